Background: an optimization exercise with open tools, aiming at small area, a short achievable clock period and few clock cycles. Do not read the settings as production practice.
RTL that was checked went through simulation tests only; none was proved equivalent to the original.
Runs are listed by start time; runs that overlapped did not see each other's results, and the first one shown may already differ from the original design.
The series may have gaps, and a smaller design here may also do less where the tests do not look.
For runs 10 and 13 to 24, only the layout was checked, not whether the RTL still works.

$ cat config.mk
export PLATFORM = sky130hd
export DESIGN_NAME = produto_escalar
export DESIGN_NICKNAME = produto_escalar
export VERILOG_FILES = /design/flow/design.v
export SDC_FILE = /design/flow/constraint.sdc
export NUM_CORES = 4
export LEC_CHECK = 0
export CAP_MARGIN = 20
export CORE_MARGIN = 2
export CORE_UTILIZATION = 40
export SLEW_MARGIN = 20
$ cat run.sh
#!/bin/bash
# synth_recipe.tcl (not shown) runs the flow's synth.tcl, then flattens the netlist and writes it again
# the make line also repeats each setting of config.mk as NAME=value (left out here)
make -C /OpenROAD-flow-scripts/flow DESIGN_CONFIG=/design/flow/config.mk WORK_HOME=/design/flow/orfs CLKGATE_MAP_FILE= SYNTH_SCRIPT=/design/flow/synth_recipe.tcl finish
$ cat design.v
module produto_escalar (
    input  logic         clk_i,
    input  logic         rst_i,      
    input  logic         iniciar,      
    input  logic [31:0]  a0, a1, a2, a3, a4, a5, a6, a7,
    input  logic [31:0]  b0, b1, b2, b3, b4, b5, b6, b7,
    output logic [63:0]  resultado,
    output logic         concluido
);
    typedef enum logic [1:0] {
        ESTADO_PARADO     = 2'b00,
        ESTADO_CALCULANDO = 2'b01,
        ESTADO_CONCLUIDO  = 2'b10
    } estado_t;
    estado_t estado, estado_proximo;
    logic [2:0] contador, contador_proximo; 
    logic signed [63:0] acumulador, acumulador_proximo;
    logic [63:0] resultado_proximo;
    logic signed [31:0] a_signed [0:7];
    logic signed [31:0] b_signed [0:7];
    logic iniciar_prev;
    always_ff @(posedge clk_i) begin
        if (rst_i) iniciar_prev <= 1'b0;
        else iniciar_prev <= iniciar;
    end
    wire iniciar_pulse = iniciar && !iniciar_prev;
    always_comb begin
        a_signed[0] = a0; a_signed[1] = a1; a_signed[2] = a2; a_signed[3] = a3;
        a_signed[4] = a4; a_signed[5] = a5; a_signed[6] = a6; a_signed[7] = a7;
        b_signed[0] = b0; b_signed[1] = b1; b_signed[2] = b2; b_signed[3] = b3;
        b_signed[4] = b4; b_signed[5] = b5; b_signed[6] = b6; b_signed[7] = b7;
    end
    always_comb begin
        estado_proximo      = estado;
        contador_proximo    = contador;
        acumulador_proximo  = acumulador;
        resultado_proximo   = resultado;  
        case (estado)
            ESTADO_PARADO: begin
                if (iniciar_pulse) begin
                    estado_proximo     = ESTADO_CALCULANDO;
                    contador_proximo   = 3'd0;
                    acumulador_proximo = 64'sd0;
                end
            end
            ESTADO_CALCULANDO: begin
                acumulador_proximo = acumulador + (a_signed[contador] * b_signed[contador]);
                contador_proximo   = contador + 3'd1;
                if (contador == 3'd7) begin
                    estado_proximo    = ESTADO_CONCLUIDO;
                    resultado_proximo = acumulador_proximo; 
                end
            end
            ESTADO_CONCLUIDO: begin
                if (iniciar_pulse) begin
                    estado_proximo     = ESTADO_CALCULANDO;
                    contador_proximo   = 3'd0;
                    acumulador_proximo = 64'sd0;
                end
            end
            default: begin
                estado_proximo = ESTADO_PARADO;
            end
        endcase
    end
    always_ff @(posedge clk_i) begin
        if (rst_i) begin
            estado      <= ESTADO_PARADO;
            contador    <= 3'd0;
            acumulador  <= 64'sd0;
            resultado   <= 64'sd0;
            concluido   <= 1'b0;
        end else begin
            estado      <= estado_proximo;
            contador    <= contador_proximo;
            acumulador  <= acumulador_proximo;
            resultado   <= resultado_proximo;
            concluido   <= (estado_proximo == ESTADO_CONCLUIDO);
        end
    end
endmodule
$ cat constraint.sdc
create_clock -name core_clock -period 11.5 [get_ports {clk_i}]
set_input_delay 2.3000 -clock core_clock [delete_from_list [all_inputs] [get_ports {clk_i}]]
set_output_delay 2.3000 -clock core_clock [all_outputs]
set_load 0.01 [all_outputs]
==> results of run 1 <==
[layout make-up]
cell class / count / area (um^2) / share of cell area [%]
clock buffers: 18 / 439 / 0.756
clock inverters: 14 / 179 / 0.308
diodes: 19 / 47.5 / 0.0819
inverters: 1331 / 5000 / 8.60
multi-input cells: 3664 / 39000 / 67.2
flip-flops and latches: 135 / 2710 / 4.66
well taps: 1536 / 1920 / 3.31
repair buffers: 947 / 8770 / 15.1
[per-layer routing]
layer  GRT usage, %  up-vias
met2           51.5     1848
met4           14.6       12
li1               -    17496
met3           6.32      334
met5              0        -
met1           39.3    20881
[per-stage QoR]
step | setup WS (ps) | std cells | instance area (um^2)
2_1_floorplan | 786 | 5415 | 47500
3_3_place_gp | 256 | 7613 | 57400
3_5_place_dp | 190 | 7613 | 57400
4_1_cts | 602 | 7645 | 58000
5_1_grt | 12.0 | 7654 | 58000
6_report | 256 | 7664 | 58100
[cell families (layout without fill, tap and decap cells)]
kind of cell,count (synthesis),count (layout),share of synthesized area [%]
mux,97,97,2.30
xor+xnor,79,79,1.46
flops,135,135,5.69
simple gates,1518,1518,13.0
fa+ha+maj,1434,1434,56.9
buf+inv,1616,2310,12.8
compound gates,536,536,7.88
other cells,0,19,0
[critical path: cells and delay by family]
kind / cells / cell delay [ps]
fa+ha+maj: 9 / 4310
compound gates: 9 / 2300
xor+xnor: 1 / 180
buf+inv: 11 / 1840
simple gates: 4 / 650
[sequential cells by signal, summed over array words and instances, names as in the netlist]
signal	flops
concluido	1
iniciar_prev	1
acumulador	64
resultado	64
contador	3
estado	2
[worst max path at each step]
stage | depth (start not counted) | end | startpoint | slack, ps
6_report | 34 | resultado[60]$_SDFFE_PP0P_ | a7[31] | 260
5_1_grt | 30 | acumulador[53]$_SDFFE_PP0P_ | b4[12] | 10
4_1_cts | 30 | acumulador[61]$_SDFFE_PP0P_ | b6[2] | 600
3_5_place_dp | 30 | acumulador[61]$_SDFFE_PP0P_ | b6[2] | 190
3_3_place_gp | 30 | resultado[63]$_SDFFE_PP0P_ | b7[17] | 260
2_1_floorplan | 28 | resultado[62]$_SDFFE_PP0P_ | b6[0] | 790
[cell usage in the layout (no fill, tap or decap), types with 96 or more instances in the layout]
cell type / instances
sky130_fd_sc_hd__clkdlybuf4s50_1: 578
sky130_fd_sc_hd__nor2_1: 503
sky130_fd_sc_hd__dfxtp_1: 134
sky130_fd_sc_hd__fa_1: 1210
sky130_fd_sc_hd__nand2_1: 816
sky130_fd_sc_hd__inv_1: 1330
sky130_fd_sc_hd__ha_1: 220
sky130_fd_sc_hd__a21oi_1: 127
sky130_fd_sc_hd__mux2_2: 96
sky130_fd_sc_hd__buf_4: 352
[synth_stat cells, drive strengths merged (27+ instances only)]
library cell	count	share of area (%)
buf	29	0.26
a222oi	64	1.3
xnor2	50	0.92
a22oi	64	1.0
and2	40	0.53
xor2	29	0.53
nor2	504	4.0
clkbuf	256	2.0
fa	1210	51
ha	224	5.9
o21a	48	0.76
dfxtp	135	5.7
nand4	62	0.82
inv	1331	11
o21ai	96	1.0
a21o	27	0.43
a21oi	127	1.3
mux2	96	2.3
nand2	819	6.5
[repair_timing]
item                                    CTS  global route
resized for setup                         0             1
endpoints found under the setup margin    0             4
buffers inserted                          0             0
==> load_flow_metrics.sql, run 1 <==
INSERT INTO impl_metrics (metric_group, metric, value, unit) VALUES
('status', 'outcome', 'finished clean', ''),
('timing', 'final_period_minus_worst_setup_slack', '11240', 'ps'),
('route', 'detailroute.via_count', '40571', ''),
('finish', 'design.final.nets', '8045', ''),
('finish', 'final_util', '49.2', '%'),
('route', 'routed_wl', '187000', 'um'),
('hold_path', 'worstHoldPathCells', '2', ''),
('setup_path', 'worst-endpoint-required', '11860', 'ps'),
('grt', 'grt.total_usage', '31.2', '%'),
('route', 'wl_met2', '89600', 'um'),
('yosys', 'ys_types', '65', ''),
('route', 'ant_nets', '0', ''),
('setup_path', 'timing.critical_path.mode_cell', 'sky130_fd_sc_hd__fa_1', ''),
('setup_path', 'category_of_the_most_critical_setup_path', 'input port to flip-flop', ''),
('route', 'route.detailed.wl_per_inst', '24.4', 'um'),
('setup_path', 'worstReg2RegStart', 'contador[0]$_SDFFE_PP0P_', ''),
('route', 'detailed_routing_iteration_count_for_the_pre_antenna_repair_pass', '6', ''),
('timing', 'fin_skew', '9.99', 'ps'),
('finish', 'final_layout_size_suffix_gt1_share', '9.12', '%'),
('timing', 'timing.setup.tns', '0', 'ps'),
('finish', 'fill_cells', '11265', ''),
('setup_path', 'crit_arrival', '11610', 'ps'),
('timing', 'tightestPinTransition', '1110', 'ps'),
('setup_path', 'worst_setup_path_start_kind', 'input port', ''),
('clock_tree', 'cts_hold_buffers', '0', ''),
('setup_path', 'regToRegEndpoint', 'acumulador[61]$_SDFFE_PP0P_', ''),
('die', 'design.die.area', '122000', 'um^2'),
('route', 'drt-met1-wl', '72200', 'um'),
('yosys', 'avgSynthCellArea', '8.77', 'um^2'),
('setup_path', 'critical_path.max_fanout', '9', ''),
('hold_path', 'whs_endpoint', 'resultado[49]$_SDFFE_PP0P_', ''),
('yosys', 'synth_seq_area_share', '5.69', '%'),
('setup_path', 'setup.worst_path.end_class', 'flip-flop', ''),
('yosys', 'synth-seq-cells', '135', ''),
('yosys', 'ys_async_sr_fraction', '0', '%'),
('route', 'detail_route.vias_per_cell', '5.29', ''),
('timing', 'max_slew_margin', '26.3', '%'),
('yosys', 'synth_flop_cell', 'sky130_fd_sc_hd__dfxtp_1', ''),
('setup_path', 'slowest_delay', '680', 'ps'),
('timing', 'hold_violations', '0', ''),
('route', 'wl_met3', '15100', 'um'),
('hold_path', 'hold_path_startpoint', 'resultado[49]$_SDFFE_PP0P_', ''),
('setup_path', 'rrSetupSlack', '850', 'ps'),
('clock_tree', 'max-clock-path-buffers', '2', ''),
('route', 'drc', '0', ''),
('hold_path', 'worstHoldPathType', 'flip-flop to flip-flop', ''),
('clock_tree', 'cts_tree', 'yes', ''),
('clock_tree', 'clk_lat_worst_skew', '430', 'ps'),
('die', 'fp.coreArea', '118000', 'um^2'),
('clock_tree', 'number_of_clock_buffers_inserted_by_tritoncts', '17', ''),
('clock_tree', 'root_buffer', 'sky130_fd_sc_hd__clkbuf_16', ''),
('setup_path', 'slowest_stage', 'sky130_fd_sc_hd__clkdlybuf4s50_1', ''),
('route', 'maxUsedRoutingLayer', 'met5', ''),
('grt', 'gr-total-overflow', '0', ''),
('timing', 'post-route-period-util', '97.8', '%'),
('grt', 'pin_count_of_the_biggest_net_entering_global_routing', '100', ''),
('die', 'placement_rows', '126', ''),
('placement', 'place_congestion', '0.955', ''),
('clock_tree', 'cts_max_level', '4', ''),
('grt', 'grt_antenna_before_repair', '23', ''),
('grt', 'wire_length_of_the_first_global_routing_pass', '281000', 'um'),
('yosys', 'post_synth_edffs', '0', ''),
('timing', 'rsz_0062_raised_after_global_routing', 'no', ''),
('yosys', 'syn-instance-count', '5415', ''),
('die', 'die-width', '349', 'um'),
('finish', 'synthToLayoutAreaGrowth', '22.2', '%'),
('placement', 'port_buffers', '579', ''),
('route', 'detail_route.iter0.violations', '3644', ''),
('grt', 'grt_pass1_vias', '42731', ''),
('timing', 'hold_ws', '455', 'ps'),
('die', 'boundaryPins', '580', ''),
('clock_tree', 'clock_sink_count', '135', ''),
('clock_tree', 'clkTransAtPathRegs', '70', 'ps'),
('yosys', 'yosys_warnings', '3', ''),
('timing', 'drv_slew', '0', ''),
('die', 'initial_utilization', '40.3', '%'),
('die', 'chipHeight', '349', 'um'),
('yosys', 'netlist_area', '47500', 'um^2'),
('flow_run', 'max-cap-violations', '0', ''),
('placement', 'place_hpwl', '161000', 'um'),
('timing', 'timing.final.setup_violations', '0', ''),
('timing', 'fmax', '0.0889', 'GHz'),
('setup_path', 'ff2ff_path_depth', '32', '');
Testbench counts, summed over its fixed seeds: cycles 24,000.
Power of run 1 is not shown: default switching activity piles up to over one toggle a cycle in this logic, so the estimate is an artifact.
## Run 2: large edit since run 1, in outline
design.v: 81 -> 1406 lines; modules unchanged: 0
  produto_escalar: edited, 81 -> 1406 lines, shown in part
==> module produto_escalar as of run 2, first 43 of 1406 lines <==
module produto_escalar (
    input  logic         clk_i,
    input  logic         rst_i,
    input  logic         iniciar,
    input  logic [31:0]  a0, a1, a2, a3, a4, a5, a6, a7,
    input  logic [31:0]  b0, b1, b2, b3, b4, b5, b6, b7,
    output logic [63:0]  resultado,
    output logic         concluido
);
  logic        iniciar_prev;
  logic [7:1]  fase;           
  logic [63:0] acc_s, acc_c;
  wire ocupado = |fase;
  wire inicio  = iniciar & ~iniciar_prev & ~ocupado;
  wire en      = ocupado | inicio;
  always_ff @(posedge clk_i) begin
    if (rst_i) begin
      iniciar_prev <= 1'b0;
      fase         <= 7'd0;
      concluido    <= 1'b0;
    end else begin
      iniciar_prev <= iniciar;
      fase         <= {fase[6:1], inicio};
      if (inicio)       concluido <= 1'b0;
      else if (fase[7]) concluido <= 1'b1;
    end
  end
  wire [31:0] a_sel = ({32{~ocupado}} & a0) | ({32{fase[1]}} & a1) |
                      ({32{fase[2]}} & a2) | ({32{fase[3]}} & a3) |
                      ({32{fase[4]}} & a4) | ({32{fase[5]}} & a5) |
                      ({32{fase[6]}} & a6) | ({32{fase[7]}} & a7);
  wire [31:0] b_sel = ({32{~ocupado}} & b0) | ({32{fase[1]}} & b1) |
                      ({32{fase[2]}} & b2) | ({32{fase[3]}} & b3) |
                      ({32{fase[4]}} & b4) | ({32{fase[5]}} & b5) |
                      ({32{fase[6]}} & b6) | ({32{fase[7]}} & b7);
  wire [32:0] a_ext = {a_sel[31], a_sel};
  wire [15:0] neg;
  wire one0 = en & (b_sel[0] ^ 1'b0);
  wire two0 = en & ((b_sel[1] & ~b_sel[0] & ~1'b0) | (~b_sel[1] & b_sel[0] & 1'b0));
  assign neg[0] = en & b_sel[1];
  wire [32:0] x0 = ({33{one0}} & a_ext) | ({33{two0}} & {a_ext[31:0], 1'b0});
  wire [32:0] pp0 = {~(x0[32] ^ neg[0]), x0[31:0] ^ {32{neg[0]}}};
  wire one1 = en & (b_sel[2] ^ b_sel[1]);
==> run 2 against run 1 <==
  * Register-to-register slack better by 2700 ps
  * Final cell count down 32%
  * Utilization up 0.12 points
  * Setup slack better by 2200 ps
  * Area after synthesis down 31%
  * Count of clock-buffer cells in the layout unchanged
  * Critical path depth down 17
  * Fmax up 24%
  * Sequential share of layout area up 1.4 points
  * Clock skew up 5.9 ps
  * Global-route usage up 7.9 points
  * Sequential cell count down 15
==> load_flow_metrics.sql, run 2 <==
INSERT INTO impl_metrics (metric_group, metric, value, unit) VALUES
('status', 'outcome', 'finished clean', ''),
('yosys', 'synthXorXnorAreaFrac', '15.8', '%'),
('route', 'drc', '0', ''),
('clock_tree', 'clk_lat_worst_skew', '500', 'ps'),
('finish', 'largest_registers_ranked_by_flip_flop_count', 'acc_s: 64 flops, acc_c: 47 flops, fase: 7 flops', ''),
('yosys', 'synth_mux_area_share', '0.218', '%'),
('timing', 'fin_skew', '15.9', 'ps'),
('grt', 'gr-total-overflow', '0', ''),
('route', 'detail_route.iter0.violations', '3801', ''),
('yosys', 'netlist_area', '32700', 'um^2'),
('timing', 'hold_violations', '0', ''),
('yosys', 'synth_seq_area_share', '7.34', '%'),
('placement', 'port_buffers', '579', ''),
('finish', 'synthToLayoutAreaGrowth', '21.9', '%'),
('placement', 'instance_area_at_placement', '39300', 'um^2'),
('timing', 'rsz_0062_raised_after_global_routing', 'no', ''),
('clock_tree', 'max-clock-path-buffers', '2', ''),
('die', 'initial_utilization', '40.5', '%'),
('yosys', 'yosys_warnings', '1', ''),
('route', 'detailed_routing_iteration_count_for_the_pre_antenna_repair_pass', '8', ''),
('placement', 'place_congestion', '1.05', ''),
('yosys', 'synth-seq-cells', '120', ''),
('clock_tree', 'clkTransAtPathRegs', '70', 'ps'),
('clock_tree', 'clock_sink_count', '120', ''),
('finish', 'design.final.nets', '5224', ''),
('timing', 'tightestPinTransition', '1190', 'ps'),
('timing', 'max_slew_margin', '20.8', '%'),
('setup_path', 'category_of_the_most_critical_setup_path', 'input port to flip-flop', ''),
('die', 'chipHeight', '290', 'um'),
('finish', 'layout_commonest_cell', 'sky130_fd_sc_hd__a22oi_1', ''),
('yosys', 'ys_types', '73', ''),
('setup_path', 'crit_arrival', '9420', 'ps'),
('die', 'boundaryPins', '580', ''),
('timing', 'timing.setup.tns', '0', 'ps'),
('finish', 'largest_reg_flops', '64', ''),
('grt', 'wire_length_of_the_first_global_routing_pass', '237000', 'um'),
('grt', 'grt.total_usage', '39.1', '%'),
('placement', 'place_hpwl', '128000', 'um'),
('die', 'design.die.area', '84100', 'um^2'),
('clock_tree', 'cts_tree', 'yes', ''),
('setup_path', 'worst-endpoint-required', '11860', 'ps'),
('grt', 'pin_count_of_the_biggest_net_entering_global_routing', '60', ''),
('yosys', 'synthTopCellsByArea', 'sky130_fd_sc_hd__fa_1 (34%), sky130_fd_sc_hd__xnor2_1 (15%), sky130_fd_sc_hd__a22oi_1 (14%)', ''),
('finish', 'final_layout_size_suffix_gt1_share', '5.69', '%'),
('timing', 'final_period_minus_worst_setup_slack', '9060', 'ps'),
('yosys', 'synthMostInstantiatedCell', 'sky130_fd_sc_hd__a22oi_1', ''),
('setup_path', 'critical_path.max_fanout', '20', ''),
('setup_path', 'worst_setup_path_start_kind', 'input port', ''),
('die', 'die-width', '290', 'um'),
('die', 'fp.coreArea', '80800', 'um^2'),
('yosys', 'synth_flop_cell', 'sky130_fd_sc_hd__dfxtp_1', ''),
('clock_tree', 'number_of_clock_buffers_inserted_by_tritoncts', '17', ''),
('yosys', 'netlist_top_cells_count', 'sky130_fd_sc_hd__a22oi_1 (596), sky130_fd_sc_hd__inv_1 (570), sky130_fd_sc_hd__fa_1 (559)', ''),
('clock_tree', 'cts_hold_buffers', '0', ''),
('timing', 'drv_slew', '0', ''),
('timing', 'post-route-period-util', '78.8', '%'),
('yosys', 'synth_adder_area_share', '36.0', '%'),
('yosys', 'avgSynthCellArea', '8.83', 'um^2'),
('yosys', 'synth_compound_area_share', '21.1', '%'),
('yosys', 'synth_top_family_by_area', 'adder cells', ''),
('grt', 'grt_pass1_vias', '32570', ''),
('clock_tree', 'cts.repair_timing.setup_buffer_count', '0', ''),
('finish', 'final_design_area_no_fill', '39900', 'um^2'),
('yosys', 'yosysTopAreaCellShare', '34.2', '%'),
('finish', 'largest-register', 'acc_s', ''),
('die', 'placement_rows', '104', ''),
('yosys', 'syn-instance-count', '3706', ''),
('setup_path', 'setup.worst_path.end_class', 'flip-flop', ''),
('timing', 'fmax', '0.110', 'GHz'),
('flow_run', 'max-cap-violations', '0', ''),
('route', 'ant_nets', '0', ''),
('clock_tree', 'cts_max_level', '4', ''),
('clock_tree', 'root_buffer', 'sky130_fd_sc_hd__clkbuf_16', ''),
('clock_tree', 'post_cts_resize_count', '0', ''),
('finish', 'final_cell_mix', 'sky130_fd_sc_hd__a22oi_1 (596), sky130_fd_sc_hd__clkdlybuf4s50_1 (579), sky130_fd_sc_hd__inv_1 (568), sky130_fd_sc_hd__fa_1 (559), sky130_fd_sc_hd__xnor2_1 (555)', ''),
('hold_path', 'worstHoldPathType', 'flip-flop to flip-flop', ''),
('grt', 'grt_antenna_before_repair', '15', ''),
('route', 'detailroute.via_count', '31222', ''),
('yosys', 'post_synth_edffs', '0', ''),
('route', 'detail_route.vias_per_cell', '6.02', ''),
('timing', 'timing.final.setup_violations', '0', ''),
('route', 'route.detailed.wl_per_inst', '31.7', 'um'),
('yosys', 'synthesized_area_fraction_occupied_by_and_or_nand_nor_cells', '7.89', '%'),
('yosys', 'synthDominantAreaCellType', 'sky130_fd_sc_hd__fa_1', ''),
('route', 'routed_wl', '165000', 'um'),
('yosys', 'ys_async_sr_fraction', '0', '%');
==> run 2: cell count changes after synthesis, moves of 37 or more <==
cell,change
sky130_fd_sc_hd__a21oi_1,-67
sky130_fd_sc_hd__a22oi_1,+532
sky130_fd_sc_hd__buf_2,+125
sky130_fd_sc_hd__buf_4,+37
sky130_fd_sc_hd__clkbuf_1,-102
sky130_fd_sc_hd__fa_1,-651
sky130_fd_sc_hd__ha_1,-177
sky130_fd_sc_hd__inv_1,-760
sky130_fd_sc_hd__mux2_2,-95
sky130_fd_sc_hd__nand2_1,-601
sky130_fd_sc_hd__nor2_1,-421
sky130_fd_sc_hd__xnor2_1,+505
==> run 2: cells by family after synthesis <==
family,count (synthesis)
compound gates,935
buf+inv,917
fa+ha+maj,606
xor+xnor,592
simple gates,529
flops,120
mux,7
==> run 2: cell type report <==
type / count / area, um^2
flip-flops and latches: 120 / 2410
multi-input cells: 2669 / 26600
clock inverters: 14 / 118
clock buffers: 18 / 429
fillers: 7830 / 40900
repair buffers: 713 / 6810
well taps: 1060 / 1330
diodes: 12 / 30.0
inverters: 582 / 2180
==> run 2: final timing paths <==
path / cells past startpoint / endpoint / slack [ps] / from
worst min register to register: 2 / concluido$_SDFFE_PP0P_ / 510 / concluido$_SDFFE_PP0P_
worst max-delay path: 17 / acc_s[39]$_DFF_P_ / 2440 / b7[22]
worst max register to register: 20 / acc_s[39]$_DFF_P_ / 3570 / fase[2]$_SDFF_PP0_
worst min-delay path: 2 / concluido$_SDFFE_PP0P_ / 510 / concluido$_SDFFE_PP0P_
==> run 2: worst max-delay path, stage by stage <==
cell and delay [ps]:
sky130_fd_sc_hd__clkdlybuf4s50_1 410, sky130_fd_sc_hd__a222oi_1 1020, sky130_fd_sc_hd__nand4_1 450, sky130_fd_sc_hd__or3_4 480, sky130_fd_sc_hd__a21oi_4 810, sky130_fd_sc_hd__a22oi_1 240
sky130_fd_sc_hd__xnor2_1 200, sky130_fd_sc_hd__fa_1 520, sky130_fd_sc_hd__inv_1 60, sky130_fd_sc_hd__fa_1 410, sky130_fd_sc_hd__inv_1 110, sky130_fd_sc_hd__fa_1 450
sky130_fd_sc_hd__fa_1 530, sky130_fd_sc_hd__fa_1 520, sky130_fd_sc_hd__fa_1 410, sky130_fd_sc_hd__inv_1 90, sky130_fd_sc_hd__fa_1 390
==> run 2: layer usage <==
metal  up-vias  global-route usage (%)  wire length [um]
li1      13157                       -                 -
met1     15649                    50.5             64700
met2      2015                    60.3             72800
met3       397                    8.96             16800
met4         4                    22.1             10400
met5         -                       0                22
==> run 2: through the flow <==
step	worst slack [ps]	instances	utilization, %	hold slack, ps
floorplan	3800	3706	-	463
detailed placement	2100	5144	48.7	496
finish	2440	5188	49.4	505
global placement	2140	5144	48.7	491
global route	2250	5187	49.4	568
CTS	2600	5176	49.3	506
Testbench counts for the RTL of run 2, summed over its fixed seeds: cycles 21,600.
Power of run 2 is left out for the same reason.
--- run 3: outline of the changes from run 2 ---
design.v: 1406 -> 1413 lines; modules unchanged: 0
  produto_escalar: edited, 1406 -> 1406 lines, shown in part
  produto_escalar_fa: new, 7 lines
==> module produto_escalar as of run 3, first 43 of 1406 lines <==
module produto_escalar (
    input  logic         clk_i,
    input  logic         rst_i,
    input  logic         iniciar,
    input  logic [31:0]  a0, a1, a2, a3, a4, a5, a6, a7,
    input  logic [31:0]  b0, b1, b2, b3, b4, b5, b6, b7,
    output logic [63:0]  resultado,
    output logic         concluido
);
  logic        iniciar_prev;
  logic [7:1]  fase;           
  logic [63:0] acc_s, acc_c;
  wire ocupado = |fase;
  wire inicio  = iniciar & ~iniciar_prev & ~ocupado;
  wire en      = ocupado | inicio;
  always_ff @(posedge clk_i) begin
    if (rst_i) begin
      iniciar_prev <= 1'b0;
      fase         <= 7'd0;
      concluido    <= 1'b0;
    end else begin
      iniciar_prev <= iniciar;
      fase         <= {fase[6:1], inicio};
      if (inicio)       concluido <= 1'b0;
      else if (fase[7]) concluido <= 1'b1;
    end
  end
  wire [31:0] a_sel = ({32{~ocupado}} & a0) | ({32{fase[1]}} & a1) |
                      ({32{fase[2]}} & a2) | ({32{fase[3]}} & a3) |
                      ({32{fase[4]}} & a4) | ({32{fase[5]}} & a5) |
                      ({32{fase[6]}} & a6) | ({32{fase[7]}} & a7);
  wire [31:0] b_sel = ({32{~ocupado}} & b0) | ({32{fase[1]}} & b1) |
                      ({32{fase[2]}} & b2) | ({32{fase[3]}} & b3) |
                      ({32{fase[4]}} & b4) | ({32{fase[5]}} & b5) |
                      ({32{fase[6]}} & b6) | ({32{fase[7]}} & b7);
  wire [32:0] a_ext = {a_sel[31], a_sel};
  wire [15:0] neg;
  wire one0 = en & (b_sel[0] ^ 1'b0);
  wire two0 = en & ((b_sel[1] & ~b_sel[0] & ~1'b0) | (~b_sel[1] & b_sel[0] & 1'b0));
  assign neg[0] = en & b_sel[1];
  wire [32:0] x0 = ({33{one0}} & a_ext) | ({33{two0}} & {a_ext[31:0], 1'b0});
  wire [32:0] pp0 = {~(x0[32] ^ neg[0]), x0[31:0] ^ {32{neg[0]}}};
  wire one1 = en & (b_sel[2] ^ b_sel[1]);
==> module produto_escalar_fa as of run 3 <==
module produto_escalar_fa (
    input  logic a, b, c,
    output logic s, co
);
  assign s  = a ^ b ^ c;
  assign co = (a & b) | (a & c) | (b & c);
endmodule
--- a/config.mk
+++ b/config.mk
@@ -11 +11,3 @@
 export SLEW_MARGIN = 20
+export SYNTH_HIERARCHICAL = 1
+export SYNTH_MINIMUM_KEEP_SIZE = 0
==> run 3 against run 2 <==
  * First-iteration DRC count is 19% higher
  * Wire length down 6.8%
  * Critical path depth fell by 2
  * Final cell count down 11%
  * Critical path type unchanged
  * Largest cell class unchanged
==> load_flow_metrics.sql, run 3 <==
INSERT INTO impl_metrics (metric_group, metric, value, unit) VALUES
('finish', 'final_layout_size_suffix_gt1_share', '5.84', '%'),
('yosys', 'netlist_top_cells_count', 'sky130_fd_sc_hd__a22oi_1 (595), sky130_fd_sc_hd__fa_1 (577), sky130_fd_sc_hd__xnor2_1 (561)', ''),
('setup_path', 'regToRegEndpoint', 'acc_s[35]$_DFF_P_', ''),
('yosys', 'synthTopCellsByArea', 'sky130_fd_sc_hd__fa_1 (37%), sky130_fd_sc_hd__xnor2_1 (16%), sky130_fd_sc_hd__a22oi_1 (14%)', ''),
('die', 'fp.coreArea', '76200', 'um^2'),
('finish', 'largest_reg_flops', '64', ''),
('finish', 'largest_registers_ranked_by_flip_flop_count', 'acc_s: 64 flops, acc_c: 47 flops, fase: 7 flops', ''),
('finish', 'synthToLayoutAreaGrowth', '23.8', '%'),
('hold_path', 'whs_endpoint', 'concluido$_SDFFE_PP0P_', ''),
('die', 'chipHeight', '282', 'um'),
('setup_path', 'worstPathCellList', 'clkdlybuf4s50_1 > a22oi_1 > nand4_1 > or3_1 > a21oi_2 > a22oi_1 > xnor2_1 > fa_1 > fa_1 > fa_1 > fa_1 > fa_1 > fa_1 > fa_1 > fa_1', ''),
('timing', 'drv_slew', '0', ''),
('clock_tree', 'root_buffer', 'sky130_fd_sc_hd__clkbuf_16', ''),
('finish', 'final_cell_mix', 'sky130_fd_sc_hd__a22oi_1 (595), sky130_fd_sc_hd__clkdlybuf4s50_1 (579), sky130_fd_sc_hd__fa_1 (577), sky130_fd_sc_hd__xnor2_1 (561), sky130_fd_sc_hd__nand2_1 (141)', ''),
('timing', 'tightestPinTransition', '1190', 'ps'),
('setup_path', 'rrSetupSlack', '3370', 'ps'),
('hold_path', 'hold_path_startpoint', 'concluido$_SDFFE_PP0P_', ''),
('yosys', 'yosys_warnings', '7', ''),
('grt', 'pin_count_of_the_biggest_net_entering_global_routing', '70', ''),
('route', 'detailed_routing_iteration_count_for_the_pre_antenna_repair_pass', '12', ''),
('route', 'drc', '0', ''),
('yosys', 'ys_async_sr_fraction', '0', '%'),
('route', 'detailroute.via_count', '29758', ''),
('clock_tree', 'cts.repair_timing.setup_buffer_count', '0', ''),
('route', 'route.detailed.wl_per_inst', '33.1', 'um'),
('clock_tree', 'cts_tree', 'yes', ''),
('timing', 'rsz_0062_raised_after_global_routing', 'no', ''),
('timing', 'hold_ws', '527', 'ps'),
('placement', 'place_hpwl', '117000', 'um'),
('die', 'die-width', '282', 'um'),
('setup_path', 'category_of_the_most_critical_setup_path', 'input port to flip-flop', ''),
('route', 'detail_route.vias_per_cell', '6.42', ''),
('timing', 'fin_skew', '26.7', 'ps'),
('grt', 'gr-total-overflow', '0', ''),
('placement', 'instance_area_at_placement', '37600', 'um^2'),
('setup_path', 'timing.critical_path.mode_cell', 'sky130_fd_sc_hd__fa_1', ''),
('hold_path', 'worstHoldPathCells', '2', ''),
('finish', 'fill_cells', '7081', ''),
('hold_path', 'worstHoldPathType', 'flip-flop to flip-flop', ''),
('setup_path', 'worst-endpoint-required', '11880', 'ps'),
('clock_tree', 'max-clock-path-buffers', '2', ''),
('route', 'ant_nets', '0', ''),
('die', 'boundaryPins', '580', ''),
('setup_path', 'worstReg2RegStart', 'fase[5]$_SDFF_PP0_', ''),
('grt', 'grt_pass1_vias', '30497', ''),
('clock_tree', 'number_of_clock_buffers_inserted_by_tritoncts', '17', ''),
('timing', 'final_period_minus_worst_setup_slack', '9050', 'ps'),
('route', 'routed_wl', '153000', 'um'),
('finish', 'final_util', '50.1', '%'),
('flow_run', 'max-cap-violations', '0', ''),
('clock_tree', 'cts_max_level', '4', ''),
('timing', 'hold_violations', '0', ''),
('setup_path', 'crit_arrival', '9430', 'ps'),
('finish', 'final_design_area_no_fill', '38200', 'um^2'),
('yosys', 'ys_types', '65', ''),
('placement', 'port_buffers', '579', ''),
('timing', 'timing.final.setup_violations', '0', ''),
('clock_tree', 'post_cts_resize_count', '0', ''),
('yosys', 'synth_seq_area_share', '7.79', '%'),
('route', 'detail_route.iter0.violations', '4530', ''),
('setup_path', 'slowest_stage', 'sky130_fd_sc_hd__a21oi_2', ''),
('yosys', 'syn-instance-count', '3182', ''),
('yosys', 'yosysTopAreaCellShare', '37.4', '%'),
('finish', 'largest-register', 'acc_s', ''),
('die', 'initial_utilization', '40.5', '%'),
('clock_tree', 'clkTransAtPathRegs', '70', 'ps'),
('setup_path', 'ff2ff_path_depth', '18', ''),
('timing', 'post-route-period-util', '78.7', '%'),
('yosys', 'post_synth_edffs', '0', ''),
('setup_path', 'setup.worst_path.end_class', 'flip-flop', ''),
('grt', 'grt_antenna_before_repair', '15', ''),
('clock_tree', 'clk_lat_worst_skew', '520', 'ps'),
('yosys', 'avgSynthCellArea', '9.69', 'um^2'),
('grt', 'grt.total_usage', '39.0', '%'),
('grt', 'wire_length_of_the_first_global_routing_pass', '221000', 'um'),
('clock_tree', 'cts_hold_buffers', '0', ''),
('setup_path', 'slowest_delay', '860', 'ps'),
('setup_path', 'critical_path.max_fanout', '12', ''),
('yosys', 'synthMostInstantiatedCell', 'sky130_fd_sc_hd__a22oi_1', ''),
('yosys', 'synth_flop_cell', 'sky130_fd_sc_hd__dfxtp_1', ''),
('die', 'design.die.area', '79400', 'um^2'),
('finish', 'layout_commonest_cell', 'sky130_fd_sc_hd__a22oi_1', ''),
('status', 'outcome', 'finished clean', ''),
('setup_path', 'worst_setup_path_start_kind', 'input port', ''),
('finish', 'design.final.nets', '4722', ''),
('timing', 'timing.setup.tns', '0', 'ps'),
('clock_tree', 'clock_sink_count', '120', ''),
('placement', 'place_congestion', '0.988', ''),
('timing', 'max_slew_margin', '19.8', '%'),
('yosys', 'synth-seq-cells', '120', ''),
('yosys', 'synthDominantAreaCellType', 'sky130_fd_sc_hd__fa_1', ''),
('die', 'placement_rows', '101', ''),
('yosys', 'netlist_area', '30800', 'um^2'),
('timing', 'fmax', '0.111', 'GHz');
run 3: cell count changes after synthesis, sizes merged, moves of 18 or more:
cell / delta
a21oi: +31
nand2: -75
o211ai: -19
clkbuf: +76
buf: -67
nor3: +33
fa: +18
and2: +84
inv: -545
o21ai: -23
run 3: layout make-up:
cell class / instances / area [um^2] / share of cell area, %
antenna: 8 / 20.0 / 0.0524
multi-input combinational: 2720 / 27100 / 71.0
clock inverter: 14 / 143 / 0.373
clock buffer: 18 / 429 / 1.12
inverter: 30 / 113 / 0.295
timing repair buffer: 694 / 6670 / 17.5
sequential: 120 / 2410 / 6.31
tap: 1030 / 1290 / 3.37
run 3: per-module statistics from Yosys (local to each module, per instance):
| module | flops+latches | cells |
|---|---|---|
| produto_escalar | 120 | 2606 |
| produto_escalar_fa | 0 | 1 |
run 3: worst max-delay path by stage:
stage | from | end | slack (ps) | depth (start not counted)
CTS | b5[7] | acc_s[37]$_DFF_P_ | 2670 | 15
detailed placement | b5[7] | acc_s[37]$_DFF_P_ | 2130 | 15
global placement | b5[7] | acc_s[35]$_DFF_P_ | 2130 | 15
floorplan | b1[3] | acc_s[35]$_DFF_P_ | 3740 | 15
finish | b5[7] | acc_s[37]$_DFF_P_ | 2450 | 15
global route | b5[27] | acc_s[35]$_DFF_P_ | 2310 | 15
run 3: kinds of logic (layout without fill, tap and decap cells):
| kind of cell | count (synthesis) | count (layout) | share of synthesized area (%) |
|---|---|---|---|
| XOR/XNOR | 586 | 586 | 16.6 |
| AO/OA/AOI/OAI | 922 | 922 | 21.7 |
| flip-flops | 120 | 120 | 7.79 |
| AND/OR/NAND/NOR | 553 | 553 | 9.37 |
| buffers and inverters | 374 | 756 | 5.06 |
| multiplexers | 1 | 1 | 0.0325 |
| other | 2 | 42 | 0.0243 |
| adder cells (fa/ha/maj) | 624 | 624 | 39.4 |
run 3: layer usage:
metal | up-vias | global-route usage [%] | routed length (um)
met5 | - | 0 | 79
met4 | 12 | 21.0 | 9620
met3 | 391 | 10.9 | 19000
met1 | 14914 | 50.3 | 56700
met2 | 2345 | 59.5 | 68100
li1 | 12096 | - | -
run 3: per-stage QoR:
stage               setup WS [ps]  instances
global route                 2310       4632
floorplan                    3740       3214
detailed placement           2130       4594
CTS                          2670       4626
global placement             2130       4594
finish                       2450       4634
run 3: worst max-delay path, delay by kind of cell:
kind | cells | cell delay, ps
buffers and inverters | 1 | 400
XOR/XNOR | 1 | 230
adder cells (fa/ha/maj) | 8 | 3590
AO/OA/AOI/OAI | 3 | 1600
AND/OR/NAND/NOR | 2 | 1290
Testbench counts for the RTL of run 3, summed over its fixed seeds: cycles 21,600.
Power of run 3 is not shown: the default activity estimate is doubtful for this run.
==> run 4, diff against run 3 <==
--- a/config.mk
+++ b/config.mk
@@ -7,2 +7,3 @@
 export LEC_CHECK = 0
+export ABC_CLOCK_PERIOD_IN_PS = 4000
 export CAP_MARGIN = 20
==> run 4 against run 3 <==
  * Still clean
  * Non-clock buffer count did not move
  * Via count did not move
  * Worst hold slack is the same
  * Utilization is the same
  * Cell area stayed put
  * Fmax did not move
  * Area after synthesis stayed put
  * Die area unchanged
  * Sequential cell count stayed put
  * Sequential share of layout area stayed put
  * Global-route usage unchanged
  * Critical path type unchanged
==> load_flow_metrics.sql, run 4 <==
INSERT INTO impl_metrics (metric_group, metric, value, unit) VALUES
('setup_path', 'worstReg2RegStart', 'fase[5]$_SDFF_PP0_', ''),
('route', 'detail_route.vias_per_cell', '6.42', ''),
('yosys', 'avgSynthCellArea', '9.69', 'um^2'),
('setup_path', 'category_of_the_most_critical_setup_path', 'input port to flip-flop', ''),
('timing', 'final_period_minus_worst_setup_slack', '9050', 'ps'),
('die', 'placement_rows', '101', ''),
('setup_path', 'slowest_delay', '860', 'ps'),
('finish', 'largest_reg_flops', '64', ''),
('setup_path', 'crit_arrival', '9430', 'ps'),
('hold_path', 'worstHoldPathType', 'flip-flop to flip-flop', ''),
('timing', 'max_slew_margin', '19.8', '%'),
('yosys', 'yosys_warnings', '7', ''),
('yosys', 'yosysTopAreaCellShare', '37.4', '%'),
('clock_tree', 'cts_tree', 'yes', ''),
('timing', 'drv_slew', '0', ''),
('route', 'detailroute.via_count', '29758', ''),
('grt', 'gr-total-overflow', '0', ''),
('yosys', 'ys_async_sr_fraction', '0', '%'),
('grt', 'grt.total_usage', '39.0', '%'),
('setup_path', 'worstPathCellList', 'clkdlybuf4s50_1 > a22oi_1 > nand4_1 > or3_1 > a21oi_2 > a22oi_1 > xnor2_1 > fa_1 > fa_1 > fa_1 > fa_1 > fa_1 > fa_1 > fa_1 > fa_1', ''),
('finish', 'layout_commonest_cell', 'sky130_fd_sc_hd__a22oi_1', ''),
('clock_tree', 'clk_lat_worst_skew', '520', 'ps'),
('die', 'initial_utilization', '40.5', '%'),
('yosys', 'syn-instance-count', '3182', ''),
('yosys', 'synthTopCellsByArea', 'sky130_fd_sc_hd__fa_1 (37%), sky130_fd_sc_hd__xnor2_1 (16%), sky130_fd_sc_hd__a22oi_1 (14%)', ''),
('clock_tree', 'root_buffer', 'sky130_fd_sc_hd__clkbuf_16', ''),
('flow_run', 'max-cap-violations', '0', ''),
('yosys', 'post_synth_edffs', '0', ''),
('clock_tree', 'cts_hold_buffers', '0', ''),
('clock_tree', 'cts.repair_timing.setup_buffer_count', '0', ''),
('timing', 'fin_skew', '26.7', 'ps'),
('setup_path', 'worst_setup_path_start_kind', 'input port', ''),
('setup_path', 'worst-endpoint-required', '11880', 'ps'),
('route', 'detail_route.iter0.violations', '4530', ''),
('setup_path', 'critical_path.startpoint', 'b5[7]', ''),
('setup_path', 'setup.worst_path.end_class', 'flip-flop', ''),
('route', 'route.detailed.wl_per_inst', '33.1', 'um'),
('die', 'chipHeight', '282', 'um'),
('timing', 'timing.final.setup_violations', '0', ''),
('placement', 'place_congestion', '0.988', ''),
('yosys', 'netlist_area', '30800', 'um^2'),
('status', 'outcome', 'finished clean', ''),
('setup_path', 'critical_path.max_fanout', '12', ''),
('grt', 'pin_count_of_the_biggest_net_entering_global_routing', '70', ''),
('placement', 'port_buffers', '579', ''),
('clock_tree', 'max-clock-path-buffers', '2', ''),
('route', 'routed_wl', '153000', 'um'),
('route', 'detailed_routing_iteration_count_for_the_pre_antenna_repair_pass', '12', ''),
('yosys', 'synthDominantAreaCellType', 'sky130_fd_sc_hd__fa_1', ''),
('die', 'die-width', '282', 'um'),
('clock_tree', 'cts_max_level', '4', ''),
('yosys', 'netlist_top_cells_count', 'sky130_fd_sc_hd__a22oi_1 (595), sky130_fd_sc_hd__fa_1 (577), sky130_fd_sc_hd__xnor2_1 (561)', ''),
('finish', 'final_cell_mix', 'sky130_fd_sc_hd__a22oi_1 (595), sky130_fd_sc_hd__clkdlybuf4s50_1 (579), sky130_fd_sc_hd__fa_1 (577), sky130_fd_sc_hd__xnor2_1 (561), sky130_fd_sc_hd__nand2_1 (141)', ''),
('grt', 'grt_antenna_before_repair', '15', ''),
('timing', 'post-route-period-util', '78.7', '%'),
('timing', 'rsz_0062_raised_after_global_routing', 'no', ''),
('route', 'ant_nets', '0', ''),
('yosys', 'synth_seq_area_share', '7.79', '%'),
('finish', 'largest_registers_ranked_by_flip_flop_count', 'acc_s: 64 flops, acc_c: 47 flops, fase: 7 flops', ''),
('clock_tree', 'number_of_clock_buffers_inserted_by_tritoncts', '17', ''),
('yosys', 'synthMostInstantiatedCell', 'sky130_fd_sc_hd__a22oi_1', ''),
('timing', 'timing.setup.tns', '0', 'ps'),
('finish', 'synthToLayoutAreaGrowth', '23.8', '%'),
('clock_tree', 'clock_sink_count', '120', ''),
('die', 'fp.coreArea', '76200', 'um^2'),
('yosys', 'synth-seq-cells', '120', ''),
('placement', 'place_hpwl', '117000', 'um'),
('finish', 'design.final.nets', '4722', ''),
('clock_tree', 'post_cts_resize_count', '0', ''),
('setup_path', 'cp_num_buf_inv', '1', ''),
('setup_path', 'timing.critical_path.mode_cell', 'sky130_fd_sc_hd__fa_1', ''),
('hold_path', 'hold_path_startpoint', 'concluido$_SDFFE_PP0P_', ''),
('finish', 'largest-register', 'acc_s', ''),
('timing', 'hold_violations', '0', ''),
('finish', 'final_layout_size_suffix_gt1_share', '5.84', '%'),
('die', 'boundaryPins', '580', ''),
('clock_tree', 'clkTransAtPathRegs', '70', 'ps'),
('timing', 'tightestPinTransition', '1190', 'ps'),
('route', 'drc', '0', ''),
('grt', 'wire_length_of_the_first_global_routing_pass', '221000', 'um'),
('yosys', 'ys_types', '65', ''),
('timing', 'fmax', '0.111', 'GHz'),
('setup_path', 'timing.critical_path.max_delay_family', 'adder cells', ''),
('die', 'design.die.area', '79400', 'um^2'),
('grt', 'grt_pass1_vias', '30497', ''),
('setup_path', 'slowest_stage', 'sky130_fd_sc_hd__a21oi_2', ''),
('yosys', 'synth_flop_cell', 'sky130_fd_sc_hd__dfxtp_1', '');
run 4: Yosys stat by module, one instance, submodules excluded:
module              cells  copies in the design  cell area [um^2]
produto_escalar      2606                     1             19300
produto_escalar_fa      1                   576              20.0
run 4: logic make-up (layout without fill, tap and decap cells):
group | Yosys count | count (layout) | synth area share [%]
buffers and inverters | 374 | 756 | 5.06
and+or+nand+nor | 553 | 553 | 9.37
AOI/OAI and AO/OA | 922 | 922 | 21.7
muxes | 1 | 1 | 0.0325
xor gates and xnor gates | 586 | 586 | 16.6
DFF | 120 | 120 | 7.79
adders and majority gates | 624 | 624 | 39.4
other | 2 | 42 | 0.0243
run 4: layout make-up:
type                       instances  area [um^2]
antenna                            8         20.0
clock buffer                      18          429
clock inverter                    14          143
fill                            7081        38000
inverter                          30          113
multi-input combinational       2720        27100
sequential                       120         2410
tap                             1030         1290
timing repair buffer             694         6670
run 4: metrics by stage:
stage	cells	util [%]	worst slack (ps)	hold WS, ps	area [um^2]
2_1_floorplan	3214	-	3740	515	31000
4_1_cts	4626	50.1	2670	531	38200
6_report	4634	50.1	2450	527	38200
3_3_place_gp	4594	49.4	2130	507	37600
3_5_place_dp	4594	49.4	2130	517	37600
5_1_grt	4632	50.1	2310	591	38200
run 4: metal layers:
metal  up-vias  part of all wire [%]  GRT usage [%]
met3       391                    12           10.9
li1      12096                     -              -
met5         -                 0.051              0
met2      2345                    44           59.5
met1     14914                    37           50.3
met4        12                   6.3           21.0
run 4: final timing paths:
check | end | slack (ps) | cells past startpoint
setup / recovery | acc_s[37]$_DFF_P_ | 2450 | 15
hold / removal | concluido$_SDFFE_PP0P_ | 530 | 2
setup reg to reg | acc_s[35]$_DFF_P_ | 3370 | 18
hold reg to reg | concluido$_SDFFE_PP0P_ | 530 | 2
run 4: worst reg2reg max path, cell delays in order, from the launching register on:
cell and delay [ps]:
sky130_fd_sc_hd__dfxtp_2 310, sky130_fd_sc_hd__buf_4 300, sky130_fd_sc_hd__or4_4 630, sky130_fd_sc_hd__nor4_4 180, sky130_fd_sc_hd__buf_4 490, sky130_fd_sc_hd__nand2_1 130, sky130_fd_sc_hd__nand4_1 460, sky130_fd_sc_hd__or3b_2 520
sky130_fd_sc_hd__a21oi_2 840, sky130_fd_sc_hd__a22oi_1 270, sky130_fd_sc_hd__xnor2_1 270, sky130_fd_sc_hd__fa_1 470, sky130_fd_sc_hd__fa_1 460, sky130_fd_sc_hd__fa_1 450, sky130_fd_sc_hd__fa_1 450, sky130_fd_sc_hd__fa_1 500
sky130_fd_sc_hd__fa_1 400, sky130_fd_sc_hd__fa_1 420, sky130_fd_sc_hd__fa_1 430
Power of run 4 is not shown: the default activity estimate is doubtful for this run.
--- run 5: outline of the changes from run 4 ---
design.v: 1413 -> 1485 lines; modules unchanged: 1
  produto_escalar: edited, 1406 -> 1478 lines, shown in part
==> module produto_escalar, changes in run 5, first 42 of 2279 lines <==
@@ -10,3 +10,5 @@
   logic        iniciar_prev;
-  logic [7:1]  fase;           
+  logic [8:1]  fase;           
+  logic [31:0] a_r;
+  logic [15:0] one_r, two_r, neg_r;
   logic [63:0] acc_s, acc_c;
@@ -14,3 +16,3 @@
   wire inicio  = iniciar & ~iniciar_prev & ~ocupado;
-  wire en      = ocupado | inicio;
+  wire en      = inicio | (|fase[7:1]);
   always_ff @(posedge clk_i) begin
@@ -18,3 +20,3 @@
       iniciar_prev <= 1'b0;
-      fase         <= 7'd0;
+      fase         <= 8'd0;
       concluido    <= 1'b0;
@@ -22,5 +24,5 @@
       iniciar_prev <= iniciar;
-      fase         <= {fase[6:1], inicio};
+      fase         <= {fase[7:1], inicio};
       if (inicio)       concluido <= 1'b0;
-      else if (fase[7]) concluido <= 1'b1;
+      else if (fase[8]) concluido <= 1'b1;
     end
@@ -35,1367 +37,1437 @@
                       ({32{fase[6]}} & b6) | ({32{fase[7]}} & b7);
-  wire [32:0] a_ext = {a_sel[31], a_sel};
-  wire [15:0] neg;
-  wire one0 = en & (b_sel[0] ^ 1'b0);
-  wire two0 = en & ((b_sel[1] & ~b_sel[0] & ~1'b0) | (~b_sel[1] & b_sel[0] & 1'b0));
-  assign neg[0] = en & b_sel[1];
-  wire [32:0] x0 = ({33{one0}} & a_ext) | ({33{two0}} & {a_ext[31:0], 1'b0});
-  wire [32:0] pp0 = {~(x0[32] ^ neg[0]), x0[31:0] ^ {32{neg[0]}}};
-  wire one1 = en & (b_sel[2] ^ b_sel[1]);
-  wire two1 = en & ((b_sel[3] & ~b_sel[2] & ~b_sel[1]) | (~b_sel[3] & b_sel[2] & b_sel[1]));
-  assign neg[1] = en & b_sel[3];
-  wire [32:0] x1 = ({33{one1}} & a_ext) | ({33{two1}} & {a_ext[31:0], 1'b0});
-  wire [32:0] pp1 = {~(x1[32] ^ neg[1]), x1[31:0] ^ {32{neg[1]}}};
-  wire one2 = en & (b_sel[4] ^ b_sel[3]);
-  wire two2 = en & ((b_sel[5] & ~b_sel[4] & ~b_sel[3]) | (~b_sel[5] & b_sel[4] & b_sel[3]));
-  assign neg[2] = en & b_sel[5];
--- a/config.mk
+++ b/config.mk
@@ -7,3 +7,2 @@
 export LEC_CHECK = 0
-export ABC_CLOCK_PERIOD_IN_PS = 4000
 export CAP_MARGIN = 20
==> run 5 against run 4 <==
  * Critical path depth down 3
  * Clock skew up 2.4 ps
  * Worst hold slack worse by 51 ps
  * Critical path type is now flip-flop to output port
  * Critical endpoint is now resultado[54]
==> load_flow_metrics.sql, run 5 <==
INSERT INTO impl_metrics (metric_group, metric, value, unit) VALUES
('status', 'outcome', 'finished clean', ''),
('die', 'chipHeight', '294', 'um'),
('setup_path', 'setup.worst_path.end_class', 'output port', ''),
('clock_tree', 'number_of_clock_buffers_inserted_by_tritoncts', '28', ''),
('route', 'route.detailed.wl_per_inst', '32.7', 'um'),
('yosys', 'synthTopCellsByArea', 'sky130_fd_sc_hd__fa_1 (33%), sky130_fd_sc_hd__xnor2_1 (14%), sky130_fd_sc_hd__a22oi_1 (14%)', ''),
('setup_path', 'worstPathCellList', 'ha_1 > fa_1 > a21oi_1 > o21ai_1 > o21a_1 > o21bai_1 > a2111oi_2 > o21ai_0 > a21oi_1 > a21oi_1 > xnor2_1 > clkdlybuf4s50_1', ''),
('finish', 'design.final.nets', '4878', ''),
('route', 'ant_nets', '0', ''),
('setup_path', 'slowest_stage', 'sky130_fd_sc_hd__o21ai_0', ''),
('clock_tree', 'cts_max_level', '1', ''),
('yosys', 'netlist_top_cells_count', 'sky130_fd_sc_hd__a22oi_1 (624), sky130_fd_sc_hd__xnor2_1 (549), sky130_fd_sc_hd__fa_1 (548)', ''),
('clock_tree', 'cts_hold_buffers', '0', ''),
('placement', 'place_congestion', '0.959', ''),
('yosys', 'synth_flop_cell', 'sky130_fd_sc_hd__dfxtp_1', ''),
('timing', 'fin_skew', '29.1', 'ps'),
('route', 'detailroute.via_count', '30415', ''),
('clock_tree', 'root_buffer', 'sky130_fd_sc_hd__clkbuf_16', ''),
('finish', 'area_of_the_multi_input_gates', '27600', 'um^2'),
('yosys', 'ys_async_sr_fraction', '0', '%'),
('setup_path', 'ff2ff_path_depth', '8', ''),
('yosys', 'yosys_warnings', '7', ''),
('die', 'die-width', '294', 'um'),
('clock_tree', 'cts_tree', 'yes', ''),
('finish', 'combined_flip_flop_and_latch_cell_area', '4420', 'um^2'),
('grt', 'wire_length_of_the_first_global_routing_pass', '226000', 'um'),
('hold_path', 'worstHoldPathType', 'flip-flop to flip-flop', ''),
('yosys', 'netlist_area', '33600', 'um^2'),
('finish', 'final_cell_mix', 'sky130_fd_sc_hd__a22oi_1 (624), sky130_fd_sc_hd__clkdlybuf4s50_1 (579), sky130_fd_sc_hd__xnor2_1 (549), sky130_fd_sc_hd__fa_1 (548), sky130_fd_sc_hd__dfxtp_1 (175)', ''),
('clock_tree', 'max-clock-path-buffers', '3', ''),
('clock_tree', 'post_cts_resize_count', '0', ''),
('yosys', 'ys_types', '77', ''),
('grt', 'grt_antenna_before_repair', '14', ''),
('timing', 'tightestPinTransition', '1230', 'ps'),
('finish', 'layout_commonest_cell', 'sky130_fd_sc_hd__a22oi_1', ''),
('die', 'fp.coreArea', '83400', 'um^2'),
('yosys', 'yosysTopAreaCellShare', '32.7', '%'),
('yosys', 'syn-instance-count', '3369', ''),
('setup_path', 'critical_path.max_fanout', '4', ''),
('yosys', 'synth_seq_area_share', '13.0', '%'),
('timing', 'max_slew_margin', '17.8', '%'),
('route', 'detail_route.vias_per_cell', '6.33', ''),
('yosys', 'synth-seq-cells', '218', ''),
('yosys', 'post_synth_edffs', '0', ''),
('flow_run', 'max-cap-violations', '0', ''),
('grt', 'gr-total-overflow', '0', ''),
('timing', 'post-route-period-util', '64.0', '%'),
('hold_path', 'worstHoldPathCells', '1', ''),
('finish', 'synthToLayoutAreaGrowth', '22.1', '%'),
('setup_path', 'category_of_the_most_critical_setup_path', 'flip-flop to output port', ''),
('yosys', 'avgSynthCellArea', '9.97', 'um^2'),
('timing', 'timing.final.setup_violations', '0', ''),
('timing', 'rsz_0062_raised_after_global_routing', 'no', ''),
('grt', 'grt.total_usage', '36.0', '%'),
('clock_tree', 'clk_lat_worst_skew', '600', 'ps'),
('clock_tree', 'clock_sink_count', '218', ''),
('finish', 'fill_cells', '7732', ''),
('route', 'detail_route.iter0.violations', '3800', ''),
('placement', 'place_hpwl', '114000', 'um'),
('timing', 'fmax', '0.136', 'GHz'),
('setup_path', 'slowest_delay', '950', 'ps'),
('die', 'boundaryPins', '580', ''),
('grt', 'grt_pass1_vias', '31881', ''),
('setup_path', 'timing.critical_path.mode_cell', 'sky130_fd_sc_hd__a21oi_1', ''),
('setup_path', 'crit_arrival', '5060', 'ps'),
('finish', 'largest_registers_ranked_by_flip_flop_count', 'acc_c: 64 flops, acc_s: 64 flops, a_r: 32 flops', ''),
('die', 'design.die.area', '86300', 'um^2'),
('clock_tree', 'cts.repair_timing.setup_buffer_count', '0', ''),
('setup_path', 'worst-endpoint-required', '9200', 'ps'),
('timing', 'final_period_minus_worst_setup_slack', '7360', 'ps'),
('die', 'initial_utilization', '40.3', '%'),
('setup_path', 'worst_setup_path_start_kind', 'flip-flop', ''),
('finish', 'final_layout_size_suffix_gt1_share', '5.92', '%'),
('timing', 'hold_violations', '0', ''),
('clock_tree', 'clkTransAtPathRegs', '60', 'ps'),
('timing', 'drv_slew', '0', ''),
('route', 'detailed_routing_iteration_count_for_the_pre_antenna_repair_pass', '11', ''),
('timing', 'timing.setup.tns', '0', 'ps'),
('die', 'placement_rows', '106', ''),
('yosys', 'synthDominantAreaCellType', 'sky130_fd_sc_hd__fa_1', ''),
('placement', 'port_buffers', '579', ''),
('route', 'drc', '0', ''),
('route', 'routed_wl', '157000', 'um'),
('yosys', 'synthMostInstantiatedCell', 'sky130_fd_sc_hd__a22oi_1', ''),
('grt', 'pin_count_of_the_biggest_net_entering_global_routing', '67', '');
[run 5: cell count changes after synthesis, moves of 29 or more]
| cell | previous run | this run |
|---|---|---|
| sky130_fd_sc_hd__fa_1 | 577 | 548 |
| sky130_fd_sc_hd__xor2_1 | 25 | 55 |
| sky130_fd_sc_hd__a21o_1 | 7 | 41 |
| sky130_fd_sc_hd__nand2_1 | 142 | 103 |
| sky130_fd_sc_hd__buf_1 | 16 | 50 |
| sky130_fd_sc_hd__a22oi_1 | 595 | 624 |
| sky130_fd_sc_hd__and2_1 | 126 | 3 |
| sky130_fd_sc_hd__nor3_1 | 42 | 10 |
| sky130_fd_sc_hd__clkbuf_1 | 232 | 314 |
| sky130_fd_sc_hd__dfxtp_1 | 120 | 218 |
| sky130_fd_sc_hd__ha_1 | 47 | 119 |
| sky130_fd_sc_hd__nor2b_1 | 12 | 116 |
| sky130_fd_sc_hd__buf_2 | 81 | 5 |
[run 5: kinds of logic (layout without fill, tap and decap cells)]
family	after synthesis	after routing	share of synthesized area [%]
buffers and inverters	417	763	4.73
flip-flops	218	218	13.0
other	0	8	0
AO/OA/AOI/OAI	965	965	21.4
adder cells (fa/ha/maj)	667	667	37.1
XOR/XNOR	604	604	15.8
AND/OR/NAND/NOR	498	498	8.06
[run 5: routing by layer]
metal | share of wire, % | wire length (um) | vias to the layer above | global-route usage (%)
met2 | 45 | 70600 | 2187 | 56.5
li1 | - | - | 12629 | -
met5 | 0 | 0 | - | 0
met3 | 10 | 16200 | 465 | 8.16
met1 | 36 | 56900 | 15134 | 43.7
met4 | 8.6 | 13500 | 0 | 25.9
[run 5: final cells by class]
class	instances	area share, %
diodes	8	0.0488
clock buffers	42	2.08
clock inverters	7	0.156
inverters	45	0.412
multi-input cells	2734	67.4
flip-flops and latches	218	10.8
well taps	1080	3.30
repair buffers	669	15.8
[run 5: worst paths after layout]
check | endpoint | from | slack [ps]
worst max-delay path | resultado[54] | acc_s[0]$_DFF_P_ | 4140
worst min-delay path | fase[7]$_SDFF_PP0_ | fase[6]$_SDFF_PP0_ | 480
worst max register to register | acc_c[36]$_DFF_P_ | a_r[10]$_DFF_P_ | 6850
worst min register to register | fase[7]$_SDFF_PP0_ | fase[6]$_SDFF_PP0_ | 480
[run 5: stage by stage]
stage	cells	worst slack, ps	util (%)	instance area, um^2	hold WS, ps
after floorplan	3369	6440	-	33600	453
after global placement	4746	4930	48.0	40100	460
after detailed placement	4746	4960	48.0	40100	464
after global routing	4802	4090	49.1	41000	494
final	4803	4140	49.1	41000	476
after CTS	4795	4300	49.1	41000	474
[run 5: critical path, delay by kind of cell (launching register included)]
family	cells	cell delay [ps]
buf+inv	1	580
flops	1	310
xor+xnor	1	150
compound gates	8	2750
fa+ha+maj	2	680
[run 5: modules after synthesis (local to each module, per instance)]
module	flops+latches	cells inside	cell area (um^2)	times used
produto_escalar_fa	0	1	20.0	547
produto_escalar	218	2822	22600	1
Testbench counts for the RTL of run 5, summed over its fixed seeds: cycles 24,000.
Power of run 5 is not shown: the default activity estimate is doubtful for this run.
==> run 6, diff against run 5 <==
--- a/config.mk
+++ b/config.mk
@@ -10,2 +10,3 @@
 export CORE_UTILIZATION = 40
+export SETUP_SLACK_MARGIN = 5
 export SLEW_MARGIN = 20
==> run 6 against run 5 <==
  * Still clean
  * Sequential share of layout area down 0.067 points
  * Setup slack better by 920 ps
  * Sequential cell count unchanged
  * Register-to-register slack about the same
  * Via count up 0.11%
  * Count of clock-buffer cells in the layout unchanged
==> load_flow_metrics.sql, run 6 <==
INSERT INTO impl_metrics (metric_group, metric, value, unit) VALUES
('clock_tree', 'max-clock-path-buffers', '3', ''),
('clock_tree', 'clk_lat_worst_skew', '610', 'ps'),
('die', 'design.die.area', '86300', 'um^2'),
('grt', 'wire_length_of_the_first_global_routing_pass', '226000', 'um'),
('setup_path', 'worstPathCellList', 'ha_1 > a211oi_1 > nor2_1 > a2111o_1 > o211ai_2 > o211a_4 > o41ai_4 > a311oi_4 > o21ai_1 > xor2_1 > clkdlybuf4s50_1', ''),
('yosys', 'avgSynthCellArea', '9.97', 'um^2'),
('timing', 'max_slew_margin', '19.9', '%'),
('grt', 'pin_count_of_the_biggest_net_entering_global_routing', '67', ''),
('yosys', 'yosysTopAreaCellShare', '32.7', '%'),
('die', 'chipHeight', '294', 'um'),
('setup_path', 'setup.worst_path.end_class', 'output port', ''),
('finish', 'final_util', '49.4', '%'),
('yosys', 'ys_async_sr_fraction', '0', '%'),
('timing', 'drv_slew', '0', ''),
('flow_run', 'max-cap-violations', '0', ''),
('yosys', 'synth_flop_cell', 'sky130_fd_sc_hd__dfxtp_1', ''),
('timing', 'post-route-period-util', '56.1', '%'),
('route', 'route.detailed.wl_per_inst', '32.8', 'um'),
('clock_tree', 'cts_max_level', '1', ''),
('die', 'placement_rows', '106', ''),
('grt', 'grt_antenna_before_repair', '15', ''),
('route', 'detailed_routing_iteration_count_for_the_pre_antenna_repair_pass', '9', ''),
('setup_path', 'category_of_the_most_critical_setup_path', 'flip-flop to output port', ''),
('route', 'detail_route.vias_per_cell', '6.33', ''),
('timing', 'tightestPinTransition', '1200', 'ps'),
('yosys', 'synthDominantAreaCellType', 'sky130_fd_sc_hd__fa_1', ''),
('timing', 'post-route-worst-setup-slack', '5050', 'ps'),
('finish', 'largest_registers_ranked_by_flip_flop_count', 'acc_c: 64 flops, acc_s: 64 flops, a_r: 32 flops', ''),
('die', 'initial_utilization', '40.3', '%'),
('die', 'die-width', '294', 'um'),
('placement', 'instance_area_at_placement', '40100', 'um^2'),
('setup_path', 'slowest_delay', '570', 'ps'),
('die', 'fp.coreArea', '83400', 'um^2'),
('placement', 'place_hpwl', '114000', 'um'),
('timing', 'timing.setup.tns', '0', 'ps'),
('grt', 'grt_pass1_vias', '31884', ''),
('setup_path', 'slowest_stage', 'sky130_fd_sc_hd__clkdlybuf4s50_1', ''),
('placement', 'dp_worst_setup_slack', '4960', 'ps'),
('finish', 'design.final.nets', '4884', ''),
('timing', 'fmax', '0.155', 'GHz'),
('route', 'detail_route.iter0.violations', '3828', ''),
('yosys', 'post_synth_edffs', '0', ''),
('clock_tree', 'clock_sink_count', '218', ''),
('timing', 'hold_violations', '0', ''),
('finish', 'final_layout_size_suffix_gt1_share', '6.72', '%'),
('clock_tree', 'clkTransAtPathRegs', '60', 'ps'),
('timing', 'timing.final.setup_violations', '0', ''),
('route', 'drc', '0', ''),
('timing', 'fin_skew', '30.8', 'ps'),
('setup_path', 'crit_arrival', '4150', 'ps'),
('grt', 'gr-total-overflow', '0', ''),
('placement', 'place_congestion', '0.959', ''),
('clock_tree', 'root_buffer', 'sky130_fd_sc_hd__clkbuf_16', ''),
('yosys', 'ys_types', '77', ''),
('timing', 'rsz_0062_raised_after_global_routing', 'yes', ''),
('finish', 'synthToLayoutAreaGrowth', '22.8', '%'),
('finish', 'fill_cells', '7709', ''),
('yosys', 'yosys_warnings', '7', ''),
('setup_path', 'timing.critical_path.max_delay_family', 'compound AO/OA/AOI/OAI gates', ''),
('setup_path', 'cp_num_buf_inv', '1', ''),
('timing', 'final_period_minus_worst_setup_slack', '6450', 'ps'),
('route', 'ant_nets', '0', ''),
('yosys', 'synthTopCellsByArea', 'sky130_fd_sc_hd__fa_1 (33%), sky130_fd_sc_hd__xnor2_1 (14%), sky130_fd_sc_hd__a22oi_1 (14%)', ''),
('placement', 'port_buffers', '579', ''),
('yosys', 'synth-seq-cells', '218', ''),
('setup_path', 'critical_path.max_fanout', '5', ''),
('yosys', 'syn-instance-count', '3369', ''),
('yosys', 'synthMostInstantiatedCell', 'sky130_fd_sc_hd__a22oi_1', ''),
('yosys', 'synth_seq_area_share', '13.0', '%'),
('finish', 'final_design_area_no_fill', '41200', 'um^2'),
('hold_path', 'worstHoldPathType', 'flip-flop to flip-flop', ''),
('setup_path', 'worst-endpoint-required', '9200', 'ps'),
('yosys', 'netlist_area', '33600', 'um^2'),
('die', 'boundaryPins', '580', ''),
('yosys', 'netlist_top_cells_count', 'sky130_fd_sc_hd__a22oi_1 (624), sky130_fd_sc_hd__xnor2_1 (549), sky130_fd_sc_hd__fa_1 (548)', ''),
('setup_path', 'worst_setup_path_start_kind', 'flip-flop', ''),
('finish', 'layout_commonest_cell', 'sky130_fd_sc_hd__a22oi_1', ''),
('finish', 'final_cell_mix', 'sky130_fd_sc_hd__a22oi_1 (624), sky130_fd_sc_hd__clkdlybuf4s50_1 (574), sky130_fd_sc_hd__xnor2_1 (549), sky130_fd_sc_hd__fa_1 (547), sky130_fd_sc_hd__dfxtp_1 (175)', ''),
('route', 'routed_wl', '158000', 'um'),
('route', 'detailroute.via_count', '30449', ''),
('clock_tree', 'cts_tree', 'yes', ''),
('grt', 'grt.total_usage', '36.1', '%'),
('clock_tree', 'number_of_clock_buffers_inserted_by_tritoncts', '28', ''),
('status', 'outcome', 'finished clean', '');
==> run 6: cell counts after synthesis <==
Identical to the previous run, type by type.
==> run 6: per-layer routing <==
layer  part of all wire (%)  global-route usage [%]  routed length, um  vias up
li1                       -                       -                  -    12642
met1                     36                    43.7              56900    15177
met2                     45                    56.4              70300     2184
met3                     10                    8.36              16500      444
met4                    8.8                    26.0              13900        2
met5                 0.0082                       0                 13        -
==> run 6: stage by stage <==
stage,std cells,hold WS (ps)
global placement,4746,460
finish,4809,475
floorplan,3369,453
detailed placement,4746,464
CTS,4799,474
global route,4808,494
==> run 6: modules after synthesis, one instance, submodules excluded <==
| module | cells inside | times used |
|---|---|---|
| produto_escalar | 2822 | 1 |
| produto_escalar_fa | 1 | 547 |
==> run 6: worst reg2reg max path, delay by kind of cell, from the launching register on <==
family,cells,cell delay [ps]
AO/OA/AOI/OAI,1,170
adder cells (fa/ha/maj),6,2940
XOR/XNOR,1,210
flip-flops,1,760
buffers and inverters,1,440
==> run 6: worst paths after layout <==
path / startpoint / slack, ps / to / depth (start not counted)
worst max-delay path: acc_s[8]$_DFF_P_ / 5050 / resultado[51] / 11
worst min-delay path: fase[6]$_SDFF_PP0_ / 480 / fase[7]$_SDFF_PP0_ / 1
worst max register to register: a_r[3]$_DFF_P_ / 6850 / acc_c[29]$_DFF_P_ / 9
worst min register to register: fase[6]$_SDFF_PP0_ / 480 / fase[7]$_SDFF_PP0_ / 1
==> run 6: final cells by class <==
| class | instances | area [um^2] | share of cell area [%] |
|---|---|---|---|
| antenna | 8 | 20.0 | 0.0485 |
| clock buffer | 42 | 855 | 2.07 |
| clock inverter | 7 | 63.8 | 0.155 |
| inverter | 45 | 169 | 0.410 |
| multi-input combinational | 2734 | 27800 | 67.4 |
| sequential | 218 | 4420 | 10.7 |
| tap | 1080 | 1350 | 3.28 |
| timing repair buffer | 675 | 6550 | 15.9 |
==> run 6: cells by family (layout without fill, tap and decap cells) <==
logic type,count (synthesis),in the layout,share of synthesized area (%)
AND/OR/NAND/NOR,498,498,8.06
buffers and inverters,417,769,4.73
flip-flops,218,218,13.0
adder cells (fa/ha/maj),667,667,37.1
AO/OA/AOI/OAI,965,965,21.4
XOR/XNOR,604,604,15.8
other,0,8,0
==> run 6: what timing repair did <==
action,4_1_cts,5_1_grt
pin swaps,4,5
endpoints found under the setup margin,20,18
hold buffers,0,0
setup buffers,4,2
resized for setup,20,20
Power of run 6 is not shown: the default activity estimate is doubtful for this run.
==> run 7, diff against run 6 <==
==> flow/run.sh (new file) <==
#!/bin/bash
set -e
echo 'export BUFFER_PORTS_ARGS = -buffer_cell sky130_fd_sc_hd__buf_1' >> config.mk
bash standard.sh > standard.log 2>&1
==> standard.sh (new file) <==
#!/bin/bash
# synth_recipe.tcl (not shown) runs the flow's synth.tcl, then flattens the netlist and writes it again
# the make line also repeats each setting of config.mk as NAME=value (left out here)
make -C /OpenROAD-flow-scripts/flow DESIGN_CONFIG=/design/flow/config.mk WORK_HOME=/design/flow/orfs CLKGATE_MAP_FILE= SYNTH_SCRIPT=/design/flow/synth_recipe.tcl "${@:-finish}"
--- a/config.mk
+++ b/config.mk
@@ -10,3 +10,2 @@
 export CORE_UTILIZATION = 40
-export SETUP_SLACK_MARGIN = 5
 export SLEW_MARGIN = 20
@@ -14 +13,2 @@
 export SYNTH_MINIMUM_KEEP_SIZE = 0
+export BUFFER_PORTS_ARGS = -buffer_cell sky130_fd_sc_hd__buf_1
removed: run.sh
==> run 7 against run 6 <==
  * Clock skew fell by 16 ps
  * Register-to-register slack worse by 60 ps
  * Critical path depth is the same
  * Area after synthesis did not move
  * Via count up 0.77%
  * Synthesized cell count stayed put
  * Highest routed layer unchanged
  * First-iteration DRC count up 5.3%
  * Die area unchanged
  * Wire length about the same
  * Utilization fell by 4.5 points
  * Global-route usage increased by 0.26 points
  * Still clean on timing, DRC and antenna
==> load_flow_metrics.sql, run 7 <==
INSERT INTO impl_metrics (metric_group, metric, value, unit) VALUES
('status', 'outcome', 'finished clean', ''),
('route', 'drc', '0', ''),
('placement', 'dp_worst_setup_slack', '5310', 'ps'),
('finish', 'combined_flip_flop_and_latch_cell_area', '4420', 'um^2'),
('placement', 'place_congestion', '0.984', ''),
('yosys', 'avgSynthCellArea', '9.97', 'um^2'),
('grt', 'grt_antenna_before_repair', '17', ''),
('yosys', 'synthMostInstantiatedCell', 'sky130_fd_sc_hd__a22oi_1', ''),
('timing', 'tightestPinTransition', '1280', 'ps'),
('yosys', 'syn-instance-count', '3369', ''),
('flow_run', 'max-cap-violations', '0', ''),
('die', 'design.die.area', '86300', 'um^2'),
('yosys', 'synth_flop_cell', 'sky130_fd_sc_hd__dfxtp_1', ''),
('route', 'detail_route.iter0.violations', '4032', ''),
('timing', 'fmax', '0.144', 'GHz'),
('finish', 'final_cell_mix', 'sky130_fd_sc_hd__a22oi_1 (623), sky130_fd_sc_hd__buf_1 (579), sky130_fd_sc_hd__xnor2_1 (549), sky130_fd_sc_hd__fa_1 (548), sky130_fd_sc_hd__dfxtp_1 (177)', ''),
('finish', 'fill_cells', '8023', ''),
('setup_path', 'setup.worst_path.end_class', 'output port', ''),
('route', 'detail_route.vias_per_cell', '6.38', ''),
('setup_path', 'timing.critical_path.max_delay_family', 'compound AO/OA/AOI/OAI gates', ''),
('timing', 'post-route-worst-setup-slack', '4570', 'ps'),
('setup_path', 'timing.critical_path.mode_cell', 'sky130_fd_sc_hd__a21oi_1', ''),
('timing', 'timing.final.setup_violations', '0', ''),
('timing', 'hold_violations', '0', ''),
('grt', 'grt_pass1_vias', '31727', ''),
('clock_tree', 'root_buffer', 'sky130_fd_sc_hd__clkbuf_16', ''),
('route', 'ant_nets', '0', ''),
('timing', 'max_slew_margin', '14.5', '%'),
('finish', 'design.final.nets', '4883', ''),
('route', 'detailed_routing_iteration_count_for_the_pre_antenna_repair_pass', '12', ''),
('setup_path', 'crit_cells', '11', ''),
('die', 'die-width', '294', 'um'),
('timing', 'drv_slew', '0', ''),
('die', 'chipHeight', '294', 'um'),
('timing', 'timing.setup.tns', '0', 'ps'),
('setup_path', 'slowest_stage', 'sky130_fd_sc_hd__o21ai_0', ''),
('timing', 'rsz_0062_raised_after_global_routing', 'no', ''),
('setup_path', 'cp_num_buf_inv', '1', ''),
('die', 'initial_utilization', '40.3', '%'),
('yosys', 'netlist_area', '33600', 'um^2'),
('finish', 'layout_commonest_cell', 'sky130_fd_sc_hd__a22oi_1', ''),
('clock_tree', 'clock_sink_count', '218', ''),
('setup_path', 'ff2ff_path_depth', '8', ''),
('placement', 'port_buffers', '579', ''),
('hold_path', 'worstHoldPathCells', '2', ''),
('yosys', 'synthTopCellsByArea', 'sky130_fd_sc_hd__fa_1 (33%), sky130_fd_sc_hd__xnor2_1 (14%), sky130_fd_sc_hd__a22oi_1 (14%)', ''),
('setup_path', 'worstPathCellList', 'ha_1 > fa_1 > a21oi_1 > o21ai_1 > o21a_1 > o21bai_1 > a2111oi_2 > o21ai_0 > a21oi_1 > o311a_1 > buf_1', ''),
('clock_tree', 'post_cts_resize_count', '0', ''),
('setup_path', 'category_of_the_most_critical_setup_path', 'flip-flop to output port', ''),
('grt', 'gr-total-overflow', '0', ''),
('setup_path', 'worst-endpoint-required', '9200', 'ps'),
('setup_path', 'worst_setup_path_start_kind', 'flip-flop', ''),
('yosys', 'ys_types', '77', ''),
('grt', 'pin_count_of_the_biggest_net_entering_global_routing', '67', ''),
('yosys', 'synth_seq_area_share', '13.0', '%'),
('grt', 'grt.total_usage', '36.3', '%'),
('yosys', 'post_synth_edffs', '0', ''),
('clock_tree', 'max-clock-path-buffers', '3', ''),
('finish', 'finish.cell_count_without_fillers', '4812', ''),
('placement', 'dpl.cell_count', '4747', ''),
('setup_path', 'crit_arrival', '4630', 'ps'),
('yosys', 'ys_async_sr_fraction', '0', '%'),
('yosys', 'synth-seq-cells', '218', ''),
('yosys', 'yosys_warnings', '7', ''),
('clock_tree', 'cts_tree', 'yes', ''),
('finish', 'area_of_the_multi_input_gates', '27600', 'um^2'),
('clock_tree', 'clkTransAtPathRegs', '70', 'ps'),
('setup_path', 'slowest_delay', '870', 'ps'),
('setup_path', 'critical_path.max_fanout', '4', ''),
('finish', 'largest_registers_ranked_by_flip_flop_count', 'acc_c: 64 flops, acc_s: 64 flops, a_r: 32 flops', ''),
('yosys', 'netlist_top_cells_count', 'sky130_fd_sc_hd__a22oi_1 (624), sky130_fd_sc_hd__xnor2_1 (549), sky130_fd_sc_hd__fa_1 (548)', ''),
('clock_tree', 'cts_max_level', '1', ''),
('finish', 'final_layout_size_suffix_gt1_share', '6.10', '%'),
('grt', 'wire_length_of_the_first_global_routing_pass', '226000', 'um'),
('timing', 'post-route-period-util', '60.2', '%'),
('placement', 'place_hpwl', '113000', 'um'),
('clock_tree', 'cts.repair_timing.setup_buffer_count', '0', ''),
('clock_tree', 'number_of_clock_buffers_inserted_by_tritoncts', '28', ''),
('die', 'placement_rows', '106', ''),
('timing', 'final_period_minus_worst_setup_slack', '6930', 'ps'),
('yosys', 'yosysTopAreaCellShare', '32.7', '%'),
('clock_tree', 'cts_hold_buffers', '0', ''),
('die', 'fp.coreArea', '83400', 'um^2'),
('hold_path', 'worstHoldPathType', 'flip-flop to flip-flop', ''),
('finish', 'synthToLayoutAreaGrowth', '11.7', '%'),
('timing', 'fin_skew', '14.6', 'ps'),
('route', 'route.detailed.wl_per_inst', '32.8', 'um'),
('die', 'boundaryPins', '580', ''),
('route', 'routed_wl', '158000', 'um'),
('clock_tree', 'clk_lat_worst_skew', '610', 'ps'),
('yosys', 'synthDominantAreaCellType', 'sky130_fd_sc_hd__fa_1', ''),
('route', 'detailroute.via_count', '30683', '');
run 7: worst paths after layout:
| check | start | end | slack [ps] |
|---|---|---|---|
| setup / recovery | acc_s[0]$_DFF_P_ | resultado[58] | 4570 |
| hold / removal | iniciar_prev$_SDFF_PP0_ | fase[1]$_SDFF_PP0_ | 530 |
| setup reg to reg | a_r[10]$_DFF_P_ | acc_c[36]$_DFF_P_ | 6790 |
| hold reg to reg | iniciar_prev$_SDFF_PP0_ | fase[1]$_SDFF_PP0_ | 530 |
run 7: final cells by class:
type / count / area share, %
diodes: 10 / 0.0667
clock buffers: 36 / 2.05
clock inverters: 15 / 0.664
inverters: 45 / 0.450
multi-input cells: 2734 / 73.7
flip-flops and latches: 218 / 11.8
well taps: 1080 / 3.60
repair buffers: 674 / 7.70
run 7: metrics by stage:
step / utilization [%] / hold WS (ps) / cell area [um^2]
after global routing: 45.0 / 544 / 37500
after floorplan: - / 453 / 33600
final: 45.0 / 529 / 37500
after CTS: 44.9 / 529 / 37500
after global placement: 43.7 / 516 / 36400
after detailed placement: 43.7 / 518 / 36400
run 7: metal layers:
layer  share of wire, %  GRT usage [%]
met3                 12           11.5
met5              0.032              0
met1                 35           42.8
met2                 43           54.2
met4                9.7           29.9
run 7: worst min-delay path: cells and delay by family (launching register included):
kind,cells,cell delay (ps)
flops,1,310
simple gates,2,170
run 7: logic make-up (layout without fill, tap and decap cells):
group	count (synthesis)	count (layout)	share of synthesized area, %
AOI/OAI and AO/OA	965	965	21.4
xor gates and xnor gates	604	604	15.8
adders and majority gates	667	667	37.1
buffers and inverters	417	770	4.73
DFF	218	218	13.0
other	0	10	0
and+or+nand+nor	498	498	8.06
run 7: Yosys stat by module, one instance, submodules excluded:
module              cells  copies in the design  area, um^2
produto_escalar      2822                     1       22600
produto_escalar_fa      1                   547        20.0
Power of run 7 is not shown: default switching activity piles up to over one toggle a cycle in this logic, so the estimate is an artifact.
==> run 8, diff against run 7 <==
==> flow/run.sh (replaced) <==
#!/bin/bash
set -e
echo 'export BUFFER_PORTS_ARGS = -buffer_cell sky130_fd_sc_hd__buf_1' >> config.mk
bash standard.sh SETUP_SLACK_MARGIN=7 ABC_CLOCK_PERIOD_IN_PS=1500 finish > standard.log 2>&1
==> run 8 against run 7 <==
  * First-iteration DRC count up 1.1%
  * Non-clock buffer count rose by 62
  * Utilization grew 2.4 points
  * Wire length shrank 1.3%
  * Die area is the same
==> load_flow_metrics.sql, run 8 <==
INSERT INTO impl_metrics (metric_group, metric, value, unit) VALUES
('yosys', 'syn-instance-count', '3369', ''),
('finish', 'final_cell_mix', 'sky130_fd_sc_hd__a22oi_1 (622), sky130_fd_sc_hd__fa_1 (547), sky130_fd_sc_hd__xnor2_1 (534), sky130_fd_sc_hd__buf_1 (520), sky130_fd_sc_hd__dfxtp_1 (153)', ''),
('clock_tree', 'cts_tree', 'yes', ''),
('grt', 'grt_pass1_vias', '32173', ''),
('yosys', 'post_synth_edffs', '0', ''),
('grt', 'gr-total-overflow', '0', ''),
('clock_tree', 'clkTransAtPathRegs', '60', 'ps'),
('yosys', 'synth_seq_area_share', '13.0', '%'),
('yosys', 'synthMostInstantiatedCell', 'sky130_fd_sc_hd__a22oi_1', ''),
('timing', 'fin_skew', '22.4', 'ps'),
('timing', 'drv_slew', '0', ''),
('setup_path', 'rrSetupSlack', '7030', 'ps'),
('grt', 'grt_antenna_before_repair', '5', ''),
('yosys', 'synth_flop_cell', 'sky130_fd_sc_hd__dfxtp_1', ''),
('route', 'routed_wl', '156000', 'um'),
('yosys', 'synthDominantAreaCellType', 'sky130_fd_sc_hd__fa_1', ''),
('die', 'chipHeight', '294', 'um'),
('route', 'detailroute.via_count', '31128', ''),
('timing', 'max_slew_margin', '14.1', '%'),
('setup_path', 'setup.worst_path.end_class', 'output port', ''),
('yosys', 'yosysTopAreaCellShare', '32.7', '%'),
('setup_path', 'critical_path.max_fanout', '4', ''),
('die', 'initial_utilization', '40.3', '%'),
('finish', 'synthToLayoutAreaGrowth', '17.7', '%'),
('setup_path', 'critical_path.startpoint', 'acc_c[0]$_DFF_P_', ''),
('grt', 'grt.total_usage', '35.6', '%'),
('route', 'detailed_routing_iteration_count_for_the_pre_antenna_repair_pass', '12', ''),
('yosys', 'ys_types', '77', ''),
('setup_path', 'worst-endpoint-required', '9200', 'ps'),
('route', 'ant_nets', '0', ''),
('yosys', 'synthTopCellsByArea', 'sky130_fd_sc_hd__fa_1 (33%), sky130_fd_sc_hd__xnor2_1 (14%), sky130_fd_sc_hd__a22oi_1 (14%)', ''),
('yosys', 'synth-seq-cells', '218', ''),
('setup_path', 'category_of_the_most_critical_setup_path', 'flip-flop to output port', ''),
('placement', 'port_buffers', '579', ''),
('finish', 'largest_registers_ranked_by_flip_flop_count', 'acc_c: 64 flops, acc_s: 64 flops, a_r: 32 flops', ''),
('placement', 'place_congestion', '0.978', ''),
('die', 'placement_rows', '106', ''),
('flow_run', 'max-cap-violations', '0', ''),
('clock_tree', 'clock_sink_count', '218', ''),
('clock_tree', 'cts_max_level', '1', ''),
('timing', 'fmax', '0.167', 'GHz'),
('setup_path', 'ff2ff_path_depth', '8', ''),
('timing', 'final_period_minus_worst_setup_slack', '5990', 'ps'),
('die', 'design.die.area', '86300', 'um^2'),
('grt', 'pin_count_of_the_biggest_net_entering_global_routing', '74', ''),
('yosys', 'avgSynthCellArea', '9.97', 'um^2'),
('clock_tree', 'number_of_clock_buffers_inserted_by_tritoncts', '28', ''),
('finish', 'final_layout_size_suffix_gt1_share', '13.5', '%'),
('route', 'detail_route.iter0.violations', '4077', ''),
('grt', 'wire_length_of_the_first_global_routing_pass', '223000', 'um'),
('placement', 'place_hpwl', '109000', 'um'),
('setup_path', 'crit_path_end', 'resultado[54]', ''),
('yosys', 'yosys_warnings', '7', ''),
('timing', 'hold_violations', '0', ''),
('timing', 'rsz_0062_raised_after_global_routing', 'yes', ''),
('finish', 'design.final.nets', '4945', ''),
('setup_path', 'crit_arrival', '3690', 'ps'),
('clock_tree', 'root_buffer', 'sky130_fd_sc_hd__clkbuf_16', ''),
('status', 'outcome', 'finished clean', ''),
('die', 'die-width', '294', 'um'),
('timing', 'timing.setup.tns', '0', 'ps'),
('route', 'detail_route.vias_per_cell', '6.39', ''),
('timing', 'timing.final.setup_violations', '0', ''),
('timing', 'post-route-period-util', '52.1', '%'),
('finish', 'layout_commonest_cell', 'sky130_fd_sc_hd__a22oi_1', ''),
('setup_path', 'regToRegEndpoint', 'acc_c[24]$_DFF_P_', ''),
('setup_path', 'worst_setup_path_start_kind', 'flip-flop', ''),
('die', 'boundaryPins', '580', ''),
('clock_tree', 'max-clock-path-buffers', '3', ''),
('setup_path', 'worstReg2RegStart', 'fase[1]$_SDFF_PP0_', ''),
('yosys', 'netlist_top_cells_count', 'sky130_fd_sc_hd__a22oi_1 (624), sky130_fd_sc_hd__xnor2_1 (549), sky130_fd_sc_hd__fa_1 (548)', ''),
('yosys', 'netlist_area', '33600', 'um^2'),
('clock_tree', 'clk_lat_worst_skew', '610', 'ps'),
('hold_path', 'worstHoldPathType', 'flip-flop to flip-flop', ''),
('timing', 'tightestPinTransition', '1290', 'ps'),
('yosys', 'ys_async_sr_fraction', '0', '%'),
('die', 'fp.coreArea', '83400', 'um^2'),
('route', 'route.detailed.wl_per_inst', '31.9', 'um'),
('route', 'drc', '0', '');
[run 8: cell counts after synthesis]
No cell type changed its count.
[run 8: logic make-up after synthesis]
family          share of synthesized area (%)
fa+ha+maj                                37.1
xor+xnor                                 15.8
buf+inv                                  4.73
compound gates                           21.4
simple gates                             8.06
flops                                    13.0
[run 8: worst min-delay path by stage]
stage                             endpoint  slack, ps                   start  cells past startpoint
floorplan                 acc_s[0]$_DFF_P_        450        neg_r[0]$_DFF_P_                      1
global placement    concluido$_SDFFE_PP0P_        480  concluido$_SDFFE_PP0P_                      2
detailed placement  concluido$_SDFFE_PP0P_        490  concluido$_SDFFE_PP0P_                      2
CTS                 concluido$_SDFFE_PP0P_        500  concluido$_SDFFE_PP0P_                      2
global route        concluido$_SDFFE_PP0P_        550  concluido$_SDFFE_PP0P_                      2
finish              concluido$_SDFFE_PP0P_        500  concluido$_SDFFE_PP0P_                      2
[run 8: modules after synthesis (local to each module, per instance)]
module	cells	cell area [um^2]	copies in the design
produto_escalar	2822	22600	1
produto_escalar_fa	1	20.0	547
[run 8: timing repair]
| item | 4_1_cts | 5_1_grt |
|---|---|---|
| buffers inserted | 35 | 33 |
| hold buffers | 0 | 0 |
| pin swaps | 46 | 69 |
| endpoints found under the setup margin | 86 | 86 |
| gates resized for setup | 167 | 151 |
[run 8: layout make-up]
| type | instances | area [um^2] |
|---|---|---|
| clock inverter | 16 | 185 |
| tap | 1080 | 1350 |
| fill | 7794 | 43900 |
| timing repair buffer | 736 | 3700 |
| inverter | 45 | 169 |
| clock buffer | 33 | 749 |
| antenna | 8 | 20.0 |
| sequential | 218 | 4470 |
| multi-input combinational | 2734 | 28900 |
[run 8: per-stage QoR]
| stage | worst slack [ps] | cells | utilization (%) | hold slack [ps] | instance area [um^2] |
|---|---|---|---|---|---|
| 2_1_floorplan | 6730 | 3369 | - | 453 | 33900 |
| 3_3_place_gp | 5710 | 4742 | 44.0 | 476 | 36700 |
| 3_5_place_dp | 5690 | 4742 | 44.0 | 491 | 36700 |
| 4_1_cts | 5570 | 4826 | 46.2 | 504 | 38600 |
| 5_1_grt | 5430 | 4864 | 47.4 | 551 | 39500 |
| 6_report | 5510 | 4870 | 47.4 | 496 | 39500 |
[run 8: per-layer routing]
metal / GRT usage, % / wire, um / up-vias
met5: 0 / 0 / -
met4: 30.8 / 16600 / 0
met3: 11.4 / 18000 / 561
met2: 52.9 / 66600 / 2289
met1: 41.4 / 54200 / 15514
li1: - / - / 12764
[run 8: critical path, cell delays in order, from the launching register on]
cell and delay (ps):
sky130_fd_sc_hd__dfxtp_2 330, sky130_fd_sc_hd__ha_4 170, sky130_fd_sc_hd__fa_2 370, sky130_fd_sc_hd__a21oi_2 200, sky130_fd_sc_hd__o21ai_2 100, sky130_fd_sc_hd__o21a_2 240, sky130_fd_sc_hd__buf_4 140, sky130_fd_sc_hd__buf_6 110
sky130_fd_sc_hd__o21bai_4 140, sky130_fd_sc_hd__a2111oi_4 90, sky130_fd_sc_hd__buf_6 160, sky130_fd_sc_hd__buf_6 120, sky130_fd_sc_hd__o21ai_4 310, sky130_fd_sc_hd__a21oi_4 150, sky130_fd_sc_hd__a21oi_2 190, sky130_fd_sc_hd__xnor2_2 120
sky130_fd_sc_hd__buf_2 140
Power of run 8 is left out for the same reason.
==> run 9, diff against run 8 <==
==> flow/run.sh (replaced) <==
#!/bin/bash
set -e
echo 'export BUFFER_PORTS_ARGS = -buffer_cell sky130_fd_sc_hd__buf_1' >> config.mk
bash standard.sh SETUP_SLACK_MARGIN=7 finish > standard.log 2>&1
==> run 9 against run 8 <==
  * Sequential cell count did not move
  * Clock skew is the same
  * Fmax unchanged
  * Worst hold slack did not move
  * Critical path type unchanged
  * Still clean
  * Global-route usage stayed put
  * Cell area unchanged
  * First-iteration DRC count did not move
==> load_flow_metrics.sql, run 9 <==
INSERT INTO impl_metrics (metric_group, metric, value, unit) VALUES
('status', 'outcome', 'finished clean', ''),
('grt', 'gr-total-overflow', '0', ''),
('placement', 'place_congestion', '0.978', ''),
('route', 'detail_route.vias_per_cell', '6.39', ''),
('setup_path', 'crit_arrival', '3690', 'ps'),
('yosys', 'yosys_warnings', '7', ''),
('setup_path', 'worst_setup_path_start_kind', 'flip-flop', ''),
('timing', 'timing.final.setup_violations', '0', ''),
('yosys', 'synth-seq-cells', '218', ''),
('finish', 'synthToLayoutAreaGrowth', '17.7', '%'),
('clock_tree', 'clkTransAtPathRegs', '60', 'ps'),
('clock_tree', 'max-clock-path-buffers', '3', ''),
('timing', 'post-route-period-util', '52.1', '%'),
('route', 'ant_nets', '0', ''),
('clock_tree', 'cts_hold_buffers', '0', ''),
('yosys', 'synthTopCellsByArea', 'sky130_fd_sc_hd__fa_1 (33%), sky130_fd_sc_hd__xnor2_1 (14%), sky130_fd_sc_hd__a22oi_1 (14%)', ''),
('setup_path', 'ff2ff_path_depth', '8', ''),
('die', 'placement_rows', '106', ''),
('finish', 'layout_commonest_cell', 'sky130_fd_sc_hd__a22oi_1', ''),
('setup_path', 'setup.worst_path.end_class', 'output port', ''),
('yosys', 'yosysTopAreaCellShare', '32.7', '%'),
('timing', 'hold_violations', '0', ''),
('timing', 'fin_skew', '22.4', 'ps'),
('setup_path', 'crit_cells', '16', ''),
('yosys', 'netlist_top_cells_count', 'sky130_fd_sc_hd__a22oi_1 (624), sky130_fd_sc_hd__xnor2_1 (549), sky130_fd_sc_hd__fa_1 (548)', ''),
('route', 'route.detailed.wl_per_inst', '31.9', 'um'),
('yosys', 'synthDominantAreaCellType', 'sky130_fd_sc_hd__fa_1', ''),
('grt', 'pin_count_of_the_biggest_net_entering_global_routing', '74', ''),
('grt', 'grt_pass1_vias', '32173', ''),
('timing', 'hold_ws', '496', 'ps'),
('route', 'drc', '0', ''),
('clock_tree', 'clk_lat_worst_skew', '610', 'ps'),
('placement', 'place_hpwl', '109000', 'um'),
('finish', 'final_cell_mix', 'sky130_fd_sc_hd__a22oi_1 (622), sky130_fd_sc_hd__fa_1 (547), sky130_fd_sc_hd__xnor2_1 (534), sky130_fd_sc_hd__buf_1 (520), sky130_fd_sc_hd__dfxtp_1 (153)', ''),
('setup_path', 'slowest_delay', '370', 'ps'),
('placement', 'port_buffers', '579', ''),
('setup_path', 'timing.critical_path.mode_cell', 'sky130_fd_sc_hd__buf_6', ''),
('setup_path', 'worst-endpoint-required', '9200', 'ps'),
('setup_path', 'worstPathCellList', 'ha_4 > fa_2 > a21oi_2 > o21ai_2 > o21a_2 > buf_4 > buf_6 > o21bai_4 > a2111oi_4 > buf_6 > buf_6 > o21ai_4 > a21oi_4 > a21oi_2 > xnor2_2 > buf_2', ''),
('finish', 'final_layout_size_suffix_gt1_share', '13.5', '%'),
('timing', 'tightestPinTransition', '1290', 'ps'),
('grt', 'grt_antenna_before_repair', '5', ''),
('clock_tree', 'cts_max_level', '1', ''),
('yosys', 'ys_types', '77', ''),
('grt', 'grt.total_usage', '35.6', '%'),
('timing', 'final_period_minus_worst_setup_slack', '5990', 'ps'),
('hold_path', 'worstHoldPathCells', '2', ''),
('setup_path', 'critical_path.max_fanout', '4', ''),
('finish', 'design.final.nets', '4945', ''),
('finish', 'fill_cells', '7794', ''),
('clock_tree', 'number_of_clock_buffers_inserted_by_tritoncts', '28', ''),
('finish', 'largest_registers_ranked_by_flip_flop_count', 'acc_c: 64 flops, acc_s: 64 flops, a_r: 32 flops', ''),
('yosys', 'netlist_area', '33600', 'um^2'),
('yosys', 'avgSynthCellArea', '9.97', 'um^2'),
('yosys', 'synth_seq_area_share', '13.0', '%'),
('timing', 'max_slew_margin', '14.1', '%'),
('die', 'design.die.area', '86300', 'um^2'),
('yosys', 'synthMostInstantiatedCell', 'sky130_fd_sc_hd__a22oi_1', ''),
('setup_path', 'cp_num_buf_inv', '5', ''),
('timing', 'rsz_0062_raised_after_global_routing', 'yes', ''),
('die', 'die-width', '294', 'um'),
('timing', 'drv_slew', '0', ''),
('flow_run', 'max-cap-violations', '0', ''),
('clock_tree', 'clock_sink_count', '218', ''),
('route', 'detailed_routing_iteration_count_for_the_pre_antenna_repair_pass', '12', ''),
('yosys', 'ys_async_sr_fraction', '0', '%'),
('route', 'detail_route.iter0.violations', '4077', ''),
('route', 'routed_wl', '156000', 'um'),
('clock_tree', 'cts_tree', 'yes', ''),
('yosys', 'syn-instance-count', '3369', ''),
('die', 'initial_utilization', '40.3', '%'),
('yosys', 'post_synth_edffs', '0', ''),
('setup_path', 'category_of_the_most_critical_setup_path', 'flip-flop to output port', ''),
('route', 'detailroute.via_count', '31128', ''),
('timing', 'fmax', '0.167', 'GHz'),
('yosys', 'synth_flop_cell', 'sky130_fd_sc_hd__dfxtp_1', ''),
('grt', 'wire_length_of_the_first_global_routing_pass', '223000', 'um'),
('die', 'chipHeight', '294', 'um'),
('die', 'boundaryPins', '580', ''),
('hold_path', 'worstHoldPathType', 'flip-flop to flip-flop', ''),
('clock_tree', 'root_buffer', 'sky130_fd_sc_hd__clkbuf_16', ''),
('timing', 'timing.setup.tns', '0', 'ps'),
('setup_path', 'slowest_stage', 'sky130_fd_sc_hd__fa_2', ''),
('setup_path', 'timing.critical_path.max_delay_family', 'compound AO/OA/AOI/OAI gates', ''),
('die', 'fp.coreArea', '83400', 'um^2');
==> run 9: layer usage <==
layer  vias to the layer above  share of wire (%)  GRT usage [%]
met5                         -                  0              0
met4                         0                 11           30.8
met3                       561                 12           11.4
met2                      2289                 43           52.9
met1                     15514                 35           41.4
li1                      12764                  -              -
==> run 9: logic make-up (layout without fill, tap and decap cells) <==
kind of cell	after synthesis	in the layout	share of synthesized area, %
AO/OA/AOI/OAI	965	965	21.4
adder cells (fa/ha/maj)	667	667	37.1
XOR/XNOR	604	604	15.8
AND/OR/NAND/NOR	498	498	8.06
buffers and inverters	417	830	4.73
flip-flops	218	218	13.0
other	0	8	0
==> run 9: final timing paths <==
| kind | from | to | slack [ps] |
|---|---|---|---|
| min reg2reg | concluido$_SDFFE_PP0P_ | concluido$_SDFFE_PP0P_ | 500 |
| max reg2reg | fase[1]$_SDFF_PP0_ | acc_c[24]$_DFF_P_ | 7030 |
| max | acc_c[0]$_DFF_P_ | resultado[54] | 5510 |
| min | concluido$_SDFFE_PP0P_ | concluido$_SDFFE_PP0P_ | 500 |
==> run 9: repair_timing <==
item                       in CTS  in global routing
setup endpoints to repair      86                 86
gates resized for setup       167                151
pin swaps                      46                 69
buffers inserted               35                 33
gates cloned                    0                  0
==> run 9: per-module statistics from Yosys, one instance, submodules excluded <==
| module | flip-flops and latches | area, um^2 | cells inside | times used |
|---|---|---|---|---|
| produto_escalar | 218 | 22600 | 2822 | 1 |
| produto_escalar_fa | 0 | 20.0 | 1 | 547 |
==> run 9: worst register-to-register path, cell delays in order, from the launching register on <==
cell                      delay (ps)
sky130_fd_sc_hd__dfxtp_4         430
sky130_fd_sc_hd__buf_12          230
sky130_fd_sc_hd__nor2b_1         550
sky130_fd_sc_hd__fa_1            550
sky130_fd_sc_hd__fa_1            460
sky130_fd_sc_hd__fa_1            600
sky130_fd_sc_hd__fa_1            440
sky130_fd_sc_hd__fa_1            470
sky130_fd_sc_hd__fa_1            580
==> run 9: area by class of cell <==
type / instances / area (um^2) / area share, %
Antenna cell: 8 / 20.0 / 0.0506
Clock buffer: 33 / 749 / 1.90
Clock inverter: 16 / 185 / 0.468
Inverter: 45 / 169 / 0.427
Multi-Input combinational cell: 2734 / 28900 / 73.1
Sequential cell: 218 / 4470 / 11.3
Tap cell: 1080 / 1350 / 3.42
Timing Repair Buffer: 736 / 3700 / 9.37
==> run 9: metrics by stage <==
| stage | setup WS, ps | util, % | cell area [um^2] | instances |
|---|---|---|---|---|
| 5_1_grt | 5430 | 47.4 | 39500 | 4864 |
| 6_report | 5510 | 47.4 | 39500 | 4870 |
| 4_1_cts | 5570 | 46.2 | 38600 | 4826 |
| 3_3_place_gp | 5710 | 44.0 | 36700 | 4742 |
| 2_1_floorplan | 6730 | - | 33900 | 3369 |
| 3_5_place_dp | 5690 | 44.0 | 36700 | 4742 |
Power of run 9 is left out for the same reason.
==> run 10, diff against run 9 <==
--- a/design.v
+++ b/design.v
@@ -1476,3 +1476,24 @@
   end
-  assign resultado = acc_s + acc_c;
+  produto_escalar_add64 u_soma (.x(acc_s), .y(acc_c), .s(resultado));
+endmodule
+module produto_escalar_add64 (
+    input  logic [63:0] x, y,
+    output logic [63:0] s
+);
+  logic [63:0] g [0:6];
+  logic [63:0] p [0:6];
+  assign g[0] = x & y;
+  assign p[0] = x ^ y;
+  for (genvar l = 0; l < 6; l++) begin : nivel
+    for (genvar i = 0; i < 64; i++) begin : bit_
+      if (i >= (1 << l)) begin : comb
+        assign g[l+1][i] = g[l][i] | (p[l][i] & g[l][i - (1 << l)]);
+        assign p[l+1][i] = p[l][i] & p[l][i - (1 << l)];
+      end else begin : pass
+        assign g[l+1][i] = g[l][i];
+        assign p[l+1][i] = p[l][i];
+      end
+    end
+  end
+  assign s = p[0] ^ {g[6][62:0], 1'b0};
 endmodule
==> run 10 against run 9 <==
  * Still clean
  * Fmax shrank 1.6%
  * Count of clock-buffer cells in the layout grew 5
  * Die area shrank 0.47%
  * Clock skew grew 21 ps
==> load_flow_metrics.sql, run 10 <==
INSERT INTO impl_metrics (metric_group, metric, value, unit) VALUES
('status', 'outcome', 'finished clean', ''),
('clock_tree', 'cts_tree', 'yes', ''),
('flow_run', 'max-cap-violations', '0', ''),
('grt', 'grt.total_usage', '37.5', '%'),
('grt', 'pin_count_of_the_biggest_net_entering_global_routing', '107', ''),
('finish', 'design.final.nets', '4955', ''),
('clock_tree', 'number_of_clock_buffers_inserted_by_tritoncts', '30', ''),
('placement', 'place_hpwl', '116000', 'um'),
('timing', 'fmax', '0.164', 'GHz'),
('timing', 'hold_violations', '0', ''),
('setup_path', 'critical_path.max_fanout', '3', ''),
('route', 'detailed_routing_iteration_count_for_the_pre_antenna_repair_pass', '8', ''),
('setup_path', 'worstReg2RegStart', 'a_r[29]$_DFF_P_', ''),
('yosys', 'yosysTopAreaCellShare', '32.8', '%'),
('finish', 'synthToLayoutAreaGrowth', '20.2', '%'),
('yosys', 'ys_types', '67', ''),
('die', 'initial_utilization', '40.2', '%'),
('setup_path', 'setup.worst_path.end_class', 'output port', ''),
('setup_path', 'worst_setup_path_start_kind', 'flip-flop', ''),
('yosys', 'synthMostInstantiatedCell', 'sky130_fd_sc_hd__xnor2_1', ''),
('route', 'routed_wl', '163000', 'um'),
('clock_tree', 'cts_max_level', '1', ''),
('finish', 'largest_registers_ranked_by_flip_flop_count', 'acc_c: 64 flops, acc_s: 64 flops, a_r: 32 flops', ''),
('die', 'fp.coreArea', '83200', 'um^2'),
('clock_tree', 'clkTransAtPathRegs', '60', 'ps'),
('route', 'detail_route.iter0.violations', '3888', ''),
('yosys', 'synthDominantAreaCellType', 'sky130_fd_sc_hd__fa_1', ''),
('hold_path', 'worstHoldPathCells', '1', ''),
('route', 'ant_nets', '0', ''),
('finish', 'fill_cells', '7740', ''),
('timing', 'max_slew_margin', '15.3', '%'),
('yosys', 'synthTopCellsByArea', 'sky130_fd_sc_hd__fa_1 (33%), sky130_fd_sc_hd__xnor2_1 (15%), sky130_fd_sc_hd__dfxtp_1 (13%)', ''),
('route', 'detailroute.via_count', '31122', ''),
('yosys', 'synth_seq_area_share', '13.1', '%'),
('timing', 'tightestPinTransition', '1270', 'ps'),
('route', 'detail_route.vias_per_cell', '6.36', ''),
('clock_tree', 'max-clock-path-buffers', '3', ''),
('setup_path', 'regToRegEndpoint', 'acc_c[35]$_DFF_P_', ''),
('yosys', 'synth_flop_cell', 'sky130_fd_sc_hd__dfxtp_1', ''),
('clock_tree', 'clk_lat_worst_skew', '630', 'ps'),
('finish', 'layout_commonest_cell', 'sky130_fd_sc_hd__a22oi_1', ''),
('hold_path', 'hold_path_startpoint', 'iniciar_prev$_SDFF_PP0_', ''),
('timing', 'timing.setup.tns', '0', 'ps'),
('timing', 'drv_slew', '0', ''),
('grt', 'wire_length_of_the_first_global_routing_pass', '232000', 'um'),
('setup_path', 'ff2ff_path_depth', '9', ''),
('grt', 'grt_pass1_vias', '31740', ''),
('placement', 'port_buffers', '579', ''),
('die', 'die-width', '293', 'um'),
('grt', 'gr-total-overflow', '0', ''),
('yosys', 'yosys_warnings', '10', ''),
('die', 'chipHeight', '293', 'um'),
('timing', 'rsz_0062_raised_after_global_routing', 'yes', ''),
('clock_tree', 'root_buffer', 'sky130_fd_sc_hd__clkbuf_16', ''),
('die', 'boundaryPins', '580', ''),
('yosys', 'post_synth_edffs', '0', ''),
('setup_path', 'worst-endpoint-required', '9200', 'ps'),
('timing', 'fin_skew', '43.2', 'ps'),
('route', 'route.detailed.wl_per_inst', '33.2', 'um'),
('yosys', 'netlist_top_cells_count', 'sky130_fd_sc_hd__xnor2_1 (564), sky130_fd_sc_hd__a22oi_1 (560), sky130_fd_sc_hd__fa_1 (548)', ''),
('clock_tree', 'clock_sink_count', '218', ''),
('yosys', 'avgSynthCellArea', '9.99', 'um^2'),
('finish', 'final_layout_size_suffix_gt1_share', '15.5', '%'),
('setup_path', 'crit_arrival', '3790', 'ps'),
('route', 'drc', '0', ''),
('setup_path', 'category_of_the_most_critical_setup_path', 'flip-flop to output port', ''),
('clock_tree', 'cts_hold_buffers', '0', ''),
('finish', 'combined_flip_flop_and_latch_cell_area', '4490', 'um^2'),
('timing', 'timing.final.setup_violations', '0', ''),
('die', 'placement_rows', '106', ''),
('yosys', 'synth-seq-cells', '218', ''),
('timing', 'post-route-period-util', '53.0', '%'),
('finish', 'area_of_the_multi_input_gates', '29100', 'um^2'),
('die', 'design.die.area', '85900', 'um^2'),
('yosys', 'syn-instance-count', '3345', ''),
('hold_path', 'whs_endpoint', 'fase[1]$_SDFF_PP0_', ''),
('yosys', 'netlist_area', '33400', 'um^2'),
('grt', 'grt_antenna_before_repair', '27', ''),
('yosys', 'ys_async_sr_fraction', '0', '%'),
('timing', 'final_period_minus_worst_setup_slack', '6090', 'ps'),
('setup_path', 'rrSetupSlack', '7040', 'ps'),
('finish', 'final_cell_mix', 'sky130_fd_sc_hd__a22oi_1 (555), sky130_fd_sc_hd__fa_1 (547), sky130_fd_sc_hd__xnor2_1 (545), sky130_fd_sc_hd__buf_1 (520), sky130_fd_sc_hd__buf_4 (147)', ''),
('hold_path', 'worstHoldPathType', 'flip-flop to flip-flop', ''),
('placement', 'place_congestion', '0.982', '');
## run 10: changes by cell type in the layout (fill, tap and decap cells not counted), moves of 18 or more
cell                       previous run  this run
sky130_fd_sc_hd__a22oi_1            622       555
sky130_fd_sc_hd__nand3_1             29        71
sky130_fd_sc_hd__nand4_1             60        20
sky130_fd_sc_hd__a22o_1               0        33
sky130_fd_sc_hd__a221oi_1             0        32
sky130_fd_sc_hd__buf_4              118       147
sky130_fd_sc_hd__xor2_1              46        26
sky130_fd_sc_hd__a21o_1              41        23
## run 10: worst max-delay path, cell delays in order (launching register included)
cell and delay (ps):
sky130_fd_sc_hd__dfxtp_2 330, sky130_fd_sc_hd__ha_4 160, sky130_fd_sc_hd__fa_2 370, sky130_fd_sc_hd__a211oi_2 220
sky130_fd_sc_hd__o21ai_2 120, sky130_fd_sc_hd__o21ai_2 150, sky130_fd_sc_hd__a211o_1 200, sky130_fd_sc_hd__a2111o_1 300
sky130_fd_sc_hd__a2111oi_4 110, sky130_fd_sc_hd__buf_4 190, sky130_fd_sc_hd__or3b_4 480, sky130_fd_sc_hd__a31oi_2 270
sky130_fd_sc_hd__xnor2_1 150, sky130_fd_sc_hd__buf_2 160
## run 10: cells by family (layout without fill, tap and decap cells)
logic type / Yosys count / after routing / share of synthesized area (%)
and+or+nand+nor: 476 / 476 / 7.58
xor gates and xnor gates: 604 / 604 / 15.8
buffers and inverters: 409 / 860 / 4.68
AOI/OAI and AO/OA: 971 / 971 / 21.6
DFF: 218 / 218 / 13.1
other: 0 / 16 / 0
adders and majority gates: 667 / 667 / 37.3
## run 10: Yosys stat by module, one instance, submodules excluded
module,area [um^2],cells inside,copies in the design
produto_escalar,18800,2248,1
produto_escalar_add64,3670,550,1
produto_escalar_fa,20.0,1,547
## run 10: layer usage
| layer | track usage, % | vias to the layer above | wire (um) |
|---|---|---|---|
| li1 | - | 12772 | - |
| met1 | 44.3 | 15561 | 57100 |
| met2 | 57.2 | 2273 | 71300 |
| met3 | 10.2 | 508 | 17400 |
| met4 | 30.9 | 8 | 16700 |
| met5 | 0.964 | - | 52 |
## run 10: cell type report
type	instances	share of cell area (%)
Multi-Input combinational cell	2718	72.6
Sequential cell	218	11.2
Timing Repair Buffer	762	9.71
Tap cell	1080	3.36
Clock buffer	38	2.04
Clock inverter	17	0.651
Inverter	43	0.402
Antenna cell	16	0.0997
## run 10: per-stage QoR
step	cells	setup slack (ps)	cell area, um^2	hold WS (ps)	util (%)
after CTS	4831	5380	39200	458	47.1
after global routing	4885	5270	40200	475	48.3
after global placement	4722	5810	36600	435	44.0
after detailed placement	4722	5770	36600	446	44.0
after floorplan	3345	6620	33800	420	-
final	4892	5410	40200	469	48.3
## run 10: how the worst max path moves through the flow
stage                            startpoint             to  slack, ps  cells after the start
after floorplan            acc_s[7]$_DFF_P_  resultado[58]       6620                     11
after global placement    acc_c[19]$_DFF_P_  resultado[60]       5810                     10
after detailed placement  acc_s[10]$_DFF_P_  resultado[62]       5770                     11
after CTS                  acc_c[0]$_DFF_P_  resultado[62]       5380                     13
after global routing       acc_c[0]$_DFF_P_  resultado[62]       5270                     13
final                      acc_c[0]$_DFF_P_  resultado[58]       5410                     13
## run 10: what timing repair did
| action | in CTS | in global routing |
|---|---|---|
| pin swaps | 88 | 81 |
| buffers inserted | 54 | 36 |
| setup endpoints to repair | 75 | 87 |
| gates resized for setup | 258 | 122 |
| cloned | 0 | 1 |
Power of run 10 is left out for the same reason.
==> run 11, diff against run 10 <==
--- a/design.v
+++ b/design.v
@@ -10,3 +10,3 @@
   logic        iniciar_prev;
-  logic [8:1]  fase;           
+  logic [9:1]  fase;           
   logic [31:0] a_r;
@@ -20,3 +20,3 @@
       iniciar_prev <= 1'b0;
-      fase         <= 8'd0;
+      fase         <= 9'd0;
       concluido    <= 1'b0;
@@ -24,5 +24,5 @@
       iniciar_prev <= iniciar;
-      fase         <= {fase[7:1], inicio};
+      fase         <= {fase[8:1], inicio};
       if (inicio)       concluido <= 1'b0;
-      else if (fase[8]) concluido <= 1'b1;
+      else if (fase[9]) concluido <= 1'b1;
     end
@@ -1475,25 +1475,4 @@
     acc_c <= nxt_c;
+    resultado <= acc_s + acc_c;
   end
-  produto_escalar_add64 u_soma (.x(acc_s), .y(acc_c), .s(resultado));
-endmodule
-module produto_escalar_add64 (
-    input  logic [63:0] x, y,
-    output logic [63:0] s
-);
-  logic [63:0] g [0:6];
-  logic [63:0] p [0:6];
-  assign g[0] = x & y;
-  assign p[0] = x ^ y;
-  for (genvar l = 0; l < 6; l++) begin : nivel
-    for (genvar i = 0; i < 64; i++) begin : bit_
-      if (i >= (1 << l)) begin : comb
-        assign g[l+1][i] = g[l][i] | (p[l][i] & g[l][i - (1 << l)]);
-        assign p[l+1][i] = p[l][i] & p[l][i - (1 << l)];
-      end else begin : pass
-        assign g[l+1][i] = g[l][i];
-        assign p[l+1][i] = p[l][i];
-      end
-    end
-  end
-  assign s = p[0] ^ {g[6][62:0], 1'b0};
 endmodule
==> run 11 against run 10 <==
  * First-iteration DRC count increased by 6.7%
  * Critical path depth decreased by 4
  * Final cell count increased by 3.0%
  * Worst hold slack improved by 12 ps
  * Non-clock buffer count decreased by 87
  * Wire length increased by 0.20%
  * Synthesized cell count increased by 4.8%
  * Area after synthesis increased by 4.7%
  * Clock skew increased by 2.3 ps
  * Fmax increased by 38%
  * Via count increased by 2.5%
  * Setup slack improved by 1700 ps
==> load_flow_metrics.sql, run 11 <==
INSERT INTO impl_metrics (metric_group, metric, value, unit) VALUES
('setup_path', 'category_of_the_most_critical_setup_path', 'flip-flop to flip-flop', ''),
('route', 'detailed_routing_iteration_count_for_the_pre_antenna_repair_pass', '10', ''),
('grt', 'grt.total_usage', '35.8', '%'),
('route', 'routed_wl', '163000', 'um'),
('die', 'placement_rows', '108', ''),
('die', 'design.die.area', '89900', 'um^2'),
('clock_tree', 'clock_sink_count', '283', ''),
('timing', 'max_slew_margin', '26.5', '%'),
('die', 'chipHeight', '300', 'um'),
('clock_tree', 'number_of_clock_buffers_inserted_by_tritoncts', '39', ''),
('clock_tree', 'root_buffer', 'sky130_fd_sc_hd__clkbuf_16', ''),
('yosys', 'yosys_warnings', '7', ''),
('grt', 'gr-total-overflow', '0', ''),
('setup_path', 'worstReg2RegStart', 'a_r[17]$_DFF_P_', ''),
('clock_tree', 'cts.repair_timing.setup_buffer_count', '0', ''),
('yosys', 'netlist_top_cells_count', 'sky130_fd_sc_hd__a22oi_1 (624), sky130_fd_sc_hd__fa_1 (548), sky130_fd_sc_hd__xnor2_1 (546)', ''),
('yosys', 'ys_async_sr_fraction', '0', '%'),
('placement', 'place_hpwl', '115000', 'um'),
('yosys', 'synth-seq-cells', '283', ''),
('clock_tree', 'clk_lat_worst_skew', '600', 'ps'),
('setup_path', 'worst_setup_path_start_kind', 'flip-flop', ''),
('finish', 'synthToLayoutAreaGrowth', '12.5', '%'),
('timing', 'tightestPinTransition', '1100', 'ps'),
('setup_path', 'regToRegEndpoint', 'acc_c[39]$_DFF_P_', ''),
('finish', 'final_layout_size_suffix_gt1_share', '5.87', '%'),
('timing', 'fmax', '0.227', 'GHz'),
('yosys', 'yosysTopAreaCellShare', '31.3', '%'),
('finish', 'finish.cell_count_without_fillers', '5037', ''),
('yosys', 'post_synth_edffs', '0', ''),
('yosys', 'netlist_area', '35000', 'um^2'),
('setup_path', 'critical_path.startpoint', 'a_r[17]$_DFF_P_', ''),
('yosys', 'synthDominantAreaCellType', 'sky130_fd_sc_hd__fa_1', ''),
('placement', 'dpl.cell_count', '4956', ''),
('die', 'die-width', '300', 'um'),
('die', 'fp.coreArea', '86800', 'um^2'),
('setup_path', 'setup.worst_path.end_class', 'flip-flop', ''),
('timing', 'post-route-period-util', '38.3', '%'),
('setup_path', 'worst-endpoint-required', '11930', 'ps'),
('flow_run', 'max-cap-violations', '0', ''),
('yosys', 'synth_seq_area_share', '16.2', '%'),
('route', 'ant_nets', '0', ''),
('finish', 'layout_commonest_cell', 'sky130_fd_sc_hd__a22oi_1', ''),
('hold_path', 'worstHoldPathType', 'flip-flop to flip-flop', ''),
('setup_path', 'ff2ff_path_depth', '9', ''),
('yosys', 'ys_types', '67', ''),
('placement', 'port_buffers', '579', ''),
('timing', 'final_period_minus_worst_setup_slack', '4410', 'ps'),
('timing', 'fin_skew', '45.5', 'ps'),
('placement', 'place_congestion', '0.965', ''),
('grt', 'pin_count_of_the_biggest_net_entering_global_routing', '67', ''),
('placement', 'dp_worst_setup_slack', '6680', 'ps'),
('finish', 'fill_cells', '8472', ''),
('route', 'detail_route.iter0.violations', '4150', ''),
('timing', 'hold_violations', '0', ''),
('finish', 'largest_registers_ranked_by_flip_flop_count', 'acc_c: 64 flops, acc_s: 64 flops, resultado: 64 flops', ''),
('grt', 'grt_pass1_vias', '32961', ''),
('route', 'route.detailed.wl_per_inst', '32.3', 'um'),
('clock_tree', 'clkTransAtPathRegs', '60', 'ps'),
('route', 'detailroute.via_count', '31887', ''),
('yosys', 'synth_flop_cell', 'sky130_fd_sc_hd__dfxtp_1', ''),
('clock_tree', 'post_cts_resize_count', '3', ''),
('timing', 'timing.setup.tns', '0', 'ps'),
('yosys', 'synthMostInstantiatedCell', 'sky130_fd_sc_hd__a22oi_1', ''),
('yosys', 'synthTopCellsByArea', 'sky130_fd_sc_hd__fa_1 (31%), sky130_fd_sc_hd__dfxtp_1 (16%), sky130_fd_sc_hd__xnor2_1 (14%)', ''),
('die', 'initial_utilization', '40.4', '%'),
('finish', 'final_cell_mix', 'sky130_fd_sc_hd__a22oi_1 (624), sky130_fd_sc_hd__buf_1 (579), sky130_fd_sc_hd__fa_1 (548), sky130_fd_sc_hd__xnor2_1 (546), sky130_fd_sc_hd__dfxtp_1 (245)', ''),
('clock_tree', 'cts_hold_buffers', '0', ''),
('timing', 'rsz_0062_raised_after_global_routing', 'yes', ''),
('yosys', 'syn-instance-count', '3504', ''),
('timing', 'drv_slew', '0', ''),
('grt', 'grt_antenna_before_repair', '14', ''),
('route', 'drc', '0', ''),
('status', 'outcome', 'finished clean', ''),
('setup_path', 'critical_path.max_fanout', '32', ''),
('clock_tree', 'cts_max_level', '2', ''),
('timing', 'post-route-worst-setup-slack', '7090', 'ps'),
('die', 'boundaryPins', '580', ''),
('setup_path', 'crit_path_end', 'acc_c[39]$_DFF_P_', ''),
('clock_tree', 'cts_tree', 'yes', ''),
('yosys', 'avgSynthCellArea', '9.99', 'um^2'),
('setup_path', 'rrSetupSlack', '7090', 'ps'),
('finish', 'design.final.nets', '5026', ''),
('grt', 'wire_length_of_the_first_global_routing_pass', '233000', 'um'),
('setup_path', 'crit_arrival', '4840', 'ps'),
('timing', 'timing.final.setup_violations', '0', ''),
('route', 'detail_route.vias_per_cell', '6.33', ''),
('clock_tree', 'max-clock-path-buffers', '3', '');
==> run 11: worst max-delay path, stage by stage (launching register included) <==
cell	delay, ps
sky130_fd_sc_hd__dfxtp_1	310
sky130_fd_sc_hd__buf_4	520
sky130_fd_sc_hd__a22oi_1	210
sky130_fd_sc_hd__xnor2_1	200
sky130_fd_sc_hd__fa_1	560
sky130_fd_sc_hd__fa_1	530
sky130_fd_sc_hd__fa_1	510
sky130_fd_sc_hd__fa_1	420
sky130_fd_sc_hd__fa_1	520
sky130_fd_sc_hd__fa_1	420
==> run 11: how the worst min path moves through the flow <==
stage	startpoint	endpoint	slack, ps	cells past startpoint
2_1_floorplan	acc_c[0]$_DFF_P_	resultado[0]$_DFF_P_	440	1
3_3_place_gp	fase[8]$_SDFF_PP0_	fase[9]$_SDFF_PP0_	460	1
3_5_place_dp	fase[8]$_SDFF_PP0_	fase[9]$_SDFF_PP0_	470	1
4_1_cts	fase[8]$_SDFF_PP0_	fase[9]$_SDFF_PP0_	480	1
5_1_grt	fase[8]$_SDFF_PP0_	fase[9]$_SDFF_PP0_	490	1
6_report	fase[8]$_SDFF_PP0_	fase[9]$_SDFF_PP0_	480	1
==> run 11: cell families after synthesis <==
logic type                 Yosys count  synth area share [%]
AOI/OAI and AO/OA                  975                  20.3
xor gates and xnor gates           600                  15.0
buffers and inverters              430                  4.64
adders and majority gates          667                  35.6
and+or+nand+nor                    548                  8.24
DFF                                283                  16.2
muxes                                1                0.0286
==> run 11: per-stage QoR <==
step	utilization [%]	area, um^2	hold slack, ps
global route	45.4	39400	488
detailed placement	43.8	38000	474
CTS	45.3	39300	481
floorplan	-	35000	435
finish	45.4	39400	481
global placement	43.8	38000	465
==> run 11: final cells by class <==
| cell class | instances | area [um^2] | share of cell area, % |
|---|---|---|---|
| clock inverters | 11 | 168 | 0.426 |
| flip-flops and latches | 283 | 5720 | 14.5 |
| repair buffers | 675 | 2910 | 7.40 |
| diodes | 12 | 30.0 | 0.0763 |
| clock buffers | 56 | 1150 | 2.92 |
| well taps | 1155 | 1450 | 3.67 |
| inverters | 54 | 203 | 0.515 |
| multi-input cells | 2791 | 27700 | 70.5 |
==> run 11: routing by layer <==
layer / vias to the layer above / part of all wire, % / global-route usage [%] / wire length, um
li1: 13103 / - / - / -
met1: 15701 / 35 / 42.7 / 57300
met2: 2493 / 44 / 54.2 / 71000
met3: 590 / 11 / 9.80 / 18500
met4: 0 / 9.8 / 29.2 / 16000
met5: - / 0 / 0.212 / 0
==> run 11: Yosys stat by module, one instance, submodules excluded <==
module | times used | flip-flops and latches | cells inside
produto_escalar | 1 | 283 | 2957
produto_escalar_fa | 547 | 0 | 1
Testbench counts for the RTL of run 11, summed over its fixed seeds: cycles 26,400.
Power of run 11 is not shown: the default activity estimate is doubtful for this run.
==> run 12: too many edits to list; what changed since run 11 <==
design.v: 1485 -> 1551 lines; modules unchanged: 1
  produto_escalar: edited, 1478 -> 1544 lines, shown in part
==> module produto_escalar, changes in run 12, first 42 of 2240 lines <==
@@ -13,3 +13,3 @@
   logic [15:0] one_r, two_r, neg_r;
-  logic [63:0] acc_s, acc_c;
+  logic [63:0] acc0, acc1, acc2;
   wire ocupado = |fase;
@@ -125,1353 +125,1419 @@
   wire [32:0] pp15 = {~(x15[32] ^ neg_r[15]), x15[31:0] ^ {32{neg_r[15]}}};
-  wire [63:0] acc_s_g = acc_s & {64{~fase[1]}};
-  wire [63:0] acc_c_g = acc_c & {64{~fase[1]}};
-  wire [63:0] nxt_s, nxt_c;
-  wire hs0 = acc_c_g[20] ^ acc_s_g[20];
-  wire hc0 = acc_c_g[20] & acc_s_g[20];
-  wire hs1 = acc_c_g[21] ^ acc_s_g[21];
-  wire hc1 = acc_c_g[21] & acc_s_g[21];
-  wire fs0, fc0;
-  produto_escalar_fa u_fa0 (.a(acc_c_g[22]), .b(acc_s_g[22]), .c(neg_r[11]), .s(fs0), .co(fc0));
-  wire hs2 = pp0[22] ^ pp10[2];
-  wire hc2 = pp0[22] & pp10[2];
+  wire [63:0] acc0_g = acc0 & {64{~fase[1]}};
+  wire [63:0] acc1_g = acc1 & {64{~fase[1]}};
+  wire [63:0] acc2_g = acc2 & {64{~fase[1]}};
+  wire [63:0] nxt0, nxt1, nxt2;
+  wire hs0 = acc0_g[30] ^ acc1_g[30];
+  wire hc0 = acc0_g[30] & acc1_g[30];
+  wire hs1 = acc0_g[31] ^ acc1_g[31];
+  wire hc1 = acc0_g[31] & acc1_g[31];
+  wire fs0 = ~(acc0_g[32] ^ acc1_g[32]);
+  wire fc0 = acc0_g[32] | acc1_g[32];
+  wire hs2 = ~acc0_g[33];
+  wire hc2 = acc0_g[33];
+  wire hs3 = acc0_g[18] ^ acc1_g[18];
+  wire hc3 = acc0_g[18] & acc1_g[18];
+  wire hs4 = acc0_g[19] ^ acc1_g[19];
+  wire hc4 = acc0_g[19] & acc1_g[19];
   wire fs1, fc1;
-  produto_escalar_fa u_fa1 (.a(acc_c_g[23]), .b(acc_s_g[23]), .c(pp0[23]), .s(fs1), .co(fc1));
-  wire hs3 = pp10[3] ^ pp11[1];
-  wire hc3 = pp10[3] & pp11[1];
+  produto_escalar_fa u_fa1 (.a(acc0_g[20]), .b(acc1_g[20]), .c(acc2_g[20]), .s(fs1), .co(fc1));
+  wire hs5 = neg_r[10] ^ pp0[20];
+  wire hc5 = neg_r[10] & pp0[20];
   wire fs2, fc2;
==> flow/run.sh (replaced) <==
#!/bin/bash
set -e
echo 'export BUFFER_PORTS_ARGS = -buffer_cell sky130_fd_sc_hd__buf_1' >> config.mk
bash standard.sh SETUP_SLACK_MARGIN=7.5 finish > standard.log 2>&1
==> run 12 against run 11 <==
  * Sequential cell count rose by 64
  * Clock skew fell by 9.5 ps
  * Worst hold slack barely moved
  * Critical endpoint is now acc2[33]$_DFF_P_
  * Critical path type unchanged
  * Global-route usage fell by 2.4 points
  * Utilization barely moved
  * Non-clock buffer count fell by 4
  * Still clean
  * Largest cell class unchanged
  * Via count rose by 2.6%
  * Synthesized cell count rose by 3.5%
==> load_flow_metrics.sql, run 12 <==
INSERT INTO impl_metrics (metric_group, metric, value, unit) VALUES
('route', 'detail_route.vias_per_cell', '6.22', ''),
('yosys', 'netlist_area', '37700', 'um^2'),
('die', 'placement_rows', '112', ''),
('finish', 'final_layout_size_suffix_gt1_share', '6.57', '%'),
('yosys', 'synth-seq-cells', '347', ''),
('timing', 'fin_skew', '36.1', 'ps'),
('setup_path', 'worstReg2RegStart', 'a_r[18]$_DFF_P_', ''),
('route', 'drc', '0', ''),
('timing', 'max_slew_margin', '16.3', '%'),
('yosys', 'synthDominantAreaCellType', 'sky130_fd_sc_hd__fa_1', ''),
('die', 'design.die.area', '96800', 'um^2'),
('route', 'detail_route.iter0.violations', '4369', ''),
('finish', 'finish.cell_count_without_fillers', '5260', ''),
('grt', 'use_met3', '8.34', '%'),
('grt', 'gr-usage-met2', '51.5', '%'),
('yosys', 'synth_flop_cell', 'sky130_fd_sc_hd__dfxtp_1', ''),
('timing', 'tightestPinTransition', '1260', 'ps'),
('grt', 'pin_count_of_the_biggest_net_entering_global_routing', '105', ''),
('placement', 'dpl.cell_count', '5163', ''),
('yosys', 'ys_async_sr_fraction', '0', '%'),
('grt', 'gr-total-overflow', '0', ''),
('finish', 'layout_commonest_cell', 'sky130_fd_sc_hd__a22oi_1', ''),
('clock_tree', 'cts_tree', 'yes', ''),
('hold_path', 'worstHoldPathCells', '1', ''),
('finish', 'fill_cells', '8951', ''),
('hold_path', 'hold_path_startpoint', 'fase[8]$_SDFF_PP0_', ''),
('yosys', 'yosys_warnings', '7', ''),
('timing', 'hold_violations', '0', ''),
('status', 'outcome', 'finished clean', ''),
('grt', 'grt.total_usage', '33.4', '%'),
('die', 'initial_utilization', '40.4', '%'),
('grt', 'grt_pass1_vias', '34264', ''),
('setup_path', 'worst-endpoint-required', '11980', 'ps'),
('timing', 'fmax', '0.253', 'GHz'),
('placement', 'port_buffers', '579', ''),
('setup_path', 'timing.critical_path.mode_cell', 'sky130_fd_sc_hd__fa_1', ''),
('finish', 'synthToLayoutAreaGrowth', '12.4', '%'),
('setup_path', 'crit_arrival', '4430', 'ps'),
('die', 'die-width', '311', 'um'),
('placement', 'dp_worst_setup_slack', '6970', 'ps'),
('setup_path', 'category_of_the_most_critical_setup_path', 'flip-flop to flip-flop', ''),
('setup_path', 'critical_path.max_fanout', '32', ''),
('die', 'fp.coreArea', '93500', 'um^2'),
('setup_path', 'regToRegEndpoint', 'acc2[33]$_DFF_P_', ''),
('clock_tree', 'clk_lat_worst_skew', '610', 'ps'),
('yosys', 'avgSynthCellArea', '10.4', 'um^2'),
('timing', 'timing.setup.tns', '0', 'ps'),
('hold_path', 'whs_endpoint', 'fase[9]$_SDFF_PP0_', ''),
('clock_tree', 'clock_sink_count', '347', ''),
('yosys', 'synth_seq_area_share', '18.4', '%'),
('setup_path', 'slowest_stage', 'sky130_fd_sc_hd__fa_1', ''),
('setup_path', 'worst_setup_path_start_kind', 'flip-flop', ''),
('yosys', 'netlist_top_cells_count', 'sky130_fd_sc_hd__a22oi_1 (626), sky130_fd_sc_hd__fa_1 (611), sky130_fd_sc_hd__xnor2_1 (545)', ''),
('die', 'boundaryPins', '580', ''),
('hold_path', 'worstHoldPathType', 'flip-flop to flip-flop', ''),
('clock_tree', 'clkTransAtPathRegs', '60', 'ps'),
('placement', 'place_congestion', '0.958', ''),
('finish', 'final_cell_mix', 'sky130_fd_sc_hd__a22oi_1 (626), sky130_fd_sc_hd__fa_1 (611), sky130_fd_sc_hd__buf_1 (579), sky130_fd_sc_hd__xnor2_1 (545), sky130_fd_sc_hd__dfxtp_1 (292)', ''),
('setup_path', 'rrSetupSlack', '7550', 'ps'),
('yosys', 'post_synth_edffs', '0', ''),
('timing', 'final_period_minus_worst_setup_slack', '3950', 'ps'),
('grt', 'grt_antenna_before_repair', '20', ''),
('grt', 'top_usage_layer', 'met2', ''),
('yosys', 'yosysTopAreaCellShare', '32.4', '%'),
('clock_tree', 'root_buffer', 'sky130_fd_sc_hd__clkbuf_16', ''),
('die', 'chipHeight', '311', 'um'),
('timing', 'drv_slew', '0', ''),
('setup_path', 'setup.worst_path.end_class', 'flip-flop', ''),
('yosys', 'ys_types', '76', ''),
('finish', 'design.final.nets', '5203', ''),
('setup_path', 'worstPathCellList', 'buf_4 > a22oi_1 > xnor2_1 > fa_1 > fa_1 > fa_1 > fa_1 > fa_1', ''),
('clock_tree', 'cts_max_level', '2', ''),
('timing', 'timing.final.setup_violations', '0', ''),
('yosys', 'synthTopCellsByArea', 'sky130_fd_sc_hd__fa_1 (32%), sky130_fd_sc_hd__dfxtp_1 (18%), sky130_fd_sc_hd__xnor2_1 (13%)', ''),
('clock_tree', 'number_of_clock_buffers_inserted_by_tritoncts', '42', ''),
('route', 'routed_wl', '164000', 'um'),
('flow_run', 'max-cap-violations', '0', ''),
('route', 'ant_nets', '0', ''),
('timing', 'rsz_0062_raised_after_global_routing', 'yes', ''),
('timing', 'post-route-worst-setup-slack', '7550', 'ps'),
('route', 'detailed_routing_iteration_count_for_the_pre_antenna_repair_pass', '10', ''),
('setup_path', 'slowest_delay', '580', 'ps'),
('clock_tree', 'max-clock-path-buffers', '3', ''),
('yosys', 'synthMostInstantiatedCell', 'sky130_fd_sc_hd__a22oi_1', ''),
('placement', 'place_hpwl', '115000', 'um'),
('yosys', 'syn-instance-count', '3627', ''),
('route', 'detailroute.via_count', '32710', ''),
('timing', 'post-route-period-util', '34.4', '%'),
('route', 'route.detailed.wl_per_inst', '31.1', 'um'),
('setup_path', 'ff2ff_path_depth', '8', ''),
('grt', 'groute.layer.met1.usage', '39.4', '%'),
('grt', 'wire_length_of_the_first_global_routing_pass', '238000', 'um');
run 12: worst max-delay path by stage:
stage                             from                    end  cells after the start
global route           a_r[18]$_DFF_P_       acc2[33]$_DFF_P_                      8
floorplan           fase[1]$_SDFF_PP0_       acc2[34]$_DFF_P_                     13
finish                 a_r[18]$_DFF_P_       acc2[33]$_DFF_P_                      8
detailed placement  fase[1]$_SDFF_PP0_       acc2[50]$_DFF_P_                      7
global placement       acc0[1]$_DFF_P_  resultado[43]$_DFF_P_                     12
CTS                   acc1[12]$_DFF_P_  resultado[62]$_DFF_P_                     11
run 12: timing repair:
action                                  CTS  global route
endpoints found under the hold margin     0             0
pin swaps                                 1             1
endpoints found under the setup margin  101            45
hold buffers                              0             0
gates resized for setup                  17            15
setup buffers                             2             3
run 12: per-stage QoR:
step	instance area, um^2	util, %	hold WS (ps)
2_1_floorplan	37800	-	439
4_1_cts	42300	45.2	482
3_3_place_gp	40700	43.6	472
5_1_grt	42400	45.4	496
6_report	42400	45.4	481
3_5_place_dp	40700	43.6	471
run 12: cell families after synthesis:
| logic type | count (synthesis) | synth area share (%) |
|---|---|---|
| compound gates | 950 | 18.5 |
| fa+ha+maj | 729 | 36.3 |
| xor+xnor | 603 | 14.0 |
| simple gates | 561 | 8.27 |
| buf+inv | 437 | 4.51 |
| flops | 347 | 18.4 |
run 12: per-module statistics from Yosys, one instance, submodules excluded:
module | cell area (um^2) | times used | cells | flops+latches
produto_escalar_fa | 20.0 | 547 | 1 | 0
produto_escalar | 26800 | 1 | 3080 | 347
run 12: final cells by class:
type	count	area, um^2	area share (%)
inverter	54	203	0.478
timing repair buffer	671	2940	6.92
antenna	16	40.0	0.0944
clock buffer	56	1180	2.79
tap	1254	1570	3.70
sequential	347	7050	16.6
multi-input combinational	2843	29200	68.8
clock inverter	19	248	0.584
run 12: critical path, delay by kind of cell (launching register included):
kind	cells	cell delay (ps)
buf+inv	1	490
fa+ha+maj	5	2550
flops	1	330
xor+xnor	1	190
compound gates	1	220
run 12: layer usage:
layer | share of wire, % | wire length [um]
met5 | 0.015 | 24
met4 | 10 | 17000
met3 | 11 | 17400
met2 | 44 | 71800
met1 | 35 | 57400
Testbench counts for the RTL of run 12, summed over its fixed seeds: cycles 26,400.
Power of run 12 is not shown: the default activity estimate is doubtful for this run.
==> run 13: too many edits to list; what changed since run 12 <==
design.v: 1551 -> 1613 lines; modules unchanged: 1
  produto_escalar: edited, 1544 -> 1606 lines, shown in part
==> module produto_escalar, changes in run 13, first 44 of 2359 lines <==
@@ -13,3 +13,3 @@
   logic [15:0] one_r, two_r, neg_r;
-  logic [63:0] acc0, acc1, acc2;
+  logic [63:0] acc0, acc1, acc2, acc3;
   wire ocupado = |fase;
@@ -128,1411 +128,1472 @@
   wire [63:0] acc2_g = acc2 & {64{~fase[1]}};
-  wire [63:0] nxt0, nxt1, nxt2;
-  wire hs0 = acc0_g[30] ^ acc1_g[30];
-  wire hc0 = acc0_g[30] & acc1_g[30];
-  wire hs1 = acc0_g[31] ^ acc1_g[31];
-  wire hc1 = acc0_g[31] & acc1_g[31];
-  wire fs0 = ~(acc0_g[32] ^ acc1_g[32]);
-  wire fc0 = acc0_g[32] | acc1_g[32];
-  wire hs2 = ~acc0_g[33];
-  wire hc2 = acc0_g[33];
-  wire hs3 = acc0_g[18] ^ acc1_g[18];
-  wire hc3 = acc0_g[18] & acc1_g[18];
-  wire hs4 = acc0_g[19] ^ acc1_g[19];
-  wire hc4 = acc0_g[19] & acc1_g[19];
+  wire [63:0] acc3_g = acc3 & {64{~fase[1]}};
+  wire [63:0] nxt0, nxt1, nxt2, nxt3;
+  wire hs0 = acc0_g[28] ^ acc1_g[28];
+  wire hc0 = acc0_g[28] & acc1_g[28];
+  wire hs1 = acc0_g[29] ^ acc1_g[29];
+  wire hc1 = acc0_g[29] & acc1_g[29];
+  wire fs0, fc0;
+  produto_escalar_fa u_fa0 (.a(acc0_g[30]), .b(acc1_g[30]), .c(acc2_g[30]), .s(fs0), .co(fc0));
+  wire hs2 = acc3_g[30] ^ neg_r[15];
+  wire hc2 = acc3_g[30] & neg_r[15];
   wire fs1, fc1;
-  produto_escalar_fa u_fa1 (.a(acc0_g[20]), .b(acc1_g[20]), .c(acc2_g[20]), .s(fs1), .co(fc1));
-  wire hs5 = neg_r[10] ^ pp0[20];
-  wire hc5 = neg_r[10] & pp0[20];
-  wire fs2, fc2;
-  produto_escalar_fa u_fa2 (.a(acc0_g[21]), .b(acc1_g[21]), .c(acc2_g[21]), .s(fs2), .co(fc2));
-  wire hs6 = pp0[21] ^ pp10[1];
-  wire hc6 = pp0[21] & pp10[1];
+  produto_escalar_fa u_fa1 (.a(acc0_g[31]), .b(acc1_g[31]), .c(acc2_g[31]), .s(fs1), .co(fc1));
+  wire hs3 = acc3_g[31] ^ pp0[31];
+  wire hc3 = acc3_g[31] & pp0[31];
+  wire fs2 = ~(acc0_g[32] ^ acc1_g[32]);
+  wire fc2 = acc0_g[32] | acc1_g[32];
   wire fs3, fc3;
==> flow/run.sh (replaced) <==
#!/bin/bash
set -e
echo 'export BUFFER_PORTS_ARGS = -buffer_cell sky130_fd_sc_hd__buf_1' >> config.mk
bash standard.sh SETUP_SLACK_MARGIN=8 finish > standard.log 2>&1
==> run 13 against run 12 <==
  * Synthesized cell count is 15% higher
  * Via count is 8.2% higher
  * Sequential share of layout area is 0.46 points higher
  * Critical path depth is 9 higher
  * Area after synthesis is 10% higher
  * Die area is 10% higher
  * Non-clock buffer count is 52 higher
  * Highest routed layer unchanged
  * Global-route usage is 1.9 points lower
  * Sequential cell count is 64 higher
  * Fmax is 2.6% higher
  * Critical endpoint is now resultado[61]$_DFF_P_
==> load_flow_metrics.sql, run 13 <==
INSERT INTO impl_metrics (metric_group, metric, value, unit) VALUES
('status', 'outcome', 'finished clean', ''),
('yosys', 'synth_adder_area_share', '35.9', '%'),
('clock_tree', 'clock_sink_count', '411', ''),
('grt', 'grt_pass1_vias', '36563', ''),
('clock_tree', 'clk_lat_worst_skew', '640', 'ps'),
('die', 'boundaryPins', '580', ''),
('finish', 'fill_cells', '9720', ''),
('finish', 'synthToLayoutAreaGrowth', '17.7', '%'),
('route', 'detail_route.iter0.violations', '4149', ''),
('finish', 'design.final.nets', '5877', ''),
('placement', 'port_buffers', '579', ''),
('yosys', 'synth_top_family_by_area', 'adder cells', ''),
('timing', 'fmax', '0.260', 'GHz'),
('hold_path', 'worstHoldPathCells', '1', ''),
('yosys', 'synth_seq_area_share', '19.8', '%'),
('flow_run', 'max-cap-violations', '0', ''),
('setup_path', 'ff2ff_path_depth', '17', ''),
('route', 'detail_route.vias_per_cell', '5.89', ''),
('yosys', 'ys_types', '78', ''),
('yosys', 'synthTopCellsByArea', 'sky130_fd_sc_hd__fa_1 (32%), sky130_fd_sc_hd__dfxtp_1 (20%), sky130_fd_sc_hd__xnor2_1 (12%)', ''),
('grt', 'gr-total-overflow', '0', ''),
('placement', 'place_congestion', '0.960', ''),
('yosys', 'netlist_area', '41600', 'um^2'),
('yosys', 'synthXorXnorAreaFrac', '12.8', '%'),
('die', 'design.die.area', '106000', 'um^2'),
('finish', 'final_cell_mix', 'sky130_fd_sc_hd__fa_1 (646), sky130_fd_sc_hd__a22oi_1 (623), sky130_fd_sc_hd__buf_1 (556), sky130_fd_sc_hd__xnor2_1 (543), sky130_fd_sc_hd__inv_1 (376)', ''),
('yosys', 'synth_compound_area_share', '17.0', '%'),
('grt', 'pin_count_of_the_biggest_net_entering_global_routing', '90', ''),
('clock_tree', 'max-clock-path-buffers', '3', ''),
('yosys', 'synthDominantAreaCellType', 'sky130_fd_sc_hd__fa_1', ''),
('timing', 'timing.setup.tns', '0', 'ps'),
('yosys', 'synth_flop_cell', 'sky130_fd_sc_hd__dfxtp_1', ''),
('die', 'placement_rows', '118', ''),
('yosys', 'synth-seq-cells', '411', ''),
('yosys', 'post_synth_edffs', '0', ''),
('timing', 'hold_violations', '0', ''),
('die', 'die-width', '326', 'um'),
('yosys', 'synth_mux_area_share', '0', '%'),
('setup_path', 'worstPathCellList', 'inv_2 > fa_1 > inv_1 > fa_1 > ha_2 > fa_2 > a21o_1 > a221oi_4 > buf_4 > buf_6 > a22o_4 > a21oi_4 > a21bo_4 > a31oi_4 > o21ai_2 > a21oi_2 > xnor2_1', ''),
('route', 'drc', '0', ''),
('timing', 'fin_skew', '21.3', 'ps'),
('timing', 'timing.final.setup_violations', '0', ''),
('yosys', 'synthMostInstantiatedCell', 'sky130_fd_sc_hd__fa_1', ''),
('hold_path', 'worstHoldPathType', 'flip-flop to flip-flop', ''),
('route', 'ant_nets', '0', ''),
('timing', 'final_period_minus_worst_setup_slack', '3850', 'ps'),
('setup_path', 'crit_cells', '17', ''),
('yosys', 'avgSynthCellArea', '9.93', 'um^2'),
('setup_path', 'slowest_delay', '540', 'ps'),
('route', 'detailroute.via_count', '35404', ''),
('setup_path', 'setup.worst_path.end_class', 'flip-flop', ''),
('clock_tree', 'number_of_clock_buffers_inserted_by_tritoncts', '51', ''),
('setup_path', 'critical_path.max_fanout', '4', ''),
('yosys', 'syn-instance-count', '4185', ''),
('grt', 'wire_length_of_the_first_global_routing_pass', '248000', 'um'),
('clock_tree', 'clkTransAtPathRegs', '60', 'ps'),
('timing', 'tightestPinTransition', '950', 'ps'),
('setup_path', 'category_of_the_most_critical_setup_path', 'flip-flop to flip-flop', ''),
('setup_path', 'timing.critical_path.max_delay_family', 'adder cells', ''),
('placement', 'place_hpwl', '117000', 'um'),
('die', 'initial_utilization', '40.2', '%'),
('setup_path', 'cp_num_buf_inv', '4', ''),
('die', 'fp.coreArea', '103000', 'um^2'),
('finish', 'final_layout_size_suffix_gt1_share', '12.5', '%'),
('yosys', 'ys_async_sr_fraction', '0', '%'),
('timing', 'drv_slew', '0', ''),
('route', 'route.detailed.wl_per_inst', '28.6', 'um'),
('setup_path', 'worst-endpoint-required', '12050', 'ps'),
('yosys', 'netlist_top_cells_count', 'sky130_fd_sc_hd__fa_1 (672), sky130_fd_sc_hd__a22oi_1 (625), sky130_fd_sc_hd__xnor2_1 (554)', ''),
('route', 'detailed_routing_iteration_count_for_the_pre_antenna_repair_pass', '12', ''),
('clock_tree', 'cts_max_level', '2', ''),
('setup_path', 'worst_setup_path_start_kind', 'flip-flop', ''),
('route', 'routed_wl', '172000', 'um'),
('grt', 'grt.total_usage', '31.5', '%'),
('finish', 'layout_commonest_cell', 'sky130_fd_sc_hd__fa_1', ''),
('setup_path', 'slowest_stage', 'sky130_fd_sc_hd__fa_1', ''),
('timing', 'rsz_0062_raised_after_global_routing', 'yes', ''),
('die', 'chipHeight', '326', 'um'),
('timing', 'max_slew_margin', '36.7', '%'),
('grt', 'grt_antenna_before_repair', '24', ''),
('yosys', 'yosys_warnings', '7', ''),
('setup_path', 'crit_arrival', '4400', 'ps'),
('setup_path', 'timing.critical_path.mode_cell', 'sky130_fd_sc_hd__fa_1', ''),
('timing', 'post-route-period-util', '33.5', '%'),
('clock_tree', 'root_buffer', 'sky130_fd_sc_hd__clkbuf_16', ''),
('clock_tree', 'cts_tree', 'yes', ''),
('yosys', 'synthesized_area_fraction_occupied_by_and_or_nand_nor_cells', '7.36', '%'),
('yosys', 'yosysTopAreaCellShare', '32.4', '%');
-- run 13: cell types whose count changed in the layout (fill, tap and decap cells not counted), sizes merged, moves of 5 or more --
cell | previous run | this run
a21oi | 111 | 116
buf | 671 | 715
clkbuf | 56 | 68
dfxtp | 347 | 411
fa | 611 | 672
inv | 57 | 396
nand2 | 116 | 122
nand3 | 33 | 26
nor2 | 57 | 272
nor2b | 176 | 42
o21ai | 58 | 63
xnor2 | 545 | 554
-- run 13: stage by stage --
| stage | area (um^2) | hold slack, ps | worst slack, ps | std cells | util [%] |
|---|---|---|---|---|---|
| 3_5_place_dp | 44900 | 456 | 7250 | 5838 | 43.4 |
| 2_1_floorplan | 41900 | 329 | 7840 | 4185 | - |
| 3_3_place_gp | 44800 | 456 | 6890 | 5837 | 43.4 |
| 6_report | 48900 | 466 | 7650 | 6006 | 47.3 |
| 5_1_grt | 48900 | 489 | 7490 | 6001 | 47.3 |
| 4_1_cts | 47900 | 463 | 7620 | 5964 | 46.3 |
-- run 13: cell type report --
type                       count  area (um^2)  share of cell area [%]
multi-input combinational   2998        31800                    64.9
inverter                     388         1460                    2.98
clock inverter                33          437                   0.893
tap                         1380         1730                    3.53
timing repair buffer         723         3750                    7.67
clock buffer                  61         1390                    2.85
antenna                       12         30.0                  0.0614
sequential                   411         8350                    17.1
-- run 13: worst paths after layout --
path | startpoint | to | slack [ps]
worst max-delay path | acc0[1]$_DFF_P_ | resultado[61]$_DFF_P_ | 7650
worst min-delay path | acc3[0]$_DFF_P_ | acc0[0]$_DFF_P_ | 470
worst max register to register | acc0[1]$_DFF_P_ | resultado[61]$_DFF_P_ | 7650
worst min register to register | acc3[0]$_DFF_P_ | acc0[0]$_DFF_P_ | 470
-- run 13: worst register-to-register path: cells and delay by family, from the launching register on --
kind / cells / cell delay [ps]
DFF: 1 / 320
AOI/OAI and AO/OA: 8 / 1480
xor gates and xnor gates: 1 / 130
buffers and inverters: 4 / 340
adders and majority gates: 4 / 1530
-- run 13: per-module statistics from Yosys, one instance, submodules excluded --
| module | area (um^2) | flops+latches |
|---|---|---|
| produto_escalar | 30600 | 411 |
| produto_escalar_fa | 20.0 | 0 |
-- run 13: logic make-up (layout without fill, tap and decap cells) --
kind of cell | count (synthesis) | after routing
xor+xnor | 608 | 608
compound gates | 966 | 966
other cells | 0 | 12
flops | 411 | 411
fa+ha+maj | 789 | 789
simple gates | 635 | 635
buf+inv | 776 | 1205
-- run 13: repair_timing --
| action | CTS | global route |
|---|---|---|
| hold buffers | 0 | 0 |
| endpoints found under the setup margin | 210 | 61 |
| cloned | 1 | 0 |
| pin swaps | 48 | 65 |
| setup buffers | 31 | 30 |
| resized for setup | 214 | 169 |
-- run 13: layer usage --
layer | wire length (um) | track usage, % | vias up | part of all wire, %
li1 | - | - | 14847 | -
met1 | 65500 | 40.6 | 17589 | 38
met2 | 75500 | 47.7 | 2466 | 44
met3 | 21700 | 10.5 | 492 | 13
met4 | 9400 | 15.4 | 10 | 5.5
met5 | 66 | 0 | - | 0.038
Power of run 13 is left out: the tool's default activity adds up to more than one toggle a clock period on the data nets, which glitch-free logic cannot reach.
## Run 14: large edit since run 13, in outline
design.v: 1613 -> 1560 lines; modules unchanged: 1
  produto_escalar: edited, 1606 -> 1553 lines, shown in part
==> module produto_escalar, changes in run 14, first 40 of 2427 lines <==
@@ -13,3 +13,3 @@
   logic [15:0] one_r, two_r, neg_r;
-  logic [63:0] acc0, acc1, acc2, acc3;
+  logic [63:0] prod0, prod1, prod2;
   wire ocupado = |fase;
@@ -125,1481 +125,1428 @@
   wire [32:0] pp15 = {~(x15[32] ^ neg_r[15]), x15[31:0] ^ {32{neg_r[15]}}};
-  wire [63:0] acc0_g = acc0 & {64{~fase[1]}};
-  wire [63:0] acc1_g = acc1 & {64{~fase[1]}};
-  wire [63:0] acc2_g = acc2 & {64{~fase[1]}};
-  wire [63:0] acc3_g = acc3 & {64{~fase[1]}};
-  wire [63:0] nxt0, nxt1, nxt2, nxt3;
-  wire hs0 = acc0_g[28] ^ acc1_g[28];
-  wire hc0 = acc0_g[28] & acc1_g[28];
-  wire hs1 = acc0_g[29] ^ acc1_g[29];
-  wire hc1 = acc0_g[29] & acc1_g[29];
+  wire [63:0] nxt0, nxt1, nxt2;
+  wire hs0 = neg_r[12] ^ pp0[24];
+  wire hc0 = neg_r[12] & pp0[24];
+  wire hs1 = pp0[25] ^ pp10[5];
+  wire hc1 = pp0[25] & pp10[5];
   wire fs0, fc0;
-  produto_escalar_fa u_fa0 (.a(acc0_g[30]), .b(acc1_g[30]), .c(acc2_g[30]), .s(fs0), .co(fc0));
-  wire hs2 = acc3_g[30] ^ neg_r[15];
-  wire hc2 = acc3_g[30] & neg_r[15];
+  produto_escalar_fa u_fa0 (.a(neg_r[13]), .b(pp0[26]), .c(pp10[6]), .s(fs0), .co(fc0));
+  wire hs2 = pp11[4] ^ pp12[2];
+  wire hc2 = pp11[4] & pp12[2];
   wire fs1, fc1;
-  produto_escalar_fa u_fa1 (.a(acc0_g[31]), .b(acc1_g[31]), .c(acc2_g[31]), .s(fs1), .co(fc1));
-  wire hs3 = acc3_g[31] ^ pp0[31];
-  wire hc3 = acc3_g[31] & pp0[31];
-  wire fs2 = ~(acc0_g[32] ^ acc1_g[32]);
-  wire fc2 = acc0_g[32] | acc1_g[32];
+  produto_escalar_fa u_fa1 (.a(pp0[27]), .b(pp10[7]), .c(pp11[5]), .s(fs1), .co(fc1));
+  wire hs3 = pp12[3] ^ pp13[1];
+  wire hc3 = pp12[3] & pp13[1];
+  wire fs2, fc2;
+  produto_escalar_fa u_fa2 (.a(neg_r[14]), .b(pp0[28]), .c(pp10[8]), .s(fs2), .co(fc2));
   wire fs3, fc3;
==> flow/run.sh (replaced) <==
#!/bin/bash
set -e
echo 'export BUFFER_PORTS_ARGS = -buffer_cell sky130_fd_sc_hd__buf_1' >> config.mk
bash standard.sh SETUP_SLACK_MARGIN=7.5 finish > standard.log 2>&1
==> run 14 against run 13 <==
  * Sequential cell count fell by 75
  * Worst hold slack got worse by 4.9 ps
  * Setup slack got worse by 480 ps
  * Synthesized cell count fell by 20%
  * Sequential share of layout area rose by 0.085 points
  * Register-to-register slack got worse by 480 ps
  * Non-clock buffer count fell by 27
  * Count of clock-buffer cells in the layout fell by 9
  * Clock skew rose by 18 ps
  * Critical path depth fell by 3
  * First-iteration DRC count fell by 6.0%
  * Utilization fell by 0.49 points
==> load_flow_metrics.sql, run 14 <==
INSERT INTO impl_metrics (metric_group, metric, value, unit) VALUES
('route', 'detail_route.iter0.violations', '3902', ''),
('die', 'fp.coreArea', '84900', 'um^2'),
('finish', 'design.final.nets', '4845', ''),
('die', 'boundaryPins', '580', ''),
('timing', 'fmax', '0.231', 'GHz'),
('timing', 'post-route-period-util', '37.6', '%'),
('placement', 'place_congestion', '0.950', ''),
('yosys', 'synthTopCellsByArea', 'sky130_fd_sc_hd__fa_1 (29%), sky130_fd_sc_hd__dfxtp_1 (20%), sky130_fd_sc_hd__a22oi_1 (14%)', ''),
('clock_tree', 'cts_tree', 'yes', ''),
('hold_path', 'hold_path_startpoint', 'hs43$_DFF_P_', ''),
('status', 'outcome', 'finished clean', ''),
('route', 'detail_route.vias_per_cell', '6.17', ''),
('setup_path', 'critical_path.startpoint', 'fase[2]$_SDFF_PP0_', ''),
('yosys', 'ys_async_sr_fraction', '0', '%'),
('yosys', 'synthDominantAreaCellType', 'sky130_fd_sc_hd__fa_1', ''),
('clock_tree', 'cts_max_level', '2', ''),
('finish', 'final_layout_size_suffix_gt1_share', '10.4', '%'),
('route', 'ant_nets', '0', ''),
('yosys', 'post_synth_edffs', '0', ''),
('yosys', 'synth-seq-cells', '336', ''),
('die', 'initial_utilization', '40.3', '%'),
('finish', 'finish.cell_count_without_fillers', '4909', ''),
('clock_tree', 'clkTransAtPathRegs', '60', 'ps'),
('yosys', 'avgSynthCellArea', '10.2', 'um^2'),
('setup_path', 'slowest_delay', '550', 'ps'),
('timing', 'max_slew_margin', '17.5', '%'),
('yosys', 'synth_seq_area_share', '19.7', '%'),
('clock_tree', 'max-clock-path-buffers', '3', ''),
('setup_path', 'slowest_stage', 'sky130_fd_sc_hd__fa_1', ''),
('yosys', 'synthesized_area_fraction_occupied_by_and_or_nand_nor_cells', '6.57', '%'),
('setup_path', 'setup.worst_path.end_class', 'flip-flop', ''),
('yosys', 'netlist_top_cells_count', 'sky130_fd_sc_hd__a22oi_1 (625), sky130_fd_sc_hd__xnor2_1 (532), sky130_fd_sc_hd__fa_1 (494)', ''),
('flow_run', 'max-cap-violations', '0', ''),
('timing', 'rsz_0062_raised_after_global_routing', 'yes', ''),
('yosys', 'synthXorXnorAreaFrac', '15.5', '%'),
('setup_path', 'worst-endpoint-required', '12020', 'ps'),
('setup_path', 'worst_setup_path_start_kind', 'flip-flop', ''),
('die', 'chipHeight', '296', 'um'),
('clock_tree', 'root_buffer', 'sky130_fd_sc_hd__clkbuf_16', ''),
('yosys', 'ys_types', '68', ''),
('finish', 'largest-register', 'resultado', ''),
('timing', 'fin_skew', '39.5', 'ps'),
('setup_path', 'rrSetupSlack', '7170', 'ps'),
('setup_path', 'cp_num_buf_inv', '2', ''),
('clock_tree', 'clock_sink_count', '336', ''),
('placement', 'dpl.cell_count', '4783', ''),
('yosys', 'synth_mux_area_share', '0', '%'),
('setup_path', 'timing.critical_path.max_delay_family', 'compound AO/OA/AOI/OAI gates', ''),
('setup_path', 'crit_arrival', '4840', 'ps'),
('grt', 'grt_antenna_before_repair', '21', ''),
('finish', 'layout_commonest_cell', 'sky130_fd_sc_hd__a22oi_1', ''),
('finish', 'area_of_the_multi_input_gates', '26800', 'um^2'),
('finish', 'fill_cells', '8141', ''),
('setup_path', 'category_of_the_most_critical_setup_path', 'flip-flop to flip-flop', ''),
('finish', 'final_design_area_no_fill', '39800', 'um^2'),
('timing', 'timing.setup.tns', '0', 'ps'),
('timing', 'drv_slew', '0', ''),
('finish', 'largest_registers_ranked_by_flip_flop_count', 'resultado: 64 flops, prod0: 62 flops, prod1: 60 flops', ''),
('timing', 'final_period_minus_worst_setup_slack', '4330', 'ps'),
('finish', 'largest_reg_flops', '64', ''),
('yosys', 'netlist_area', '34200', 'um^2'),
('die', 'die-width', '296', 'um'),
('setup_path', 'worstPathCellList', 'buf_12 > buf_16 > nor2b_1 > fa_1 > fa_1 > ha_4 > nand2_1 > a21o_1 > a2111oi_4 > a311oi_4 > a211o_4 > o2111a_1 > a211oi_2 > xor2_1', ''),
('grt', 'grt_pass1_vias', '31173', ''),
('route', 'route.detailed.wl_per_inst', '31.4', 'um'),
('finish', 'synthToLayoutAreaGrowth', '16.3', '%'),
('die', 'placement_rows', '107', ''),
('route', 'detailed_routing_iteration_count_for_the_pre_antenna_repair_pass', '7', ''),
('route', 'detailroute.via_count', '30304', ''),
('clock_tree', 'number_of_clock_buffers_inserted_by_tritoncts', '41', ''),
('setup_path', 'timing.critical_path.mode_cell', 'sky130_fd_sc_hd__fa_1', ''),
('placement', 'instance_area_at_placement', '37200', 'um^2'),
('route', 'routed_wl', '154000', 'um'),
('yosys', 'synthMostInstantiatedCell', 'sky130_fd_sc_hd__a22oi_1', ''),
('grt', 'wire_length_of_the_first_global_routing_pass', '220000', 'um'),
('hold_path', 'worstHoldPathType', 'flip-flop to flip-flop', ''),
('timing', 'timing.final.setup_violations', '0', ''),
('finish', 'combined_flip_flop_and_latch_cell_area', '6820', 'um^2'),
('clock_tree', 'clk_lat_worst_skew', '590', 'ps'),
('finish', 'final_cell_mix', 'sky130_fd_sc_hd__a22oi_1 (617), sky130_fd_sc_hd__buf_1 (579), sky130_fd_sc_hd__xnor2_1 (532), sky130_fd_sc_hd__fa_1 (494), sky130_fd_sc_hd__dfxtp_1 (278)', ''),
('timing', 'hold_violations', '0', ''),
('placement', 'port_buffers', '579', ''),
('yosys', 'synth_top_family_by_area', 'adder cells', ''),
('setup_path', 'critical_path.max_fanout', '13', ''),
('placement', 'place_hpwl', '108000', 'um'),
('grt', 'gr-total-overflow', '0', ''),
('yosys', 'synth_flop_cell', 'sky130_fd_sc_hd__dfxtp_1', ''),
('grt', 'grt.total_usage', '34.9', '%'),
('setup_path', 'worstReg2RegStart', 'fase[2]$_SDFF_PP0_', ''),
('yosys', 'synth_compound_area_share', '20.8', '%'),
('route', 'drc', '0', ''),
('yosys', 'yosys_warnings', '7', ''),
('yosys', 'yosysTopAreaCellShare', '28.9', '%'),
('timing', 'hold_ws', '461', 'ps'),
('die', 'design.die.area', '87800', 'um^2'),
('timing', 'tightestPinTransition', '1240', 'ps'),
('yosys', 'synth_adder_area_share', '33.0', '%'),
('grt', 'pin_count_of_the_biggest_net_entering_global_routing', '67', ''),
('yosys', 'syn-instance-count', '3345', '');
[run 14: cells by family after synthesis]
kind of cell	count (synthesis)
AO/OA/AOI/OAI	958
XOR/XNOR	605
adder cells (fa/ha/maj)	605
buffers and inverters	408
flip-flops	336
other	2
AND/OR/NAND/NOR	431
[run 14: metrics by stage]
stage,utilization [%],worst slack (ps)
after floorplan,-,7510
after global placement,43.8,5870
after detailed placement,43.8,5890
after CTS,46.4,7240
after global routing,46.8,7040
final,46.8,7170
[run 14: cell type report]
| type | count | share of cell area (%) |
|---|---|---|
| inverters | 41 | 0.387 |
| flip-flops and latches | 336 | 17.2 |
| diodes | 12 | 0.0755 |
| well taps | 1144 | 3.60 |
| repair buffers | 696 | 8.10 |
| clock buffers | 52 | 2.91 |
| multi-input cells | 2609 | 67.3 |
| clock inverters | 19 | 0.453 |
[run 14: worst paths after layout]
check | endpoint | cells after the start
max reg2reg | resultado[60]$_DFF_P_ | 14
max | resultado[60]$_DFF_P_ | 14
min | resultado[0]$_DFF_P_ | 1
min reg2reg | resultado[0]$_DFF_P_ | 1
[run 14: modules after synthesis, one instance, submodules excluded]
module / copies in the design / cells inside / area, um^2 / flip-flops and latches
produto_escalar_fa: 494 / 1 / 20.0 / 0
produto_escalar: 1 / 2851 / 24300 / 336
[run 14: timing repair]
item	in CTS	in global routing
setup endpoints to repair	48	52
gates cloned	3	0
hold buffers	0	0
buffers inserted	29	7
gates resized for setup	108	50
pin swaps	25	10
[run 14: metal layers]
metal | vias to the layer above | global-route usage (%) | wire length (um)
li1 | 12658 | - | -
met1 | 15062 | 40.8 | 54100
met2 | 2096 | 52.2 | 67500
met3 | 476 | 9.06 | 15400
met4 | 12 | 32.8 | 16800
met5 | - | 0 | 111
Power of run 14 is left out for the same reason.
==> run 15, diff against run 14 <==
==> flow/run.sh (replaced) <==
#!/bin/bash
set -e
echo 'export BUFFER_PORTS_ARGS = -buffer_cell sky130_fd_sc_hd__buf_1' >> config.mk
bash standard.sh SETUP_SLACK_MARGIN=7 finish > standard.log 2>&1
==> run 15 against run 14 <==
  * Global-route usage fell by 0.43 points
  * Highest routed layer unchanged
  * Sequential share of layout area rose by 0.43 points
  * Critical path type unchanged
  * Via count fell by 0.71%
  * Largest cell class unchanged
  * Fmax fell by 1.7%
==> load_flow_metrics.sql, run 15 <==
INSERT INTO impl_metrics (metric_group, metric, value, unit) VALUES
('finish', 'final_layout_size_suffix_gt1_share', '7.08', '%'),
('grt', 'grt_pass1_vias', '30416', ''),
('clock_tree', 'clock_sink_count', '336', ''),
('hold_path', 'worstHoldPathType', 'flip-flop to flip-flop', ''),
('finish', 'final_cell_mix', 'sky130_fd_sc_hd__a22oi_1 (625), sky130_fd_sc_hd__buf_1 (579), sky130_fd_sc_hd__xnor2_1 (532), sky130_fd_sc_hd__fa_1 (494), sky130_fd_sc_hd__dfxtp_1 (279)', ''),
('setup_path', 'category_of_the_most_critical_setup_path', 'flip-flop to flip-flop', ''),
('route', 'ant_nets', '0', ''),
('timing', 'fmax', '0.227', 'GHz'),
('yosys', 'syn-instance-count', '3345', ''),
('setup_path', 'worst_setup_path_start_kind', 'flip-flop', ''),
('route', 'detailroute.via_count', '30090', ''),
('finish', 'largest_reg_flops', '64', ''),
('timing', 'final_period_minus_worst_setup_slack', '4400', 'ps'),
('setup_path', 'crit_arrival', '4860', 'ps'),
('status', 'outcome', 'finished clean', ''),
('finish', 'synthToLayoutAreaGrowth', '13.1', '%'),
('timing', 'post-route-period-util', '38.3', '%'),
('grt', 'grt_antenna_before_repair', '8', ''),
('yosys', 'yosys_warnings', '7', ''),
('clock_tree', 'number_of_clock_buffers_inserted_by_tritoncts', '40', ''),
('yosys', 'synthMostInstantiatedCell', 'sky130_fd_sc_hd__a22oi_1', ''),
('yosys', 'avgSynthCellArea', '10.2', 'um^2'),
('grt', 'pin_count_of_the_biggest_net_entering_global_routing', '67', ''),
('placement', 'place_congestion', '0.940', ''),
('yosys', 'netlist_area', '34200', 'um^2'),
('yosys', 'synthDominantAreaCellType', 'sky130_fd_sc_hd__fa_1', ''),
('clock_tree', 'cts_max_level', '2', ''),
('timing', 'timing.setup.tns', '0', 'ps'),
('clock_tree', 'cts_tree', 'yes', ''),
('yosys', 'netlist_top_cells_count', 'sky130_fd_sc_hd__a22oi_1 (625), sky130_fd_sc_hd__xnor2_1 (532), sky130_fd_sc_hd__fa_1 (494)', ''),
('timing', 'rsz_0062_raised_after_global_routing', 'yes', ''),
('die', 'chipHeight', '296', 'um'),
('finish', 'largest_registers_ranked_by_flip_flop_count', 'resultado: 64 flops, prod0: 62 flops, prod1: 60 flops', ''),
('route', 'detail_route.iter0.violations', '4326', ''),
('route', 'routed_wl', '154000', 'um'),
('clock_tree', 'cts_hold_buffers', '0', ''),
('timing', 'drv_slew', '0', ''),
('yosys', 'synth_seq_area_share', '19.7', '%'),
('flow_run', 'max-cap-violations', '0', ''),
('finish', 'layout_commonest_cell', 'sky130_fd_sc_hd__a22oi_1', ''),
('finish', 'largest-register', 'resultado', ''),
('die', 'initial_utilization', '40.3', '%'),
('placement', 'port_buffers', '579', ''),
('yosys', 'synth-seq-cells', '336', ''),
('yosys', 'yosysTopAreaCellShare', '28.9', '%'),
('setup_path', 'worst-endpoint-required', '11960', 'ps'),
('placement', 'place_hpwl', '108000', 'um'),
('timing', 'hold_violations', '0', ''),
('route', 'drc', '0', ''),
('yosys', 'post_synth_edffs', '0', ''),
('setup_path', 'setup.worst_path.end_class', 'flip-flop', ''),
('die', 'boundaryPins', '580', ''),
('clock_tree', 'clkTransAtPathRegs', '60', 'ps'),
('die', 'design.die.area', '87800', 'um^2'),
('timing', 'fin_skew', '20.0', 'ps'),
('grt', 'wire_length_of_the_first_global_routing_pass', '217000', 'um'),
('timing', 'timing.final.setup_violations', '0', ''),
('timing', 'tightestPinTransition', '1300', 'ps'),
('grt', 'gr-total-overflow', '0', ''),
('grt', 'grt.total_usage', '34.5', '%'),
('setup_path', 'critical_path.max_fanout', '11', ''),
('clock_tree', 'root_buffer', 'sky130_fd_sc_hd__clkbuf_16', ''),
('finish', 'design.final.nets', '4807', ''),
('route', 'detailed_routing_iteration_count_for_the_pre_antenna_repair_pass', '9', ''),
('die', 'fp.coreArea', '84900', 'um^2'),
('die', 'placement_rows', '107', ''),
('yosys', 'ys_async_sr_fraction', '0', '%'),
('route', 'route.detailed.wl_per_inst', '31.6', 'um'),
('timing', 'max_slew_margin', '13.1', '%'),
('yosys', 'synth_flop_cell', 'sky130_fd_sc_hd__dfxtp_1', ''),
('clock_tree', 'max-clock-path-buffers', '3', ''),
('route', 'detail_route.vias_per_cell', '6.19', ''),
('yosys', 'ys_types', '68', ''),
('clock_tree', 'clk_lat_worst_skew', '590', 'ps'),
('yosys', 'synthTopCellsByArea', 'sky130_fd_sc_hd__fa_1 (29%), sky130_fd_sc_hd__dfxtp_1 (20%), sky130_fd_sc_hd__a22oi_1 (14%)', ''),
('die', 'die-width', '296', 'um');
run 15: path summary, 6_finish.rpt:
check | startpoint | to | slack [ps] | depth (start not counted)
max reg2reg | fase[2]$_SDFF_PP0_ | resultado[60]$_DFF_P_ | 7100 | 16
max | fase[2]$_SDFF_PP0_ | resultado[60]$_DFF_P_ | 7100 | 16
min reg2reg | hs43$_DFF_P_ | resultado[0]$_DFF_P_ | 460 | 1
min | hs43$_DFF_P_ | resultado[0]$_DFF_P_ | 460 | 1
run 15: layout make-up:
type | instances | area (um^2)
clock buffers | 48 | 1080
repair buffers | 659 | 2860
well taps | 1144 | 1430
multi-input cells | 2609 | 26100
clock inverters | 24 | 273
flip-flops and latches | 336 | 6800
inverters | 41 | 154
diodes | 3 | 7.51
fillers | 8208 | 46200
run 15: layer usage:
metal	vias to the layer above	GRT usage (%)	wire, um
li1	12581	-	-
met1	14846	41.8	55100
met5	-	0	10
met2	2199	51.1	65400
met4	2	26.6	14300
met3	462	10.7	18800
run 15: cells by family after synthesis:
kind of cell | after synthesis | share of synthesized area (%)
AO/OA/AOI/OAI | 958 | 20.8
XOR/XNOR | 605 | 15.5
adder cells (fa/ha/maj) | 605 | 33.0
buffers and inverters | 408 | 4.50
flip-flops | 336 | 19.7
other | 2 | 0.0220
AND/OR/NAND/NOR | 431 | 6.58
run 15: modules after synthesis, one instance, submodules excluded:
module	flip-flops and latches	area, um^2	times used
produto_escalar	336	24300	1
produto_escalar_fa	0	20.0	494
run 15: timing repair:
| action | 4_1_cts | 5_1_grt |
|---|---|---|
| setup endpoints to repair | 24 | 19 |
| pin swaps | 2 | 8 |
| resized for setup | 2 | 25 |
| buffers inserted | 5 | 8 |
| gates cloned | 0 | 1 |
run 15: per-stage QoR:
step / cell area [um^2] / instances / utilization (%) / setup slack, ps / hold WS, ps
2_1_floorplan: 34200 / 3353 / - / 7050 / 329
3_3_place_gp: 37000 / 4771 / 43.6 / 6490 / 445
3_5_place_dp: 37000 / 4771 / 43.6 / 6470 / 447
4_1_cts: 38400 / 4848 / 45.3 / 6930 / 462
5_1_grt: 38700 / 4863 / 45.6 / 6950 / 467
6_report: 38700 / 4864 / 45.6 / 7100 / 459
run 15: critical path: stages, from the launching register on:
cell,delay [ps]
sky130_fd_sc_hd__dfxtp_4,380
sky130_fd_sc_hd__buf_4,140
sky130_fd_sc_hd__buf_16,170
sky130_fd_sc_hd__nor2b_1,90
sky130_fd_sc_hd__fa_1,560
sky130_fd_sc_hd__fa_1,420
sky130_fd_sc_hd__ha_1,380
sky130_fd_sc_hd__a21oi_1,230
sky130_fd_sc_hd__o21ai_0,170
sky130_fd_sc_hd__a21oi_1,340
sky130_fd_sc_hd__nand4_1,140
sky130_fd_sc_hd__buf_4,190
sky130_fd_sc_hd__a311oi_2,300
sky130_fd_sc_hd__a211o_1,320
sky130_fd_sc_hd__o2111a_1,260
sky130_fd_sc_hd__a211oi_2,50
sky130_fd_sc_hd__xor2_1,150
Power of run 15 is left out for the same reason.
==> run 16, diff against run 15 <==
--- a/design.v
+++ b/design.v
@@ -12,3 +12,3 @@
   logic [31:0] a_r;
-  logic [15:0] one_r, two_r, neg_r;
+  logic [15:0] one_r, dif_r, neg_r;
   logic [63:0] prod0, prod1, prod2;
@@ -37,50 +37,50 @@
                       ({32{fase[6]}} & b6) | ({32{fase[7]}} & b7);
-  wire [15:0] one_d, two_d, neg_d;
+  wire [15:0] one_d, dif_d, neg_d;
   assign one_d[0] = en & (b_sel[0] ^ 1'b0);
-  assign two_d[0] = en & ((b_sel[1] & ~b_sel[0] & ~1'b0) | (~b_sel[1] & b_sel[0] & 1'b0));
+  assign dif_d[0] = en & (b_sel[1] ^ b_sel[0]);
   assign neg_d[0] = en & b_sel[1];
   assign one_d[1] = en & (b_sel[2] ^ b_sel[1]);
-  assign two_d[1] = en & ((b_sel[3] & ~b_sel[2] & ~b_sel[1]) | (~b_sel[3] & b_sel[2] & b_sel[1]));
+  assign dif_d[1] = en & (b_sel[3] ^ b_sel[2]);
   assign neg_d[1] = en & b_sel[3];
   assign one_d[2] = en & (b_sel[4] ^ b_sel[3]);
-  assign two_d[2] = en & ((b_sel[5] & ~b_sel[4] & ~b_sel[3]) | (~b_sel[5] & b_sel[4] & b_sel[3]));
+  assign dif_d[2] = en & (b_sel[5] ^ b_sel[4]);
   assign neg_d[2] = en & b_sel[5];
   assign one_d[3] = en & (b_sel[6] ^ b_sel[5]);
-  assign two_d[3] = en & ((b_sel[7] & ~b_sel[6] & ~b_sel[5]) | (~b_sel[7] & b_sel[6] & b_sel[5]));
+  assign dif_d[3] = en & (b_sel[7] ^ b_sel[6]);
   assign neg_d[3] = en & b_sel[7];
   assign one_d[4] = en & (b_sel[8] ^ b_sel[7]);
-  assign two_d[4] = en & ((b_sel[9] & ~b_sel[8] & ~b_sel[7]) | (~b_sel[9] & b_sel[8] & b_sel[7]));
+  assign dif_d[4] = en & (b_sel[9] ^ b_sel[8]);
   assign neg_d[4] = en & b_sel[9];
   assign one_d[5] = en & (b_sel[10] ^ b_sel[9]);
-  assign two_d[5] = en & ((b_sel[11] & ~b_sel[10] & ~b_sel[9]) | (~b_sel[11] & b_sel[10] & b_sel[9]));
+  assign dif_d[5] = en & (b_sel[11] ^ b_sel[10]);
   assign neg_d[5] = en & b_sel[11];
   assign one_d[6] = en & (b_sel[12] ^ b_sel[11]);
-  assign two_d[6] = en & ((b_sel[13] & ~b_sel[12] & ~b_sel[11]) | (~b_sel[13] & b_sel[12] & b_sel[11]));
+  assign dif_d[6] = en & (b_sel[13] ^ b_sel[12]);
   assign neg_d[6] = en & b_sel[13];
   assign one_d[7] = en & (b_sel[14] ^ b_sel[13]);
-  assign two_d[7] = en & ((b_sel[15] & ~b_sel[14] & ~b_sel[13]) | (~b_sel[15] & b_sel[14] & b_sel[13]));
+  assign dif_d[7] = en & (b_sel[15] ^ b_sel[14]);
   assign neg_d[7] = en & b_sel[15];
   assign one_d[8] = en & (b_sel[16] ^ b_sel[15]);
-  assign two_d[8] = en & ((b_sel[17] & ~b_sel[16] & ~b_sel[15]) | (~b_sel[17] & b_sel[16] & b_sel[15]));
+  assign dif_d[8] = en & (b_sel[17] ^ b_sel[16]);
   assign neg_d[8] = en & b_sel[17];
   assign one_d[9] = en & (b_sel[18] ^ b_sel[17]);
-  assign two_d[9] = en & ((b_sel[19] & ~b_sel[18] & ~b_sel[17]) | (~b_sel[19] & b_sel[18] & b_sel[17]));
+  assign dif_d[9] = en & (b_sel[19] ^ b_sel[18]);
   assign neg_d[9] = en & b_sel[19];
   assign one_d[10] = en & (b_sel[20] ^ b_sel[19]);
-  assign two_d[10] = en & ((b_sel[21] & ~b_sel[20] & ~b_sel[19]) | (~b_sel[21] & b_sel[20] & b_sel[19]));
+  assign dif_d[10] = en & (b_sel[21] ^ b_sel[20]);
   assign neg_d[10] = en & b_sel[21];
   assign one_d[11] = en & (b_sel[22] ^ b_sel[21]);
-  assign two_d[11] = en & ((b_sel[23] & ~b_sel[22] & ~b_sel[21]) | (~b_sel[23] & b_sel[22] & b_sel[21]));
+  assign dif_d[11] = en & (b_sel[23] ^ b_sel[22]);
   assign neg_d[11] = en & b_sel[23];
   assign one_d[12] = en & (b_sel[24] ^ b_sel[23]);
-  assign two_d[12] = en & ((b_sel[25] & ~b_sel[24] & ~b_sel[23]) | (~b_sel[25] & b_sel[24] & b_sel[23]));
+  assign dif_d[12] = en & (b_sel[25] ^ b_sel[24]);
   assign neg_d[12] = en & b_sel[25];
   assign one_d[13] = en & (b_sel[26] ^ b_sel[25]);
-  assign two_d[13] = en & ((b_sel[27] & ~b_sel[26] & ~b_sel[25]) | (~b_sel[27] & b_sel[26] & b_sel[25]));
+  assign dif_d[13] = en & (b_sel[27] ^ b_sel[26]);
   assign neg_d[13] = en & b_sel[27];
   assign one_d[14] = en & (b_sel[28] ^ b_sel[27]);
-  assign two_d[14] = en & ((b_sel[29] & ~b_sel[28] & ~b_sel[27]) | (~b_sel[29] & b_sel[28] & b_sel[27]));
+  assign dif_d[14] = en & (b_sel[29] ^ b_sel[28]);
   assign neg_d[14] = en & b_sel[29];
   assign one_d[15] = en & (b_sel[30] ^ b_sel[29]);
-  assign two_d[15] = en & ((b_sel[31] & ~b_sel[30] & ~b_sel[29]) | (~b_sel[31] & b_sel[30] & b_sel[29]));
+  assign dif_d[15] = en & (b_sel[31] ^ b_sel[30]);
   assign neg_d[15] = en & b_sel[31];
@@ -89,3 +89,3 @@
     one_r <= one_d;
-    two_r <= two_d;
+    dif_r <= dif_d;
     neg_r <= neg_d;
@@ -93,2 +93,3 @@
   wire [32:0] a_ext = {a_r[31], a_r};
+  wire [15:0] two_r = dif_r & ~one_r;
   wire [32:0] x0 = ({33{one_r[0]}} & a_ext) | ({33{two_r[0]}} & {a_r, 1'b0});
@@ -1549,6 +1550,400 @@
   assign soma1[63] = fs503;
+  wire [63:0] g0, p0;
+  produto_escalar_ha u_pg0 (.a(soma0[0]), .b(soma1[0]), .s(p0[0]), .co(g0[0]));
+  produto_escalar_ha u_pg1 (.a(soma0[1]), .b(soma1[1]), .s(p0[1]), .co(g0[1]));
+  produto_escalar_ha u_pg2 (.a(soma0[2]), .b(soma1[2]), .s(p0[2]), .co(g0[2]));
+  produto_escalar_ha u_pg3 (.a(soma0[3]), .b(soma1[3]), .s(p0[3]), .co(g0[3]));
+  produto_escalar_ha u_pg4 (.a(soma0[4]), .b(soma1[4]), .s(p0[4]), .co(g0[4]));
+  produto_escalar_ha u_pg5 (.a(soma0[5]), .b(soma1[5]), .s(p0[5]), .co(g0[5]));
+  produto_escalar_ha u_pg6 (.a(soma0[6]), .b(soma1[6]), .s(p0[6]), .co(g0[6]));
+  produto_escalar_ha u_pg7 (.a(soma0[7]), .b(soma1[7]), .s(p0[7]), .co(g0[7]));
+  produto_escalar_ha u_pg8 (.a(soma0[8]), .b(soma1[8]), .s(p0[8]), .co(g0[8]));
+  produto_escalar_ha u_pg9 (.a(soma0[9]), .b(soma1[9]), .s(p0[9]), .co(g0[9]));
+  produto_escalar_ha u_pg10 (.a(soma0[10]), .b(soma1[10]), .s(p0[10]), .co(g0[10]));
+  produto_escalar_ha u_pg11 (.a(soma0[11]), .b(soma1[11]), .s(p0[11]), .co(g0[11]));
+  produto_escalar_ha u_pg12 (.a(soma0[12]), .b(soma1[12]), .s(p0[12]), .co(g0[12]));
+  produto_escalar_ha u_pg13 (.a(soma0[13]), .b(soma1[13]), .s(p0[13]), .co(g0[13]));
+  produto_escalar_ha u_pg14 (.a(soma0[14]), .b(soma1[14]), .s(p0[14]), .co(g0[14]));
+  produto_escalar_ha u_pg15 (.a(soma0[15]), .b(soma1[15]), .s(p0[15]), .co(g0[15]));
+  produto_escalar_ha u_pg16 (.a(soma0[16]), .b(soma1[16]), .s(p0[16]), .co(g0[16]));
+  produto_escalar_ha u_pg17 (.a(soma0[17]), .b(soma1[17]), .s(p0[17]), .co(g0[17]));
+  produto_escalar_ha u_pg18 (.a(soma0[18]), .b(soma1[18]), .s(p0[18]), .co(g0[18]));
+  produto_escalar_ha u_pg19 (.a(soma0[19]), .b(soma1[19]), .s(p0[19]), .co(g0[19]));
+  produto_escalar_ha u_pg20 (.a(soma0[20]), .b(soma1[20]), .s(p0[20]), .co(g0[20]));
+  produto_escalar_ha u_pg21 (.a(soma0[21]), .b(soma1[21]), .s(p0[21]), .co(g0[21]));
+  produto_escalar_ha u_pg22 (.a(soma0[22]), .b(soma1[22]), .s(p0[22]), .co(g0[22]));
+  produto_escalar_ha u_pg23 (.a(soma0[23]), .b(soma1[23]), .s(p0[23]), .co(g0[23]));
+  produto_escalar_ha u_pg24 (.a(soma0[24]), .b(soma1[24]), .s(p0[24]), .co(g0[24]));
+  produto_escalar_ha u_pg25 (.a(soma0[25]), .b(soma1[25]), .s(p0[25]), .co(g0[25]));
+  produto_escalar_ha u_pg26 (.a(soma0[26]), .b(soma1[26]), .s(p0[26]), .co(g0[26]));
+  produto_escalar_ha u_pg27 (.a(soma0[27]), .b(soma1[27]), .s(p0[27]), .co(g0[27]));
+  produto_escalar_ha u_pg28 (.a(soma0[28]), .b(soma1[28]), .s(p0[28]), .co(g0[28]));
+  produto_escalar_ha u_pg29 (.a(soma0[29]), .b(soma1[29]), .s(p0[29]), .co(g0[29]));
+  produto_escalar_ha u_pg30 (.a(soma0[30]), .b(soma1[30]), .s(p0[30]), .co(g0[30]));
+  produto_escalar_ha u_pg31 (.a(soma0[31]), .b(soma1[31]), .s(p0[31]), .co(g0[31]));
+  produto_escalar_ha u_pg32 (.a(soma0[32]), .b(soma1[32]), .s(p0[32]), .co(g0[32]));
+  produto_escalar_ha u_pg33 (.a(soma0[33]), .b(soma1[33]), .s(p0[33]), .co(g0[33]));
+  produto_escalar_ha u_pg34 (.a(soma0[34]), .b(soma1[34]), .s(p0[34]), .co(g0[34]));
+  produto_escalar_ha u_pg35 (.a(soma0[35]), .b(soma1[35]), .s(p0[35]), .co(g0[35]));
+  produto_escalar_ha u_pg36 (.a(soma0[36]), .b(soma1[36]), .s(p0[36]), .co(g0[36]));
+  produto_escalar_ha u_pg37 (.a(soma0[37]), .b(soma1[37]), .s(p0[37]), .co(g0[37]));
+  produto_escalar_ha u_pg38 (.a(soma0[38]), .b(soma1[38]), .s(p0[38]), .co(g0[38]));
+  produto_escalar_ha u_pg39 (.a(soma0[39]), .b(soma1[39]), .s(p0[39]), .co(g0[39]));
+  produto_escalar_ha u_pg40 (.a(soma0[40]), .b(soma1[40]), .s(p0[40]), .co(g0[40]));
+  produto_escalar_ha u_pg41 (.a(soma0[41]), .b(soma1[41]), .s(p0[41]), .co(g0[41]));
+  produto_escalar_ha u_pg42 (.a(soma0[42]), .b(soma1[42]), .s(p0[42]), .co(g0[42]));
+  produto_escalar_ha u_pg43 (.a(soma0[43]), .b(soma1[43]), .s(p0[43]), .co(g0[43]));
+  produto_escalar_ha u_pg44 (.a(soma0[44]), .b(soma1[44]), .s(p0[44]), .co(g0[44]));
+  produto_escalar_ha u_pg45 (.a(soma0[45]), .b(soma1[45]), .s(p0[45]), .co(g0[45]));
+  produto_escalar_ha u_pg46 (.a(soma0[46]), .b(soma1[46]), .s(p0[46]), .co(g0[46]));
+  produto_escalar_ha u_pg47 (.a(soma0[47]), .b(soma1[47]), .s(p0[47]), .co(g0[47]));
+  produto_escalar_ha u_pg48 (.a(soma0[48]), .b(soma1[48]), .s(p0[48]), .co(g0[48]));
+  produto_escalar_ha u_pg49 (.a(soma0[49]), .b(soma1[49]), .s(p0[49]), .co(g0[49]));
+  produto_escalar_ha u_pg50 (.a(soma0[50]), .b(soma1[50]), .s(p0[50]), .co(g0[50]));
+  produto_escalar_ha u_pg51 (.a(soma0[51]), .b(soma1[51]), .s(p0[51]), .co(g0[51]));
+  produto_escalar_ha u_pg52 (.a(soma0[52]), .b(soma1[52]), .s(p0[52]), .co(g0[52]));
+  produto_escalar_ha u_pg53 (.a(soma0[53]), .b(soma1[53]), .s(p0[53]), .co(g0[53]));
+  produto_escalar_ha u_pg54 (.a(soma0[54]), .b(soma1[54]), .s(p0[54]), .co(g0[54]));
+  produto_escalar_ha u_pg55 (.a(soma0[55]), .b(soma1[55]), .s(p0[55]), .co(g0[55]));
+  produto_escalar_ha u_pg56 (.a(soma0[56]), .b(soma1[56]), .s(p0[56]), .co(g0[56]));
+  produto_escalar_ha u_pg57 (.a(soma0[57]), .b(soma1[57]), .s(p0[57]), .co(g0[57]));
+  produto_escalar_ha u_pg58 (.a(soma0[58]), .b(soma1[58]), .s(p0[58]), .co(g0[58]));
+  produto_escalar_ha u_pg59 (.a(soma0[59]), .b(soma1[59]), .s(p0[59]), .co(g0[59]));
+  produto_escalar_ha u_pg60 (.a(soma0[60]), .b(soma1[60]), .s(p0[60]), .co(g0[60]));
+  produto_escalar_ha u_pg61 (.a(soma0[61]), .b(soma1[61]), .s(p0[61]), .co(g0[61]));
+  produto_escalar_ha u_pg62 (.a(soma0[62]), .b(soma1[62]), .s(p0[62]), .co(g0[62]));
+  produto_escalar_ha u_pg63 (.a(soma0[63]), .b(soma1[63]), .s(p0[63]), .co(g0[63]));
+  wire gk1_1 = g0[1] | (p0[1] & g0[0]);
+  wire gk1_3 = g0[3] | (p0[3] & g0[2]);
+  wire pk1_3 = p0[3] & p0[2];
+  wire gk1_5 = g0[5] | (p0[5] & g0[4]);
+  wire pk1_5 = p0[5] & p0[4];
+  wire gk1_7 = g0[7] | (p0[7] & g0[6]);
+  wire pk1_7 = p0[7] & p0[6];
+  wire gk1_9 = g0[9] | (p0[9] & g0[8]);
+  wire pk1_9 = p0[9] & p0[8];
+  wire gk1_11 = g0[11] | (p0[11] & g0[10]);
+  wire pk1_11 = p0[11] & p0[10];
+  wire gk1_13 = g0[13] | (p0[13] & g0[12]);
+  wire pk1_13 = p0[13] & p0[12];
+  wire gk1_15 = g0[15] | (p0[15] & g0[14]);
+  wire pk1_15 = p0[15] & p0[14];
+  wire gk1_17 = g0[17] | (p0[17] & g0[16]);
+  wire pk1_17 = p0[17] & p0[16];
+  wire gk1_19 = g0[19] | (p0[19] & g0[18]);
+  wire pk1_19 = p0[19] & p0[18];
+  wire gk1_21 = g0[21] | (p0[21] & g0[20]);
+  wire pk1_21 = p0[21] & p0[20];
+  wire gk1_23 = g0[23] | (p0[23] & g0[22]);
+  wire pk1_23 = p0[23] & p0[22];
+  wire gk1_25 = g0[25] | (p0[25] & g0[24]);
+  wire pk1_25 = p0[25] & p0[24];
+  wire gk1_27 = g0[27] | (p0[27] & g0[26]);
+  wire pk1_27 = p0[27] & p0[26];
+  wire gk1_29 = g0[29] | (p0[29] & g0[28]);
+  wire pk1_29 = p0[29] & p0[28];
+  wire gk1_31 = g0[31] | (p0[31] & g0[30]);
+  wire pk1_31 = p0[31] & p0[30];
+  wire gk1_33 = g0[33] | (p0[33] & g0[32]);
+  wire pk1_33 = p0[33] & p0[32];
+  wire gk1_35 = g0[35] | (p0[35] & g0[34]);
+  wire pk1_35 = p0[35] & p0[34];
+  wire gk1_37 = g0[37] | (p0[37] & g0[36]);
+  wire pk1_37 = p0[37] & p0[36];
+  wire gk1_39 = g0[39] | (p0[39] & g0[38]);
+  wire pk1_39 = p0[39] & p0[38];
+  wire gk1_41 = g0[41] | (p0[41] & g0[40]);
+  wire pk1_41 = p0[41] & p0[40];
+  wire gk1_43 = g0[43] | (p0[43] & g0[42]);
+  wire pk1_43 = p0[43] & p0[42];
+  wire gk1_45 = g0[45] | (p0[45] & g0[44]);
+  wire pk1_45 = p0[45] & p0[44];
+  wire gk1_47 = g0[47] | (p0[47] & g0[46]);
+  wire pk1_47 = p0[47] & p0[46];
+  wire gk1_49 = g0[49] | (p0[49] & g0[48]);
+  wire pk1_49 = p0[49] & p0[48];
+  wire gk1_51 = g0[51] | (p0[51] & g0[50]);
+  wire pk1_51 = p0[51] & p0[50];
+  wire gk1_53 = g0[53] | (p0[53] & g0[52]);
+  wire pk1_53 = p0[53] & p0[52];
+  wire gk1_55 = g0[55] | (p0[55] & g0[54]);
+  wire pk1_55 = p0[55] & p0[54];
+  wire gk1_57 = g0[57] | (p0[57] & g0[56]);
+  wire pk1_57 = p0[57] & p0[56];
+  wire gk1_59 = g0[59] | (p0[59] & g0[58]);
+  wire pk1_59 = p0[59] & p0[58];
+  wire gk1_61 = g0[61] | (p0[61] & g0[60]);
+  wire pk1_61 = p0[61] & p0[60];
+  wire gk1_63 = g0[63] | (p0[63] & g0[62]);
+  wire pk1_63 = p0[63] & p0[62];
+  wire gk2_2 = g0[2] | (p0[2] & gk1_1);
+  wire gk2_3 = gk1_3 | (pk1_3 & gk1_1);
+  wire gk2_6 = g0[6] | (p0[6] & gk1_5);
+  wire pk2_6 = p0[6] & pk1_5;
+  wire gk2_7 = gk1_7 | (pk1_7 & gk1_5);
+  wire pk2_7 = pk1_7 & pk1_5;
+  wire gk2_10 = g0[10] | (p0[10] & gk1_9);
+  wire pk2_10 = p0[10] & pk1_9;
+  wire gk2_11 = gk1_11 | (pk1_11 & gk1_9);
+  wire pk2_11 = pk1_11 & pk1_9;
+  wire gk2_14 = g0[14] | (p0[14] & gk1_13);
+  wire pk2_14 = p0[14] & pk1_13;
+  wire gk2_15 = gk1_15 | (pk1_15 & gk1_13);
+  wire pk2_15 = pk1_15 & pk1_13;
+  wire gk2_18 = g0[18] | (p0[18] & gk1_17);
+  wire pk2_18 = p0[18] & pk1_17;
+  wire gk2_19 = gk1_19 | (pk1_19 & gk1_17);
+  wire pk2_19 = pk1_19 & pk1_17;
+  wire gk2_22 = g0[22] | (p0[22] & gk1_21);
+  wire pk2_22 = p0[22] & pk1_21;
+  wire gk2_23 = gk1_23 | (pk1_23 & gk1_21);
+  wire pk2_23 = pk1_23 & pk1_21;
+  wire gk2_26 = g0[26] | (p0[26] & gk1_25);
+  wire pk2_26 = p0[26] & pk1_25;
+  wire gk2_27 = gk1_27 | (pk1_27 & gk1_25);
+  wire pk2_27 = pk1_27 & pk1_25;
+  wire gk2_30 = g0[30] | (p0[30] & gk1_29);
+  wire pk2_30 = p0[30] & pk1_29;
+  wire gk2_31 = gk1_31 | (pk1_31 & gk1_29);
+  wire pk2_31 = pk1_31 & pk1_29;
+  wire gk2_34 = g0[34] | (p0[34] & gk1_33);
+  wire pk2_34 = p0[34] & pk1_33;
+  wire gk2_35 = gk1_35 | (pk1_35 & gk1_33);
+  wire pk2_35 = pk1_35 & pk1_33;
+  wire gk2_38 = g0[38] | (p0[38] & gk1_37);
+  wire pk2_38 = p0[38] & pk1_37;
+  wire gk2_39 = gk1_39 | (pk1_39 & gk1_37);
+  wire pk2_39 = pk1_39 & pk1_37;
+  wire gk2_42 = g0[42] | (p0[42] & gk1_41);
+  wire pk2_42 = p0[42] & pk1_41;
+  wire gk2_43 = gk1_43 | (pk1_43 & gk1_41);
+  wire pk2_43 = pk1_43 & pk1_41;
+  wire gk2_46 = g0[46] | (p0[46] & gk1_45);
+  wire pk2_46 = p0[46] & pk1_45;
+  wire gk2_47 = gk1_47 | (pk1_47 & gk1_45);
+  wire pk2_47 = pk1_47 & pk1_45;
+  wire gk2_50 = g0[50] | (p0[50] & gk1_49);
+  wire pk2_50 = p0[50] & pk1_49;
+  wire gk2_51 = gk1_51 | (pk1_51 & gk1_49);
+  wire pk2_51 = pk1_51 & pk1_49;
+  wire gk2_54 = g0[54] | (p0[54] & gk1_53);
+  wire pk2_54 = p0[54] & pk1_53;
+  wire gk2_55 = gk1_55 | (pk1_55 & gk1_53);
+  wire pk2_55 = pk1_55 & pk1_53;
+  wire gk2_58 = g0[58] | (p0[58] & gk1_57);
+  wire pk2_58 = p0[58] & pk1_57;
+  wire gk2_59 = gk1_59 | (pk1_59 & gk1_57);
+  wire pk2_59 = pk1_59 & pk1_57;
+  wire gk2_62 = g0[62] | (p0[62] & gk1_61);
+  wire pk2_62 = p0[62] & pk1_61;
+  wire gk2_63 = gk1_63 | (pk1_63 & gk1_61);
+  wire pk2_63 = pk1_63 & pk1_61;
+  wire gk3_4 = g0[4] | (p0[4] & gk2_3);
+  wire gk3_5 = gk1_5 | (pk1_5 & gk2_3);
+  wire gk3_6 = gk2_6 | (pk2_6 & gk2_3);
+  wire gk3_7 = gk2_7 | (pk2_7 & gk2_3);
+  wire gk3_12 = g0[12] | (p0[12] & gk2_11);
+  wire pk3_12 = p0[12] & pk2_11;
+  wire gk3_13 = gk1_13 | (pk1_13 & gk2_11);
+  wire pk3_13 = pk1_13 & pk2_11;
+  wire gk3_14 = gk2_14 | (pk2_14 & gk2_11);
+  wire pk3_14 = pk2_14 & pk2_11;
+  wire gk3_15 = gk2_15 | (pk2_15 & gk2_11);
+  wire pk3_15 = pk2_15 & pk2_11;
+  wire gk3_20 = g0[20] | (p0[20] & gk2_19);
+  wire pk3_20 = p0[20] & pk2_19;
+  wire gk3_21 = gk1_21 | (pk1_21 & gk2_19);
+  wire pk3_21 = pk1_21 & pk2_19;
+  wire gk3_22 = gk2_22 | (pk2_22 & gk2_19);
+  wire pk3_22 = pk2_22 & pk2_19;
+  wire gk3_23 = gk2_23 | (pk2_23 & gk2_19);
+  wire pk3_23 = pk2_23 & pk2_19;
+  wire gk3_28 = g0[28] | (p0[28] & gk2_27);
+  wire pk3_28 = p0[28] & pk2_27;
+  wire gk3_29 = gk1_29 | (pk1_29 & gk2_27);
+  wire pk3_29 = pk1_29 & pk2_27;
+  wire gk3_30 = gk2_30 | (pk2_30 & gk2_27);
+  wire pk3_30 = pk2_30 & pk2_27;
+  wire gk3_31 = gk2_31 | (pk2_31 & gk2_27);
+  wire pk3_31 = pk2_31 & pk2_27;
+  wire gk3_36 = g0[36] | (p0[36] & gk2_35);
+  wire pk3_36 = p0[36] & pk2_35;
+  wire gk3_37 = gk1_37 | (pk1_37 & gk2_35);
+  wire pk3_37 = pk1_37 & pk2_35;
+  wire gk3_38 = gk2_38 | (pk2_38 & gk2_35);
+  wire pk3_38 = pk2_38 & pk2_35;
+  wire gk3_39 = gk2_39 | (pk2_39 & gk2_35);
+  wire pk3_39 = pk2_39 & pk2_35;
+  wire gk3_44 = g0[44] | (p0[44] & gk2_43);
+  wire pk3_44 = p0[44] & pk2_43;
+  wire gk3_45 = gk1_45 | (pk1_45 & gk2_43);
+  wire pk3_45 = pk1_45 & pk2_43;
+  wire gk3_46 = gk2_46 | (pk2_46 & gk2_43);
+  wire pk3_46 = pk2_46 & pk2_43;
+  wire gk3_47 = gk2_47 | (pk2_47 & gk2_43);
+  wire pk3_47 = pk2_47 & pk2_43;
+  wire gk3_52 = g0[52] | (p0[52] & gk2_51);
+  wire pk3_52 = p0[52] & pk2_51;
+  wire gk3_53 = gk1_53 | (pk1_53 & gk2_51);
+  wire pk3_53 = pk1_53 & pk2_51;
+  wire gk3_54 = gk2_54 | (pk2_54 & gk2_51);
+  wire pk3_54 = pk2_54 & pk2_51;
+  wire gk3_55 = gk2_55 | (pk2_55 & gk2_51);
+  wire pk3_55 = pk2_55 & pk2_51;
+  wire gk3_60 = g0[60] | (p0[60] & gk2_59);
+  wire pk3_60 = p0[60] & pk2_59;
+  wire gk3_61 = gk1_61 | (pk1_61 & gk2_59);
+  wire pk3_61 = pk1_61 & pk2_59;
+  wire gk3_62 = gk2_62 | (pk2_62 & gk2_59);
+  wire pk3_62 = pk2_62 & pk2_59;
+  wire gk3_63 = gk2_63 | (pk2_63 & gk2_59);
+  wire pk3_63 = pk2_63 & pk2_59;
+  wire gk4_8 = g0[8] | (p0[8] & gk3_7);
+  wire gk4_9 = gk1_9 | (pk1_9 & gk3_7);
+  wire gk4_10 = gk2_10 | (pk2_10 & gk3_7);
+  wire gk4_11 = gk2_11 | (pk2_11 & gk3_7);
+  wire gk4_12 = gk3_12 | (pk3_12 & gk3_7);
+  wire gk4_13 = gk3_13 | (pk3_13 & gk3_7);
+  wire gk4_14 = gk3_14 | (pk3_14 & gk3_7);
+  wire gk4_15 = gk3_15 | (pk3_15 & gk3_7);
+  wire gk4_24 = g0[24] | (p0[24] & gk3_23);
+  wire pk4_24 = p0[24] & pk3_23;
+  wire gk4_25 = gk1_25 | (pk1_25 & gk3_23);
+  wire pk4_25 = pk1_25 & pk3_23;
+  wire gk4_26 = gk2_26 | (pk2_26 & gk3_23);
+  wire pk4_26 = pk2_26 & pk3_23;
+  wire gk4_27 = gk2_27 | (pk2_27 & gk3_23);
+  wire pk4_27 = pk2_27 & pk3_23;
+  wire gk4_28 = gk3_28 | (pk3_28 & gk3_23);
+  wire pk4_28 = pk3_28 & pk3_23;
+  wire gk4_29 = gk3_29 | (pk3_29 & gk3_23);
+  wire pk4_29 = pk3_29 & pk3_23;
+  wire gk4_30 = gk3_30 | (pk3_30 & gk3_23);
+  wire pk4_30 = pk3_30 & pk3_23;
+  wire gk4_31 = gk3_31 | (pk3_31 & gk3_23);
+  wire pk4_31 = pk3_31 & pk3_23;
+  wire gk4_40 = g0[40] | (p0[40] & gk3_39);
+  wire pk4_40 = p0[40] & pk3_39;
+  wire gk4_41 = gk1_41 | (pk1_41 & gk3_39);
+  wire pk4_41 = pk1_41 & pk3_39;
+  wire gk4_42 = gk2_42 | (pk2_42 & gk3_39);
+  wire pk4_42 = pk2_42 & pk3_39;
+  wire gk4_43 = gk2_43 | (pk2_43 & gk3_39);
+  wire pk4_43 = pk2_43 & pk3_39;
+  wire gk4_44 = gk3_44 | (pk3_44 & gk3_39);
+  wire pk4_44 = pk3_44 & pk3_39;
+  wire gk4_45 = gk3_45 | (pk3_45 & gk3_39);
+  wire pk4_45 = pk3_45 & pk3_39;
+  wire gk4_46 = gk3_46 | (pk3_46 & gk3_39);
+  wire pk4_46 = pk3_46 & pk3_39;
+  wire gk4_47 = gk3_47 | (pk3_47 & gk3_39);
+  wire pk4_47 = pk3_47 & pk3_39;
+  wire gk4_56 = g0[56] | (p0[56] & gk3_55);
+  wire pk4_56 = p0[56] & pk3_55;
+  wire gk4_57 = gk1_57 | (pk1_57 & gk3_55);
+  wire pk4_57 = pk1_57 & pk3_55;
+  wire gk4_58 = gk2_58 | (pk2_58 & gk3_55);
+  wire pk4_58 = pk2_58 & pk3_55;
+  wire gk4_59 = gk2_59 | (pk2_59 & gk3_55);
+  wire pk4_59 = pk2_59 & pk3_55;
+  wire gk4_60 = gk3_60 | (pk3_60 & gk3_55);
+  wire pk4_60 = pk3_60 & pk3_55;
+  wire gk4_61 = gk3_61 | (pk3_61 & gk3_55);
+  wire pk4_61 = pk3_61 & pk3_55;
+  wire gk4_62 = gk3_62 | (pk3_62 & gk3_55);
+  wire pk4_62 = pk3_62 & pk3_55;
+  wire gk4_63 = gk3_63 | (pk3_63 & gk3_55);
+  wire pk4_63 = pk3_63 & pk3_55;
+  wire gk5_16 = g0[16] | (p0[16] & gk4_15);
+  wire gk5_17 = gk1_17 | (pk1_17 & gk4_15);
+  wire gk5_18 = gk2_18 | (pk2_18 & gk4_15);
+  wire gk5_19 = gk2_19 | (pk2_19 & gk4_15);
+  wire gk5_20 = gk3_20 | (pk3_20 & gk4_15);
+  wire gk5_21 = gk3_21 | (pk3_21 & gk4_15);
+  wire gk5_22 = gk3_22 | (pk3_22 & gk4_15);
+  wire gk5_23 = gk3_23 | (pk3_23 & gk4_15);
+  wire gk5_24 = gk4_24 | (pk4_24 & gk4_15);
+  wire gk5_25 = gk4_25 | (pk4_25 & gk4_15);
+  wire gk5_26 = gk4_26 | (pk4_26 & gk4_15);
+  wire gk5_27 = gk4_27 | (pk4_27 & gk4_15);
+  wire gk5_28 = gk4_28 | (pk4_28 & gk4_15);
+  wire gk5_29 = gk4_29 | (pk4_29 & gk4_15);
+  wire gk5_30 = gk4_30 | (pk4_30 & gk4_15);
+  wire gk5_31 = gk4_31 | (pk4_31 & gk4_15);
+  wire gk5_48 = g0[48] | (p0[48] & gk4_47);
+  wire pk5_48 = p0[48] & pk4_47;
+  wire gk5_49 = gk1_49 | (pk1_49 & gk4_47);
+  wire pk5_49 = pk1_49 & pk4_47;
+  wire gk5_50 = gk2_50 | (pk2_50 & gk4_47);
+  wire pk5_50 = pk2_50 & pk4_47;
+  wire gk5_51 = gk2_51 | (pk2_51 & gk4_47);
+  wire pk5_51 = pk2_51 & pk4_47;
+  wire gk5_52 = gk3_52 | (pk3_52 & gk4_47);
+  wire pk5_52 = pk3_52 & pk4_47;
+  wire gk5_53 = gk3_53 | (pk3_53 & gk4_47);
+  wire pk5_53 = pk3_53 & pk4_47;
+  wire gk5_54 = gk3_54 | (pk3_54 & gk4_47);
+  wire pk5_54 = pk3_54 & pk4_47;
+  wire gk5_55 = gk3_55 | (pk3_55 & gk4_47);
+  wire pk5_55 = pk3_55 & pk4_47;
+  wire gk5_56 = gk4_56 | (pk4_56 & gk4_47);
+  wire pk5_56 = pk4_56 & pk4_47;
+  wire gk5_57 = gk4_57 | (pk4_57 & gk4_47);
+  wire pk5_57 = pk4_57 & pk4_47;
+  wire gk5_58 = gk4_58 | (pk4_58 & gk4_47);
+  wire pk5_58 = pk4_58 & pk4_47;
+  wire gk5_59 = gk4_59 | (pk4_59 & gk4_47);
+  wire pk5_59 = pk4_59 & pk4_47;
+  wire gk5_60 = gk4_60 | (pk4_60 & gk4_47);
+  wire pk5_60 = pk4_60 & pk4_47;
+  wire gk5_61 = gk4_61 | (pk4_61 & gk4_47);
+  wire pk5_61 = pk4_61 & pk4_47;
+  wire gk5_62 = gk4_62 | (pk4_62 & gk4_47);
+  wire pk5_62 = pk4_62 & pk4_47;
+  wire gk5_63 = gk4_63 | (pk4_63 & gk4_47);
+  wire pk5_63 = pk4_63 & pk4_47;
+  wire gk6_32 = g0[32] | (p0[32] & gk5_31);
+  wire gk6_33 = gk1_33 | (pk1_33 & gk5_31);
+  wire gk6_34 = gk2_34 | (pk2_34 & gk5_31);
+  wire gk6_35 = gk2_35 | (pk2_35 & gk5_31);
+  wire gk6_36 = gk3_36 | (pk3_36 & gk5_31);
+  wire gk6_37 = gk3_37 | (pk3_37 & gk5_31);
+  wire gk6_38 = gk3_38 | (pk3_38 & gk5_31);
+  wire gk6_39 = gk3_39 | (pk3_39 & gk5_31);
+  wire gk6_40 = gk4_40 | (pk4_40 & gk5_31);
+  wire gk6_41 = gk4_41 | (pk4_41 & gk5_31);
+  wire gk6_42 = gk4_42 | (pk4_42 & gk5_31);
+  wire gk6_43 = gk4_43 | (pk4_43 & gk5_31);
+  wire gk6_44 = gk4_44 | (pk4_44 & gk5_31);
+  wire gk6_45 = gk4_45 | (pk4_45 & gk5_31);
+  wire gk6_46 = gk4_46 | (pk4_46 & gk5_31);
+  wire gk6_47 = gk4_47 | (pk4_47 & gk5_31);
+  wire gk6_48 = gk5_48 | (pk5_48 & gk5_31);
+  wire gk6_49 = gk5_49 | (pk5_49 & gk5_31);
+  wire gk6_50 = gk5_50 | (pk5_50 & gk5_31);
+  wire gk6_51 = gk5_51 | (pk5_51 & gk5_31);
+  wire gk6_52 = gk5_52 | (pk5_52 & gk5_31);
+  wire gk6_53 = gk5_53 | (pk5_53 & gk5_31);
+  wire gk6_54 = gk5_54 | (pk5_54 & gk5_31);
+  wire gk6_55 = gk5_55 | (pk5_55 & gk5_31);
+  wire gk6_56 = gk5_56 | (pk5_56 & gk5_31);
+  wire gk6_57 = gk5_57 | (pk5_57 & gk5_31);
+  wire gk6_58 = gk5_58 | (pk5_58 & gk5_31);
+  wire gk6_59 = gk5_59 | (pk5_59 & gk5_31);
+  wire gk6_60 = gk5_60 | (pk5_60 & gk5_31);
+  wire gk6_61 = gk5_61 | (pk5_61 & gk5_31);
+  wire gk6_62 = gk5_62 | (pk5_62 & gk5_31);
+  wire gk6_63 = gk5_63 | (pk5_63 & gk5_31);
+  wire [63:0] cy = {gk6_63, gk6_62, gk6_61, gk6_60, gk6_59, gk6_58, gk6_57, gk6_56, gk6_55, gk6_54, gk6_53, gk6_52, gk6_51, gk6_50, gk6_49, gk6_48, gk6_47, gk6_46, gk6_45, gk6_44, gk6_43, gk6_42, gk6_41, gk6_40, gk6_39, gk6_38, gk6_37, gk6_36, gk6_35, gk6_34, gk6_33, gk6_32, gk5_31, gk5_30, gk5_29, gk5_28, gk5_27, gk5_26, gk5_25, gk5_24, gk5_23, gk5_22, gk5_21, gk5_20, gk5_19, gk5_18, gk5_17, gk5_16, gk4_15, gk4_14, gk4_13, gk4_12, gk4_11, gk4_10, gk4_9, gk4_8, gk3_7, gk3_6, gk3_5, gk3_4, gk2_3, gk2_2, gk1_1, g0[0]};
   always_ff @(posedge clk_i) begin
-    resultado <= soma0 + soma1;
+    resultado <= p0 ^ {cy[62:0], 1'b0};
   end
 endmodule
+module produto_escalar_ha (
+    input  logic a, b,
+    output logic s, co
+);
+  assign s  = a ^ b;
+  assign co = a & b;
+endmodule
 module produto_escalar_fa (
==> flow/run.sh (replaced) <==
#!/bin/bash
set -e
echo 'export BUFFER_PORTS_ARGS = -buffer_cell sky130_fd_sc_hd__buf_1' >> config.mk
bash standard.sh SETUP_SLACK_MARGIN=7.5 finish > standard.log 2>&1
==> run 16 against run 15 <==
  * Non-clock buffer count increased by 35
  * Synthesized cell count increased by 23%
  * Worst hold slack got worse by 19 ps
  * Cell area increased by 6.7%
  * Clock skew increased by 1.4 ps
  * Sequential cell count unchanged
  * Sequential share of layout area decreased by 1.1 points
==> load_flow_metrics.sql, run 16 <==
INSERT INTO impl_metrics (metric_group, metric, value, unit) VALUES
('status', 'outcome', 'finished clean', ''),
('setup_path', 'setup.worst_path.end_class', 'flip-flop', ''),
('yosys', 'ys_async_sr_fraction', '0', '%'),
('grt', 'gr-usage-met2', '50.7', '%'),
('route', 'route.detailed.wl_per_inst', '27.6', 'um'),
('clock_tree', 'root_buffer', 'sky130_fd_sc_hd__clkbuf_16', ''),
('yosys', 'synthTopCellsByArea', 'sky130_fd_sc_hd__fa_1 (28%), sky130_fd_sc_hd__dfxtp_1 (19%), sky130_fd_sc_hd__xor2_1 (12%)', ''),
('finish', 'synthToLayoutAreaGrowth', '16.0', '%'),
('yosys', 'avgSynthCellArea', '8.62', 'um^2'),
('route', 'detail_route.iter0.violations', '3428', ''),
('yosys', 'synth_flop_cell', 'sky130_fd_sc_hd__dfxtp_1', ''),
('timing', 'hold_violations', '0', ''),
('placement', 'port_buffers', '579', ''),
('clock_tree', 'cts_max_level', '2', ''),
('clock_tree', 'cts_tree', 'yes', ''),
('setup_path', 'crit_arrival', '4580', 'ps'),
('finish', 'final_design_area_no_fill', '41200', 'um^2'),
('timing', 'timing.setup.tns', '0', 'ps'),
('finish', 'largest_reg_flops', '64', ''),
('yosys', 'syn-instance-count', '4125', ''),
('grt', 'grt_pass1_vias', '32233', ''),
('route', 'detailroute.via_count', '32293', ''),
('placement', 'place_hpwl', '108000', 'um'),
('die', 'design.die.area', '91300', 'um^2'),
('finish', 'fill_cells', '8472', ''),
('route', 'drc', '0', ''),
('timing', 'post-route-period-util', '35.6', '%'),
('clock_tree', 'clock_sink_count', '336', ''),
('hold_path', 'worstHoldPathType', 'flip-flop to flip-flop', ''),
('die', 'placement_rows', '109', ''),
('yosys', 'ys_types', '54', ''),
('grt', 'pin_count_of_the_biggest_net_entering_global_routing', '66', ''),
('yosys', 'synthDominantAreaCellType', 'sky130_fd_sc_hd__fa_1', ''),
('grt', 'wire_length_of_the_first_global_routing_pass', '225000', 'um'),
('timing', 'rsz_0062_raised_after_global_routing', 'yes', ''),
('die', 'initial_utilization', '40.3', '%'),
('timing', 'drv_slew', '0', ''),
('route', 'ant_nets', '0', ''),
('die', 'chipHeight', '302', 'um'),
('grt', 'grt.total_usage', '34.2', '%'),
('grt', 'gr-total-overflow', '0', ''),
('setup_path', 'worst_setup_path_start_kind', 'flip-flop', ''),
('die', 'boundaryPins', '580', ''),
('finish', 'layout_commonest_cell', 'sky130_fd_sc_hd__nand2_1', ''),
('yosys', 'yosys_warnings', '7', ''),
('timing', 'fmax', '0.244', 'GHz'),
('clock_tree', 'max-clock-path-buffers', '3', ''),
('grt', 'grt_antenna_before_repair', '16', ''),
('clock_tree', 'clkTransAtPathRegs', '60', 'ps'),
('timing', 'timing.final.setup_violations', '0', ''),
('finish', 'final_cell_mix', 'sky130_fd_sc_hd__nand2_1 (1032), sky130_fd_sc_hd__buf_1 (579), sky130_fd_sc_hd__fa_1 (492), sky130_fd_sc_hd__o21ai_0 (487), sky130_fd_sc_hd__xor2_1 (469)', ''),
('yosys', 'post_synth_edffs', '0', ''),
('timing', 'max_slew_margin', '14.1', '%'),
('finish', 'area_of_the_multi_input_gates', '28000', 'um^2'),
('flow_run', 'max-cap-violations', '0', ''),
('timing', 'final_period_minus_worst_setup_slack', '4090', 'ps'),
('route', 'routed_wl', '157000', 'um'),
('route', 'detailed_routing_iteration_count_for_the_pre_antenna_repair_pass', '10', ''),
('grt', 'use_met3', '8.22', '%'),
('yosys', 'yosysTopAreaCellShare', '27.8', '%'),
('route', 'detail_route.vias_per_cell', '5.67', ''),
('grt', 'groute.layer.met1.usage', '41.1', '%'),
('finish', 'final_layout_size_suffix_gt1_share', '8.02', '%'),
('finish', 'final_util', '46.7', '%'),
('setup_path', 'category_of_the_most_critical_setup_path', 'flip-flop to flip-flop', ''),
('yosys', 'netlist_area', '35500', 'um^2'),
('yosys', 'netlist_top_cells_count', 'sky130_fd_sc_hd__nand2_1 (1034), sky130_fd_sc_hd__o21ai_0 (495), sky130_fd_sc_hd__fa_1 (494)', ''),
('clock_tree', 'number_of_clock_buffers_inserted_by_tritoncts', '41', ''),
('finish', 'largest-register', 'resultado', ''),
('setup_path', 'critical_path.max_fanout', '5', ''),
('placement', 'place_congestion', '0.941', ''),
('die', 'die-width', '302', 'um'),
('yosys', 'synth_seq_area_share', '18.9', '%'),
('setup_path', 'worst-endpoint-required', '11990', 'ps'),
('finish', 'design.final.nets', '5611', ''),
('die', 'fp.coreArea', '88200', 'um^2'),
('timing', 'fin_skew', '21.5', 'ps'),
('finish', 'combined_flip_flop_and_latch_cell_area', '6810', 'um^2'),
('placement', 'instance_area_at_placement', '38500', 'um^2'),
('clock_tree', 'clk_lat_worst_skew', '600', 'ps'),
('timing', 'tightestPinTransition', '1290', 'ps'),
('yosys', 'synthMostInstantiatedCell', 'sky130_fd_sc_hd__nand2_1', ''),
('finish', 'largest_registers_ranked_by_flip_flop_count', 'resultado: 64 flops, prod0: 62 flops, prod1: 60 flops', ''),
('yosys', 'synth-seq-cells', '336', ''),
('grt', 'top_usage_layer', 'met2', '');
[run 16: cell count changes after synthesis, moves of 13 or more]
cell | before | now
sky130_fd_sc_hd__or3b_2 | 14 | 0
sky130_fd_sc_hd__clkbuf_1 | 309 | 345
sky130_fd_sc_hd__a21o_1 | 40 | 10
sky130_fd_sc_hd__o21ai_0 | 47 | 495
sky130_fd_sc_hd__nor2b_1 | 81 | 96
sky130_fd_sc_hd__nand2_1 | 121 | 1034
sky130_fd_sc_hd__a21oi_1 | 104 | 40
sky130_fd_sc_hd__nand3_1 | 30 | 10
sky130_fd_sc_hd__xor2_1 | 73 | 469
sky130_fd_sc_hd__a22oi_1 | 625 | 159
sky130_fd_sc_hd__nand3b_1 | 14 | 1
sky130_fd_sc_hd__xnor2_1 | 532 | 138
[run 16: metrics by stage]
step	instances	setup WS [ps]	hold slack (ps)
after detailed placement	5569	6250	430
after global routing	5688	7260	463
after floorplan	4134	7470	329
final	5695	7410	440
after CTS	5667	7430	444
after global placement	5569	6250	430
[run 16: metal layers]
layer	share of wire [%]	up-vias
met2	43	1966
met5	0.020	-
met4	11	6
met3	9.9	419
met1	37	15639
li1	-	14263
[run 16: path summary, 6_finish.rpt]
| kind | from | cells past startpoint | endpoint | slack (ps) |
|---|---|---|---|---|
| max reg2reg | fase[2]$_SDFF_PP0_ | 18 | resultado[61]$_DFF_P_ | 7410 |
| max | fase[2]$_SDFF_PP0_ | 18 | resultado[61]$_DFF_P_ | 7410 |
| min | hs43$_DFF_P_ | 1 | resultado[0]$_DFF_P_ | 440 |
| min reg2reg | hs43$_DFF_P_ | 1 | resultado[0]$_DFF_P_ | 440 |
[run 16: kinds of logic (layout without fill, tap and decap cells)]
family / after synthesis / in the layout / synth area share (%)
xor gates and xnor gates: 607 / 607 / 15.0
buffers and inverters: 423 / 805 / 4.47
other: 2 / 25 / 0.0211
and+or+nand+nor: 1324 / 1324 / 15.5
adders and majority gates: 612 / 612 / 32.0
DFF: 336 / 336 / 18.9
AOI/OAI and AO/OA: 821 / 821 / 14.2
[run 16: critical path, cell delays in order (launching register included)]
cell	delay [ps]
sky130_fd_sc_hd__dfxtp_4	370
sky130_fd_sc_hd__buf_12	150
sky130_fd_sc_hd__bufbuf_16	290
sky130_fd_sc_hd__nor2b_2	50
sky130_fd_sc_hd__fa_1	560
sky130_fd_sc_hd__fa_1	460
sky130_fd_sc_hd__ha_4	250
sky130_fd_sc_hd__a21oi_2	150
sky130_fd_sc_hd__o21ai_1	110
sky130_fd_sc_hd__a221oi_2	240
sky130_fd_sc_hd__buf_4	190
sky130_fd_sc_hd__a21oi_4	70
sky130_fd_sc_hd__buf_12	150
sky130_fd_sc_hd__buf_4	140
sky130_fd_sc_hd__o21ai_4	130
sky130_fd_sc_hd__buf_12	160
sky130_fd_sc_hd__nand2_1	130
sky130_fd_sc_hd__a311oi_2	300
sky130_fd_sc_hd__nor3_1	60
[run 16: modules after synthesis, one instance, submodules excluded]
module              copies in the design  flops+latches
produto_escalar_ha                    64              0
produto_escalar                        1            336
produto_escalar_fa                   494              0
[run 16: area by class of cell]
cell class | count | area share (%)
flip-flops and latches | 336 | 16.5
diodes | 14 | 0.0849
inverters | 36 | 0.328
clock buffers | 50 | 2.74
repair buffers | 694 | 8.16
well taps | 1165 | 3.53
clock inverters | 25 | 0.749
multi-input cells | 3375 | 67.9
[run 16: what timing repair did]
action | in CTS | in global routing
setup endpoints to repair | 52 | 52
hold buffers | 0 | 0
gates resized for setup | 89 | 71
buffers inserted | 20 | 10
gates cloned | 3 | 2
endpoints found under the hold margin | 0 | 0
pin swaps | 31 | 16
Power of run 16 is not shown: the default activity estimate is doubtful for this run.
==> run 17, diff against run 16 <==
--- a/design.v
+++ b/design.v
@@ -127,14 +127,14 @@
   wire [63:0] nxt0, nxt1, nxt2;
-  wire hs0 = neg_r[12] ^ pp0[24];
-  wire hc0 = neg_r[12] & pp0[24];
-  wire hs1 = pp0[25] ^ pp10[5];
-  wire hc1 = pp0[25] & pp10[5];
+  wire hs0, hc0;
+  produto_escalar_ha u_ha0 (.a(neg_r[12]), .b(pp0[24]), .s(hs0), .co(hc0));
+  wire hs1, hc1;
+  produto_escalar_ha u_ha1 (.a(pp0[25]), .b(pp10[5]), .s(hs1), .co(hc1));
   wire fs0, fc0;
   produto_escalar_fa u_fa0 (.a(neg_r[13]), .b(pp0[26]), .c(pp10[6]), .s(fs0), .co(fc0));
-  wire hs2 = pp11[4] ^ pp12[2];
-  wire hc2 = pp11[4] & pp12[2];
+  wire hs2, hc2;
+  produto_escalar_ha u_ha2 (.a(pp11[4]), .b(pp12[2]), .s(hs2), .co(hc2));
   wire fs1, fc1;
   produto_escalar_fa u_fa1 (.a(pp0[27]), .b(pp10[7]), .c(pp11[5]), .s(fs1), .co(fc1));
-  wire hs3 = pp12[3] ^ pp13[1];
-  wire hc3 = pp12[3] & pp13[1];
+  wire hs3, hc3;
+  produto_escalar_ha u_ha3 (.a(pp12[3]), .b(pp13[1]), .s(hs3), .co(hc3));
   wire fs2, fc2;
@@ -143,4 +143,4 @@
   produto_escalar_fa u_fa3 (.a(pp11[6]), .b(pp12[4]), .c(pp13[2]), .s(fs3), .co(fc3));
-  wire hs4 = pp14[0] ^ pp1[26];
-  wire hc4 = pp14[0] & pp1[26];
+  wire hs4, hc4;
+  produto_escalar_ha u_ha4 (.a(pp14[0]), .b(pp1[26]), .s(hs4), .co(hc4));
   wire fs4, fc4;
@@ -149,4 +149,4 @@
   produto_escalar_fa u_fa5 (.a(pp12[5]), .b(pp13[3]), .c(pp14[1]), .s(fs5), .co(fc5));
-  wire hs5 = pp1[27] ^ pp2[25];
-  wire hc5 = pp1[27] & pp2[25];
+  wire hs5, hc5;
+  produto_escalar_ha u_ha5 (.a(pp1[27]), .b(pp2[25]), .s(hs5), .co(hc5));
   wire fs6, fc6;
@@ -157,4 +157,4 @@
   produto_escalar_fa u_fa8 (.a(pp14[2]), .b(pp15[0]), .c(pp1[28]), .s(fs8), .co(fc8));
-  wire hs6 = pp2[26] ^ pp3[24];
-  wire hc6 = pp2[26] & pp3[24];
+  wire hs6, hc6;
+  produto_escalar_ha u_ha6 (.a(pp2[26]), .b(pp3[24]), .s(hs6), .co(hc6));
   wire fs9, fc9;
@@ -165,4 +165,4 @@
   produto_escalar_fa u_fa11 (.a(pp15[1]), .b(pp1[29]), .c(pp2[27]), .s(fs11), .co(fc11));
-  wire hs7 = pp3[25] ^ pp4[23];
-  wire hc7 = pp3[25] & pp4[23];
+  wire hs7, hc7;
+  produto_escalar_ha u_ha7 (.a(pp3[25]), .b(pp4[23]), .s(hs7), .co(hc7));
   wire fs12 = ~(pp0[32] ^ pp10[12]);
@@ -181,4 +181,4 @@
   produto_escalar_fa u_fa18 (.a(pp15[3]), .b(pp1[31]), .c(pp2[29]), .s(fs18), .co(fc18));
-  wire hs8 = pp3[27] ^ pp4[25];
-  wire hc8 = pp3[27] & pp4[25];
+  wire hs8, hc8;
+  produto_escalar_ha u_ha8 (.a(pp3[27]), .b(pp4[25]), .s(hs8), .co(hc8));
   wire fs19, fc19;
@@ -193,4 +193,4 @@
   produto_escalar_fa u_fa23 (.a(pp12[11]), .b(pp13[9]), .c(pp14[7]), .s(fs23), .co(fc23));
-  wire hs9 = pp15[5] ^ pp2[31];
-  wire hc9 = pp15[5] & pp2[31];
+  wire hs9, hc9;
+  produto_escalar_ha u_ha9 (.a(pp15[5]), .b(pp2[31]), .s(hs9), .co(hc9));
   wire fs24, fc24;
@@ -201,4 +201,4 @@
   wire fc26 = pp10[17] | pp11[15];
-  wire hs10 = pp12[13] ^ pp13[11];
-  wire hc10 = pp12[13] & pp13[11];
+  wire hs10, hc10;
+  produto_escalar_ha u_ha10 (.a(pp12[13]), .b(pp13[11]), .s(hs10), .co(hc10));
   wire fs27, fc27;
@@ -207,14 +207,14 @@
   wire hc11 = pp10[19];
-  wire hs12 = neg_r[8] ^ pp0[16];
-  wire hc12 = neg_r[8] & pp0[16];
-  wire hs13 = pp0[17] ^ pp1[15];
-  wire hc13 = pp0[17] & pp1[15];
+  wire hs12, hc12;
+  produto_escalar_ha u_ha12 (.a(neg_r[8]), .b(pp0[16]), .s(hs12), .co(hc12));
+  wire hs13, hc13;
+  produto_escalar_ha u_ha13 (.a(pp0[17]), .b(pp1[15]), .s(hs13), .co(hc13));
   wire fs28, fc28;
   produto_escalar_fa u_fa28 (.a(neg_r[9]), .b(pp0[18]), .c(pp1[16]), .s(fs28), .co(fc28));
-  wire hs14 = pp2[14] ^ pp3[12];
-  wire hc14 = pp2[14] & pp3[12];
+  wire hs14, hc14;
+  produto_escalar_ha u_ha14 (.a(pp2[14]), .b(pp3[12]), .s(hs14), .co(hc14));
   wire fs29, fc29;
   produto_escalar_fa u_fa29 (.a(pp0[19]), .b(pp1[17]), .c(pp2[15]), .s(fs29), .co(fc29));
-  wire hs15 = pp3[13] ^ pp4[11];
-  wire hc15 = pp3[13] & pp4[11];
+  wire hs15, hc15;
+  produto_escalar_ha u_ha15 (.a(pp3[13]), .b(pp4[11]), .s(hs15), .co(hc15));
   wire fs30, fc30;
@@ -223,4 +223,4 @@
   produto_escalar_fa u_fa31 (.a(pp1[18]), .b(pp2[16]), .c(pp3[14]), .s(fs31), .co(fc31));
-  wire hs16 = pp4[12] ^ pp5[10];
-  wire hc16 = pp4[12] & pp5[10];
+  wire hs16, hc16;
+  produto_escalar_ha u_ha16 (.a(pp4[12]), .b(pp5[10]), .s(hs16), .co(hc16));
   wire fs32, fc32;
@@ -229,4 +229,4 @@
   produto_escalar_fa u_fa33 (.a(pp2[17]), .b(pp3[15]), .c(pp4[13]), .s(fs33), .co(fc33));
-  wire hs17 = pp5[11] ^ pp6[9];
-  wire hc17 = pp5[11] & pp6[9];
+  wire hs17, hc17;
+  produto_escalar_ha u_ha17 (.a(pp5[11]), .b(pp6[9]), .s(hs17), .co(hc17));
   wire fs34, fc34;
@@ -237,4 +237,4 @@
   produto_escalar_fa u_fa36 (.a(pp3[16]), .b(pp4[14]), .c(pp5[12]), .s(fs36), .co(fc36));
-  wire hs18 = pp6[10] ^ pp7[8];
-  wire hc18 = pp6[10] & pp7[8];
+  wire hs18, hc18;
+  produto_escalar_ha u_ha18 (.a(pp6[10]), .b(pp7[8]), .s(hs18), .co(hc18));
   wire fs37, fc37;
@@ -245,4 +245,4 @@
   produto_escalar_fa u_fa39 (.a(pp4[15]), .b(pp5[13]), .c(pp6[11]), .s(fs39), .co(fc39));
-  wire hs19 = pp7[9] ^ pp8[7];
-  wire hc19 = pp7[9] & pp8[7];
+  wire hs19, hc19;
+  produto_escalar_ha u_ha19 (.a(pp7[9]), .b(pp8[7]), .s(hs19), .co(hc19));
   wire fs40, fc40;
@@ -389,4 +389,4 @@
   produto_escalar_fa u_fa110 (.a(pp15[11]), .b(pp5[31]), .c(pp6[29]), .s(fs110), .co(fc110));
-  wire hs20 = pp7[27] ^ pp8[25];
-  wire hc20 = pp7[27] & pp8[25];
+  wire hs20, hc20;
+  produto_escalar_ha u_ha20 (.a(pp7[27]), .b(pp8[25]), .s(hs20), .co(hc20));
   wire fs111, fc111;
@@ -401,4 +401,4 @@
   produto_escalar_fa u_fa115 (.a(pp12[19]), .b(pp13[17]), .c(pp14[15]), .s(fs115), .co(fc115));
-  wire hs21 = pp15[13] ^ pp6[31];
-  wire hc21 = pp15[13] & pp6[31];
+  wire hs21, hc21;
+  produto_escalar_ha u_ha21 (.a(pp15[13]), .b(pp6[31]), .s(hs21), .co(hc21));
   wire fs116, fc116;
@@ -409,4 +409,4 @@
   wire fc118 = pp10[25] | pp11[23];
-  wire hs22 = pp12[21] ^ pp13[19];
-  wire hc22 = pp12[21] & pp13[19];
+  wire hs22, hc22;
+  produto_escalar_ha u_ha22 (.a(pp12[21]), .b(pp13[19]), .s(hs22), .co(hc22));
   wire fs119, fc119;
@@ -415,14 +415,14 @@
   wire hc23 = pp10[27];
-  wire hs24 = neg_r[5] ^ pp0[10];
-  wire hc24 = neg_r[5] & pp0[10];
-  wire hs25 = pp0[11] ^ pp1[9];
-  wire hc25 = pp0[11] & pp1[9];
+  wire hs24, hc24;
+  produto_escalar_ha u_ha24 (.a(neg_r[5]), .b(pp0[10]), .s(hs24), .co(hc24));
+  wire hs25, hc25;
+  produto_escalar_ha u_ha25 (.a(pp0[11]), .b(pp1[9]), .s(hs25), .co(hc25));
   wire fs120, fc120;
   produto_escalar_fa u_fa120 (.a(neg_r[6]), .b(pp0[12]), .c(pp1[10]), .s(fs120), .co(fc120));
-  wire hs26 = pp2[8] ^ pp3[6];
-  wire hc26 = pp2[8] & pp3[6];
+  wire hs26, hc26;
+  produto_escalar_ha u_ha26 (.a(pp2[8]), .b(pp3[6]), .s(hs26), .co(hc26));
   wire fs121, fc121;
   produto_escalar_fa u_fa121 (.a(pp0[13]), .b(pp1[11]), .c(pp2[9]), .s(fs121), .co(fc121));
-  wire hs27 = pp3[7] ^ pp4[5];
-  wire hc27 = pp3[7] & pp4[5];
+  wire hs27, hc27;
+  produto_escalar_ha u_ha27 (.a(pp3[7]), .b(pp4[5]), .s(hs27), .co(hc27));
   wire fs122, fc122;
@@ -431,4 +431,4 @@
   produto_escalar_fa u_fa123 (.a(pp2[10]), .b(pp3[8]), .c(pp4[6]), .s(fs123), .co(fc123));
-  wire hs28 = pp5[4] ^ pp6[2];
-  wire hc28 = pp5[4] & pp6[2];
+  wire hs28, hc28;
+  produto_escalar_ha u_ha28 (.a(pp5[4]), .b(pp6[2]), .s(hs28), .co(hc28));
   wire fs124, fc124;
@@ -437,4 +437,4 @@
   produto_escalar_fa u_fa125 (.a(pp3[9]), .b(pp4[7]), .c(pp5[5]), .s(fs125), .co(fc125));
-  wire hs29 = pp6[3] ^ pp7[1];
-  wire hc29 = pp6[3] & pp7[1];
+  wire hs29, hc29;
+  produto_escalar_ha u_ha29 (.a(pp6[3]), .b(pp7[1]), .s(hs29), .co(hc29));
   wire fs126, fc126;
@@ -641,4 +641,4 @@
   produto_escalar_fa u_fa226 (.a(pp12[25]), .b(pp13[23]), .c(pp14[21]), .s(fs226), .co(fc226));
-  wire hs30 = pp15[19] ^ pp9[31];
-  wire hc30 = pp15[19] & pp9[31];
+  wire hs30, hc30;
+  produto_escalar_ha u_ha30 (.a(pp15[19]), .b(pp9[31]), .s(hs30), .co(hc30));
   wire fs227, fc227;
@@ -649,4 +649,4 @@
   wire fc229 = pp10[31] | pp11[29];
-  wire hs31 = pp12[27] ^ pp13[25];
-  wire hc31 = pp12[27] & pp13[25];
+  wire hs31, hc31;
+  produto_escalar_ha u_ha31 (.a(pp12[27]), .b(pp13[25]), .s(hs31), .co(hc31));
   wire fs230, fc230;
@@ -655,14 +655,14 @@
   wire hc32 = pp11[31];
-  wire hs33 = neg_r[3] ^ pp0[6];
-  wire hc33 = neg_r[3] & pp0[6];
-  wire hs34 = pp0[7] ^ pp1[5];
-  wire hc34 = pp0[7] & pp1[5];
+  wire hs33, hc33;
+  produto_escalar_ha u_ha33 (.a(neg_r[3]), .b(pp0[6]), .s(hs33), .co(hc33));
+  wire hs34, hc34;
+  produto_escalar_ha u_ha34 (.a(pp0[7]), .b(pp1[5]), .s(hs34), .co(hc34));
   wire fs231, fc231;
   produto_escalar_fa u_fa231 (.a(neg_r[4]), .b(pp0[8]), .c(pp1[6]), .s(fs231), .co(fc231));
-  wire hs35 = pp2[4] ^ pp3[2];
-  wire hc35 = pp2[4] & pp3[2];
+  wire hs35, hc35;
+  produto_escalar_ha u_ha35 (.a(pp2[4]), .b(pp3[2]), .s(hs35), .co(hc35));
   wire fs232, fc232;
   produto_escalar_fa u_fa232 (.a(pp0[9]), .b(pp1[7]), .c(pp2[5]), .s(fs232), .co(fc232));
-  wire hs36 = pp3[3] ^ pp4[1];
-  wire hc36 = pp3[3] & pp4[1];
+  wire hs36, hc36;
+  produto_escalar_ha u_ha36 (.a(pp3[3]), .b(pp4[1]), .s(hs36), .co(hc36));
   wire fs233, fc233;
@@ -849,4 +849,4 @@
   wire fc323 = pp12[31] | pp13[29];
-  wire hs37 = pp14[27] ^ pp15[25];
-  wire hc37 = pp14[27] & pp15[25];
+  wire hs37, hc37;
+  produto_escalar_ha u_ha37 (.a(pp14[27]), .b(pp15[25]), .s(hs37), .co(hc37));
   wire fs324, fc324;
@@ -855,6 +855,6 @@
   wire hc38 = pp13[31];
-  wire hs39 = neg_r[2] ^ pp0[4];
-  wire hc39 = neg_r[2] & pp0[4];
-  wire hs40 = pp0[5] ^ pp1[3];
-  wire hc40 = pp0[5] & pp1[3];
+  wire hs39, hc39;
+  produto_escalar_ha u_ha39 (.a(neg_r[2]), .b(pp0[4]), .s(hs39), .co(hc39));
+  wire hs40, hc40;
+  produto_escalar_ha u_ha40 (.a(pp0[5]), .b(pp1[3]), .s(hs40), .co(hc40));
   wire fs325, fc325;
@@ -1166,4 +1166,4 @@
   wire [63:0] soma0, soma1;
-  wire hs42 = acc_g[0] ^ prod0[0];
-  wire hc42 = acc_g[0] & prod0[0];
+  wire hs42, hc42;
+  produto_escalar_ha u_ha42 (.a(acc_g[0]), .b(prod0[0]), .s(hs42), .co(hc42));
   wire fs378, fc378;
@@ -1294,4 +1294,4 @@
   produto_escalar_fa u_fa440 (.a(acc_g[63]), .b(prod0[63]), .c(prod1[63]), .s(fs440), .co(fc440));
-  wire hs43 = prod1[0] ^ prod2[0];
-  wire hc43 = prod1[0] & prod2[0];
+  wire hs43, hc43;
+  produto_escalar_ha u_ha43 (.a(prod1[0]), .b(prod2[0]), .s(hs43), .co(hc43));
   wire fs441, fc441;
==> run 17 against run 16 <==
  * Clock skew up 0.57 ps
  * Cell area up 0.83%
  * Utilization up 0.32 points
  * Non-clock buffer count up 21
  * Worst hold slack better by 43 ps
  * Fmax down 4.4%
  * Final cell count up 0.25%
  * Setup slack worse by 190 ps
  * Critical path depth down 3
  * Sequential cell count unchanged
  * Critical endpoint is now resultado[53]$_DFF_P_
  * Wire length down 2.1%
  * Sequential share of layout area down 0.14 points
==> load_flow_metrics.sql, run 17 <==
INSERT INTO impl_metrics (metric_group, metric, value, unit) VALUES
('status', 'outcome', 'finished clean', ''),
('clock_tree', 'cts_max_level', '2', ''),
('setup_path', 'ff2ff_path_depth', '15', ''),
('hold_path', 'hold_path_startpoint', 'fase[8]$_SDFF_PP0_', ''),
('finish', 'design.final.nets', '5621', ''),
('finish', 'final_cell_mix', 'sky130_fd_sc_hd__nand2_1 (1029), sky130_fd_sc_hd__buf_1 (579), sky130_fd_sc_hd__fa_1 (489), sky130_fd_sc_hd__o21ai_0 (483), sky130_fd_sc_hd__xor2_1 (474)', ''),
('route', 'detailed_routing_iteration_count_for_the_pre_antenna_repair_pass', '13', ''),
('route', 'detailroute.via_count', '32437', ''),
('timing', 'final_period_minus_worst_setup_slack', '4280', 'ps'),
('placement', 'place_hpwl', '105000', 'um'),
('yosys', 'synthMostInstantiatedCell', 'sky130_fd_sc_hd__nand2_1', ''),
('grt', 'pin_count_of_the_biggest_net_entering_global_routing', '65', ''),
('yosys', 'post_synth_edffs', '0', ''),
('finish', 'largest_reg_flops', '64', ''),
('clock_tree', 'clock_sink_count', '336', ''),
('timing', 'max_slew_margin', '19.2', '%'),
('yosys', 'yosysTopAreaCellShare', '27.8', '%'),
('finish', 'largest_registers_ranked_by_flip_flop_count', 'resultado: 64 flops, prod0: 62 flops, prod1: 61 flops', ''),
('die', 'fp.coreArea', '88400', 'um^2'),
('yosys', 'yosys_warnings', '7', ''),
('finish', 'largest-register', 'resultado', ''),
('setup_path', 'cp_num_buf_inv', '3', ''),
('clock_tree', 'root_buffer', 'sky130_fd_sc_hd__clkbuf_16', ''),
('yosys', 'avgSynthCellArea', '8.66', 'um^2'),
('yosys', 'synth_seq_area_share', '18.9', '%'),
('setup_path', 'slowest_delay', '550', 'ps'),
('route', 'ant_nets', '0', ''),
('setup_path', 'timing.critical_path.max_delay_family', 'adder cells', ''),
('grt', 'grt.total_usage', '33.6', '%'),
('route', 'routed_wl', '154000', 'um'),
('finish', 'synthToLayoutAreaGrowth', '16.8', '%'),
('setup_path', 'worstReg2RegStart', 'fase[2]$_SDFF_PP0_', ''),
('finish', 'layout_commonest_cell', 'sky130_fd_sc_hd__nand2_1', ''),
('yosys', 'ys_types', '67', ''),
('setup_path', 'rrSetupSlack', '7220', 'ps'),
('setup_path', 'critical_path.max_fanout', '5', ''),
('timing', 'tightestPinTransition', '1210', 'ps'),
('yosys', 'syn-instance-count', '4112', ''),
('die', 'initial_utilization', '40.3', '%'),
('yosys', 'synth_mux_area_share', '0', '%'),
('setup_path', 'setup.worst_path.end_class', 'flip-flop', ''),
('clock_tree', 'clkTransAtPathRegs', '60', 'ps'),
('yosys', 'synth-seq-cells', '336', ''),
('timing', 'fmax', '0.233', 'GHz'),
('clock_tree', 'clk_lat_worst_skew', '600', 'ps'),
('die', 'die-width', '302', 'um'),
('hold_path', 'whs_endpoint', 'fase[9]$_SDFF_PP0_', ''),
('yosys', 'synthXorXnorAreaFrac', '15.1', '%'),
('setup_path', 'worst_setup_path_start_kind', 'flip-flop', ''),
('yosys', 'synth_top_family_by_area', 'adder cells', ''),
('setup_path', 'worstPathCellList', 'buf_12 > buf_16 > buf_12 > nor2b_2 > fa_1 > fa_1 > ha_1 > a21oi_1 > o21ai_2 > a221o_1 > o221ai_4 > nor2_1 > or4_4 > a21oi_2 > xnor2_1', ''),
('timing', 'rsz_0062_raised_after_global_routing', 'yes', ''),
('die', 'placement_rows', '109', ''),
('clock_tree', 'max-clock-path-buffers', '3', ''),
('grt', 'wire_length_of_the_first_global_routing_pass', '224000', 'um'),
('setup_path', 'category_of_the_most_critical_setup_path', 'flip-flop to flip-flop', ''),
('timing', 'fin_skew', '22.0', 'ps'),
('die', 'design.die.area', '91400', 'um^2'),
('grt', 'grt_pass1_vias', '32649', ''),
('placement', 'place_congestion', '0.954', ''),
('yosys', 'synthTopCellsByArea', 'sky130_fd_sc_hd__fa_1 (28%), sky130_fd_sc_hd__dfxtp_1 (19%), sky130_fd_sc_hd__xor2_1 (12%)', ''),
('yosys', 'synth_adder_area_share', '32.0', '%'),
('yosys', 'netlist_top_cells_count', 'sky130_fd_sc_hd__nand2_1 (1035), sky130_fd_sc_hd__fa_1 (494), sky130_fd_sc_hd__o21ai_0 (487)', ''),
('clock_tree', 'cts_tree', 'yes', ''),
('yosys', 'synth_compound_area_share', '14.2', '%'),
('timing', 'post-route-period-util', '37.3', '%'),
('timing', 'drv_slew', '0', ''),
('route', 'route.detailed.wl_per_inst', '27.0', 'um'),
('route', 'detail_route.iter0.violations', '3652', ''),
('route', 'detail_route.vias_per_cell', '5.68', ''),
('clock_tree', 'number_of_clock_buffers_inserted_by_tritoncts', '41', ''),
('timing', 'timing.final.setup_violations', '0', ''),
('hold_path', 'worstHoldPathCells', '1', ''),
('die', 'chipHeight', '302', 'um'),
('route', 'drc', '0', ''),
('flow_run', 'max-cap-violations', '0', ''),
('finish', 'final_layout_size_suffix_gt1_share', '8.80', '%'),
('setup_path', 'slowest_stage', 'sky130_fd_sc_hd__fa_1', ''),
('hold_path', 'worstHoldPathType', 'flip-flop to flip-flop', ''),
('yosys', 'ys_async_sr_fraction', '0', '%'),
('finish', 'fill_cells', '8538', ''),
('yosys', 'synthesized_area_fraction_occupied_by_and_or_nand_nor_cells', '15.5', '%'),
('timing', 'timing.setup.tns', '0', 'ps'),
('die', 'boundaryPins', '580', ''),
('setup_path', 'regToRegEndpoint', 'resultado[53]$_DFF_P_', ''),
('yosys', 'netlist_area', '35600', 'um^2'),
('yosys', 'synth_flop_cell', 'sky130_fd_sc_hd__dfxtp_1', ''),
('grt', 'grt_antenna_before_repair', '22', ''),
('yosys', 'synthDominantAreaCellType', 'sky130_fd_sc_hd__fa_1', ''),
('placement', 'port_buffers', '579', ''),
('timing', 'hold_violations', '0', ''),
('setup_path', 'crit_arrival', '4810', 'ps'),
('grt', 'gr-total-overflow', '0', ''),
('setup_path', 'worst-endpoint-required', '12030', 'ps');
[run 17: worst max path at each step]
| stage | slack (ps) | start | depth (start not counted) | to |
|---|---|---|---|---|
| floorplan | 7510 | fase[2]$_SDFF_PP0_ | 15 | resultado[29]$_DFF_P_ |
| global placement | 6210 | fase[2]$_SDFF_PP0_ | 13 | resultado[50]$_DFF_P_ |
| detailed placement | 6080 | fase[2]$_SDFF_PP0_ | 13 | resultado[50]$_DFF_P_ |
| CTS | 7270 | fase[2]$_SDFF_PP0_ | 14 | resultado[47]$_DFF_P_ |
| global route | 7110 | fase[2]$_SDFF_PP0_ | 15 | resultado[50]$_DFF_P_ |
| finish | 7220 | fase[2]$_SDFF_PP0_ | 15 | resultado[53]$_DFF_P_ |
[run 17: per-module statistics from Yosys, one instance, submodules excluded]
| module | cells | flip-flops and latches | area [um^2] |
|---|---|---|---|
| produto_escalar | 3515 | 336 | 24400 |
| produto_escalar_fa | 1 | 0 | 20.0 |
| produto_escalar_ha | 1 | 0 | 12.5 |
[run 17: stage by stage]
| stage | setup WS [ps] | hold WS [ps] | std cells | util [%] | area (um^2) |
|---|---|---|---|---|---|
| finish | 7220 | 483 | 5709 | 47.1 | 41600 |
| global placement | 6210 | 472 | 5562 | 43.8 | 38700 |
| floorplan | 7510 | 329 | 4121 | - | 35800 |
| CTS | 7270 | 485 | 5669 | 46.4 | 41000 |
| global route | 7110 | 508 | 5701 | 47.0 | 41600 |
| detailed placement | 6080 | 476 | 5562 | 43.8 | 38700 |
[run 17: layout make-up]
class	instances	area, um^2	share of cell area [%]
flip-flops and latches	336	6810	16.4
multi-input cells	3368	28100	67.7
clock buffers	56	1190	2.87
well taps	1165	1460	3.50
diodes	20	50.0	0.120
inverters	31	116	0.280
repair buffers	715	3550	8.55
clock inverters	18	259	0.623
[run 17: cell families (layout without fill, tap and decap cells)]
family	count (synthesis)	count (layout)
AOI/OAI and AO/OA	810	810
xor gates and xnor gates	613	613
adders and majority gates	613	613
buffers and inverters	417	820
DFF	336	336
other	2	31
and+or+nand+nor	1321	1321
[run 17: metal layers]
| layer | part of all wire [%] | vias up | global-route usage, % |
|---|---|---|---|
| met5 | 0.018 | - | 0 |
| met3 | 9.4 | 519 | 7.80 |
| li1 | - | 14275 | - |
| met1 | 37 | 15564 | 40.5 |
| met4 | 9.4 | 4 | 27.1 |
| met2 | 44 | 2075 | 51.4 |
[run 17: timing repair]
action / CTS / global route
gates resized for setup: 94 / 73
gates cloned: 4 / 2
hold buffers: 0 / 0
pin swaps: 51 / 48
setup buffers: 29 / 15
endpoints found under the setup margin: 61 / 51
Power of run 17 is not shown: the default activity estimate is doubtful for this run.
==> run 18, diff against run 17 <==
--- a/design.v
+++ b/design.v
@@ -1678,261 +1678,261 @@
   wire pk1_63 = p0[63] & p0[62];
-  wire gk2_2 = g0[2] | (p0[2] & gk1_1);
-  wire gk2_3 = gk1_3 | (pk1_3 & gk1_1);
-  wire gk2_6 = g0[6] | (p0[6] & gk1_5);
-  wire pk2_6 = p0[6] & pk1_5;
-  wire gk2_7 = gk1_7 | (pk1_7 & gk1_5);
-  wire pk2_7 = pk1_7 & pk1_5;
-  wire gk2_10 = g0[10] | (p0[10] & gk1_9);
-  wire pk2_10 = p0[10] & pk1_9;
-  wire gk2_11 = gk1_11 | (pk1_11 & gk1_9);
-  wire pk2_11 = pk1_11 & pk1_9;
-  wire gk2_14 = g0[14] | (p0[14] & gk1_13);
-  wire pk2_14 = p0[14] & pk1_13;
-  wire gk2_15 = gk1_15 | (pk1_15 & gk1_13);
-  wire pk2_15 = pk1_15 & pk1_13;
-  wire gk2_18 = g0[18] | (p0[18] & gk1_17);
-  wire pk2_18 = p0[18] & pk1_17;
-  wire gk2_19 = gk1_19 | (pk1_19 & gk1_17);
-  wire pk2_19 = pk1_19 & pk1_17;
-  wire gk2_22 = g0[22] | (p0[22] & gk1_21);
-  wire pk2_22 = p0[22] & pk1_21;
-  wire gk2_23 = gk1_23 | (pk1_23 & gk1_21);
-  wire pk2_23 = pk1_23 & pk1_21;
-  wire gk2_26 = g0[26] | (p0[26] & gk1_25);
-  wire pk2_26 = p0[26] & pk1_25;
-  wire gk2_27 = gk1_27 | (pk1_27 & gk1_25);
-  wire pk2_27 = pk1_27 & pk1_25;
-  wire gk2_30 = g0[30] | (p0[30] & gk1_29);
-  wire pk2_30 = p0[30] & pk1_29;
-  wire gk2_31 = gk1_31 | (pk1_31 & gk1_29);
-  wire pk2_31 = pk1_31 & pk1_29;
-  wire gk2_34 = g0[34] | (p0[34] & gk1_33);
-  wire pk2_34 = p0[34] & pk1_33;
-  wire gk2_35 = gk1_35 | (pk1_35 & gk1_33);
-  wire pk2_35 = pk1_35 & pk1_33;
-  wire gk2_38 = g0[38] | (p0[38] & gk1_37);
-  wire pk2_38 = p0[38] & pk1_37;
-  wire gk2_39 = gk1_39 | (pk1_39 & gk1_37);
-  wire pk2_39 = pk1_39 & pk1_37;
-  wire gk2_42 = g0[42] | (p0[42] & gk1_41);
-  wire pk2_42 = p0[42] & pk1_41;
-  wire gk2_43 = gk1_43 | (pk1_43 & gk1_41);
-  wire pk2_43 = pk1_43 & pk1_41;
-  wire gk2_46 = g0[46] | (p0[46] & gk1_45);
-  wire pk2_46 = p0[46] & pk1_45;
-  wire gk2_47 = gk1_47 | (pk1_47 & gk1_45);
-  wire pk2_47 = pk1_47 & pk1_45;
-  wire gk2_50 = g0[50] | (p0[50] & gk1_49);
-  wire pk2_50 = p0[50] & pk1_49;
-  wire gk2_51 = gk1_51 | (pk1_51 & gk1_49);
-  wire pk2_51 = pk1_51 & pk1_49;
-  wire gk2_54 = g0[54] | (p0[54] & gk1_53);
-  wire pk2_54 = p0[54] & pk1_53;
-  wire gk2_55 = gk1_55 | (pk1_55 & gk1_53);
-  wire pk2_55 = pk1_55 & pk1_53;
-  wire gk2_58 = g0[58] | (p0[58] & gk1_57);
-  wire pk2_58 = p0[58] & pk1_57;
-  wire gk2_59 = gk1_59 | (pk1_59 & gk1_57);
-  wire pk2_59 = pk1_59 & pk1_57;
-  wire gk2_62 = g0[62] | (p0[62] & gk1_61);
-  wire pk2_62 = p0[62] & pk1_61;
   wire gk2_63 = gk1_63 | (pk1_63 & gk1_61);
   wire pk2_63 = pk1_63 & pk1_61;
-  wire gk3_4 = g0[4] | (p0[4] & gk2_3);
-  wire gk3_5 = gk1_5 | (pk1_5 & gk2_3);
-  wire gk3_6 = gk2_6 | (pk2_6 & gk2_3);
-  wire gk3_7 = gk2_7 | (pk2_7 & gk2_3);
-  wire gk3_12 = g0[12] | (p0[12] & gk2_11);
-  wire pk3_12 = p0[12] & pk2_11;
-  wire gk3_13 = gk1_13 | (pk1_13 & gk2_11);
-  wire pk3_13 = pk1_13 & pk2_11;
-  wire gk3_14 = gk2_14 | (pk2_14 & gk2_11);
-  wire pk3_14 = pk2_14 & pk2_11;
-  wire gk3_15 = gk2_15 | (pk2_15 & gk2_11);
-  wire pk3_15 = pk2_15 & pk2_11;
-  wire gk3_20 = g0[20] | (p0[20] & gk2_19);
-  wire pk3_20 = p0[20] & pk2_19;
-  wire gk3_21 = gk1_21 | (pk1_21 & gk2_19);
-  wire pk3_21 = pk1_21 & pk2_19;
-  wire gk3_22 = gk2_22 | (pk2_22 & gk2_19);
-  wire pk3_22 = pk2_22 & pk2_19;
-  wire gk3_23 = gk2_23 | (pk2_23 & gk2_19);
-  wire pk3_23 = pk2_23 & pk2_19;
-  wire gk3_28 = g0[28] | (p0[28] & gk2_27);
-  wire pk3_28 = p0[28] & pk2_27;
-  wire gk3_29 = gk1_29 | (pk1_29 & gk2_27);
-  wire pk3_29 = pk1_29 & pk2_27;
-  wire gk3_30 = gk2_30 | (pk2_30 & gk2_27);
-  wire pk3_30 = pk2_30 & pk2_27;
-  wire gk3_31 = gk2_31 | (pk2_31 & gk2_27);
-  wire pk3_31 = pk2_31 & pk2_27;
-  wire gk3_36 = g0[36] | (p0[36] & gk2_35);
-  wire pk3_36 = p0[36] & pk2_35;
-  wire gk3_37 = gk1_37 | (pk1_37 & gk2_35);
-  wire pk3_37 = pk1_37 & pk2_35;
-  wire gk3_38 = gk2_38 | (pk2_38 & gk2_35);
-  wire pk3_38 = pk2_38 & pk2_35;
-  wire gk3_39 = gk2_39 | (pk2_39 & gk2_35);
-  wire pk3_39 = pk2_39 & pk2_35;
-  wire gk3_44 = g0[44] | (p0[44] & gk2_43);
-  wire pk3_44 = p0[44] & pk2_43;
-  wire gk3_45 = gk1_45 | (pk1_45 & gk2_43);
-  wire pk3_45 = pk1_45 & pk2_43;
-  wire gk3_46 = gk2_46 | (pk2_46 & gk2_43);
-  wire pk3_46 = pk2_46 & pk2_43;
-  wire gk3_47 = gk2_47 | (pk2_47 & gk2_43);
-  wire pk3_47 = pk2_47 & pk2_43;
-  wire gk3_52 = g0[52] | (p0[52] & gk2_51);
-  wire pk3_52 = p0[52] & pk2_51;
-  wire gk3_53 = gk1_53 | (pk1_53 & gk2_51);
-  wire pk3_53 = pk1_53 & pk2_51;
-  wire gk3_54 = gk2_54 | (pk2_54 & gk2_51);
-  wire pk3_54 = pk2_54 & pk2_51;
-  wire gk3_55 = gk2_55 | (pk2_55 & gk2_51);
-  wire pk3_55 = pk2_55 & pk2_51;
-  wire gk3_60 = g0[60] | (p0[60] & gk2_59);
-  wire pk3_60 = p0[60] & pk2_59;
-  wire gk3_61 = gk1_61 | (pk1_61 & gk2_59);
-  wire pk3_61 = pk1_61 & pk2_59;
-  wire gk3_62 = gk2_62 | (pk2_62 & gk2_59);
-  wire pk3_62 = pk2_62 & pk2_59;
+  wire gk2_61 = gk1_61 | (pk1_61 & gk1_59);
+  wire pk2_61 = pk1_61 & pk1_59;
+  wire gk2_59 = gk1_59 | (pk1_59 & gk1_57);
+  wire pk2_59 = pk1_59 & pk1_57;
+  wire gk2_57 = gk1_57 | (pk1_57 & gk1_55);
+  wire pk2_57 = pk1_57 & pk1_55;
+  wire gk2_55 = gk1_55 | (pk1_55 & gk1_53);
+  wire pk2_55 = pk1_55 & pk1_53;
+  wire gk2_53 = gk1_53 | (pk1_53 & gk1_51);
+  wire pk2_53 = pk1_53 & pk1_51;
+  wire gk2_51 = gk1_51 | (pk1_51 & gk1_49);
+  wire pk2_51 = pk1_51 & pk1_49;
+  wire gk2_49 = gk1_49 | (pk1_49 & gk1_47);
+  wire pk2_49 = pk1_49 & pk1_47;
+  wire gk2_47 = gk1_47 | (pk1_47 & gk1_45);
+  wire pk2_47 = pk1_47 & pk1_45;
+  wire gk2_45 = gk1_45 | (pk1_45 & gk1_43);
+  wire pk2_45 = pk1_45 & pk1_43;
+  wire gk2_43 = gk1_43 | (pk1_43 & gk1_41);
+  wire pk2_43 = pk1_43 & pk1_41;
+  wire gk2_41 = gk1_41 | (pk1_41 & gk1_39);
+  wire pk2_41 = pk1_41 & pk1_39;
+  wire gk2_39 = gk1_39 | (pk1_39 & gk1_37);
+  wire pk2_39 = pk1_39 & pk1_37;
+  wire gk2_37 = gk1_37 | (pk1_37 & gk1_35);
+  wire pk2_37 = pk1_37 & pk1_35;
+  wire gk2_35 = gk1_35 | (pk1_35 & gk1_33);
+  wire pk2_35 = pk1_35 & pk1_33;
+  wire gk2_33 = gk1_33 | (pk1_33 & gk1_31);
+  wire pk2_33 = pk1_33 & pk1_31;
+  wire gk2_31 = gk1_31 | (pk1_31 & gk1_29);
+  wire pk2_31 = pk1_31 & pk1_29;
+  wire gk2_29 = gk1_29 | (pk1_29 & gk1_27);
+  wire pk2_29 = pk1_29 & pk1_27;
+  wire gk2_27 = gk1_27 | (pk1_27 & gk1_25);
+  wire pk2_27 = pk1_27 & pk1_25;
+  wire gk2_25 = gk1_25 | (pk1_25 & gk1_23);
+  wire pk2_25 = pk1_25 & pk1_23;
+  wire gk2_23 = gk1_23 | (pk1_23 & gk1_21);
+  wire pk2_23 = pk1_23 & pk1_21;
+  wire gk2_21 = gk1_21 | (pk1_21 & gk1_19);
+  wire pk2_21 = pk1_21 & pk1_19;
+  wire gk2_19 = gk1_19 | (pk1_19 & gk1_17);
+  wire pk2_19 = pk1_19 & pk1_17;
+  wire gk2_17 = gk1_17 | (pk1_17 & gk1_15);
+  wire pk2_17 = pk1_17 & pk1_15;
+  wire gk2_15 = gk1_15 | (pk1_15 & gk1_13);
+  wire pk2_15 = pk1_15 & pk1_13;
+  wire gk2_13 = gk1_13 | (pk1_13 & gk1_11);
+  wire pk2_13 = pk1_13 & pk1_11;
+  wire gk2_11 = gk1_11 | (pk1_11 & gk1_9);
+  wire pk2_11 = pk1_11 & pk1_9;
+  wire gk2_9 = gk1_9 | (pk1_9 & gk1_7);
+  wire pk2_9 = pk1_9 & pk1_7;
+  wire gk2_7 = gk1_7 | (pk1_7 & gk1_5);
+  wire pk2_7 = pk1_7 & pk1_5;
+  wire gk2_5 = gk1_5 | (pk1_5 & gk1_3);
+  wire pk2_5 = pk1_5 & pk1_3;
+  wire gk2_3 = gk1_3 | (pk1_3 & gk1_1);
   wire gk3_63 = gk2_63 | (pk2_63 & gk2_59);
   wire pk3_63 = pk2_63 & pk2_59;
-  wire gk4_8 = g0[8] | (p0[8] & gk3_7);
-  wire gk4_9 = gk1_9 | (pk1_9 & gk3_7);
-  wire gk4_10 = gk2_10 | (pk2_10 & gk3_7);
-  wire gk4_11 = gk2_11 | (pk2_11 & gk3_7);
-  wire gk4_12 = gk3_12 | (pk3_12 & gk3_7);
-  wire gk4_13 = gk3_13 | (pk3_13 & gk3_7);
-  wire gk4_14 = gk3_14 | (pk3_14 & gk3_7);
-  wire gk4_15 = gk3_15 | (pk3_15 & gk3_7);
-  wire gk4_24 = g0[24] | (p0[24] & gk3_23);
-  wire pk4_24 = p0[24] & pk3_23;
-  wire gk4_25 = gk1_25 | (pk1_25 & gk3_23);
-  wire pk4_25 = pk1_25 & pk3_23;
-  wire gk4_26 = gk2_26 | (pk2_26 & gk3_23);
-  wire pk4_26 = pk2_26 & pk3_23;
-  wire gk4_27 = gk2_27 | (pk2_27 & gk3_23);
-  wire pk4_27 = pk2_27 & pk3_23;
-  wire gk4_28 = gk3_28 | (pk3_28 & gk3_23);
-  wire pk4_28 = pk3_28 & pk3_23;
-  wire gk4_29 = gk3_29 | (pk3_29 & gk3_23);
-  wire pk4_29 = pk3_29 & pk3_23;
-  wire gk4_30 = gk3_30 | (pk3_30 & gk3_23);
-  wire pk4_30 = pk3_30 & pk3_23;
-  wire gk4_31 = gk3_31 | (pk3_31 & gk3_23);
-  wire pk4_31 = pk3_31 & pk3_23;
-  wire gk4_40 = g0[40] | (p0[40] & gk3_39);
-  wire pk4_40 = p0[40] & pk3_39;
-  wire gk4_41 = gk1_41 | (pk1_41 & gk3_39);
-  wire pk4_41 = pk1_41 & pk3_39;
-  wire gk4_42 = gk2_42 | (pk2_42 & gk3_39);
-  wire pk4_42 = pk2_42 & pk3_39;
-  wire gk4_43 = gk2_43 | (pk2_43 & gk3_39);
-  wire pk4_43 = pk2_43 & pk3_39;
-  wire gk4_44 = gk3_44 | (pk3_44 & gk3_39);
-  wire pk4_44 = pk3_44 & pk3_39;
-  wire gk4_45 = gk3_45 | (pk3_45 & gk3_39);
-  wire pk4_45 = pk3_45 & pk3_39;
-  wire gk4_46 = gk3_46 | (pk3_46 & gk3_39);
-  wire pk4_46 = pk3_46 & pk3_39;
-  wire gk4_47 = gk3_47 | (pk3_47 & gk3_39);
-  wire pk4_47 = pk3_47 & pk3_39;
-  wire gk4_56 = g0[56] | (p0[56] & gk3_55);
-  wire pk4_56 = p0[56] & pk3_55;
-  wire gk4_57 = gk1_57 | (pk1_57 & gk3_55);
-  wire pk4_57 = pk1_57 & pk3_55;
-  wire gk4_58 = gk2_58 | (pk2_58 & gk3_55);
-  wire pk4_58 = pk2_58 & pk3_55;
-  wire gk4_59 = gk2_59 | (pk2_59 & gk3_55);
-  wire pk4_59 = pk2_59 & pk3_55;
-  wire gk4_60 = gk3_60 | (pk3_60 & gk3_55);
-  wire pk4_60 = pk3_60 & pk3_55;
-  wire gk4_61 = gk3_61 | (pk3_61 & gk3_55);
-  wire pk4_61 = pk3_61 & pk3_55;
-  wire gk4_62 = gk3_62 | (pk3_62 & gk3_55);
-  wire pk4_62 = pk3_62 & pk3_55;
+  wire gk3_61 = gk2_61 | (pk2_61 & gk2_57);
+  wire pk3_61 = pk2_61 & pk2_57;
+  wire gk3_59 = gk2_59 | (pk2_59 & gk2_55);
+  wire pk3_59 = pk2_59 & pk2_55;
+  wire gk3_57 = gk2_57 | (pk2_57 & gk2_53);
+  wire pk3_57 = pk2_57 & pk2_53;
+  wire gk3_55 = gk2_55 | (pk2_55 & gk2_51);
+  wire pk3_55 = pk2_55 & pk2_51;
+  wire gk3_53 = gk2_53 | (pk2_53 & gk2_49);
+  wire pk3_53 = pk2_53 & pk2_49;
+  wire gk3_51 = gk2_51 | (pk2_51 & gk2_47);
+  wire pk3_51 = pk2_51 & pk2_47;
+  wire gk3_49 = gk2_49 | (pk2_49 & gk2_45);
+  wire pk3_49 = pk2_49 & pk2_45;
+  wire gk3_47 = gk2_47 | (pk2_47 & gk2_43);
+  wire pk3_47 = pk2_47 & pk2_43;
+  wire gk3_45 = gk2_45 | (pk2_45 & gk2_41);
+  wire pk3_45 = pk2_45 & pk2_41;
+  wire gk3_43 = gk2_43 | (pk2_43 & gk2_39);
+  wire pk3_43 = pk2_43 & pk2_39;
+  wire gk3_41 = gk2_41 | (pk2_41 & gk2_37);
+  wire pk3_41 = pk2_41 & pk2_37;
+  wire gk3_39 = gk2_39 | (pk2_39 & gk2_35);
+  wire pk3_39 = pk2_39 & pk2_35;
+  wire gk3_37 = gk2_37 | (pk2_37 & gk2_33);
+  wire pk3_37 = pk2_37 & pk2_33;
+  wire gk3_35 = gk2_35 | (pk2_35 & gk2_31);
+  wire pk3_35 = pk2_35 & pk2_31;
+  wire gk3_33 = gk2_33 | (pk2_33 & gk2_29);
+  wire pk3_33 = pk2_33 & pk2_29;
+  wire gk3_31 = gk2_31 | (pk2_31 & gk2_27);
+  wire pk3_31 = pk2_31 & pk2_27;
+  wire gk3_29 = gk2_29 | (pk2_29 & gk2_25);
+  wire pk3_29 = pk2_29 & pk2_25;
+  wire gk3_27 = gk2_27 | (pk2_27 & gk2_23);
+  wire pk3_27 = pk2_27 & pk2_23;
+  wire gk3_25 = gk2_25 | (pk2_25 & gk2_21);
+  wire pk3_25 = pk2_25 & pk2_21;
+  wire gk3_23 = gk2_23 | (pk2_23 & gk2_19);
+  wire pk3_23 = pk2_23 & pk2_19;
+  wire gk3_21 = gk2_21 | (pk2_21 & gk2_17);
+  wire pk3_21 = pk2_21 & pk2_17;
+  wire gk3_19 = gk2_19 | (pk2_19 & gk2_15);
+  wire pk3_19 = pk2_19 & pk2_15;
+  wire gk3_17 = gk2_17 | (pk2_17 & gk2_13);
+  wire pk3_17 = pk2_17 & pk2_13;
+  wire gk3_15 = gk2_15 | (pk2_15 & gk2_11);
+  wire pk3_15 = pk2_15 & pk2_11;
+  wire gk3_13 = gk2_13 | (pk2_13 & gk2_9);
+  wire pk3_13 = pk2_13 & pk2_9;
+  wire gk3_11 = gk2_11 | (pk2_11 & gk2_7);
+  wire pk3_11 = pk2_11 & pk2_7;
+  wire gk3_9 = gk2_9 | (pk2_9 & gk2_5);
+  wire pk3_9 = pk2_9 & pk2_5;
+  wire gk3_7 = gk2_7 | (pk2_7 & gk2_3);
+  wire gk3_5 = gk2_5 | (pk2_5 & gk1_1);
   wire gk4_63 = gk3_63 | (pk3_63 & gk3_55);
   wire pk4_63 = pk3_63 & pk3_55;
-  wire gk5_16 = g0[16] | (p0[16] & gk4_15);
-  wire gk5_17 = gk1_17 | (pk1_17 & gk4_15);
-  wire gk5_18 = gk2_18 | (pk2_18 & gk4_15);
-  wire gk5_19 = gk2_19 | (pk2_19 & gk4_15);
-  wire gk5_20 = gk3_20 | (pk3_20 & gk4_15);
-  wire gk5_21 = gk3_21 | (pk3_21 & gk4_15);
-  wire gk5_22 = gk3_22 | (pk3_22 & gk4_15);
-  wire gk5_23 = gk3_23 | (pk3_23 & gk4_15);
-  wire gk5_24 = gk4_24 | (pk4_24 & gk4_15);
-  wire gk5_25 = gk4_25 | (pk4_25 & gk4_15);
-  wire gk5_26 = gk4_26 | (pk4_26 & gk4_15);
-  wire gk5_27 = gk4_27 | (pk4_27 & gk4_15);
-  wire gk5_28 = gk4_28 | (pk4_28 & gk4_15);
-  wire gk5_29 = gk4_29 | (pk4_29 & gk4_15);
-  wire gk5_30 = gk4_30 | (pk4_30 & gk4_15);
-  wire gk5_31 = gk4_31 | (pk4_31 & gk4_15);
-  wire gk5_48 = g0[48] | (p0[48] & gk4_47);
-  wire pk5_48 = p0[48] & pk4_47;
-  wire gk5_49 = gk1_49 | (pk1_49 & gk4_47);
-  wire pk5_49 = pk1_49 & pk4_47;
-  wire gk5_50 = gk2_50 | (pk2_50 & gk4_47);
-  wire pk5_50 = pk2_50 & pk4_47;
-  wire gk5_51 = gk2_51 | (pk2_51 & gk4_47);
-  wire pk5_51 = pk2_51 & pk4_47;
-  wire gk5_52 = gk3_52 | (pk3_52 & gk4_47);
-  wire pk5_52 = pk3_52 & pk4_47;
-  wire gk5_53 = gk3_53 | (pk3_53 & gk4_47);
-  wire pk5_53 = pk3_53 & pk4_47;
-  wire gk5_54 = gk3_54 | (pk3_54 & gk4_47);
-  wire pk5_54 = pk3_54 & pk4_47;
-  wire gk5_55 = gk3_55 | (pk3_55 & gk4_47);
-  wire pk5_55 = pk3_55 & pk4_47;
-  wire gk5_56 = gk4_56 | (pk4_56 & gk4_47);
-  wire pk5_56 = pk4_56 & pk4_47;
-  wire gk5_57 = gk4_57 | (pk4_57 & gk4_47);
-  wire pk5_57 = pk4_57 & pk4_47;
-  wire gk5_58 = gk4_58 | (pk4_58 & gk4_47);
-  wire pk5_58 = pk4_58 & pk4_47;
-  wire gk5_59 = gk4_59 | (pk4_59 & gk4_47);
-  wire pk5_59 = pk4_59 & pk4_47;
-  wire gk5_60 = gk4_60 | (pk4_60 & gk4_47);
-  wire pk5_60 = pk4_60 & pk4_47;
-  wire gk5_61 = gk4_61 | (pk4_61 & gk4_47);
-  wire pk5_61 = pk4_61 & pk4_47;
-  wire gk5_62 = gk4_62 | (pk4_62 & gk4_47);
-  wire pk5_62 = pk4_62 & pk4_47;
+  wire gk4_61 = gk3_61 | (pk3_61 & gk3_53);
+  wire pk4_61 = pk3_61 & pk3_53;
+  wire gk4_59 = gk3_59 | (pk3_59 & gk3_51);
+  wire pk4_59 = pk3_59 & pk3_51;
+  wire gk4_57 = gk3_57 | (pk3_57 & gk3_49);
+  wire pk4_57 = pk3_57 & pk3_49;
+  wire gk4_55 = gk3_55 | (pk3_55 & gk3_47);
+  wire pk4_55 = pk3_55 & pk3_47;
+  wire gk4_53 = gk3_53 | (pk3_53 & gk3_45);
+  wire pk4_53 = pk3_53 & pk3_45;
+  wire gk4_51 = gk3_51 | (pk3_51 & gk3_43);
+  wire pk4_51 = pk3_51 & pk3_43;
+  wire gk4_49 = gk3_49 | (pk3_49 & gk3_41);
+  wire pk4_49 = pk3_49 & pk3_41;
+  wire gk4_47 = gk3_47 | (pk3_47 & gk3_39);
+  wire pk4_47 = pk3_47 & pk3_39;
+  wire gk4_45 = gk3_45 | (pk3_45 & gk3_37);
+  wire pk4_45 = pk3_45 & pk3_37;
+  wire gk4_43 = gk3_43 | (pk3_43 & gk3_35);
+  wire pk4_43 = pk3_43 & pk3_35;
+  wire gk4_41 = gk3_41 | (pk3_41 & gk3_33);
+  wire pk4_41 = pk3_41 & pk3_33;
+  wire gk4_39 = gk3_39 | (pk3_39 & gk3_31);
+  wire pk4_39 = pk3_39 & pk3_31;
+  wire gk4_37 = gk3_37 | (pk3_37 & gk3_29);
+  wire pk4_37 = pk3_37 & pk3_29;
+  wire gk4_35 = gk3_35 | (pk3_35 & gk3_27);
+  wire pk4_35 = pk3_35 & pk3_27;
+  wire gk4_33 = gk3_33 | (pk3_33 & gk3_25);
+  wire pk4_33 = pk3_33 & pk3_25;
+  wire gk4_31 = gk3_31 | (pk3_31 & gk3_23);
+  wire pk4_31 = pk3_31 & pk3_23;
+  wire gk4_29 = gk3_29 | (pk3_29 & gk3_21);
+  wire pk4_29 = pk3_29 & pk3_21;
+  wire gk4_27 = gk3_27 | (pk3_27 & gk3_19);
+  wire pk4_27 = pk3_27 & pk3_19;
+  wire gk4_25 = gk3_25 | (pk3_25 & gk3_17);
+  wire pk4_25 = pk3_25 & pk3_17;
+  wire gk4_23 = gk3_23 | (pk3_23 & gk3_15);
+  wire pk4_23 = pk3_23 & pk3_15;
+  wire gk4_21 = gk3_21 | (pk3_21 & gk3_13);
+  wire pk4_21 = pk3_21 & pk3_13;
+  wire gk4_19 = gk3_19 | (pk3_19 & gk3_11);
+  wire pk4_19 = pk3_19 & pk3_11;
+  wire gk4_17 = gk3_17 | (pk3_17 & gk3_9);
+  wire pk4_17 = pk3_17 & pk3_9;
+  wire gk4_15 = gk3_15 | (pk3_15 & gk3_7);
+  wire gk4_13 = gk3_13 | (pk3_13 & gk3_5);
+  wire gk4_11 = gk3_11 | (pk3_11 & gk2_3);
+  wire gk4_9 = gk3_9 | (pk3_9 & gk1_1);
   wire gk5_63 = gk4_63 | (pk4_63 & gk4_47);
   wire pk5_63 = pk4_63 & pk4_47;
-  wire gk6_32 = g0[32] | (p0[32] & gk5_31);
-  wire gk6_33 = gk1_33 | (pk1_33 & gk5_31);
-  wire gk6_34 = gk2_34 | (pk2_34 & gk5_31);
-  wire gk6_35 = gk2_35 | (pk2_35 & gk5_31);
-  wire gk6_36 = gk3_36 | (pk3_36 & gk5_31);
-  wire gk6_37 = gk3_37 | (pk3_37 & gk5_31);
-  wire gk6_38 = gk3_38 | (pk3_38 & gk5_31);
-  wire gk6_39 = gk3_39 | (pk3_39 & gk5_31);
-  wire gk6_40 = gk4_40 | (pk4_40 & gk5_31);
-  wire gk6_41 = gk4_41 | (pk4_41 & gk5_31);
-  wire gk6_42 = gk4_42 | (pk4_42 & gk5_31);
-  wire gk6_43 = gk4_43 | (pk4_43 & gk5_31);
-  wire gk6_44 = gk4_44 | (pk4_44 & gk5_31);
-  wire gk6_45 = gk4_45 | (pk4_45 & gk5_31);
-  wire gk6_46 = gk4_46 | (pk4_46 & gk5_31);
-  wire gk6_47 = gk4_47 | (pk4_47 & gk5_31);
-  wire gk6_48 = gk5_48 | (pk5_48 & gk5_31);
-  wire gk6_49 = gk5_49 | (pk5_49 & gk5_31);
-  wire gk6_50 = gk5_50 | (pk5_50 & gk5_31);
-  wire gk6_51 = gk5_51 | (pk5_51 & gk5_31);
-  wire gk6_52 = gk5_52 | (pk5_52 & gk5_31);
-  wire gk6_53 = gk5_53 | (pk5_53 & gk5_31);
-  wire gk6_54 = gk5_54 | (pk5_54 & gk5_31);
-  wire gk6_55 = gk5_55 | (pk5_55 & gk5_31);
-  wire gk6_56 = gk5_56 | (pk5_56 & gk5_31);
-  wire gk6_57 = gk5_57 | (pk5_57 & gk5_31);
-  wire gk6_58 = gk5_58 | (pk5_58 & gk5_31);
-  wire gk6_59 = gk5_59 | (pk5_59 & gk5_31);
-  wire gk6_60 = gk5_60 | (pk5_60 & gk5_31);
-  wire gk6_61 = gk5_61 | (pk5_61 & gk5_31);
-  wire gk6_62 = gk5_62 | (pk5_62 & gk5_31);
+  wire gk5_61 = gk4_61 | (pk4_61 & gk4_45);
+  wire pk5_61 = pk4_61 & pk4_45;
+  wire gk5_59 = gk4_59 | (pk4_59 & gk4_43);
+  wire pk5_59 = pk4_59 & pk4_43;
+  wire gk5_57 = gk4_57 | (pk4_57 & gk4_41);
+  wire pk5_57 = pk4_57 & pk4_41;
+  wire gk5_55 = gk4_55 | (pk4_55 & gk4_39);
+  wire pk5_55 = pk4_55 & pk4_39;
+  wire gk5_53 = gk4_53 | (pk4_53 & gk4_37);
+  wire pk5_53 = pk4_53 & pk4_37;
+  wire gk5_51 = gk4_51 | (pk4_51 & gk4_35);
+  wire pk5_51 = pk4_51 & pk4_35;
+  wire gk5_49 = gk4_49 | (pk4_49 & gk4_33);
+  wire pk5_49 = pk4_49 & pk4_33;
+  wire gk5_47 = gk4_47 | (pk4_47 & gk4_31);
+  wire pk5_47 = pk4_47 & pk4_31;
+  wire gk5_45 = gk4_45 | (pk4_45 & gk4_29);
+  wire pk5_45 = pk4_45 & pk4_29;
+  wire gk5_43 = gk4_43 | (pk4_43 & gk4_27);
+  wire pk5_43 = pk4_43 & pk4_27;
+  wire gk5_41 = gk4_41 | (pk4_41 & gk4_25);
+  wire pk5_41 = pk4_41 & pk4_25;
+  wire gk5_39 = gk4_39 | (pk4_39 & gk4_23);
+  wire pk5_39 = pk4_39 & pk4_23;
+  wire gk5_37 = gk4_37 | (pk4_37 & gk4_21);
+  wire pk5_37 = pk4_37 & pk4_21;
+  wire gk5_35 = gk4_35 | (pk4_35 & gk4_19);
+  wire pk5_35 = pk4_35 & pk4_19;
+  wire gk5_33 = gk4_33 | (pk4_33 & gk4_17);
+  wire pk5_33 = pk4_33 & pk4_17;
+  wire gk5_31 = gk4_31 | (pk4_31 & gk4_15);
+  wire gk5_29 = gk4_29 | (pk4_29 & gk4_13);
+  wire gk5_27 = gk4_27 | (pk4_27 & gk4_11);
+  wire gk5_25 = gk4_25 | (pk4_25 & gk4_9);
+  wire gk5_23 = gk4_23 | (pk4_23 & gk3_7);
+  wire gk5_21 = gk4_21 | (pk4_21 & gk3_5);
+  wire gk5_19 = gk4_19 | (pk4_19 & gk2_3);
+  wire gk5_17 = gk4_17 | (pk4_17 & gk1_1);
   wire gk6_63 = gk5_63 | (pk5_63 & gk5_31);
-  wire [63:0] cy = {gk6_63, gk6_62, gk6_61, gk6_60, gk6_59, gk6_58, gk6_57, gk6_56, gk6_55, gk6_54, gk6_53, gk6_52, gk6_51, gk6_50, gk6_49, gk6_48, gk6_47, gk6_46, gk6_45, gk6_44, gk6_43, gk6_42, gk6_41, gk6_40, gk6_39, gk6_38, gk6_37, gk6_36, gk6_35, gk6_34, gk6_33, gk6_32, gk5_31, gk5_30, gk5_29, gk5_28, gk5_27, gk5_26, gk5_25, gk5_24, gk5_23, gk5_22, gk5_21, gk5_20, gk5_19, gk5_18, gk5_17, gk5_16, gk4_15, gk4_14, gk4_13, gk4_12, gk4_11, gk4_10, gk4_9, gk4_8, gk3_7, gk3_6, gk3_5, gk3_4, gk2_3, gk2_2, gk1_1, g0[0]};
+  wire gk6_61 = gk5_61 | (pk5_61 & gk5_29);
+  wire gk6_59 = gk5_59 | (pk5_59 & gk5_27);
+  wire gk6_57 = gk5_57 | (pk5_57 & gk5_25);
+  wire gk6_55 = gk5_55 | (pk5_55 & gk5_23);
+  wire gk6_53 = gk5_53 | (pk5_53 & gk5_21);
+  wire gk6_51 = gk5_51 | (pk5_51 & gk5_19);
+  wire gk6_49 = gk5_49 | (pk5_49 & gk5_17);
+  wire gk6_47 = gk5_47 | (pk5_47 & gk4_15);
+  wire gk6_45 = gk5_45 | (pk5_45 & gk4_13);
+  wire gk6_43 = gk5_43 | (pk5_43 & gk4_11);
+  wire gk6_41 = gk5_41 | (pk5_41 & gk4_9);
+  wire gk6_39 = gk5_39 | (pk5_39 & gk3_7);
+  wire gk6_37 = gk5_37 | (pk5_37 & gk3_5);
+  wire gk6_35 = gk5_35 | (pk5_35 & gk2_3);
+  wire gk6_33 = gk5_33 | (pk5_33 & gk1_1);
+  wire gk7_2 = g0[2] | (p0[2] & gk1_1);
+  wire gk7_4 = g0[4] | (p0[4] & gk2_3);
+  wire gk7_6 = g0[6] | (p0[6] & gk3_5);
+  wire gk7_8 = g0[8] | (p0[8] & gk3_7);
+  wire gk7_10 = g0[10] | (p0[10] & gk4_9);
+  wire gk7_12 = g0[12] | (p0[12] & gk4_11);
+  wire gk7_14 = g0[14] | (p0[14] & gk4_13);
+  wire gk7_16 = g0[16] | (p0[16] & gk4_15);
+  wire gk7_18 = g0[18] | (p0[18] & gk5_17);
+  wire gk7_20 = g0[20] | (p0[20] & gk5_19);
+  wire gk7_22 = g0[22] | (p0[22] & gk5_21);
+  wire gk7_24 = g0[24] | (p0[24] & gk5_23);
+  wire gk7_26 = g0[26] | (p0[26] & gk5_25);
+  wire gk7_28 = g0[28] | (p0[28] & gk5_27);
+  wire gk7_30 = g0[30] | (p0[30] & gk5_29);
+  wire gk7_32 = g0[32] | (p0[32] & gk5_31);
+  wire gk7_34 = g0[34] | (p0[34] & gk6_33);
+  wire gk7_36 = g0[36] | (p0[36] & gk6_35);
+  wire gk7_38 = g0[38] | (p0[38] & gk6_37);
+  wire gk7_40 = g0[40] | (p0[40] & gk6_39);
+  wire gk7_42 = g0[42] | (p0[42] & gk6_41);
+  wire gk7_44 = g0[44] | (p0[44] & gk6_43);
+  wire gk7_46 = g0[46] | (p0[46] & gk6_45);
+  wire gk7_48 = g0[48] | (p0[48] & gk6_47);
+  wire gk7_50 = g0[50] | (p0[50] & gk6_49);
+  wire gk7_52 = g0[52] | (p0[52] & gk6_51);
+  wire gk7_54 = g0[54] | (p0[54] & gk6_53);
+  wire gk7_56 = g0[56] | (p0[56] & gk6_55);
+  wire gk7_58 = g0[58] | (p0[58] & gk6_57);
+  wire gk7_60 = g0[60] | (p0[60] & gk6_59);
+  wire gk7_62 = g0[62] | (p0[62] & gk6_61);
+  wire [63:0] cy = {gk6_63, gk7_62, gk6_61, gk7_60, gk6_59, gk7_58, gk6_57, gk7_56, gk6_55, gk7_54, gk6_53, gk7_52, gk6_51, gk7_50, gk6_49, gk7_48, gk6_47, gk7_46, gk6_45, gk7_44, gk6_43, gk7_42, gk6_41, gk7_40, gk6_39, gk7_38, gk6_37, gk7_36, gk6_35, gk7_34, gk6_33, gk7_32, gk5_31, gk7_30, gk5_29, gk7_28, gk5_27, gk7_26, gk5_25, gk7_24, gk5_23, gk7_22, gk5_21, gk7_20, gk5_19, gk7_18, gk5_17, gk7_16, gk4_15, gk7_14, gk4_13, gk7_12, gk4_11, gk7_10, gk4_9, gk7_8, gk3_7, gk7_6, gk3_5, gk7_4, gk2_3, gk7_2, gk1_1, g0[0]};
   always_ff @(posedge clk_i) begin
==> run 18 against run 17 <==
  * Non-clock buffer count is 11 lower
  * Utilization shrank 0.21 points
  * Synthesized cell count up 0.44%
  * First-iteration DRC count is 4.5% lower
  * Register-to-register slack got worse by 60 ps
  * Still clean
  * Area after synthesis barely moved
  * Global-route usage is 0.33 points lower
==> load_flow_metrics.sql, run 18 <==
INSERT INTO impl_metrics (metric_group, metric, value, unit) VALUES
('yosys', 'ys_async_sr_fraction', '0', '%'),
('route', 'detailed_routing_iteration_count_for_the_pre_antenna_repair_pass', '13', ''),
('clock_tree', 'cts_max_level', '2', ''),
('timing', 'timing.final.setup_violations', '0', ''),
('route', 'detail_route.vias_per_cell', '5.61', ''),
('flow_run', 'max-cap-violations', '0', ''),
('placement', 'place_congestion', '1.02', ''),
('clock_tree', 'clkTransAtPathRegs', '60', 'ps'),
('yosys', 'ys_types', '43', ''),
('die', 'design.die.area', '91500', 'um^2'),
('die', 'die-width', '302', 'um'),
('setup_path', 'worst-endpoint-required', '11990', 'ps'),
('yosys', 'avgSynthCellArea', '8.63', 'um^2'),
('clock_tree', 'cts_tree', 'yes', ''),
('route', 'route.detailed.wl_per_inst', '27.0', 'um'),
('grt', 'grt.total_usage', '33.2', '%'),
('setup_path', 'category_of_the_most_critical_setup_path', 'flip-flop to flip-flop', ''),
('finish', 'final_layout_size_suffix_gt1_share', '8.48', '%'),
('die', 'chipHeight', '302', 'um'),
('timing', 'max_slew_margin', '14.3', '%'),
('timing', 'hold_violations', '0', ''),
('grt', 'wire_length_of_the_first_global_routing_pass', '221000', 'um'),
('yosys', 'synth_seq_area_share', '18.9', '%'),
('yosys', 'yosys_warnings', '7', ''),
('yosys', 'synthesized_area_fraction_occupied_by_and_or_nand_nor_cells', '15.4', '%'),
('setup_path', 'rrSetupSlack', '7160', 'ps'),
('clock_tree', 'root_buffer', 'sky130_fd_sc_hd__clkbuf_16', ''),
('die', 'placement_rows', '109', ''),
('route', 'ant_nets', '0', ''),
('yosys', 'synthMostInstantiatedCell', 'sky130_fd_sc_hd__nand2_1', ''),
('finish', 'layout_commonest_cell', 'sky130_fd_sc_hd__nand2_1', ''),
('setup_path', 'worst_setup_path_start_kind', 'flip-flop', ''),
('yosys', 'post_synth_edffs', '0', ''),
('finish', 'largest_registers_ranked_by_flip_flop_count', 'resultado: 64 flops, prod0: 62 flops, prod1: 61 flops', ''),
('status', 'outcome', 'finished clean', ''),
('route', 'detailroute.via_count', '32018', ''),
('setup_path', 'regToRegEndpoint', 'resultado[63]$_DFF_P_', ''),
('finish', 'design.final.nets', '5654', ''),
('grt', 'grt_pass1_vias', '31910', ''),
('yosys', 'synth_compound_area_share', '13.9', '%'),
('clock_tree', 'clk_lat_worst_skew', '610', 'ps'),
('route', 'drc', '0', ''),
('placement', 'place_hpwl', '107000', 'um'),
('placement', 'dp_worst_setup_slack', '6160', 'ps'),
('timing', 'post-route-period-util', '37.8', '%'),
('setup_path', 'crit_arrival', '4830', 'ps'),
('yosys', 'synth_flop_cell', 'sky130_fd_sc_hd__dfxtp_1', ''),
('grt', 'gr-total-overflow', '0', ''),
('clock_tree', 'max-clock-path-buffers', '3', ''),
('yosys', 'synthXorXnorAreaFrac', '14.5', '%'),
('clock_tree', 'cts_hold_buffers', '0', ''),
('setup_path', 'critical_path.max_fanout', '8', ''),
('die', 'boundaryPins', '580', ''),
('timing', 'timing.setup.tns', '0', 'ps'),
('timing', 'final_period_minus_worst_setup_slack', '4340', 'ps'),
('setup_path', 'critical_path.startpoint', 'fase[2]$_SDFF_PP0_', ''),
('timing', 'drv_slew', '0', ''),
('grt', 'pin_count_of_the_biggest_net_entering_global_routing', '65', ''),
('yosys', 'synth-seq-cells', '336', ''),
('route', 'routed_wl', '154000', 'um'),
('finish', 'final_cell_mix', 'sky130_fd_sc_hd__nand2_1 (1033), sky130_fd_sc_hd__buf_1 (579), sky130_fd_sc_hd__o21ai_0 (488), sky130_fd_sc_hd__fa_1 (486), sky130_fd_sc_hd__xor2_1 (457)', ''),
('hold_path', 'worstHoldPathType', 'flip-flop to flip-flop', ''),
('finish', 'largest-register', 'resultado', ''),
('timing', 'fmax', '0.230', 'GHz'),
('clock_tree', 'clock_sink_count', '336', ''),
('timing', 'fin_skew', '35.5', 'ps'),
('yosys', 'netlist_area', '35600', 'um^2'),
('clock_tree', 'number_of_clock_buffers_inserted_by_tritoncts', '41', ''),
('yosys', 'synth_adder_area_share', '32.8', '%'),
('timing', 'post-route-worst-setup-slack', '7160', 'ps'),
('timing', 'tightestPinTransition', '1290', 'ps'),
('placement', 'port_buffers', '579', ''),
('finish', 'largest_reg_flops', '64', ''),
('hold_path', 'worstHoldPathCells', '1', ''),
('die', 'fp.coreArea', '88400', 'um^2'),
('setup_path', 'ff2ff_path_depth', '19', ''),
('setup_path', 'setup.worst_path.end_class', 'flip-flop', ''),
('yosys', 'netlist_top_cells_count', 'sky130_fd_sc_hd__nand2_1 (1035), sky130_fd_sc_hd__o21ai_0 (500), sky130_fd_sc_hd__fa_1 (494)', ''),
('yosys', 'synthDominantAreaCellType', 'sky130_fd_sc_hd__fa_1', ''),
('yosys', 'syn-instance-count', '4130', ''),
('grt', 'grt_antenna_before_repair', '14', ''),
('yosys', 'synth_top_family_by_area', 'adder cells', ''),
('hold_path', 'whs_endpoint', 'fase[9]$_SDFF_PP0_', ''),
('route', 'detail_route.iter0.violations', '3488', ''),
('finish', 'synthToLayoutAreaGrowth', '16.2', '%'),
('timing', 'rsz_0062_raised_after_global_routing', 'yes', ''),
('yosys', 'synthTopCellsByArea', 'sky130_fd_sc_hd__fa_1 (28%), sky130_fd_sc_hd__dfxtp_1 (19%), sky130_fd_sc_hd__xor2_1 (11%)', ''),
('yosys', 'synth_mux_area_share', '0', '%'),
('setup_path', 'worstReg2RegStart', 'fase[2]$_SDFF_PP0_', ''),
('die', 'initial_utilization', '40.3', '%'),
('yosys', 'yosysTopAreaCellShare', '27.8', '%'),
('hold_path', 'hold_path_startpoint', 'fase[8]$_SDFF_PP0_', '');
[run 18: cell types whose count changed in the layout (fill, tap and decap cells not counted), sizes merged, moves of 11 or more]
cell and delta:
xor2 -17, nor2 +15, buf -11, a21o +11
ha +26
[run 18: final cells by class]
cell class | instances | area (um^2)
antenna | 14 | 35.0
clock buffer | 48 | 1110
clock inverter | 25 | 338
fill | 8548 | 47000
inverter | 36 | 135
multi-input combinational | 3381 | 28100
sequential | 336 | 6820
tap | 1165 | 1460
timing repair buffer | 704 | 3380
[run 18: what timing repair did]
| action | in CTS | in global routing |
|---|---|---|
| gates resized for setup | 112 | 70 |
| buffers inserted | 33 | 11 |
| endpoints found under the setup margin | 59 | 59 |
| pin swaps | 40 | 24 |
| gates cloned | 3 | 0 |
[run 18: critical path, stage by stage, from the launching register on]
cell and delay [ps]:
sky130_fd_sc_hd__dfxtp_4 360, sky130_fd_sc_hd__buf_8 130, sky130_fd_sc_hd__buf_16 150, sky130_fd_sc_hd__buf_12 150, sky130_fd_sc_hd__nor2b_4 110, sky130_fd_sc_hd__fa_1 450
sky130_fd_sc_hd__fa_1 510, sky130_fd_sc_hd__ha_4 320, sky130_fd_sc_hd__nand4_1 170, sky130_fd_sc_hd__nor4_4 290, sky130_fd_sc_hd__nand2_2 140, sky130_fd_sc_hd__nor4_4 240
sky130_fd_sc_hd__buf_6 160, sky130_fd_sc_hd__a31oi_4 80, sky130_fd_sc_hd__o21a_4 200, sky130_fd_sc_hd__o311a_1 320, sky130_fd_sc_hd__o21bai_2 120, sky130_fd_sc_hd__ha_2 170
sky130_fd_sc_hd__nor2_1 50, sky130_fd_sc_hd__xnor2_1 110
[run 18: cell families (layout without fill, tap and decap cells)]
| family | Yosys count | after routing |
|---|---|---|
| xor+xnor | 590 | 590 |
| buf+inv | 422 | 813 |
| compound gates | 818 | 818 |
| fa+ha+maj | 639 | 639 |
| other cells | 2 | 25 |
| simple gates | 1323 | 1323 |
| flops | 336 | 336 |
[run 18: per-module statistics from Yosys, one instance, submodules excluded]
module | area [um^2] | cells inside | flops+latches
produto_escalar | 24500 | 3533 | 336
produto_escalar_fa | 20.0 | 1 | 0
produto_escalar_ha | 12.5 | 1 | 0
[run 18: metrics by stage]
| stage | instance area, um^2 | std cells | hold WS, ps | utilization, % |
|---|---|---|---|---|
| 6_report | 41400 | 5709 | 473 | 46.9 |
| 5_1_grt | 41400 | 5700 | 512 | 46.8 |
| 4_1_cts | 41000 | 5682 | 474 | 46.4 |
| 3_5_place_dp | 38700 | 5573 | 471 | 43.7 |
| 3_3_place_gp | 38700 | 5573 | 465 | 43.7 |
| 2_1_floorplan | 35800 | 4139 | 329 | - |
[run 18: per-layer routing]
metal	part of all wire, %	global-route usage, %	vias to the layer above
li1	-	-	14300
met1	38	41.3	15260
met2	43	50.1	2050
met3	11	8.26	402
met4	9.0	24.9	6
met5	0.022	0	-
[run 18: worst max-delay path by stage]
stage / to / slack (ps) / cells past startpoint
6_report: resultado[63]$_DFF_P_ / 7160 / 19
5_1_grt: resultado[63]$_DFF_P_ / 7030 / 19
4_1_cts: resultado[63]$_DFF_P_ / 7220 / 19
3_5_place_dp: resultado[57]$_DFF_P_ / 6160 / 16
3_3_place_gp: resultado[57]$_DFF_P_ / 6170 / 16
2_1_floorplan: resultado[63]$_DFF_P_ / 7500 / 18
Power of run 18 is not shown: the default activity estimate is doubtful for this run.
==> run 19, diff against run 18 <==
--- a/design.v
+++ b/design.v
@@ -127,14 +127,14 @@
   wire [63:0] nxt0, nxt1, nxt2;
-  wire hs0, hc0;
-  produto_escalar_ha u_ha0 (.a(neg_r[12]), .b(pp0[24]), .s(hs0), .co(hc0));
-  wire hs1, hc1;
-  produto_escalar_ha u_ha1 (.a(pp0[25]), .b(pp10[5]), .s(hs1), .co(hc1));
+  wire hs0 = neg_r[12] ^ pp0[24];
+  wire hc0 = neg_r[12] & pp0[24];
+  wire hs1 = pp0[25] ^ pp10[5];
+  wire hc1 = pp0[25] & pp10[5];
   wire fs0, fc0;
   produto_escalar_fa u_fa0 (.a(neg_r[13]), .b(pp0[26]), .c(pp10[6]), .s(fs0), .co(fc0));
-  wire hs2, hc2;
-  produto_escalar_ha u_ha2 (.a(pp11[4]), .b(pp12[2]), .s(hs2), .co(hc2));
+  wire hs2 = pp11[4] ^ pp12[2];
+  wire hc2 = pp11[4] & pp12[2];
   wire fs1, fc1;
   produto_escalar_fa u_fa1 (.a(pp0[27]), .b(pp10[7]), .c(pp11[5]), .s(fs1), .co(fc1));
-  wire hs3, hc3;
-  produto_escalar_ha u_ha3 (.a(pp12[3]), .b(pp13[1]), .s(hs3), .co(hc3));
+  wire hs3 = pp12[3] ^ pp13[1];
+  wire hc3 = pp12[3] & pp13[1];
   wire fs2, fc2;
@@ -143,4 +143,4 @@
   produto_escalar_fa u_fa3 (.a(pp11[6]), .b(pp12[4]), .c(pp13[2]), .s(fs3), .co(fc3));
-  wire hs4, hc4;
-  produto_escalar_ha u_ha4 (.a(pp14[0]), .b(pp1[26]), .s(hs4), .co(hc4));
+  wire hs4 = pp14[0] ^ pp1[26];
+  wire hc4 = pp14[0] & pp1[26];
   wire fs4, fc4;
@@ -149,4 +149,4 @@
   produto_escalar_fa u_fa5 (.a(pp12[5]), .b(pp13[3]), .c(pp14[1]), .s(fs5), .co(fc5));
-  wire hs5, hc5;
-  produto_escalar_ha u_ha5 (.a(pp1[27]), .b(pp2[25]), .s(hs5), .co(hc5));
+  wire hs5 = pp1[27] ^ pp2[25];
+  wire hc5 = pp1[27] & pp2[25];
   wire fs6, fc6;
@@ -157,4 +157,4 @@
   produto_escalar_fa u_fa8 (.a(pp14[2]), .b(pp15[0]), .c(pp1[28]), .s(fs8), .co(fc8));
-  wire hs6, hc6;
-  produto_escalar_ha u_ha6 (.a(pp2[26]), .b(pp3[24]), .s(hs6), .co(hc6));
+  wire hs6 = pp2[26] ^ pp3[24];
+  wire hc6 = pp2[26] & pp3[24];
   wire fs9, fc9;
@@ -165,4 +165,4 @@
   produto_escalar_fa u_fa11 (.a(pp15[1]), .b(pp1[29]), .c(pp2[27]), .s(fs11), .co(fc11));
-  wire hs7, hc7;
-  produto_escalar_ha u_ha7 (.a(pp3[25]), .b(pp4[23]), .s(hs7), .co(hc7));
+  wire hs7 = pp3[25] ^ pp4[23];
+  wire hc7 = pp3[25] & pp4[23];
   wire fs12 = ~(pp0[32] ^ pp10[12]);
@@ -181,4 +181,4 @@
   produto_escalar_fa u_fa18 (.a(pp15[3]), .b(pp1[31]), .c(pp2[29]), .s(fs18), .co(fc18));
-  wire hs8, hc8;
-  produto_escalar_ha u_ha8 (.a(pp3[27]), .b(pp4[25]), .s(hs8), .co(hc8));
+  wire hs8 = pp3[27] ^ pp4[25];
+  wire hc8 = pp3[27] & pp4[25];
   wire fs19, fc19;
@@ -193,4 +193,4 @@
   produto_escalar_fa u_fa23 (.a(pp12[11]), .b(pp13[9]), .c(pp14[7]), .s(fs23), .co(fc23));
-  wire hs9, hc9;
-  produto_escalar_ha u_ha9 (.a(pp15[5]), .b(pp2[31]), .s(hs9), .co(hc9));
+  wire hs9 = pp15[5] ^ pp2[31];
+  wire hc9 = pp15[5] & pp2[31];
   wire fs24, fc24;
@@ -201,4 +201,4 @@
   wire fc26 = pp10[17] | pp11[15];
-  wire hs10, hc10;
-  produto_escalar_ha u_ha10 (.a(pp12[13]), .b(pp13[11]), .s(hs10), .co(hc10));
+  wire hs10 = pp12[13] ^ pp13[11];
+  wire hc10 = pp12[13] & pp13[11];
   wire fs27, fc27;
@@ -207,14 +207,14 @@
   wire hc11 = pp10[19];
-  wire hs12, hc12;
-  produto_escalar_ha u_ha12 (.a(neg_r[8]), .b(pp0[16]), .s(hs12), .co(hc12));
-  wire hs13, hc13;
-  produto_escalar_ha u_ha13 (.a(pp0[17]), .b(pp1[15]), .s(hs13), .co(hc13));
+  wire hs12 = neg_r[8] ^ pp0[16];
+  wire hc12 = neg_r[8] & pp0[16];
+  wire hs13 = pp0[17] ^ pp1[15];
+  wire hc13 = pp0[17] & pp1[15];
   wire fs28, fc28;
   produto_escalar_fa u_fa28 (.a(neg_r[9]), .b(pp0[18]), .c(pp1[16]), .s(fs28), .co(fc28));
-  wire hs14, hc14;
-  produto_escalar_ha u_ha14 (.a(pp2[14]), .b(pp3[12]), .s(hs14), .co(hc14));
+  wire hs14 = pp2[14] ^ pp3[12];
+  wire hc14 = pp2[14] & pp3[12];
   wire fs29, fc29;
   produto_escalar_fa u_fa29 (.a(pp0[19]), .b(pp1[17]), .c(pp2[15]), .s(fs29), .co(fc29));
-  wire hs15, hc15;
-  produto_escalar_ha u_ha15 (.a(pp3[13]), .b(pp4[11]), .s(hs15), .co(hc15));
+  wire hs15 = pp3[13] ^ pp4[11];
+  wire hc15 = pp3[13] & pp4[11];
   wire fs30, fc30;
@@ -223,4 +223,4 @@
   produto_escalar_fa u_fa31 (.a(pp1[18]), .b(pp2[16]), .c(pp3[14]), .s(fs31), .co(fc31));
-  wire hs16, hc16;
-  produto_escalar_ha u_ha16 (.a(pp4[12]), .b(pp5[10]), .s(hs16), .co(hc16));
+  wire hs16 = pp4[12] ^ pp5[10];
+  wire hc16 = pp4[12] & pp5[10];
   wire fs32, fc32;
@@ -229,4 +229,4 @@
   produto_escalar_fa u_fa33 (.a(pp2[17]), .b(pp3[15]), .c(pp4[13]), .s(fs33), .co(fc33));
-  wire hs17, hc17;
-  produto_escalar_ha u_ha17 (.a(pp5[11]), .b(pp6[9]), .s(hs17), .co(hc17));
+  wire hs17 = pp5[11] ^ pp6[9];
+  wire hc17 = pp5[11] & pp6[9];
   wire fs34, fc34;
@@ -237,4 +237,4 @@
   produto_escalar_fa u_fa36 (.a(pp3[16]), .b(pp4[14]), .c(pp5[12]), .s(fs36), .co(fc36));
-  wire hs18, hc18;
-  produto_escalar_ha u_ha18 (.a(pp6[10]), .b(pp7[8]), .s(hs18), .co(hc18));
+  wire hs18 = pp6[10] ^ pp7[8];
+  wire hc18 = pp6[10] & pp7[8];
   wire fs37, fc37;
@@ -245,4 +245,4 @@
   produto_escalar_fa u_fa39 (.a(pp4[15]), .b(pp5[13]), .c(pp6[11]), .s(fs39), .co(fc39));
-  wire hs19, hc19;
-  produto_escalar_ha u_ha19 (.a(pp7[9]), .b(pp8[7]), .s(hs19), .co(hc19));
+  wire hs19 = pp7[9] ^ pp8[7];
+  wire hc19 = pp7[9] & pp8[7];
   wire fs40, fc40;
@@ -389,4 +389,4 @@
   produto_escalar_fa u_fa110 (.a(pp15[11]), .b(pp5[31]), .c(pp6[29]), .s(fs110), .co(fc110));
-  wire hs20, hc20;
-  produto_escalar_ha u_ha20 (.a(pp7[27]), .b(pp8[25]), .s(hs20), .co(hc20));
+  wire hs20 = pp7[27] ^ pp8[25];
+  wire hc20 = pp7[27] & pp8[25];
   wire fs111, fc111;
@@ -401,4 +401,4 @@
   produto_escalar_fa u_fa115 (.a(pp12[19]), .b(pp13[17]), .c(pp14[15]), .s(fs115), .co(fc115));
-  wire hs21, hc21;
-  produto_escalar_ha u_ha21 (.a(pp15[13]), .b(pp6[31]), .s(hs21), .co(hc21));
+  wire hs21 = pp15[13] ^ pp6[31];
+  wire hc21 = pp15[13] & pp6[31];
   wire fs116, fc116;
@@ -409,4 +409,4 @@
   wire fc118 = pp10[25] | pp11[23];
-  wire hs22, hc22;
-  produto_escalar_ha u_ha22 (.a(pp12[21]), .b(pp13[19]), .s(hs22), .co(hc22));
+  wire hs22 = pp12[21] ^ pp13[19];
+  wire hc22 = pp12[21] & pp13[19];
   wire fs119, fc119;
@@ -415,14 +415,14 @@
   wire hc23 = pp10[27];
-  wire hs24, hc24;
-  produto_escalar_ha u_ha24 (.a(neg_r[5]), .b(pp0[10]), .s(hs24), .co(hc24));
-  wire hs25, hc25;
-  produto_escalar_ha u_ha25 (.a(pp0[11]), .b(pp1[9]), .s(hs25), .co(hc25));
+  wire hs24 = neg_r[5] ^ pp0[10];
+  wire hc24 = neg_r[5] & pp0[10];
+  wire hs25 = pp0[11] ^ pp1[9];
+  wire hc25 = pp0[11] & pp1[9];
   wire fs120, fc120;
   produto_escalar_fa u_fa120 (.a(neg_r[6]), .b(pp0[12]), .c(pp1[10]), .s(fs120), .co(fc120));
-  wire hs26, hc26;
-  produto_escalar_ha u_ha26 (.a(pp2[8]), .b(pp3[6]), .s(hs26), .co(hc26));
+  wire hs26 = pp2[8] ^ pp3[6];
+  wire hc26 = pp2[8] & pp3[6];
   wire fs121, fc121;
   produto_escalar_fa u_fa121 (.a(pp0[13]), .b(pp1[11]), .c(pp2[9]), .s(fs121), .co(fc121));
-  wire hs27, hc27;
-  produto_escalar_ha u_ha27 (.a(pp3[7]), .b(pp4[5]), .s(hs27), .co(hc27));
+  wire hs27 = pp3[7] ^ pp4[5];
+  wire hc27 = pp3[7] & pp4[5];
   wire fs122, fc122;
@@ -431,4 +431,4 @@
   produto_escalar_fa u_fa123 (.a(pp2[10]), .b(pp3[8]), .c(pp4[6]), .s(fs123), .co(fc123));
-  wire hs28, hc28;
-  produto_escalar_ha u_ha28 (.a(pp5[4]), .b(pp6[2]), .s(hs28), .co(hc28));
+  wire hs28 = pp5[4] ^ pp6[2];
+  wire hc28 = pp5[4] & pp6[2];
   wire fs124, fc124;
@@ -437,4 +437,4 @@
   produto_escalar_fa u_fa125 (.a(pp3[9]), .b(pp4[7]), .c(pp5[5]), .s(fs125), .co(fc125));
-  wire hs29, hc29;
-  produto_escalar_ha u_ha29 (.a(pp6[3]), .b(pp7[1]), .s(hs29), .co(hc29));
+  wire hs29 = pp6[3] ^ pp7[1];
+  wire hc29 = pp6[3] & pp7[1];
   wire fs126, fc126;
@@ -641,4 +641,4 @@
   produto_escalar_fa u_fa226 (.a(pp12[25]), .b(pp13[23]), .c(pp14[21]), .s(fs226), .co(fc226));
-  wire hs30, hc30;
-  produto_escalar_ha u_ha30 (.a(pp15[19]), .b(pp9[31]), .s(hs30), .co(hc30));
+  wire hs30 = pp15[19] ^ pp9[31];
+  wire hc30 = pp15[19] & pp9[31];
   wire fs227, fc227;
@@ -649,4 +649,4 @@
   wire fc229 = pp10[31] | pp11[29];
-  wire hs31, hc31;
-  produto_escalar_ha u_ha31 (.a(pp12[27]), .b(pp13[25]), .s(hs31), .co(hc31));
+  wire hs31 = pp12[27] ^ pp13[25];
+  wire hc31 = pp12[27] & pp13[25];
   wire fs230, fc230;
@@ -655,14 +655,14 @@
   wire hc32 = pp11[31];
-  wire hs33, hc33;
-  produto_escalar_ha u_ha33 (.a(neg_r[3]), .b(pp0[6]), .s(hs33), .co(hc33));
-  wire hs34, hc34;
-  produto_escalar_ha u_ha34 (.a(pp0[7]), .b(pp1[5]), .s(hs34), .co(hc34));
+  wire hs33 = neg_r[3] ^ pp0[6];
+  wire hc33 = neg_r[3] & pp0[6];
+  wire hs34 = pp0[7] ^ pp1[5];
+  wire hc34 = pp0[7] & pp1[5];
   wire fs231, fc231;
   produto_escalar_fa u_fa231 (.a(neg_r[4]), .b(pp0[8]), .c(pp1[6]), .s(fs231), .co(fc231));
-  wire hs35, hc35;
-  produto_escalar_ha u_ha35 (.a(pp2[4]), .b(pp3[2]), .s(hs35), .co(hc35));
+  wire hs35 = pp2[4] ^ pp3[2];
+  wire hc35 = pp2[4] & pp3[2];
   wire fs232, fc232;
   produto_escalar_fa u_fa232 (.a(pp0[9]), .b(pp1[7]), .c(pp2[5]), .s(fs232), .co(fc232));
-  wire hs36, hc36;
-  produto_escalar_ha u_ha36 (.a(pp3[3]), .b(pp4[1]), .s(hs36), .co(hc36));
+  wire hs36 = pp3[3] ^ pp4[1];
+  wire hc36 = pp3[3] & pp4[1];
   wire fs233, fc233;
@@ -849,4 +849,4 @@
   wire fc323 = pp12[31] | pp13[29];
-  wire hs37, hc37;
-  produto_escalar_ha u_ha37 (.a(pp14[27]), .b(pp15[25]), .s(hs37), .co(hc37));
+  wire hs37 = pp14[27] ^ pp15[25];
+  wire hc37 = pp14[27] & pp15[25];
   wire fs324, fc324;
@@ -855,6 +855,6 @@
   wire hc38 = pp13[31];
-  wire hs39, hc39;
-  produto_escalar_ha u_ha39 (.a(neg_r[2]), .b(pp0[4]), .s(hs39), .co(hc39));
-  wire hs40, hc40;
-  produto_escalar_ha u_ha40 (.a(pp0[5]), .b(pp1[3]), .s(hs40), .co(hc40));
+  wire hs39 = neg_r[2] ^ pp0[4];
+  wire hc39 = neg_r[2] & pp0[4];
+  wire hs40 = pp0[5] ^ pp1[3];
+  wire hc40 = pp0[5] & pp1[3];
   wire fs325, fc325;
@@ -1166,4 +1166,4 @@
   wire [63:0] soma0, soma1;
-  wire hs42, hc42;
-  produto_escalar_ha u_ha42 (.a(acc_g[0]), .b(prod0[0]), .s(hs42), .co(hc42));
+  wire hs42 = acc_g[0] ^ prod0[0];
+  wire hc42 = acc_g[0] & prod0[0];
   wire fs378, fc378;
@@ -1294,4 +1294,4 @@
   produto_escalar_fa u_fa440 (.a(acc_g[63]), .b(prod0[63]), .c(prod1[63]), .s(fs440), .co(fc440));
-  wire hs43, hc43;
-  produto_escalar_ha u_ha43 (.a(prod1[0]), .b(prod2[0]), .s(hs43), .co(hc43));
+  wire hs43 = prod1[0] ^ prod2[0];
+  wire hc43 = prod1[0] & prod2[0];
   wire fs441, fc441;
==> run 19 against run 18 <==
  * Still clean on timing, DRC and antenna
  * Wire length rose by 0.26%
  * Sequential cell count did not move
  * Clock skew rose by 1.1 ps
==> load_flow_metrics.sql, run 19 <==
INSERT INTO impl_metrics (metric_group, metric, value, unit) VALUES
('clock_tree', 'clkTransAtPathRegs', '60', 'ps'),
('clock_tree', 'cts_hold_buffers', '0', ''),
('finish', 'layout_commonest_cell', 'sky130_fd_sc_hd__nand2_1', ''),
('setup_path', 'timing.critical_path.max_delay_family', 'compound AO/OA/AOI/OAI gates', ''),
('yosys', 'avgSynthCellArea', '8.64', 'um^2'),
('setup_path', 'crit_arrival', '5010', 'ps'),
('placement', 'port_buffers', '579', ''),
('setup_path', 'category_of_the_most_critical_setup_path', 'flip-flop to flip-flop', ''),
('grt', 'grt.total_usage', '33.8', '%'),
('yosys', 'post_synth_edffs', '0', ''),
('setup_path', 'slowest_delay', '450', 'ps'),
('route', 'ant_nets', '0', ''),
('die', 'initial_utilization', '40.3', '%'),
('setup_path', 'timing.critical_path.mode_cell', 'sky130_fd_sc_hd__buf_12', ''),
('yosys', 'ys_async_sr_fraction', '0', '%'),
('clock_tree', 'clk_lat_worst_skew', '600', 'ps'),
('placement', 'place_hpwl', '107000', 'um'),
('status', 'outcome', 'finished clean', ''),
('setup_path', 'cp_num_buf_inv', '3', ''),
('route', 'detailed_routing_iteration_count_for_the_pre_antenna_repair_pass', '11', ''),
('die', 'fp.coreArea', '88100', 'um^2'),
('yosys', 'yosysTopAreaCellShare', '27.9', '%'),
('timing', 'max_slew_margin', '24.7', '%'),
('grt', 'wire_length_of_the_first_global_routing_pass', '222000', 'um'),
('die', 'design.die.area', '91100', 'um^2'),
('setup_path', 'worstPathCellList', 'buf_12 > buf_12 > nor2b_1 > fa_1 > fa_1 > ha_1 > a21oi_2 > o21ai_0 > a21oi_2 > nor2b_4 > a311oi_4 > buf_12 > nor2_4 > a21oi_4 > nand2_2 > a221o_1 > ha_4 > nor2_4 > xnor2_1', ''),
('finish', 'largest-register', 'resultado', ''),
('grt', 'gr-total-overflow', '0', ''),
('timing', 'post-route-period-util', '38.9', '%'),
('timing', 'hold_violations', '0', ''),
('route', 'detailroute.via_count', '32303', ''),
('clock_tree', 'number_of_clock_buffers_inserted_by_tritoncts', '42', ''),
('timing', 'final_period_minus_worst_setup_slack', '4480', 'ps'),
('timing', 'fmax', '0.223', 'GHz'),
('setup_path', 'worst-endpoint-required', '12030', 'ps'),
('finish', 'fill_cells', '8533', ''),
('placement', 'place_congestion', '0.958', ''),
('route', 'routed_wl', '155000', 'um'),
('clock_tree', 'cts_max_level', '2', ''),
('route', 'detail_route.iter0.violations', '3835', ''),
('setup_path', 'slowest_stage', 'sky130_fd_sc_hd__fa_1', ''),
('finish', 'final_cell_mix', 'sky130_fd_sc_hd__nand2_1 (1034), sky130_fd_sc_hd__buf_1 (579), sky130_fd_sc_hd__fa_1 (493), sky130_fd_sc_hd__o21ai_0 (489), sky130_fd_sc_hd__xor2_1 (457)', ''),
('route', 'detail_route.vias_per_cell', '5.67', ''),
('finish', 'area_of_the_multi_input_gates', '27900', 'um^2'),
('yosys', 'synth-seq-cells', '336', ''),
('finish', 'synthToLayoutAreaGrowth', '16.4', '%'),
('setup_path', 'crit_cells', '19', ''),
('hold_path', 'hold_path_startpoint', 'hs43$_DFF_P_', ''),
('finish', 'largest_reg_flops', '64', ''),
('route', 'drc', '0', ''),
('setup_path', 'ff2ff_path_depth', '19', ''),
('timing', 'timing.final.setup_violations', '0', ''),
('timing', 'tightestPinTransition', '1130', 'ps'),
('yosys', 'netlist_top_cells_count', 'sky130_fd_sc_hd__nand2_1 (1037), sky130_fd_sc_hd__o21ai_0 (495), sky130_fd_sc_hd__fa_1 (494)', ''),
('clock_tree', 'max-clock-path-buffers', '3', ''),
('clock_tree', 'root_buffer', 'sky130_fd_sc_hd__clkbuf_16', ''),
('die', 'chipHeight', '302', 'um'),
('yosys', 'synthTopCellsByArea', 'sky130_fd_sc_hd__fa_1 (28%), sky130_fd_sc_hd__dfxtp_1 (19%), sky130_fd_sc_hd__xor2_1 (11%)', ''),
('timing', 'drv_slew', '0', ''),
('yosys', 'synthMostInstantiatedCell', 'sky130_fd_sc_hd__nand2_1', ''),
('yosys', 'yosys_warnings', '7', ''),
('grt', 'grt_antenna_before_repair', '24', ''),
('die', 'placement_rows', '109', ''),
('yosys', 'synthDominantAreaCellType', 'sky130_fd_sc_hd__fa_1', ''),
('timing', 'rsz_0062_raised_after_global_routing', 'yes', ''),
('yosys', 'syn-instance-count', '4106', ''),
('hold_path', 'worstHoldPathCells', '1', ''),
('finish', 'final_layout_size_suffix_gt1_share', '8.41', '%'),
('setup_path', 'critical_path.max_fanout', '8', ''),
('clock_tree', 'cts_tree', 'yes', ''),
('setup_path', 'setup.worst_path.end_class', 'flip-flop', ''),
('finish', 'combined_flip_flop_and_latch_cell_area', '6830', 'um^2'),
('die', 'boundaryPins', '580', ''),
('timing', 'fin_skew', '36.6', 'ps'),
('hold_path', 'worstHoldPathType', 'flip-flop to flip-flop', ''),
('die', 'die-width', '302', 'um'),
('finish', 'largest_registers_ranked_by_flip_flop_count', 'resultado: 64 flops, prod0: 62 flops, prod1: 60 flops', ''),
('yosys', 'netlist_area', '35500', 'um^2'),
('setup_path', 'critical_path.startpoint', 'fase[2]$_SDFF_PP0_', ''),
('setup_path', 'worst_setup_path_start_kind', 'flip-flop', ''),
('setup_path', 'worstReg2RegStart', 'fase[2]$_SDFF_PP0_', ''),
('flow_run', 'max-cap-violations', '0', ''),
('grt', 'grt_pass1_vias', '32126', ''),
('yosys', 'synth_flop_cell', 'sky130_fd_sc_hd__dfxtp_1', ''),
('clock_tree', 'clock_sink_count', '336', ''),
('grt', 'pin_count_of_the_biggest_net_entering_global_routing', '67', ''),
('yosys', 'ys_types', '51', ''),
('finish', 'design.final.nets', '5635', ''),
('timing', 'timing.setup.tns', '0', 'ps'),
('yosys', 'synth_seq_area_share', '19.0', '%'),
('timing', 'hold_ws', '473', 'ps'),
('route', 'route.detailed.wl_per_inst', '27.1', 'um');
==> run 19: cell count changes in the layout (fill, tap and decap cells not counted), moves of 10 or more <==
cell / delta
sky130_fd_sc_hd__a21o_1: -16
sky130_fd_sc_hd__dfxtp_2: +10
sky130_fd_sc_hd__nor2_1: -12
sky130_fd_sc_hd__nor2_4: +11
sky130_fd_sc_hd__nor2b_1: +15
sky130_fd_sc_hd__nor2b_2: -13
==> run 19: worst paths after layout <==
path,slack (ps),end
setup / recovery,7020,resultado[61]$_DFF_P_
hold / removal,470,resultado[0]$_DFF_P_
setup reg to reg,7020,resultado[61]$_DFF_P_
hold reg to reg,470,resultado[0]$_DFF_P_
==> run 19: final cells by class <==
class	count	area share [%]
multi-input cells	3356	67.5
flip-flops and latches	336	16.5
repair buffers	709	8.30
well taps	1165	3.53
clock buffers	52	2.73
clock inverters	26	0.903
inverters	37	0.342
diodes	20	0.121
==> run 19: kinds of logic (layout without fill, tap and decap cells) <==
family / after synthesis / in the layout / synth area share, %
AND/OR/NAND/NOR: 1316 / 1316 / 15.3
AO/OA/AOI/OAI: 801 / 801 / 13.7
adder cells (fa/ha/maj): 638 / 638 / 33.0
XOR/XNOR: 590 / 590 / 14.6
buffers and inverters: 423 / 824 / 4.48
flip-flops: 336 / 336 / 19.0
other: 2 / 31 / 0.0212
==> run 19: Yosys stat by module, one instance, submodules excluded <==
module | cell area [um^2] | flops+latches | copies in the design | cells
produto_escalar | 24800 | 336 | 1 | 3548
produto_escalar_fa | 20.0 | 0 | 494 | 1
produto_escalar_ha | 12.5 | 0 | 64 | 1
==> run 19: worst register-to-register path, stage by stage (launching register included) <==
cell	delay, ps
sky130_fd_sc_hd__dfxtp_4	370
sky130_fd_sc_hd__buf_12	150
sky130_fd_sc_hd__buf_12	150
sky130_fd_sc_hd__nor2b_1	210
sky130_fd_sc_hd__fa_1	450
sky130_fd_sc_hd__fa_1	450
sky130_fd_sc_hd__ha_1	370
sky130_fd_sc_hd__a21oi_2	200
sky130_fd_sc_hd__o21ai_0	140
sky130_fd_sc_hd__a21oi_2	260
sky130_fd_sc_hd__nor2b_4	70
sky130_fd_sc_hd__a311oi_4	310
sky130_fd_sc_hd__buf_12	180
sky130_fd_sc_hd__nor2_4	80
sky130_fd_sc_hd__a21oi_4	250
sky130_fd_sc_hd__nand2_2	80
sky130_fd_sc_hd__a221o_1	340
sky130_fd_sc_hd__ha_4	180
sky130_fd_sc_hd__nor2_4	100
sky130_fd_sc_hd__xnor2_1	110
==> run 19: metrics by stage <==
step / std cells / area, um^2 / util (%) / setup WS, ps
2_1_floorplan: 4115 / 35700 / - / 7180
3_3_place_gp: 5557 / 38500 / 43.7 / 6070
3_5_place_dp: 5558 / 38500 / 43.7 / 6000
4_1_cts: 5661 / 40600 / 46.1 / 6810
5_1_grt: 5690 / 41300 / 46.8 / 6860
6_report: 5701 / 41300 / 46.9 / 7020
==> run 19: timing repair <==
action                     4_1_cts  5_1_grt
setup endpoints to repair       52       61
buffers inserted                24       16
gates resized for setup         73      111
pin swaps                       40       69
gates cloned                     1        2
==> run 19: layer usage <==
metal	track usage, %	wire (um)	vias to the layer above
met4	29.6	16400	8
met1	40.2	55300	15465
li1	-	-	14218
met2	50.7	66700	2098
met3	8.86	16100	514
met5	0	56	-
Power of run 19 is not shown: the default activity estimate is doubtful for this run.
--- run 20: outline of the changes from run 19 ---
design.v: 1955 -> 2065 lines; modules unchanged: 2
  produto_escalar: edited, 1941 -> 2025 lines, shown in part
  produto_escalar_pgn: new, 7 lines
  produto_escalar_gn: new, 6 lines
  produto_escalar_pgp: new, 7 lines
  produto_escalar_gp: new, 6 lines
==> module produto_escalar, changes in run 20, first 45 of 734 lines <==
@@ -1615,326 +1615,410 @@
   produto_escalar_ha u_pg63 (.a(soma0[63]), .b(soma1[63]), .s(p0[63]), .co(g0[63]));
-  wire gk1_1 = g0[1] | (p0[1] & g0[0]);
-  wire gk1_3 = g0[3] | (p0[3] & g0[2]);
-  wire pk1_3 = p0[3] & p0[2];
-  wire gk1_5 = g0[5] | (p0[5] & g0[4]);
-  wire pk1_5 = p0[5] & p0[4];
-  wire gk1_7 = g0[7] | (p0[7] & g0[6]);
-  wire pk1_7 = p0[7] & p0[6];
-  wire gk1_9 = g0[9] | (p0[9] & g0[8]);
-  wire pk1_9 = p0[9] & p0[8];
-  wire gk1_11 = g0[11] | (p0[11] & g0[10]);
-  wire pk1_11 = p0[11] & p0[10];
-  wire gk1_13 = g0[13] | (p0[13] & g0[12]);
-  wire pk1_13 = p0[13] & p0[12];
-  wire gk1_15 = g0[15] | (p0[15] & g0[14]);
-  wire pk1_15 = p0[15] & p0[14];
-  wire gk1_17 = g0[17] | (p0[17] & g0[16]);
-  wire pk1_17 = p0[17] & p0[16];
-  wire gk1_19 = g0[19] | (p0[19] & g0[18]);
-  wire pk1_19 = p0[19] & p0[18];
-  wire gk1_21 = g0[21] | (p0[21] & g0[20]);
-  wire pk1_21 = p0[21] & p0[20];
-  wire gk1_23 = g0[23] | (p0[23] & g0[22]);
-  wire pk1_23 = p0[23] & p0[22];
-  wire gk1_25 = g0[25] | (p0[25] & g0[24]);
-  wire pk1_25 = p0[25] & p0[24];
-  wire gk1_27 = g0[27] | (p0[27] & g0[26]);
-  wire pk1_27 = p0[27] & p0[26];
-  wire gk1_29 = g0[29] | (p0[29] & g0[28]);
-  wire pk1_29 = p0[29] & p0[28];
-  wire gk1_31 = g0[31] | (p0[31] & g0[30]);
-  wire pk1_31 = p0[31] & p0[30];
-  wire gk1_33 = g0[33] | (p0[33] & g0[32]);
-  wire pk1_33 = p0[33] & p0[32];
-  wire gk1_35 = g0[35] | (p0[35] & g0[34]);
-  wire pk1_35 = p0[35] & p0[34];
-  wire gk1_37 = g0[37] | (p0[37] & g0[36]);
-  wire pk1_37 = p0[37] & p0[36];
-  wire gk1_39 = g0[39] | (p0[39] & g0[38]);
-  wire pk1_39 = p0[39] & p0[38];
-  wire gk1_41 = g0[41] | (p0[41] & g0[40]);
-  wire pk1_41 = p0[41] & p0[40];
-  wire gk1_43 = g0[43] | (p0[43] & g0[42]);
-  wire pk1_43 = p0[43] & p0[42];
==> module produto_escalar_pgn as of run 20 <==
module produto_escalar_pgn (
    input  logic gh, ph, gl, pl,
    output logic g, p
);
  assign g = ~(gh | (ph & gl));
  assign p = ~(ph & pl);
endmodule
==> module produto_escalar_gn as of run 20 <==
module produto_escalar_gn (
    input  logic gh, ph, gl,
    output logic g
);
  assign g = ~(gh | (ph & gl));
endmodule
==> module produto_escalar_pgp as of run 20 <==
module produto_escalar_pgp (
    input  logic gh, ph, gl, pl,
    output logic g, p
);
  assign g = ~(gh & (ph | gl));
  assign p = ~(ph | pl);
endmodule
==> module produto_escalar_gp as of run 20 <==
module produto_escalar_gp (
    input  logic gh, ph, gl,
    output logic g
);
  assign g = ~(gh & (ph | gl));
endmodule
==> run 20 against run 19 <==
  * Still clean
  * Die area is 4.2% higher
  * Clock skew is 11 ps higher
  * Sequential share of layout area is 0.33 points lower
  * Setup slack better by 410 ps
  * Critical path type is now input port to flip-flop
  * Highest routed layer unchanged
==> load_flow_metrics.sql, run 20 <==
INSERT INTO impl_metrics (metric_group, metric, value, unit) VALUES
('clock_tree', 'root_buffer', 'sky130_fd_sc_hd__clkbuf_16', ''),
('yosys', 'ys_types', '36', ''),
('route', 'ant_nets', '0', ''),
('die', 'design.die.area', '94900', 'um^2'),
('setup_path', 'rrSetupSlack', '7540', 'ps'),
('setup_path', 'critical_path.max_fanout', '4', ''),
('finish', 'design.final.nets', '5821', ''),
('placement', 'place_congestion', '1.05', ''),
('setup_path', 'setup.worst_path.end_class', 'flip-flop', ''),
('yosys', 'netlist_area', '37000', 'um^2'),
('die', 'fp.coreArea', '91700', 'um^2'),
('yosys', 'ys_async_sr_fraction', '0', '%'),
('finish', 'final_layout_size_suffix_gt1_share', '9.17', '%'),
('status', 'outcome', 'finished clean', ''),
('yosys', 'synth-seq-cells', '336', ''),
('setup_path', 'category_of_the_most_critical_setup_path', 'input port to flip-flop', ''),
('timing', 'fin_skew', '47.6', 'ps'),
('route', 'route.detailed.wl_per_inst', '30.9', 'um'),
('route', 'detailed_routing_iteration_count_for_the_pre_antenna_repair_pass', '17', ''),
('timing', 'hold_ws', '452', 'ps'),
('finish', 'largest_registers_ranked_by_flip_flop_count', 'resultado: 64 flops, prod0: 62 flops, prod1: 60 flops', ''),
('clock_tree', 'clock_sink_count', '336', ''),
('timing', 'final_period_minus_worst_setup_slack', '4070', 'ps'),
('yosys', 'yosys_warnings', '7', ''),
('route', 'detail_route.iter0.violations', '4536', ''),
('grt', 'wire_length_of_the_first_global_routing_pass', '259000', 'um'),
('clock_tree', 'clkTransAtPathRegs', '60', 'ps'),
('grt', 'gr-total-overflow', '0', ''),
('timing', 'rsz_0062_raised_after_global_routing', 'yes', ''),
('finish', 'synthToLayoutAreaGrowth', '13.4', '%'),
('yosys', 'avgSynthCellArea', '8.48', 'um^2'),
('hold_path', 'worstHoldPathType', 'flip-flop to flip-flop', ''),
('die', 'chipHeight', '308', 'um'),
('setup_path', 'crit_path_end', 'dif_r[15]$_DFF_P_', ''),
('yosys', 'syn-instance-count', '4363', ''),
('route', 'routed_wl', '184000', 'um'),
('flow_run', 'max-cap-violations', '0', ''),
('yosys', 'synthMostInstantiatedCell', 'sky130_fd_sc_hd__nand2_1', ''),
('timing', 'post-route-period-util', '35.4', '%'),
('grt', 'grt_antenna_before_repair', '51', ''),
('die', 'boundaryPins', '580', ''),
('setup_path', 'critical_path.startpoint', 'b4[31]', ''),
('grt', 'pin_count_of_the_biggest_net_entering_global_routing', '67', ''),
('timing', 'tightestPinTransition', '1170', 'ps'),
('setup_path', 'worst-endpoint-required', '11910', 'ps'),
('clock_tree', 'clk_lat_worst_skew', '620', 'ps'),
('finish', 'final_cell_mix', 'sky130_fd_sc_hd__nand2_1 (1079), sky130_fd_sc_hd__buf_1 (577), sky130_fd_sc_hd__o21ai_0 (507), sky130_fd_sc_hd__fa_1 (490), sky130_fd_sc_hd__xor2_1 (478)', ''),
('setup_path', 'worstReg2RegStart', 'a_r[13]$_DFF_P_', ''),
('finish', 'layout_commonest_cell', 'sky130_fd_sc_hd__nand2_1', ''),
('timing', 'max_slew_margin', '21.8', '%'),
('finish', 'final_util', '45.7', '%'),
('die', 'initial_utilization', '40.3', '%'),
('yosys', 'synth_flop_cell', 'sky130_fd_sc_hd__dfxtp_1', ''),
('timing', 'timing.final.setup_violations', '0', ''),
('clock_tree', 'cts_max_level', '2', ''),
('setup_path', 'worst_setup_path_start_kind', 'input port', ''),
('finish', 'largest_reg_flops', '64', ''),
('die', 'placement_rows', '111', ''),
('route', 'detailroute.via_count', '35379', ''),
('die', 'die-width', '308', 'um'),
('yosys', 'synthTopCellsByArea', 'sky130_fd_sc_hd__fa_1 (27%), sky130_fd_sc_hd__dfxtp_1 (18%), sky130_fd_sc_hd__xor2_1 (11%)', ''),
('route', 'detail_route.vias_per_cell', '5.95', ''),
('clock_tree', 'cts_hold_buffers', '0', ''),
('placement', 'port_buffers', '579', ''),
('grt', 'grt_pass1_vias', '34245', ''),
('yosys', 'synthDominantAreaCellType', 'sky130_fd_sc_hd__fa_1', ''),
('yosys', 'synth_seq_area_share', '18.2', '%'),
('setup_path', 'crit_arrival', '4480', 'ps'),
('timing', 'timing.setup.tns', '0', 'ps'),
('clock_tree', 'cts_tree', 'yes', ''),
('placement', 'place_hpwl', '123000', 'um'),
('setup_path', 'regToRegEndpoint', 'prod2[38]$_DFF_P_', ''),
('grt', 'grt.total_usage', '38.7', '%'),
('timing', 'drv_slew', '0', ''),
('clock_tree', 'max-clock-path-buffers', '3', ''),
('yosys', 'yosysTopAreaCellShare', '26.7', '%'),
('timing', 'fmax', '0.246', 'GHz'),
('setup_path', 'ff2ff_path_depth', '9', ''),
('finish', 'fill_cells', '9014', ''),
('yosys', 'netlist_top_cells_count', 'sky130_fd_sc_hd__nand2_1 (1079), sky130_fd_sc_hd__o21ai_0 (507), sky130_fd_sc_hd__fa_1 (494)', ''),
('yosys', 'post_synth_edffs', '0', ''),
('timing', 'hold_violations', '0', ''),
('route', 'drc', '0', ''),
('finish', 'largest-register', 'resultado', ''),
('clock_tree', 'number_of_clock_buffers_inserted_by_tritoncts', '41', '');
==> run 20: layout make-up <==
| class | count | area [um^2] | area share [%] |
|---|---|---|---|
| Multi-Input combinational cell | 3604 | 28900 | 68.8 |
| Sequential cell | 336 | 6800 | 16.2 |
| Timing Repair Buffer | 676 | 3070 | 7.33 |
| Tap cell | 1186 | 1480 | 3.54 |
| Clock buffer | 50 | 1110 | 2.65 |
| Clock inverter | 26 | 383 | 0.913 |
| Inverter | 41 | 154 | 0.367 |
| Antenna cell | 26 | 65.1 | 0.155 |
==> run 20: worst min-delay path by stage <==
stage,startpoint,end,slack [ps],cells past startpoint
finish,hs43$_DFF_P_,resultado[0]$_DFF_P_,450,1
global route,hs43$_DFF_P_,resultado[0]$_DFF_P_,470,1
CTS,hs43$_DFF_P_,resultado[0]$_DFF_P_,460,1
detailed placement,hs43$_DFF_P_,resultado[0]$_DFF_P_,440,1
global placement,hs43$_DFF_P_,resultado[0]$_DFF_P_,430,1
floorplan,neg_r[0]$_DFF_P_,prod0[0]$_DFF_P_,330,0
==> run 20: kinds of logic after synthesis <==
family	after synthesis	share of synthesized area [%]
other	2	0.0203
XOR/XNOR	591	14.0
AO/OA/AOI/OAI	1002	17.6
buffers and inverters	432	4.51
adder cells (fa/ha/maj)	606	30.5
flip-flops	336	18.2
AND/OR/NAND/NOR	1394	15.2
==> run 20: stage by stage <==
| stage | worst slack [ps] | cell area, um^2 | cells |
|---|---|---|---|
| final | 7430 | 41900 | 5945 |
| after global routing | 7450 | 41900 | 5928 |
| after CTS | 7500 | 41600 | 5912 |
| after detailed placement | 6600 | 39900 | 5832 |
| after global placement | 6650 | 39900 | 5832 |
| after floorplan | 7510 | 37000 | 4372 |
==> run 20: routing by layer <==
layer / vias up / GRT usage (%) / share of wire (%) / routed length [um]
met3: 742 / 17.7 / 14 / 25500
met4: 32 / 29.5 / 9.3 / 17000
met2: 2734 / 55.7 / 42 / 76700
met1: 16768 / 44.8 / 35 / 64100
met5: - / 0.0517 / 0.10 / 185
li1: 15103 / - / - / -
==> run 20: per-module statistics from Yosys (local to each module, per instance) <==
module	cells	cell area, um^2	flip-flops and latches	copies in the design
produto_escalar	3495	24300	336	1
produto_escalar_fa	1	20.0	0	494
produto_escalar_ha	1	12.5	0	64
produto_escalar_pgn	2	12.5	0	72
produto_escalar_pgp	2	12.5	0	52
produto_escalar_gn	1	8.76	0	42
produto_escalar_gp	1	5.00	0	20
==> run 20: worst max-delay path, cell delays in order <==
cell and delay (ps):
sky130_fd_sc_hd__buf_1 180, sky130_fd_sc_hd__a222oi_1 360, sky130_fd_sc_hd__nand3_1 600, sky130_fd_sc_hd__o21ai_0 360
sky130_fd_sc_hd__a21oi_1 90, sky130_fd_sc_hd__a2111oi_0 580
==> run 20: timing repair <==
item                                    4_1_cts  5_1_grt
gates resized for setup                      36       62
pin swaps                                     0        9
gates cloned                                  1        0
endpoints found under the hold margin         0        0
buffers inserted                              3        4
endpoints found under the setup margin       70       41
Power of run 20 is left out: the tool's default activity adds up to more than one toggle a clock period on the data nets, which glitch-free logic cannot reach.
--- run 21: outline of the changes from run 20 ---
design.v: 2065 -> 2146 lines; modules unchanged: 6
  produto_escalar: edited, 2025 -> 2106 lines, shown in part
==> module produto_escalar, changes in run 21, first 60 of 1305 lines <==
@@ -13,3 +13,3 @@
   logic [15:0] one_r, dif_r, neg_r;
-  logic [63:0] prod0, prod1, prod2;
+  logic [63:0] prod0, prod1, prod2, prod3;
   wire ocupado = |fase;
@@ -126,3 +126,3 @@
   wire [32:0] pp15 = {~(x15[32] ^ neg_r[15]), x15[31:0] ^ {32{neg_r[15]}}};
-  wire [63:0] nxt0, nxt1, nxt2;
+  wire [63:0] nxt0, nxt1, nxt2, nxt3;
   wire hs0 = neg_r[12] ^ pp0[24];
@@ -855,697 +855,778 @@
   wire hc38 = pp13[31];
-  wire hs39 = neg_r[2] ^ pp0[4];
-  wire hc39 = neg_r[2] & pp0[4];
-  wire hs40 = pp0[5] ^ pp1[3];
-  wire hc40 = pp0[5] & pp1[3];
+  assign nxt0[0] = neg_r[0];
+  assign nxt0[1] = pp0[1];
+  assign nxt0[2] = neg_r[1];
+  assign nxt0[3] = pp0[3];
+  assign nxt0[4] = neg_r[2];
+  assign nxt0[5] = pp0[5];
+  assign nxt0[6] = pp1[4];
+  assign nxt0[7] = pp2[3];
+  assign nxt0[8] = pp4[0];
+  assign nxt0[9] = hc35;
+  assign nxt0[10] = hc36;
+  assign nxt0[11] = fc233;
+  assign nxt0[12] = fc235;
+  assign nxt0[13] = fc237;
+  assign nxt0[14] = fc239;
+  assign nxt0[15] = fc241;
+  assign nxt0[16] = fc243;
+  assign nxt0[17] = fc245;
+  assign nxt0[18] = fc247;
+  assign nxt0[19] = fc249;
+  assign nxt0[20] = fc251;
+  assign nxt0[21] = fc253;
+  assign nxt0[22] = fc255;
+  assign nxt0[23] = fc257;
+  assign nxt0[24] = fc259;
+  assign nxt0[25] = fc261;
+  assign nxt0[26] = fc263;
+  assign nxt0[27] = fc265;
+  assign nxt0[28] = fc267;
+  assign nxt0[29] = fc269;
+  assign nxt0[30] = fc271;
+  assign nxt0[31] = fc273;
+  assign nxt0[32] = fc275;
+  assign nxt0[33] = fc277;
+  assign nxt0[34] = fc279;
+  assign nxt0[35] = fs283;
+  assign nxt0[36] = fs285;
+  assign nxt0[37] = fs287;
+  assign nxt0[38] = fc287;
+  assign nxt0[39] = fc289;
+  assign nxt0[40] = fc291;
+  assign nxt0[41] = fc293;
+  assign nxt0[42] = fc295;
+  assign nxt0[43] = fc297;
==> run 21 against run 20 <==
  * Cell area grew 8.5%
  * Non-clock buffer count grew 47
  * Clock skew shrank 13 ps
  * Wire length grew 2.2%
  * Fmax is essentially flat
  * Critical path type is now flip-flop to flip-flop
  * Sequential share of layout area grew 1.0 points
  * First-iteration DRC count grew 0.20%
  * Critical path depth grew 10
  * Still clean on timing, DRC and antenna
  * Sequential cell count grew 52
  * Area after synthesis grew 3.3%
  * Utilization grew 2.2 points
==> load_flow_metrics.sql, run 21 <==
INSERT INTO impl_metrics (metric_group, metric, value, unit) VALUES
('grt', 'grt.total_usage', '37.3', '%'),
('route', 'detailed_routing_iteration_count_for_the_pre_antenna_repair_pass', '8', ''),
('yosys', 'netlist_area', '38200', 'um^2'),
('grt', 'gr-usage-met2', '57.5', '%'),
('finish', 'largest_reg_flops', '64', ''),
('setup_path', 'setup.worst_path.end_class', 'flip-flop', ''),
('yosys', 'yosysTopAreaCellShare', '26.4', '%'),
('route', 'routed_wl', '188000', 'um'),
('placement', 'place_hpwl', '130000', 'um'),
('yosys', 'synth_compound_area_share', '17.0', '%'),
('yosys', 'synth_flop_cell', 'sky130_fd_sc_hd__dfxtp_1', ''),
('yosys', 'syn-instance-count', '4422', ''),
('finish', 'largest_registers_ranked_by_flip_flop_count', 'resultado: 64 flops, prod0: 61 flops, prod1: 60 flops', ''),
('clock_tree', 'clock_sink_count', '388', ''),
('yosys', 'synth_adder_area_share', '30.0', '%'),
('clock_tree', 'number_of_clock_buffers_inserted_by_tritoncts', '46', ''),
('setup_path', 'worst_setup_path_start_kind', 'flip-flop', ''),
('timing', 'fmax', '0.246', 'GHz'),
('setup_path', 'crit_arrival', '4570', 'ps'),
('grt', 'grt_antenna_before_repair', '30', ''),
('setup_path', 'category_of_the_most_critical_setup_path', 'flip-flop to flip-flop', ''),
('finish', 'final_cell_mix', 'sky130_fd_sc_hd__nand2_1 (1030), sky130_fd_sc_hd__buf_1 (577), sky130_fd_sc_hd__o21ai_0 (507), sky130_fd_sc_hd__fa_1 (485), sky130_fd_sc_hd__xor2_1 (479)', ''),
('grt', 'top_usage_layer', 'met2', ''),
('hold_path', 'worstHoldPathType', 'flip-flop to flip-flop', ''),
('yosys', 'synthesized_area_fraction_occupied_by_and_or_nand_nor_cells', '14.7', '%'),
('yosys', 'yosys_warnings', '7', ''),
('clock_tree', 'cts_max_level', '2', ''),
('grt', 'wire_length_of_the_first_global_routing_pass', '260000', 'um'),
('clock_tree', 'cts_hold_buffers', '0', ''),
('yosys', 'synthMostInstantiatedCell', 'sky130_fd_sc_hd__nand2_1', ''),
('grt', 'groute.layer.met1.usage', '44.6', '%'),
('yosys', 'synth_seq_area_share', '20.3', '%'),
('grt', 'use_met3', '9.88', '%'),
('yosys', 'synthDominantAreaCellType', 'sky130_fd_sc_hd__fa_1', ''),
('timing', 'drv_slew', '0', ''),
('timing', 'post-route-period-util', '35.3', '%'),
('route', 'detailroute.via_count', '35444', ''),
('finish', 'design.final.nets', '5952', ''),
('yosys', 'synth_mux_area_share', '0', '%'),
('setup_path', 'worst-endpoint-required', '12000', 'ps'),
('yosys', 'netlist_top_cells_count', 'sky130_fd_sc_hd__nand2_1 (1080), sky130_fd_sc_hd__o21ai_0 (508), sky130_fd_sc_hd__fa_1 (504)', ''),
('finish', 'layout_commonest_cell', 'sky130_fd_sc_hd__nand2_1', ''),
('die', 'design.die.area', '98000', 'um^2'),
('timing', 'max_slew_margin', '27.6', '%'),
('timing', 'rsz_0062_raised_after_global_routing', 'yes', ''),
('timing', 'timing.setup.tns', '0', 'ps'),
('clock_tree', 'max-clock-path-buffers', '3', ''),
('setup_path', 'worstPathCellList', 'buf_12 > buf_12 > buf_16 > nor2b_4 > fa_2 > fa_1 > fa_2 > ha_4 > a21oi_4 > o21ai_4 > a21oi_4 > o21ai_4 > a21oi_4 > o21ai_4 > a21oi_2 > xnor2_1', ''),
('timing', 'tightestPinTransition', '1090', 'ps'),
('grt', 'grt_pass1_vias', '34498', ''),
('setup_path', 'slowest_delay', '590', 'ps'),
('die', 'chipHeight', '313', 'um'),
('die', 'placement_rows', '113', ''),
('die', 'initial_utilization', '40.3', '%'),
('timing', 'hold_violations', '0', ''),
('yosys', 'synthTopCellsByArea', 'sky130_fd_sc_hd__fa_1 (26%), sky130_fd_sc_hd__dfxtp_1 (20%), sky130_fd_sc_hd__xor2_1 (11%)', ''),
('setup_path', 'cp_num_buf_inv', '3', ''),
('route', 'detail_route.vias_per_cell', '5.77', ''),
('finish', 'synthToLayoutAreaGrowth', '19.2', '%'),
('timing', 'fin_skew', '35.0', 'ps'),
('flow_run', 'max-cap-violations', '0', ''),
('yosys', 'post_synth_edffs', '0', ''),
('clock_tree', 'clk_lat_worst_skew', '640', 'ps'),
('route', 'detail_route.iter0.violations', '4545', ''),
('grt', 'pin_count_of_the_biggest_net_entering_global_routing', '65', ''),
('timing', 'timing.final.setup_violations', '0', ''),
('yosys', 'synthXorXnorAreaFrac', '13.6', '%'),
('clock_tree', 'clkTransAtPathRegs', '70', 'ps'),
('route', 'route.detailed.wl_per_inst', '30.5', 'um'),
('placement', 'place_congestion', '0.997', ''),
('setup_path', 'slowest_stage', 'sky130_fd_sc_hd__fa_2', ''),
('yosys', 'ys_types', '36', ''),
('yosys', 'synth_top_family_by_area', 'adder cells', ''),
('clock_tree', 'cts_tree', 'yes', ''),
('die', 'die-width', '313', 'um'),
('yosys', 'avgSynthCellArea', '8.64', 'um^2'),
('clock_tree', 'root_buffer', 'sky130_fd_sc_hd__clkbuf_16', ''),
('route', 'ant_nets', '0', ''),
('timing', 'final_period_minus_worst_setup_slack', '4060', 'ps'),
('finish', 'final_layout_size_suffix_gt1_share', '13.2', '%'),
('yosys', 'synth-seq-cells', '388', ''),
('finish', 'largest-register', 'resultado', ''),
('die', 'boundaryPins', '580', ''),
('placement', 'port_buffers', '579', ''),
('grt', 'gr-total-overflow', '0', ''),
('yosys', 'ys_async_sr_fraction', '0', '%'),
('setup_path', 'critical_path.max_fanout', '7', ''),
('route', 'drc', '0', ''),
('die', 'fp.coreArea', '94900', 'um^2'),
('setup_path', 'timing.critical_path.max_delay_family', 'adder cells', ''),
('status', 'outcome', 'finished clean', '');
## run 21: cell types whose count changed in the layout (fill, tap and decap cells not counted), sizes merged, moves of 6 or more
cell,delta
buf,+47
bufinv,+6
diode,-6
fa,+10
clkbuf,+7
conb,+12
dfxtp,+52
## run 21: worst register-to-register path: cells and delay by family (launching register included)
kind                     cells  cell delay (ps)
flip-flops                   1              360
AND/OR/NAND/NOR              1               50
buffers and inverters        3              470
AO/OA/AOI/OAI                7             1290
XOR/XNOR                     1               80
adder cells (fa/ha/maj)      4             1690
## run 21: timing repair
| action | CTS | global route |
|---|---|---|
| buffers inserted | 30 | 21 |
| pin swaps | 45 | 79 |
| resized for setup | 186 | 164 |
| setup endpoints to repair | 63 | 44 |
| gates cloned | 4 | 1 |
## run 21: area by class of cell
cell class,count,area (um^2)
clock inverter,29,475
timing repair buffer,723,3490
multi-input combinational,3624,30700
clock buffer,56,1250
fill,8892,49400
tap,1265,1580
sequential,388,7840
antenna,20,50.0
inverter,40,153
## run 21: worst paths after layout
kind,cells past startpoint,slack (ps),to,start
worst min-delay path,1,460,resultado[0]$_DFF_P_,hs40$_DFF_P_
worst max-delay path,16,7440,resultado[51]$_DFF_P_,fase[2]$_SDFF_PP0_
worst max register to register,16,7440,resultado[51]$_DFF_P_,fase[2]$_SDFF_PP0_
worst min register to register,1,460,resultado[0]$_DFF_P_,hs40$_DFF_P_
## run 21: cell families after synthesis
logic type               after synthesis
AND/OR/NAND/NOR                     1394
flip-flops                           388
AO/OA/AOI/OAI                       1002
XOR/XNOR                             591
buffers and inverters                431
other                                  2
adder cells (fa/ha/maj)              614
## run 21: Yosys stat by module (local to each module, per instance)
module / times used / cells
produto_escalar: 1 / 3544
produto_escalar_fa: 504 / 1
produto_escalar_gn: 42 / 1
produto_escalar_gp: 20 / 1
produto_escalar_ha: 64 / 1
produto_escalar_pgn: 72 / 2
produto_escalar_pgp: 52 / 2
## run 21: through the flow
step | utilization (%) | hold WS (ps) | setup slack (ps) | instances | instance area, um^2
floorplan | - | 329 | 7520 | 4443 | 38300
global placement | 43.5 | 458 | 6090 | 5978 | 41300
detailed placement | 43.5 | 446 | 6060 | 5978 | 41300
CTS | 46.7 | 469 | 7460 | 6097 | 44300
global route | 47.9 | 489 | 7370 | 6135 | 45500
finish | 48.0 | 464 | 7440 | 6145 | 45500
## run 21: layer usage
layer	vias to the layer above	part of all wire, %
met4	8	9.2
met5	-	0.030
met3	513	10
met1	17098	36
met2	2443	44
li1	15382	-
Power of run 21 is left out for the same reason.
==> run 22, diff against run 21 <==
==> design.v: back to that of run 20 <==
==> flow/run.sh (replaced) <==
#!/bin/bash
set -e
echo 'export BUFFER_PORTS_ARGS = -buffer_cell sky130_fd_sc_hd__buf_1' >> config.mk
bash standard.sh SETUP_SLACK_MARGIN=7.8 finish > standard.log 2>&1
==> run 22 against run 21 <==
  * Die area decreased by 3.1%
  * Critical path depth decreased by 9
  * Count of clock-buffer cells in the layout decreased by 3
  * Still clean on timing, DRC and antenna
  * Via count increased by 0.94%
  * Sequential cell count decreased by 52
  * Fmax increased by 9.2%
  * Largest cell class unchanged
  * Clock skew increased by 3.3 ps
==> load_flow_metrics.sql, run 22 <==
INSERT INTO impl_metrics (metric_group, metric, value, unit) VALUES
('status', 'outcome', 'finished clean', ''),
('yosys', 'post_synth_edffs', '0', ''),
('yosys', 'synthDominantAreaCellType', 'sky130_fd_sc_hd__fa_1', ''),
('timing', 'fmax', '0.269', 'GHz'),
('route', 'routed_wl', '182000', 'um'),
('setup_path', 'worstReg2RegStart', 'neg_r[13]$_DFF_P_', ''),
('clock_tree', 'cts_tree', 'yes', ''),
('yosys', 'avgSynthCellArea', '8.48', 'um^2'),
('setup_path', 'critical_path.max_fanout', '34', ''),
('timing', 'tightestPinTransition', '1310', 'ps'),
('yosys', 'ys_types', '36', ''),
('setup_path', 'critical_path.startpoint', 'neg_r[13]$_DFF_P_', ''),
('die', 'placement_rows', '111', ''),
('clock_tree', 'cts_hold_buffers', '0', ''),
('yosys', 'synth_seq_area_share', '18.2', '%'),
('die', 'chipHeight', '308', 'um'),
('die', 'boundaryPins', '580', ''),
('timing', 'final_period_minus_worst_setup_slack', '3720', 'ps'),
('yosys', 'syn-instance-count', '4363', ''),
('clock_tree', 'cts_max_level', '2', ''),
('finish', 'synthToLayoutAreaGrowth', '19.3', '%'),
('setup_path', 'crit_arrival', '4190', 'ps'),
('finish', 'largest_registers_ranked_by_flip_flop_count', 'resultado: 64 flops, prod0: 62 flops, prod1: 60 flops', ''),
('grt', 'top_usage_layer', 'met2', ''),
('timing', 'drv_slew', '0', ''),
('placement', 'port_buffers', '579', ''),
('timing', 'fin_skew', '38.3', 'ps'),
('clock_tree', 'clkTransAtPathRegs', '60', 'ps'),
('setup_path', 'worstPathCellList', 'buf_4 > xor2_1 > fa_1 > fa_1 > fa_1 > fa_1 > fa_1', ''),
('yosys', 'netlist_area', '37000', 'um^2'),
('die', 'die-width', '308', 'um'),
('route', 'detail_route.iter0.violations', '4466', ''),
('setup_path', 'slowest_delay', '600', 'ps'),
('grt', 'grt_antenna_before_repair', '38', ''),
('setup_path', 'category_of_the_most_critical_setup_path', 'flip-flop to flip-flop', ''),
('timing', 'timing.final.setup_violations', '0', ''),
('yosys', 'netlist_top_cells_count', 'sky130_fd_sc_hd__nand2_1 (1079), sky130_fd_sc_hd__o21ai_0 (507), sky130_fd_sc_hd__fa_1 (494)', ''),
('placement', 'place_congestion', '1.00', ''),
('yosys', 'synthTopCellsByArea', 'sky130_fd_sc_hd__fa_1 (27%), sky130_fd_sc_hd__dfxtp_1 (18%), sky130_fd_sc_hd__xor2_1 (11%)', ''),
('route', 'ant_nets', '0', ''),
('die', 'initial_utilization', '40.3', '%'),
('route', 'drc', '0', ''),
('finish', 'design.final.nets', '5891', ''),
('finish', 'layout_commonest_cell', 'sky130_fd_sc_hd__nand2_1', ''),
('hold_path', 'worstHoldPathType', 'flip-flop to flip-flop', ''),
('timing', 'post-route-period-util', '32.4', '%'),
('clock_tree', 'clock_sink_count', '336', ''),
('setup_path', 'worst_setup_path_start_kind', 'flip-flop', ''),
('route', 'route.detailed.wl_per_inst', '30.3', 'um'),
('clock_tree', 'number_of_clock_buffers_inserted_by_tritoncts', '44', ''),
('finish', 'largest_reg_flops', '64', ''),
('finish', 'final_layout_size_suffix_gt1_share', '12.9', '%'),
('flow_run', 'max-cap-violations', '0', ''),
('setup_path', 'slowest_stage', 'sky130_fd_sc_hd__buf_4', ''),
('timing', 'hold_violations', '0', ''),
('yosys', 'synth-seq-cells', '336', ''),
('route', 'detailroute.via_count', '35776', ''),
('setup_path', 'setup.worst_path.end_class', 'flip-flop', ''),
('finish', 'largest-register', 'resultado', ''),
('setup_path', 'timing.critical_path.max_delay_family', 'adder cells', ''),
('route', 'detail_route.vias_per_cell', '5.95', ''),
('yosys', 'synth_flop_cell', 'sky130_fd_sc_hd__dfxtp_1', ''),
('setup_path', 'cp_num_buf_inv', '1', ''),
('yosys', 'yosysTopAreaCellShare', '26.7', '%'),
('finish', 'final_cell_mix', 'sky130_fd_sc_hd__nand2_1 (1047), sky130_fd_sc_hd__buf_1 (572), sky130_fd_sc_hd__o21ai_0 (501), sky130_fd_sc_hd__fa_1 (492), sky130_fd_sc_hd__xor2_1 (478)', ''),
('grt', 'wire_length_of_the_first_global_routing_pass', '255000', 'um'),
('setup_path', 'timing.critical_path.mode_cell', 'sky130_fd_sc_hd__fa_1', ''),
('timing', 'rsz_0062_raised_after_global_routing', 'yes', ''),
('yosys', 'ys_async_sr_fraction', '0', '%'),
('grt', 'gr-total-overflow', '0', ''),
('placement', 'place_hpwl', '123000', 'um'),
('grt', 'use_met3', '13.4', '%'),
('route', 'detailed_routing_iteration_count_for_the_pre_antenna_repair_pass', '10', ''),
('die', 'design.die.area', '94900', 'um^2'),
('setup_path', 'worst-endpoint-required', '11970', 'ps'),
('clock_tree', 'root_buffer', 'sky130_fd_sc_hd__clkbuf_16', ''),
('yosys', 'synthMostInstantiatedCell', 'sky130_fd_sc_hd__nand2_1', ''),
('grt', 'gr-usage-met2', '54.6', '%'),
('grt', 'grt.total_usage', '37.7', '%'),
('timing', 'max_slew_margin', '12.7', '%'),
('die', 'fp.coreArea', '91700', 'um^2'),
('grt', 'grt_pass1_vias', '34769', ''),
('yosys', 'yosys_warnings', '7', ''),
('clock_tree', 'max-clock-path-buffers', '3', ''),
('timing', 'timing.setup.tns', '0', 'ps'),
('grt', 'pin_count_of_the_biggest_net_entering_global_routing', '66', ''),
('clock_tree', 'clk_lat_worst_skew', '610', 'ps'),
('grt', 'groute.layer.met1.usage', '45.0', '%'),
('hold_path', 'hold_path_startpoint', 'hs43$_DFF_P_', '');
## run 22: per-stage QoR
stage	cell area [um^2]	util [%]	hold WS [ps]	cells	worst slack [ps]
global placement	39900	43.5	435	5829	6200
detailed placement	39900	43.5	473	5830	6910
CTS	42300	46.2	487	5934	7760
floorplan	37000	-	329	4372	7800
global route	44100	48.1	509	6003	7700
finish	44100	48.1	477	6017	7780
## run 22: area by class of cell
cell class	instances	area, um^2
antenna	25	62.6
clock buffer	53	1160
clock inverter	29	387
fill	8761	47600
inverter	41	154
multi-input combinational	3604	29700
sequential	336	6850
tap	1186	1480
timing repair buffer	743	4270
## run 22: repair_timing
action                                  4_1_cts  5_1_grt
setup buffers                                20       46
pin swaps                                    16       34
gates cloned                                  2       11
endpoints found under the setup margin      103       82
resized for setup                           151      276
## run 22: per-module statistics from Yosys, one instance, submodules excluded
| module | cells inside | flops+latches | cell area (um^2) |
|---|---|---|---|
| produto_escalar | 3495 | 336 | 24300 |
| produto_escalar_fa | 1 | 0 | 20.0 |
| produto_escalar_gn | 1 | 0 | 8.76 |
| produto_escalar_gp | 1 | 0 | 5.00 |
| produto_escalar_ha | 1 | 0 | 12.5 |
| produto_escalar_pgn | 2 | 0 | 12.5 |
| produto_escalar_pgp | 2 | 0 | 12.5 |
## run 22: cells by family after synthesis
kind of cell | share of synthesized area [%]
buffers and inverters | 4.51
flip-flops | 18.2
AO/OA/AOI/OAI | 17.6
adder cells (fa/ha/maj) | 30.5
other | 0.0203
XOR/XNOR | 14.0
AND/OR/NAND/NOR | 15.2
## run 22: path summary, 6_finish.rpt
path,to,slack (ps),cells after the start
worst max-delay path,prod2[31]$_DFF_P_,7780,7
worst min-delay path,resultado[0]$_DFF_P_,480,1
worst min register to register,resultado[0]$_DFF_P_,480,1
worst max register to register,prod2[31]$_DFF_P_,7780,7
## run 22: layer usage
layer,vias up,part of all wire [%]
met3,742,13
met5,-,0.063
met4,18,9.8
met2,2714,42
met1,17042,36
li1,15260,-
Power of run 22 is left out for the same reason.
==> run 23, diff against run 22 <==
==> design.v: back to that of run 16 <==
==> run 23 against run 22 <==
  * Global-route usage is 3.9 points lower
  * Worst hold slack lost 36 ps
  * Critical endpoint is now resultado[39]$_DFF_P_
  * Cell area fell by 4.0%
  * Critical path type unchanged
==> load_flow_metrics.sql, run 23 <==
INSERT INTO impl_metrics (metric_group, metric, value, unit) VALUES
('clock_tree', 'clk_lat_worst_skew', '600', 'ps'),
('finish', 'synthToLayoutAreaGrowth', '19.1', '%'),
('setup_path', 'ff2ff_path_depth', '15', ''),
('finish', 'design.final.nets', '5655', ''),
('setup_path', 'worstPathCellList', 'buf_8 > buf_12 > nor2b_4 > fa_1 > fa_1 > ha_4 > a21oi_2 > o21ai_2 > a221o_1 > a311o_2 > o21ai_4 > buf_6 > a21oi_4 > or4_1 > nand3_1', ''),
('finish', 'final_layout_size_suffix_gt1_share', '9.19', '%'),
('clock_tree', 'clock_sink_count', '336', ''),
('route', 'detailroute.via_count', '32524', ''),
('die', 'fp.coreArea', '88200', 'um^2'),
('yosys', 'synth_seq_area_share', '18.9', '%'),
('placement', 'place_congestion', '0.960', ''),
('timing', 'post-route-worst-setup-slack', '7370', 'ps'),
('route', 'detailed_routing_iteration_count_for_the_pre_antenna_repair_pass', '8', ''),
('yosys', 'syn-instance-count', '4125', ''),
('placement', 'dp_worst_setup_slack', '6400', 'ps'),
('timing', 'timing.final.setup_violations', '0', ''),
('setup_path', 'slowest_stage', 'sky130_fd_sc_hd__fa_1', ''),
('yosys', 'synthTopCellsByArea', 'sky130_fd_sc_hd__fa_1 (28%), sky130_fd_sc_hd__dfxtp_1 (19%), sky130_fd_sc_hd__xor2_1 (12%)', ''),
('yosys', 'avgSynthCellArea', '8.62', 'um^2'),
('route', 'detail_route.iter0.violations', '3999', ''),
('grt', 'grt_pass1_vias', '32312', ''),
('clock_tree', 'root_buffer', 'sky130_fd_sc_hd__clkbuf_16', ''),
('timing', 'hold_violations', '0', ''),
('finish', 'largest_registers_ranked_by_flip_flop_count', 'resultado: 64 flops, prod0: 62 flops, prod1: 60 flops', ''),
('die', 'die-width', '302', 'um'),
('route', 'drc', '0', ''),
('timing', 'fmax', '0.242', 'GHz'),
('yosys', 'ys_types', '54', ''),
('hold_path', 'worstHoldPathCells', '1', ''),
('yosys', 'yosys_warnings', '7', ''),
('finish', 'final_design_area_no_fill', '42300', 'um^2'),
('clock_tree', 'number_of_clock_buffers_inserted_by_tritoncts', '41', ''),
('finish', 'largest_reg_flops', '64', ''),
('finish', 'final_cell_mix', 'sky130_fd_sc_hd__nand2_1 (1030), sky130_fd_sc_hd__buf_1 (579), sky130_fd_sc_hd__fa_1 (485), sky130_fd_sc_hd__o21ai_0 (480), sky130_fd_sc_hd__xor2_1 (469)', ''),
('yosys', 'ys_async_sr_fraction', '0', '%'),
('placement', 'instance_area_at_placement', '38600', 'um^2'),
('setup_path', 'critical_path.max_fanout', '8', ''),
('timing', 'tightestPinTransition', '1190', 'ps'),
('die', 'chipHeight', '302', 'um'),
('setup_path', 'setup.worst_path.end_class', 'flip-flop', ''),
('yosys', 'synthDominantAreaCellType', 'sky130_fd_sc_hd__fa_1', ''),
('timing', 'rsz_0062_raised_after_global_routing', 'yes', ''),
('setup_path', 'category_of_the_most_critical_setup_path', 'flip-flop to flip-flop', ''),
('clock_tree', 'cts_max_level', '2', ''),
('route', 'detail_route.vias_per_cell', '5.67', ''),
('die', 'boundaryPins', '580', ''),
('route', 'routed_wl', '160000', 'um'),
('grt', 'grt.total_usage', '33.8', '%'),
('placement', 'place_hpwl', '108000', 'um'),
('route', 'route.detailed.wl_per_inst', '27.9', 'um'),
('finish', 'largest-register', 'resultado', ''),
('timing', 'post-route-period-util', '35.9', '%'),
('finish', 'layout_commonest_cell', 'sky130_fd_sc_hd__nand2_1', ''),
('yosys', 'synthMostInstantiatedCell', 'sky130_fd_sc_hd__nand2_1', ''),
('clock_tree', 'cts_tree', 'yes', ''),
('route', 'ant_nets', '0', ''),
('timing', 'timing.setup.tns', '0', 'ps'),
('clock_tree', 'clkTransAtPathRegs', '60', 'ps'),
('setup_path', 'worst-endpoint-required', '12020', 'ps'),
('yosys', 'yosysTopAreaCellShare', '27.8', '%'),
('grt', 'grt_antenna_before_repair', '12', ''),
('grt', 'wire_length_of_the_first_global_routing_pass', '224000', 'um'),
('yosys', 'synth_flop_cell', 'sky130_fd_sc_hd__dfxtp_1', ''),
('setup_path', 'worst_setup_path_start_kind', 'flip-flop', ''),
('placement', 'dpl.cell_count', '5573', ''),
('status', 'outcome', 'finished clean', ''),
('yosys', 'post_synth_edffs', '0', ''),
('die', 'design.die.area', '91300', 'um^2'),
('grt', 'pin_count_of_the_biggest_net_entering_global_routing', '66', ''),
('grt', 'gr-total-overflow', '0', ''),
('placement', 'port_buffers', '579', ''),
('setup_path', 'crit_arrival', '4650', 'ps'),
('yosys', 'synth-seq-cells', '336', ''),
('setup_path', 'timing.critical_path.mode_cell', 'sky130_fd_sc_hd__fa_1', ''),
('yosys', 'netlist_area', '35500', 'um^2'),
('flow_run', 'max-cap-violations', '0', ''),
('timing', 'final_period_minus_worst_setup_slack', '4130', 'ps'),
('setup_path', 'slowest_delay', '570', 'ps'),
('timing', 'max_slew_margin', '20.5', '%'),
('clock_tree', 'max-clock-path-buffers', '3', ''),
('yosys', 'netlist_top_cells_count', 'sky130_fd_sc_hd__nand2_1 (1034), sky130_fd_sc_hd__o21ai_0 (495), sky130_fd_sc_hd__fa_1 (494)', ''),
('die', 'placement_rows', '109', ''),
('die', 'initial_utilization', '40.3', '%'),
('hold_path', 'worstHoldPathType', 'flip-flop to flip-flop', ''),
('timing', 'fin_skew', '33.7', 'ps'),
('timing', 'drv_slew', '0', ''),
('finish', 'finish.cell_count_without_fillers', '5736', '');
run 23: changes by cell type in the layout (fill, tap and decap cells not counted), moves of 28 or more:
cell	before	now
sky130_fd_sc_hd__a21oi_2	93	18
sky130_fd_sc_hd__o21ai_2	48	6
sky130_fd_sc_hd__a21oi_1	52	22
sky130_fd_sc_hd__nor2_1	95	63
sky130_fd_sc_hd__nand4_1	32	69
sky130_fd_sc_hd__nand2_2	31	3
sky130_fd_sc_hd__nor2_4	35	4
run 23: layout make-up:
cell class                 count  area [um^2]
clock buffer                  52         1120
inverter                      36          135
fill                        8374        45900
clock inverter                20          307
tap                         1165         1460
antenna                       14         35.0
timing repair buffer         738         4420
sequential                   336         6870
multi-input combinational   3375        28000
run 23: path summary, 6_finish.rpt:
path,startpoint,endpoint,slack [ps]
worst max-delay path,fase[2]$_SDFF_PP0_,resultado[39]$_DFF_P_,7370
worst max register to register,fase[2]$_SDFF_PP0_,resultado[39]$_DFF_P_,7370
worst min register to register,hs43$_DFF_P_,resultado[0]$_DFF_P_,440
worst min-delay path,hs43$_DFF_P_,resultado[0]$_DFF_P_,440
run 23: worst max-delay path: cells and delay by family, from the launching register on:
kind	cells	cell delay, ps
compound gates	6	1450
fa+ha+maj	3	1220
buf+inv	3	440
flops	1	360
simple gates	3	580
run 23: logic make-up (layout without fill, tap and decap cells):
kind of cell,count (synthesis),after routing,synth area share [%]
AO/OA/AOI/OAI,821,821,14.2
XOR/XNOR,607,607,15.0
adder cells (fa/ha/maj),612,612,32.0
buffers and inverters,423,846,4.47
flip-flops,336,336,18.9
other,2,25,0.0211
AND/OR/NAND/NOR,1324,1324,15.5
run 23: repair_timing:
| action | 4_1_cts | 5_1_grt |
|---|---|---|
| buffers inserted | 37 | 21 |
| cloned | 3 | 16 |
| pin swaps | 52 | 52 |
| resized for setup | 128 | 204 |
| endpoints found under the setup margin | 100 | 82 |
| hold buffers | 0 | 0 |
run 23: per-layer routing:
metal	global-route usage (%)	wire length [um]	up-vias
met5	0	27	-
met4	31.2	17400	4
met3	7.02	15700	449
met2	50.4	68600	2042
met1	41.0	58000	15649
li1	-	-	14380
run 23: Yosys stat by module (local to each module, per instance):
module / copies in the design / area, um^2 / cells / flip-flops and latches
produto_escalar: 1 / 24900 / 3567 / 336
produto_escalar_fa: 494 / 20.0 / 1 / 0
produto_escalar_ha: 64 / 12.5 / 1 / 0
run 23: metrics by stage:
| step | hold WS (ps) | util [%] |
|---|---|---|
| 6_report | 440 | 48.0 |
| 5_1_grt | 457 | 48.0 |
| 4_1_cts | 445 | 46.6 |
| 3_5_place_dp | 431 | 43.8 |
| 3_3_place_gp | 429 | 43.8 |
| 2_1_floorplan | 329 | - |
Power of run 23 is not shown: the default activity estimate is doubtful for this run.
==> run 24, diff against run 23 <==
==> design.v: back to that of run 20 <==
==> flow/run.sh (replaced) <==
#!/bin/bash
set -e
echo 'export BUFFER_PORTS_ARGS = -buffer_cell sky130_fd_sc_hd__buf_1' >> config.mk
bash standard.sh SETUP_SLACK_MARGIN=8.1 finish > standard.log 2>&1
==> run 24 against run 23 <==
  * Still clean
  * Fmax is 9.6% higher
  * Global-route usage is 7.2 points higher
  * First-iteration DRC count is 34% higher
  * Area after synthesis is 4.0% higher
  * Critical endpoint is now resultado[63]$_DFF_P_
  * Largest cell class unchanged
==> load_flow_metrics.sql, run 24 <==
INSERT INTO impl_metrics (metric_group, metric, value, unit) VALUES
('timing', 'hold_violations', '0', ''),
('setup_path', 'crit_arrival', '4260', 'ps'),
('yosys', 'synth_flop_cell', 'sky130_fd_sc_hd__dfxtp_1', ''),
('finish', 'design.final.nets', '6112', ''),
('setup_path', 'rrSetupSlack', '7740', 'ps'),
('finish', 'largest_reg_flops', '64', ''),
('yosys', 'synth_seq_area_share', '18.2', '%'),
('setup_path', 'critical_path.startpoint', 'fase[2]$_SDFF_PP0_', ''),
('placement', 'place_hpwl', '121000', 'um'),
('die', 'chipHeight', '308', 'um'),
('status', 'outcome', 'finished clean', ''),
('setup_path', 'ff2ff_path_depth', '16', ''),
('setup_path', 'worst_setup_path_start_kind', 'flip-flop', ''),
('route', 'detail_route.iter0.violations', '5340', ''),
('timing', 'hold_ws', '441', 'ps'),
('timing', 'post-route-worst-setup-slack', '7740', 'ps'),
('finish', 'largest-register', 'resultado', ''),
('timing', 'fin_skew', '41.8', 'ps'),
('timing', 'tightestPinTransition', '934', 'ps'),
('die', 'fp.coreArea', '91700', 'um^2'),
('die', 'die-width', '308', 'um'),
('setup_path', 'regToRegEndpoint', 'resultado[63]$_DFF_P_', ''),
('yosys', 'synthDominantAreaCellType', 'sky130_fd_sc_hd__fa_1', ''),
('setup_path', 'worst-endpoint-required', '12000', 'ps'),
('setup_path', 'crit_path_end', 'resultado[63]$_DFF_P_', ''),
('grt', 'wire_length_of_the_first_global_routing_pass', '275000', 'um'),
('die', 'boundaryPins', '580', ''),
('clock_tree', 'number_of_clock_buffers_inserted_by_tritoncts', '41', ''),
('timing', 'max_slew_margin', '37.8', '%'),
('route', 'routed_wl', '199000', 'um'),
('timing', 'final_period_minus_worst_setup_slack', '3760', 'ps'),
('die', 'initial_utilization', '40.3', '%'),
('yosys', 'yosysTopAreaCellShare', '26.7', '%'),
('flow_run', 'max-cap-violations', '0', ''),
('placement', 'place_congestion', '1.04', ''),
('finish', 'finish.cell_count_without_fillers', '6231', ''),
('yosys', 'synth-seq-cells', '336', ''),
('yosys', 'synthTopCellsByArea', 'sky130_fd_sc_hd__fa_1 (27%), sky130_fd_sc_hd__dfxtp_1 (18%), sky130_fd_sc_hd__xor2_1 (11%)', ''),
('yosys', 'post_synth_edffs', '0', ''),
('finish', 'layout_commonest_cell', 'sky130_fd_sc_hd__nand2_1', ''),
('clock_tree', 'max-clock-path-buffers', '3', ''),
('clock_tree', 'cts_hold_buffers', '0', ''),
('grt', 'grt_antenna_before_repair', '34', ''),
('clock_tree', 'cts_max_level', '2', ''),
('setup_path', 'critical_path.max_fanout', '8', ''),
('grt', 'grt_pass1_vias', '37036', ''),
('route', 'ant_nets', '0', ''),
('yosys', 'syn-instance-count', '4363', ''),
('yosys', 'netlist_top_cells_count', 'sky130_fd_sc_hd__nand2_1 (1079), sky130_fd_sc_hd__o21ai_0 (507), sky130_fd_sc_hd__fa_1 (494)', ''),
('finish', 'synthToLayoutAreaGrowth', '35.6', '%'),
('route', 'detailed_routing_iteration_count_for_the_pre_antenna_repair_pass', '11', ''),
('placement', 'port_buffers', '579', ''),
('route', 'drc', '0', ''),
('hold_path', 'worstHoldPathCells', '1', ''),
('timing', 'drv_slew', '0', ''),
('timing', 'timing.final.setup_violations', '0', ''),
('timing', 'rsz_0062_raised_after_global_routing', 'yes', ''),
('die', 'design.die.area', '94900', 'um^2'),
('yosys', 'avgSynthCellArea', '8.48', 'um^2'),
('setup_path', 'category_of_the_most_critical_setup_path', 'flip-flop to flip-flop', ''),
('placement', 'dpl.cell_count', '5834', ''),
('timing', 'post-route-period-util', '32.7', '%'),
('clock_tree', 'clock_sink_count', '336', ''),
('yosys', 'synthMostInstantiatedCell', 'sky130_fd_sc_hd__nand2_1', ''),
('timing', 'timing.setup.tns', '0', 'ps'),
('grt', 'gr-total-overflow', '0', ''),
('grt', 'grt.total_usage', '41.1', '%'),
('clock_tree', 'clk_lat_worst_skew', '610', 'ps'),
('route', 'route.detailed.wl_per_inst', '32.0', 'um'),
('grt', 'pin_count_of_the_biggest_net_entering_global_routing', '65', ''),
('placement', 'dp_worst_setup_slack', '6980', 'ps'),
('yosys', 'netlist_area', '37000', 'um^2'),
('timing', 'fmax', '0.266', 'GHz'),
('setup_path', 'setup.worst_path.end_class', 'flip-flop', ''),
('finish', 'final_cell_mix', 'sky130_fd_sc_hd__nand2_1 (1015), sky130_fd_sc_hd__buf_1 (503), sky130_fd_sc_hd__xor2_1 (471), sky130_fd_sc_hd__fa_1 (408), sky130_fd_sc_hd__o21ai_0 (396)', ''),
('clock_tree', 'cts_tree', 'yes', ''),
('route', 'detailroute.via_count', '37914', ''),
('yosys', 'ys_async_sr_fraction', '0', '%'),
('hold_path', 'worstHoldPathType', 'flip-flop to flip-flop', ''),
('clock_tree', 'root_buffer', 'sky130_fd_sc_hd__clkbuf_16', ''),
('die', 'placement_rows', '111', ''),
('yosys', 'ys_types', '36', ''),
('clock_tree', 'clkTransAtPathRegs', '60', 'ps'),
('route', 'detail_route.vias_per_cell', '6.08', ''),
('finish', 'final_layout_size_suffix_gt1_share', '25.0', '%'),
('finish', 'largest_registers_ranked_by_flip_flop_count', 'resultado: 64 flops, prod0: 62 flops, prod1: 60 flops', ''),
('setup_path', 'worstReg2RegStart', 'fase[2]$_SDFF_PP0_', ''),
('yosys', 'yosys_warnings', '7', '');
==> run 24: changes by cell type in the layout (fill, tap and decap cells not counted), sizes merged, moves of 25 or more <==
cell and delta:
nand4 -37, xnor2 -25, buf +180, nor2 +72, nand2 +45, o21ai +80, a21oi +123, bufbuf +48
a2111oi +31
==> run 24: cell type report <==
cell class	instances	area [um^2]
multi-input combinational	3604	31600
tap	1186	1480
antenna	22	55.1
fill	7992	41500
clock inverter	19	258
inverter	41	159
sequential	336	7100
clock buffer	56	1230
timing repair buffer	967	8250
==> run 24: repair_timing <==
action,4_1_cts,5_1_grt
setup endpoints to repair,191,137
pin swaps,169,154
buffers inserted,164,70
gates resized for setup,844,319
gates cloned,58,5
==> run 24: per-module statistics from Yosys, one instance, submodules excluded <==
| module | flip-flops and latches | times used | cells |
|---|---|---|---|
| produto_escalar_ha | 0 | 64 | 1 |
| produto_escalar_fa | 0 | 494 | 1 |
| produto_escalar | 336 | 1 | 3495 |
| produto_escalar_gp | 0 | 20 | 1 |
| produto_escalar_pgp | 0 | 52 | 2 |
| produto_escalar_gn | 0 | 42 | 1 |
| produto_escalar_pgn | 0 | 72 | 2 |
==> run 24: critical path, stage by stage (launching register included) <==
cell	delay (ps)
sky130_fd_sc_hd__dfxtp_4	380
sky130_fd_sc_hd__buf_12	150
sky130_fd_sc_hd__buf_12	130
sky130_fd_sc_hd__buf_16	150
sky130_fd_sc_hd__nor2b_4	50
sky130_fd_sc_hd__fa_1	560
sky130_fd_sc_hd__fa_1	460
sky130_fd_sc_hd__ha_4	330
sky130_fd_sc_hd__nand2_4	80
sky130_fd_sc_hd__nor2_4	200
sky130_fd_sc_hd__buf_6	130
sky130_fd_sc_hd__nand2_4	50
sky130_fd_sc_hd__o21ai_4	250
sky130_fd_sc_hd__a21oi_4	150
sky130_fd_sc_hd__o21ai_4	300
sky130_fd_sc_hd__a21oi_2	100
sky130_fd_sc_hd__xnor2_1	140
==> run 24: how the worst min path moves through the flow <==
stage / from / to
final: hs43$_DFF_P_ / resultado[0]$_DFF_P_
after detailed placement: hs43$_DFF_P_ / resultado[0]$_DFF_P_
after CTS: hs43$_DFF_P_ / resultado[0]$_DFF_P_
after floorplan: neg_r[0]$_DFF_P_ / prod0[0]$_DFF_P_
after global placement: hs43$_DFF_P_ / resultado[0]$_DFF_P_
after global routing: hs43$_DFF_P_ / resultado[0]$_DFF_P_
==> run 24: cells by family after synthesis <==
family                     after synthesis  synth area share [%]
and+or+nand+nor                       1394                  15.2
AOI/OAI and AO/OA                     1002                  17.6
DFF                                    336                  18.2
xor gates and xnor gates               591                  14.0
buffers and inverters                  432                  4.51
adders and majority gates              606                  30.5
other                                    2                0.0203
==> run 24: routing by layer <==
layer | routed length, um | GRT usage (%) | up-vias | part of all wire [%]
li1 | - | - | 15733 | -
met1 | 66800 | 45.7 | 17886 | 33
met2 | 80900 | 58.0 | 3246 | 41
met3 | 28100 | 19.0 | 1021 | 14
met4 | 23300 | 37.6 | 28 | 12
met5 | 334 | 0.724 | - | 0.17
==> run 24: through the flow <==
stage                     util, %  area [um^2]
after floorplan                 -        37500
after global placement       44.0        40300
after detailed placement     44.0        40300
after CTS                    52.7        48300
after global routing         54.7        50100
final                        54.7        50100
Power of run 24 is not shown: default switching activity piles up to over one toggle a cycle in this logic, so the estimate is an artifact.
==> run 25, diff against run 24 <==
--- a/design.v
+++ b/design.v
@@ -16,3 +16,2 @@
   wire inicio  = iniciar & ~iniciar_prev & ~ocupado;
-  wire en      = inicio | (|fase[7:1]);
   always_ff @(posedge clk_i) begin
@@ -29,3 +28,3 @@
   end
-  wire [31:0] a_sel = ({32{~ocupado}} & a0) | ({32{fase[1]}} & a1) |
+  wire [31:0] a_sel = ({32{inicio}}   & a0) | ({32{fase[1]}} & a1) |
                       ({32{fase[2]}} & a2) | ({32{fase[3]}} & a3) |
@@ -38,50 +37,50 @@
   wire [15:0] one_d, dif_d, neg_d;
-  assign one_d[0] = en & (b_sel[0] ^ 1'b0);
-  assign dif_d[0] = en & (b_sel[1] ^ b_sel[0]);
-  assign neg_d[0] = en & b_sel[1];
-  assign one_d[1] = en & (b_sel[2] ^ b_sel[1]);
-  assign dif_d[1] = en & (b_sel[3] ^ b_sel[2]);
-  assign neg_d[1] = en & b_sel[3];
-  assign one_d[2] = en & (b_sel[4] ^ b_sel[3]);
-  assign dif_d[2] = en & (b_sel[5] ^ b_sel[4]);
-  assign neg_d[2] = en & b_sel[5];
-  assign one_d[3] = en & (b_sel[6] ^ b_sel[5]);
-  assign dif_d[3] = en & (b_sel[7] ^ b_sel[6]);
-  assign neg_d[3] = en & b_sel[7];
-  assign one_d[4] = en & (b_sel[8] ^ b_sel[7]);
-  assign dif_d[4] = en & (b_sel[9] ^ b_sel[8]);
-  assign neg_d[4] = en & b_sel[9];
-  assign one_d[5] = en & (b_sel[10] ^ b_sel[9]);
-  assign dif_d[5] = en & (b_sel[11] ^ b_sel[10]);
-  assign neg_d[5] = en & b_sel[11];
-  assign one_d[6] = en & (b_sel[12] ^ b_sel[11]);
-  assign dif_d[6] = en & (b_sel[13] ^ b_sel[12]);
-  assign neg_d[6] = en & b_sel[13];
-  assign one_d[7] = en & (b_sel[14] ^ b_sel[13]);
-  assign dif_d[7] = en & (b_sel[15] ^ b_sel[14]);
-  assign neg_d[7] = en & b_sel[15];
-  assign one_d[8] = en & (b_sel[16] ^ b_sel[15]);
-  assign dif_d[8] = en & (b_sel[17] ^ b_sel[16]);
-  assign neg_d[8] = en & b_sel[17];
-  assign one_d[9] = en & (b_sel[18] ^ b_sel[17]);
-  assign dif_d[9] = en & (b_sel[19] ^ b_sel[18]);
-  assign neg_d[9] = en & b_sel[19];
-  assign one_d[10] = en & (b_sel[20] ^ b_sel[19]);
-  assign dif_d[10] = en & (b_sel[21] ^ b_sel[20]);
-  assign neg_d[10] = en & b_sel[21];
-  assign one_d[11] = en & (b_sel[22] ^ b_sel[21]);
-  assign dif_d[11] = en & (b_sel[23] ^ b_sel[22]);
-  assign neg_d[11] = en & b_sel[23];
-  assign one_d[12] = en & (b_sel[24] ^ b_sel[23]);
-  assign dif_d[12] = en & (b_sel[25] ^ b_sel[24]);
-  assign neg_d[12] = en & b_sel[25];
-  assign one_d[13] = en & (b_sel[26] ^ b_sel[25]);
-  assign dif_d[13] = en & (b_sel[27] ^ b_sel[26]);
-  assign neg_d[13] = en & b_sel[27];
-  assign one_d[14] = en & (b_sel[28] ^ b_sel[27]);
-  assign dif_d[14] = en & (b_sel[29] ^ b_sel[28]);
-  assign neg_d[14] = en & b_sel[29];
-  assign one_d[15] = en & (b_sel[30] ^ b_sel[29]);
-  assign dif_d[15] = en & (b_sel[31] ^ b_sel[30]);
-  assign neg_d[15] = en & b_sel[31];
+  assign one_d[0] = b_sel[0] ^ 1'b0;
+  assign dif_d[0] = b_sel[1] ^ b_sel[0];
+  assign neg_d[0] = b_sel[1];
+  assign one_d[1] = b_sel[2] ^ b_sel[1];
+  assign dif_d[1] = b_sel[3] ^ b_sel[2];
+  assign neg_d[1] = b_sel[3];
+  assign one_d[2] = b_sel[4] ^ b_sel[3];
+  assign dif_d[2] = b_sel[5] ^ b_sel[4];
+  assign neg_d[2] = b_sel[5];
+  assign one_d[3] = b_sel[6] ^ b_sel[5];
+  assign dif_d[3] = b_sel[7] ^ b_sel[6];
+  assign neg_d[3] = b_sel[7];
+  assign one_d[4] = b_sel[8] ^ b_sel[7];
+  assign dif_d[4] = b_sel[9] ^ b_sel[8];
+  assign neg_d[4] = b_sel[9];
+  assign one_d[5] = b_sel[10] ^ b_sel[9];
+  assign dif_d[5] = b_sel[11] ^ b_sel[10];
+  assign neg_d[5] = b_sel[11];
+  assign one_d[6] = b_sel[12] ^ b_sel[11];
+  assign dif_d[6] = b_sel[13] ^ b_sel[12];
+  assign neg_d[6] = b_sel[13];
+  assign one_d[7] = b_sel[14] ^ b_sel[13];
+  assign dif_d[7] = b_sel[15] ^ b_sel[14];
+  assign neg_d[7] = b_sel[15];
+  assign one_d[8] = b_sel[16] ^ b_sel[15];
+  assign dif_d[8] = b_sel[17] ^ b_sel[16];
+  assign neg_d[8] = b_sel[17];
+  assign one_d[9] = b_sel[18] ^ b_sel[17];
+  assign dif_d[9] = b_sel[19] ^ b_sel[18];
+  assign neg_d[9] = b_sel[19];
+  assign one_d[10] = b_sel[20] ^ b_sel[19];
+  assign dif_d[10] = b_sel[21] ^ b_sel[20];
+  assign neg_d[10] = b_sel[21];
+  assign one_d[11] = b_sel[22] ^ b_sel[21];
+  assign dif_d[11] = b_sel[23] ^ b_sel[22];
+  assign neg_d[11] = b_sel[23];
+  assign one_d[12] = b_sel[24] ^ b_sel[23];
+  assign dif_d[12] = b_sel[25] ^ b_sel[24];
+  assign neg_d[12] = b_sel[25];
+  assign one_d[13] = b_sel[26] ^ b_sel[25];
+  assign dif_d[13] = b_sel[27] ^ b_sel[26];
+  assign neg_d[13] = b_sel[27];
+  assign one_d[14] = b_sel[28] ^ b_sel[27];
+  assign dif_d[14] = b_sel[29] ^ b_sel[28];
+  assign neg_d[14] = b_sel[29];
+  assign one_d[15] = b_sel[30] ^ b_sel[29];
+  assign dif_d[15] = b_sel[31] ^ b_sel[30];
+  assign neg_d[15] = b_sel[31];
   always_ff @(posedge clk_i) begin
==> flow/run.sh (replaced) <==
#!/bin/bash
set -e
echo 'export BUFFER_PORTS_ARGS = -buffer_cell sky130_fd_sc_hd__buf_1' >> config.mk
bash standard.sh SETUP_SLACK_MARGIN=7.5 finish > standard.log 2>&1
==> run 25 against run 24 <==
  * Still clean
  * Fmax fell by 3.9%
  * Utilization fell by 8.8 points
  * Synthesized cell count fell by 4.7%
  * Cell area fell by 18%
  * Wire length fell by 9.3%
  * Final cell count fell by 7.7%
  * Global-route usage fell by 2.3 points
  * Critical path depth fell by 7
  * Count of clock-buffer cells in the layout rose by 2
  * Worst hold slack got worse by 0.63 ps
  * Critical path type unchanged
  * Largest cell class unchanged
==> load_flow_metrics.sql, run 25 <==
INSERT INTO impl_metrics (metric_group, metric, value, unit) VALUES
('finish', 'design.final.nets', '5627', ''),
('placement', 'place_hpwl', '128000', 'um'),
('clock_tree', 'cts_max_level', '2', ''),
('finish', 'final_cell_mix', 'sky130_fd_sc_hd__nand2_1 (1015), sky130_fd_sc_hd__buf_1 (578), sky130_fd_sc_hd__xor2_1 (514), sky130_fd_sc_hd__fa_1 (494), sky130_fd_sc_hd__o21ai_0 (477)', ''),
('setup_path', 'setup.worst_path.end_class', 'flip-flop', ''),
('setup_path', 'worstReg2RegStart', 'a_r[17]$_DFF_P_', ''),
('finish', 'final_layout_size_suffix_gt1_share', '9.27', '%'),
('route', 'detail_route.iter0.violations', '3931', ''),
('clock_tree', 'clock_sink_count', '336', ''),
('grt', 'wire_length_of_the_first_global_routing_pass', '254000', 'um'),
('timing', 'timing.final.setup_violations', '0', ''),
('route', 'routed_wl', '181000', 'um'),
('setup_path', 'timing.critical_path.max_delay_family', 'adder cells', ''),
('hold_path', 'hold_path_startpoint', 'hs43$_DFF_P_', ''),
('yosys', 'synth-seq-cells', '336', ''),
('route', 'drc', '0', ''),
('setup_path', 'slowest_stage', 'sky130_fd_sc_hd__dfxtp_2', ''),
('timing', 'final_period_minus_worst_setup_slack', '3920', 'ps'),
('yosys', 'yosys_warnings', '7', ''),
('clock_tree', 'clk_lat_worst_skew', '640', 'ps'),
('finish', 'layout_commonest_cell', 'sky130_fd_sc_hd__nand2_1', ''),
('route', 'route.detailed.wl_per_inst', '31.5', 'um'),
('finish', 'fill_cells', '8758', ''),
('timing', 'rsz_0062_raised_after_global_routing', 'no', ''),
('timing', 'post-route-period-util', '34.1', '%'),
('yosys', 'yosysTopAreaCellShare', '27.3', '%'),
('setup_path', 'cp_num_buf_inv', '1', ''),
('die', 'boundaryPins', '580', ''),
('setup_path', 'worst-endpoint-required', '12000', 'ps'),
('timing', 'fmax', '0.255', 'GHz'),
('yosys', 'synthTopCellsByArea', 'sky130_fd_sc_hd__fa_1 (27%), sky130_fd_sc_hd__dfxtp_1 (19%), sky130_fd_sc_hd__xor2_1 (12%)', ''),
('clock_tree', 'root_buffer', 'sky130_fd_sc_hd__clkbuf_16', ''),
('hold_path', 'worstHoldPathType', 'flip-flop to flip-flop', ''),
('placement', 'place_congestion', '1.00', ''),
('grt', 'grt_antenna_before_repair', '41', ''),
('flow_run', 'max-cap-violations', '0', ''),
('grt', 'pin_count_of_the_biggest_net_entering_global_routing', '67', ''),
('placement', 'dpl.cell_count', '5626', ''),
('hold_path', 'worstHoldPathCells', '1', ''),
('yosys', 'ys_types', '29', ''),
('route', 'detail_route.vias_per_cell', '5.78', ''),
('grt', 'grt.total_usage', '38.8', '%'),
('route', 'detailroute.via_count', '33229', ''),
('setup_path', 'ff2ff_path_depth', '9', ''),
('setup_path', 'worstPathCellList', 'nand2_1 > o21ai_0 > xnor2_1 > ha_1 > inv_1 > fa_1 > fa_1 > fa_1 > fa_1', ''),
('clock_tree', 'cts_hold_buffers', '0', ''),
('yosys', 'post_synth_edffs', '0', ''),
('die', 'initial_utilization', '40.3', '%'),
('timing', 'timing.setup.tns', '0', 'ps'),
('clock_tree', 'cts_tree', 'yes', ''),
('yosys', 'ys_async_sr_fraction', '0', '%'),
('yosys', 'netlist_top_cells_count', 'sky130_fd_sc_hd__nand2_1 (1015), sky130_fd_sc_hd__xor2_1 (514), sky130_fd_sc_hd__fa_1 (494)', ''),
('yosys', 'avgSynthCellArea', '8.71', 'um^2'),
('yosys', 'syn-instance-count', '4159', ''),
('finish', 'largest_reg_flops', '64', ''),
('setup_path', 'slowest_delay', '1060', 'ps'),
('hold_path', 'whs_endpoint', 'resultado[0]$_DFF_P_', ''),
('clock_tree', 'max-clock-path-buffers', '3', ''),
('setup_path', 'worst_setup_path_start_kind', 'flip-flop', ''),
('clock_tree', 'clkTransAtPathRegs', '60', 'ps'),
('grt', 'grt_pass1_vias', '32554', ''),
('setup_path', 'timing.critical_path.mode_cell', 'sky130_fd_sc_hd__fa_1', ''),
('route', 'ant_nets', '0', ''),
('setup_path', 'rrSetupSlack', '7580', 'ps'),
('grt', 'gr-total-overflow', '0', ''),
('yosys', 'synth_seq_area_share', '18.6', '%'),
('timing', 'tightestPinTransition', '1160', 'ps'),
('timing', 'max_slew_margin', '22.5', '%'),
('yosys', 'synthMostInstantiatedCell', 'sky130_fd_sc_hd__nand2_1', ''),
('timing', 'post-route-worst-setup-slack', '7580', 'ps'),
('finish', 'finish.cell_count_without_fillers', '5750', ''),
('clock_tree', 'number_of_clock_buffers_inserted_by_tritoncts', '44', ''),
('die', 'placement_rows', '110', ''),
('die', 'fp.coreArea', '89900', 'um^2'),
('setup_path', 'regToRegEndpoint', 'prod2[39]$_DFF_P_', ''),
('finish', 'largest-register', 'resultado', ''),
('finish', 'synthToLayoutAreaGrowth', '13.7', '%'),
('timing', 'drv_slew', '0', ''),
('yosys', 'synthDominantAreaCellType', 'sky130_fd_sc_hd__fa_1', ''),
('placement', 'dp_worst_setup_slack', '6640', 'ps'),
('route', 'detailed_routing_iteration_count_for_the_pre_antenna_repair_pass', '6', ''),
('timing', 'fin_skew', '40.9', 'ps'),
('die', 'die-width', '305', 'um'),
('die', 'chipHeight', '305', 'um'),
('status', 'outcome', 'finished clean', ''),
('setup_path', 'crit_arrival', '4420', 'ps'),
('die', 'design.die.area', '93000', 'um^2'),
('placement', 'port_buffers', '579', ''),
('setup_path', 'category_of_the_most_critical_setup_path', 'flip-flop to flip-flop', ''),
('yosys', 'netlist_area', '36200', 'um^2'),
('setup_path', 'critical_path.max_fanout', '32', ''),
('finish', 'largest_registers_ranked_by_flip_flop_count', 'resultado: 64 flops, prod0: 62 flops, prod1: 60 flops', ''),
('timing', 'hold_violations', '0', ''),
('timing', 'hold_ws', '440', 'ps'),
('yosys', 'synth_flop_cell', 'sky130_fd_sc_hd__dfxtp_1', '');
[run 25: per-layer routing]
metal | track usage (%) | vias to the layer above | wire length, um
met4 | 33.2 | 16 | 17800
met2 | 56.1 | 2287 | 77200
met5 | 0 | - | 197
met1 | 45.7 | 15998 | 65200
met3 | 14.0 | 578 | 20500
li1 | - | 14350 | -
[run 25: cells by family (layout without fill, tap and decap cells)]
group	after synthesis	in the layout	share of synthesized area, %
fa+ha+maj	606	606	31.2
buf+inv	417	791	4.38
simple gates	1217	1217	13.4
flops	336	336	18.6
other cells	2	43	0.0207
compound gates	954	954	17.3
xor+xnor	627	627	15.2
[run 25: cell type report]
type | count | area, um^2 | area share, %
inverters | 36 | 135 | 0.328
diodes | 32 | 80.1 | 0.194
clock buffers | 58 | 1240 | 3.02
clock inverters | 24 | 372 | 0.902
repair buffers | 673 | 2990 | 7.25
multi-input cells | 3415 | 28100 | 68.2
well taps | 1176 | 1470 | 3.57
flip-flops and latches | 336 | 6840 | 16.6
[run 25: Yosys stat by module, one instance, submodules excluded]
module	cells	flops+latches	times used
produto_escalar_pgn	2	0	72
produto_escalar_ha	1	0	64
produto_escalar_gp	1	0	20
produto_escalar_gn	1	0	42
produto_escalar	3291	336	1
produto_escalar_fa	1	0	494
produto_escalar_pgp	2	0	52
[run 25: worst reg2reg max path: cells and delay by family (launching register included)]
family / cells / cell delay (ps)
compound gates: 1 / 140
xor+xnor: 1 / 90
fa+ha+maj: 5 / 2350
buf+inv: 1 / 50
flops: 1 / 1060
simple gates: 1 / 100
[run 25: repair_timing]
| item | CTS | global route |
|---|---|---|
| hold endpoints to repair | 0 | 0 |
| pin swaps | 0 | 1 |
| buffers inserted | 2 | 5 |
| gates cloned | 0 | 1 |
| gates resized for setup | 20 | 34 |
| endpoints found under the setup margin | 78 | 49 |
[run 25: how the worst max path moves through the flow]
stage,depth (start not counted),from,end
after global placement,13,fase[2]$_SDFF_PP0_,resultado[49]$_DFF_P_
after CTS,13,fase[2]$_SDFF_PP0_,resultado[49]$_DFF_P_
after floorplan,15,fase[2]$_SDFF_PP0_,resultado[61]$_DFF_P_
final,9,a_r[17]$_DFF_P_,prod2[39]$_DFF_P_
after global routing,9,dif_r[2]$_DFF_P_,prod2[32]$_DFF_P_
after detailed placement,13,fase[2]$_SDFF_PP0_,resultado[49]$_DFF_P_
[run 25: through the flow]
step	cell area, um^2	util, %
2_1_floorplan	36300	-
3_3_place_gp	39200	43.6
3_5_place_dp	39200	43.6
4_1_cts	40900	45.5
5_1_grt	41200	45.8
6_report	41200	45.9
Testbench counts for the RTL of run 25, summed over its fixed seeds: cycles 26,400.
Power of run 25 is left out for the same reason.
==> run 26, diff against run 25 <==
==> flow/run.sh (replaced) <==
#!/bin/bash
set -e
echo 'export BUFFER_PORTS_ARGS = -buffer_cell sky130_fd_sc_hd__buf_1' >> config.mk
bash standard.sh SETUP_SLACK_MARGIN=7.8 finish > standard.log 2>&1
==> run 26 against run 25 <==
  * Largest cell class unchanged
  * Clock skew shrank 1.6 ps
  * Setup slack gained 170 ps
  * Still clean
  * Fmax grew 4.5%
  * Sequential cell count is the same
==> load_flow_metrics.sql, run 26 <==
INSERT INTO impl_metrics (metric_group, metric, value, unit) VALUES
('setup_path', 'worstPathCellList', 'buf_12 > nand2_1 > o21ai_1 > xor2_1 > fa_1 > fa_1 > fa_1 > fa_1 > fa_2', ''),
('route', 'routed_wl', '189000', 'um'),
('route', 'route.detailed.wl_per_inst', '32.6', 'um'),
('grt', 'grt_pass1_vias', '33121', ''),
('yosys', 'ys_async_sr_fraction', '0', '%'),
('timing', 'timing.final.setup_violations', '0', ''),
('finish', 'layout_commonest_cell', 'sky130_fd_sc_hd__nand2_1', ''),
('clock_tree', 'cts_max_level', '2', ''),
('timing', 'final_period_minus_worst_setup_slack', '3750', 'ps'),
('setup_path', 'ff2ff_path_depth', '9', ''),
('finish', 'final_design_area_no_fill', '43000', 'um^2'),
('finish', 'synthToLayoutAreaGrowth', '18.5', '%'),
('yosys', 'synth_flop_cell', 'sky130_fd_sc_hd__dfxtp_1', ''),
('placement', 'place_hpwl', '127000', 'um'),
('die', 'design.die.area', '93000', 'um^2'),
('setup_path', 'slowest_stage', 'sky130_fd_sc_hd__fa_2', ''),
('placement', 'instance_area_at_placement', '39100', 'um^2'),
('route', 'detailroute.via_count', '33998', ''),
('finish', 'design.final.nets', '5684', ''),
('setup_path', 'regToRegEndpoint', 'prod2[39]$_DFF_P_', ''),
('placement', 'dpl.cell_count', '5612', ''),
('yosys', 'synthDominantAreaCellType', 'sky130_fd_sc_hd__fa_1', ''),
('finish', 'largest-register', 'resultado', ''),
('timing', 'rsz_0062_raised_after_global_routing', 'yes', ''),
('yosys', 'synthTopCellsByArea', 'sky130_fd_sc_hd__fa_1 (27%), sky130_fd_sc_hd__dfxtp_1 (19%), sky130_fd_sc_hd__xor2_1 (12%)', ''),
('clock_tree', 'clkTransAtPathRegs', '60', 'ps'),
('timing', 'drv_slew', '0', ''),
('setup_path', 'crit_path_end', 'prod2[39]$_DFF_P_', ''),
('setup_path', 'timing.critical_path.mode_cell', 'sky130_fd_sc_hd__fa_1', ''),
('setup_path', 'worst_setup_path_start_kind', 'flip-flop', ''),
('flow_run', 'max-cap-violations', '0', ''),
('yosys', 'ys_types', '29', ''),
('setup_path', 'worstReg2RegStart', 'a_r[13]$_DFF_P_', ''),
('setup_path', 'critical_path.startpoint', 'a_r[13]$_DFF_P_', ''),
('finish', 'final_layout_size_suffix_gt1_share', '12.4', '%'),
('finish', 'final_cell_mix', 'sky130_fd_sc_hd__nand2_1 (995), sky130_fd_sc_hd__buf_1 (578), sky130_fd_sc_hd__xor2_1 (514), sky130_fd_sc_hd__fa_1 (490), sky130_fd_sc_hd__o21ai_0 (471)', ''),
('yosys', 'synth_seq_area_share', '18.6', '%'),
('yosys', 'post_synth_edffs', '0', ''),
('finish', 'finish.cell_count_without_fillers', '5791', ''),
('timing', 'timing.setup.tns', '0', 'ps'),
('placement', 'place_congestion', '0.987', ''),
('setup_path', 'cp_num_buf_inv', '1', ''),
('route', 'detail_route.iter0.violations', '4122', ''),
('setup_path', 'slowest_delay', '660', 'ps'),
('finish', 'largest_registers_ranked_by_flip_flop_count', 'resultado: 64 flops, prod0: 62 flops, prod1: 60 flops', ''),
('yosys', 'synth_mux_area_share', '0', '%'),
('setup_path', 'crit_cells', '9', ''),
('grt', 'grt_antenna_before_repair', '33', ''),
('grt', 'gr-total-overflow', '0', ''),
('setup_path', 'critical_path.max_fanout', '14', ''),
('route', 'ant_nets', '0', ''),
('yosys', 'syn-instance-count', '4159', ''),
('yosys', 'yosysTopAreaCellShare', '27.3', '%'),
('finish', 'largest_reg_flops', '64', ''),
('yosys', 'synthesized_area_fraction_occupied_by_and_or_nand_nor_cells', '13.4', '%'),
('yosys', 'synthXorXnorAreaFrac', '15.2', '%'),
('placement', 'port_buffers', '579', ''),
('die', 'placement_rows', '110', ''),
('timing', 'fmax', '0.267', 'GHz'),
('status', 'outcome', 'finished clean', ''),
('hold_path', 'hold_path_startpoint', 'hs43$_DFF_P_', ''),
('clock_tree', 'number_of_clock_buffers_inserted_by_tritoncts', '42', ''),
('route', 'detailed_routing_iteration_count_for_the_pre_antenna_repair_pass', '8', ''),
('route', 'drc', '0', ''),
('timing', 'tightestPinTransition', '1150', 'ps'),
('hold_path', 'worstHoldPathType', 'flip-flop to flip-flop', ''),
('yosys', 'synth-seq-cells', '336', ''),
('timing', 'fin_skew', '39.4', 'ps'),
('clock_tree', 'cts_hold_buffers', '0', ''),
('clock_tree', 'root_buffer', 'sky130_fd_sc_hd__clkbuf_16', ''),
('die', 'chipHeight', '305', 'um'),
('yosys', 'netlist_area', '36200', 'um^2'),
('yosys', 'synthMostInstantiatedCell', 'sky130_fd_sc_hd__nand2_1', ''),
('yosys', 'synth_adder_area_share', '31.2', '%'),
('die', 'die-width', '305', 'um'),
('clock_tree', 'clock_sink_count', '336', ''),
('route', 'detail_route.vias_per_cell', '5.87', ''),
('clock_tree', 'max-clock-path-buffers', '3', ''),
('timing', 'hold_ws', '444', 'ps'),
('setup_path', 'category_of_the_most_critical_setup_path', 'flip-flop to flip-flop', ''),
('setup_path', 'worst-endpoint-required', '12010', 'ps'),
('clock_tree', 'cts_tree', 'yes', ''),
('setup_path', 'rrSetupSlack', '7750', 'ps'),
('clock_tree', 'clk_lat_worst_skew', '620', 'ps'),
('yosys', 'avgSynthCellArea', '8.71', 'um^2'),
('die', 'initial_utilization', '40.3', '%'),
('setup_path', 'setup.worst_path.end_class', 'flip-flop', ''),
('die', 'boundaryPins', '580', ''),
('grt', 'pin_count_of_the_biggest_net_entering_global_routing', '65', ''),
('timing', 'hold_violations', '0', ''),
('die', 'fp.coreArea', '89900', 'um^2'),
('setup_path', 'crit_arrival', '4260', 'ps'),
('yosys', 'netlist_top_cells_count', 'sky130_fd_sc_hd__nand2_1 (1015), sky130_fd_sc_hd__xor2_1 (514), sky130_fd_sc_hd__fa_1 (494)', ''),
('hold_path', 'worstHoldPathCells', '1', ''),
('setup_path', 'timing.critical_path.max_delay_family', 'adder cells', ''),
('timing', 'max_slew_margin', '23.1', '%'),
('grt', 'wire_length_of_the_first_global_routing_pass', '257000', 'um'),
('timing', 'post-route-period-util', '32.6', '%'),
('yosys', 'synth_compound_area_share', '17.3', '%'),
('grt', 'grt.total_usage', '39.1', '%'),
('yosys', 'yosys_warnings', '7', ''),
('yosys', 'synth_top_family_by_area', 'adder cells', '');
[run 26: cell type report]
class / count / area (um^2)
Tap cell: 1176 / 1470
Clock inverter: 20 / 231
Inverter: 36 / 135
Timing Repair Buffer: 732 / 4360
Fill cell: 8552 / 46900
Antenna cell: 21 / 52.6
Sequential cell: 336 / 6910
Multi-Input combinational cell: 3415 / 28600
Clock buffer: 55 / 1170
[run 26: Yosys stat by module, one instance, submodules excluded]
module	cell area [um^2]	flops+latches
produto_escalar	23500	336
produto_escalar_fa	20.0	0
produto_escalar_gn	8.76	0
produto_escalar_gp	5.00	0
produto_escalar_ha	12.5	0
produto_escalar_pgn	12.5	0
produto_escalar_pgp	12.5	0
[run 26: worst min path at each step]
| stage | end | slack (ps) |
|---|---|---|
| global route | resultado[0]$_DFF_P_ | 470 |
| CTS | resultado[0]$_DFF_P_ | 450 |
| floorplan | prod0[0]$_DFF_P_ | 330 |
| detailed placement | resultado[0]$_DFF_P_ | 440 |
| global placement | resultado[0]$_DFF_P_ | 430 |
| finish | resultado[0]$_DFF_P_ | 440 |
[run 26: logic make-up after synthesis]
kind of cell / after synthesis
fa+ha+maj: 606
compound gates: 954
buf+inv: 417
other cells: 2
simple gates: 1217
xor+xnor: 627
flops: 336
[run 26: stage by stage]
stage,util (%),worst slack (ps)
2_1_floorplan,-,7810
3_3_place_gp,43.5,6820
3_5_place_dp,43.5,6720
4_1_cts,46.0,7740
5_1_grt,47.8,7690
6_report,47.8,7750
[run 26: layer usage]
layer	part of all wire (%)	wire, um	up-vias	track usage [%]
met4	11	21200	22	34.4
met2	42	78700	2527	57.7
met3	12	23500	692	13.1
met1	34	65000	16305	45.3
met5	0.10	198	-	0
li1	-	-	14452	-
[run 26: timing repair]
action	CTS	global route
pin swaps	3	16
resized for setup	125	199
cloned	3	15
buffers inserted	14	50
hold endpoints to repair	0	0
setup endpoints to repair	90	72
Power of run 26 is left out for the same reason.

## port drivers added, routing unchanged
The results above use ideal ports. As a check the final layouts listed here were re-extracted and re-timed, cells and wires unchanged. Step 1 sets driving cells, clkbuf_16 on the clock port and buf_2 on the other inputs (assumed; they add their load-dependent delay and slew). Step 2 moves the port delays by t, midway between the first and last clock arrival at a register: inputs arrive t later, outputs are due t later. That takes back most of the time a late clock gives input paths. Three values: ideal, step 1, step 2; two values: the first two.
run	shift t [ns]	setup WS [ns]	worst hold slack (ns)	latest minus earliest clock arrival (ns)	worst register clock-pin slew, ns
run 1	0.467	0.256 / 0.271 / -0.196	0.455 / 0.455 / 0.455	0.010 / 0.010	0.07 / 0.07
run 2	0.567	2.441 / 2.484 / 1.917	0.505 / 0.505 / 0.505	0.016 / 0.016	0.07 / 0.07
run 3	0.581	2.453 / 2.491 / 1.910	0.527 / 0.527 / 0.527	0.029 / 0.028	0.09 / 0.09
run 4	0.581	2.453 / 2.491 / 1.910	0.527 / 0.527 / 0.527	0.029 / 0.028	0.09 / 0.09
run 5	0.657	4.137 / 4.071 / 4.728	0.476 / 0.476 / 0.476	0.029 / 0.030	0.07 / 0.07
run 6	0.659	5.053 / 4.984 / 5.643	0.475 / 0.475 / 0.475	0.031 / 0.032	0.07 / 0.07
run 7	0.673	4.573 / 4.505 / 5.178	0.529 / 0.529 / 0.529	0.015 / 0.015	0.07 / 0.07
run 8	0.668	5.505 / 5.434 / 6.102	0.496 / 0.496 / 0.496	0.022 / 0.022	0.07 / 0.07
run 9	0.668	5.505 / 5.434 / 6.102	0.496 / 0.496 / 0.496	0.022 / 0.022	0.07 / 0.07
run 10	0.685	5.405 / 5.329 / 6.014	0.469 / 0.469 / 0.469	0.044 / 0.043	0.07 / 0.07
run 11	0.639	7.092 / 7.092 / 6.858	0.481 / 0.481 / 0.481	0.046 / 0.045	0.07 / 0.07
run 12	0.651	7.549 / 7.549 / 7.004	0.481 / 0.481 / 0.481	0.036 / 0.037	0.07 / 0.07
run 13	0.691	7.650 / 7.650 / 7.283	0.466 / 0.466 / 0.466	0.022 / 0.021	0.07 / 0.07
run 14	0.635	7.172 / 7.172 / 6.892	0.461 / 0.461 / 0.461	0.039 / 0.039	0.06 / 0.06
run 15	0.647	7.099 / 7.099 / 6.864	0.459 / 0.459 / 0.459	0.021 / 0.021	0.07 / 0.07
run 16	0.653	7.406 / 7.406 / 7.263	0.440 / 0.440 / 0.440	0.021 / 0.021	0.07 / 0.07
run 17	0.653	7.216 / 7.216 / 7.216	0.483 / 0.483 / 0.483	0.022 / 0.022	0.07 / 0.07
run 18	0.649	7.157 / 7.157 / 7.042	0.473 / 0.473 / 0.473	0.035 / 0.036	0.07 / 0.07
run 19	0.653	7.022 / 7.022 / 7.022	0.473 / 0.473 / 0.473	0.037 / 0.037	0.06 / 0.06
run 20	0.666	7.433 / 7.482 / 6.816	0.452 / 0.452 / 0.452	0.047 / 0.048	0.07 / 0.07
run 21	0.692	7.435 / 7.435 / 6.793	0.464 / 0.464 / 0.464	0.035 / 0.035	0.07 / 0.07
run 22	0.663	7.778 / 7.746 / 7.172	0.477 / 0.477 / 0.477	0.039 / 0.039	0.07 / 0.07
run 23	0.650	7.372 / 7.372 / 7.333	0.440 / 0.440 / 0.440	0.035 / 0.036	0.07 / 0.07
run 24	0.659	7.735 / 7.735 / 7.460	0.441 / 0.441 / 0.441	0.043 / 0.042	0.08 / 0.08
run 25	0.684	7.582 / 7.582 / 6.970	0.440 / 0.440 / 0.440	0.044 / 0.044	0.07 / 0.07
run 26	0.678	7.749 / 7.749 / 7.229	0.444 / 0.444 / 0.444	0.042 / 0.042	0.07 / 0.07
With both steps, setup timing fails in run 1, where it was met with ideal ports. The setup slack of run 21, which loses most, moves by 0.000 ns with the drivers and by -0.642 ns with both steps.
